This design comes from an exercise in tuning for small area and a short achievable clock period on the open sky130 flow, not from production work. RTL that was checked went through simulation tests only; none was proved equivalent to the original. Order is by start time. A run may have started before the one above it ended, and the first run may already hold edits. The series may have gaps, and a smaller design here may also do less where the tests do not look. The RTL of runs 3, 5, 9 to 11, 14 to 17, 20 to 23, 28 to 30, 32, 43 to 45 and 48 to 51 was laid out without a check of its function.

<file path="flow/run.sh">
#!/bin/bash
# synth_recipe.tcl (not shown) runs the flow's synth.tcl, then flattens the netlist and writes it again
# the make line also repeats each setting of config.mk as NAME=value (left out here)
make -C /OpenROAD-flow-scripts/flow DESIGN_CONFIG=/design/flow/config.mk WORK_HOME=/design/flow/orfs CLKGATE_MAP_FILE= SYNTH_SCRIPT=/design/flow/synth_recipe.tcl finish
</file>
<file path="flow/config.mk">
export PLATFORM = sky130hd
export DESIGN_NAME = awstm
export DESIGN_NICKNAME = awstm
export VERILOG_FILES = /design/flow/design.v
export SDC_FILE = /design/flow/constraint.sdc
export NUM_CORES = 4
export LEC_CHECK = 0
export CAP_MARGIN = 20
export CORE_MARGIN = 2
export CORE_UTILIZATION = 40
export PLACE_DENSITY = 0.6
export SLEW_MARGIN = 20
</file>
<file path="flow/constraint.sdc">
create_clock -name core_clock -period 6.0 [get_ports {clk}]
set_input_delay 1.2000 -clock core_clock [delete_from_list [all_inputs] [get_ports {clk}]]
set_output_delay 1.2000 -clock core_clock [all_outputs]
set_load 0.01 [all_outputs]
</file>
<file path="flow/design.v">
`timescale 1ns / 1ps
module awstm(
        pps,
        tevt,
        evt,
        rst_n,
        clk
    );
    input pps;
    input [31:0] tevt;
    output [31:0] evt;
    input rst_n;
    input clk;
    reg r_pps, r_awspps;
    reg [26:0] r_tcyc;       
    reg [26:0] r_td;         
    reg [30:0] r_awstm;      
    reg [30:0] r_tmev_next;  
    reg [31:0] r_set_tmev;  
    reg [10:0] r_tcor;       
    reg [10:0] r_tcor_max;   
    reg r_pps_lock;          
    wire evt_pps;            
    parameter [26:0] p_cyc_per_sec  = 27'd9_999;   
    parameter [26:0] p_pps_to       = 27'd14_999;  
    parameter [30:0] p_awstm_max    = 31'd99_999;   
    assign evt = r_set_tmev;
    assign evt_pps = pps & ~r_pps;
    wire [26:0] td_abs;
    wire [25:0] tmp1_td_abs;
    wire [25:0] tmp2_td_abs;
    wire [10:0] tmp_tcor_max;
    assign td_abs = (r_td[26] ? (~r_td + 17'd1): r_td);
    genvar i;
    assign tmp1_td_abs[25] = td_abs[25];  
    generate 
        for(i = 24; i >= 0; i=i-1) begin :g_tmp1_td_abs
            assign tmp1_td_abs[i] = td_abs[i+1] | td_abs[i];  
        end 
    endgenerate
    assign tmp2_td_abs[25] = tmp1_td_abs[25];
    generate
        for(i = 24; i >= 0; i=i-1) begin: g_tmp2_td_abs
            assign tmp2_td_abs[i] = tmp1_td_abs[i+1] ^ tmp1_td_abs[i];
        end
    endgenerate
    assign tmp_tcor_max[2:0] = 3'b000;
    generate 
        for(i = 0; i < 7; i=i+1) begin: g_tmp_tcor_max
            assign tmp_tcor_max[i+3] = tmp2_td_abs[25-i]; 
        end
    endgenerate
    assign tmp_tcor_max[10] = (tmp1_td_abs[20] & !tmp2_td_abs[20] ? 1'b0 : 1'b1); 
    always @(posedge clk or negedge rst_n) begin
        if(rst_n == 1'b0) begin
            r_pps <= 1'b0;
            r_awspps <= 1'b0;
            r_pps_lock <= 1'b0;
            r_tcyc <= 27'd0;
            r_td <= 27'd0;
            r_tcor <= 11'd0;
            r_tcor_max <= 11'd1024;
            r_awstm <= 31'd0;
            r_tmev_next <= 31'd0;
            r_set_tmev <= 32'd0;
        end else begin
            r_pps <= pps;
            r_tcyc <= r_tcyc + 1;
            r_tcor_max <= tmp_tcor_max;
            if(r_tcor >= r_tcor_max) begin
                r_tcor <= 10'd0;
            end else begin
                r_tcor <= r_tcor + 1;
            end
            if(r_tcyc == p_cyc_per_sec) begin
                r_awspps <= 1'b1;
            end else begin
                r_awspps <= 1'b0;
            end
            if(evt_pps) begin
                r_pps_lock <= 1'b1;
                r_tcyc <= 27'd0;
                r_td <= r_td + p_cyc_per_sec + ~r_tcyc + 27'd1;
            end else begin
                if(r_tcyc == p_pps_to) begin  
                    r_pps_lock <= 1'b0;
                    r_tcyc <= (p_pps_to - p_cyc_per_sec);     
                end                
            end
            if(r_awstm >= p_awstm_max) begin
                r_awstm <= 31'd0;
            end else begin
                if(r_tcor == r_tcor_max) begin
                    if(r_td[26]) begin  
                        r_awstm <= r_awstm;
                        r_td <= r_td + 27'd1;
                    end else begin  
                        r_awstm <= r_awstm + 31'd2;
                        r_td <= r_td - 27'd1;
                    end
                end else begin
                    r_awstm <= r_awstm + 31'd1;
                end
            end
            if(r_tmev_next == r_awstm || (r_tmev_next + 31'd1) == r_awstm) begin
                r_set_tmev <= {r_pps_lock, r_awstm};
                r_tmev_next <= r_tmev_next + tevt;
            end
            if(r_tmev_next > p_awstm_max) begin
                r_tmev_next <= r_tmev_next + ~p_awstm_max + 31'd1;
            end             
        end
    end
endmodule
</file>
==> summary.md, run 1 <==
| Metric | Value |
|---|---|
| Crit share post-route | 69.3% |
| Top cells by area, synth | dfrtp_1, ha_1, xnor2_1, xor2_1, a21oi_1 |
| Critical path class | in -> reg |
| CP bufs+invs | 1 |
| Post-CTS sizing | 0 |
| IO Pins | 67 |
| Final nets | 1,781 |
| Delay-heaviest family, CP | compound AO/OA/AOI/OAI gates |
| Antenna diodes | 0 |
| Area share of fa/ha/maj cells after synthesis | 11.5% |
| Synth unique cells | 80 |
| Worst path cell trace | clkdlybuf4s50_1 -> ha_1 -> a2111oi_0 -> a211oi_1 -> nor3_1 -> o31a_1 -> o211ai_1 -> nor2_1 -> nor3_1 -> a311oi_1 -> o21ai_1 |
| Setup WS post-layout | 1.84 ns |
| CTS tree | built |
| DIE WIDTH | 189 µm |
| Post-Synth Simple-Gate Area | 19.3% |
| Die area | 35,800 µm² |
| HP Class | reg -> reg |
| Port bufs | 65 |
| Worst skew pair latency | 0.44 ns |
| Site Rows | 67 |
| Total of max-cap violations | 0 |
| Die Y | 189 µm |
| Final hold violations | 0 |
| Commonest register cell after synthesis | dfrtp_1 |
| Starting Density | 40.7% |
| Area Growth Syn to Fin | 11.5% |
| WP data required | 6.30 ns |
| Total number of vias | 11,674 |
| Global-route wire length before repair | 57,100 µm |
| Post-Synth XOR/XNOR Area | 11.7% |
| Htree depth | 4 |
| Largest net degree at the start of global routing | 64 |
| Ys Warns | 1 |
| Leading area contributor after synthesis | dfrtp_1 |
| Vias in the first global route | 11,257 |
| WHS | 0.468 ns |
| TritonRoute pass-1 iters | 7 |
| Post-synthesis mux area share | 3.43% |
| DR DRC count | 0 |
| Fin. max-slew vios | 0 |
| Async set-or-reset flop fraction in the synthesized netlist | 100% |
| First-iteration detailed-routing DRC count | 756 |
| Mapped Cells | 1,587 |
| Post-synth top area share | 30.6% |
| Max Fanout on Critical Path | 8 |
| Main combinational cell family by area after synthesis | simple AND/OR/NAND/NOR gates |
| Vias/cell | 5.60 |
| Core Area | 33,700 µm² |
| Clk sink count | 169 |
| Post-Place Setup Slack | 1.39 ns |
| Most used cell, CP | nor3_1 |
| Post-CTS Setup Bufs | 0 |
| Num CTS Buffers | 17 |
| CTS root buffer | clkbuf_16 |
| Grt ovf | 0 |
| Avg Cell Area, Syn | 8.65 µm² |
| Antenna Violating Nets Remaining | 0 |
| Gr usage total | 19.5% |
| Number of enable flip-flop cells after synthesis | 0 |
| Worst stage delay on the critical path | 0.67 ns |
| Clock buffer depth | 2 |
| Final setup viols | 0 |
| Clock Skew | 0.0115 ns |
| Critical-path top delay cell | a2111oi_0 |
| Register bit count reported by yosys | 169 |
| Setup crit end kind | register |
| Initial antenna violation count | 0 |
| Complex-gate fraction of the synthesized area | 18.5% |
| Measured slew at the worst slew-check pin | 0.795 ns |
| Drt wl/cell | 16.4 µm |
| Mapped Area | 13,700 µm² |
| Unrepaired setup endpoints after global routing | no |
| Worst Setup Start Kind | input pin |
| Outcome | complete, no violations |
| Drt total wl | 34,100 µm |
| TNS Setup | 0 ns |
| Critical path arrival | 4.46 ns |
| Share of the yosys chip area belonging to registers | 30.8% |
| Slew HR | 47.0% |
| Layout cells sized above 1 | 5.57% |
| Cts hold-fix bufs | 0 |
| DP HPWL | 25,900 µm |
| Max Freq | 240 MHz |
| Clock-pin slew on the worst setup and hold paths | 0.07 ns |
| GPL Wtd Cong | 0.880 |
| Post-layout minimum cycle time | 4.16 ns |
## cells by family after synthesis
logic type               Yosys count
adder cells (fa/ha/maj)          124
buffers and inverters            150
multiplexers                      34
flip-flops                       169
other                              1
AND/OR/NAND/NOR                  533
AO/OA/AOI/OAI                    392
XOR/XNOR                         184
## worst paths after layout
kind                                   startpoint                           to  slack (ns)  cells after the start
max                                       tevt[5]  r_tmev_next[30]$_DFFE_PN0P_        1.84                     11
min                        r_pps_lock$_DFFE_PN0P_       r_pps_lock$_DFFE_PN0P_        0.47                      2
max reg2reg                    r_td[26]$_DFF_PN0_           r_td[25]$_DFF_PN0_        2.02                     13
min reg2reg                r_pps_lock$_DFFE_PN0P_       r_pps_lock$_DFFE_PN0P_        0.47                      2
max in group asynchronous                   rst_n  r_tmev_next[15]$_DFFE_PN0P_        4.13                      2
min in group asynchronous                   rst_n         r_tcyc[23]$_DFF_PN0_        0.68                      1
## worst register-to-register path: stages, from the launching register on
cell,delay [ns]
dfrtp_1,0.36
buf_4,0.20
inv_1,0.14
buf_4,0.30
ha_1,0.34
a2111oi_0,0.59
o21a_1,0.27
o311ai_1,0.16
a211oi_1,0.45
o21ai_1,0.16
a21o_1,0.24
a2111oi_0,0.41
a41o_1,0.15
a221oi_1,0.07
## cell usage in the layout (no fill, tap or decap), types with 6 or more instances in the layout
cell type        Yosys  final
and2_1               8      8
inv_1               78     78
and3_1              20     20
dfrtp_1            168    168
and4_1               6      6
buf_4                2     10
o21bai_1            13     13
xor2_1              81     81
clkbuf_16            0     17
conb_1               1     14
o211ai_1             8      8
nor2b_1             15     15
o21ai_1             13     13
nor2_1             142    142
clkdlybuf4s50_1      0     64
a221o_1              7      7
nand3_1             62     62
o22ai_1             13     13
nand2b_1            16     16
a211oi_1            29     29
or3_1               10     10
nand4_1             40     40
o21a_1              13     13
ha_1               121    121
nor3_1              39     38
nor4_1              24     24
a31oi_1             15     15
o21ai_0             69     69
nor3b_1              7      7
o31ai_1              6      6
a21o_1              34     34
nand2_1            120    120
xnor2_1            103    103
a21oi_1            117    117
mux2_4              25     25
## layout make-up
cell class,count,area (µm²)
clock buffers,20,457
clock inverters,12,103
fillers,3324,18400
inverters,78,293
multi-input cells,1281,8930
flip-flops and latches,169,4230
well taps,448,561
repair buffers,75,727
## cells in the mapped netlist (24+ instances only)
| library cell | n |
|---|---|
| a211oi_1 | 29 |
| a21o_1 | 34 |
| a21oi_1 | 117 |
| clkbuf_1 | 46 |
| dfrtp_1 | 168 |
| ha_1 | 121 |
| inv_1 | 78 |
| mux2_4 | 25 |
| nand2_1 | 120 |
| nand3_1 | 62 |
| nand4_1 | 40 |
| nor2_1 | 142 |
| nor3_1 | 39 |
| nor4_1 | 24 |
| o21ai_0 | 69 |
| xnor2_1 | 103 |
| xor2_1 | 81 |
## state kept, by name, summed over array words and instances (netlist names)
name	count
r_tcor	11
r_tmev_next	31
r_pps_lock	1
r_awstm	31
r_set_tmev	32
r_td	27
r_pps	1
r_tcyc	27
r_tcor_max	8
## through the flow
step | util (%) | std cells | cell area [µm²]
after floorplan | - | 1600 | 13800
after global placement | 43.7 | 2051 | 14700
after detailed placement | 43.7 | 2051 | 14700
after CTS | 45.4 | 2083 | 15300
after global routing | 45.4 | 2083 | 15300
final | 45.4 | 2083 | 15300
## per-layer routing
layer / vias to the layer above / global-route usage [%] / wire, µm
met3: 41 / 3.04 / 1360
met2: 249 / 32.1 / 15900
met1: 5581 / 26.8 / 16400
li1: 5803 / - / -
met5: - / 0 / 0
met4: 0 / 4.59 / 498
Power of run 1 is not shown: the default activity estimate is doubtful for this run.
==> inputs of run 2 (changes only) <==
==> flow/design.v (replaced) <==
`timescale 1ns / 1ps
module awstm(
        pps,
        tevt,
        evt,
        rst_n,
        clk
    );
    input pps;
    input [31:0] tevt;
    output [31:0] evt;
    input rst_n;
    input clk;
    reg r_pps;
    reg r_pps_lock;
    reg [13:0] r_tcyc;
    reg [26:0] r_td;
    reg [16:0] r_awstm;
    reg [30:0] r_tmev_next;
    reg [17:0] r_set_tmev;    
    reg [10:0] r_tcor;
    reg [7:0]  r_tcor_max;    
    wire evt_pps = pps & ~r_pps;
    assign evt = {r_set_tmev[17], 14'd0, r_set_tmev[16:0]};
    wire        low_zero = ~|r_td[18:0];
    wire [6:0]  a = r_td[26] ? (~r_td[25:19] + {6'd0, low_zero}) : r_td[25:19];
    wire [6:0]  t1;
    wire [6:0]  t2;
    assign t1[6] = a[6];
    assign t1[5:0] = a[6:1] | a[5:0];
    assign t2[6] = t1[6];
    assign t2[5:0] = t1[6:1] ^ t1[5:0];
    wire [7:0]  tcm_next = {~(t1[1] & ~t2[1]), t2[0], t2[1], t2[2], t2[3], t2[4], t2[5], t2[6]};
    wire tcor_ge = r_tcor[10:3] >= r_tcor_max;
    wire tcor_eq = (r_tcor[10:3] == r_tcor_max) && (r_tcor[2:0] == 3'd0);
    wire tcyc_to = (r_tcyc == 14'd14999);
    wire aws_wrap = (r_awstm >= 17'd99999);
    wire cor = ~aws_wrap & tcor_eq;
    wire        tm_gt = (r_tmev_next > 31'd99999);
    wire [31:0] tm_d  = {15'd0, r_awstm} - {1'b0, r_tmev_next};
    wire        match = (tm_d[30:0] == 31'd0) || (tm_d[30:0] == 31'd1);
    always @(posedge clk or negedge rst_n) begin
        if (rst_n == 1'b0) begin
            r_pps <= 1'b0;
            r_pps_lock <= 1'b0;
            r_tcyc <= 14'd0;
            r_td <= 27'd0;
            r_tcor <= 11'd0;
            r_tcor_max <= 8'd128;
            r_awstm <= 17'd0;
            r_tmev_next <= 31'd0;
            r_set_tmev <= 18'd0;
        end else begin
            r_pps <= pps;
            r_tcor_max <= tcm_next;
            r_tcor <= tcor_ge ? 11'd0 : r_tcor + 11'd1;
            if (evt_pps) begin
                r_pps_lock <= 1'b1;
                r_tcyc <= 14'd0;
            end else if (tcyc_to) begin
                r_pps_lock <= 1'b0;
                r_tcyc <= 14'd5000;
            end else begin
                r_tcyc <= r_tcyc + 14'd1;
            end
            if (cor)
                r_td <= r_td[26] ? r_td + 27'd1 : r_td - 27'd1;
            else if (evt_pps)
                r_td <= r_td + 27'd9999 - {13'd0, r_tcyc};
            if (aws_wrap)
                r_awstm <= 17'd0;
            else if (tcor_eq)
                r_awstm <= r_td[26] ? r_awstm : r_awstm + 17'd2;
            else
                r_awstm <= r_awstm + 17'd1;
            if (match)
                r_set_tmev <= {r_pps_lock, r_awstm};
            if (tm_gt)
                r_tmev_next <= r_tmev_next - 31'd99999;
            else if (match)
                r_tmev_next <= r_tmev_next + tevt[30:0];
        end
    end
endmodule
==> run 2 against run 1 <==
  * Wire length fell by 9.4%
  * Highest routed layer unchanged
  * Critical endpoint is now r_tmev_next[29]$_DFFE_PN0P_
  * Register-to-register slack got worse by 0.24 ns
  * Flip-flop and latch count fell by 41
  * Clock-buffer cell count rose by 6
  * Critical path type unchanged
  * Final area fell by 12%
  * Sequential share of layout area fell by 3.8 points
  * Die area fell by 12%
  * Hold slack improved by 0.0057 ns
  * Via count fell by 9.9%
  * Still clean
==> summary.md, run 2 <==
| Metric | Value |
|---|---|
| Starting Density | 40.6% (was 40.7%) |
| Complex-gate fraction of the synthesized area | 22.8% (was 18.5%) |
| Post-synth top area share | 26.3% (was 30.6%) |
| Grt ovf | 0 (unchanged) |
| First-iteration detailed-routing DRC count | 810 (was 756) |
| Post-Synth Simple-Gate Area | 18.9% (was 19.3%) |
| Antenna diodes | 0 (unchanged) |
| Drt total wl | 30,900 µm (was 34,100 µm) |
| TritonRoute pass-1 iters | 5 (was 7) |
| Initial antenna violation count | 0 (unchanged) |
| Area occupied by registers | 3200 µm² (was 4230 µm²) |
| Area of the multi-input gates | 8310 µm² (was 8930 µm²) |
| Clk sink count | 128 (was 169) |
| Post-synthesis mux area share | 2.39% (was 3.43%) |
| WP data required | 6.32 ns (was 6.30 ns) |
| Synth unique cells | 87 (was 80) |
| Fin. max-slew vios | 0 (unchanged) |
| Max reg flops | 31 (was 32) |
| Measured slew at the worst slew-check pin | 0.963 ns (was 0.795 ns) |
| Setup crit end kind | register (unchanged) |
| Vias in the first global route | 10,298 (was 11,257) |
| Mapped Cells | 1,444 (was 1,587) |
| Max Freq | 224 MHz (was 240 MHz) |
| Final nets | 1,657 (was 1,781) |
| CTS tree | built (unchanged) |
| Cts hold-fix bufs | 0 (unchanged) |
| Port bufs | 51 (was 65) |
| R2r startpoint | r_tmev_next[8]$_DFFE_PN0P_ (was r_td[26]$_DFF_PN0_) |
| Gr usage total | 20.0% (was 19.5%) |
| Clock buffer depth | 2 (unchanged) |
| Reg with most FFs | r_tmev_next (was r_set_tmev) |
| IO Pins | 67 (unchanged) |
| TNS Setup | 0 ns (unchanged) |
| DIE WIDTH | 178 µm (was 189 µm) |
| Fillers | 2,980 (was 3,324) |
| Top cells by area, synth | dfrtp_1, ha_1, xnor2_1, a21oi_1, nor2_1 (was dfrtp_1, ha_1, xnor2_1, xor2_1, a21oi_1) |
| DP HPWL | 23,600 µm (was 25,900 µm) |
| Launch point of the critical path | tevt[1] (was tevt[5]) |
| Most common cell after layout, fill and taps aside | ha_1 (was dfrtp_1) |
| Core Area | 29,700 µm² (was 33,700 µm²) |
| Critical path arrival | 4.77 ns (was 4.46 ns) |
| Site Rows | 63 (was 67) |
| Max Fanout on Critical Path | 3 (was 8) |
| Async set-or-reset flop fraction in the synthesized netlist | 100% (unchanged) |
| Final hold violations | 0 (unchanged) |
| Crit share post-route | 74.3% (was 69.3%) |
| Die area | 31,600 µm² (was 35,800 µm²) |
| Slew HR | 35.8% (was 47.0%) |
| Clock Skew | 0.0147 ns (was 0.0115 ns) |
| Outcome | complete, no violations (unchanged) |
| Drt wl/cell | 16.4 µm (about the same) |
| Final setup viols | 0 (unchanged) |
| Number of enable flip-flop cells after synthesis | 0 (unchanged) |
| Post-layout minimum cycle time | 4.46 ns (was 4.16 ns) |
| Leading area contributor after synthesis | dfrtp_1 (unchanged) |
| WHS | 0.474 ns (was 0.468 ns) |
| Total of max-cap violations | 0 (unchanged) |
| Avg Cell Area, Syn | 8.36 µm² (was 8.65 µm²) |
| Ys Warns | 1 (unchanged) |
| GPL Wtd Cong | 0.902 (was 0.880) |
| Most common cell in the synthesized netlist | ha_1 (was dfrtp_1) |
| Post-Synth XOR/XNOR Area | 9.58% (was 11.7%) |
| Layout cells sized above 1 | 5.34% (was 5.57%) |
| Num CTS Buffers | 17 (unchanged) |
| Clock-pin slew on the worst setup and hold paths | 0.06 ns (was 0.07 ns) |
| Antenna Violating Nets Remaining | 0 (unchanged) |
| Post-CTS Setup Bufs | 0 (unchanged) |
| Global-route wire length before repair | 51,100 µm (was 57,100 µm) |
| Hold path startpoint | r_pps_lock$_DFFE_PN0P_ (unchanged) |
| Most frequent cells in the layout | ha_1, nor2_1, dfrtp_1 (was dfrtp_1, nor2_1, ha_1) |
| Unrepaired setup endpoints after global routing | no (unchanged) |
==> run 2: cell types whose count changed in the layout (fill, tap and decap cells not counted), sizes merged, moves of 16 or more <==
cell and change:
nand4 -22, xnor2 -27, nand3 -17, o211ai +26, dfrtp -41, a21oi -16
xor2 -25
==> run 2: cell families (layout without fill, tap and decap cells) <==
logic type               Yosys count  count (layout)
AND/OR/NAND/NOR                  461             461
AO/OA/AOI/OAI                    410             410
buffers and inverters            147             187
adder cells (fa/ha/maj)          138             138
XOR/XNOR                         132             132
flip-flops                       128             128
multiplexers                      27              27
other                              1              14
==> run 2: metrics by stage <==
step	utilization, %	cell area [µm²]	setup slack, ns	std cells
floorplan	-	12100	2.21	1457
global placement	43.5	12900	1.15	1855
detailed placement	43.5	12900	1.11	1855
CTS	45.3	13500	1.57	1887
global route	45.3	13500	1.33	1887
finish	45.3	13500	1.54	1887
==> run 2: path summary, 6_finish.rpt <==
path                                               end  slack, ns  cells after the start
max                        r_tmev_next[29]$_DFFE_PN0P_       1.54                     12
min                             r_pps_lock$_DFFE_PN0P_       0.47                      2
max reg2reg                 r_tmev_next[6]$_DFFE_PN0P_       1.78                     13
min reg2reg                     r_pps_lock$_DFFE_PN0P_       0.47                      2
max in group asynchronous      r_awstm[16]$_DFFE_PN0N_       4.04                      2
min in group asynchronous         r_td[19]$_DFFE_PN0P_       0.82                      1
==> run 2: metal layers <==
| metal | GRT usage (%) | share of wire (%) |
|---|---|---|
| met1 | 26.6 | 47 |
| met2 | 34.4 | 48 |
| met3 | 2.68 | 3.5 |
| met4 | 4.58 | 1.3 |
| met5 | 0 | 0 |
==> run 2: layout make-up <==
cell class | instances | area share [%]
Clock buffer | 26 | 3.63
Tap cell | 390 | 3.62
Sequential cell | 128 | 23.8
Inverter | 94 | 2.62
Clock inverter | 6 | 0.260
Timing Repair Buffer | 61 | 4.36
Multi-Input combinational cell | 1182 | 61.7
==> run 2: critical path: stages <==
cell and delay [ns]:
clkdlybuf4s50_1 0.49, ha_1 0.32, a21oi_1 0.29, o2111ai_1 0.27, o211ai_1 0.36, a31oi_1 0.17
o41a_1 0.39, a22o_1 0.27, a221oi_1 0.49, o21ai_0 0.19, xnor2_1 0.16, o31ai_1 0.18
Power of run 2 is not shown: the default activity estimate is doubtful for this run.
==> inputs of run 3 (changes only) <==
==> flow/design.v (replaced) <==
`timescale 1ns / 1ps
module awstm(
        pps,
        tevt,
        evt,
        rst_n,
        clk
    );
    input pps;
    input [31:0] tevt;
    output [31:0] evt;
    input rst_n;
    input clk;
    reg r_pps;
    reg r_pps_lock;
    reg [14:0] r_k;           
    reg [26:0] r_td;
    reg [16:0] r_awstm;
    reg [30:0] r_tmev_next;
    reg [17:0] r_set_tmev;    
    reg [10:0] r_tcor;
    reg [7:0]  r_tcor_max;    
    wire evt_pps = pps & ~r_pps;
    assign evt = {r_set_tmev[17], 14'd0, r_set_tmev[16:0]};
    wire        low_zero = ~|r_td[18:0];
    wire [6:0]  a = (r_td[25:19] ^ {7{r_td[26]}}) + {6'd0, r_td[26] & low_zero};
    wire [6:0]  t1;
    wire [6:0]  t2;
    assign t1[6] = a[6];
    assign t1[5:0] = a[6:1] | a[5:0];
    assign t2[6] = t1[6];
    assign t2[5:0] = t1[6:1] ^ t1[5:0];
    wire [7:0]  tcm_next = {~(t1[1] & t1[2]), t2[0], t2[1], t2[2], t2[3], t2[4], t2[5], t2[6]};
    wire tcor_ge = r_tcor[10:3] >= r_tcor_max;
    wire tcor_eq = (r_tcor[10:3] == r_tcor_max) && (r_tcor[2:0] == 3'd0);
    wire k_to = r_k[14] & ~r_k[12] & ~r_k[9] & ~r_k[8] & ~r_k[7] & ~r_k[2] & ~r_k[1] & ~r_k[0];
    wire aws_wrap = r_awstm[16] & r_awstm[15] & r_awstm[10] & r_awstm[9] & r_awstm[7] &
                    (r_awstm[5] | (&r_awstm[4:0]));
    wire cor = ~aws_wrap & tcor_eq;
    wire [26:0] td_op = cor ? {{26{~r_td[26]}}, 1'b1} : (evt_pps ? {{12{r_k[14]}}, r_k} : 27'd0);
    wire [1:0]  aws_inc = tcor_eq ? (r_td[26] ? 2'd0 : 2'd2) : 2'd1;
    wire        tm_gt = (r_tmev_next > 31'd99999);
    wire        tm_hz = ~|r_tmev_next[30:17];
    wire        tm_ho = &r_tmev_next[30:17];
    wire [16:0] tm_l = r_tmev_next[16:0];
    wire        match = (tm_hz & ((tm_l == r_awstm) | ({1'b0, tm_l} + 18'd1 == {1'b0, r_awstm}))) |
                        (tm_ho & (&tm_l) & (r_awstm == 17'd0));
    wire [30:0] tm_op = tm_gt ? 31'h7ffe7961 : (match ? tevt[30:0] : 31'd0);
    always @(posedge clk or negedge rst_n) begin
        if (rst_n == 1'b0) begin
            r_pps <= 1'b0;
            r_pps_lock <= 1'b0;
            r_k <= 15'd9999;
            r_td <= 27'd0;
            r_tcor <= 11'd0;
            r_tcor_max <= 8'd128;
            r_awstm <= 17'd0;
            r_tmev_next <= 31'd0;
            r_set_tmev <= 18'd0;
        end else begin
            r_pps <= pps;
            r_tcor_max <= tcm_next;
            r_tcor <= tcor_ge ? 11'd0 : r_tcor + 11'd1;
            if (evt_pps) begin
                r_pps_lock <= 1'b1;
                r_k <= 15'd9999;
            end else if (k_to) begin
                r_pps_lock <= 1'b0;
                r_k <= 15'd4999;
            end else begin
                r_k <= r_k - 15'd1;
            end
            r_td <= r_td + td_op;
            r_awstm <= aws_wrap ? 17'd0 : r_awstm + {15'd0, aws_inc};
            if (match)
                r_set_tmev <= {r_pps_lock, r_awstm};
            r_tmev_next <= r_tmev_next + tm_op;
        end
    end
endmodule
==> run 3 against run 2 <==
  * Hold slack worse by 0.012 ns
  * Clock-buffer cell count down 9
  * First-iteration DRC count decreased by 57%
  * Via count down 37%
  * Utilization is 1.8 points higher
  * Flip-flop and latch count grew 1
  * Sequential share of layout area is 8.0 points higher
  * Clock skew shrank 0.0027 ns
  * Fmax decreased by 21%
  * Critical endpoint is now r_tmev_next[30]$_DFF_PN0_
==> summary.md, run 3 <==
| Metric | Value |
|---|---|
| DP HPWL | 14,500 µm (was 23,600 µm) |
| CTS tree | built (unchanged) |
| Crit share post-route | 93.6% (was 74.3%) |
| Post-CTS Setup Bufs | 0 (unchanged) |
| Setup WS post-layout | 0.384 ns (was 1.54 ns) |
| Critical path arrival | 5.95 ns (was 4.77 ns) |
| Num CTS Buffers | 17 (unchanged) |
| Hold path startpoint | r_k[0]$_DFF_PN1_ (was r_pps_lock$_DFFE_PN0P_) |
| Antenna diodes | 0 (unchanged) |
| Top cells by count, synth | dfrtp_1, nor2_1, ha_1 (was ha_1, nor2_1, dfrtp_1) |
| Most common cell after layout, fill and taps aside | dfrtp_1 (was ha_1) |
| Die Y | 152 µm (was 178 µm) |
| Cts hold-fix bufs | 0 (unchanged) |
| Biggest regs | r_tmev_next: 31 flops, r_td: 27 flops, r_set_tmev: 18 flops (unchanged) |
| Ys Warns | 1 (unchanged) |
| Largest net degree at the start of global routing | 77 (was 81) |
| Total of max-cap violations | 0 (unchanged) |
| TNS Setup | 0 ns (unchanged) |
| Drt total wl | 19,500 µm (was 30,900 µm) |
| DR DRC count | 0 (unchanged) |
| Worst path cell trace | ha_1 -> and4_1 -> and3_1 -> and3_1 -> ha_1 -> xor2_1 -> nor4_1 -> nand3_1 -> nand4b_1 -> o41ai_4 -> o21a_2 -> a21o_1 -> ha_1 -> fa_1 -> a211oi_1 -> o21a_1 -> o31ai_1 -> o41a_1 -> a21oi_1 -> o221ai_1 -> o211ai_1 -> a31o_2 -> xnor2_1 (was clkdlybuf4s50_1 -> ha_1 -> a21oi_1 -> o2111ai_1 -> o211ai_1 -> a31oi_1 -> o41a_1 -> a22o_1 -> a221oi_1 -> o21ai_0 -> xnor2_1 -> o31ai_1) |
| Final hold violations | 0 (unchanged) |
| IO Pins | 67 (unchanged) |
| Launch point of the critical path | r_tmev_next[0]$_DFF_PN0_ (was tevt[1]) |
| TritonRoute pass-1 iters | 5 (unchanged) |
| Max reg flops | 31 (unchanged) |
| Reg with most FFs | r_tmev_next (unchanged) |
| Core Util, Final | 47.1% (was 45.3%) |
| Clock buffer depth | 2 (unchanged) |
| Core Area | 21,600 µm² (was 29,700 µm²) |
| Initial antenna violation count | 0 (unchanged) |
| Post-layout minimum cycle time | 5.62 ns (was 4.46 ns) |
| WHS | 0.462 ns (was 0.474 ns) |
| Final setup viols | 0 (unchanged) |
| Grt ovf | 0 (unchanged) |
| Unrepaired setup endpoints after global routing | no (unchanged) |
| WP data required | 6.33 ns (was 6.32 ns) |
| DIE WIDTH | 152 µm (was 178 µm) |
| Avg Cell Area, Syn | 9.52 µm² (was 8.36 µm²) |
| Async set-or-reset flop fraction in the synthesized netlist | 100% (unchanged) |
| Leading area contributor after synthesis | dfrtp_1 (unchanged) |
| Worst skew pair latency | 0.42 ns (about the same) |
| First-iteration detailed-routing DRC count | 351 (was 810) |
| Register bit count reported by yosys | 129 (was 128) |
| Share of the yosys chip area belonging to registers | 37.0% (was 26.5%) |
| Critical-path top delay cell | dfrtp_1 (was clkdlybuf4s50_1) |
| Vias in the first global route | 6,859 (was 10,298) |
| Port bufs | 51 (unchanged) |
| Starting Density | 40.5% (was 40.6%) |
| Outcome | complete, no violations (unchanged) |
| Global-route wire length before repair | 33,400 µm (was 51,100 µm) |
| R2r startpoint | r_tmev_next[0]$_DFF_PN0_ (was r_tmev_next[8]$_DFFE_PN0P_) |
| Most used cell, CP | ha_1 |
| Mapped Cells | 920 (was 1,444) |
| HP Class | reg -> reg (unchanged) |
| Setup crit end kind | register (unchanged) |
| Most common cell in the synthesized netlist | dfrtp_1 (was ha_1) |
| Worst Setup Start Kind | register (was input pin) |
| Synth unique cells | 63 (was 87) |
| Post-synth top area share | 34.3% (was 26.3%) |
| Max Fanout on Critical Path | 4 (was 3) |
| Clock Skew | 0.0120 ns (was 0.0147 ns) |
| Antenna Violating Nets Remaining | 0 (unchanged) |
| Critical path class | reg -> reg (was in -> reg) |
| Total number of vias | 6,679 (was 10,523) |
| Fin. max-slew vios | 0 (unchanged) |
| Worst stage delay on the critical path | 0.41 ns (was 0.49 ns) |
| Area Growth Syn to Fin | 16.4% (was 11.5%) |
| Clock-pin slew on the worst setup and hold paths | 0.06 ns (about the same) |
| CTS root buffer | clkbuf_16 (unchanged) |
| Measured slew at the worst slew-check pin | 0.730 ns (was 0.963 ns) |
## run 3: logic make-up (layout without fill, tap and decap cells)
group	after synthesis	count (layout)	share of synthesized area, %
AO/OA/AOI/OAI	207	207	15.8
XOR/XNOR	126	126	12.6
adder cells (fa/ha/maj)	77	77	11.3
buffers and inverters	73	137	4.02
flip-flops	129	129	37.0
multiplexers	20	20	2.70
other	1	14	0.0428
AND/OR/NAND/NOR	287	287	16.5
## run 3: area by class of cell
type                    instances  area (µm²)
inverters                      36         135
fillers                      2076       11400
well taps                     280         350
clock buffers                  17         425
flip-flops and latches        129        3240
repair buffers                 69         651
multi-input cells             731        5230
clock inverters                15         160
## run 3: path summary, 6_finish.rpt
kind	to	slack (ns)	depth (start not counted)
hold / removal	r_k[0]$_DFF_PN1_	0.46	1
setup / recovery	r_tmev_next[30]$_DFF_PN0_	0.38	23
setup reg to reg	r_tmev_next[30]$_DFF_PN0_	0.38	23
max in group asynchronous	r_tcor_max[0]$_DFF_PN0_	3.98	2
min in group asynchronous	r_tmev_next[24]$_DFF_PN0_	0.81	1
hold reg to reg	r_k[0]$_DFF_PN1_	0.46	1
## run 3: repair_timing
action	4_1_cts	5_1_grt
setup endpoints to repair	0	2
hold endpoints to repair	0	0
gates resized for setup	0	3
## run 3: through the flow
step	area (µm²)	instances
2_1_floorplan	8800	933
3_5_place_dp	9590	1245
4_1_cts	10200	1277
6_report	10200	1277
3_3_place_gp	9590	1245
5_1_grt	10200	1277
## run 3: critical path: cells and delay by family, from the launching register on
| family | cells | cell delay, ns |
|---|---|---|
| flops | 1 | 0.41 |
| simple gates | 6 | 1.22 |
| fa+ha+maj | 4 | 1.06 |
| compound gates | 11 | 2.50 |
| xor+xnor | 2 | 0.32 |
## run 3: metal layers
metal / routed length [µm] / global-route usage [%]
met4: 260 / 4.76
met1: 9200 / 23.3
met5: 0 / 0
met3: 649 / 3.28
met2: 9340 / 29.7
Power of run 3 is not shown: the default activity estimate is doubtful for this run.
==> inputs of run 4 (changes only) <==
--- a/flow/design.v
+++ b/flow/design.v
@@ -22,2 +22,4 @@
     reg [7:0]  r_tcor_max;    
+    reg r_eq;                 
+    reg r_wrap;               
     wire evt_pps = pps & ~r_pps;
@@ -34,16 +36,27 @@
     wire tcor_ge = r_tcor[10:3] >= r_tcor_max;
-    wire tcor_eq = (r_tcor[10:3] == r_tcor_max) && (r_tcor[2:0] == 3'd0);
+    wire eq_next = ~tcor_ge & (&r_tcor[2:0]) & (r_tcor[10:3] + 8'd1 == tcm_next);
     wire k_to = r_k[14] & ~r_k[12] & ~r_k[9] & ~r_k[8] & ~r_k[7] & ~r_k[2] & ~r_k[1] & ~r_k[0];
-    wire aws_wrap = r_awstm[16] & r_awstm[15] & r_awstm[10] & r_awstm[9] & r_awstm[7] &
-                    (r_awstm[5] | (&r_awstm[4:0]));
-    wire cor = ~aws_wrap & tcor_eq;
-    wire [26:0] td_op = cor ? {{26{~r_td[26]}}, 1'b1} : (evt_pps ? {{12{r_k[14]}}, r_k} : 27'd0);
-    wire [1:0]  aws_inc = tcor_eq ? (r_td[26] ? 2'd0 : 2'd2) : 2'd1;
-    wire        tm_gt = (r_tmev_next > 31'd99999);
+    wire cor = ~r_wrap & r_eq;
+    wire inc0 = r_eq & r_td[26];
+    wire inc2 = r_eq & ~r_td[26];
+    wire at_99998 = (&r_awstm[16:15]) & (&r_awstm[10:9]) & r_awstm[7] & (&r_awstm[4:1]);
+    wire at_99997 = (&r_awstm[16:15]) & (&r_awstm[10:9]) & r_awstm[7] & (&r_awstm[4:2]) & r_awstm[0];
+    wire wrap_next = ~r_wrap & ((at_99998 & ~inc0) | (at_99997 & inc2));
+    wire [16:0] aws_next = r_wrap ? 17'd0 : (inc2 ? r_awstm + 17'd2 : (inc0 ? r_awstm : r_awstm + 17'd1));
+    wire [26:0] td_pk = r_td + {{12{r_k[14]}}, r_k};
+    wire [26:0] td_pm = r_td + {{26{~r_td[26]}}, 1'b1};
+    wire [16:0] tm_l = r_tmev_next[16:0];
     wire        tm_hz = ~|r_tmev_next[30:17];
     wire        tm_ho = &r_tmev_next[30:17];
-    wire [16:0] tm_l = r_tmev_next[16:0];
-    wire        match = (tm_hz & ((tm_l == r_awstm) | ({1'b0, tm_l} + 18'd1 == {1'b0, r_awstm}))) |
-                        (tm_ho & (&tm_l) & (r_awstm == 17'd0));
-    wire [30:0] tm_op = tm_gt ? 31'h7ffe7961 : (match ? tevt[30:0] : 31'd0);
+    wire        l_ones = &tm_l;
+    wire [16:0] e = ~(tm_l ^ r_awstm);
+    wire [16:0] q;
+    assign q[16:0] = {e[16:1] ^ ~(r_awstm[15:0] | ~tm_l[15:0]), ~e[0]};
+    wire        m_eq = tm_hz & (&e);
+    wire        m_p1 = (&q) & (l_ones ? tm_ho : tm_hz);
+    wire        match = m_eq | m_p1;
+    wire        tm_gt = ~tm_hz | (tm_l > 17'd99999);
+    wire [30:0] tm_sum = {tevt[30:17], 17'd0} + {14'd0, tm_l} + {14'd0, tevt[16:0]};
+    wire [30:0] tm_sub = r_tmev_next - 31'd99999;
+    wire [30:0] tm_keep = tm_gt ? tm_sub : r_tmev_next;
     always @(posedge clk or negedge rst_n) begin
@@ -56,2 +69,4 @@
             r_tcor_max <= 8'd128;
+            r_eq <= 1'b0;
+            r_wrap <= 1'b0;
             r_awstm <= 17'd0;
@@ -63,2 +78,4 @@
             r_tcor <= tcor_ge ? 11'd0 : r_tcor + 11'd1;
+            r_eq <= eq_next;
+            r_wrap <= wrap_next;
             if (evt_pps) begin
@@ -72,7 +89,10 @@
             end
-            r_td <= r_td + td_op;
-            r_awstm <= aws_wrap ? 17'd0 : r_awstm + {15'd0, aws_inc};
+            if (cor)
+                r_td <= td_pm;
+            else if (evt_pps)
+                r_td <= td_pk;
+            r_awstm <= aws_next;
             if (match)
                 r_set_tmev <= {r_pps_lock, r_awstm};
-            r_tmev_next <= r_tmev_next + tm_op;
+            r_tmev_next <= (match & ~tm_gt) ? tm_sum : tm_keep;
         end
==> run 4 against run 3 <==
  * Flip-flop and latch count up 2
  * Register-to-register slack better by 0.92 ns
  * Largest cell class unchanged
  * Global-route usage rose by 2.1 points
  * Clock skew up 0.0059 ns
  * Non-clock buffer count fell by 14
  * Die area grew 14%
  * Critical path depth is 11 lower
  * Via count up 29%
  * Sequential share of layout area decreased by 2.7 points
  * Worst setup slack improved by 0.92 ns
==> summary.md, run 4 <==
| Metric | Value |
|---|---|
| Critical-path top delay cell | dfrtp_1 (unchanged) |
| Synth unique cells | 73 (was 63) |
| Max Freq | 213 MHz (was 178 MHz) |
| Total of max-cap violations | 0 (unchanged) |
| Measured slew at the worst slew-check pin | 0.896 ns (was 0.730 ns) |
| Max reg flops | 31 (unchanged) |
| Gr usage total | 19.8% (was 17.6%) |
| DP HPWL | 18,600 µm (was 14,500 µm) |
| Critical path class | reg -> reg (unchanged) |
| Delay-heaviest family, CP | simple AND/OR/NAND/NOR gates (was compound AO/OA/AOI/OAI gates) |
| Number of enable flip-flop cells after synthesis | 0 (unchanged) |
| R2r startpoint | r_wrap$_DFF_PN0_ (was r_tmev_next[0]$_DFF_PN0_) |
| Worst skew pair latency | 0.43 ns (was 0.42 ns) |
| CTS tree | built (unchanged) |
| Post-layout minimum cycle time | 4.69 ns (was 5.62 ns) |
| DIE WIDTH | 162 µm (was 152 µm) |
| DR DRC count | 0 (unchanged) |
| Reg-to-reg endpoint | r_td[26]$_DFFE_PN0P_ (was r_tmev_next[30]$_DFF_PN0_) |
| Htree depth | 4 (unchanged) |
| FF-to-FF setup slack | 1.31 ns (was 0.38 ns) |
| Cts hold-fix bufs | 0 (unchanged) |
| Top cells by count, synth | dfrtp_1, nand2_1, nor2_1 (was dfrtp_1, nor2_1, ha_1) |
| Layout cells sized above 1 | 5.46% (was 7.62%) |
| Vias/cell | 5.57 (was 5.23) |
| Fillers | 2,394 (was 2,076) |
| R2R cell count | 12 (was 23) |
| Grt ovf | 0 (unchanged) |
| Launch point of the critical path | r_wrap$_DFF_PN0_ (was r_tmev_next[0]$_DFF_PN0_) |
| Setup crit end kind | register (unchanged) |
| Avg Cell Area, Syn | 8.44 µm² (was 9.52 µm²) |
| TNS Setup | 0 ns (unchanged) |
| Worst Setup Start Kind | register (unchanged) |
| GPL Wtd Cong | 0.858 (was 0.868) |
| Register bit count reported by yosys | 131 (was 129) |
| Commonest register cell after synthesis | dfrtp_1 (unchanged) |
| Biggest regs | r_tmev_next: 31 flops, r_td: 27 flops, r_set_tmev: 18 flops (unchanged) |
| Antenna Violating Nets Remaining | 0 (unchanged) |
| Vias in the first global route | 8,246 (was 6,859) |
| Area Growth Syn to Fin | 12.9% (was 16.4%) |
| CP Depth | 12 (was 23) |
| Largest net degree at the start of global routing | 95 (was 77) |
| Die area | 26,300 µm² (was 23,100 µm²) |
| Critical path arrival | 4.97 ns (was 5.95 ns) |
| Final setup viols | 0 (unchanged) |
| Drt wl/cell | 16.2 µm (was 15.2 µm) |
| Most frequent cells in the layout | dfrtp_1, nand2_1, nor2_1 (was dfrtp_1, nor2_1, ha_1) |
| First-iteration detailed-routing DRC count | 555 (was 351) |
| Outcome | complete, no violations (unchanged) |
| Mapped Area | 10,000 µm² (was 8750 µm²) |
run 4: cell types whose count changed after synthesis, moves of 18 or more:
cell / previous run / this run
mux2_1: 18 / 0
nand2_1: 46 / 114
o21ai_0: 26 / 87
clkbuf_1: 17 / 37
a21oi_1: 62 / 85
a21o_1: 58 / 38
run 4: logic make-up (layout without fill, tap and decap cells):
family / Yosys count / in the layout / share of synthesized area (%)
buffers and inverters: 108 / 136 / 4.67
xor gates and xnor gates: 129 / 129 / 11.3
adders and majority gates: 80 / 80 / 10.1
DFF: 131 / 131 / 32.8
other: 1 / 14 / 0.0374
and+or+nand+nor: 422 / 422 / 20.9
AOI/OAI and AO/OA: 311 / 311 / 19.7
muxes: 4 / 4 / 0.425
run 4: worst min path at each step:
stage                           from               end  slack, ns  cells past startpoint
finish              r_k[0]$_DFF_PN1_  r_k[0]$_DFF_PN1_       0.47                      1
global route        r_k[0]$_DFF_PN1_  r_k[0]$_DFF_PN1_       0.48                      1
global placement    r_k[0]$_DFF_PN1_  r_k[0]$_DFF_PN1_       0.45                      1
floorplan           r_k[0]$_DFF_PN1_  r_k[0]$_DFF_PN1_       0.43                      1
CTS                 r_k[0]$_DFF_PN1_  r_k[0]$_DFF_PN1_       0.47                      1
detailed placement  r_k[0]$_DFF_PN1_  r_k[0]$_DFF_PN1_       0.46                      1
run 4: final cells by class:
class                           count  area (µm²)  area share, %
Multi-Input combinational cell    960        6310           55.8
Tap cell                          324         405           3.59
Clock buffer                       17         425           3.76
Inverter                           49         184           1.63
Clock inverter                     15         146           1.30
Sequential cell                   131        3290           29.1
Timing Repair Buffer               55         542           4.79
run 4: per-stage QoR:
step / util (%) / hold WS (ns) / setup WS (ns) / instances / instance area [µm²]
6_report: 46.2 / 0.466 / 1.31 / 1551 / 11300
5_1_grt: 46.2 / 0.480 / 0.852 / 1551 / 11300
4_1_cts: 46.2 / 0.472 / 1.37 / 1551 / 11300
3_5_place_dp: 43.9 / 0.456 / 1.38 / 1519 / 10700
3_3_place_gp: 43.9 / 0.448 / 1.45 / 1519 / 10700
2_1_floorplan: - / 0.433 / 2.07 / 1199 / 10100
run 4: metal layers:
layer  wire length, µm  up-vias  share of wire, %  track usage, %
li1                  -     4308                 -               -
met1             12900     4153                51            29.6
met2             11000      169                44            30.2
met3              1080       14               4.3            2.94
met4               211        0              0.84            4.26
met5                 0        -                 0               0
Power of run 4 is not shown: the default activity estimate is doubtful for this run.
==> inputs of run 5 (changes only) <==
==> flow/design.v: back to that of run 3 <==
--- a/flow/config.mk
+++ b/flow/config.mk
@@ -11,2 +11,3 @@
 export PLACE_DENSITY = 0.6
+export SETUP_SLACK_MARGIN = 3.5
 export SLEW_MARGIN = 20
==> run 5 against run 4 <==
  * Clock-buffer cell count increased by 1
  * Sequential share of layout area is 2.6 points lower
  * Non-clock buffer count up 100
  * Clock skew shrank 0.0064 ns
  * Final cell count fell by 12%
  * Die area decreased by 12%
  * Area after synthesis fell by 13%
==> summary.md, run 5 <==
| Metric | Value |
|---|---|
| Outcome | complete, no violations (unchanged) |
| Critical path class | reg -> reg (unchanged) |
| Clk sink count | 129 (was 131) |
| Starting Density | 40.5% (was 40.9%) |
| Share of the yosys chip area belonging to registers | 37.0% (was 32.8%) |
| CTS tree | built (unchanged) |
| Max Fanout on Critical Path | 6 (was 20) |
| Ys Warns | 1 (unchanged) |
| Setup crit end kind | register (unchanged) |
| Synth unique cells | 63 (was 73) |
| Antenna diodes | 0 (unchanged) |
| Crit share post-route | 84.2% (was 78.2%) |
| Leading area contributor after synthesis | dfrtp_1 (unchanged) |
| Setup WS post-layout | 0.946 ns (was 1.31 ns) |
| TritonRoute pass-1 iters | 4 (was 6) |
| Worst skew pair latency | 0.43 ns (about the same) |
| Worst stage delay on the critical path | 0.57 ns (was 0.78 ns) |
| Register bit count reported by yosys | 129 (was 131) |
| Most common cell in the synthesized netlist | dfrtp_1 (unchanged) |
| Max reg flops | 31 (unchanged) |
| Placed instance area | 10,000 µm² (was 10,700 µm²) |
| Drt total wl | 22,100 µm (was 25,200 µm) |
| Area Growth Syn to Fin | 40.0% (was 12.9%) |
| Critical-path top delay cell | or4_1 (was dfrtp_1) |
| Top cells by count, synth | dfrtp_1, nor2_1, ha_1 (was dfrtp_1, nand2_1, nor2_1) |
| Commonest register cell after synthesis | dfrtp_1 (unchanged) |
| Area occupied by registers | 3250 µm² (was 3290 µm²) |
| Antenna Violating Nets Remaining | 0 (unchanged) |
| Vias in the first global route | 7,325 (was 8,246) |
| Global-route wire length before repair | 36,200 µm (was 42,400 µm) |
| Final hold violations | 0 (unchanged) |
| Post-Place Setup Slack | 0.443 ns (was 1.38 ns) |
| GPL Wtd Cong | 0.877 (was 0.858) |
| Fillers | 1,878 (was 2,394) |
| Worst Setup Start Kind | register (unchanged) |
| Mapped Cells | 920 (was 1,186) |
| WP data required | 6.31 ns (was 6.27 ns) |
| Gr usage total | 19.1% (was 19.8%) |
| Initial antenna violation count | 0 (unchanged) |
| Total number of vias | 7,160 (was 8,644) |
| Delay-heaviest family, CP | simple AND/OR/NAND/NOR gates (unchanged) |
| Max Freq | 198 MHz (was 213 MHz) |
| Most frequent cells in the layout | dfrtp_1, nor2_1, buf_4 (was dfrtp_1, nand2_1, nor2_1) |
| Vias/cell | 5.25 (was 5.57) |
| CP bufs+invs | 2 (was 0) |
| Number of enable flip-flop cells after synthesis | 0 (unchanged) |
| Clock Skew | 0.0115 ns (was 0.0179 ns) |
| Most used cell, CP | ha_4 (was a21oi_1) |
| Die area | 23,100 µm² (was 26,300 µm²) |
| Mapped Area | 8750 µm² (was 10,000 µm²) |
| Num CTS Buffers | 17 (unchanged) |
| Slew HR | 43.7% (was 40.2%) |
| DP HPWL | 14,900 µm (was 18,600 µm) |
| TNS Setup | 0 ns (unchanged) |
| Total of max-cap violations | 0 (unchanged) |
| CTS root buffer | clkbuf_16 (unchanged) |
| HP Class | reg -> reg (unchanged) |
| Drt wl/cell | 16.2 µm (about the same) |
| Fin. max-slew vios | 0 (unchanged) |
| DIE WIDTH | 152 µm (was 162 µm) |
| IO Pins | 67 (unchanged) |
| Worst path cell trace | ha_4 -> and4_4 -> and3_4 -> and3_4 -> ha_4 -> nand4_1 -> or4_1 -> nor2_1 -> a21oi_2 -> o41ai_4 -> buf_4 -> nand3_4 -> nor2_1 -> ha_4 -> o21ai_2 -> o21a_1 -> o31ai_4 -> o41a_1 -> buf_6 -> a21oi_4 -> o221ai_4 -> o211ai_1 -> nand3b_1 -> xor2_1 (was nand2b_1 -> nor2_1 -> a21o_1 -> fa_1 -> a21oi_1 -> o211ai_1 -> a221oi_1 -> a21oi_1 -> and3_1 -> or3_1 -> a21oi_1 -> xor2_1) |
| Clock buffer depth | 2 (unchanged) |
| Core Util, Final | 56.7% (was 46.2%) |
| Measured slew at the worst slew-check pin | 0.844 ns (was 0.896 ns) |
| Critical path arrival | 5.36 ns (was 4.97 ns) |
| Most common cell after layout, fill and taps aside | dfrtp_1 (unchanged) |
| Top cells by area, synth | dfrtp_1, ha_1, xnor2_1, xor2_1, a21o_1 (was dfrtp_1, ha_1, xnor2_1, xor2_1, o21ai_0) |
| Biggest regs | r_tmev_next: 31 flops, r_td: 27 flops, r_set_tmev: 18 flops (unchanged) |
| Cts hold-fix bufs | 0 (unchanged) |
| Reg with most FFs | r_tmev_next (unchanged) |
[run 5: changes by cell type after synthesis, moves of 17 or more]
cell / before / now
mux2_1: 0 / 18
o21ai_0: 87 / 26
nand2_1: 114 / 46
clkbuf_1: 37 / 17
a21oi_1: 85 / 62
a21o_1: 38 / 58
nor2_1: 104 / 87
[run 5: final timing paths]
| path | from | end | slack, ns | cells past startpoint |
|---|---|---|---|---|
| min | r_k[0]$_DFF_PN1_ | r_k[0]$_DFF_PN1_ | 0.46 | 1 |
| max in group asynchronous | rst_n | r_td[26]$_DFF_PN0_ | 4.03 | 2 |
| min in group asynchronous | rst_n | r_tmev_next[25]$_DFF_PN0_ | 0.85 | 1 |
| max | r_tmev_next[1]$_DFF_PN0_ | r_tmev_next[28]$_DFF_PN0_ | 0.95 | 24 |
| max reg2reg | r_tmev_next[1]$_DFF_PN0_ | r_tmev_next[28]$_DFF_PN0_ | 0.95 | 24 |
| min reg2reg | r_k[0]$_DFF_PN1_ | r_k[0]$_DFF_PN1_ | 0.46 | 1 |
[run 5: area by class of cell]
cell class / count / area share [%]
inverters: 36 / 1.10
flip-flops and latches: 129 / 26.5
repair buffers: 155 / 11.6
multi-input cells: 731 / 53.0
clock inverters: 14 / 1.37
clock buffers: 18 / 3.58
well taps: 280 / 2.86
[run 5: cells by family after synthesis]
family	count (synthesis)	synth area share, %
adders and majority gates	77	11.3
xor gates and xnor gates	126	12.6
muxes	20	2.70
buffers and inverters	73	4.02
other	1	0.0428
and+or+nand+nor	287	16.5
AOI/OAI and AO/OA	207	15.8
DFF	129	37.0
[run 5: timing repair]
action	4_1_cts	5_1_grt
pin swaps	55	76
setup endpoints to repair	113	98
buffers inserted	53	36
gates cloned	1	0
gates resized for setup	106	95
[run 5: worst reg2reg max path: cells and delay by family, from the launching register on]
family | cells | cell delay (ns)
flip-flops | 1 | 0.43
adder cells (fa/ha/maj) | 3 | 0.54
AND/OR/NAND/NOR | 9 | 1.92
AO/OA/AOI/OAI | 9 | 1.58
buffers and inverters | 2 | 0.33
XOR/XNOR | 1 | 0.15
[run 5: layer usage]
metal / global-route usage [%] / share of wire [%] / vias to the layer above
met5: 0 / 0 / -
met3: 3.71 / 3.0 / 16
met2: 32.8 / 51 / 84
met4: 5.79 / 1.1 / 0
li1: - / - / 3568
met1: 24.3 / 45 / 3492
Power of run 5 is not shown: the default activity estimate is doubtful for this run.
==> inputs of run 6 (changes only) <==
==> flow/design.v: back to that of run 4 <==
==> run 6 against run 5 <==
  * Still clean
  * Clock-buffer cell count down 1
  * Area after synthesis grew 14%
  * Utilization is 3.8 points higher
  * Final cell count rose by 27%
  * Flip-flop and latch count is 2 higher
  * Critical endpoint is now r_td[26]$_DFFE_PN0P_
==> summary.md, run 6 <==
| Metric | Value |
|---|---|
| Cell count of the worst hold path | 1 (unchanged) |
| Most common cell after layout, fill and taps aside | buf_4 (was dfrtp_1) |
| Port bufs | 51 (unchanged) |
| Antenna diodes | 0 (unchanged) |
| Worst Setup Start Kind | register (unchanged) |
| Crit share post-route | 52.4% (was 84.2%) |
| Unrepaired setup endpoints after global routing | yes (unchanged) |
| Complex-gate fraction of the synthesized area | 19.7% (was 15.8%) |
| GPL Wtd Cong | 0.892 (was 0.877) |
| Cts hold-fix bufs | 0 (unchanged) |
| Clock Skew | 0.0171 ns (was 0.0115 ns) |
| Post-synth top area share | 30.5% (was 34.3%) |
| Post-CTS sizing | 236 (was 106) |
| Total of max-cap violations | 0 (unchanged) |
| Antenna Violating Nets Remaining | 0 (unchanged) |
| Largest net degree at the start of global routing | 70 (was 89) |
| FF-to-FF setup slack | 2.86 ns (was 0.95 ns) |
| TNS Setup | 0 ns (unchanged) |
| Max Fanout on Critical Path | 7 (was 6) |
| Top cells by count, synth | dfrtp_1, nand2_1, nor2_1 (was dfrtp_1, nor2_1, ha_1) |
| Drt total wl | 31,500 µm (was 22,100 µm) |
| Register bit count reported by yosys | 131 (was 129) |
| Vias in the first global route | 9,312 (was 7,325) |
| Gr usage total | 22.8% (was 19.1%) |
| Reg-to-reg endpoint | r_td[26]$_DFFE_PN0P_ (was r_tmev_next[28]$_DFF_PN0_) |
| Reg with most FFs | r_tmev_next (unchanged) |
| Core Area | 24,500 µm² (was 21,600 µm²) |
| Max reg flops | 31 (unchanged) |
| First-iteration detailed-routing DRC count | 725 (was 264) |
| Clock buffer depth | 2 (unchanged) |
| Synth unique cells | 73 (was 63) |
| Site Rows | 57 (was 54) |
| Final hold violations | 0 (unchanged) |
| Setup crit end kind | register (unchanged) |
| Mapped Cells | 1,186 (was 920) |
| Critical path class | reg -> reg (unchanged) |
| Ys Warns | 1 (unchanged) |
| Most common cell in the synthesized netlist | dfrtp_1 (unchanged) |
| Avg Cell Area, Syn | 8.44 µm² (was 9.52 µm²) |
| Grt ovf | 0 (unchanged) |
| Area Growth Syn to Fin | 47.7% (was 40.0%) |
| Post-CTS Setup Bufs | 106 (was 53) |
| IO Pins | 67 (unchanged) |
| HP Class | reg -> reg (unchanged) |
| Layout cells sized above 1 | 37.0% (was 31.6%) |
| Most frequent cells in the layout | buf_4, dfrtp_1, nor2_1, nand2_1, xnor2_1 (was dfrtp_1, nor2_1, buf_4) |
| Num CTS Buffers | 17 (unchanged) |
| DP HPWL | 19,000 µm (was 14,900 µm) |
| Measured slew at the worst slew-check pin | 0.848 ns (was 0.844 ns) |
| Outcome | complete, no violations (unchanged) |
| Clk sink count | 131 (was 129) |
| WP data required | 6.35 ns (was 6.31 ns) |
| Initial antenna violation count | 0 (unchanged) |
| Critical path arrival | 3.49 ns (was 5.36 ns) |
| R2R cell count | 13 (was 24) |
| Leading area contributor after synthesis | dfrtp_1 (unchanged) |
| Fin. max-slew vios | 0 (unchanged) |
| Mapped Area | 10,000 µm² (was 8750 µm²) |
| Async set-or-reset flop fraction in the synthesized netlist | 100% (unchanged) |
| Max Freq | 318 MHz (was 198 MHz) |
| Post-layout minimum cycle time | 3.14 ns (was 5.05 ns) |
| Main combinational cell family by area after synthesis | simple AND/OR/NAND/NOR gates (unchanged) |
| Final setup viols | 0 (unchanged) |
| Hold Crit Endpoint | r_k[0]$_DFF_PN1_ (unchanged) |
| Global-route wire length before repair | 48,300 µm (was 36,200 µm) |
| CTS root buffer | clkbuf_16 (unchanged) |
| Slew HR | 42.9% (was 43.7%) |
| Die area | 26,300 µm² (was 23,100 µm²) |
| Worst skew pair latency | 0.44 ns (was 0.43 ns) |
| Post-Synth XOR/XNOR Area | 11.3% (was 12.6%) |
| Total number of vias | 9,797 (was 7,160) |
run 6: cell count changes after synthesis, moves of 11 or more:
cell / delta
mux2_1: -18
clkbuf_1: +20
a21o_1: -20
nor3_1: +11
inv_1: +13
nor2_1: +17
a21oi_1: +23
nand4_1: +11
o21ai_0: +61
nand2_1: +68
run 6: how the worst max path moves through the flow:
stage / from / end / slack (ns)
global route: r_wrap$_DFF_PN0_ / r_td[26]$_DFFE_PN0P_ / 2.69
detailed placement: tevt[0] / r_tmev_next[22]$_DFFE_PN0P_ / 1.94
global placement: r_td[26]$_DFFE_PN0P_ / r_eq$_DFF_PN0_ / 1.92
finish: r_wrap$_DFF_PN0_ / r_td[26]$_DFFE_PN0P_ / 2.86
CTS: r_td[9]$_DFFE_PN0P_ / r_eq$_DFF_PN0_ / 2.81
floorplan: r_td[26]$_DFFE_PN0P_ / r_eq$_DFF_PN0_ / 2.83
run 6: final cells by class:
type / count / area [µm²]
Timing Repair inverter: 1 / 6.26
Clock buffer: 17 / 425
Multi-Input combinational cell: 963 / 8150
Timing Repair Buffer: 234 / 2110
Tap cell: 324 / 405
Sequential cell: 131 / 3320
Inverter: 49 / 191
Clock inverter: 15 / 181
Fill cell: 1959 / 9670
run 6: per-stage QoR:
| stage | instances | setup WS (ns) | utilization, % | hold slack (ns) | area [µm²] |
|---|---|---|---|---|---|
| after global routing | 1734 | 2.69 | 60.5 | 0.489 | 14800 |
| after CTS | 1667 | 2.81 | 55.0 | 0.468 | 13500 |
| after detailed placement | 1520 | 1.94 | 46.0 | 0.450 | 11300 |
| final | 1734 | 2.86 | 60.5 | 0.462 | 14800 |
| after global placement | 1520 | 1.92 | 46.0 | 0.447 | 11300 |
| after floorplan | 1199 | 2.83 | - | 0.433 | 10700 |
run 6: worst max-delay path, stage by stage (launching register included):
cell	delay [ns]
dfrtp_4	0.51
nand2b_4	0.21
nor2_4	0.23
buf_12	0.15
a21o_1	0.11
ha_4	0.22
a21oi_2	0.21
o211ai_1	0.19
a221oi_4	0.33
a21oi_2	0.11
and3_4	0.18
or3_1	0.33
a21oi_2	0.15
xor2_1	0.14
run 6: per-layer routing:
metal / GRT usage, % / vias up / share of wire, %
met3: 4.14 / 56 / 4.6
met5: 0 / - / 0
met2: 38.1 / 301 / 49
met1: 30.4 / 4767 / 44
li1: - / 4673 / -
met4: 6.07 / 0 / 2.0
Power of run 6 is not shown: the default activity estimate is doubtful for this run.
==> inputs of run 7 (changes only) <==
--- a/flow/config.mk
+++ b/flow/config.mk
@@ -11,3 +11,3 @@
 export PLACE_DENSITY = 0.6
-export SETUP_SLACK_MARGIN = 3.5
+export SETUP_SLACK_MARGIN = 1.5
 export SLEW_MARGIN = 20
==> run 7 against run 6 <==
  * Worst setup slack got worse by 1.1 ns
  * Utilization decreased by 14 points
  * Via count decreased by 12%
  * Fmax decreased by 26%
  * Hold slack improved by 0.0037 ns
  * Synthesized cell count unchanged
  * Clock skew decreased by 0.00066 ns
  * Wire length decreased by 20%
  * Critical endpoint unchanged
==> summary.md, run 7 <==
| Metric | Value |
|---|---|
| Fin. max-slew vios | 0 (unchanged) |
| Most common cell in the synthesized netlist | dfrtp_1 (unchanged) |
| Cts hold-fix bufs | 0 (unchanged) |
| CTS root buffer | clkbuf_16 (unchanged) |
| Total of max-cap violations | 0 (unchanged) |
| Synth unique cells | 73 (unchanged) |
| Top cells by count, synth | dfrtp_1, nand2_1, nor2_1 (unchanged) |
| Outcome | complete, no violations (unchanged) |
| Avg Cell Area, Syn | 8.44 µm² (unchanged) |
| Unrepaired setup endpoints after global routing | yes (unchanged) |
| Slew HR | 40.5% (was 42.9%) |
| Final setup viols | 0 (unchanged) |
| Hold path startpoint | r_k[0]$_DFF_PN1_ (unchanged) |
| Clock-pin slew on the worst setup and hold paths | 0.06 ns (was 0.07 ns) |
| Drt total wl | 25,200 µm (was 31,500 µm) |
| Max reg flops | 31 (unchanged) |
| Worst path cell trace | nand2b_2 -> nor2_4 -> a21o_1 -> fa_1 -> a21oi_1 -> o211ai_1 -> a221oi_1 -> a21oi_1 -> and3_1 -> or3_1 -> a21oi_1 -> xor2_1 (was nand2b_4 -> nor2_4 -> buf_12 -> a21o_1 -> ha_4 -> a21oi_2 -> o211ai_1 -> a221oi_4 -> a21oi_2 -> and3_4 -> or3_1 -> a21oi_2 -> xor2_1) |
| Biggest regs | r_tmev_next: 31 flops, r_td: 27 flops, r_set_tmev: 18 flops (unchanged) |
| Fillers | 2,390 (was 1,959) |
| Antenna diodes | 0 (unchanged) |
| Worst stage delay on the critical path | 0.77 ns (was 0.51 ns) |
| Ys Warns | 1 (unchanged) |
| Port bufs | 51 (unchanged) |
| Drt wl/cell | 16.2 µm (was 18.1 µm) |
| Leading area contributor after synthesis | dfrtp_1 (unchanged) |
| Launch point of the critical path | r_wrap$_DFF_PN0_ (unchanged) |
| Reg with most FFs | r_tmev_next (unchanged) |
| Cell count of the worst hold path | 1 (unchanged) |
| GPL Wtd Cong | 0.858 (was 0.892) |
| Site Rows | 57 (unchanged) |
| Core Area | 24,500 µm² (unchanged) |
| Total number of vias | 8,651 (was 9,797) |
| Gr usage total | 19.8% (was 22.8%) |
| Max Freq | 234 MHz (was 318 MHz) |
| Max Fanout on Critical Path | 20 (was 7) |
| Worst skew pair latency | 0.43 ns (was 0.44 ns) |
| CP bufs+invs | 0 (was 1) |
| Die Y | 162 µm (unchanged) |
| Post-synth top area share | 30.5% (unchanged) |
| Post-CTS sizing | 1 (was 236) |
| TritonRoute pass-1 iters | 5 (unchanged) |
| Mapped Cells | 1,186 (unchanged) |
| Layout cells sized above 1 | 5.70% (was 37.0%) |
| Post-layout minimum cycle time | 4.27 ns (was 3.14 ns) |
| Clock Skew | 0.0164 ns (was 0.0171 ns) |
| Async set-or-reset flop fraction in the synthesized netlist | 100% (unchanged) |
| Clock buffer depth | 2 (unchanged) |
| Register bit count reported by yosys | 131 (unchanged) |
| Antenna Violating Nets Remaining | 0 (unchanged) |
| DR DRC count | 0 (unchanged) |
| Worst Setup Start Kind | register (unchanged) |
| Setup crit end kind | register (unchanged) |
| Critical path class | reg -> reg (unchanged) |
| HP Class | reg -> reg (unchanged) |
| Vias in the first global route | 8,247 (was 9,312) |
| Largest net degree at the start of global routing | 95 (was 70) |
| DP HPWL | 18,600 µm (was 19,000 µm) |
| Post-CTS Setup Bufs | 0 (was 106) |
| Mapped Area | 10,000 µm² (unchanged) |
| Most frequent cells in the layout | dfrtp_1, nand2_1, nor2_1 (was buf_4, dfrtp_1, nor2_1, nand2_1, xnor2_1) |
| Clk sink count | 131 (unchanged) |
| Grt ovf | 0 (unchanged) |
| WP data required | 6.34 ns (was 6.35 ns) |
| Global-route wire length before repair | 42,400 µm (was 48,300 µm) |
| Measured slew at the worst slew-check pin | 0.893 ns (was 0.848 ns) |
| Share of the yosys chip area belonging to registers | 32.8% (unchanged) |
| Initial antenna violation count | 0 (unchanged) |
| Commonest register cell after synthesis | dfrtp_1 (unchanged) |
| First-iteration detailed-routing DRC count | 540 (was 725) |
| DIE WIDTH | 162 µm (unchanged) |
| IO Pins | 67 (unchanged) |
-- run 7: cell counts after synthesis --
No cell type changed its count.
-- run 7: cell type report --
| class | count | area, µm² | share of cell area, % |
|---|---|---|---|
| Sequential cell | 131 | 3290 | 29.1 |
| Tap cell | 324 | 405 | 3.58 |
| Timing Repair Buffer | 55 | 542 | 4.79 |
| Clock buffer | 17 | 425 | 3.76 |
| Multi-Input combinational cell | 960 | 6320 | 55.9 |
| Inverter | 49 | 184 | 1.63 |
| Clock inverter | 15 | 146 | 1.29 |
-- run 7: kinds of logic after synthesis --
group	after synthesis	synth area share, %
buffers and inverters	108	4.67
XOR/XNOR	129	11.3
adder cells (fa/ha/maj)	80	10.1
other	1	0.0374
AO/OA/AOI/OAI	311	19.7
AND/OR/NAND/NOR	422	20.9
multiplexers	4	0.425
flip-flops	131	32.8
-- run 7: worst reg2reg max path: stages, from the launching register on --
cell,delay (ns)
dfrtp_1,0.77
nand2b_2,0.48
nor2_4,0.14
a21o_1,0.22
fa_1,0.42
a21oi_1,0.26
o211ai_1,0.13
a221oi_1,0.54
a21oi_1,0.21
and3_1,0.31
or3_1,0.37
a21oi_1,0.18
xor2_1,0.16
-- run 7: stage by stage --
stage	worst slack (ns)	utilization (%)	hold slack [ns]	area, µm²	std cells
2_1_floorplan	2.07	-	0.433	10100	1199
4_1_cts	1.53	46.2	0.472	11300	1551
5_1_grt	1.38	46.2	0.480	11300	1551
6_report	1.73	46.2	0.466	11300	1551
3_3_place_gp	1.45	43.9	0.448	10700	1519
3_5_place_dp	1.38	43.9	0.456	10700	1519
-- run 7: layer usage --
metal	part of all wire (%)	GRT usage [%]	up-vias	wire, µm
met2	44	30.2	180	11000
met1	51	29.6	4144	12900
met3	4.1	2.94	16	1030
li1	-	-	4311	-
met5	0	0	-	0
met4	0.87	4.26	0	219
-- run 7: final timing paths --
kind | to | slack, ns
min in group asynchronous | r_td[10]$_DFFE_PN0P_ | 0.88
max in group asynchronous | r_td[26]$_DFFE_PN0P_ | 4.03
worst min register to register | r_k[0]$_DFF_PN1_ | 0.47
worst max-delay path | r_td[26]$_DFFE_PN0P_ | 1.73
worst min-delay path | r_k[0]$_DFF_PN1_ | 0.47
worst max register to register | r_td[26]$_DFFE_PN0P_ | 1.73
Power of run 7 is not shown: the default activity estimate is doubtful for this run.
==> inputs of run 8 (changes only) <==
--- a/flow/config.mk
+++ b/flow/config.mk
@@ -11,3 +11,3 @@
 export PLACE_DENSITY = 0.6
-export SETUP_SLACK_MARGIN = 1.5
+export SETUP_SLACK_MARGIN = 2.5
 export SLEW_MARGIN = 20
==> run 8 against run 7 <==
  * Largest cell class unchanged
  * Hold slack worse by 0.00089 ns
  * Still clean on timing, DRC and antenna
  * Worst setup slack better by 0.83 ns
  * Global-route usage up 0.24 points
==> summary.md, run 8 <==
| Metric | Value |
|---|---|
| Main combinational cell family by area after synthesis | simple AND/OR/NAND/NOR gates (unchanged) |
| Most common cell after layout, fill and taps aside | dfrtp_1 (unchanged) |
| Final setup viols | 0 (unchanged) |
| Unrepaired setup endpoints after global routing | yes (unchanged) |
| Placed instance area | 10,700 µm² (about the same) |
| Post-synth top area share | 30.5% (unchanged) |
| Cts hold-fix bufs | 0 (unchanged) |
| Final nets | 1,365 (was 1,328) |
| Fillers | 2,329 (was 2,390) |
| Worst stage delay on the critical path | 0.43 ns (was 0.77 ns) |
| Outcome | complete, no violations (unchanged) |
| Reg with most FFs | r_tmev_next (unchanged) |
| Async set-or-reset flop fraction in the synthesized netlist | 100% (unchanged) |
| Avg Cell Area, Syn | 8.44 µm² (unchanged) |
| Grt ovf | 0 (unchanged) |
| Max reg flops | 31 (unchanged) |
| Crit share post-route | 57.3% (was 71.2%) |
| TNS Setup | 0 ns (unchanged) |
| Fin. max-slew vios | 0 (unchanged) |
| WP data required | 6.31 ns (was 6.34 ns) |
| Worst Setup Start Kind | input pin (was register) |
| Mapped Cells | 1,186 (unchanged) |
| Critical path class | in -> reg (was reg -> reg) |
| Antenna Violating Nets Remaining | 0 (unchanged) |
| Register bit count reported by yosys | 131 (unchanged) |
| Clock Skew | 0.0115 ns (was 0.0164 ns) |
| DP HPWL | 18,600 µm (about the same) |
| Mapped Area | 10,000 µm² (unchanged) |
| Total number of vias | 8,814 (was 8,651) |
| Post-layout minimum cycle time | 3.44 ns (was 4.27 ns) |
| Vias in the first global route | 8,355 (was 8,247) |
| Die Y | 162 µm (unchanged) |
| GPL Wtd Cong | 0.855 (was 0.858) |
| CTS tree | built (unchanged) |
| Worst skew pair latency | 0.43 ns (about the same) |
| Critical-path top delay cell | clkdlybuf4s50_1 (was dfrtp_1) |
| Gr usage total | 20.0% (was 19.8%) |
| Clock-pin slew on the worst setup and hold paths | 0.07 ns (was 0.06 ns) |
| Initial antenna violation count | 0 (unchanged) |
| Starting Density | 40.9% (unchanged) |
| Area of the multi-input gates | 6650 µm² (was 6320 µm²) |
| Critical path arrival | 3.74 ns (was 4.61 ns) |
| Clock buffer depth | 2 (unchanged) |
| Ys Warns | 1 (unchanged) |
| Leading area contributor after synthesis | dfrtp_1 (unchanged) |
| Clk sink count | 131 (unchanged) |
| Post-synthesis mux area share | 0.425% (unchanged) |
| First-iteration detailed-routing DRC count | 559 (was 540) |
| Antenna diodes | 0 (unchanged) |
| Worst path cell trace | clkdlybuf4s50_1 -> ha_1 -> a21o_1 -> a21o_1 -> a211oi_1 -> o31a_1 -> o21ai_0 -> a2111oi_1 -> a211oi_1 (was nand2b_2 -> nor2_4 -> a21o_1 -> fa_1 -> a21oi_1 -> o211ai_1 -> a221oi_1 -> a21oi_1 -> and3_1 -> or3_1 -> a21oi_1 -> xor2_1) |
| Slew HR | 40.1% (was 40.5%) |
| Max Freq | 291 MHz (was 234 MHz) |
| Top cells by area, synth | dfrtp_1, ha_1, xnor2_1, xor2_1, o21ai_0 (unchanged) |
| Biggest regs | r_tmev_next: 31 flops, r_td: 27 flops, r_set_tmev: 18 flops (unchanged) |
| Num CTS Buffers | 17 (unchanged) |
| HP Class | reg -> reg (unchanged) |
| Vias/cell | 5.55 (was 5.58) |
| Site Rows | 57 (unchanged) |
| Htree depth | 4 (unchanged) |
| Synth unique cells | 73 (unchanged) |
| Area Growth Syn to Fin | 19.3% (was 13.0%) |
| Global-route wire length before repair | 42,500 µm (was 42,400 µm) |
| TritonRoute pass-1 iters | 5 (unchanged) |
| Setup crit end kind | register (unchanged) |
| Core Util, Final | 48.8% (was 46.2%) |
| IO Pins | 67 (unchanged) |
| Die area | 26,300 µm² (unchanged) |
| Complex-gate fraction of the synthesized area | 19.7% (unchanged) |
| Largest net degree at the start of global routing | 90 (was 95) |
| Port bufs | 51 (unchanged) |
| Most frequent cells in the layout | dfrtp_1, nand2_1, nor2_1 (unchanged) |
run 8: cell count changes in the layout (fill, tap and decap cells not counted), sizes merged:
cell,before,now
clkdlybuf4s50,50,49
clkinvlp,4,1
inv,56,59
a21boi,5,6
nor2,104,105
buf,5,40
dlymetal6s2s,0,1
run 8: timing repair:
| action | 4_1_cts | 5_1_grt |
|---|---|---|
| gates cloned | 1 | 1 |
| buffers inserted | 14 | 20 |
| endpoints found under the setup margin | 50 | 38 |
| pin swaps | 10 | 25 |
| gates resized for setup | 35 | 33 |
run 8: logic make-up after synthesis:
kind of cell | after synthesis
AOI/OAI and AO/OA | 311
xor gates and xnor gates | 129
adders and majority gates | 80
buffers and inverters | 108
DFF | 131
muxes | 4
other | 1
and+or+nand+nor | 422
run 8: through the flow:
step / instances / hold slack (ns) / setup WS [ns]
after floorplan: 1199 / 0.433 / 2.45
after global placement: 1520 / 0.446 / 1.50
after detailed placement: 1520 / 0.450 / 1.45
after CTS: 1567 / 0.467 / 2.48
after global routing: 1588 / 0.482 / 2.37
final: 1588 / 0.465 / 2.56
run 8: worst max-delay path: cells and delay by family:
kind | cells | cell delay [ns]
AO/OA/AOI/OAI | 7 | 1.81
adder cells (fa/ha/maj) | 1 | 0.31
buffers and inverters | 1 | 0.43
run 8: path summary, 6_finish.rpt:
kind / startpoint / endpoint / slack (ns) / cells past startpoint
max: tevt[1] / r_tmev_next[21]$_DFFE_PN0P_ / 2.56 / 9
min: r_k[0]$_DFF_PN1_ / r_k[0]$_DFF_PN1_ / 0.47 / 1
max reg2reg: r_wrap$_DFF_PN0_ / r_td[26]$_DFFE_PN0P_ / 2.59 / 12
min reg2reg: r_k[0]$_DFF_PN1_ / r_k[0]$_DFF_PN1_ / 0.47 / 1
max in group asynchronous: rst_n / r_tmev_next[6]$_DFFE_PN0P_ / 4.06 / 2
min in group asynchronous: rst_n / r_tcor[10]$_DFF_PN0_ / 0.85 / 1
run 8: cell type report:
class / instances / area share, %
clock buffers: 17 / 3.56
clock inverters: 15 / 1.34
inverters: 49 / 1.56
multi-input cells: 962 / 55.6
flip-flops and latches: 131 / 27.6
well taps: 324 / 3.39
repair buffers: 90 / 6.89
run 8: per-layer routing:
layer	track usage [%]	share of wire, %	vias up
li1	-	-	4382
met1	28.7	48	4190
met2	31.2	46	214
met3	3.58	5.1	28
met4	5.11	1.4	0
met5	0	0	-
Power of run 8 is not shown: the default activity estimate is doubtful for this run.
==> inputs of run 9 (changes only) <==
--- a/flow/design.v
+++ b/flow/design.v
@@ -44,5 +44,5 @@
     wire wrap_next = ~r_wrap & ((at_99998 & ~inc0) | (at_99997 & inc2));
-    wire [16:0] aws_next = r_wrap ? 17'd0 : (inc2 ? r_awstm + 17'd2 : (inc0 ? r_awstm : r_awstm + 17'd1));
-    wire [26:0] td_pk = r_td + {{12{r_k[14]}}, r_k};
-    wire [26:0] td_pm = r_td + {{26{~r_td[26]}}, 1'b1};
+    wire [16:0] aws_next = {17{~r_wrap}} & (r_awstm + {15'd0, inc2, ~inc0 & ~inc2});
+    wire [26:0] td_op = cor ? {{26{~r_td[26]}}, 1'b1} : ({27{evt_pps}} & {{12{r_k[14]}}, r_k});
+    wire [26:0] td_nx = r_td + td_op;
     wire [16:0] tm_l = r_tmev_next[16:0];
@@ -58,5 +58,6 @@
     wire        tm_gt = ~tm_hz | (tm_l > 17'd99999);
-    wire [30:0] tm_sum = {tevt[30:17], 17'd0} + {14'd0, tm_l} + {14'd0, tevt[16:0]};
-    wire [30:0] tm_sub = r_tmev_next - 31'd99999;
-    wire [30:0] tm_keep = tm_gt ? tm_sub : r_tmev_next;
+    wire        tm_add = match & ~tm_gt;
+    wire [30:0] tm_a = {r_tmev_next[30:17] | ({14{tm_add}} & tevt[30:17]), tm_l};
+    wire [30:0] tm_b = tm_gt ? 31'h7ffe7961 : {14'd0, {17{tm_add}} & tevt[16:0]};
+    wire [30:0] tm_nx = tm_a + tm_b;
     always @(posedge clk or negedge rst_n) begin
@@ -89,6 +90,3 @@
             end
-            if (cor)
-                r_td <= td_pm;
-            else if (evt_pps)
-                r_td <= td_pk;
+            r_td <= td_nx;
             r_awstm <= aws_next;
@@ -96,3 +94,3 @@
                 r_set_tmev <= {r_pps_lock, r_awstm};
-            r_tmev_next <= (match & ~tm_gt) ? tm_sum : tm_keep;
+            r_tmev_next <= tm_nx;
         end
--- a/flow/config.mk
+++ b/flow/config.mk
@@ -11,3 +11,3 @@
 export PLACE_DENSITY = 0.6
-export SETUP_SLACK_MARGIN = 2.5
+export SETUP_SLACK_MARGIN = 3.0
 export SLEW_MARGIN = 20
==> run 9 against run 8 <==
  * Flip-flop and latch count did not move
  * Hold slack got worse by 0.0058 ns
  * Utilization is 4.9 points higher
  * Critical endpoint is now r_tmev_next[30]$_DFF_PN0_
  * Fmax is 21% lower
  * Register-to-register slack lost 0.94 ns
==> summary.md, run 9 <==
| Metric | Value |
|---|---|
| Post-synth top area share | 33.4% (was 30.5%) |
| Clk sink count | 131 (unchanged) |
| Final design instance area without fill | 12,100 µm² (was 11,900 µm²) |
| Most frequent cells in the layout | dfrtp_1, nand2_1, nor2_1 (unchanged) |
| Cts hold-fix bufs | 0 (unchanged) |
| Core Util, Final | 53.8% (was 48.8%) |
| Leading cell kind | multi-input combinational cells (unchanged) |
| Register bit count reported by yosys | 131 (unchanged) |
| Reg with most FFs | r_tmev_next (unchanged) |
| Seq area share | 27.3% (was 27.6%) |
| Unrepaired setup endpoints after global routing | yes (unchanged) |
| Num CTS Buffers | 17 (unchanged) |
| Area of the multi-input gates | 6420 µm² (was 6650 µm²) |
| TritonRoute pass-1 iters | 5 (unchanged) |
| Layout clock buffers | 19 (was 17) |
| WP data required | 6.31 ns (about the same) |
| Fin. max-slew vios | 0 (unchanged) |
| Top cells by area, synth | dfrtp_1, ha_1, xnor2_1, a21o_1, xor2_1 (was dfrtp_1, ha_1, xnor2_1, xor2_1, o21ai_0) |
| Worst Setup Start Kind | register (was input pin) |
| Mapped Cells | 976 (was 1,186) |
| Antenna Violating Nets Remaining | 0 (unchanged) |
| Most common cell in the synthesized netlist | dfrtp_1 (unchanged) |
| Crit share post-route | 72.6% (was 57.3%) |
| CTS root buffer | clkbuf_16 (unchanged) |
| Final nets | 1,243 (was 1,365) |
| IO Pins | 67 (unchanged) |
| DP HPWL | 15,200 µm (was 18,600 µm) |
| Total number of vias | 7,558 (was 8,814) |
| Critical path class | reg -> reg (was in -> reg) |
| DR DRC count | 0 (unchanged) |
| Max reg flops | 31 (unchanged) |
| Antenna diodes | 0 (unchanged) |
| Placed instance area | 10,200 µm² (was 10,700 µm²) |
| Outcome | complete, no violations (unchanged) |
| Final setup viols | 0 (unchanged) |
| Area Growth Syn to Fin | 32.4% (was 19.3%) |
| GPL Wtd Cong | 0.855 (about the same) |
| Non-clock buffer count | 137 (was 90) |
| Commonest register cell after synthesis | dfrtp_1 (unchanged) |
| Post-CTS Setup Bufs | 63 (was 14) |
| Drt total wl | 22,200 µm (was 26,000 µm) |
| Core Area | 22,500 µm² (was 24,500 µm²) |
| Synth unique cells | 64 (was 73) |
| Share of the yosys chip area belonging to registers | 36.0% (was 32.8%) |
| Cell Count, Final, Fillers Out | 1,414 (was 1,588) |
| Most common cell after layout, fill and taps aside | dfrtp_1 (unchanged) |
| Vias in the first global route | 7,545 (was 8,355) |
| Max Freq | 230 MHz (was 291 MHz) |
| Dpl cells | 1,298 (was 1,520) |
| Measured slew at the worst slew-check pin | 0.918 ns (was 0.898 ns) |
| Total of max-cap violations | 0 (unchanged) |
| Drt wl/cell | 15.7 µm (was 16.3 µm) |
| Site Rows | 55 (was 57) |
| Critical path arrival | 4.66 ns (was 3.74 ns) |
| Avg Cell Area, Syn | 9.36 µm² (was 8.44 µm²) |
| Fillers | 1,979 (was 2,329) |
| Leading area contributor after synthesis | dfrtp_1 (unchanged) |
| Async set-or-reset flop fraction in the synthesized netlist | 100% (unchanged) |
| CTS tree | built (unchanged) |
| Ys Warns | 1 (unchanged) |
| Global-route wire length before repair | 37,200 µm (was 42,500 µm) |
| #MultiIn Comb | 778 (was 962) |
| Post-layout minimum cycle time | 4.35 ns (was 3.44 ns) |
| Post-CTS sizing | 88 (was 35) |
| Layout cells sized above 1 | 25.7% (was 11.7%) |
| Final hold violations | 0 (unchanged) |
| Worst skew pair latency | 0.42 ns (was 0.43 ns) |
| Mapped Area | 9140 µm² (was 10,000 µm²) |
| Final non-clock buffer share | 10.3% (was 6.89%) |
| Top cells by count, synth | dfrtp_1, ha_1, nor2_1 (was dfrtp_1, nand2_1, nor2_1) |
| Flip-flop and latch count | 131 (unchanged) |
-- run 9: cell types whose count changed in the layout (fill, tap and decap cells not counted), sizes merged, moves of 16 or more --
cell / change
o21ai: -49
buf: +48
nand2: -42
nor2: -32
a21o: +22
a21oi: -18
nand3: -17
mux2: +16
nor3: -16
-- run 9: final timing paths --
| kind | slack, ns | cells past startpoint | from | endpoint |
|---|---|---|---|---|
| worst max-delay path | 1.65 | 18 | r_awstm[1]$_DFF_PN0_ | r_tmev_next[30]$_DFF_PN0_ |
| worst min-delay path | 0.46 | 1 | r_k[0]$_DFF_PN1_ | r_k[0]$_DFF_PN1_ |
| worst max register to register | 1.65 | 18 | r_awstm[1]$_DFF_PN0_ | r_tmev_next[30]$_DFF_PN0_ |
| worst min register to register | 0.46 | 1 | r_k[0]$_DFF_PN1_ | r_k[0]$_DFF_PN1_ |
| max in group asynchronous | 4.06 | 2 | rst_n | r_tmev_next[1]$_DFF_PN0_ |
| min in group asynchronous | 0.80 | 1 | rst_n | r_td[2]$_DFF_PN0_ |
-- run 9: kinds of logic (layout without fill, tap and decap cells) --
| kind of cell | count (synthesis) | in the layout | synth area share (%) |
|---|---|---|---|
| AOI/OAI and AO/OA | 239 | 239 | 17.3 |
| DFF | 131 | 131 | 36.0 |
| xor gates and xnor gates | 120 | 120 | 11.5 |
| buffers and inverters | 81 | 220 | 4.05 |
| and+or+nand+nor | 292 | 293 | 15.9 |
| muxes | 19 | 19 | 2.33 |
| other | 1 | 14 | 0.0410 |
| adders and majority gates | 93 | 93 | 13.0 |
-- run 9: critical path: stages (launching register included) --
cell and delay [ns]:
dfrtp_2 0.43, inv_2 0.08, ha_4 0.21, xnor2_2 0.13
nor4_2 0.32, nand2_1 0.12, or4_4 0.44, o21a_1 0.22
o22ai_4 0.24, and3_4 0.23, ha_4 0.19, nor2b_4 0.12
o31a_1 0.26, o31a_1 0.30, o31ai_4 0.22, nand3_1 0.15
a211oi_2 0.31, o21ai_1 0.12, xor2_1 0.15
-- run 9: layer usage --
layer / GRT usage (%) / part of all wire [%] / vias to the layer above / wire, µm
met5: 0 / 0 / - / 0
met3: 2.67 / 2.3 / 26 / 512
met4: 6.35 / 1.8 / 0 / 393
li1: - / - / 3758 / -
met1: 26.1 / 49 / 3675 / 10800
met2: 31.0 / 47 / 99 / 10500
Power of run 9 is not shown: the default activity estimate is doubtful for this run.
==> inputs of run 10 (changes only) <==
--- a/flow/config.mk
+++ b/flow/config.mk
@@ -11,3 +11,3 @@
 export PLACE_DENSITY = 0.6
-export SETUP_SLACK_MARGIN = 3.0
+export SETUP_SLACK_MARGIN = 2.5
 export SLEW_MARGIN = 20
==> run 10 against run 9 <==
  * Still clean on timing, DRC and antenna
  * Clock-buffer cell count fell by 2
  * Final area fell by 3.4%
  * Sequential share of layout area up 0.99 points
  * Non-clock buffer count is 30 lower
  * Wire length decreased by 2.8%
  * Via count shrank 1.2%
  * Register-to-register slack lost 0.02 ns
  * Final cell count fell by 2.1%
  * Fmax shrank 0.36%
  * Die area unchanged
  * First-iteration DRC count up 3.2%
  * Utilization is 1.8 points lower
  * Critical path type unchanged
==> summary.md, run 10 <==
| Metric | Value |
|---|---|
| Synth unique cells | 64 (unchanged) |
| Commonest register cell after synthesis | dfrtp_1 (unchanged) |
| FF-to-FF setup slack | 1.63 ns (was 1.65 ns) |
| Clock buffer depth | 2 (unchanged) |
| Most frequent cells in the layout | dfrtp_1, nand2_1, nor2_1 (unchanged) |
| Max Freq | 229 MHz (was 230 MHz) |
| DR DRC count | 0 (unchanged) |
| Placed instance area | 10,000 µm² (was 10,200 µm²) |
| Final hold violations | 0 (unchanged) |
| M1 GR Usage | 24.9% (was 26.1%) |
| CTS tree | built (unchanged) |
| Most common cell after layout, fill and taps aside | dfrtp_1 (unchanged) |
| Gr usage total | 18.1% (was 19.0%) |
| Global-route wire length before repair | 35,600 µm (was 37,200 µm) |
| GPL Wtd Cong | 0.824 (was 0.855) |
| Grt ovf | 0 (unchanged) |
| Final setup viols | 0 (unchanged) |
| CTS root buffer | clkbuf_16 (unchanged) |
| Worst skew pair latency | 0.43 ns (was 0.42 ns) |
| Post-layout minimum cycle time | 4.37 ns (was 4.35 ns) |
| Port bufs | 51 (unchanged) |
| Worst Setup Start Kind | register (unchanged) |
| Most Used Layer, Global Route | met2 (unchanged) |
| Post-synth top area share | 33.4% (unchanged) |
| Highest routed layer | met4 (unchanged) |
| Vias/cell | 5.40 (was 5.35) |
| Drt total wl | 21,500 µm (was 22,200 µm) |
| Vias in the first global route | 7,263 (was 7,545) |
| Routed wl met3 | 539 µm (was 512 µm) |
| Die Y | 155 µm (unchanged) |
| Total number of vias | 7,469 (was 7,558) |
| Drt wl/cell | 15.6 µm (was 15.7 µm) |
| Final design instance area without fill | 11,700 µm² (was 12,100 µm²) |
| DP HPWL | 14,700 µm (was 15,200 µm) |
| Top cells by count, synth | dfrtp_1, ha_1, nor2_1 (unchanged) |
| Clock-pin slew on the worst setup and hold paths | 0.06 ns (about the same) |
| Initial antenna violation count | 0 (unchanged) |
| Number of enable flip-flop cells after synthesis | 0 (unchanged) |
| WP data required | 6.31 ns (about the same) |
| Setup WS post-layout | 1.63 ns (was 1.65 ns) |
| Clock Skew | 0.0118 ns (was 0.00971 ns) |
| Leading area contributor after synthesis | dfrtp_1 (unchanged) |
| Biggest regs | r_tmev_next: 31 flops, r_td: 27 flops, r_set_tmev: 18 flops (unchanged) |
| Layout cells sized above 1 | 21.7% (was 25.7%) |
| Crit share post-route | 72.8% (was 72.6%) |
| Async set-or-reset flop fraction in the synthesized netlist | 100% (unchanged) |
| Slew HR | 38.6% (was 38.8%) |
| Clk sink count | 131 (unchanged) |
| Die area | 24,100 µm² (unchanged) |
| Reg with most FFs | r_tmev_next (unchanged) |
| Post-Place Setup Slack | 1.19 ns (was 1.29 ns) |
| Metal2 WL | 10,100 µm (was 10,500 µm) |
| Area Growth Syn to Fin | 27.9% (was 32.4%) |
| Met2 Track Usage GR | 29.1% (was 31.0%) |
| Register bit count reported by yosys | 131 (unchanged) |
| Met1 WL | 10,400 µm (was 10,800 µm) |
| Outcome | complete, no violations (unchanged) |
| Unrepaired setup endpoints after global routing | yes (unchanged) |
| Max Fanout on Critical Path | 4 (was 5) |
| Mapped Area | 9140 µm² (unchanged) |
| Max reg flops | 31 (unchanged) |
| TNS Setup | 0 ns (unchanged) |
| Critical path class | reg -> reg (unchanged) |
| Antenna Violating Nets Remaining | 0 (unchanged) |
| IO Pins | 67 (unchanged) |
| Top cells by area, synth | dfrtp_1, ha_1, xnor2_1, a21o_1, xor2_1 (unchanged) |
| WHS | 0.461 ns (was 0.459 ns) |
| Most common cell in the synthesized netlist | dfrtp_1 (unchanged) |
| Largest net degree at the start of global routing | 91 (was 87) |
| Core Area | 22,500 µm² (unchanged) |
| Fin. max-slew vios | 0 (unchanged) |
-- run 10: cell counts after synthesis --
No cell type changed its count.
-- run 10: what timing repair did --
action,in CTS,in global routing
setup buffers,34,18
endpoints found under the hold margin,0,0
setup endpoints to repair,42,38
gates cloned,1,1
pin swaps,40,38
gates resized for setup,72,59
-- run 10: critical path, stage by stage (launching register included) --
cell      delay [ns]
dfrtp_1         0.50
ha_4            0.35
xor2_2          0.20
nand4_1         0.14
or4_4           0.55
o21a_1          0.23
o22ai_4         0.21
buf_6           0.14
and3_4          0.17
ha_4            0.21
o21a_1          0.17
o31a_1          0.12
o31a_1          0.30
o31ai_4         0.24
nand3_2         0.14
a211oi_4        0.31
o21bai_1        0.13
xor2_1          0.15
-- run 10: cells by family (layout without fill, tap and decap cells) --
group / Yosys count / count (layout) / synth area share (%)
and+or+nand+nor: 292 / 293 / 15.9
AOI/OAI and AO/OA: 239 / 239 / 17.3
DFF: 131 / 131 / 36.0
xor gates and xnor gates: 120 / 120 / 11.5
adders and majority gates: 93 / 93 / 13.0
buffers and inverters: 81 / 190 / 4.05
muxes: 19 / 19 / 2.33
other: 1 / 14 / 0.0410
-- run 10: final timing paths --
kind	from	endpoint	cells after the start
worst min-delay path	r_k[0]$_DFF_PN1_	r_k[0]$_DFF_PN1_	1
worst min register to register	r_k[0]$_DFF_PN1_	r_k[0]$_DFF_PN1_	1
max in group asynchronous	rst_n	r_td[26]$_DFF_PN0_	2
worst max register to register	r_tmev_next[10]$_DFF_PN0_	r_tmev_next[28]$_DFF_PN0_	17
worst max-delay path	r_tmev_next[10]$_DFF_PN0_	r_tmev_next[28]$_DFF_PN0_	17
min in group asynchronous	rst_n	r_td[4]$_DFF_PN0_	1
-- run 10: stage by stage --
step	instances	utilization, %
6_report	1384	52.0
3_3_place_gp	1298	44.6
2_1_floorplan	989	-
3_5_place_dp	1298	44.6
5_1_grt	1384	52.0
4_1_cts	1365	49.9
-- run 10: layout make-up --
class / instances / area, µm²
fillers: 2024 / 10800
well taps: 285 / 357
multi-input cells: 778 / 6230
clock buffers: 17 / 425
repair buffers: 107 / 978
flip-flops and latches: 131 / 3310
inverters: 51 / 191
clock inverters: 15 / 206
Power of run 10 is not shown: the default activity estimate is doubtful for this run.
==> inputs of run 11 (changes only) <==
--- a/flow/design.v
+++ b/flow/design.v
@@ -58,6 +58,5 @@
     wire        tm_gt = ~tm_hz | (tm_l > 17'd99999);
-    wire        tm_add = match & ~tm_gt;
-    wire [30:0] tm_a = {r_tmev_next[30:17] | ({14{tm_add}} & tevt[30:17]), tm_l};
-    wire [30:0] tm_b = tm_gt ? 31'h7ffe7961 : {14'd0, {17{tm_add}} & tevt[16:0]};
-    wire [30:0] tm_nx = tm_a + tm_b;
+    wire [30:0] tm_a = {r_tmev_next[30:17] | ({14{~tm_gt}} & tevt[30:17]), tm_l};
+    wire [30:0] tm_b = tm_gt ? 31'h7ffe7961 : {14'd0, tevt[16:0]};
+    wire [30:0] tm_s = tm_a + tm_b;
     always @(posedge clk or negedge rst_n) begin
@@ -94,3 +93,4 @@
                 r_set_tmev <= {r_pps_lock, r_awstm};
-            r_tmev_next <= tm_nx;
+            if (tm_gt | match)
+                r_tmev_next <= tm_s;
         end
==> run 11 against run 10 <==
  * Sequential share of layout area shrank 1.0 points
  * Critical path depth down 6
  * Clock skew fell by 0.00078 ns
==> summary.md, run 11 <==
| Metric | Value |
|---|---|
| Post-synthesis mux area share | 1.35% (was 2.33%) |
| Clk sink count | 131 (unchanged) |
| M3 GR Usage | 2.76% (was 2.53%) |
| M1 GR Usage | 27.4% (was 24.9%) |
| Main combinational cell family by area after synthesis | compound AO/OA/AOI/OAI gates (unchanged) |
| Met1 WL | 11,400 µm (was 10,400 µm) |
| Antenna diodes | 0 (unchanged) |
| Critical path class | in -> reg (was reg -> reg) |
| Final setup viols | 0 (unchanged) |
| Outcome | complete, no violations (unchanged) |
| Most Used Layer, Global Route | met2 (unchanged) |
| Synth unique cells | 67 (was 64) |
| Core Area | 23,300 µm² (was 22,500 µm²) |
| Layout cells sized above 1 | 19.9% (was 21.7%) |
| Grt ovf | 0 (unchanged) |
| GPL Wtd Cong | 0.837 (was 0.824) |
| Antenna Violating Nets Remaining | 0 (unchanged) |
| Post-Synth Simple-Gate Area | 17.3% (was 15.9%) |
| Crit share post-route | 61.8% (was 72.8%) |
| Clock-pin slew on the worst setup and hold paths | 0.06 ns (about the same) |
| CTS root buffer | clkbuf_16 (unchanged) |
| Fillers | 2,095 (was 2,024) |
| IO Pins | 67 (unchanged) |
| Htree depth | 4 (unchanged) |
| Global-route wire length before repair | 38,500 µm (was 35,600 µm) |
| Post-Synth XOR/XNOR Area | 10.8% (was 11.5%) |
| Critical path arrival | 4.07 ns (was 4.68 ns) |
| Cts hold-fix bufs | 0 (unchanged) |
| Die area | 24,900 µm² (was 24,100 µm²) |
| Met2 Track Usage GR | 30.8% (was 29.1%) |
| Measured slew at the worst slew-check pin | 0.896 ns (was 0.921 ns) |
| Clock buffer depth | 2 (unchanged) |
| Vias in the first global route | 7,612 (was 7,263) |
| Vias/cell | 5.33 (was 5.40) |
| Area Growth Syn to Fin | 27.8% (was 27.9%) |
| Complex-gate fraction of the synthesized area | 18.9% (was 17.3%) |
| Num CTS Buffers | 17 (unchanged) |
| Post-layout minimum cycle time | 3.71 ns (was 4.37 ns) |
| Ys Warns | 1 (unchanged) |
| Most frequent cells in the layout | dfrtp_1, nor2_1, xnor2_1 (was dfrtp_1, nand2_1, nor2_1) |
| Drt total wl | 23,300 µm (was 21,500 µm) |
| Number of enable flip-flop cells after synthesis | 0 (unchanged) |
| Final hold violations | 0 (unchanged) |
| Commonest register cell after synthesis | dfrtp_1 (unchanged) |
| Die Y | 158 µm (was 155 µm) |
| Top cells by count, synth | dfrtp_1, nor2_1, ha_1 (was dfrtp_1, ha_1, nor2_1) |
| Max reg flops | 31 (unchanged) |
| Routed wl met3 | 549 µm (was 539 µm) |
| Max Freq | 270 MHz (was 229 MHz) |
| Top cells by area, synth | dfrtp_1, ha_1, xnor2_1, a21o_1, a21oi_1 (was dfrtp_1, ha_1, xnor2_1, a21o_1, xor2_1) |
| Most common cell in the synthesized netlist | dfrtp_1 (unchanged) |
| Post-CTS Setup Bufs | 28 (was 34) |
| Max Fanout on Critical Path | 4 (unchanged) |
| Area occupied by registers | 3300 µm² (was 3310 µm²) |
| Post-synth top area share | 32.2% (was 33.4%) |
| Leading area contributor after synthesis | dfrtp_1 (unchanged) |
| Async set-or-reset flop fraction in the synthesized netlist | 100% (unchanged) |
| Register bit count reported by yosys | 131 (unchanged) |
| Area of the multi-input gates | 6640 µm² (was 6230 µm²) |
| Clock Skew | 0.0110 ns (was 0.0118 ns) |
| Fin. max-slew vios | 0 (unchanged) |
| Share of the yosys chip area belonging to registers | 34.7% (was 36.0%) |
| Gr usage total | 19.3% (was 18.1%) |
| DP HPWL | 16,100 µm (was 14,700 µm) |
| Worst Setup Start Kind | input pin (was register) |
| Mapped Area | 9470 µm² (was 9140 µm²) |
| Avg Cell Area, Syn | 9.04 µm² (was 9.36 µm²) |
| Unrepaired setup endpoints after global routing | yes (unchanged) |
| Setup crit end kind | register (unchanged) |
| Metal2 WL | 11,000 µm (was 10,100 µm) |
| Drt wl/cell | 15.7 µm (was 15.6 µm) |
## run 11: changes by cell type in the layout (fill, tap and decap cells not counted), sizes merged, moves of 7 or more
cell    before  now
a211oi       8   16
and2         8   18
and3        21    9
nor2        73   93
a21oi       68   78
xnor2       71   79
xor2        49   35
mux2        18    6
a21o        60   70
nand3       20   27
or3          6   23
o21ai       39   47
## run 11: path summary, 6_finish.rpt
| check | startpoint | endpoint | cells past startpoint |
|---|---|---|---|
| worst max-delay path | tevt[8] | r_tmev_next[28]$_DFFE_PN0P_ | 11 |
| worst max register to register | r_tmev_next[17]$_DFFE_PN0P_ | r_tmev_next[30]$_DFFE_PN0P_ | 15 |
| min in group asynchronous | rst_n | r_td[6]$_DFF_PN0_ | 1 |
| worst min-delay path | r_k[0]$_DFF_PN1_ | r_k[0]$_DFF_PN1_ | 1 |
| max in group asynchronous | rst_n | r_wrap$_DFF_PN0_ | 2 |
| worst min register to register | r_k[0]$_DFF_PN1_ | r_k[0]$_DFF_PN1_ | 1 |
## run 11: layout make-up
cell class,count,area share (%)
clock inverter,12,1.06
tap,319,3.30
clock buffer,20,3.86
timing repair buffer,108,8.18
inverter,48,1.52
sequential,131,27.2
multi-input combinational,844,54.9
## run 11: metrics by stage
stage / instance area (µm²) / util [%] / std cells / setup slack [ns] / hold WS [ns]
floorplan: 9640 / - / 1061 / 2.37 / 0.433
global placement: 10400 / 44.4 / 1395 / 1.51 / 0.447
detailed placement: 10400 / 44.4 / 1395 / 1.51 / 0.447
CTS: 11700 / 50.0 / 1457 / 2.28 / 0.462
global route: 12100 / 51.9 / 1482 / 2.15 / 0.490
finish: 12100 / 51.9 / 1482 / 2.29 / 0.461
## run 11: critical path, stage by stage
cell	delay [ns]
clkdlybuf4s50_1	0.40
or3_4	0.38
ha_4	0.30
nand3_2	0.07
or3_4	0.38
o22ai_4	0.23
a2111oi_4	0.12
a211oi_2	0.37
a31oi_1	0.16
or3_1	0.33
a21oi_1	0.13
## run 11: logic make-up (layout without fill, tap and decap cells)
kind of cell,Yosys count,in the layout
mux,12,12
flops,131,131
buf+inv,88,188
simple gates,334,335
fa+ha+maj,94,94
compound gates,274,275
xor+xnor,114,114
other cells,1,14
Power of run 11 is not shown: the default activity estimate is doubtful for this run.
==> inputs of run 12 (changes only) <==
--- a/flow/design.v
+++ b/flow/design.v
@@ -44,5 +44,5 @@
     wire wrap_next = ~r_wrap & ((at_99998 & ~inc0) | (at_99997 & inc2));
-    wire [16:0] aws_next = {17{~r_wrap}} & (r_awstm + {15'd0, inc2, ~inc0 & ~inc2});
-    wire [26:0] td_op = cor ? {{26{~r_td[26]}}, 1'b1} : ({27{evt_pps}} & {{12{r_k[14]}}, r_k});
-    wire [26:0] td_nx = r_td + td_op;
+    wire [16:0] aws_next = r_wrap ? 17'd0 : (inc2 ? r_awstm + 17'd2 : (inc0 ? r_awstm : r_awstm + 17'd1));
+    wire [26:0] td_pk = r_td + {{12{r_k[14]}}, r_k};
+    wire [26:0] td_pm = r_td + {{26{~r_td[26]}}, 1'b1};
     wire [16:0] tm_l = r_tmev_next[16:0];
@@ -58,5 +58,5 @@
     wire        tm_gt = ~tm_hz | (tm_l > 17'd99999);
-    wire [30:0] tm_a = {r_tmev_next[30:17] | ({14{~tm_gt}} & tevt[30:17]), tm_l};
-    wire [30:0] tm_b = tm_gt ? 31'h7ffe7961 : {14'd0, tevt[16:0]};
-    wire [30:0] tm_s = tm_a + tm_b;
+    wire [30:0] tm_sum = {tevt[30:17], 17'd0} + {14'd0, tm_l} + {14'd0, tevt[16:0]};
+    wire [30:0] tm_sub = r_tmev_next - 31'd99999;
+    wire [30:0] tm_keep = tm_gt ? tm_sub : r_tmev_next;
     always @(posedge clk or negedge rst_n) begin
@@ -89,3 +89,6 @@
             end
-            r_td <= td_nx;
+            if (cor)
+                r_td <= td_pm;
+            else if (evt_pps)
+                r_td <= td_pk;
             r_awstm <= aws_next;
@@ -93,4 +96,3 @@
                 r_set_tmev <= {r_pps_lock, r_awstm};
-            if (tm_gt | match)
-                r_tmev_next <= tm_s;
+            r_tmev_next <= (match & ~tm_gt) ? tm_sum : tm_keep;
         end
--- a/flow/config.mk
+++ b/flow/config.mk
@@ -11,3 +11,3 @@
 export PLACE_DENSITY = 0.6
-export SETUP_SLACK_MARGIN = 2.5
+export SETUP_SLACK_MARGIN = 3.0
 export SLEW_MARGIN = 20
==> run 12 against run 11 <==
  * Highest routed layer unchanged
  * Critical endpoint is now r_eq$_DFF_PN0_
  * Largest cell class unchanged
  * Synthesized cell count increased by 13%
  * Global-route usage increased by 1.7 points
  * Clock skew is 0.00083 ns lower
  * First-iteration DRC count grew 39%
==> summary.md, run 12 <==
| Metric | Value |
|---|---|
| Outcome | complete, no violations (unchanged) |
| HP Class | reg -> reg (unchanged) |
| Async set-or-reset flop fraction in the synthesized netlist | 100% (unchanged) |
| Measured slew at the worst slew-check pin | 0.760 ns (was 0.896 ns) |
| Die Y | 162 µm (was 158 µm) |
| TritonRoute pass-1 iters | 7 (was 4) |
| Post-layout minimum cycle time | 3.16 ns (was 3.71 ns) |
| Grt ovf | 0 (unchanged) |
| Clock Skew | 0.0102 ns (was 0.0110 ns) |
| Top cells by count, synth | dfrtp_1, nand2_1, nor2_1 (was dfrtp_1, nor2_1, ha_1) |
| Num CTS Buffers | 17 (unchanged) |
| Max reg flops | 31 (unchanged) |
| Antenna Violating Nets Remaining | 0 (unchanged) |
| Post-synth top area share | 30.5% (was 32.2%) |
| Avg Cell Area, Syn | 8.44 µm² (was 9.04 µm²) |
| Final nets | 1,417 (was 1,278) |
| Antenna diodes | 0 (unchanged) |
| Mapped Cells | 1,186 (was 1,048) |
| M1 GR Usage | 28.0% (was 27.4%) |
| TNS Setup | 0 ns (unchanged) |
| Most frequent cells in the layout | dfrtp_1, nand2_1, nor2_1 (was dfrtp_1, nor2_1, xnor2_1) |
| Site Rows | 57 (was 56) |
| Met1 WL | 12,700 µm (was 11,400 µm) |
| Biggest regs | r_tmev_next: 31 flops, r_td: 27 flops, r_set_tmev: 18 flops (unchanged) |
| Mapped Area | 10,000 µm² (was 9470 µm²) |
| WP data required | 6.29 ns (was 6.36 ns) |
| Vias/cell | 5.60 (was 5.33) |
| Largest net degree at the start of global routing | 79 (was 94) |
| First-iteration detailed-routing DRC count | 608 (was 437) |
| Synth unique cells | 73 (was 67) |
| Leading area contributor after synthesis | dfrtp_1 (unchanged) |
| Final hold violations | 0 (unchanged) |
| CTS root buffer | clkbuf_16 (unchanged) |
| Max Freq | 317 MHz (was 270 MHz) |
| Final setup viols | 0 (unchanged) |
| DR DRC count | 0 (unchanged) |
| Total number of vias | 9,177 (was 7,903) |
| Clock-pin slew on the worst setup and hold paths | 0.07 ns (was 0.06 ns) |
| Critical path arrival | 3.45 ns (was 4.07 ns) |
| Ys Warns | 1 (unchanged) |
| Starting Density | 40.9% (was 40.6%) |
| Number of enable flip-flop cells after synthesis | 0 (unchanged) |
| GPL Wtd Cong | 0.906 (was 0.837) |
| Drt wl/cell | 17.0 µm (was 15.7 µm) |
| Slew HR | 49.4% (was 40.3%) |
| Most common cell in the synthesized netlist | dfrtp_1 (unchanged) |
| Critical path class | reg -> reg (was in -> reg) |
| Commonest register cell after synthesis | dfrtp_1 (unchanged) |
| Area Growth Syn to Fin | 31.5% (was 27.8%) |
| Global-route wire length before repair | 44,900 µm (was 38,500 µm) |
| Htree depth | 4 (unchanged) |
| Initial antenna violation count | 0 (unchanged) |
| Met2 Track Usage GR | 35.2% (was 30.8%) |
| M3 GR Usage | 3.70% (was 2.76%) |
| Metal2 WL | 13,400 µm (was 11,000 µm) |
| IO Pins | 67 (unchanged) |
| Vias in the first global route | 8,934 (was 7,612) |
| Register bit count reported by yosys | 131 (unchanged) |
| Gr usage total | 21.0% (was 19.3%) |
| Worst Setup Start Kind | register (was input pin) |
| CTS tree | built (unchanged) |
| Most common cell after layout, fill and taps aside | dfrtp_1 (unchanged) |
| Setup crit end kind | register (unchanged) |
| Total of max-cap violations | 0 (unchanged) |
| Layout cells sized above 1 | 22.3% (was 19.9%) |
| Core Area | 24,500 µm² (was 23,300 µm²) |
| Clock buffer depth | 2 (unchanged) |
| Routed wl met3 | 1210 µm (was 549 µm) |
| Max Fanout on Critical Path | 3 (was 4) |
| Port bufs | 51 (unchanged) |
| Die area | 26,300 µm² (was 24,900 µm²) |
==> run 12: logic make-up (layout without fill, tap and decap cells) <==
kind of cell | Yosys count | in the layout | share of synthesized area [%]
fa+ha+maj | 80 | 80 | 10.1
buf+inv | 108 | 224 | 4.67
flops | 131 | 131 | 32.8
simple gates | 422 | 422 | 20.9
compound gates | 311 | 312 | 19.7
mux | 4 | 4 | 0.425
other cells | 1 | 14 | 0.0374
xor+xnor | 129 | 129 | 11.3
==> run 12: final cells by class <==
cell class / count / area, µm²
clock buffer: 17 / 425
clock inverter: 15 / 193
fill: 2147 / 11300
inverter: 49 / 189
multi-input combinational: 961 / 7340
sequential: 131 / 3300
tap: 324 / 405
timing repair buffer: 143 / 1310
==> run 12: path summary, 6_finish.rpt <==
kind                                           from                         end  slack (ns)  cells after the start
worst max-delay path            r_td[4]$_DFFE_PN0P_              r_eq$_DFF_PN0_        2.84                     13
worst min-delay path               r_k[0]$_DFF_PN1_            r_k[0]$_DFF_PN1_        0.47                      1
worst max register to register  r_td[4]$_DFFE_PN0P_              r_eq$_DFF_PN0_        2.84                     13
worst min register to register     r_k[0]$_DFF_PN1_            r_k[0]$_DFF_PN1_        0.47                      1
max in group asynchronous                     rst_n  r_tmev_next[6]$_DFFE_PN0P_        3.91                      2
min in group asynchronous                     rst_n         r_tcor[1]$_DFF_PN0_        0.81                      1
==> run 12: metrics by stage <==
stage	std cells	area, µm²	setup slack [ns]	utilization, %	hold WS (ns)
after detailed placement	1522	11000	1.99	44.8	0.453
final	1640	13200	2.84	53.8	0.468
after floorplan	1199	10300	2.83	-	0.433
after global placement	1522	11000	2.03	44.8	0.447
after global routing	1640	13200	2.69	53.8	0.482
after CTS	1617	12600	2.88	51.4	0.471
==> run 12: worst max-delay path, cell delays in order, from the launching register on <==
cell and delay (ns):
dfrtp_1 0.43, nor4_2 0.34, nand3_1 0.17, nor2_2 0.17, ha_4 0.17, ha_4 0.15, or4b_4 0.46, a22oi_2 0.21
xor2_2 0.16, nand2_1 0.10, a2bb2o_4 0.21, mux2_4 0.26, a2bb2oi_2 0.14, nor4_2 0.06
==> run 12: what timing repair did <==
item	in CTS	in global routing
gates cloned	1	3
gates resized for setup	112	84
hold buffers	0	0
setup endpoints to repair	53	44
endpoints found under the hold margin	0	0
pin swaps	54	48
buffers inserted	62	20
Power of run 12 is not shown: the default activity estimate is doubtful for this run.
==> inputs of run 13 (changes only) <==
--- a/flow/config.mk
+++ b/flow/config.mk
@@ -10,4 +10,5 @@
 export CORE_UTILIZATION = 40
+export CTS_BUF_LIST = sky130_fd_sc_hd__clkbuf_8
 export PLACE_DENSITY = 0.6
-export SETUP_SLACK_MARGIN = 3.0
+export SETUP_SLACK_MARGIN = 2.5
 export SLEW_MARGIN = 20
==> run 13 against run 12 <==
  * Final cell count fell by 3.3%
  * Global-route usage decreased by 1.1 points
  * Area after synthesis unchanged
  * Non-clock buffer count is 55 lower
  * Worst setup slack worse by 0.27 ns
  * Clock skew rose by 0.0074 ns
  * Hold slack improved by 0.0038 ns
==> summary.md, run 13 <==
| Metric | Value |
|---|---|
| First-iteration detailed-routing DRC count | 588 (was 608) |
| Initial antenna violation count | 0 (unchanged) |
| Unrepaired setup endpoints after global routing | yes (unchanged) |
| WP data required | 6.31 ns (was 6.29 ns) |
| Final nets | 1,363 (was 1,417) |
| Max reg flops | 31 (unchanged) |
| Measured slew at the worst slew-check pin | 0.892 ns (was 0.760 ns) |
| Setup crit end kind | register (unchanged) |
| Site Rows | 57 (unchanged) |
| Fin. max-slew vios | 0 (unchanged) |
| Cts hold-fix bufs | 0 (unchanged) |
| Worst stage delay on the critical path | 0.60 ns (was 0.46 ns) |
| Clock buffer depth | 2 (unchanged) |
| Htree depth | 4 (unchanged) |
| Mapped Cells | 1,186 (unchanged) |
| Port bufs | 51 (unchanged) |
| Leading area contributor after synthesis | dfrtp_1 (unchanged) |
| TritonRoute pass-1 iters | 5 (was 7) |
| Share of the yosys chip area belonging to registers | 32.8% (unchanged) |
| Worst path cell trace | nor4_4 -> nand3_2 -> nor2_4 -> ha_4 -> ha_4 -> or4b_2 -> a22oi_2 -> xor2_2 -> nand2_1 -> a2bb2o_1 -> mux2_2 -> a2bb2oi_2 -> nor4_2 (was nor4_2 -> nand3_1 -> nor2_2 -> ha_4 -> ha_4 -> or4b_4 -> a22oi_2 -> xor2_2 -> nand2_1 -> a2bb2o_4 -> mux2_4 -> a2bb2oi_2 -> nor4_2) |
| Critical path arrival | 3.73 ns (was 3.45 ns) |
| Vias in the first global route | 8,351 (was 8,934) |
| Commonest register cell after synthesis | dfrtp_1 (unchanged) |
| Clock-pin slew on the worst setup and hold paths | 0.09 ns (was 0.07 ns) |
| CTS root buffer | clkbuf_8 (was clkbuf_16) |
| Worst Setup Start Kind | register (unchanged) |
| Post-layout minimum cycle time | 3.42 ns (was 3.16 ns) |
| CTS tree | built (unchanged) |
| Max Freq | 292 MHz (was 317 MHz) |
| TNS Setup | 0 ns (unchanged) |
| Grt ovf | 0 (unchanged) |
| Post-synth top area share | 30.5% (unchanged) |
| Final setup viols | 0 (unchanged) |
| Antenna diodes | 0 (unchanged) |
| Largest net degree at the start of global routing | 90 (was 79) |
| CP bufs+invs | 0 (unchanged) |
| FF-to-FF setup slack | 2.58 ns (was 2.84 ns) |
| Delay-heaviest family, CP | simple AND/OR/NAND/NOR gates (unchanged) |
| Num CTS Buffers | 17 (unchanged) |
| Starting Density | 40.9% (unchanged) |
| Register bit count reported by yosys | 131 (unchanged) |
| Total of max-cap violations | 0 (unchanged) |
| Async set-or-reset flop fraction in the synthesized netlist | 100% (unchanged) |
| Crit share post-route | 57.1% (was 52.6%) |
| Ys Warns | 1 (unchanged) |
| Outcome | complete, no violations (unchanged) |
| Area Growth Syn to Fin | 16.9% (was 31.5%) |
| Total number of vias | 8,768 (was 9,177) |
| Core Area | 24,500 µm² (unchanged) |
| Most used cell, CP | ha_4 |
| Post-CTS sizing | 32 (was 112) |
| Critical path class | reg -> reg (unchanged) |
| Most common cell in the synthesized netlist | dfrtp_1 (unchanged) |
| Clk sink count | 131 (unchanged) |
| Reg with most FFs | r_tmev_next (unchanged) |
| Die area | 26,300 µm² (unchanged) |
| Post-CTS Setup Bufs | 13 (was 62) |
| HP Class | reg -> reg (unchanged) |
| Vias/cell | 5.53 (was 5.60) |
| Biggest regs | r_tmev_next: 31 flops, r_td: 27 flops, r_set_tmev: 18 flops (unchanged) |
| Clock Skew | 0.0176 ns (was 0.0102 ns) |
| Worst skew pair latency | 0.46 ns (was 0.42 ns) |
| GPL Wtd Cong | 0.855 (was 0.906) |
| Slew HR | 40.5% (was 49.4%) |
| Top cells by area, synth | dfrtp_1, ha_1, xnor2_1, xor2_1, o21ai_0 (unchanged) |
| Most common cell after layout, fill and taps aside | dfrtp_1 (unchanged) |
| Number of enable flip-flop cells after synthesis | 0 (unchanged) |
| Most frequent cells in the layout | dfrtp_1, nand2_1, nor2_1 (unchanged) |
| DP HPWL | 18,600 µm (was 18,400 µm) |
| Die Y | 162 µm (unchanged) |
| Global-route wire length before repair | 42,500 µm (was 44,900 µm) |
run 13: worst paths after layout:
| check | start | endpoint | cells past startpoint |
|---|---|---|---|
| worst max-delay path | r_td[8]$_DFFE_PN0P_ | r_eq$_DFF_PN0_ | 13 |
| worst min-delay path | r_k[0]$_DFF_PN1_ | r_k[0]$_DFF_PN1_ | 1 |
| worst max register to register | r_td[8]$_DFFE_PN0P_ | r_eq$_DFF_PN0_ | 13 |
| worst min register to register | r_k[0]$_DFF_PN1_ | r_k[0]$_DFF_PN1_ | 1 |
| max in group asynchronous | rst_n | r_awstm[14]$_DFFE_PN0P_ | 2 |
| min in group asynchronous | rst_n | r_tcor[10]$_DFF_PN0_ | 1 |
run 13: layer usage:
metal	track usage [%]	share of wire, %	up-vias
li1	-	-	4379
met1	28.8	49	4187
met2	31.1	46	184
met3	3.40	4.0	18
met4	4.79	1.1	0
met5	0	0	-
run 13: logic make-up (layout without fill, tap and decap cells):
family          Yosys count  count (layout)  share of synthesized area [%]
buf+inv                 108             169                           4.67
simple gates            422             423                           20.9
mux                       4               4                          0.425
compound gates          311             312                           19.7
flops                   131             131                           32.8
xor+xnor                129             129                           11.3
fa+ha+maj                80              80                           10.1
other cells               1              14                         0.0374
run 13: area by class of cell:
class | instances | area, µm²
Timing Repair Buffer | 88 | 806
Tap cell | 324 | 405
Multi-Input combinational cell | 962 | 6620
Fill cell | 2368 | 12800
Clock inverter | 15 | 160
Inverter | 49 | 186
Sequential cell | 131 | 3300
Clock buffer | 17 | 234
run 13: through the flow:
stage	instance area, µm²	hold WS (ns)	util [%]	worst slack (ns)	cells
floorplan	10100	0.433	-	2.45	1199
global placement	10700	0.446	43.9	1.50	1520
detailed placement	10700	0.450	43.9	1.45	1520
CTS	11400	0.474	46.7	2.50	1566
global route	11700	0.490	47.9	2.39	1586
finish	11700	0.472	47.9	2.58	1586
run 13: worst register-to-register path, cell delays in order, from the launching register on:
cell and delay (ns):
dfrtp_1 0.42, nor4_4 0.34, nand3_2 0.15, nor2_4 0.16, ha_4 0.18, ha_4 0.17, or4b_2 0.60, a22oi_2 0.22
xor2_2 0.19, nand2_1 0.09, a2bb2o_1 0.28, mux2_2 0.27, a2bb2oi_2 0.15, nor4_2 0.07
Power of run 13 is not shown: the default activity estimate is doubtful for this run.
==> inputs of run 14 (changes only) <==
--- a/flow/design.v
+++ b/flow/design.v
@@ -45,4 +45,8 @@
     wire [16:0] aws_next = r_wrap ? 17'd0 : (inc2 ? r_awstm + 17'd2 : (inc0 ? r_awstm : r_awstm + 17'd1));
-    wire [26:0] td_pk = r_td + {{12{r_k[14]}}, r_k};
-    wire [26:0] td_pm = r_td + {{26{~r_td[26]}}, 1'b1};
+    wire [14:0] td_o = cor ? {{14{~r_td[26]}}, 1'b1} : ({15{evt_pps}} & r_k);
+    wire [15:0] td_lo = {1'b0, r_td[14:0]} + {1'b0, td_o};
+    wire [11:0] td_hi_p = r_td[26:15] + 12'd1;
+    wire [11:0] td_hi_m = r_td[26:15] - 12'd1;
+    wire [11:0] td_hi = (td_o[14] == td_lo[15]) ? r_td[26:15] : (td_lo[15] ? td_hi_p : td_hi_m);
+    wire [26:0] td_nx = {td_hi, td_lo[14:0]};
     wire [16:0] tm_l = r_tmev_next[16:0];
@@ -58,3 +62,3 @@
     wire        tm_gt = ~tm_hz | (tm_l > 17'd99999);
-    wire [30:0] tm_sum = {tevt[30:17], 17'd0} + {14'd0, tm_l} + {14'd0, tevt[16:0]};
+    wire [30:0] tm_sum = tevt[30:0] + {14'd0, tm_l};
     wire [30:0] tm_sub = r_tmev_next - 31'd99999;
@@ -89,6 +93,3 @@
             end
-            if (cor)
-                r_td <= td_pm;
-            else if (evt_pps)
-                r_td <= td_pk;
+            r_td <= td_nx;
             r_awstm <= aws_next;
==> flow/flow/run.sh (new file) <==
#!/bin/bash
# Standard ORFS layout; the only change is the cell used to buffer the ports.
set -euo pipefail
bash standard.sh finish "BUFFER_PORTS_ARGS=-buffer_cell sky130_fd_sc_hd__buf_1" > make_finish.log 2>&1
==> flow/standard.sh (new file) <==
#!/bin/bash
# synth_recipe.tcl (not shown) runs the flow's synth.tcl, then flattens the netlist and writes it again
# the make line also repeats each setting of config.mk as NAME=value (left out here)
make -C /OpenROAD-flow-scripts/flow DESIGN_CONFIG=/design/flow/config.mk WORK_HOME=/design/flow/orfs CLKGATE_MAP_FILE= SYNTH_SCRIPT=/design/flow/synth_recipe.tcl "${@:-finish}"
removed: flow/run.sh
==> run 14 against run 13 <==
  * Still clean on timing, DRC and antenna
  * First-iteration DRC count shrank 35%
  * Synthesized cell count decreased by 10%
  * Area after synthesis decreased by 5.3%
  * Wire length is 14% lower
  * Die area is 5.2% lower
  * Via count down 10%
  * Utilization fell by 0.61 points
  * Sequential share of layout area up 1.6 points
  * Critical path depth is 6 higher
  * Non-clock buffer count down 1
==> summary.md, run 14 <==
| Metric | Value |
|---|---|
| DR DRC count | 0 (unchanged) |
| Site Rows | 56 (was 57) |
| Post-layout minimum cycle time | 4.23 ns (was 3.42 ns) |
| Number of enable flip-flop cells after synthesis | 0 (unchanged) |
| Max reg flops | 31 (unchanged) |
| Most common cell after layout, fill and taps aside | dfrtp_1 (unchanged) |
| Top cells by area, synth | dfrtp_1, ha_1, xnor2_1, nor2_1, nand2_1 (was dfrtp_1, ha_1, xnor2_1, xor2_1, o21ai_0) |
| Final hold violations | 0 (unchanged) |
| M3 GR Usage | 2.90% (was 3.40%) |
| Clock buffer depth | 2 (unchanged) |
| Initial antenna violation count | 0 (unchanged) |
| Die Y | 158 µm (was 162 µm) |
| Post-synthesis mux area share | 1.00% (was 0.425%) |
| Measured slew at the worst slew-check pin | 0.967 ns (was 0.892 ns) |
| Complex-gate fraction of the synthesized area | 17.4% (was 19.7%) |
| Critical path arrival | 4.56 ns (was 3.73 ns) |
| Avg Cell Area, Syn | 8.89 µm² (was 8.44 µm²) |
| Commonest register cell after synthesis | dfrtp_1 (unchanged) |
| Post-Synth XOR/XNOR Area | 11.7% (was 11.3%) |
| DP HPWL | 16,000 µm (was 18,600 µm) |
| Post-synth top area share | 32.2% (was 30.5%) |
| Layout cells sized above 1 | 14.0% (was 11.6%) |
| Fillers | 2,266 (was 2,368) |
| Met2 Track Usage GR | 28.9% (was 31.1%) |
| CTS tree | built (unchanged) |
| Fin. max-slew vios | 0 (unchanged) |
| Vias in the first global route | 7,411 (was 8,351) |
| Total number of vias | 7,856 (was 8,768) |
| Max Fanout on Critical Path | 8 (was 7) |
| Mapped Area | 9490 µm² (was 10,000 µm²) |
| Grt ovf | 0 (unchanged) |
| Antenna diodes | 0 (unchanged) |
| Slew HR | 35.5% (was 40.5%) |
| Clock Skew | 0.0138 ns (was 0.0176 ns) |
| Mapped Cells | 1,067 (was 1,186) |
| Most used cell, CP | a21o_1 (was ha_4) |
| TritonRoute pass-1 iters | 5 (unchanged) |
| Largest net degree at the start of global routing | 60 (was 90) |
| Htree depth | 4 (unchanged) |
| Worst Setup Start Kind | input pin (was register) |
| Crit share post-route | 70.4% (was 57.1%) |
| Clock-pin slew on the worst setup and hold paths | 0.07 ns (was 0.09 ns) |
| Gr usage total | 18.3% (was 20.0%) |
| Total of max-cap violations | 0 (unchanged) |
| Share of the yosys chip area belonging to registers | 34.7% (was 32.8%) |
| Area share of fa/ha/maj cells after synthesis | 10.9% (was 10.1%) |
| CTS root buffer | clkbuf_8 (unchanged) |
| Critical-path top delay cell | or4_4 (was or4b_2) |
| TNS Setup | 0 ns (unchanged) |
| Main combinational cell family by area after synthesis | simple AND/OR/NAND/NOR gates (unchanged) |
| Async set-or-reset flop fraction in the synthesized netlist | 100% (unchanged) |
| Cts hold-fix bufs | 0 (unchanged) |
| Outcome | complete, no violations (unchanged) |
| Top cells by count, synth | dfrtp_1, nor2_1, nand2_1 (was dfrtp_1, nand2_1, nor2_1) |
| Setup crit end kind | register (unchanged) |
| Synth unique cells | 78 (was 73) |
| Drt wl/cell | 15.0 µm (was 16.2 µm) |
| Metal2 WL | 10,000 µm (was 11,800 µm) |
| First-iteration detailed-routing DRC count | 380 (was 588) |
| Highest routed layer | met4 (unchanged) |
| Post-Synth Simple-Gate Area | 19.4% (was 20.9%) |
| Area Growth Syn to Fin | 16.6% (was 16.9%) |
| Worst skew pair latency | 0.45 ns (was 0.46 ns) |
| Biggest regs | r_tmev_next: 31 flops, r_td: 27 flops, r_set_tmev: 18 flops (unchanged) |
| Register bit count reported by yosys | 131 (unchanged) |
| Max Freq | 237 MHz (was 292 MHz) |
| Port bufs | 51 (unchanged) |
| Leading area contributor after synthesis | dfrtp_1 (unchanged) |
| Ys Warns | 1 (unchanged) |
| WP data required | 6.33 ns (was 6.31 ns) |
| Routed wl met3 | 815 µm (was 1030 µm) |
[run 14: cell count changes after synthesis, moves of 8 or more]
cell | previous run | this run
o21ai_0 | 87 | 61
nand2_1 | 114 | 95
nor3_1 | 35 | 27
nand3_1 | 37 | 28
a21oi_1 | 85 | 60
xor2_1 | 53 | 29
o21ai_1 | 1 | 9
xnor2_1 | 76 | 94
clkbuf_1 | 37 | 14
[run 14: stage by stage]
stage	hold WS, ns	std cells	setup WS, ns	utilization (%)	area (µm²)
after floorplan	0.436	1080	1.34	-	9660
after global placement	0.453	1410	0.672	42.8	10000
after detailed placement	0.453	1410	0.629	42.8	10000
after CTS	0.472	1465	1.66	46.2	10800
after global routing	0.495	1473	1.62	47.2	11100
final	0.469	1473	1.77	47.2	11100
[run 14: area by class of cell]
cell class | count | area (µm²) | area share (%)
Clock buffer | 18 | 248 | 2.24
Clock inverter | 14 | 149 | 1.35
Inverter | 47 | 176 | 1.60
Multi-Input combinational cell | 857 | 6240 | 56.4
Sequential cell | 131 | 3290 | 29.8
Tap cell | 319 | 399 | 3.61
Timing Repair Buffer | 87 | 554 | 5.01
[run 14: cell families after synthesis]
logic type / Yosys count
simple gates: 374
compound gates: 253
flops: 131
xor+xnor: 125
buf+inv: 93
fa+ha+maj: 81
mux: 9
other cells: 1
[run 14: worst max-delay path, delay by kind of cell]
kind                       cells  cell delay (ns)
and+or+nand+nor                4             0.76
AOI/OAI and AO/OA              9             1.68
xor gates and xnor gates       1             0.14
adders and majority gates      2             0.38
buffers and inverters          3             0.39
[run 14: worst paths after layout]
kind	start	end	slack [ns]	depth (start not counted)
worst max-delay path	pps	r_td[23]$_DFFE_PN0P_	1.77	19
worst min-delay path	r_k[0]$_DFF_PN1_	r_k[0]$_DFF_PN1_	0.47	1
worst max register to register	r_wrap$_DFF_PN0_	r_td[23]$_DFFE_PN0P_	1.89	18
worst min register to register	r_k[0]$_DFF_PN1_	r_k[0]$_DFF_PN1_	0.47	1
max in group asynchronous	rst_n	r_eq$_DFF_PN0_	3.84	2
min in group asynchronous	rst_n	r_tcor_max[6]$_DFF_PN0_	0.87	1
[run 14: what timing repair did]
item                                    4_1_cts  5_1_grt
endpoints found under the setup margin       15       32
cloned                                        1        1
gates resized for setup                      45       36
setup buffers                                22        7
pin swaps                                    31       25
Power of run 14 is not shown: the default activity estimate is doubtful for this run.
==> inputs of run 15 (changes only) <==
--- a/flow/design.v
+++ b/flow/design.v
@@ -62,5 +62,7 @@
     wire        tm_gt = ~tm_hz | (tm_l > 17'd99999);
-    wire [30:0] tm_sum = tevt[30:0] + {14'd0, tm_l};
-    wire [30:0] tm_sub = r_tmev_next - 31'd99999;
-    wire [30:0] tm_keep = tm_gt ? tm_sub : r_tmev_next;
+    wire [17:0] tm_sl = {1'b0, tm_l} + {1'b0, tm_gt ? 17'd31073 : tevt[16:0]};
+    wire [13:0] tm_h = r_tmev_next[30:17];
+    wire [13:0] tm_hi = tm_sl[17] ? (tm_gt ? tm_h : tevt[30:17] + 14'd1)
+                                  : (tm_gt ? tm_h - 14'd1 : tevt[30:17]);
+    wire        tm_upd = tm_gt | match;
     always @(posedge clk or negedge rst_n) begin
@@ -97,3 +99,4 @@
                 r_set_tmev <= {r_pps_lock, r_awstm};
-            r_tmev_next <= (match & ~tm_gt) ? tm_sum : tm_keep;
+            if (tm_upd)
+                r_tmev_next <= {tm_hi, tm_sl[16:0]};
         end
==> run 15 against run 14 <==
  * Still clean on timing, DRC and antenna
  * Worst setup slack lost 0.12 ns
  * Final area grew 10%
  * Die area shrank 2.7%
  * Critical path depth grew 7
  * Largest cell class unchanged
  * Sequential share of layout area shrank 2.7 points
  * Register-to-register slack lost 0.11 ns
==> summary.md, run 15 <==
| Metric | Value |
|---|---|
| Outcome | complete, no violations (unchanged) |
| Core Area | 22,600 µm² (was 23,400 µm²) |
| Gr usage total | 18.7% (was 18.3%) |
| Fin. max-slew vios | 0 (unchanged) |
| TNS Setup | 0 ns (unchanged) |
| Leading area contributor after synthesis | dfrtp_1 (unchanged) |
| Htree depth | 4 (unchanged) |
| Reg-to-reg endpoint | r_td[22]$_DFFE_PN0P_ (was r_td[23]$_DFFE_PN0P_) |
| Reg with most FFs | r_tmev_next (unchanged) |
| HP Class | reg -> reg (unchanged) |
| Synth unique cells | 64 (was 78) |
| Crit share post-route | 72.5% (was 70.4%) |
| R2r startpoint | r_eq$_DFF_PN0_ (was r_wrap$_DFF_PN0_) |
| Clock buffer depth | 2 (unchanged) |
| Die Y | 156 µm (was 158 µm) |
| Final nets | 1,298 (was 1,255) |
| WHS | 0.461 ns (was 0.469 ns) |
| Critical path class | in -> reg (unchanged) |
| Total of max-cap violations | 0 (unchanged) |
| Final hold violations | 0 (unchanged) |
| Post-synth top area share | 33.1% (was 32.2%) |
| Most used cell, CP | buf_6 (was a21o_1) |
| Clk sink count | 131 (unchanged) |
| R2R cell count | 25 (was 18) |
| Die area | 24,300 µm² (was 25,000 µm²) |
| Mapped Area | 9220 µm² (was 9490 µm²) |
| DR DRC count | 0 (unchanged) |
| Avg Cell Area, Syn | 8.93 µm² (was 8.89 µm²) |
| Delay-heaviest family, CP | buffers and inverters (was compound AO/OA/AOI/OAI gates) |
| Most frequent cells in the layout | dfrtp_1, nor2_1, nand2_1 (was dfrtp_1, nor2_1, nand2_1, xnor2_1, ha_1) |
| Max Freq | 230 MHz (was 237 MHz) |
| Drt wl/cell | 15.5 µm (was 15.0 µm) |
| Site Rows | 55 (was 56) |
| Worst stage delay on the critical path | 0.29 ns (was 0.50 ns) |
| Async set-or-reset flop fraction in the synthesized netlist | 100% (unchanged) |
| Initial antenna violation count | 0 (unchanged) |
| Ys Warns | 1 (unchanged) |
| Launch point of the critical path | pps (unchanged) |
| Mapped Cells | 1,032 (was 1,067) |
| Grt ovf | 0 (unchanged) |
| Largest net degree at the start of global routing | 62 (was 60) |
| Cts hold-fix bufs | 0 (unchanged) |
| Vias/cell | 5.27 (was 5.33) |
| Clock-pin slew on the worst setup and hold paths | 0.08 ns (was 0.07 ns) |
| GPL Wtd Cong | 0.820 (was 0.866) |
| Top cells by count, synth | dfrtp_1, nor2_1, nand2_1 (unchanged) |
| Number of enable flip-flop cells after synthesis | 0 (unchanged) |
| Max reg flops | 31 (unchanged) |
| Critical-path top delay cell | ha_4 (was or4_4) |
| Critical path arrival | 4.68 ns (was 4.56 ns) |
| Worst skew pair latency | 0.45 ns (about the same) |
| Most common cell after layout, fill and taps aside | dfrtp_1 (unchanged) |
| Slew HR | 30.4% (was 35.5%) |
| DP HPWL | 14,900 µm (was 16,000 µm) |
| Unrepaired setup endpoints after global routing | yes (unchanged) |
| Starting Density | 40.7% (was 40.5%) |
| CP Depth | 26 (was 19) |
| Global-route wire length before repair | 36,700 µm (about the same) |
| Post-Place Setup Slack | 0.794 ns (was 0.629 ns) |
| Port bufs | 51 (unchanged) |
| Final setup viols | 0 (unchanged) |
| Clock Skew | 0.0175 ns (was 0.0138 ns) |
| FF-to-FF setup slack | 1.78 ns (was 1.89 ns) |
| Vias in the first global route | 7,514 (was 7,411) |
| Antenna Violating Nets Remaining | 0 (unchanged) |
| WP data required | 6.34 ns (was 6.33 ns) |
| Max Fanout on Critical Path | 7 (was 8) |
| Total number of vias | 7,792 (was 7,856) |
| Layout cells sized above 1 | 25.1% (was 14.0%) |
| Commonest register cell after synthesis | dfrtp_1 (unchanged) |
| Top cells by area, synth | dfrtp_1, ha_1, xnor2_1, xor2_1, nor2_1 (was dfrtp_1, ha_1, xnor2_1, nor2_1, nand2_1) |
==> run 15: changes by cell type after synthesis, sizes merged, moves of 7 or more <==
cell,previous run,this run
nor2,104,95
buf,29,22
nand2b,13,23
and2,8,17
xor2,31,49
xnor2,94,76
nand3,28,35
a21o,32,24
nand2,95,87
==> run 15: what timing repair did <==
action,4_1_cts,5_1_grt
gates resized for setup,99,102
cloned,4,0
setup buffers,64,29
endpoints found under the setup margin,36,40
pin swaps,64,90
hold endpoints to repair,0,0
==> run 15: worst min path at each step <==
stage	start	endpoint	slack (ns)	cells after the start
final	r_k[0]$_DFF_PN1_	r_k[0]$_DFF_PN1_	0.46	1
after global routing	r_k[0]$_DFF_PN1_	r_k[0]$_DFF_PN1_	0.48	1
after CTS	r_k[0]$_DFF_PN1_	r_k[0]$_DFF_PN1_	0.46	1
after detailed placement	r_k[0]$_DFF_PN1_	r_k[0]$_DFF_PN1_	0.45	1
after global placement	r_k[0]$_DFF_PN1_	r_k[0]$_DFF_PN1_	0.44	1
after floorplan	r_k[0]$_DFF_PN1_	r_k[0]$_DFF_PN1_	0.43	1
==> run 15: kinds of logic (layout without fill, tap and decap cells) <==
kind of cell / after synthesis / after routing / share of synthesized area, %
buffers and inverters: 93 / 239 / 4.48
adder cells (fa/ha/maj): 83 / 83 / 11.5
other: 1 / 14 / 0.0407
AND/OR/NAND/NOR: 384 / 385 / 21.5
flip-flops: 131 / 131 / 35.7
multiplexers: 14 / 14 / 1.60
AO/OA/AOI/OAI: 201 / 202 / 13.3
XOR/XNOR: 125 / 125 / 11.9
==> run 15: per-stage QoR <==
step,util [%],std cells
floorplan,-,1045
global placement,43.5,1349
detailed placement,43.5,1349
CTS,50.7,1448
global route,53.8,1478
finish,53.8,1478
==> run 15: routing by layer <==
metal | part of all wire [%] | track usage (%)
met2 | 49 | 31.4
met3 | 3.2 | 3.36
met5 | 0 | 0
met1 | 46 | 25.0
met4 | 1.7 | 4.72
==> run 15: area by class of cell <==
type | instances | area, µm²
flip-flops and latches | 131 | 3290
well taps | 285 | 357
repair buffers | 155 | 1250
multi-input cells | 823 | 6600
clock buffers | 22 | 303
clock inverters | 9 | 175
fillers | 2001 | 10500
inverters | 53 | 199
Power of run 15 is not shown: the default activity estimate is doubtful for this run.
==> inputs of run 16 (changes only) <==
--- a/flow/design.v
+++ b/flow/design.v
@@ -36,3 +36,4 @@
     wire tcor_ge = r_tcor[10:3] >= r_tcor_max;
-    wire eq_next = ~tcor_ge & (&r_tcor[2:0]) & (r_tcor[10:3] + 8'd1 == tcm_next);
+    wire [10:0] tcor_next = tcor_ge ? 11'd0 : r_tcor + 11'd1;
+    wire eq_next = (tcor_next == {tcm_next, 3'd0});
     wire k_to = r_k[14] & ~r_k[12] & ~r_k[9] & ~r_k[8] & ~r_k[7] & ~r_k[2] & ~r_k[1] & ~r_k[0];
@@ -45,3 +46,3 @@
     wire [16:0] aws_next = r_wrap ? 17'd0 : (inc2 ? r_awstm + 17'd2 : (inc0 ? r_awstm : r_awstm + 17'd1));
-    wire [14:0] td_o = cor ? {{14{~r_td[26]}}, 1'b1} : ({15{evt_pps}} & r_k);
+    wire [14:0] td_o = cor ? {{14{~r_td[26]}}, 1'b1} : r_k;
     wire [15:0] td_lo = {1'b0, r_td[14:0]} + {1'b0, td_o};
@@ -62,7 +63,5 @@
     wire        tm_gt = ~tm_hz | (tm_l > 17'd99999);
-    wire [17:0] tm_sl = {1'b0, tm_l} + {1'b0, tm_gt ? 17'd31073 : tevt[16:0]};
-    wire [13:0] tm_h = r_tmev_next[30:17];
-    wire [13:0] tm_hi = tm_sl[17] ? (tm_gt ? tm_h : tevt[30:17] + 14'd1)
-                                  : (tm_gt ? tm_h - 14'd1 : tevt[30:17]);
-    wire        tm_upd = tm_gt | match;
+    wire [30:0] tm_sum = tevt[30:0] + {14'd0, tm_l};
+    wire [30:0] tm_sub = r_tmev_next - 31'd99999;
+    wire [30:0] tm_keep = tm_gt ? tm_sub : r_tmev_next;
     always @(posedge clk or negedge rst_n) begin
@@ -83,3 +82,3 @@
             r_tcor_max <= tcm_next;
-            r_tcor <= tcor_ge ? 11'd0 : r_tcor + 11'd1;
+            r_tcor <= tcor_next;
             r_eq <= eq_next;
@@ -95,3 +94,4 @@
             end
-            r_td <= td_nx;
+            if (cor | evt_pps)
+                r_td <= td_nx;
             r_awstm <= aws_next;
@@ -99,4 +99,3 @@
                 r_set_tmev <= {r_pps_lock, r_awstm};
-            if (tm_upd)
-                r_tmev_next <= {tm_hi, tm_sl[16:0]};
+            r_tmev_next <= (match & ~tm_gt) ? tm_sum : tm_keep;
         end
==> run 16 against run 15 <==
  * Flip-flop and latch count is the same
  * Final area shrank 6.3%
  * Clock-buffer cell count shrank 4
  * Largest cell class unchanged
==> summary.md, run 16 <==
| Metric | Value |
|---|---|
| Initial antenna violation count | 0 (unchanged) |
| Vias in the first global route | 7,903 (was 7,514) |
| Top cells by count, synth | dfrtp_1, nand2_1, nor2_1 (was dfrtp_1, nor2_1, nand2_1) |
| Clk sink count | 131 (unchanged) |
| Post-synth top area share | 31.6% (was 33.1%) |
| M1 GR Usage | 26.5% (was 25.0%) |
| Post-Synth XOR/XNOR Area | 11.1% (was 11.9%) |
| Total of max-cap violations | 0 (unchanged) |
| CP bufs+invs | 3 (was 10) |
| Drt total wl | 23,400 µm (was 23,000 µm) |
| Site Rows | 56 (was 55) |
| Clock buffer depth | 2 (unchanged) |
| Cts hold-fix bufs | 0 (unchanged) |
| Fin. max-slew vios | 0 (unchanged) |
| Worst stage delay on the critical path | 0.41 ns (was 0.29 ns) |
| Critical-path top delay cell | dfrtp_1 (was ha_4) |
| Fillers | 2,234 (was 2,001) |
| GPL Wtd Cong | 0.869 (was 0.820) |
| CTS root buffer | clkbuf_8 (unchanged) |
| Die Y | 159 µm (was 156 µm) |
| Die area | 25,400 µm² (was 24,300 µm²) |
| HP Class | reg -> reg (unchanged) |
| M3 GR Usage | 3.18% (was 3.36%) |
| Met2 Track Usage GR | 29.7% (was 31.4%) |
| Worst path cell trace | nand2b_4 -> buf_4 -> buf_4 -> a21o_1 -> ha_1 -> a21o_1 -> a21o_1 -> a21oi_2 -> o21ai_2 -> a311oi_4 -> inv_1 -> fa_2 -> nor2b_4 -> o21ai_2 -> a21boi_2 -> o21ai_2 -> a211oi_2 -> o21ai_1 -> nor3b_1 -> o41ai_1 |
| Htree depth | 4 (unchanged) |
| Total number of vias | 8,104 (was 7,792) |
| Top cells by area, synth | dfrtp_1, ha_1, xor2_1, xnor2_1, nand2_1 (was dfrtp_1, ha_1, xnor2_1, xor2_1, nor2_1) |
| Gr usage total | 18.8% (was 18.7%) |
| Unrepaired setup endpoints after global routing | yes (unchanged) |
| Crit share post-route | 69.1% (was 72.5%) |
| Most Used Layer, Global Route | met2 (unchanged) |
| Synth unique cells | 79 (was 64) |
| Avg Cell Area, Syn | 8.73 µm² (was 8.93 µm²) |
| Clock-pin slew on the worst setup and hold paths | 0.08 ns (about the same) |
| Number of enable flip-flop cells after synthesis | 0 (unchanged) |
| Most common cell after layout, fill and taps aside | dfrtp_1 (unchanged) |
| DR DRC count | 0 (unchanged) |
| Layout cells sized above 1 | 16.0% (was 25.1%) |
| TNS Setup | 0 ns (unchanged) |
| Setup crit end kind | register (unchanged) |
| TritonRoute pass-1 iters | 5 (unchanged) |
| CTS tree | built (unchanged) |
| Worst skew pair latency | 0.45 ns (about the same) |
| Outcome | complete, no violations (unchanged) |
| First-iteration detailed-routing DRC count | 520 (was 423) |
| Clock Skew | 0.0141 ns (was 0.0175 ns) |
| Mapped Area | 9660 µm² (was 9220 µm²) |
| Reg with most FFs | r_tmev_next (unchanged) |
| Port bufs | 51 (unchanged) |
| Max Freq | 241 MHz (was 230 MHz) |
| Mapped Cells | 1,106 (was 1,032) |
| Most frequent cells in the layout | dfrtp_1, nand2_1, nor2_1 (was dfrtp_1, nor2_1, nand2_1) |
| Ys Warns | 1 (unchanged) |
| Biggest regs | r_tmev_next: 31 flops, r_td: 27 flops, r_set_tmev: 18 flops (unchanged) |
| Final nets | 1,305 (was 1,298) |
| Critical path class | reg -> reg (was in -> reg) |
| Drt wl/cell | 15.3 µm (was 15.5 µm) |
| Max Fanout on Critical Path | 7 (unchanged) |
| Worst Setup Start Kind | register (was input pin) |
| Post-Synth Simple-Gate Area | 19.8% (was 21.5%) |
| Slew HR | 39.6% (was 30.4%) |
| Global-route wire length before repair | 39,400 µm (was 36,700 µm) |
| Core Area | 23,600 µm² (was 22,600 µm²) |
| Complex-gate fraction of the synthesized area | 18.0% (was 13.3%) |
| Measured slew at the worst slew-check pin | 0.903 ns (was 1.04 ns) |
| Async set-or-reset flop fraction in the synthesized netlist | 100% (unchanged) |
| Vias/cell | 5.31 (was 5.27) |
| Delay-heaviest family, CP | compound AO/OA/AOI/OAI gates (was buffers and inverters) |
| Post-synthesis mux area share | 1.68% (was 1.60%) |
| Critical path arrival | 4.49 ns (was 4.68 ns) |
## run 16: what timing repair did
| item | 4_1_cts | 5_1_grt |
|---|---|---|
| pin swaps | 29 | 14 |
| resized for setup | 49 | 32 |
| buffers inserted | 37 | 9 |
| setup endpoints to repair | 19 | 23 |
## run 16: worst paths after layout
path,start,to,slack [ns],cells after the start
max,r_wrap$_DFF_PN0_,r_td[25]$_DFFE_PN0P_,1.85,20
min,r_k[0]$_DFF_PN1_,r_k[0]$_DFF_PN1_,0.46,1
max reg2reg,r_wrap$_DFF_PN0_,r_td[25]$_DFFE_PN0P_,1.85,20
min reg2reg,r_k[0]$_DFF_PN1_,r_k[0]$_DFF_PN1_,0.46,1
max in group asynchronous,rst_n,r_eq$_DFF_PN0_,4.05,2
min in group asynchronous,rst_n,r_k[4]$_DFF_PN0_,0.83,1
## run 16: layout make-up
type | count | area (µm²) | share of cell area, %
multi-input combinational | 881 | 6410 | 56.2
tap | 319 | 399 | 3.50
inverter | 56 | 210 | 1.84
sequential | 131 | 3290 | 28.8
clock buffer | 18 | 248 | 2.17
timing repair buffer | 106 | 667 | 5.84
clock inverter | 14 | 186 | 1.63
## run 16: kinds of logic after synthesis
logic type / Yosys count
compound gates: 265
xor+xnor: 122
fa+ha+maj: 78
buf+inv: 107
flops: 131
mux: 15
other cells: 1
simple gates: 387
## run 16: worst reg2reg max path: stages (launching register included)
cell and delay, ns:
dfrtp_1 0.41, nand2b_4 0.21, buf_4 0.17, buf_4 0.15, a21o_1 0.18, ha_1 0.20, a21o_1 0.17, a21o_1 0.18
a21oi_2 0.16, o21ai_2 0.11, a311oi_4 0.29, inv_1 0.10, fa_2 0.38, nor2b_4 0.13, o21ai_2 0.07, a21boi_2 0.20
o21ai_2 0.10, a211oi_2 0.22, o21ai_1 0.13, nor3b_1 0.15, o41ai_1 0.33
## run 16: per-stage QoR
stage	cell area [µm²]	setup WS [ns]	hold slack (ns)	cells	util [%]
after floorplan	9840	1.69	0.428	1119	-
after global placement	10200	1.12	0.440	1447	43.2
after detailed placement	10200	1.03	0.444	1447	43.2
after CTS	11200	1.95	0.467	1516	47.4
after global routing	11400	1.64	0.490	1525	48.3
final	11400	1.85	0.462	1525	48.3
## run 16: metal layers
layer,routed length (µm),up-vias
met5,0,-
met4,301,0
met3,767,22
met2,10600,149
met1,11700,3853
li1,-,4080
Power of run 16 is not shown: the default activity estimate is doubtful for this run.
==> inputs of run 17 (changes only) <==
--- a/flow/design.v
+++ b/flow/design.v
@@ -63,5 +63,7 @@
     wire        tm_gt = ~tm_hz | (tm_l > 17'd99999);
-    wire [30:0] tm_sum = tevt[30:0] + {14'd0, tm_l};
-    wire [30:0] tm_sub = r_tmev_next - 31'd99999;
-    wire [30:0] tm_keep = tm_gt ? tm_sub : r_tmev_next;
+    wire [17:0] tm_sl = {1'b0, tm_l} + {1'b0, tm_gt ? 17'd31073 : tevt[16:0]};
+    wire [13:0] tm_h = r_tmev_next[30:17];
+    wire [13:0] tm_hi = tm_sl[17] ? (tm_gt ? tm_h : tevt[30:17] + 14'd1)
+                                  : (tm_gt ? tm_h - 14'd1 : tevt[30:17]);
+    wire        tm_upd = tm_gt | match;
     always @(posedge clk or negedge rst_n) begin
@@ -99,3 +101,4 @@
                 r_set_tmev <= {r_pps_lock, r_awstm};
-            r_tmev_next <= (match & ~tm_gt) ? tm_sum : tm_keep;
+            if (tm_upd)
+                r_tmev_next <= {tm_hi, tm_sl[16:0]};
         end
==> run 17 against run 16 <==
  * Fmax rose by 4.8%
  * Via count increased by 0.48%
  * Global-route usage increased by 0.69 points
  * Critical endpoint is now r_tmev_next[23]$_DFFE_PN0P_
  * First-iteration DRC count down 9.4%
  * Flip-flop and latch count stayed put
  * Non-clock buffer count grew 41
  * Sequential share of layout area decreased by 1.8 points
  * Clock skew hardly changed
  * Largest cell class unchanged
  * Area after synthesis fell by 2.7%
  * Synthesized cell count shrank 6.1%
  * Register-to-register slack better by 0.19 ns
==> summary.md, run 17 <==
| Metric | Value |
|---|---|
| Outcome | complete, no violations (unchanged) |
| TNS Setup | 0 ns (unchanged) |
| Placed instance area | 10,100 µm² (was 10,200 µm²) |
| Met2 Track Usage GR | 30.2% (was 29.7%) |
| WP data required | 6.36 ns (was 6.34 ns) |
| Worst Setup Start Kind | register (unchanged) |
| M3 GR Usage | 2.95% (was 3.18%) |
| Fillers | 2,088 (was 2,234) |
| Avg Cell Area, Syn | 9.05 µm² (was 8.73 µm²) |
| Post-synth top area share | 32.5% (was 31.6%) |
| Mapped Cells | 1,038 (was 1,106) |
| Post-synthesis mux area share | 4.02% (was 1.68%) |
| Worst skew pair latency | 0.46 ns (was 0.45 ns) |
| Clock Skew | 0.0142 ns (was 0.0141 ns) |
| DR DRC count | 0 (unchanged) |
| Top cells by count, synth | dfrtp_1, nand2_1, nor2_1 (unchanged) |
| Gr usage total | 19.4% (was 18.8%) |
| Most Used Layer, Global Route | met2 (unchanged) |
| FF-to-FF setup slack | 2.04 ns (was 1.85 ns) |
| Post-Synth XOR/XNOR Area | 10.1% (was 11.1%) |
| Commonest register cell after synthesis | dfrtp_1 (unchanged) |
| GPL Wtd Cong | 0.856 (was 0.869) |
| Post-Synth Simple-Gate Area | 19.2% (was 19.8%) |
| HP Class | reg -> reg (unchanged) |
| Total of max-cap violations | 0 (unchanged) |
| Metal2 WL | 11,200 µm (was 10,600 µm) |
| TritonRoute pass-1 iters | 5 (unchanged) |
| Launch point of the critical path | r_tmev_next[25]$_DFFE_PN0P_ (was r_wrap$_DFF_PN0_) |
| Num CTS Buffers | 17 (unchanged) |
| Antenna Violating Nets Remaining | 0 (unchanged) |
| Final hold violations | 0 (unchanged) |
| Final setup viols | 0 (unchanged) |
| Htree depth | 4 (unchanged) |
| Starting Density | 40.4% (was 40.9%) |
| Share of the yosys chip area belonging to registers | 35.0% (was 34.1%) |
| CTS root buffer | clkbuf_8 (unchanged) |
| Complex-gate fraction of the synthesized area | 16.3% (was 18.0%) |
| Clock buffer depth | 2 (unchanged) |
| Drt total wl | 23,900 µm (was 23,400 µm) |
| Critical path class | reg -> reg (unchanged) |
| Crit share post-route | 65.9% (was 69.1%) |
| Global-route wire length before repair | 38,800 µm (was 39,400 µm) |
| Die Y | 157 µm (was 159 µm) |
| First-iteration detailed-routing DRC count | 471 (was 520) |
| Mapped Area | 9390 µm² (was 9660 µm²) |
| Drt wl/cell | 15.9 µm (was 15.3 µm) |
| Max reg flops | 31 (unchanged) |
| Initial antenna violation count | 0 (unchanged) |
| Hold path startpoint | r_k[0]$_DFF_PN1_ (unchanged) |
| Most common cell in the synthesized netlist | dfrtp_1 (unchanged) |
| Met1 WL | 11,300 µm (was 11,700 µm) |
| Reg-to-reg endpoint | r_tmev_next[23]$_DFFE_PN0P_ (was r_td[25]$_DFFE_PN0P_) |
| Number of enable flip-flop cells after synthesis | 0 (unchanged) |
| Fin. max-slew vios | 0 (unchanged) |
| Area Growth Syn to Fin | 29.6% (was 18.2%) |
| Measured slew at the worst slew-check pin | 1.02 ns (was 0.903 ns) |
| DP HPWL | 15,700 µm (was 16,700 µm) |
| Max Fanout on Critical Path | 9 (was 7) |
| Slew HR | 32.1% (was 39.6%) |
| IO Pins | 67 (unchanged) |
| Largest net degree at the start of global routing | 51 (was 53) |
| CTS tree | built (unchanged) |
| Max Freq | 253 MHz (was 241 MHz) |
| Die area | 24,700 µm² (was 25,400 µm²) |
| Biggest regs | r_tmev_next: 31 flops, r_td: 27 flops, r_set_tmev: 18 flops (unchanged) |
| Highest routed layer | met4 (unchanged) |
| Total number of vias | 8,143 (was 8,104) |
| Clk sink count | 131 (unchanged) |
| Ys Warns | 1 (unchanged) |
| Final design instance area without fill | 12,200 µm² (was 11,400 µm²) |
| Site Rows | 56 (unchanged) |
run 17: cell count changes after synthesis, sizes merged, moves of 14 or more:
cell / before / now
nand3: 37 / 23
a21oi: 75 / 49
nor2: 103 / 83
mux2: 10 / 30
o21ai: 73 / 47
xor2: 62 / 36
run 17: stage by stage:
step	std cells	utilization, %	hold slack (ns)	setup slack [ns]
2_1_floorplan	1051	-	0.432	2.06
3_3_place_gp	1384	43.3	0.443	1.30
3_5_place_dp	1384	43.3	0.450	1.25
4_1_cts	1478	49.4	0.471	2.07
5_1_grt	1505	52.3	0.488	1.90
6_report	1505	52.3	0.466	2.04
run 17: final cells by class:
class / count / share of cell area (%)
clock buffers: 18 / 2.04
clock inverters: 14 / 1.45
inverters: 50 / 1.60
multi-input cells: 825 / 55.5
flip-flops and latches: 131 / 27.1
well taps: 319 / 3.28
repair buffers: 147 / 9.02
repair inverters: 1 / 0.0514
run 17: repair_timing:
| action | 4_1_cts | 5_1_grt |
|---|---|---|
| hold buffers | 0 | 0 |
| gates cloned | 6 | 0 |
| setup endpoints to repair | 35 | 34 |
| gates resized for setup | 106 | 87 |
| pin swaps | 58 | 36 |
| buffers inserted | 56 | 27 |
run 17: worst min path at each step:
stage	to	cells past startpoint	slack, ns
2_1_floorplan	r_k[0]$_DFF_PN1_	1	0.43
3_3_place_gp	r_k[0]$_DFF_PN1_	1	0.44
3_5_place_dp	r_k[0]$_DFF_PN1_	1	0.45
4_1_cts	r_k[0]$_DFF_PN1_	1	0.47
5_1_grt	r_k[0]$_DFF_PN1_	1	0.49
6_report	r_k[0]$_DFF_PN1_	1	0.47
run 17: cells by family (layout without fill, tap and decap cells):
kind of cell | count (synthesis) | in the layout
simple gates | 359 | 360
compound gates | 229 | 229
flops | 131 | 131
xor+xnor | 108 | 108
buf+inv | 96 | 230
fa+ha+maj | 80 | 80
mux | 34 | 34
other cells | 1 | 14
run 17: worst max-delay path, stage by stage (launching register included):
cell      delay [ns]
dfrtp_2         0.42
or4_4           0.54
and4bb_2        0.39
o21a_4          0.22
buf_6           0.11
buf_6           0.09
buf_12          0.11
and2_4          0.14
ha_4            0.20
a21o_1          0.17
a221o_1         0.36
nand2_2         0.13
nand3_4         0.10
a21oi_2         0.15
buf_6           0.14
a21oi_4         0.04
buf_12          0.14
buf_8           0.14
o31ai_1         0.25
Power of run 17 is not shown: the default activity estimate is doubtful for this run.
==> inputs of run 18 (changes only) <==
--- a/flow/design.v
+++ b/flow/design.v
@@ -36,4 +36,3 @@
     wire tcor_ge = r_tcor[10:3] >= r_tcor_max;
-    wire [10:0] tcor_next = tcor_ge ? 11'd0 : r_tcor + 11'd1;
-    wire eq_next = (tcor_next == {tcm_next, 3'd0});
+    wire eq_next = ~tcor_ge & (&r_tcor[2:0]) & (r_tcor[10:3] + 8'd1 == tcm_next);
     wire k_to = r_k[14] & ~r_k[12] & ~r_k[9] & ~r_k[8] & ~r_k[7] & ~r_k[2] & ~r_k[1] & ~r_k[0];
@@ -46,8 +45,4 @@
     wire [16:0] aws_next = r_wrap ? 17'd0 : (inc2 ? r_awstm + 17'd2 : (inc0 ? r_awstm : r_awstm + 17'd1));
-    wire [14:0] td_o = cor ? {{14{~r_td[26]}}, 1'b1} : r_k;
-    wire [15:0] td_lo = {1'b0, r_td[14:0]} + {1'b0, td_o};
-    wire [11:0] td_hi_p = r_td[26:15] + 12'd1;
-    wire [11:0] td_hi_m = r_td[26:15] - 12'd1;
-    wire [11:0] td_hi = (td_o[14] == td_lo[15]) ? r_td[26:15] : (td_lo[15] ? td_hi_p : td_hi_m);
-    wire [26:0] td_nx = {td_hi, td_lo[14:0]};
+    wire [26:0] td_pk = r_td + {{12{r_k[14]}}, r_k};
+    wire [26:0] td_pm = r_td + {{26{~r_td[26]}}, 1'b1};
     wire [16:0] tm_l = r_tmev_next[16:0];
@@ -63,7 +58,5 @@
     wire        tm_gt = ~tm_hz | (tm_l > 17'd99999);
-    wire [17:0] tm_sl = {1'b0, tm_l} + {1'b0, tm_gt ? 17'd31073 : tevt[16:0]};
-    wire [13:0] tm_h = r_tmev_next[30:17];
-    wire [13:0] tm_hi = tm_sl[17] ? (tm_gt ? tm_h : tevt[30:17] + 14'd1)
-                                  : (tm_gt ? tm_h - 14'd1 : tevt[30:17]);
-    wire        tm_upd = tm_gt | match;
+    wire [30:0] tm_sum = {tevt[30:17], 17'd0} + {14'd0, tm_l} + {14'd0, tevt[16:0]};
+    wire [30:0] tm_sub = r_tmev_next - 31'd99999;
+    wire [30:0] tm_keep = tm_gt ? tm_sub : r_tmev_next;
     always @(posedge clk or negedge rst_n) begin
@@ -84,3 +77,3 @@
             r_tcor_max <= tcm_next;
-            r_tcor <= tcor_next;
+            r_tcor <= tcor_ge ? 11'd0 : r_tcor + 11'd1;
             r_eq <= eq_next;
@@ -96,4 +89,6 @@
             end
-            if (cor | evt_pps)
-                r_td <= td_nx;
+            if (cor)
+                r_td <= td_pm;
+            else if (evt_pps)
+                r_td <= td_pk;
             r_awstm <= aws_next;
@@ -101,4 +96,3 @@
                 r_set_tmev <= {r_pps_lock, r_awstm};
-            if (tm_upd)
-                r_tmev_next <= {tm_hi, tm_sl[16:0]};
+            r_tmev_next <= (match & ~tm_gt) ? tm_sum : tm_keep;
         end
==> run 18 against run 17 <==
  * Hold slack about the same
  * Utilization down 6.4 points
  * Via count grew 6.3%
  * Critical path depth shrank 5
  * Worst setup slack gained 0.54 ns
  * First-iteration DRC count is 20% higher
  * Global-route usage grew 0.24 points
  * Critical path type unchanged
==> summary.md, run 18 <==
| Metric | Value |
|---|---|
| CTS root buffer | clkbuf_8 (unchanged) |
| Vias/cell | 5.50 (was 5.41) |
| Antenna diodes | 0 (unchanged) |
| Num CTS Buffers | 17 (unchanged) |
| Critical path class | reg -> reg (unchanged) |
| TritonRoute pass-1 iters | 6 (was 5) |
| Mapped Cells | 1,186 (was 1,038) |
| Max reg flops | 31 (unchanged) |
| Most common cell in the synthesized netlist | dfrtp_1 (unchanged) |
| Avg Cell Area, Syn | 8.44 µm² (was 9.05 µm²) |
| GPL Wtd Cong | 0.884 (was 0.856) |
| Drt wl/cell | 16.2 µm (was 15.9 µm) |
| Crit share post-route | 56.9% (was 65.9%) |
| Clk sink count | 131 (unchanged) |
| Layout cells sized above 1 | 9.67% (was 26.1%) |
| Max Freq | 293 MHz (was 253 MHz) |
| R2r startpoint | r_wrap$_DFF_PN0_ (was r_tmev_next[25]$_DFFE_PN0P_) |
| Die area | 26,300 µm² (was 24,700 µm²) |
| Die Y | 162 µm (was 157 µm) |
| Antenna Violating Nets Remaining | 0 (unchanged) |
| Clock Skew | 0.0197 ns (was 0.0142 ns) |
| Largest net degree at the start of global routing | 51 (unchanged) |
| DP HPWL | 18,300 µm (was 15,700 µm) |
| Worst Setup Start Kind | register (unchanged) |
| Clock-pin slew on the worst setup and hold paths | 0.09 ns (was 0.08 ns) |
| CP bufs+invs | 1 (was 6) |
| Setup crit end kind | register (unchanged) |
| Slew HR | 48.3% (was 32.1%) |
| Unrepaired setup endpoints after global routing | yes (unchanged) |
| Measured slew at the worst slew-check pin | 0.772 ns (was 1.02 ns) |
| HP Class | reg -> reg (unchanged) |
| Number of enable flip-flop cells after synthesis | 0 (unchanged) |
| Final nets | 1,352 (was 1,288) |
| Core Area | 24,500 µm² (was 23,300 µm²) |
| Post-synth top area share | 30.5% (was 32.5%) |
| Synth unique cells | 73 (was 64) |
| First-iteration detailed-routing DRC count | 564 (was 471) |
| Port bufs | 51 (unchanged) |
| Biggest regs | r_tmev_next: 31 flops, r_td: 27 flops, r_set_tmev: 18 flops (unchanged) |
| Vias in the first global route | 8,282 (was 7,806) |
| Leading area contributor after synthesis | dfrtp_1 (unchanged) |
| Critical path arrival | 3.78 ns (was 4.31 ns) |
| Final setup viols | 0 (unchanged) |
| DIE WIDTH | 162 µm (was 157 µm) |
| Clock buffer depth | 2 (unchanged) |
| WHS | 0.466 ns (about the same) |
| R2R cell count | 13 (was 18) |
| Ys Warns | 1 (unchanged) |
| Most common cell after layout, fill and taps aside | dfrtp_1 (unchanged) |
| Mapped Area | 10,000 µm² (was 9390 µm²) |
| Top cells by count, synth | dfrtp_1, nand2_1, nor2_1 (unchanged) |
| Cell count of the worst hold path | 1 (unchanged) |
| Worst skew pair latency | 0.45 ns (was 0.46 ns) |
| Starting Density | 40.9% (was 40.4%) |
| Htree depth | 4 (unchanged) |
| Most frequent cells in the layout | dfrtp_1, nand2_1, nor2_1 (unchanged) |
| Fin. max-slew vios | 0 (unchanged) |
| Final hold violations | 0 (unchanged) |
| Global-route wire length before repair | 42,000 µm (was 38,800 µm) |
| WP data required | 6.37 ns (was 6.36 ns) |
| Async set-or-reset flop fraction in the synthesized netlist | 100% (unchanged) |
| Grt ovf | 0 (unchanged) |
| Post-layout minimum cycle time | 3.41 ns (was 3.96 ns) |
| DR DRC count | 0 (unchanged) |
| Commonest register cell after synthesis | dfrtp_1 (unchanged) |
| Total number of vias | 8,658 (was 8,143) |
| Outcome | complete, no violations (unchanged) |
| Hold Crit Endpoint | r_k[0]$_DFF_PN1_ (unchanged) |
| Hold path startpoint | r_k[0]$_DFF_PN1_ (unchanged) |
| Most used cell, CP | a21oi_1 (was buf_6) |
| Total of max-cap violations | 0 (unchanged) |
-- run 18: worst max path at each step --
stage / cells past startpoint / start / slack, ns / to
after floorplan: 15 / r_td[26]$_DFFE_PN0P_ / 2.45 / r_eq$_DFF_PN0_
final: 13 / r_wrap$_DFF_PN0_ / 2.59 / r_td[26]$_DFFE_PN0P_
after detailed placement: 13 / r_wrap$_DFF_PN0_ / 1.71 / r_td[26]$_DFFE_PN0P_
after CTS: 13 / r_wrap$_DFF_PN0_ / 2.38 / r_td[26]$_DFFE_PN0P_
after global placement: 13 / r_wrap$_DFF_PN0_ / 1.76 / r_td[26]$_DFFE_PN0P_
after global routing: 13 / r_eq$_DFF_PN0_ / 2.34 / r_td[26]$_DFFE_PN0P_
-- run 18: layout make-up --
cell class	count	area, µm²	share of cell area, %
clock inverter	14	175	1.56
sequential	131	3300	29.4
clock buffer	18	248	2.21
timing repair buffer	78	402	3.58
tap	324	405	3.61
multi-input combinational	961	6510	58.0
inverter	49	184	1.64
-- run 18: repair_timing --
| action | in CTS | in global routing |
|---|---|---|
| cloned | 1 | 0 |
| setup endpoints to repair | 35 | 26 |
| buffers inserted | 5 | 15 |
| resized for setup | 17 | 22 |
| hold buffers | 0 | 0 |
| pin swaps | 3 | 9 |
-- run 18: cell families after synthesis --
family,share of synthesized area (%)
simple gates,20.9
compound gates,19.7
flops,32.8
xor+xnor,11.3
buf+inv,4.67
fa+ha+maj,10.1
mux,0.425
other cells,0.0374
-- run 18: per-stage QoR --
stage | setup WS [ns] | instances | instance area (µm²)
after floorplan | 2.45 | 1199 | 10100
after global placement | 1.76 | 1522 | 10400
after detailed placement | 1.71 | 1522 | 10400
after CTS | 2.38 | 1560 | 11000
after global routing | 2.34 | 1575 | 11200
final | 2.59 | 1575 | 11200
-- run 18: per-layer routing --
layer  wire length [µm]  vias up  global-route usage [%]  part of all wire [%]
met5                  0        -                       0                     0
met4                319        0                    4.71                   1.2
met3               1120       22                    3.63                   4.4
met2              11900      171                    31.5                    46
met1              12300     4114                    27.6                    48
li1                   -     4351                       -                     -
Power of run 18 is not shown: the default activity estimate is doubtful for this run.
==> inputs of run 19 (changes only) <==
--- a/flow/design.v
+++ b/flow/design.v
@@ -36,3 +36,4 @@
     wire tcor_ge = r_tcor[10:3] >= r_tcor_max;
-    wire eq_next = ~tcor_ge & (&r_tcor[2:0]) & (r_tcor[10:3] + 8'd1 == tcm_next);
+    wire [10:0] tcor_next = tcor_ge ? 11'd0 : r_tcor + 11'd1;
+    wire eq_next = (tcor_next == {tcm_next, 3'd0});
     wire k_to = r_k[14] & ~r_k[12] & ~r_k[9] & ~r_k[8] & ~r_k[7] & ~r_k[2] & ~r_k[1] & ~r_k[0];
@@ -45,4 +46,13 @@
     wire [16:0] aws_next = r_wrap ? 17'd0 : (inc2 ? r_awstm + 17'd2 : (inc0 ? r_awstm : r_awstm + 17'd1));
-    wire [26:0] td_pk = r_td + {{12{r_k[14]}}, r_k};
-    wire [26:0] td_pm = r_td + {{26{~r_td[26]}}, 1'b1};
+    wire [14:0] td_l = r_td[14:0];
+    wire [11:0] td_h = r_td[26:15];
+    wire [15:0] pk_l = {1'b0, td_l} + {1'b0, r_k};
+    wire [11:0] td_h_p = td_h + 12'd1;
+    wire [11:0] td_h_m = td_h - 12'd1;
+    wire [11:0] pk_h = (r_k[14] == pk_l[15]) ? td_h : (pk_l[15] ? td_h_p : td_h_m);
+    wire [14:0] pm_l = r_td[26] ? td_l + 15'd1 : td_l - 15'd1;
+    wire        pm_c = r_td[26] ? (&td_l) : ~|td_l;
+    wire [11:0] pm_h = pm_c ? (r_td[26] ? td_h_p : td_h_m) : td_h;
+    wire [26:0] td_pk = {pk_h, pk_l[14:0]};
+    wire [26:0] td_pm = {pm_h, pm_l};
     wire [16:0] tm_l = r_tmev_next[16:0];
@@ -58,3 +68,3 @@
     wire        tm_gt = ~tm_hz | (tm_l > 17'd99999);
-    wire [30:0] tm_sum = {tevt[30:17], 17'd0} + {14'd0, tm_l} + {14'd0, tevt[16:0]};
+    wire [30:0] tm_sum = tevt[30:0] + {14'd0, tm_l};
     wire [30:0] tm_sub = r_tmev_next - 31'd99999;
@@ -77,3 +87,3 @@
             r_tcor_max <= tcm_next;
-            r_tcor <= tcor_ge ? 11'd0 : r_tcor + 11'd1;
+            r_tcor <= tcor_next;
             r_eq <= eq_next;
==> run 19 against run 18 <==
  * Final area down 1.5%
  * Still clean on timing, DRC and antenna
  * Global-route usage down 0.42 points
  * Synthesized cell count down 1.1%
  * Clock-buffer cell count down 1
  * Area after synthesis up 0.20%
  * Clock skew down 0.0060 ns
==> summary.md, run 19 <==
| Metric | Value |
|---|---|
| Outcome | complete, no violations (unchanged) |
| Vias/cell | 5.53 (was 5.50) |
| Complex-gate fraction of the synthesized area | 17.9% (was 19.7%) |
| Vias in the first global route | 8,221 (was 8,282) |
| Area of the multi-input gates | 6390 µm² (was 6510 µm²) |
| WHS | 0.476 ns (was 0.466 ns) |
| Final hold violations | 0 (unchanged) |
| Ys Warns | 1 (unchanged) |
| Worst stage delay on the critical path | 0.47 ns (was 0.46 ns) |
| Crit share post-route | 55.7% (was 56.9%) |
| M1 GR Usage | 27.4% (was 27.6%) |
| Number of enable flip-flop cells after synthesis | 0 (unchanged) |
| Antenna diodes | 0 (unchanged) |
| Slew HR | 50.3% (was 48.3%) |
| Met2 Track Usage GR | 31.2% (was 31.5%) |
| Worst Setup Start Kind | register (unchanged) |
| HP Class | reg -> reg (unchanged) |
| Post-Synth Simple-Gate Area | 21.3% (was 20.9%) |
| FF-to-FF setup slack | 2.66 ns (was 2.59 ns) |
| Fin. max-slew vios | 0 (unchanged) |
| CP bufs+invs | 0 (was 1) |
| Num CTS Buffers | 17 (unchanged) |
| Most frequent cells in the layout | dfrtp_1, nor2_1, xnor2_1 (was dfrtp_1, nand2_1, nor2_1) |
| Unrepaired setup endpoints after global routing | yes (unchanged) |
| CP Depth | 13 (unchanged) |
| Clock buffer depth | 2 (unchanged) |
| Top cells by count, synth | dfrtp_1, nor2_1, xnor2_1 (was dfrtp_1, nand2_1, nor2_1) |
| Clk sink count | 131 (unchanged) |
| Synth unique cells | 74 (was 73) |
| Area occupied by registers | 3290 µm² (was 3300 µm²) |
| Port bufs | 51 (unchanged) |
| Worst path cell trace | nor3_1 -> nand4_1 -> nor3_1 -> ha_1 -> ha_2 -> nand2b_1 -> o31a_1 -> a21oi_1 -> xnor2_2 -> xnor2_1 -> and3_1 -> o21ai_0 -> nor4b_2 (was nand2b_4 -> buf_6 -> nand2_1 -> ha_1 -> fa_1 -> a21oi_2 -> o211ai_1 -> a221oi_2 -> a21oi_1 -> and3_1 -> or3_1 -> a21oi_1 -> xor2_1) |
| Mapped Area | 10,000 µm² (about the same) |
| Worst setup path end | r_eq$_DFF_PN0_ (was r_td[26]$_DFFE_PN0P_) |
| Highest routed layer | met4 (unchanged) |
| Reg-to-reg endpoint | r_eq$_DFF_PN0_ (was r_td[26]$_DFFE_PN0P_) |
| Most Used Layer, Global Route | met2 (unchanged) |
| Avg Cell Area, Syn | 8.55 µm² (was 8.44 µm²) |
| Area Growth Syn to Fin | 10.2% (was 12.1%) |
| Share of the yosys chip area belonging to registers | 32.8% (about the same) |
| Drt total wl | 24,600 µm (was 25,600 µm) |
| Critical path class | reg -> reg (unchanged) |
| Global-route wire length before repair | 41,300 µm (was 42,000 µm) |
| Grt ovf | 0 (unchanged) |
| Die area | 26,400 µm² (was 26,300 µm²) |
| R2r startpoint | r_td[10]$_DFFE_PN0P_ (was r_wrap$_DFF_PN0_) |
| Clock-pin slew on the worst setup and hold paths | 0.08 ns (was 0.09 ns) |
| Register bit count reported by yosys | 131 (unchanged) |
| GPL Wtd Cong | 0.861 (was 0.884) |
| IO Pins | 67 (unchanged) |
| Site Rows | 57 (unchanged) |
| R2R cell count | 13 (unchanged) |
| DR DRC count | 0 (unchanged) |
| Commonest register cell after synthesis | dfrtp_1 (unchanged) |
| Main combinational cell family by area after synthesis | simple AND/OR/NAND/NOR gates (unchanged) |
| Max reg flops | 31 (unchanged) |
| Post-layout minimum cycle time | 3.34 ns (was 3.41 ns) |
| Max Freq | 299 MHz (was 293 MHz) |
| Delay-heaviest family, CP | simple AND/OR/NAND/NOR gates (was compound AO/OA/AOI/OAI gates) |
| Worst skew pair latency | 0.45 ns (about the same) |
| Metal2 WL | 11,300 µm (was 11,900 µm) |
| Htree depth | 4 (unchanged) |
| Mapped Cells | 1,173 (was 1,186) |
| Antenna Violating Nets Remaining | 0 (unchanged) |
| Launch point of the critical path | r_td[10]$_DFFE_PN0P_ (was r_wrap$_DFF_PN0_) |
| DIE WIDTH | 162 µm (about the same) |
| Measured slew at the worst slew-check pin | 0.741 ns (was 0.772 ns) |
| Setup crit end kind | register (unchanged) |
| Fillers | 2,420 (was 2,378) |
| Core Area | 24,500 µm² (unchanged) |
| Gr usage total | 19.3% (was 19.7%) |
[run 19: changes by cell type after synthesis, moves of 6 or more]
| cell | previous run | this run |
|---|---|---|
| a211oi_1 | 7 | 23 |
| a21o_1 | 38 | 19 |
| and3_1 | 9 | 17 |
| clkbuf_1 | 37 | 30 |
| inv_1 | 49 | 55 |
| mux2i_1 | 2 | 9 |
| nand2_1 | 114 | 88 |
| nand3_1 | 37 | 44 |
| o21ai_0 | 87 | 62 |
| or4_1 | 2 | 14 |
| xnor2_1 | 76 | 90 |
| xor2_1 | 53 | 43 |
[run 19: metrics by stage]
stage                     cell area, µm²  utilization [%]  setup slack (ns)  std cells
after floorplan                    10100                -              2.53       1186
after global placement             10500             42.8              1.97       1515
after detailed placement           10500             42.8              1.94       1515
after CTS                          11000             44.9              2.43       1550
after global routing               11100             45.2              2.32       1553
final                              11100             45.2              2.66       1553
[run 19: layout make-up]
class | instances | area share, %
Tap cell | 324 | 3.67
Sequential cell | 131 | 29.8
Clock inverter | 15 | 2.08
Clock buffer | 17 | 2.12
Timing Repair Buffer | 64 | 2.65
Inverter | 55 | 1.90
Multi-Input combinational cell | 947 | 57.8
[run 19: how the worst min path moves through the flow]
stage	from	to	slack (ns)	depth (start not counted)
CTS	r_k[0]$_DFF_PN1_	r_k[0]$_DFF_PN1_	0.48	1
global route	r_k[0]$_DFF_PN1_	r_k[0]$_DFF_PN1_	0.49	1
finish	r_k[0]$_DFF_PN1_	r_k[0]$_DFF_PN1_	0.48	1
floorplan	r_k[0]$_DFF_PN1_	r_k[0]$_DFF_PN1_	0.44	1
global placement	r_k[0]$_DFF_PN1_	r_k[0]$_DFF_PN1_	0.45	1
detailed placement	r_k[0]$_DFF_PN1_	r_k[0]$_DFF_PN1_	0.46	1
[run 19: kinds of logic after synthesis]
family / Yosys count
AO/OA/AOI/OAI: 281
XOR/XNOR: 133
adder cells (fa/ha/maj): 82
buffers and inverters: 108
flip-flops: 131
multiplexers: 12
other: 1
AND/OR/NAND/NOR: 425
[run 19: repair_timing]
| action | 4_1_cts | 5_1_grt |
|---|---|---|
| setup buffers | 3 | 3 |
| resized for setup | 3 | 14 |
| pin swaps | 0 | 1 |
| endpoints found under the setup margin | 15 | 24 |
Power of run 19 is not shown: the default activity estimate is doubtful for this run.
==> inputs of run 20 (changes only) <==
--- a/flow/design.v
+++ b/flow/design.v
@@ -49,7 +49,26 @@
     wire [15:0] pk_l = {1'b0, td_l} + {1'b0, r_k};
-    wire [11:0] td_h_p = td_h + 12'd1;
-    wire [11:0] td_h_m = td_h - 12'd1;
+    wire [11:0] td_h_p;
+    wire [11:0] td_h_m;
+    wire [14:0] pm_l;
+    genvar gi;
+    generate
+        for (gi = 0; gi < 12; gi = gi + 1) begin : g_td_h
+            if (gi == 0) begin : g0
+                assign td_h_p[gi] = ~td_h[gi];
+                assign td_h_m[gi] = ~td_h[gi];
+            end else begin : gn
+                assign td_h_p[gi] = td_h[gi] ^ (&td_h[gi-1:0]);
+                assign td_h_m[gi] = td_h[gi] ^ ~(|td_h[gi-1:0]);
+            end
+        end
+        for (gi = 0; gi < 15; gi = gi + 1) begin : g_pm_l
+            if (gi == 0) begin : g0
+                assign pm_l[gi] = ~td_l[gi];
+            end else begin : gn
+                assign pm_l[gi] = td_l[gi] ^ (&(td_l[gi-1:0] ~^ {gi{r_td[26]}}));
+            end
+        end
+    endgenerate
     wire [11:0] pk_h = (r_k[14] == pk_l[15]) ? td_h : (pk_l[15] ? td_h_p : td_h_m);
-    wire [14:0] pm_l = r_td[26] ? td_l + 15'd1 : td_l - 15'd1;
-    wire        pm_c = r_td[26] ? (&td_l) : ~|td_l;
+    wire        pm_c = &(td_l ~^ {15{r_td[26]}});
     wire [11:0] pm_h = pm_c ? (r_td[26] ? td_h_p : td_h_m) : td_h;
==> run 20 against run 19 <==
  * Sequential share of layout area about the same
  * First-iteration DRC count up 5.1%
  * Hold slack improved by 0.0049 ns
  * Area after synthesis increased by 0.31%
  * Critical path type unchanged
  * Register-to-register slack got worse by 0.40 ns
  * Fmax is 11% lower
==> summary.md, run 20 <==
| Metric | Value |
|---|---|
| Share of the yosys chip area belonging to registers | 32.7% (was 32.8%) |
| Top cells by count, synth | dfrtp_1, nor2_1, nand2_1 (was dfrtp_1, nor2_1, xnor2_1) |
| Total number of vias | 8,631 (was 8,586) |
| Worst stage delay on the critical path | 0.55 ns (was 0.47 ns) |
| Avg Cell Area, Syn | 8.44 µm² (was 8.55 µm²) |
| Cts hold-fix bufs | 0 (unchanged) |
| Global-route wire length before repair | 40,600 µm (was 41,300 µm) |
| Leading area contributor after synthesis | dfrtp_1 (unchanged) |
| Dpl cells | 1,537 (was 1,515) |
| Synth unique cells | 88 (was 74) |
| Crit share post-route | 62.3% (was 55.7%) |
| CTS tree | built (unchanged) |
| Initial antenna violation count | 0 (unchanged) |
| Num CTS Buffers | 17 (unchanged) |
| TritonRoute pass-1 iters | 5 (unchanged) |
| Vias/cell | 5.48 (was 5.53) |
| Number of enable flip-flop cells after synthesis | 0 (unchanged) |
| Post-synth top area share | 30.3% (was 30.4%) |
| Met2 Track Usage GR | 30.3% (was 31.2%) |
| Worst Setup Start Kind | register (unchanged) |
| Final setup viols | 0 (unchanged) |
| Ys Warns | 1 (unchanged) |
| R2R cell count | 14 (was 13) |
| Most common cell in the synthesized netlist | dfrtp_1 (unchanged) |
| Post-Synth Simple-Gate Area | 22.5% (was 21.3%) |
| Starting Density | 40.3% (was 41.0%) |
| Cell Count, Final, Fillers Out | 1,575 (was 1,553) |
| DR DRC count | 0 (unchanged) |
| Area share of fa/ha/maj cells after synthesis | 9.35% (was 10.4%) |
| Vias in the first global route | 8,177 (was 8,221) |
| Grt ovf | 0 (unchanged) |
| Clock buffer depth | 2 (unchanged) |
| Clock-pin slew on the worst setup and hold paths | 0.08 ns (about the same) |
| Fin. max-slew vios | 0 (unchanged) |
| Htree depth | 4 (unchanged) |
| Mapped Cells | 1,192 (was 1,173) |
| Max Freq | 267 MHz (was 299 MHz) |
| Complex-gate fraction of the synthesized area | 18.2% (was 17.9%) |
| HP Class | reg -> reg (unchanged) |
| Unrepaired setup endpoints after global routing | yes (unchanged) |
| Mapped Area | 10,100 µm² (was 10,000 µm²) |
| Slew HR | 41.8% (was 50.3%) |
| DP HPWL | 17,900 µm (was 18,400 µm) |
| Cell count of the worst hold path | 1 (unchanged) |
| Antenna diodes | 0 (unchanged) |
| First-iteration detailed-routing DRC count | 598 (was 569) |
| Outcome | complete, no violations (unchanged) |
| Post-layout minimum cycle time | 3.74 ns (was 3.34 ns) |
| Clk sink count | 131 (unchanged) |
| Critical path arrival | 4.12 ns (was 3.69 ns) |
| Final hold violations | 0 (unchanged) |
| Core Area | 25,000 µm² (was 24,500 µm²) |
| Post-synthesis mux area share | 1.70% (was 1.23%) |
| Total of max-cap violations | 0 (unchanged) |
| Register bit count reported by yosys | 131 (unchanged) |
| M1 GR Usage | 27.1% (was 27.4%) |
| Fillers | 2,571 (was 2,420) |
| Setup crit end kind | register (unchanged) |
| WP data required | 6.38 ns (was 6.35 ns) |
| Reg with most FFs | r_tmev_next (unchanged) |
| Biggest regs | r_tmev_next: 31 flops, r_td: 27 flops, r_set_tmev: 18 flops (unchanged) |
| Layout cells sized above 1 | 8.19% (was 7.24%) |
| Site Rows | 58 (was 57) |
| Most common cell after layout, fill and taps aside | dfrtp_1 (unchanged) |
| Drt wl/cell | 15.5 µm (was 15.8 µm) |
| Async set-or-reset flop fraction in the synthesized netlist | 100% (unchanged) |
| Port bufs | 51 (unchanged) |
| Commonest register cell after synthesis | dfrtp_1 (unchanged) |
| Final nets | 1,341 (was 1,333) |
| Largest net degree at the start of global routing | 53 (unchanged) |
| Max reg flops | 31 (unchanged) |
[run 20: routing by layer]
layer  vias to the layer above  share of wire (%)
li1                       4359                  -
met1                      4116                 51
met2                       135                 45
met3                        21                2.9
met4                         0                1.1
met5                         -                  0
[run 20: worst paths after layout]
path	from	slack (ns)	endpoint
min in group asynchronous	rst_n	0.73	r_set_tmev[9]$_DFFE_PN0P_
setup / recovery	r_td[12]$_DFFE_PN0P_	2.26	r_eq$_DFF_PN0_
setup reg to reg	r_td[12]$_DFFE_PN0P_	2.26	r_eq$_DFF_PN0_
hold reg to reg	r_k[0]$_DFF_PN1_	0.48	r_k[0]$_DFF_PN1_
hold / removal	r_k[0]$_DFF_PN1_	0.48	r_k[0]$_DFF_PN1_
max in group asynchronous	rst_n	4.20	r_td[16]$_DFFE_PN0P_
[run 20: metrics by stage]
stage	hold WS [ns]	cell area, µm²	worst slack (ns)
finish	0.481	11100	2.26
global route	0.499	11100	2.06
CTS	0.484	11000	2.32
detailed placement	0.464	10500	1.75
global placement	0.459	10500	1.79
floorplan	0.438	10200	2.45
[run 20: worst max-delay path: cells and delay by family (launching register included)]
family                   cells  cell delay (ns)
AO/OA/AOI/OAI                1             0.09
XOR/XNOR                     3             0.60
adder cells (fa/ha/maj)      2             0.50
flip-flops                   1             0.40
multiplexers                 1             0.29
AND/OR/NAND/NOR              7             1.80
[run 20: logic make-up after synthesis]
group           after synthesis
simple gates                446
buf+inv                     113
fa+ha+maj                    74
compound gates              291
xor+xnor                    120
other cells                   1
mux                          16
flops                       131
[run 20: area by class of cell]
type | instances | area [µm²] | share of cell area (%)
clock buffer | 17 | 234 | 2.12
tap | 330 | 413 | 3.73
inverter | 55 | 206 | 1.87
sequential | 131 | 3290 | 29.8
timing repair buffer | 66 | 308 | 2.78
clock inverter | 15 | 173 | 1.56
multi-input combinational | 961 | 6430 | 58.2
[run 20: what timing repair did]
| item | CTS | global route |
|---|---|---|
| setup buffers | 5 | 1 |
| gates resized for setup | 12 | 7 |
| setup endpoints to repair | 18 | 10 |
| pin swaps | 2 | 3 |
Power of run 20 is not shown: the default activity estimate is doubtful for this run.
==> inputs of run 21 (changes only) <==
--- a/flow/design.v
+++ b/flow/design.v
@@ -25,2 +25,18 @@
     wire evt_pps = pps & ~r_pps;
+    function [16:0] inc17;
+        input [16:0] x;
+        integer i;
+        begin
+            for (i = 0; i < 17; i = i + 1)
+                inc17[i] = x[i] ^ (&(x | ~((17'd1 << i) - 17'd1)));
+        end
+    endfunction
+    function [16:0] dec17;
+        input [16:0] x;
+        integer i;
+        begin
+            for (i = 0; i < 17; i = i + 1)
+                dec17[i] = x[i] ^ ~(|(x & ((17'd1 << i) - 17'd1)));
+        end
+    endfunction
     assign evt = {r_set_tmev[17], 14'd0, r_set_tmev[16:0]};
@@ -36,5 +52,7 @@
     wire tcor_ge = r_tcor[10:3] >= r_tcor_max;
-    wire [10:0] tcor_next = tcor_ge ? 11'd0 : r_tcor + 11'd1;
+    wire [16:0] tcor_p1 = inc17({6'd0, r_tcor});
+    wire [10:0] tcor_next = tcor_ge ? 11'd0 : tcor_p1[10:0];
     wire eq_next = (tcor_next == {tcm_next, 3'd0});
     wire k_to = r_k[14] & ~r_k[12] & ~r_k[9] & ~r_k[8] & ~r_k[7] & ~r_k[2] & ~r_k[1] & ~r_k[0];
+    wire [16:0] k_m1 = dec17({2'd0, r_k});
     wire cor = ~r_wrap & r_eq;
@@ -45,3 +63,5 @@
     wire wrap_next = ~r_wrap & ((at_99998 & ~inc0) | (at_99997 & inc2));
-    wire [16:0] aws_next = r_wrap ? 17'd0 : (inc2 ? r_awstm + 17'd2 : (inc0 ? r_awstm : r_awstm + 17'd1));
+    wire [16:0] aws_p1 = inc17(r_awstm);
+    wire [15:0] aws_p2h = inc17({1'b0, r_awstm[16:1]});
+    wire [16:0] aws_next = r_wrap ? 17'd0 : (inc2 ? {aws_p2h, r_awstm[0]} : (inc0 ? r_awstm : aws_p1));
     wire [14:0] td_l = r_td[14:0];
@@ -87,4 +107,8 @@
     wire        tm_gt = ~tm_hz | (tm_l > 17'd99999);
-    wire [30:0] tm_sum = tevt[30:0] + {14'd0, tm_l};
-    wire [30:0] tm_sub = r_tmev_next - 31'd99999;
+    wire [17:0] tm_sl = {1'b0, tm_l} + {1'b0, tevt[16:0]};
+    wire [16:0] tevt_hi_p = inc17({3'd0, tevt[30:17]});
+    wire [30:0] tm_sum = {tm_sl[17] ? tevt_hi_p[13:0] : tevt[30:17], tm_sl[16:0]};
+    wire [17:0] tm_dl = {1'b0, tm_l} + 18'd31073;
+    wire [16:0] tm_hi_m = dec17({3'd0, r_tmev_next[30:17]});
+    wire [30:0] tm_sub = {tm_dl[17] ? r_tmev_next[30:17] : tm_hi_m[13:0], tm_dl[16:0]};
     wire [30:0] tm_keep = tm_gt ? tm_sub : r_tmev_next;
@@ -116,3 +140,3 @@
             end else begin
-                r_k <= r_k - 15'd1;
+                r_k <= k_m1[14:0];
             end
==> run 21 against run 20 <==
  * Still clean on timing, DRC and antenna
  * Synthesized cell count fell by 4.5%
  * Clock skew grew 0.0076 ns
  * Wire length shrank 2.0%
  * Non-clock buffer count shrank 9
==> summary.md, run 21 <==
| Metric | Value |
|---|---|
| Critical-path top delay cell | or4_1 (was or4_4) |
| Drt total wl | 23,900 µm (was 24,400 µm) |
| Num CTS Buffers | 17 (unchanged) |
| Slew HR | 31.4% (was 41.8%) |
| Max Fanout on Critical Path | 7 (was 8) |
| Critical path arrival | 3.86 ns (was 4.12 ns) |
| Async set-or-reset flop fraction in the synthesized netlist | 100% (unchanged) |
| Area Growth Syn to Fin | 8.36% (was 9.87%) |
| DP HPWL | 17,800 µm (was 17,900 µm) |
| Most used cell, CP | ha_2 (was xor2_1) |
| WP data required | 6.39 ns (was 6.38 ns) |
| Core Area | 24,300 µm² (was 25,000 µm²) |
| Biggest regs | r_tmev_next: 31 flops, r_td: 27 flops, r_set_tmev: 18 flops (unchanged) |
| Gr usage total | 18.9% (was 19.0%) |
| Critical path class | reg -> reg (unchanged) |
| Largest net degree at the start of global routing | 60 (was 53) |
| Reg with most FFs | r_tmev_next (unchanged) |
| Ys Warns | 1 (unchanged) |
| Final setup viols | 0 (unchanged) |
| Port bufs | 51 (unchanged) |
| Top cells by count, synth | dfrtp_1, nand2_1, nor2_1 (was dfrtp_1, nor2_1, nand2_1) |
| Grt ovf | 0 (unchanged) |
| WHS | 0.474 ns (was 0.481 ns) |
| Worst Setup Start Kind | register (unchanged) |
| Site Rows | 57 (was 58) |
| Vias/cell | 5.42 (was 5.48) |
| TritonRoute pass-1 iters | 5 (unchanged) |
| Commonest register cell after synthesis | dfrtp_1 (unchanged) |
| CTS root buffer | clkbuf_8 (unchanged) |
| Number of enable flip-flop cells after synthesis | 0 (unchanged) |
| Mapped Area | 9930 µm² (was 10,100 µm²) |
| Clock buffer depth | 2 (unchanged) |
| HP Class | reg -> reg (unchanged) |
| Avg Cell Area, Syn | 8.72 µm² (was 8.44 µm²) |
| Clock-pin slew on the worst setup and hold paths | 0.09 ns (was 0.08 ns) |
| Most frequent cells in the layout | dfrtp_1, nand2_1, nor2_1 (unchanged) |
| Synth unique cells | 92 (was 88) |
| Antenna Violating Nets Remaining | 0 (unchanged) |
| Mapped Cells | 1,138 (was 1,192) |
| Final hold violations | 0 (unchanged) |
| Drt wl/cell | 15.8 µm (was 15.5 µm) |
| Outcome | complete, no violations (unchanged) |
| Die area | 26,100 µm² (was 26,500 µm²) |
| DIE WIDTH | 162 µm (was 163 µm) |
| Fin. max-slew vios | 0 (unchanged) |
| FF-to-FF setup slack | 2.52 ns (was 2.26 ns) |
| Post-layout minimum cycle time | 3.48 ns (was 3.74 ns) |
| Global-route wire length before repair | 40,200 µm (was 40,600 µm) |
| GPL Wtd Cong | 0.815 (was 0.916) |
| Crit share post-route | 57.9% (was 62.3%) |
| Total number of vias | 8,182 (was 8,631) |
| Die Y | 162 µm (was 163 µm) |
| Starting Density | 40.8% (was 40.3%) |
| Worst path cell trace | or4_1 -> nor4_2 -> ha_2 -> ha_2 -> xnor2_1 -> xnor2_2 -> xnor3_1 -> and2_1 -> xor2_1 -> nor4_1 -> and4_1 (was or4_4 -> or4_1 -> nor4_4 -> ha_2 -> ha_4 -> nand2_1 -> or2_0 -> o21ai_1 -> xor2_1 -> xor2_1 -> mux2i_2 -> xnor2_1 -> nand4_1 -> nor3_2) |
| Total of max-cap violations | 0 (unchanged) |
| Most common cell in the synthesized netlist | dfrtp_1 (unchanged) |
| Top cells by area, synth | dfrtp_1, ha_1, xnor2_1, nand2_1, xor2_1 (was dfrtp_1, ha_1, xnor2_1, a21oi_1, nor2_1) |
| Clk sink count | 131 (unchanged) |
| Vias in the first global route | 8,093 (was 8,177) |
| Post-CTS Setup Bufs | 0 (was 5) |
| Cts hold-fix bufs | 0 (unchanged) |
| Clock Skew | 0.0229 ns (was 0.0153 ns) |
| CTS tree | built (unchanged) |
| Most common cell after layout, fill and taps aside | dfrtp_1 (unchanged) |
| Htree depth | 4 (unchanged) |
| IO Pins | 67 (unchanged) |
| Fillers | 2,388 (was 2,571) |
| Max reg flops | 31 (unchanged) |
| Register bit count reported by yosys | 131 (unchanged) |
| Setup crit end kind | register (unchanged) |
| Unrepaired setup endpoints after global routing | yes (unchanged) |
-- run 21: routing by layer --
layer / track usage (%) / wire (µm) / part of all wire, % / up-vias
li1: - / - / - / 4116
met1: 24.2 / 11000 / 46 / 3918
met2: 33.4 / 11900 / 50 / 129
met3: 3.08 / 615 / 2.6 / 19
met4: 4.75 / 329 / 1.4 / 0
met5: 0 / 0 / 0 / -
-- run 21: repair_timing --
item | CTS | global route
resized for setup | 6 | 6
pin swaps | 0 | 2
setup endpoints to repair | 1 | 5
-- run 21: critical path: cells and delay by family, from the launching register on --
family | cells | cell delay (ns)
xor+xnor | 4 | 0.88
fa+ha+maj | 2 | 0.50
simple gates | 5 | 1.59
flops | 1 | 0.45
-- run 21: layout make-up --
cell class	count	area [µm²]	area share, %
Sequential cell	131	3290	30.6
Clock inverter	14	139	1.29
Multi-Input combinational cell	903	6190	57.6
Inverter	63	238	2.21
Tap cell	324	405	3.77
Timing Repair Buffer	57	240	2.23
Clock buffer	18	248	2.30
-- run 21: worst paths after layout --
path	cells past startpoint	startpoint	to
min	1	r_k[0]$_DFF_PN1_	r_k[0]$_DFF_PN1_
max	11	r_td[18]$_DFFE_PN0P_	r_eq$_DFF_PN0_
max in group asynchronous	2	rst_n	r_tmev_next[18]$_DFFE_PN0P_
max reg2reg	11	r_td[18]$_DFFE_PN0P_	r_eq$_DFF_PN0_
min reg2reg	1	r_k[0]$_DFF_PN1_	r_k[0]$_DFF_PN1_
min in group asynchronous	1	rst_n	r_set_tmev[12]$_DFFE_PN0P_
-- run 21: cells by family (layout without fill, tap and decap cells) --
family                     Yosys count  after routing  synth area share (%)
DFF                                131            131                  33.1
xor gates and xnor gates           119            119                  10.8
and+or+nand+nor                    388            388                  19.4
other                                1             14                0.0378
buffers and inverters              117            152                  5.51
muxes                               16             16                  1.66
AOI/OAI and AO/OA                  278            278                  18.2
adders and majority gates           88             88                  11.2
-- run 21: through the flow --
stage / setup slack (ns) / instances / area (µm²) / utilization [%]
after floorplan: 2.79 / 1151 / 9970 / -
after global placement: 2.26 / 1478 / 10300 / 42.4
after detailed placement: 2.27 / 1478 / 10300 / 42.4
after CTS: 2.51 / 1510 / 10700 / 44.1
after global routing: 2.36 / 1510 / 10800 / 44.2
final: 2.52 / 1510 / 10800 / 44.2
Power of run 21 is not shown: the default activity estimate is doubtful for this run.
==> inputs of run 22 (changes only) <==
--- a/flow/design.v
+++ b/flow/design.v
@@ -43,3 +43,14 @@
     wire        low_zero = ~|r_td[18:0];
-    wire [6:0]  a = (r_td[25:19] ^ {7{r_td[26]}}) + {6'd0, r_td[26] & low_zero};
+    wire [6:0]  td_x = r_td[25:19];
+    wire [6:0]  a;
+    genvar ga;
+    generate
+        for (ga = 0; ga < 7; ga = ga + 1) begin : g_abs
+            if (ga == 0) begin : g0
+                assign a[ga] = td_x[ga] ^ (r_td[26] & ~low_zero);
+            end else begin : gn
+                assign a[ga] = td_x[ga] ^ (r_td[26] & ~(low_zero & ~|td_x[ga-1:0]));
+            end
+        end
+    endgenerate
     wire [6:0]  t1;
==> run 22 against run 21 <==
  * Clock skew decreased by 0.0093 ns
  * Worst setup slack improved by 0.024 ns
  * Critical path depth is 1 higher
  * Non-clock buffer count up 16
  * Register-to-register slack improved by 0.02 ns
  * Final area increased by 2.9%
  * Final cell count rose by 1.6%
  * Via count increased by 3.1%
  * Area after synthesis hardly changed
  * Critical endpoint unchanged
  * Largest cell class unchanged
==> summary.md, run 22 <==
| Metric | Value |
|---|---|
| Site Rows | 57 (unchanged) |
| Die Y | 162 µm (about the same) |
| Number of enable flip-flop cells after synthesis | 0 (unchanged) |
| Max Freq | 290 MHz (was 288 MHz) |
| Total of max-cap violations | 0 (unchanged) |
| HP Class | reg -> reg (unchanged) |
| Most common cell in the synthesized netlist | dfrtp_1 (unchanged) |
| Critical-path top delay cell | or4_1 (unchanged) |
| Num CTS Buffers | 17 (unchanged) |
| Launch point of the critical path | r_td[5]$_DFFE_PN0P_ (was r_td[18]$_DFFE_PN0P_) |
| Final setup viols | 0 (unchanged) |
| Post-synth top area share | 30.7% (was 30.8%) |
| Clock-pin slew on the worst setup and hold paths | 0.08 ns (was 0.09 ns) |
| CTS root buffer | clkbuf_8 (unchanged) |
| M3 GR Usage | 2.70% (was 3.08%) |
| Vias/cell | 5.50 (was 5.42) |
| Commonest register cell after synthesis | dfrtp_1 (unchanged) |
| Critical path class | reg -> reg (unchanged) |
| Clock buffer depth | 2 (unchanged) |
| Worst setup path end | r_eq$_DFF_PN0_ (unchanged) |
| Largest net degree at the start of global routing | 70 (was 60) |
| Biggest regs | r_tmev_next: 31 flops, r_td: 27 flops, r_set_tmev: 18 flops (unchanged) |
| Outcome | complete, no violations (unchanged) |
| Worst stage delay on the critical path | 0.64 ns (was 0.55 ns) |
| Leading area contributor after synthesis | dfrtp_1 (unchanged) |
| Fin. max-slew vios | 0 (unchanged) |
| Top cells by count, synth | dfrtp_1, nor2_1, o21ai_0 (was dfrtp_1, nand2_1, nor2_1) |
| Vias in the first global route | 8,046 (was 8,093) |
| R2R cell count | 12 (was 11) |
| CP Depth | 12 (was 11) |
| Met2 Track Usage GR | 32.1% (was 33.4%) |
| Slew HR | 34.8% (was 31.4%) |
| Grt ovf | 0 (unchanged) |
| Final nets | 1,318 (was 1,296) |
| CTS tree | built (unchanged) |
| Clk sink count | 131 (unchanged) |
| Most Used Layer, Global Route | met2 (unchanged) |
| Cts hold-fix bufs | 0 (unchanged) |
| R2r startpoint | r_td[5]$_DFFE_PN0P_ (was r_td[18]$_DFFE_PN0P_) |
| Fillers | 2,394 (was 2,388) |
| Register bit count reported by yosys | 131 (unchanged) |
| Antenna diodes | 0 (unchanged) |
| Synth unique cells | 65 (was 92) |
| Drt total wl | 24,100 µm (was 23,900 µm) |
| Measured slew at the worst slew-check pin | 0.978 ns (was 1.02 ns) |
| Area Growth Syn to Fin | 11.3% (was 8.36%) |
| Final design instance area without fill | 11,100 µm² (was 10,800 µm²) |
| Most frequent cells in the layout | dfrtp_1, nor2_1, o21ai_0 (was dfrtp_1, nand2_1, nor2_1) |
| Delay-heaviest family, CP | simple AND/OR/NAND/NOR gates (unchanged) |
| Final hold violations | 0 (unchanged) |
| Die area | 26,100 µm² (about the same) |
| DR DRC count | 0 (unchanged) |
| Share of the yosys chip area belonging to registers | 33.1% (about the same) |
| FF-to-FF setup slack | 2.55 ns (was 2.52 ns) |
| M1 GR Usage | 25.1% (was 24.2%) |
| First-iteration detailed-routing DRC count | 412 (was 459) |
| Antenna Violating Nets Remaining | 0 (unchanged) |
| TritonRoute pass-1 iters | 5 (unchanged) |
| Drt wl/cell | 15.7 µm (was 15.8 µm) |
| Global-route wire length before repair | 40,500 µm (was 40,200 µm) |
| TNS Setup | 0 ns (unchanged) |
| IO Pins | 67 (unchanged) |
| Most used cell, CP | nand2_1 (was ha_2) |
| CP bufs+invs | 0 (unchanged) |
| Placed instance area | 10,400 µm² (was 10,300 µm²) |
| Reg with most FFs | r_tmev_next (unchanged) |
| Top cells by area, synth | dfrtp_1, ha_1, xnor2_1, o21ai_0, nor2_1 (was dfrtp_1, ha_1, xnor2_1, nand2_1, xor2_1) |
| Clock Skew | 0.0136 ns (was 0.0229 ns) |
| Mapped Area | 9930 µm² (about the same) |
| Crit share post-route | 57.5% (was 57.9%) |
| DP HPWL | 17,400 µm (was 17,800 µm) |
run 22: cells by family (layout without fill, tap and decap cells):
| family | after synthesis | in the layout | synth area share (%) |
|---|---|---|---|
| muxes | 34 | 34 | 3.68 |
| adders and majority gates | 86 | 86 | 11.0 |
| buffers and inverters | 126 | 178 | 5.35 |
| AOI/OAI and AO/OA | 303 | 304 | 19.7 |
| and+or+nand+nor | 359 | 359 | 18.0 |
| other | 1 | 14 | 0.0377 |
| DFF | 131 | 131 | 33.1 |
| xor gates and xnor gates | 104 | 104 | 9.17 |
run 22: metrics by stage:
| stage | setup slack (ns) | instances | util, % | hold WS, ns |
|---|---|---|---|---|
| after floorplan | 2.56 | 1157 | - | 0.432 |
| after global placement | 2.02 | 1488 | 42.8 | 0.453 |
| after detailed placement | 1.99 | 1488 | 42.9 | 0.460 |
| after CTS | 2.49 | 1521 | 44.8 | 0.474 |
| after global routing | 2.29 | 1534 | 45.5 | 0.477 |
| final | 2.55 | 1534 | 45.5 | 0.473 |
run 22: final cells by class:
type / count / area [µm²] / area share (%)
Clock inverter: 15 / 171 / 1.55
Timing Repair Buffer: 73 / 380 / 3.44
Clock buffer: 17 / 234 / 2.12
Sequential cell: 131 / 3290 / 29.7
Inverter: 73 / 274 / 2.48
Tap cell: 324 / 405 / 3.66
Multi-Input combinational cell: 901 / 6310 / 57.0
run 22: worst min path at each step:
stage                        startpoint             endpoint  cells after the start
floorplan           r_tcor[0]$_DFF_PN0_  r_tcor[0]$_DFF_PN0_                      1
global placement       r_k[0]$_DFF_PN1_     r_k[0]$_DFF_PN1_                      1
detailed placement     r_k[0]$_DFF_PN1_     r_k[0]$_DFF_PN1_                      1
CTS                 r_tcor[0]$_DFF_PN0_  r_tcor[0]$_DFF_PN0_                      1
global route        r_tcor[0]$_DFF_PN0_  r_tcor[0]$_DFF_PN0_                      1
finish              r_tcor[0]$_DFF_PN0_  r_tcor[0]$_DFF_PN0_                      1
run 22: what timing repair did:
item                       4_1_cts  5_1_grt
resized for setup               13       12
gates cloned                     0        1
setup endpoints to repair       50       46
setup buffers                    1       12
pin swaps                        3        3
run 22: routing by layer:
metal	up-vias	wire length, µm
li1	4222	-
met1	4051	11200
met2	129	11800
met3	30	631
met4	0	433
met5	-	0
Power of run 22 is not shown: the default activity estimate is doubtful for this run.
==> inputs of run 23 (changes only) <==
--- a/flow/design.v
+++ b/flow/design.v
@@ -43,14 +43,3 @@
     wire        low_zero = ~|r_td[18:0];
-    wire [6:0]  td_x = r_td[25:19];
-    wire [6:0]  a;
-    genvar ga;
-    generate
-        for (ga = 0; ga < 7; ga = ga + 1) begin : g_abs
-            if (ga == 0) begin : g0
-                assign a[ga] = td_x[ga] ^ (r_td[26] & ~low_zero);
-            end else begin : gn
-                assign a[ga] = td_x[ga] ^ (r_td[26] & ~(low_zero & ~|td_x[ga-1:0]));
-            end
-        end
-    endgenerate
+    wire [6:0]  a = (r_td[25:19] ^ {7{r_td[26]}}) + {6'd0, r_td[26] & low_zero};
     wire [6:0]  t1;
--- a/flow/config.mk
+++ b/flow/config.mk
@@ -12,3 +12,3 @@
 export PLACE_DENSITY = 0.6
-export SETUP_SLACK_MARGIN = 2.5
+export SETUP_SLACK_MARGIN = 2.8
 export SLEW_MARGIN = 20
==> run 23 against run 22 <==
  * Still clean
  * Clock-buffer cell count did not move
  * Flip-flop and latch count unchanged
  * Clock skew is 0.0017 ns lower
  * Area after synthesis about the same
  * Final area rose by 0.51%
  * Global-route usage decreased by 0.33 points
  * Highest routed layer unchanged
==> summary.md, run 23 <==
| Metric | Value |
|---|---|
| IO Pins | 67 (unchanged) |
| FF-to-FF setup slack | 2.78 ns (was 2.55 ns) |
| Number of enable flip-flop cells after synthesis | 0 (unchanged) |
| Vias/cell | 5.42 (was 5.50) |
| Register bit count reported by yosys | 131 (unchanged) |
| Synth unique cells | 92 (was 65) |
| Max reg flops | 31 (unchanged) |
| GPL Wtd Cong | 0.854 (was 0.840) |
| Setup WS post-layout | 2.78 ns (was 2.55 ns) |
| Final hold violations | 0 (unchanged) |
| Core Area | 24,300 µm² (unchanged) |
| Total of max-cap violations | 0 (unchanged) |
| Fillers | 2,399 (was 2,394) |
| Die Y | 162 µm (about the same) |
| Area Growth Syn to Fin | 12.0% (was 11.3%) |
| Post-layout minimum cycle time | 3.22 ns (was 3.45 ns) |
| Drt wl/cell | 15.9 µm (was 15.7 µm) |
| Post-CTS sizing | 13 (unchanged) |
| Clock-pin slew on the worst setup and hold paths | 0.08 ns (about the same) |
| TritonRoute pass-1 iters | 5 (unchanged) |
| Total number of vias | 8,297 (was 8,432) |
| WP data required | 6.38 ns (was 6.39 ns) |
| DIE WIDTH | 162 µm (about the same) |
| Outcome | complete, no violations (unchanged) |
| Antenna Violating Nets Remaining | 0 (unchanged) |
| Antenna diodes | 0 (unchanged) |
| Most frequent cells in the layout | dfrtp_1, nand2_1, nor2_1 (was dfrtp_1, nor2_1, o21ai_0) |
| Share of the yosys chip area belonging to registers | 33.1% (about the same) |
| Num CTS Buffers | 17 (unchanged) |
| Top cells by count, synth | dfrtp_1, nand2_1, nor2_1 (was dfrtp_1, nor2_1, o21ai_0) |
| Cell Count, Final, Fillers Out | 1,531 (was 1,534) |
| First-iteration detailed-routing DRC count | 391 (was 412) |
| Mapped Area | 9930 µm² (about the same) |
| Mapped Cells | 1,138 (was 1,144) |
| Post-Place Setup Slack | 2.24 ns (was 1.99 ns) |
| Final setup viols | 0 (unchanged) |
| Largest net degree at the start of global routing | 60 (was 70) |
| Gr usage total | 18.7% (was 19.0%) |
| Initial antenna violation count | 0 (unchanged) |
| Final nets | 1,317 (was 1,318) |
| Critical path class | reg -> reg (unchanged) |
| Slew HR | 31.1% (was 34.8%) |
| Clock Skew | 0.0119 ns (was 0.0136 ns) |
| Fin. max-slew vios | 0 (unchanged) |
| Async set-or-reset flop fraction in the synthesized netlist | 100% (unchanged) |
| Setup crit end kind | register (unchanged) |
| Htree depth | 4 (unchanged) |
| Cts hold-fix bufs | 0 (unchanged) |
| Layout cells sized above 1 | 10.7% (was 8.84%) |
| Worst Setup Start Kind | register (unchanged) |
| Dpl cells | 1,479 (was 1,488) |
| DR DRC count | 0 (unchanged) |
| TNS Setup | 0 ns (unchanged) |
| Reg with most FFs | r_tmev_next (unchanged) |
| Max Fanout on Critical Path | 5 (was 8) |
| Critical path arrival | 3.60 ns (was 3.84 ns) |
| Clock buffer depth | 2 (unchanged) |
| Global-route wire length before repair | 39,500 µm (was 40,500 µm) |
| Crit share post-route | 53.7% (was 57.5%) |
| Drt total wl | 24,300 µm (was 24,100 µm) |
| Max Freq | 311 MHz (was 290 MHz) |
| Die area | 26,100 µm² (about the same) |
| Grt ovf | 0 (unchanged) |
| Port bufs | 51 (unchanged) |
| Measured slew at the worst slew-check pin | 1.03 ns (was 0.978 ns) |
| CTS tree | built (unchanged) |
| Unrepaired setup endpoints after global routing | yes (unchanged) |
| Starting Density | 40.8% (about the same) |
| CTS root buffer | clkbuf_8 (unchanged) |
| Ys Warns | 1 (unchanged) |
| Avg Cell Area, Syn | 8.72 µm² (was 8.68 µm²) |
run 23: cell types whose count changed in the layout (fill, tap and decap cells not counted), moves of 10 or more:
cell     delta
o21ai_1    +11
nand2_1    +44
o21ai_0    -11
or3_1      -12
inv_1      -10
mux2_2     -19
run 23: cells by family (layout without fill, tap and decap cells):
group / after synthesis / after routing / synth area share, %
XOR/XNOR: 119 / 119 / 10.8
multiplexers: 16 / 16 / 1.66
other: 1 / 14 / 0.0378
flip-flops: 131 / 131 / 33.1
AO/OA/AOI/OAI: 278 / 281 / 18.2
AND/OR/NAND/NOR: 388 / 388 / 19.4
buffers and inverters: 117 / 170 / 5.51
adder cells (fa/ha/maj): 88 / 88 / 11.2
run 23: layer usage:
layer | GRT usage [%] | routed length [µm] | share of wire [%] | vias to the layer above
li1 | - | - | - | 4154
met1 | 26.2 | 11900 | 49 | 3977
met2 | 30.2 | 11300 | 47 | 144
met3 | 2.65 | 758 | 3.1 | 22
met4 | 4.99 | 317 | 1.3 | 0
met5 | 0 | 0 | 0 | -
run 23: area by class of cell:
class	count	area [µm²]	share of cell area [%]
multi-input combinational	906	6350	57.1
sequential	131	3300	29.7
tap	324	405	3.65
timing repair buffer	75	375	3.38
inverter	63	239	2.15
clock buffer	17	234	2.10
clock inverter	15	213	1.91
run 23: critical path: stages, from the launching register on:
cell and delay [ns]:
dfrtp_2 0.44, nor4_4 0.34, nand4_1 0.19, nor4_4 0.27
ha_2 0.25, ha_4 0.19, xnor2_4 0.08, xnor2_2 0.26
buf_4 0.17, nand2_2 0.07, ha_4 0.23, xor2_1 0.16
nor4_2 0.27, and4_1 0.24
run 23: final timing paths:
path,depth (start not counted),start,end
setup / recovery,13,r_td[3]$_DFFE_PN0P_,r_eq$_DFF_PN0_
hold / removal,1,r_tcor[0]$_DFF_PN0_,r_tcor[0]$_DFF_PN0_
setup reg to reg,13,r_td[3]$_DFFE_PN0P_,r_eq$_DFF_PN0_
hold reg to reg,1,r_tcor[0]$_DFF_PN0_,r_tcor[0]$_DFF_PN0_
max in group asynchronous,2,rst_n,r_td[1]$_DFFE_PN0P_
min in group asynchronous,1,rst_n,r_k[11]$_DFF_PN0_
run 23: stage by stage:
stage	hold slack [ns]	cell area, µm²
floorplan	0.432	9980
detailed placement	0.451	10300
global route	0.487	11100
finish	0.469	11100
CTS	0.471	10900
global placement	0.452	10300
Power of run 23 is not shown: the default activity estimate is doubtful for this run.
==> inputs of run 24 (changes only) <==
==> flow/design.v: back to that of run 19 <==
--- a/flow/config.mk
+++ b/flow/config.mk
@@ -12,3 +12,3 @@
 export PLACE_DENSITY = 0.6
-export SETUP_SLACK_MARGIN = 2.8
+export SETUP_SLACK_MARGIN = 3.1
 export SLEW_MARGIN = 20
==> run 24 against run 23 <==
  * Still clean
  * Final cell count grew 6.0%
  * First-iteration DRC count grew 20%
  * Die area grew 1.1%
  * Final area grew 11%
  * Via count grew 8.4%
  * Wire length grew 9.9%
  * Critical path type unchanged
  * Highest routed layer unchanged
==> summary.md, run 24 <==
| Metric | Value |
|---|---|
| Avg Cell Area, Syn | 8.55 µm² (was 8.72 µm²) |
| TritonRoute pass-1 iters | 7 (was 5) |
| Max Freq | 336 MHz (was 311 MHz) |
| WP data required | 6.36 ns (was 6.38 ns) |
| Post-layout minimum cycle time | 2.97 ns (was 3.22 ns) |
| Mapped Area | 10,000 µm² (was 9930 µm²) |
| Fillers | 2,319 (was 2,399) |
| Clock-pin slew on the worst setup and hold paths | 0.08 ns (about the same) |
| Total number of vias | 8,996 (was 8,297) |
| R2r startpoint | r_td[3]$_DFFE_PN0P_ (unchanged) |
| Worst stage delay on the critical path | 0.43 ns (was 0.44 ns) |
| Most common cell after layout, fill and taps aside | nor2_1 (was dfrtp_1) |
| Port bufs | 51 (unchanged) |
| Crit share post-route | 49.6% (was 53.7%) |
| R2R cell count | 13 (unchanged) |
| Clock Skew | 0.0164 ns (was 0.0119 ns) |
| Drt total wl | 26,700 µm (was 24,300 µm) |
| IO Pins | 67 (unchanged) |
| Critical path class | reg -> reg (unchanged) |
| Unrepaired setup endpoints after global routing | yes (unchanged) |
| Top cells by area, synth | dfrtp_1, ha_1, xnor2_1, nor2_1, a21oi_1 (was dfrtp_1, ha_1, xnor2_1, nand2_1, xor2_1) |
| Register bit count reported by yosys | 131 (unchanged) |
| Die Y | 162 µm (about the same) |
| Worst path cell trace | nor4_2 -> nand4_1 -> nor3_2 -> ha_2 -> ha_4 -> nand2b_4 -> o31a_1 -> a21oi_2 -> xnor2_2 -> xnor2_1 -> and3_1 -> o21ai_0 -> nor4b_2 (was nor4_4 -> nand4_1 -> nor4_4 -> ha_2 -> ha_4 -> xnor2_4 -> xnor2_2 -> buf_4 -> nand2_2 -> ha_4 -> xor2_1 -> nor4_2 -> and4_1) |
| Initial antenna violation count | 0 (unchanged) |
| Critical-path top delay cell | dfrtp_2 (unchanged) |
| Clock buffer depth | 2 (unchanged) |
| Global-route wire length before repair | 44,000 µm (was 39,500 µm) |
| Hold path startpoint | r_set_tmev[4]$_DFFE_PN0P_ (was r_tcor[0]$_DFF_PN0_) |
| GPL Wtd Cong | 0.886 (was 0.854) |
| Antenna Violating Nets Remaining | 0 (unchanged) |
| Clk sink count | 131 (unchanged) |
| Final hold violations | 0 (unchanged) |
| Gr usage total | 20.7% (was 18.7%) |
| Num CTS Buffers | 17 (unchanged) |
| Area Growth Syn to Fin | 23.0% (was 12.0%) |
| Antenna diodes | 0 (unchanged) |
| Cell count of the worst hold path | 2 (was 1) |
| TNS Setup | 0 ns (unchanged) |
| Measured slew at the worst slew-check pin | 0.705 ns (was 1.03 ns) |
| DP HPWL | 18,400 µm (was 17,400 µm) |
| Launch point of the critical path | r_td[3]$_DFFE_PN0P_ (unchanged) |
| DR DRC count | 0 (unchanged) |
| Biggest regs | r_tmev_next: 31 flops, r_td: 27 flops, r_set_tmev: 18 flops (unchanged) |
| Final setup viols | 0 (unchanged) |
| Most common cell in the synthesized netlist | dfrtp_1 (unchanged) |
| Number of enable flip-flop cells after synthesis | 0 (unchanged) |
| Total of max-cap violations | 0 (unchanged) |
| Post-synth top area share | 30.4% (was 30.8%) |
| Outcome | complete, no violations (unchanged) |
| Synth unique cells | 74 (was 92) |
| Reg with most FFs | r_tmev_next (unchanged) |
| Max Fanout on Critical Path | 4 (was 5) |
| FF-to-FF setup slack | 3.03 ns (was 2.78 ns) |
| Area of the multi-input gates | 7000 µm² (was 6350 µm²) |
| Commonest register cell after synthesis | dfrtp_1 (unchanged) |
| Site Rows | 57 (unchanged) |
| Top cells by count, synth | dfrtp_1, nor2_1, xnor2_1 (was dfrtp_1, nand2_1, nor2_1) |
| Worst Setup Start Kind | register (unchanged) |
| Reg-to-reg endpoint | r_eq$_DFF_PN0_ (unchanged) |
| Worst skew pair latency | 0.46 ns (was 0.44 ns) |
| Grt ovf | 0 (unchanged) |
| First-iteration detailed-routing DRC count | 470 (was 391) |
| Starting Density | 41.0% (was 40.8%) |
| Fin. max-slew vios | 0 (unchanged) |
| Max reg flops | 31 (unchanged) |
| Area occupied by registers | 3320 µm² (was 3300 µm²) |
| Async set-or-reset flop fraction in the synthesized netlist | 100% (unchanged) |
| CTS tree | built (unchanged) |
| Mapped Cells | 1,173 (was 1,138) |
| Worst setup path end | r_eq$_DFF_PN0_ (unchanged) |
-- run 24: cell types whose count changed after synthesis, moves of 11 or more --
cell	before	now
nor2_1	90	109
a211oi_1	7	23
clkbuf_1	17	30
nand3_1	31	44
a21oi_1	69	80
nand2_1	114	88
o21ai_0	75	62
xnor2_1	70	90
-- run 24: repair_timing --
action / CTS / global route
hold buffers: 0 / 0
gates resized for setup: 81 / 60
setup buffers: 44 / 29
cloned: 2 / 1
endpoints found under the setup margin: 53 / 47
pin swaps: 35 / 27
endpoints found under the hold margin: 0 / 0
-- run 24: worst max-delay path, delay by kind of cell (launching register included) --
| family | cells | cell delay [ns] |
|---|---|---|
| and+or+nand+nor | 6 | 1.14 |
| AOI/OAI and AO/OA | 3 | 0.47 |
| DFF | 1 | 0.43 |
| xor gates and xnor gates | 2 | 0.40 |
| adders and majority gates | 2 | 0.43 |
-- run 24: metal layers --
layer	wire length, µm	up-vias	GRT usage (%)
met1	12600	4346	28.2
met5	0	-	0
li1	-	4441	-
met4	301	0	5.31
met2	12700	187	34.3
met3	1010	22	3.36
-- run 24: logic make-up (layout without fill, tap and decap cells) --
| kind of cell | count (synthesis) | count (layout) | synth area share, % |
|---|---|---|---|
| multiplexers | 12 | 12 | 1.23 |
| buffers and inverters | 108 | 221 | 4.71 |
| AND/OR/NAND/NOR | 425 | 425 | 21.3 |
| AO/OA/AOI/OAI | 281 | 281 | 17.9 |
| flip-flops | 131 | 131 | 32.8 |
| XOR/XNOR | 133 | 133 | 11.6 |
| other | 1 | 14 | 0.0374 |
| adder cells (fa/ha/maj) | 82 | 82 | 10.4 |
-- run 24: through the flow --
step | util (%) | instance area (µm²) | instances | setup slack [ns] | hold WS, ns
2_1_floorplan | - | 10300 | 1186 | 2.82 | 0.438
3_3_place_gp | 43.6 | 10700 | 1515 | 2.24 | 0.458
3_5_place_dp | 43.6 | 10700 | 1515 | 2.20 | 0.463
4_1_cts | 48.4 | 11900 | 1593 | 3.02 | 0.487
5_1_grt | 50.5 | 12300 | 1623 | 2.72 | 0.515
6_report | 50.5 | 12300 | 1623 | 3.03 | 0.482
-- run 24: layout make-up --
type / instances / area share (%)
clock buffer: 17 / 1.90
clock inverter: 15 / 1.67
tap: 324 / 3.28
multi-input combinational: 947 / 56.7
timing repair buffer: 134 / 7.88
inverter: 55 / 1.69
sequential: 131 / 26.9
Power of run 24 is not shown: the default activity estimate is doubtful for this run.
==> inputs of run 25 (changes only) <==
--- a/flow/config.mk
+++ b/flow/config.mk
@@ -12,3 +12,3 @@
 export PLACE_DENSITY = 0.6
-export SETUP_SLACK_MARGIN = 3.1
+export SETUP_SLACK_MARGIN = 2.8
 export SLEW_MARGIN = 20
==> run 25 against run 24 <==
  * Fmax decreased by 4.6%
  * Still clean
  * Non-clock buffer count decreased by 53
  * Utilization decreased by 4.0 points
  * Synthesized cell count unchanged
  * Final cell count decreased by 3.3%
  * First-iteration DRC count increased by 16%
  * Critical path depth decreased by 4
==> summary.md, run 25 <==
| Metric | Value |
|---|---|
| Outcome | complete, no violations (unchanged) |
| WP data required | 6.35 ns (was 6.36 ns) |
| Final hold violations | 0 (unchanged) |
| Critical path class | in -> reg (was reg -> reg) |
| Vias in the first global route | 8,299 (was 8,651) |
| Clock buffer depth | 2 (unchanged) |
| Final design instance area without fill | 11,400 µm² (was 12,300 µm²) |
| Hold Crit Endpoint | r_set_tmev[13]$_DFFE_PN0P_ (was r_set_tmev[4]$_DFFE_PN0P_) |
| Max Freq | 321 MHz (was 336 MHz) |
| Clk sink count | 131 (unchanged) |
| TNS Setup | 0 ns (unchanged) |
| DR DRC count | 0 (unchanged) |
| DP HPWL | 18,400 µm (about the same) |
| Die area | 26,400 µm² (unchanged) |
| Final setup viols | 0 (unchanged) |
| Most common cell after layout, fill and taps aside | dfrtp_1 (was nor2_1) |
| Core Area | 24,500 µm² (unchanged) |
| GPL Wtd Cong | 0.883 (was 0.886) |
| Biggest regs | r_tmev_next: 31 flops, r_td: 27 flops, r_set_tmev: 18 flops (unchanged) |
| Die Y | 162 µm (unchanged) |
| Antenna Violating Nets Remaining | 0 (unchanged) |
| Drt total wl | 25,300 µm (was 26,700 µm) |
| Avg Cell Area, Syn | 8.55 µm² (unchanged) |
| Critical path arrival | 3.46 ns (was 3.33 ns) |
| Max reg flops | 31 (unchanged) |
| Drt wl/cell | 16.1 µm (was 16.4 µm) |
| Most frequent cells in the layout | dfrtp_1, nor2_1, xnor2_1 (was nor2_1, dfrtp_1, xnor2_1) |
| DIE WIDTH | 162 µm (unchanged) |
| Hold path startpoint | r_set_tmev[13]$_DFFE_PN0P_ (was r_set_tmev[4]$_DFFE_PN0P_) |
| WHS | 0.486 ns (was 0.482 ns) |
| Area Growth Syn to Fin | 13.2% (was 23.0%) |
| Met2 Track Usage GR | 31.9% (was 34.3%) |
| Global-route wire length before repair | 42,000 µm (was 44,000 µm) |
| Vias/cell | 5.51 (was 5.54) |
| Leading area contributor after synthesis | dfrtp_1 (unchanged) |
| Slew HR | 41.6% (was 52.6%) |
| Top cells by count, synth | dfrtp_1, nor2_1, xnor2_1 (unchanged) |
| Antenna diodes | 0 (unchanged) |
| M3 GR Usage | 3.00% (was 3.36%) |
| Synth unique cells | 74 (unchanged) |
| Top cells by area, synth | dfrtp_1, ha_1, xnor2_1, nor2_1, a21oi_1 (unchanged) |
| Final nets | 1,350 (was 1,403) |
| IO Pins | 67 (unchanged) |
| Cell count of the worst hold path | 2 (unchanged) |
| Ys Warns | 1 (unchanged) |
| CTS root buffer | clkbuf_8 (unchanged) |
| Launch point of the critical path | tevt[13] (was r_td[3]$_DFFE_PN0P_) |
| Most Used Layer, Global Route | met2 (unchanged) |
| M1 GR Usage | 27.6% (was 28.2%) |
| Gr usage total | 19.7% (was 20.7%) |
| FF-to-FF setup slack | 2.90 ns (was 3.03 ns) |
| Number of enable flip-flop cells after synthesis | 0 (unchanged) |
| Largest net degree at the start of global routing | 57 (was 50) |
| TritonRoute pass-1 iters | 5 (was 7) |
| Worst Setup Start Kind | input pin (was register) |
| Grt ovf | 0 (unchanged) |
| Worst skew pair latency | 0.45 ns (was 0.46 ns) |
| Post-synth top area share | 30.4% (unchanged) |
| Mapped Area | 10,000 µm² (unchanged) |
| R2r startpoint | r_td[5]$_DFFE_PN0P_ (was r_td[3]$_DFFE_PN0P_) |
| Register bit count reported by yosys | 131 (unchanged) |
| Setup crit end kind | register (unchanged) |
| HP Class | reg -> reg (unchanged) |
| Total number of vias | 8,644 (was 8,996) |
| Post-layout minimum cycle time | 3.11 ns (was 2.97 ns) |
| Port bufs | 51 (unchanged) |
| Htree depth | 4 (unchanged) |
| Mapped Cells | 1,173 (unchanged) |
| Most common cell in the synthesized netlist | dfrtp_1 (unchanged) |
| Num CTS Buffers | 17 (unchanged) |
| Commonest register cell after synthesis | dfrtp_1 (unchanged) |
==> run 25: cell counts after synthesis <==
Identical to the previous run, type by type.
==> run 25: worst max-delay path, cell delays in order <==
cell,delay [ns]
buf_1,0.07
ha_1,0.36
a21o_1,0.21
a21o_1,0.18
a21o_1,0.19
a21oi_1,0.67
nand2_1,0.13
and3b_1,0.21
o31a_1,0.23
==> run 25: what timing repair did <==
item | CTS | global route
resized for setup | 21 | 37
gates cloned | 0 | 0
pin swaps | 6 | 14
setup endpoints to repair | 33 | 31
buffers inserted | 11 | 11
==> run 25: metrics by stage <==
| stage | worst slack, ns | cells |
|---|---|---|
| 4_1_cts | 2.78 | 1559 |
| 6_report | 2.89 | 1570 |
| 5_1_grt | 2.64 | 1570 |
| 3_5_place_dp | 2.28 | 1516 |
| 2_1_floorplan | 2.75 | 1186 |
| 3_3_place_gp | 2.33 | 1516 |
==> run 25: kinds of logic after synthesis <==
kind of cell    synth area share, %
fa+ha+maj                      10.4
mux                            1.23
compound gates                 17.9
xor+xnor                       11.6
buf+inv                        4.71
flops                          32.8
simple gates                   21.3
other cells                  0.0374
==> run 25: worst max path at each step <==
stage / cells past startpoint / to / slack, ns
final: 9 / r_tmev_next[20]$_DFFE_PN0P_ / 2.89
after global routing: 13 / r_eq$_DFF_PN0_ / 2.64
after CTS: 8 / r_tmev_next[2]$_DFFE_PN0P_ / 2.78
after detailed placement: 12 / r_tmev_next[30]$_DFFE_PN0P_ / 2.28
after global placement: 12 / r_tmev_next[30]$_DFFE_PN0P_ / 2.33
after floorplan: 11 / r_tmev_next[30]$_DFFE_PN0P_ / 2.75
==> run 25: metal layers <==
| layer | vias to the layer above | wire [µm] |
|---|---|---|
| met5 | - | 0 |
| met2 | 175 | 11600 |
| met3 | 25 | 1030 |
| met4 | 0 | 267 |
| li1 | 4340 | - |
| met1 | 4104 | 12400 |
==> run 25: cell type report <==
type | instances | area, µm²
well taps | 324 | 405
repair buffers | 81 | 424
clock inverters | 12 | 154
multi-input cells | 947 | 6600
inverters | 55 | 206
clock buffers | 20 | 275
fillers | 2398 | 13100
flip-flops and latches | 131 | 3300
Power of run 25 is not shown: the default activity estimate is doubtful for this run.
==> inputs of run 26 (changes only) <==
--- a/flow/config.mk
+++ b/flow/config.mk
@@ -9,5 +9,5 @@
 export CORE_MARGIN = 2
-export CORE_UTILIZATION = 40
+export CORE_UTILIZATION = 60
 export CTS_BUF_LIST = sky130_fd_sc_hd__clkbuf_8
-export PLACE_DENSITY = 0.6
+export PLACE_DENSITY = 0.75
 export SETUP_SLACK_MARGIN = 2.8
==> run 26 against run 25 <==
  * Register-to-register slack worse by 0.04 ns
  * Sequential share of layout area increased by 0.87 points
  * Flip-flop and latch count did not move
  * Final area down 3.1%
  * Clock-buffer cell count decreased by 2
  * Final cell count down 7.3%
  * Synthesized cell count stayed put
  * Hold slack worse by 0.0084 ns
  * Critical endpoint is now r_eq$_DFF_PN0_
  * Wire length shrank 5.0%
==> summary.md, run 26 <==
| Metric | Value |
|---|---|
| Fin. max-slew vios | 0 (unchanged) |
| Starting Density | 60.9% (was 41.0%) |
| Worst skew pair latency | 0.46 ns (was 0.45 ns) |
| Post-synth top area share | 30.4% (unchanged) |
| Num CTS Buffers | 17 (unchanged) |
| Worst path cell trace | nor4_1 -> nand4_1 -> nor3_2 -> ha_2 -> nand2b_1 -> o31a_1 -> a21oi_1 -> xor2_1 -> nor2_1 -> mux2i_1 -> o21a_1 -> nor4b_2 (was buf_1 -> ha_1 -> a21o_1 -> a21o_1 -> a21o_1 -> a21oi_1 -> nand2_1 -> and3b_1 -> o31a_1) |
| Leading area contributor after synthesis | dfrtp_1 (unchanged) |
| Htree depth | 4 (unchanged) |
| Clock buffer depth | 2 (unchanged) |
| Max Fanout on Critical Path | 5 (was 7) |
| Most common cell after layout, fill and taps aside | dfrtp_1 (unchanged) |
| Outcome | complete, no violations (unchanged) |
| Core Area | 16,500 µm² (was 24,500 µm²) |
| GPL Wtd Cong | 0.874 (was 0.883) |
| Initial antenna violation count | 1 (was 0) |
| Worst Setup Start Kind | register (was input pin) |
| Max reg flops | 31 (unchanged) |
| Mapped Cells | 1,173 (unchanged) |
| Most frequent cells in the layout | dfrtp_1, nor2_1, xnor2_1 (unchanged) |
| Drt total wl | 24,100 µm (was 25,300 µm) |
| Mapped Area | 10,000 µm² (unchanged) |
| TNS Setup | 0 ns (unchanged) |
| HP Class | reg -> reg (unchanged) |
| Post-layout minimum cycle time | 3.14 ns (was 3.11 ns) |
| Die area | 17,800 µm² (was 26,400 µm²) |
| Clock-pin slew on the worst setup and hold paths | 0.08 ns (was 0.09 ns) |
| Biggest regs | r_tmev_next: 31 flops, r_td: 27 flops, r_set_tmev: 18 flops (unchanged) |
| Avg Cell Area, Syn | 8.55 µm² (unchanged) |
| Cts hold-fix bufs | 0 (unchanged) |
| Vias/cell | 6.03 (was 5.51) |
| Worst stage delay on the critical path | 0.46 ns (was 0.67 ns) |
| Vias in the first global route | 8,164 (was 8,299) |
| WP data required | 6.37 ns (was 6.35 ns) |
| Clock Skew | 0.0101 ns (was 0.0160 ns) |
| Delay-heaviest family, CP | simple AND/OR/NAND/NOR gates (was compound AO/OA/AOI/OAI gates) |
| CP bufs+invs | 0 (was 1) |
| Global-route wire length before repair | 40,200 µm (was 42,000 µm) |
| Final setup viols | 0 (unchanged) |
| Port bufs | 51 (unchanged) |
| Critical-path top delay cell | dfrtp_1 (was a21oi_1) |
| Crit share post-route | 52.3% (was 51.9%) |
| Drt wl/cell | 16.5 µm (was 16.1 µm) |
| Top cells by area, synth | dfrtp_1, ha_1, xnor2_1, nor2_1, a21oi_1 (unchanged) |
| Critical path arrival | 3.51 ns (was 3.46 ns) |
| Register bit count reported by yosys | 131 (unchanged) |
| Measured slew at the worst slew-check pin | 0.823 ns (was 0.877 ns) |
| DP HPWL | 17,400 µm (was 18,400 µm) |
| CTS root buffer | clkbuf_8 (unchanged) |
| Grt ovf | 0 (unchanged) |
| Commonest register cell after synthesis | dfrtp_1 (unchanged) |
| Async set-or-reset flop fraction in the synthesized netlist | 100% (unchanged) |
| Critical path class | reg -> reg (was in -> reg) |
| Clk sink count | 131 (unchanged) |
| Reg with most FFs | r_tmev_next (unchanged) |
| Gr usage total | 27.7% (was 19.7%) |
| Unrepaired setup endpoints after global routing | yes (unchanged) |
| DIE WIDTH | 133 µm (was 162 µm) |
| Largest net degree at the start of global routing | 79 (was 57) |
| DR DRC count | 0 (unchanged) |
| Slew HR | 45.2% (was 41.6%) |
| TritonRoute pass-1 iters | 5 (unchanged) |
| Max Freq | 319 MHz (was 321 MHz) |
| Final hold violations | 0 (unchanged) |
| Setup crit end kind | register (unchanged) |
| Final nets | 1,338 (was 1,350) |
| IO Pins | 67 (unchanged) |
| Most common cell in the synthesized netlist | dfrtp_1 (unchanged) |
| Ys Warns | 1 (unchanged) |
| Share of the yosys chip area belonging to registers | 32.8% (unchanged) |
| Site Rows | 47 (was 57) |
| CTS tree | built (unchanged) |
run 26: final cells by class:
class / count / area (µm²) / share of cell area (%)
Multi-Input combinational cell: 949 / 6530 / 59.3
Sequential cell: 131 / 3300 / 29.9
Timing Repair Buffer: 67 / 319 / 2.90
Tap cell: 220 / 275 / 2.50
Clock buffer: 18 / 248 / 2.25
Inverter: 55 / 210 / 1.91
Clock inverter: 14 / 129 / 1.17
Antenna cell: 1 / 2.50 / 0.0227
run 26: cells by family after synthesis:
kind of cell             share of synthesized area [%]
AO/OA/AOI/OAI                                     17.9
XOR/XNOR                                          11.6
adder cells (fa/ha/maj)                           10.4
buffers and inverters                             4.71
flip-flops                                        32.8
multiplexers                                      1.23
other                                           0.0374
AND/OR/NAND/NOR                                   21.3
run 26: through the flow:
step	cells	hold WS (ns)	setup slack [ns]	area (µm²)	util [%]
floorplan	1186	0.438	2.75	10100	-
global placement	1410	0.455	2.09	10400	63.0
detailed placement	1410	0.461	2.06	10400	63.0
CTS	1450	0.482	2.76	10900	66.2
global route	1455	0.495	2.57	11000	66.8
finish	1455	0.478	2.86	11000	66.8
run 26: repair_timing:
action | in CTS | in global routing
gates cloned | 2 | 0
setup endpoints to repair | 36 | 47
buffers inserted | 6 | 4
resized for setup | 22 | 15
pin swaps | 5 | 6
run 26: worst paths after layout:
kind	startpoint	endpoint	slack, ns	cells past startpoint
max reg2reg	r_td[2]$_DFFE_PN0P_	r_eq$_DFF_PN0_	2.86	12
min	r_set_tmev[7]$_DFFE_PN0P_	r_set_tmev[7]$_DFFE_PN0P_	0.48	2
min reg2reg	r_set_tmev[7]$_DFFE_PN0P_	r_set_tmev[7]$_DFFE_PN0P_	0.48	2
min in group asynchronous	rst_n	r_tcor[10]$_DFF_PN0_	0.66	1
max in group asynchronous	rst_n	r_tmev_next[11]$_DFFE_PN0P_	4.27	2
max	r_td[2]$_DFFE_PN0P_	r_eq$_DFF_PN0_	2.86	12
run 26: metal layers:
layer | wire length (µm) | track usage (%) | vias up
li1 | - | - | 4328
met1 | 11400 | 40.0 | 4135
met2 | 10700 | 42.2 | 277
met3 | 1650 | 6.58 | 27
met4 | 320 | 6.97 | 0
met5 | 0 | 0 | -
Power of run 26 is not shown: the default activity estimate is doubtful for this run.
==> inputs of run 27 (changes only) <==
--- a/flow/config.mk
+++ b/flow/config.mk
@@ -9,5 +9,7 @@
 export CORE_MARGIN = 2
-export CORE_UTILIZATION = 60
+export CORE_UTILIZATION = 40
 export CTS_BUF_LIST = sky130_fd_sc_hd__clkbuf_8
-export PLACE_DENSITY = 0.75
+export CTS_CLUSTER_DIAMETER = 100
+export CTS_CLUSTER_SIZE = 30
+export PLACE_DENSITY = 0.6
 export SETUP_SLACK_MARGIN = 2.8
==> run 27 against run 26 <==
  * Die area is 48% higher
  * Critical endpoint is now r_tmev_next[20]$_DFFE_PN0P_
  * Hold slack better by 0.0084 ns
  * Clock skew up 0.0059 ns
  * Still clean
  * Largest cell class unchanged
  * Clock-buffer cell count rose by 2
  * Register-to-register slack improved by 0.04 ns
  * Wire length increased by 5.3%
  * Synthesized cell count unchanged
  * Utilization decreased by 20 points
  * Final cell count increased by 7.9%
==> summary.md, run 27 <==
| Metric | Value |
|---|---|
| Launch point of the critical path | tevt[13] (was r_td[2]$_DFFE_PN0P_) |
| Site Rows | 57 (was 47) |
| Mapped Area | 10,000 µm² (unchanged) |
| Max reg flops | 31 (unchanged) |
| Ys Warns | 1 (unchanged) |
| Drt total wl | 25,300 µm (was 24,100 µm) |
| IO Pins | 67 (unchanged) |
| Port bufs | 51 (unchanged) |
| Num CTS Buffers | 17 (unchanged) |
| Metal2 WL | 11,600 µm (was 10,700 µm) |
| Max Freq | 321 MHz (was 319 MHz) |
| Setup crit end kind | register (unchanged) |
| Total number of vias | 8,644 (was 8,767) |
| Worst skew pair latency | 0.45 ns (was 0.46 ns) |
| Largest net degree at the start of global routing | 57 (was 79) |
| DIE WIDTH | 162 µm (was 133 µm) |
| Share of the yosys chip area belonging to registers | 32.8% (unchanged) |
| Mapped Cells | 1,173 (unchanged) |
| Worst path cell trace | buf_1 -> ha_1 -> a21o_1 -> a21o_1 -> a21o_1 -> a21oi_1 -> nand2_1 -> and3b_1 -> o31a_1 (was nor4_1 -> nand4_1 -> nor3_2 -> ha_2 -> nand2b_1 -> o31a_1 -> a21oi_1 -> xor2_1 -> nor2_1 -> mux2i_1 -> o21a_1 -> nor4b_2) |
| Drt wl/cell | 16.1 µm (was 16.5 µm) |
| R2r startpoint | r_td[5]$_DFFE_PN0P_ (was r_td[2]$_DFFE_PN0P_) |
| Final hold violations | 0 (unchanged) |
| Gr usage total | 19.7% (was 27.7%) |
| Highest routed layer | met4 (unchanged) |
| Measured slew at the worst slew-check pin | 0.877 ns (was 0.823 ns) |
| Area Growth Syn to Fin | 13.2% (was 9.69%) |
| Post-synth top area share | 30.4% (unchanged) |
| Initial antenna violation count | 0 (was 1) |
| Reg with most FFs | r_tmev_next (unchanged) |
| Async set-or-reset flop fraction in the synthesized netlist | 100% (unchanged) |
| Hold path startpoint | r_set_tmev[13]$_DFFE_PN0P_ (was r_set_tmev[7]$_DFFE_PN0P_) |
| Starting Density | 41.0% (was 60.9%) |
| CTS tree | built (unchanged) |
| Number of enable flip-flop cells after synthesis | 0 (unchanged) |
| Vias/cell | 5.51 (was 6.03) |
| Final nets | 1,350 (was 1,338) |
| Synth unique cells | 74 (unchanged) |
| TNS Setup | 0 ns (unchanged) |
| Top cells by area, synth | dfrtp_1, ha_1, xnor2_1, nor2_1, a21oi_1 (unchanged) |
| Final setup viols | 0 (unchanged) |
| Die Y | 162 µm (was 133 µm) |
| Most common cell in the synthesized netlist | dfrtp_1 (unchanged) |
| Crit share post-route | 51.9% (was 52.3%) |
| Unrepaired setup endpoints after global routing | yes (unchanged) |
| Register bit count reported by yosys | 131 (unchanged) |
| Fin. max-slew vios | 0 (unchanged) |
| Max Fanout on Critical Path | 7 (was 5) |
| Htree depth | 4 (unchanged) |
| Slew HR | 41.6% (was 45.2%) |
| WP data required | 6.35 ns (was 6.37 ns) |
| Post-layout minimum cycle time | 3.11 ns (was 3.14 ns) |
| Core Area | 24,500 µm² (was 16,500 µm²) |
| Biggest regs | r_tmev_next: 31 flops, r_td: 27 flops, r_set_tmev: 18 flops (unchanged) |
| Total of max-cap violations | 0 (unchanged) |
| TritonRoute pass-1 iters | 5 (unchanged) |
| DR DRC count | 0 (unchanged) |
| Cts hold-fix bufs | 0 (unchanged) |
| Clock buffer depth | 2 (unchanged) |
| Met1 WL | 12,400 µm (was 11,400 µm) |
| Most used cell, CP | a21o_1 |
| Avg Cell Area, Syn | 8.55 µm² (unchanged) |
| Commonest register cell after synthesis | dfrtp_1 (unchanged) |
| HP Class | reg -> reg (unchanged) |
| Antenna diodes | 0 (was 1) |
| Routed wl met3 | 1030 µm (was 1650 µm) |
| Clock-pin slew on the worst setup and hold paths | 0.09 ns (was 0.08 ns) |
| Clk sink count | 131 (unchanged) |
| Leading area contributor after synthesis | dfrtp_1 (unchanged) |
| First-iteration detailed-routing DRC count | 546 (was 675) |
| GPL Wtd Cong | 0.883 (was 0.874) |
| Outcome | complete, no violations (unchanged) |
[run 27: cell types whose count changed in the layout (fill, tap and decap cells not counted), moves of 3 or more]
cell and delta:
nor4_2 +3, dfrtp_2 +6, dfrtp_1 -6, buf_4 +14
nor4_1 -3
[run 27: metal layers]
metal / GRT usage, % / vias to the layer above
li1: - / 4340
met4: 4.87 / 0
met3: 3.00 / 25
met1: 27.6 / 4104
met5: 0 / -
met2: 31.9 / 175
[run 27: final timing paths]
check                                               to  depth (start not counted)
max in group asynchronous         r_td[26]$_DFFE_PN0P_                          2
max reg2reg                             r_eq$_DFF_PN0_                         13
min reg2reg                 r_set_tmev[13]$_DFFE_PN0P_                          2
max                        r_tmev_next[20]$_DFFE_PN0P_                          9
min                         r_set_tmev[13]$_DFFE_PN0P_                          2
min in group asynchronous         r_td[20]$_DFFE_PN0P_                          1
[run 27: cell type report]
cell class                 instances  area [µm²]
multi-input combinational        947        6600
sequential                       131        3300
clock buffer                      20         275
tap                              324         405
inverter                          55         206
timing repair buffer              81         424
clock inverter                    12         154
fill                            2398       13100
[run 27: what timing repair did]
action | CTS | global route
pin swaps | 6 | 14
buffers inserted | 11 | 11
gates resized for setup | 21 | 37
setup endpoints to repair | 33 | 31
[run 27: metrics by stage]
step / utilization (%) / instance area [µm²] / instances / setup slack [ns]
floorplan: - / 10100 / 1186 / 2.75
global placement: 43.0 / 10500 / 1516 / 2.33
detailed placement: 43.0 / 10500 / 1516 / 2.28
CTS: 45.4 / 11100 / 1559 / 2.78
global route: 46.5 / 11400 / 1570 / 2.64
finish: 46.5 / 11400 / 1570 / 2.89
[run 27: critical path, delay by kind of cell]
kind	cells	cell delay, ns
adders and majority gates	1	0.36
and+or+nand+nor	2	0.34
buffers and inverters	1	0.07
AOI/OAI and AO/OA	5	1.48
[run 27: cell families after synthesis]
logic type / after synthesis / share of synthesized area, %
other cells: 1 / 0.0374
flops: 131 / 32.8
simple gates: 425 / 21.3
mux: 12 / 1.23
compound gates: 281 / 17.9
buf+inv: 108 / 4.71
xor+xnor: 133 / 11.6
fa+ha+maj: 82 / 10.4
Power of run 27 is not shown: the default activity estimate is doubtful for this run.
==> inputs of run 28 (changes only) <==
--- a/flow/design.v
+++ b/flow/design.v
@@ -69,4 +69,5 @@
     wire [30:0] tm_sum = tevt[30:0] + {14'd0, tm_l};
-    wire [30:0] tm_sub = r_tmev_next - 31'd99999;
-    wire [30:0] tm_keep = tm_gt ? tm_sub : r_tmev_next;
+    wire [17:0] tm_dl = {1'b0, tm_l} + {1'b0, {17{tm_gt}} & 17'd31073};
+    wire [13:0] tm_dh = r_tmev_next[30:17] - {13'd0, tm_gt & ~tm_dl[17]};
+    wire [30:0] tm_keep = {tm_dh, tm_dl[16:0]};
     always @(posedge clk or negedge rst_n) begin
--- a/flow/config.mk
+++ b/flow/config.mk
@@ -11,4 +11,2 @@
 export CTS_BUF_LIST = sky130_fd_sc_hd__clkbuf_8
-export CTS_CLUSTER_DIAMETER = 100
-export CTS_CLUSTER_SIZE = 30
 export PLACE_DENSITY = 0.6
==> run 28 against run 27 <==
  * Clock-buffer cell count is the same
  * Clock skew is essentially flat
  * Wire length shrank 7.9%
  * Final area grew 2.5%
  * Worst setup slack lost 0.76 ns
  * Die area grew 1.3%
  * Utilization shrank 0.051 points
  * Still clean
  * Final cell count grew 0.89%
==> summary.md, run 28 <==
| Metric | Value |
|---|---|
| Core Util, Final | 46.4% (was 46.5%) |
| Largest net degree at the start of global routing | 62 (was 57) |
| Post-Synth XOR/XNOR Area | 13.4% (was 11.6%) |
| Mapped Area | 10,200 µm² (was 10,000 µm²) |
| Unrepaired setup endpoints after global routing | yes (unchanged) |
| Post-layout minimum cycle time | 3.87 ns (was 3.11 ns) |
| Post-Place Setup Slack | 1.80 ns (was 2.28 ns) |
| Leading area contributor after synthesis | dfrtp_1 (unchanged) |
| Reg with most FFs | r_tmev_next (unchanged) |
| Final design instance area without fill | 11,700 µm² (was 11,400 µm²) |
| Total number of vias | 8,509 (was 8,644) |
| Outcome | complete, no violations (unchanged) |
| Mapped Cells | 1,161 (was 1,173) |
| Initial antenna violation count | 0 (unchanged) |
| Antenna Violating Nets Remaining | 0 (unchanged) |
| Complex-gate fraction of the synthesized area | 16.0% (was 17.9%) |
| Vias in the first global route | 8,023 (was 8,299) |
| Antenna diodes | 0 (unchanged) |
| Die Y | 163 µm (was 162 µm) |
| Top cells by area, synth | dfrtp_1, ha_1, xnor2_1, xor2_1, nor2_1 (was dfrtp_1, ha_1, xnor2_1, nor2_1, a21oi_1) |
| HP Class | reg -> reg (unchanged) |
| GPL Wtd Cong | 0.834 (was 0.883) |
| R2R cell count | 20 (was 13) |
| Core Area | 25,100 µm² (was 24,500 µm²) |
| Top cells by count, synth | nor2_1, dfrtp_1, nand2_1 (was dfrtp_1, nor2_1, xnor2_1) |
| Gr usage total | 18.0% (was 19.7%) |
| IO Pins | 67 (unchanged) |
| Measured slew at the worst slew-check pin | 1.00 ns (was 0.877 ns) |
| DP HPWL | 17,200 µm (was 18,400 µm) |
| DR DRC count | 0 (unchanged) |
| Register bit count reported by yosys | 131 (unchanged) |
| Async set-or-reset flop fraction in the synthesized netlist | 100% (unchanged) |
| Clk sink count | 131 (unchanged) |
| Htree depth | 4 (unchanged) |
| Port bufs | 51 (unchanged) |
| Die area | 26,700 µm² (was 26,400 µm²) |
| Dpl cells | 1,519 (was 1,516) |
| Critical path arrival | 4.17 ns (was 3.46 ns) |
| Main combinational cell family by area after synthesis | simple AND/OR/NAND/NOR gates (unchanged) |
| Post-synthesis mux area share | 1.83% (was 1.23%) |
| Clock-pin slew on the worst setup and hold paths | 0.08 ns (was 0.09 ns) |
| Fin. max-slew vios | 0 (unchanged) |
| DIE WIDTH | 163 µm (was 162 µm) |
| Vias/cell | 5.37 (was 5.51) |
| Area share of fa/ha/maj cells after synthesis | 11.6% (was 10.4%) |
| Number of enable flip-flop cells after synthesis | 0 (unchanged) |
| Clock buffer depth | 2 (unchanged) |
| Drt total wl | 23,300 µm (was 25,300 µm) |
| Slew HR | 32.4% (was 41.6%) |
| Post-Synth Simple-Gate Area | 20.2% (was 21.3%) |
| WP data required | 6.30 ns (was 6.35 ns) |
| Crit share post-route | 64.5% (was 51.9%) |
| Final hold violations | 0 (unchanged) |
| Ys Warns | 1 (unchanged) |
| Starting Density | 40.5% (was 41.0%) |
| Cell Count, Final, Fillers Out | 1,584 (was 1,570) |
| Critical path class | reg -> reg (was in -> reg) |
| TritonRoute pass-1 iters | 5 (unchanged) |
| Site Rows | 58 (was 57) |
| Global-route wire length before repair | 39,200 µm (was 42,000 µm) |
| Share of the yosys chip area belonging to registers | 32.3% (was 32.8%) |
| Most common cell in the synthesized netlist | nor2_1 (was dfrtp_1) |
| Worst Setup Start Kind | register (was input pin) |
| First-iteration detailed-routing DRC count | 526 (was 546) |
| Clock Skew | 0.0157 ns (was 0.0160 ns) |
| Layout cells sized above 1 | 14.1% (was 11.4%) |
| Setup crit end kind | register (unchanged) |
| Final setup viols | 0 (unchanged) |
| Worst skew pair latency | 0.45 ns (about the same) |
| Post-synth top area share | 30.0% (was 30.4%) |
| Cell count of the worst hold path | 1 (was 2) |
[run 28: logic make-up (layout without fill, tap and decap cells)]
| family | count (synthesis) | after routing |
|---|---|---|
| flops | 131 | 131 |
| compound gates | 253 | 253 |
| mux | 18 | 18 |
| buf+inv | 95 | 175 |
| other cells | 1 | 14 |
| xor+xnor | 155 | 155 |
| simple gates | 415 | 415 |
| fa+ha+maj | 93 | 93 |
[run 28: routing by layer]
layer  vias to the layer above  track usage, %  part of all wire, %
met1                      4069            25.7                   50
met3                        22            2.87                  3.3
met2                       122            28.5                   46
met4                         0            3.99                 0.96
met5                         -               0                    0
li1                       4296               -                    -
[run 28: path summary, 6_finish.rpt]
check	end	startpoint	slack, ns
worst max-delay path	r_tmev_next[29]$_DFF_PN0_	r_tmev_next[21]$_DFF_PN0_	2.13
worst min-delay path	r_k[0]$_DFF_PN1_	r_k[0]$_DFF_PN1_	0.48
worst max register to register	r_tmev_next[29]$_DFF_PN0_	r_tmev_next[21]$_DFF_PN0_	2.13
worst min register to register	r_k[0]$_DFF_PN1_	r_k[0]$_DFF_PN1_	0.48
max in group asynchronous	r_td[26]$_DFFE_PN0P_	rst_n	4.13
min in group asynchronous	r_tmev_next[22]$_DFF_PN0_	rst_n	0.70
[run 28: layout make-up]
class	instances	area [µm²]
fillers	2479	13500
inverters	51	195
well taps	330	413
clock inverters	12	106
flip-flops and latches	131	3300
multi-input cells	948	6840
repair buffers	92	519
clock buffers	20	275
[run 28: timing repair]
action,in CTS,in global routing
hold buffers,0,0
setup endpoints to repair,39,34
gates resized for setup,41,22
setup buffers,25,8
pin swaps,21,15
[run 28: worst max-delay path, stage by stage (launching register included)]
cell,delay (ns)
dfrtp_2,0.43
nor4_4,0.32
nand3_1,0.11
or3_4,0.36
a31o_4,0.27
ha_4,0.27
nand4_1,0.11
o21ai_2,0.23
a31oi_4,0.12
o21ai_2,0.15
nor2_2,0.06
o21bai_1,0.17
a21oi_2,0.08
o21a_1,0.20
ha_4,0.18
ha_4,0.16
and3_4,0.16
nand2_4,0.07
nor3_4,0.04
xnor2_1,0.13
mux2i_1,0.08
Power of run 28 is not shown: the default activity estimate is doubtful for this run.
==> inputs of run 29 (changes only) <==
--- a/flow/config.mk
+++ b/flow/config.mk
@@ -9,5 +9,5 @@
 export CORE_MARGIN = 2
-export CORE_UTILIZATION = 40
+export CORE_UTILIZATION = 60
 export CTS_BUF_LIST = sky130_fd_sc_hd__clkbuf_8
-export PLACE_DENSITY = 0.6
+export PLACE_DENSITY = 0.75
 export SETUP_SLACK_MARGIN = 2.8
==> run 29 against run 28 <==
  * Still clean on timing, DRC and antenna
  * Clock skew shrank 0.0039 ns
  * Flip-flop and latch count did not move
  * Die area decreased by 33%
  * Final area grew 0.48%
  * Utilization up 24 points
  * Wire length grew 1.7%
  * Hold slack got worse by 0.0032 ns
  * Clock-buffer cell count is 1 lower
  * Register-to-register slack got worse by 0.13 ns
  * Critical path type unchanged
  * Critical endpoint unchanged
==> summary.md, run 29 <==
| Metric | Value |
|---|---|
| Post-synth top area share | 30.0% (unchanged) |
| Clock-pin slew on the worst setup and hold paths | 0.08 ns (about the same) |
| Antenna Violating Nets Remaining | 0 (unchanged) |
| CTS root buffer | clkbuf_8 (unchanged) |
| TritonRoute pass-1 iters | 5 (unchanged) |
| Post-Synth XOR/XNOR Area | 13.4% (unchanged) |
| Complex-gate fraction of the synthesized area | 16.0% (unchanged) |
| Most used cell, CP | ha_4 (unchanged) |
| Htree depth | 4 (unchanged) |
| Gr usage total | 26.3% (was 18.0%) |
| Starting Density | 61.3% (was 40.5%) |
| Fillers | 1,333 (was 2,479) |
| HP Class | reg -> reg (unchanged) |
| Final design instance area without fill | 11,700 µm² (about the same) |
| IO Pins | 67 (unchanged) |
| Outcome | complete, no violations (unchanged) |
| Synth unique cells | 79 (unchanged) |
| DIE WIDTH | 134 µm (was 163 µm) |
| Max reg flops | 31 (unchanged) |
| TNS Setup | 0 ns (unchanged) |
| Crit share post-route | 66.7% (was 64.5%) |
| Area Growth Syn to Fin | 15.1% (was 14.5%) |
| Clock buffer depth | 2 (unchanged) |
| Total number of vias | 8,693 (was 8,509) |
| Unrepaired setup endpoints after global routing | yes (unchanged) |
| Site Rows | 47 (was 58) |
| Grt ovf | 0 (unchanged) |
| Async set-or-reset flop fraction in the synthesized netlist | 100% (unchanged) |
| DP HPWL | 16,400 µm (was 17,200 µm) |
| Slew HR | 28.6% (was 32.4%) |
| CP bufs+invs | 0 (unchanged) |
| Critical path arrival | 4.30 ns (was 4.17 ns) |
| Critical-path top delay cell | dfrtp_2 (unchanged) |
| WP data required | 6.30 ns (about the same) |
| GPL Wtd Cong | 0.869 (was 0.834) |
| Hold path startpoint | r_k[0]$_DFF_PN1_ (unchanged) |
| Mapped Area | 10,200 µm² (unchanged) |
| Delay-heaviest family, CP | compound AO/OA/AOI/OAI gates (was simple AND/OR/NAND/NOR gates) |
| Biggest regs | r_tmev_next: 31 flops, r_td: 27 flops, r_set_tmev: 18 flops (unchanged) |
| Final setup viols | 0 (unchanged) |
| Max Freq | 250 MHz (was 258 MHz) |
| Ys Warns | 1 (unchanged) |
| Vias/cell | 5.83 (was 5.37) |
| Mapped Cells | 1,161 (unchanged) |
| Most frequent cells in the layout | nor2_1, dfrtp_1, nand2_1 (unchanged) |
| Port bufs | 51 (unchanged) |
| Post-layout minimum cycle time | 4.00 ns (was 3.87 ns) |
| CP Depth | 20 (unchanged) |
| Largest net degree at the start of global routing | 65 (was 62) |
| R2r startpoint | r_tmev_next[21]$_DFF_PN0_ (unchanged) |
| Placed instance area | 10,600 µm² (was 10,700 µm²) |
| Leading area contributor after synthesis | dfrtp_1 (unchanged) |
| Top cells by count, synth | nor2_1, dfrtp_1, nand2_1 (unchanged) |
| Measured slew at the worst slew-check pin | 1.06 ns (was 1.00 ns) |
| Core Area | 16,600 µm² (was 25,100 µm²) |
| Worst skew pair latency | 0.44 ns (was 0.45 ns) |
| Die Y | 134 µm (was 163 µm) |
| Post-synthesis mux area share | 1.83% (unchanged) |
| Reg-to-reg endpoint | r_tmev_next[29]$_DFF_PN0_ (unchanged) |
| Layout cells sized above 1 | 15.9% (was 14.1%) |
| R2R cell count | 20 (unchanged) |
| Clock Skew | 0.0118 ns (was 0.0157 ns) |
| Core Util, Final | 70.6% (was 46.4%) |
| Total of max-cap violations | 0 (unchanged) |
| Drt wl/cell | 15.9 µm (was 14.7 µm) |
| FF-to-FF setup slack | 2.00 ns (was 2.13 ns) |
| Worst stage delay on the critical path | 0.44 ns (was 0.43 ns) |
| Most common cell in the synthesized netlist | nor2_1 (unchanged) |
| Max Fanout on Critical Path | 6 (unchanged) |
| Cell count of the worst hold path | 1 (unchanged) |
| Main combinational cell family by area after synthesis | simple AND/OR/NAND/NOR gates (unchanged) |
-- run 29: cells by family after synthesis --
| family | count (synthesis) |
|---|---|
| compound gates | 253 |
| xor+xnor | 155 |
| fa+ha+maj | 93 |
| buf+inv | 95 |
| flops | 131 |
| mux | 18 |
| other cells | 1 |
| simple gates | 415 |
-- run 29: routing by layer --
layer  up-vias  share of wire (%)  global-route usage, %
met2       159                 49                   44.0
li1       4318                  -                      -
met1      4192                 47                   36.0
met3        24                3.3                   4.20
met5         -                  0                      0
met4         0                1.2                   6.14
-- run 29: repair_timing --
action / CTS / global route
gates cloned: 0 / 0
resized for setup: 25 / 54
hold buffers: 0 / 0
pin swaps: 20 / 41
endpoints found under the hold margin: 0 / 0
buffers inserted: 20 / 28
setup endpoints to repair: 30 / 31
-- run 29: cell type report --
| type | count | area, µm² | share of cell area [%] |
|---|---|---|---|
| multi-input combinational | 948 | 6910 | 59.0 |
| timing repair buffer | 108 | 659 | 5.63 |
| clock buffer | 19 | 262 | 2.23 |
| sequential | 131 | 3310 | 28.2 |
| inverter | 51 | 195 | 1.67 |
| tap | 220 | 275 | 2.35 |
| clock inverter | 13 | 97.6 | 0.834 |
-- run 29: worst max path at each step --
stage | start | endpoint | slack [ns]
floorplan | r_tmev_next[21]$_DFF_PN0_ | r_tmev_next[29]$_DFF_PN0_ | 2.19
global placement | r_tmev_next[21]$_DFF_PN0_ | r_tmev_next[29]$_DFF_PN0_ | 1.88
detailed placement | r_tmev_next[21]$_DFF_PN0_ | r_tmev_next[28]$_DFF_PN0_ | 1.80
CTS | r_tmev_next[23]$_DFF_PN0_ | r_tmev_next[29]$_DFF_PN0_ | 2.13
global route | r_tmev_next[21]$_DFF_PN0_ | r_tmev_next[29]$_DFF_PN0_ | 1.83
finish | r_tmev_next[21]$_DFF_PN0_ | r_tmev_next[29]$_DFF_PN0_ | 2.00
-- run 29: per-stage QoR --
stage / instances / hold WS, ns / setup slack [ns]
after CTS: 1462 / 0.480 / 2.13
after detailed placement: 1410 / 0.463 / 1.80
final: 1490 / 0.478 / 2.00
after global routing: 1490 / 0.488 / 1.83
after floorplan: 1174 / 0.438 / 2.19
after global placement: 1410 / 0.460 / 1.88
Power of run 29 is not shown: the default activity estimate is doubtful for this run.
==> inputs of run 30 (changes only) <==
--- a/flow/design.v
+++ b/flow/design.v
@@ -52,3 +52,3 @@
     wire [11:0] pk_h = (r_k[14] == pk_l[15]) ? td_h : (pk_l[15] ? td_h_p : td_h_m);
-    wire [14:0] pm_l = r_td[26] ? td_l + 15'd1 : td_l - 15'd1;
+    wire [14:0] pm_l = td_l + {{14{~r_td[26]}}, 1'b1};
     wire        pm_c = r_td[26] ? (&td_l) : ~|td_l;
@@ -69,5 +69,4 @@
     wire [30:0] tm_sum = tevt[30:0] + {14'd0, tm_l};
-    wire [17:0] tm_dl = {1'b0, tm_l} + {1'b0, {17{tm_gt}} & 17'd31073};
-    wire [13:0] tm_dh = r_tmev_next[30:17] - {13'd0, tm_gt & ~tm_dl[17]};
-    wire [30:0] tm_keep = {tm_dh, tm_dl[16:0]};
+    wire [30:0] tm_sub = r_tmev_next - 31'd99999;
+    wire [30:0] tm_keep = tm_gt ? tm_sub : r_tmev_next;
     always @(posedge clk or negedge rst_n) begin
--- a/flow/config.mk
+++ b/flow/config.mk
@@ -9,5 +9,5 @@
 export CORE_MARGIN = 2
-export CORE_UTILIZATION = 60
+export CORE_UTILIZATION = 40
 export CTS_BUF_LIST = sky130_fd_sc_hd__clkbuf_8
-export PLACE_DENSITY = 0.75
+export PLACE_DENSITY = 0.6
 export SETUP_SLACK_MARGIN = 2.8
==> run 30 against run 29 <==
  * First-iteration DRC count up 15%
  * Clock skew up 0.0094 ns
  * Critical path depth down 8
  * Via count up 0.93%
  * Final cell count up 5.8%
  * Sequential share of layout area up 0.47 points
  * Fmax up 20%
  * Register-to-register slack better by 0.68 ns
  * Area after synthesis unchanged
  * Critical endpoint is now r_eq$_DFF_PN0_
  * Worst setup slack better by 0.68 ns
  * Global-route usage down 6.9 points
  * Die area up 48%
==> summary.md, run 30 <==
| Metric | Value |
|---|---|
| Worst skew pair latency | 0.48 ns (was 0.44 ns) |
| Starting Density | 40.5% (was 61.3%) |
| Mapped Area | 10,200 µm² (unchanged) |
| Die Y | 163 µm (was 134 µm) |
| Core Area | 25,100 µm² (was 16,600 µm²) |
| Mapped Cells | 1,168 (was 1,161) |
| Cts hold-fix bufs | 0 (unchanged) |
| Register bit count reported by yosys | 131 (unchanged) |
| Max Freq | 301 MHz (was 250 MHz) |
| Critical-path top delay cell | or4b_4 (was dfrtp_2) |
| Clock-pin slew on the worst setup and hold paths | 0.09 ns (was 0.08 ns) |
| Port bufs | 51 (unchanged) |
| Slew HR | 50.1% (was 28.6%) |
| Grt ovf | 0 (unchanged) |
| HP Class | reg -> reg (unchanged) |
| FF-to-FF setup slack | 2.68 ns (was 2.00 ns) |
| Measured slew at the worst slew-check pin | 0.748 ns (was 1.06 ns) |
| Drt total wl | 25,300 µm (was 23,700 µm) |
| Reg-to-reg endpoint | r_eq$_DFF_PN0_ (was r_tmev_next[29]$_DFF_PN0_) |
| Async set-or-reset flop fraction in the synthesized netlist | 100% (unchanged) |
| R2R cell count | 12 (was 20) |
| CTS root buffer | clkbuf_8 (unchanged) |
| Placed instance area | 10,700 µm² (was 10,600 µm²) |
| Clk sink count | 131 (unchanged) |
| Cell count of the worst hold path | 1 (unchanged) |
| DP HPWL | 18,400 µm (was 16,400 µm) |
| Commonest register cell after synthesis | dfrtp_1 (unchanged) |
| Dpl cells | 1,520 (was 1,410) |
| IO Pins | 67 (unchanged) |
| WHS | 0.484 ns (was 0.478 ns) |
| Antenna diodes | 0 (unchanged) |
| Vias/cell | 5.56 (was 5.83) |
| Share of the yosys chip area belonging to registers | 32.3% (unchanged) |
| Area occupied by registers | 3300 µm² (was 3310 µm²) |
| Hold path startpoint | r_k[0]$_DFF_PN1_ (unchanged) |
| DIE WIDTH | 163 µm (was 134 µm) |
| Leading area contributor after synthesis | dfrtp_1 (unchanged) |
| Top cells by area, synth | dfrtp_1, ha_1, xnor2_1, xor2_1, nor2_1 (unchanged) |
| Initial antenna violation count | 0 (unchanged) |
| Critical path class | reg -> reg (unchanged) |
| Total number of vias | 8,774 (was 8,693) |
| Worst stage delay on the critical path | 0.51 ns (was 0.44 ns) |
| Ys Warns | 1 (unchanged) |
| Core Util, Final | 45.8% (was 70.6%) |
| Cell Count, Final, Fillers Out | 1,577 (was 1,490) |
| Drt wl/cell | 16.1 µm (was 15.9 µm) |
| Worst Setup Start Kind | register (unchanged) |
| Hold Crit Endpoint | r_k[0]$_DFF_PN1_ (unchanged) |
| Global-route wire length before repair | 41,600 µm (was 39,100 µm) |
| Clock Skew | 0.0212 ns (was 0.0118 ns) |
| TritonRoute pass-1 iters | 5 (unchanged) |
| Setup WS post-layout | 2.68 ns (was 2.00 ns) |
| Outcome | complete, no violations (unchanged) |
| Largest net degree at the start of global routing | 56 (was 65) |
| Post-Place Setup Slack | 2.10 ns (was 1.80 ns) |
| Area of the multi-input gates | 6720 µm² (was 6910 µm²) |
| Site Rows | 58 (was 47) |
| Delay-heaviest family, CP | simple AND/OR/NAND/NOR gates (was compound AO/OA/AOI/OAI gates) |
| Final nets | 1,351 (was 1,384) |
| DR DRC count | 0 (unchanged) |
| Most frequent cells in the layout | dfrtp_1, nor2_1, nand2_1 (was nor2_1, dfrtp_1, nand2_1) |
| Final design instance area without fill | 11,500 µm² (was 11,700 µm²) |
| Clock buffer depth | 2 (unchanged) |
| Final setup viols | 0 (unchanged) |
| Num CTS Buffers | 17 (unchanged) |
| TNS Setup | 0 ns (unchanged) |
| R2r startpoint | r_td[14]$_DFFE_PN0P_ (was r_tmev_next[21]$_DFF_PN0_) |
| GPL Wtd Cong | 0.828 (was 0.869) |
| Post-synth top area share | 30.0% (unchanged) |
| Biggest regs | r_tmev_next: 31 flops, r_td: 27 flops, r_set_tmev: 18 flops (unchanged) |
| Max reg flops | 31 (unchanged) |
## run 30: cell count changes in the layout (fill, tap and decap cells not counted), moves of 7 or more
cell      before  now
mux2_2         5   19
o22ai_1        0    9
a21oi_1       68   79
and3_1         9   20
nor2_1       123  111
xor2_1        66   52
o211ai_1       5   14
o21ai_1       23    9
a211oi_1       9   17
nand2b_1       8   15
mux2i_1       13    5
inv_8          0    7
buf_4         52   33
## run 30: what timing repair did
action,CTS,global route
gates resized for setup,26,20
buffers inserted,13,12
endpoints found under the setup margin,41,41
pin swaps,10,11
## run 30: worst register-to-register path, stage by stage, from the launching register on
cell and delay [ns]:
dfrtp_2 0.45, nor4_4 0.25, nand4_1 0.23, nor2_1 0.18
ha_2 0.25, ha_4 0.17, a41oi_1 0.15, o22ai_2 0.25
xor2_2 0.33, or4b_4 0.51, a21oi_2 0.13, a211oi_1 0.08
nor4b_4 0.27
## run 30: layout make-up
type / instances / area share, %
Clock buffer: 17 / 2.03
Clock inverter: 15 / 1.59
Inverter: 54 / 1.80
Multi-Input combinational cell: 946 / 58.4
Sequential cell: 131 / 28.7
Tap cell: 330 / 3.59
Timing Repair Buffer: 84 / 3.85
## run 30: worst max-delay path by stage
stage	to	cells past startpoint	slack, ns	start
after CTS	r_eq$_DFF_PN0_	12	2.69	r_td[3]$_DFFE_PN0P_
after floorplan	r_eq$_DFF_PN0_	13	2.78	r_td[8]$_DFFE_PN0P_
after global routing	r_eq$_DFF_PN0_	12	2.45	r_td[4]$_DFFE_PN0P_
after global placement	r_eq$_DFF_PN0_	12	2.12	r_td[12]$_DFFE_PN0P_
after detailed placement	r_eq$_DFF_PN0_	12	2.10	r_td[12]$_DFFE_PN0P_
final	r_eq$_DFF_PN0_	12	2.68	r_td[14]$_DFFE_PN0P_
## run 30: metal layers
metal / wire [µm] / global-route usage (%)
met2: 11700 / 31.1
met1: 12400 / 27.4
met5: 0 / 0
met4: 377 / 5.54
met3: 901 / 2.59
## run 30: logic make-up (layout without fill, tap and decap cells)
logic type	Yosys count	count (layout)	share of synthesized area (%)
AND/OR/NAND/NOR	418	418	20.8
AO/OA/AOI/OAI	267	267	17.0
XOR/XNOR	139	139	12.1
flip-flops	131	131	32.3
buffers and inverters	104	170	4.56
adder cells (fa/ha/maj)	83	83	10.4
multiplexers	25	25	2.73
other	1	14	0.0369
Power of run 30 is not shown: the default activity estimate is doubtful for this run.
==> inputs of run 31 (changes only) <==
--- a/flow/design.v
+++ b/flow/design.v
@@ -52,3 +52,3 @@
     wire [11:0] pk_h = (r_k[14] == pk_l[15]) ? td_h : (pk_l[15] ? td_h_p : td_h_m);
-    wire [14:0] pm_l = td_l + {{14{~r_td[26]}}, 1'b1};
+    wire [14:0] pm_l = r_td[26] ? td_l + 15'd1 : td_l - 15'd1;
     wire        pm_c = r_td[26] ? (&td_l) : ~|td_l;
--- a/flow/config.mk
+++ b/flow/config.mk
@@ -10,3 +10,3 @@
 export CORE_UTILIZATION = 40
-export CTS_BUF_LIST = sky130_fd_sc_hd__clkbuf_8
+export CTS_BUF_LIST = sky130_fd_sc_hd__clkbuf_4 sky130_fd_sc_hd__clkbuf_8
 export PLACE_DENSITY = 0.6
==> run 31 against run 30 <==
  * Sequential share of layout area rose by 0.35 points
  * Die area shrank 1.3%
  * Clock-buffer cell count increased by 3
  * Flip-flop and latch count is the same
  * Hold slack improved by 0.0018 ns
  * Still clean
  * Synthesized cell count increased by 0.43%
  * Non-clock buffer count is 3 lower
  * Critical path type is now in -> reg
  * First-iteration DRC count fell by 13%
  * Global-route usage rose by 0.25 points
==> summary.md, run 31 <==
| Metric | Value |
|---|---|
| Outcome | complete, no violations (unchanged) |
| Critical path class | in -> reg (was reg -> reg) |
| Post-synth top area share | 30.4% (was 30.0%) |
| IO Pins | 67 (unchanged) |
| Top cells by area, synth | dfrtp_1, ha_1, xnor2_1, nor2_1, a21oi_1 (was dfrtp_1, ha_1, xnor2_1, xor2_1, nor2_1) |
| Biggest regs | r_tmev_next: 31 flops, r_td: 27 flops, r_set_tmev: 18 flops (unchanged) |
| Initial antenna violation count | 0 (unchanged) |
| Num CTS Buffers | 17 (unchanged) |
| Largest net degree at the start of global routing | 57 (was 56) |
| Clock buffer depth | 2 (unchanged) |
| CTS root buffer | clkbuf_8 (unchanged) |
| Reg with most FFs | r_tmev_next (unchanged) |
| Die area | 26,400 µm² (was 26,700 µm²) |
| Register bit count reported by yosys | 131 (unchanged) |
| Global-route wire length before repair | 42,000 µm (was 41,600 µm) |
| Area Growth Syn to Fin | 13.2% (was 13.0%) |
| Drt wl/cell | 16.1 µm (about the same) |
| HP Class | reg -> reg (unchanged) |
| Main combinational cell family by area after synthesis | simple AND/OR/NAND/NOR gates (unchanged) |
| Final setup viols | 0 (unchanged) |
| DR DRC count | 0 (unchanged) |
| Layout cells sized above 1 | 11.4% (was 12.3%) |
| Core Area | 24,500 µm² (was 25,100 µm²) |
| M3 GR Usage | 3.00% (was 2.59%) |
| Vias/cell | 5.51 (was 5.56) |
| Vias in the first global route | 8,299 (was 8,272) |
| Fillers | 2,398 (was 2,469) |
| Unrepaired setup endpoints after global routing | yes (unchanged) |
| Most frequent cells in the layout | dfrtp_1, nor2_1, xnor2_1 (was dfrtp_1, nor2_1, nand2_1) |
| Post-layout minimum cycle time | 3.11 ns (was 3.32 ns) |
| Die Y | 162 µm (was 163 µm) |
| CTS tree | built (unchanged) |
| Max Freq | 321 MHz (was 301 MHz) |
| Highest routed layer | met4 (unchanged) |
| GPL Wtd Cong | 0.883 (was 0.828) |
| Grt ovf | 0 (unchanged) |
| Most Used Layer, Global Route | met2 (unchanged) |
| Site Rows | 57 (was 58) |
| Met2 Track Usage GR | 31.9% (was 31.1%) |
| Most common cell in the synthesized netlist | dfrtp_1 (unchanged) |
| Crit share post-route | 51.9% (was 55.4%) |
| First-iteration detailed-routing DRC count | 546 (was 625) |
| TritonRoute pass-1 iters | 5 (unchanged) |
| Most common cell after layout, fill and taps aside | dfrtp_1 (unchanged) |
| Total number of vias | 8,644 (was 8,774) |
| Final nets | 1,350 (was 1,351) |
| Worst skew pair latency | 0.45 ns (was 0.48 ns) |
| Gr usage total | 19.7% (was 19.4%) |
| Cell Count, Final, Fillers Out | 1,570 (was 1,577) |
| Drt total wl | 25,300 µm (about the same) |
| Avg Cell Area, Syn | 8.55 µm² (was 8.71 µm²) |
| TNS Setup | 0 ns (unchanged) |
| Setup crit end kind | register (unchanged) |
| Mapped Cells | 1,173 (was 1,168) |
| Area share of fa/ha/maj cells after synthesis | 10.4% (about the same) |
| M1 GR Usage | 27.6% (was 27.4%) |
| WP data required | 6.35 ns (was 6.37 ns) |
| Final design instance area without fill | 11,400 µm² (was 11,500 µm²) |
| Htree depth | 4 (unchanged) |
| Mapped Area | 10,000 µm² (was 10,200 µm²) |
| Starting Density | 41.0% (was 40.5%) |
| Critical path arrival | 3.46 ns (was 3.69 ns) |
| Complex-gate fraction of the synthesized area | 17.9% (was 17.0%) |
| Max Fanout on Critical Path | 7 (was 5) |
| Worst Setup Start Kind | input pin (was register) |
| Port bufs | 51 (unchanged) |
| Total of max-cap violations | 0 (unchanged) |
| Met1 WL | 12,400 µm (about the same) |
| Post-Synth Simple-Gate Area | 21.3% (was 20.8%) |
| Post-Synth XOR/XNOR Area | 11.6% (was 12.1%) |
| Placed instance area | 10,500 µm² (was 10,700 µm²) |
[run 31: cell count changes in the layout (fill, tap and decap cells not counted), sizes merged, moves of 5 or more]
cell,previous run,this run
mux2,19,3
o21ai,51,65
nor3,27,38
or4,4,15
xor2,53,43
o211ai,14,5
inv,63,56
o21a,5,11
a21oi,85,80
nor2,114,109
xnor2,85,90
[run 31: logic make-up after synthesis]
| kind of cell | Yosys count |
|---|---|
| and+or+nand+nor | 425 |
| DFF | 131 |
| muxes | 12 |
| AOI/OAI and AO/OA | 281 |
| buffers and inverters | 108 |
| other | 1 |
| xor gates and xnor gates | 133 |
| adders and majority gates | 82 |
[run 31: through the flow]
step                      setup slack (ns)  utilization, %  hold slack, ns
final                                 2.89            46.5           0.486
after global routing                  2.64            46.5           0.498
after CTS                             2.78            45.4           0.486
after detailed placement              2.28            43.0           0.464
after global placement                2.33            43.0           0.461
after floorplan                       2.75               -           0.438
[run 31: final timing paths]
check | start | end | slack (ns) | depth (start not counted)
setup / recovery | tevt[13] | r_tmev_next[20]$_DFFE_PN0P_ | 2.89 | 9
hold reg to reg | r_set_tmev[13]$_DFFE_PN0P_ | r_set_tmev[13]$_DFFE_PN0P_ | 0.49 | 2
min in group asynchronous | rst_n | r_td[20]$_DFFE_PN0P_ | 0.88 | 1
hold / removal | r_set_tmev[13]$_DFFE_PN0P_ | r_set_tmev[13]$_DFFE_PN0P_ | 0.49 | 2
max in group asynchronous | rst_n | r_td[26]$_DFFE_PN0P_ | 4.04 | 2
setup reg to reg | r_td[5]$_DFFE_PN0P_ | r_eq$_DFF_PN0_ | 2.90 | 13
[run 31: final cells by class]
cell class / count / area, µm² / share of cell area (%)
multi-input combinational: 947 / 6600 / 58.0
clock inverter: 12 / 154 / 1.35
clock buffer: 20 / 275 / 2.42
tap: 324 / 405 / 3.57
inverter: 55 / 206 / 1.82
timing repair buffer: 81 / 424 / 3.73
sequential: 131 / 3300 / 29.1
[run 31: critical path, stage by stage]
cell and delay, ns:
buf_1 0.07, ha_1 0.36, a21o_1 0.21, a21o_1 0.18, a21o_1 0.19, a21oi_1 0.67
nand2_1 0.13, and3b_1 0.21, o31a_1 0.23
[run 31: timing repair]
action	CTS	global route
pin swaps	6	14
hold buffers	0	0
gates cloned	0	0
endpoints found under the setup margin	33	31
gates resized for setup	21	37
setup buffers	11	11
Power of run 31 is not shown: the default activity estimate is doubtful for this run.
==> inputs of run 32 (changes only) <==
--- a/flow/design.v
+++ b/flow/design.v
@@ -22,3 +22,2 @@
     reg [7:0]  r_tcor_max;    
-    reg r_eq;                 
     reg r_wrap;               
@@ -37,7 +36,7 @@
     wire [10:0] tcor_next = tcor_ge ? 11'd0 : r_tcor + 11'd1;
-    wire eq_next = (tcor_next == {tcm_next, 3'd0});
+    wire cor_eq = (r_tcor == {r_tcor_max, 3'd0});
     wire k_to = r_k[14] & ~r_k[12] & ~r_k[9] & ~r_k[8] & ~r_k[7] & ~r_k[2] & ~r_k[1] & ~r_k[0];
-    wire cor = ~r_wrap & r_eq;
-    wire inc0 = r_eq & r_td[26];
-    wire inc2 = r_eq & ~r_td[26];
+    wire cor = ~r_wrap & cor_eq;
+    wire inc0 = cor_eq & r_td[26];
+    wire inc2 = cor_eq & ~r_td[26];
     wire at_99998 = (&r_awstm[16:15]) & (&r_awstm[10:9]) & r_awstm[7] & (&r_awstm[4:1]);
@@ -52,3 +51,3 @@
     wire [11:0] pk_h = (r_k[14] == pk_l[15]) ? td_h : (pk_l[15] ? td_h_p : td_h_m);
-    wire [14:0] pm_l = r_td[26] ? td_l + 15'd1 : td_l - 15'd1;
+    wire [14:0] pm_l = td_l + {{14{~r_td[26]}}, 1'b1};
     wire        pm_c = r_td[26] ? (&td_l) : ~|td_l;
@@ -79,3 +78,2 @@
             r_tcor_max <= 8'd128;
-            r_eq <= 1'b0;
             r_wrap <= 1'b0;
@@ -88,3 +86,2 @@
             r_tcor <= tcor_next;
-            r_eq <= eq_next;
             r_wrap <= wrap_next;
--- a/flow/config.mk
+++ b/flow/config.mk
@@ -10,3 +10,3 @@
 export CORE_UTILIZATION = 40
-export CTS_BUF_LIST = sky130_fd_sc_hd__clkbuf_4 sky130_fd_sc_hd__clkbuf_8
+export CTS_BUF_LIST = sky130_fd_sc_hd__clkbuf_8
 export PLACE_DENSITY = 0.6
==> run 32 against run 31 <==
  * Still clean on timing, DRC and antenna
  * Global-route usage is 0.36 points lower
  * Clock-buffer cell count is 2 lower
  * Utilization is 0.58 points lower
==> summary.md, run 32 <==
| Metric | Value |
|---|---|
| Outcome | complete, no violations (unchanged) |
| Reg-to-reg endpoint | r_tmev_next[12]$_DFFE_PN0P_ (was r_eq$_DFF_PN0_) |
| Grt ovf | 0 (unchanged) |
| Top cells by count, synth | dfrtp_1, nand2_1, nor2_1 (was dfrtp_1, nor2_1, xnor2_1) |
| First-iteration detailed-routing DRC count | 507 (was 546) |
| Initial antenna violation count | 0 (unchanged) |
| Final hold violations | 0 (unchanged) |
| Clock Skew | 0.0155 ns (was 0.0160 ns) |
| R2R cell count | 10 (was 13) |
| DIE WIDTH | 160 µm (was 162 µm) |
| Most frequent cells in the layout | dfrtp_1, nand2_1, nor2_1 (was dfrtp_1, nor2_1, xnor2_1) |
| Setup crit end kind | register (unchanged) |
| Area Growth Syn to Fin | 13.3% (was 13.2%) |
| Most common cell after layout, fill and taps aside | dfrtp_1 (unchanged) |
| Global-route wire length before repair | 40,700 µm (was 42,000 µm) |
| Slew HR | 46.7% (was 41.6%) |
| WP data required | 6.38 ns (was 6.35 ns) |
| Clk sink count | 130 (was 131) |
| Max Freq | 317 MHz (was 321 MHz) |
| Share of the yosys chip area belonging to registers | 33.5% (was 32.8%) |
| Port bufs | 51 (unchanged) |
| Final nets | 1,322 (was 1,350) |
| Post-synth top area share | 31.0% (was 30.4%) |
| Worst Setup Start Kind | input pin (unchanged) |
| WHS | 0.474 ns (was 0.486 ns) |
| Clock buffer depth | 2 (unchanged) |
| Mapped Cells | 1,142 (was 1,173) |
| Worst skew pair latency | 0.47 ns (was 0.45 ns) |
| Critical-path top delay cell | a2111oi_4 (was a21oi_1) |
| CTS root buffer | clkbuf_8 (unchanged) |
| Mapped Area | 9760 µm² (was 10,000 µm²) |
| Most common cell in the synthesized netlist | dfrtp_1 (unchanged) |
| Num CTS Buffers | 17 (unchanged) |
| Crit share post-route | 52.6% (was 51.9%) |
| Post-Place Setup Slack | 2.21 ns (was 2.28 ns) |
| Total of max-cap violations | 0 (unchanged) |
| CTS tree | built (unchanged) |
| Vias in the first global route | 8,088 (was 8,299) |
| Max reg flops | 31 (unchanged) |
| Gr usage total | 19.3% (was 19.7%) |
| Critical path arrival | 3.54 ns (was 3.46 ns) |
| Largest net degree at the start of global routing | 49 (was 57) |
| Hold Crit Endpoint | r_k[0]$_DFF_PN1_ (was r_set_tmev[13]$_DFFE_PN0P_) |
| Die area | 25,700 µm² (was 26,400 µm²) |
| TritonRoute pass-1 iters | 6 (was 5) |
| Max Fanout on Critical Path | 4 (was 7) |
| Cell count of the worst hold path | 1 (was 2) |
| Measured slew at the worst slew-check pin | 0.794 ns (was 0.877 ns) |
| CP bufs+invs | 1 (unchanged) |
| Critical path class | in -> reg (unchanged) |
| TNS Setup | 0 ns (unchanged) |
| Ys Warns | 1 (unchanged) |
| IO Pins | 67 (unchanged) |
| Post-layout minimum cycle time | 3.16 ns (was 3.11 ns) |
| Htree depth | 4 (unchanged) |
| Starting Density | 40.5% (was 41.0%) |
| Worst path cell trace | buf_1 -> ha_4 -> nand3_2 -> a2bb2oi_4 -> a2111oi_4 -> o21ai_2 -> a32oi_2 -> nor2b_4 -> nand4_1 -> xor2_1 -> o31ai_1 (was buf_1 -> ha_1 -> a21o_1 -> a21o_1 -> a21o_1 -> a21oi_1 -> nand2_1 -> and3b_1 -> o31a_1) |
| Fin. max-slew vios | 0 (unchanged) |
| Delay-heaviest family, CP | compound AO/OA/AOI/OAI gates (unchanged) |
| Commonest register cell after synthesis | dfrtp_1 (unchanged) |
| Layout cells sized above 1 | 10.2% (was 11.4%) |
| Clock-pin slew on the worst setup and hold paths | 0.08 ns (was 0.09 ns) |
| Hold path startpoint | r_k[0]$_DFF_PN1_ (was r_set_tmev[13]$_DFFE_PN0P_) |
| Setup WS post-layout | 2.84 ns (was 2.89 ns) |
| Leading area contributor after synthesis | dfrtp_1 (unchanged) |
| Drt wl/cell | 15.7 µm (was 16.1 µm) |
| R2r startpoint | r_tmev_next[0]$_DFFE_PN0P_ (was r_td[5]$_DFFE_PN0P_) |
| Vias/cell | 5.38 (was 5.51) |
| Async set-or-reset flop fraction in the synthesized netlist | 100% (unchanged) |
| Core Area | 24,100 µm² (was 24,500 µm²) |
| Drt total wl | 24,100 µm (was 25,300 µm) |
==> run 32: cell type report <==
type,count,area (µm²)
Timing Repair inverter,1,5.00
Multi-Input combinational cell,929,6430
Fill cell,2402,13000
Sequential cell,130,3280
Clock inverter,13,113
Inverter,51,195
Tap cell,324,405
Clock buffer,18,248
Timing Repair Buffer,74,385
==> run 32: cells by family (layout without fill, tap and decap cells) <==
family	count (synthesis)	after routing	share of synthesized area, %
AO/OA/AOI/OAI	269	270	17.0
XOR/XNOR	132	132	11.8
adder cells (fa/ha/maj)	83	83	10.9
buffers and inverters	98	157	4.49
flip-flops	130	130	33.5
multiplexers	11	11	1.17
other	1	14	0.0384
AND/OR/NAND/NOR	418	419	21.1
==> run 32: what timing repair did <==
action                     CTS  global route
hold endpoints to repair     0             0
setup buffers                9             3
resized for setup           10            25
hold buffers                 0             0
pin swaps                    9             7
gates cloned                 3             0
setup endpoints to repair   57            42
==> run 32: stage by stage <==
stage | utilization [%] | instances | area (µm²)
after detailed placement | 43.1 | 1494 | 10400
after CTS | 45.1 | 1537 | 10900
after floorplan | - | 1155 | 9930
after global placement | 43.1 | 1494 | 10400
final | 45.9 | 1540 | 11100
after global routing | 45.9 | 1540 | 11100
==> run 32: worst max path at each step <==
stage	start	slack [ns]	depth (start not counted)	to
final	tevt[4]	2.84	11	r_tmev_next[25]$_DFFE_PN0P_
after global routing	tevt[4]	2.75	11	r_tmev_next[25]$_DFFE_PN0P_
after CTS	r_tmev_next[1]$_DFFE_PN0P_	2.80	10	r_tmev_next[14]$_DFFE_PN0P_
after detailed placement	tevt[0]	2.21	13	r_tmev_next[26]$_DFFE_PN0P_
after global placement	tevt[0]	2.30	13	r_tmev_next[26]$_DFFE_PN0P_
after floorplan	tevt[0]	2.75	12	r_tmev_next[16]$_DFFE_PN0P_
==> run 32: routing by layer <==
metal,vias to the layer above,share of wire [%],global-route usage [%]
met5,-,0,0
met4,0,1.0,4.22
met3,21,3.9,3.51
met2,133,45,30.8
met1,3938,50,27.3
li1,4200,-,-
Power of run 32 is not shown: the default activity estimate is doubtful for this run.
==> inputs of run 33 (changes only) <==
--- a/flow/design.v
+++ b/flow/design.v
@@ -22,3 +22,2 @@
     reg [7:0]  r_tcor_max;    
-    reg r_wrap;               
     wire evt_pps = pps & ~r_pps;
@@ -38,9 +37,7 @@
     wire k_to = r_k[14] & ~r_k[12] & ~r_k[9] & ~r_k[8] & ~r_k[7] & ~r_k[2] & ~r_k[1] & ~r_k[0];
-    wire cor = ~r_wrap & cor_eq;
+    wire cor = ~aws_wrap & cor_eq;
     wire inc0 = cor_eq & r_td[26];
     wire inc2 = cor_eq & ~r_td[26];
-    wire at_99998 = (&r_awstm[16:15]) & (&r_awstm[10:9]) & r_awstm[7] & (&r_awstm[4:1]);
-    wire at_99997 = (&r_awstm[16:15]) & (&r_awstm[10:9]) & r_awstm[7] & (&r_awstm[4:2]) & r_awstm[0];
-    wire wrap_next = ~r_wrap & ((at_99998 & ~inc0) | (at_99997 & inc2));
-    wire [16:0] aws_next = r_wrap ? 17'd0 : (inc2 ? r_awstm + 17'd2 : (inc0 ? r_awstm : r_awstm + 17'd1));
+    wire aws_wrap = (&r_awstm[16:15]) & (&r_awstm[10:9]) & r_awstm[7] & (r_awstm[5] | (&r_awstm[4:0]));
+    wire [16:0] aws_next = aws_wrap ? 17'd0 : (inc2 ? r_awstm + 17'd2 : (inc0 ? r_awstm : r_awstm + 17'd1));
     wire [14:0] td_l = r_td[14:0];
@@ -78,3 +75,2 @@
             r_tcor_max <= 8'd128;
-            r_wrap <= 1'b0;
             r_awstm <= 17'd0;
@@ -86,3 +82,2 @@
             r_tcor <= tcor_next;
-            r_wrap <= wrap_next;
             if (evt_pps) begin
==> run 33 against run 32 <==
  * Highest routed layer unchanged
  * Utilization down 0.33 points
  * Still clean on timing, DRC and antenna
  * Flip-flop and latch count down 1
  * First-iteration DRC count up 31%
  * Critical endpoint is now r_tmev_next[24]$_DFFE_PN0P_
  * Worst setup slack better by 0.10 ns
==> summary.md, run 33 <==
| Metric | Value |
|---|---|
| Core Area | 24,900 µm² (was 24,100 µm²) |
| Mapped Cells | 1,171 (was 1,142) |
| Clk sink count | 129 (was 130) |
| Site Rows | 58 (was 57) |
| Cell Count, Final, Fillers Out | 1,585 (was 1,540) |
| DP HPWL | 17,800 µm (was 17,100 µm) |
| Reg with most FFs | r_tmev_next (unchanged) |
| Largest net degree at the start of global routing | 66 (was 49) |
| Most frequent cells in the layout | dfrtp_1, nor2_1, nand2_1 (was dfrtp_1, nand2_1, nor2_1) |
| Register bit count reported by yosys | 129 (was 130) |
| Unrepaired setup endpoints after global routing | no (was yes) |
| Clock Skew | 0.0148 ns (was 0.0155 ns) |
| Final setup viols | 0 (unchanged) |
| Clock-pin slew on the worst setup and hold paths | 0.08 ns (about the same) |
| Async set-or-reset flop fraction in the synthesized netlist | 100% (unchanged) |
| ClkCell Share | 3.43% (was 3.26%) |
| Post-synthesis mux area share | 1.43% (was 1.17%) |
| Area Growth Syn to Fin | 12.8% (was 13.3%) |
| Avg Cell Area, Syn | 8.58 µm² (was 8.54 µm²) |
| DIE WIDTH | 162 µm (was 160 µm) |
| Grt ovf | 0 (unchanged) |
| CTS root buffer | clkbuf_8 (unchanged) |
| Multi-input combinational area share | 58.3% (was 58.2%) |
| Placed instance area | 10,500 µm² (was 10,400 µm²) |
| Final non-clock buffer share | 4.36% (was 3.49%) |
| Area of the multi-input gates | 6610 µm² (was 6430 µm²) |
| Worst skew pair latency | 0.46 ns (was 0.47 ns) |
| Synth unique cells | 71 (was 68) |
| TAP cells | 330 (was 324) |
| Share of the yosys chip area belonging to registers | 32.2% (was 33.5%) |
| Commonest register cell after synthesis | dfrtp_1 (unchanged) |
| WHS | 0.468 ns (was 0.474 ns) |
| Flip-flop and latch count | 129 (was 130) |
| Setup crit end kind | register (unchanged) |
| Die area | 26,400 µm² (was 25,700 µm²) |
| Layout cells sized above 1 | 11.0% (was 10.2%) |
| IO Pins | 67 (unchanged) |
| Fillers | 2,496 (was 2,402) |
| Post-Synth Simple-Gate Area | 20.7% (was 21.1%) |
| Most common cell in the synthesized netlist | dfrtp_1 (unchanged) |
| Vias in the first global route | 8,316 (was 8,088) |
| Vias/cell | 5.50 (was 5.38) |
| Max reg flops | 31 (unchanged) |
| Ys Warns | 1 (unchanged) |
| Final design instance area without fill | 11,300 µm² (was 11,100 µm²) |
| Layout clock buffers | 18 (unchanged) |
| #MultiIn Comb | 961 (was 929) |
| HP Class | reg -> reg (unchanged) |
| Drt total wl | 25,100 µm (was 24,100 µm) |
| Non-clock inverters | 49 (was 52) |
| Post-layout minimum cycle time | 3.06 ns (was 3.16 ns) |
| WP data required | 6.36 ns (was 6.38 ns) |
| Critical path class | in -> reg (unchanged) |
| Post-Place Setup Slack | 2.08 ns (was 2.21 ns) |
| Outcome | complete, no violations (unchanged) |
| TNS Setup | 0 ns (unchanged) |
| Post-Synth XOR/XNOR Area | 12.0% (was 11.8%) |
| Total of max-cap violations | 0 (unchanged) |
| Antenna diodes | 0 (unchanged) |
| Top cells by area, synth | dfrtp_1, ha_1, xnor2_1, xor2_1, nor2_1 (was dfrtp_1, ha_1, xnor2_1, xor2_1, a21oi_1) |
| Fin. max-slew vios | 0 (unchanged) |
| Final nets | 1,361 (was 1,322) |
| Crit share post-route | 50.9% (was 52.6%) |
| Setup WS post-layout | 2.94 ns (was 2.84 ns) |
| Initial antenna violation count | 0 (unchanged) |
| Total number of vias | 8,721 (was 8,292) |
| Leading area contributor after synthesis | dfrtp_1 (unchanged) |
| Clock buffer depth | 2 (unchanged) |
| Htree depth | 4 (unchanged) |
| TritonRoute pass-1 iters | 5 (was 6) |
| Mapped Area | 10,000 µm² (was 9760 µm²) |
-- run 33: changes by cell type in the layout (fill, tap and decap cells not counted), moves of 6 or more --
cell      before  now
nand2_1      105   92
xor2_1        61   52
nand4_1       20   26
o21ai_1        1   18
nor2_1        98  106
xnor2_1       70   86
o21ai_0       71   59
nand3_1       46   38
a21oi_1       85   79
nand2b_1      18   10
-- run 33: routing by layer --
| layer | up-vias | GRT usage (%) | wire length, µm |
|---|---|---|---|
| li1 | 4338 | - | - |
| met1 | 4182 | 27.4 | 12500 |
| met2 | 184 | 30.5 | 11300 |
| met3 | 17 | 3.41 | 1140 |
| met4 | 0 | 4.02 | 185 |
| met5 | - | 0 | 0 |
-- run 33: what timing repair did --
action,in CTS,in global routing
buffers inserted,11,12
cloned,2,6
hold buffers,0,0
pin swaps,4,12
gates resized for setup,11,26
endpoints found under the setup margin,41,45
-- run 33: critical path: stages --
cell and delay [ns]:
clkbuf_2 0.10, ha_4 0.15, inv_2 0.04, fa_2 0.35, nor2b_2 0.15, o2111ai_2 0.14
a31oi_2 0.22, a41o_1 0.22, nand4_1 0.11, buf_6 0.17, a211oi_1 0.27, xnor2_1 0.10
o31ai_1 0.19
-- run 33: worst paths after layout --
path	startpoint	to	slack [ns]	cells past startpoint
setup / recovery	tevt[0]	r_tmev_next[24]$_DFFE_PN0P_	2.94	13
hold / removal	r_k[0]$_DFF_PN1_	r_k[0]$_DFF_PN1_	0.47	1
setup reg to reg	r_tmev_next[19]$_DFFE_PN0P_	r_tmev_next[0]$_DFFE_PN0P_	2.95	9
hold reg to reg	r_k[0]$_DFF_PN1_	r_k[0]$_DFF_PN1_	0.47	1
max in group asynchronous	rst_n	r_tmev_next[19]$_DFFE_PN0P_	4.14	2
min in group asynchronous	rst_n	r_td[5]$_DFFE_PN0P_	0.67	1
-- run 33: cell families (layout without fill, tap and decap cells) --
family,count (synthesis),in the layout
buffers and inverters,102,165
xor gates and xnor gates,138,138
other,1,14
DFF,129,129
adders and majority gates,84,84
and+or+nand+nor,416,420
muxes,13,13
AOI/OAI and AO/OA,288,292
Power of run 33 is not shown: the default activity estimate is doubtful for this run.
==> inputs of run 34 (changes only) <==
--- a/flow/config.mk
+++ b/flow/config.mk
@@ -12,3 +12,3 @@
 export PLACE_DENSITY = 0.6
-export SETUP_SLACK_MARGIN = 2.8
+export SETUP_SLACK_MARGIN = 3.0
 export SLEW_MARGIN = 20
==> run 34 against run 33 <==
  * Area after synthesis unchanged
  * Critical path type unchanged
  * Still clean on timing, DRC and antenna
  * Hold slack improved by 0.0056 ns
  * Worst setup slack improved by 0.0084 ns
  * Via count increased by 2.2%
  * Largest cell class unchanged
  * Final cell count increased by 0.57%
  * Utilization increased by 2.0 points
  * Final area increased by 4.4%
  * Non-clock buffer count increased by 11
  * Global-route usage increased by 0.89 points
==> summary.md, run 34 <==
| Metric | Value |
|---|---|
| Outcome | complete, no violations (unchanged) |
| Max Fanout on Critical Path | 6 (was 7) |
| Max reg flops | 31 (unchanged) |
| Worst skew pair latency | 0.45 ns (was 0.46 ns) |
| Area Growth Syn to Fin | 17.8% (was 12.8%) |
| Initial antenna violation count | 0 (unchanged) |
| Gr usage total | 20.1% (was 19.2%) |
| Post-layout minimum cycle time | 3.05 ns (was 3.06 ns) |
| Vias/cell | 5.59 (was 5.50) |
| DR DRC count | 0 (unchanged) |
| First-iteration detailed-routing DRC count | 624 (was 664) |
| Worst Setup Start Kind | input pin (unchanged) |
| HP Class | reg -> reg (unchanged) |
| Placed instance area | 10,600 µm² (was 10,500 µm²) |
| Most common cell in the synthesized netlist | dfrtp_1 (unchanged) |
| DIE WIDTH | 162 µm (unchanged) |
| Ys Warns | 1 (unchanged) |
| GPL Wtd Cong | 0.852 (was 0.868) |
| CTS tree | built (unchanged) |
| Met1 WL | 13,100 µm (was 12,500 µm) |
| Measured slew at the worst slew-check pin | 0.996 ns (was 0.987 ns) |
| Site Rows | 58 (unchanged) |
| Htree depth | 4 (unchanged) |
| Metal2 WL | 11,600 µm (was 11,300 µm) |
| Top cells by count, synth | dfrtp_1, nor2_1, nand2_1 (unchanged) |
| Unrepaired setup endpoints after global routing | yes (was no) |
| Final setup viols | 0 (unchanged) |
| Global-route wire length before repair | 42,900 µm (was 41,500 µm) |
| Clock buffer depth | 2 (unchanged) |
| Total of max-cap violations | 0 (unchanged) |
| Final hold violations | 0 (unchanged) |
| Grt ovf | 0 (unchanged) |
| Leading area contributor after synthesis | dfrtp_1 (unchanged) |
| Top cells by area, synth | dfrtp_1, ha_1, xnor2_1, xor2_1, nor2_1 (unchanged) |
| TNS Setup | 0 ns (unchanged) |
| CTS root buffer | clkbuf_8 (unchanged) |
| Crit share post-route | 50.8% (was 50.9%) |
| Clock-pin slew on the worst setup and hold paths | 0.08 ns (about the same) |
| Area share of fa/ha/maj cells after synthesis | 10.7% (unchanged) |
| Die area | 26,400 µm² (unchanged) |
| Reg with most FFs | r_tmev_next (unchanged) |
| Main combinational cell family by area after synthesis | simple AND/OR/NAND/NOR gates (unchanged) |
| Clk sink count | 129 (unchanged) |
| DP HPWL | 17,800 µm (about the same) |
| Most common cell after layout, fill and taps aside | dfrtp_1 (unchanged) |
| Clock Skew | 0.0168 ns (was 0.0148 ns) |
| Number of enable flip-flop cells after synthesis | 0 (unchanged) |
| Die Y | 162 µm (unchanged) |
| Commonest register cell after synthesis | dfrtp_1 (unchanged) |
| Post-synth top area share | 29.9% (unchanged) |
| Port bufs | 51 (unchanged) |
| TritonRoute pass-1 iters | 5 (unchanged) |
| Layout cells sized above 1 | 14.2% (was 11.0%) |
| Antenna Violating Nets Remaining | 0 (unchanged) |
| Fin. max-slew vios | 0 (unchanged) |
| Final nets | 1,371 (was 1,361) |
| Setup crit end kind | register (unchanged) |
| Starting Density | 40.4% (unchanged) |
| Synth unique cells | 71 (unchanged) |
| Drt wl/cell | 16.5 µm (was 15.8 µm) |
| FF-to-FF setup slack | 3.06 ns (was 2.95 ns) |
| Max Freq | 328 MHz (was 327 MHz) |
| Most frequent cells in the layout | dfrtp_1, nor2_1, nand2_1 (unchanged) |
| Critical path class | in -> reg (unchanged) |
| Highest routed layer | met4 (unchanged) |
| Slew HR | 33.1% (was 34.1%) |
| Post-synthesis mux area share | 1.43% (unchanged) |
| WP data required | 6.33 ns (was 6.36 ns) |
| Post-Synth Simple-Gate Area | 20.7% (unchanged) |
| Drt total wl | 26,200 µm (was 25,100 µm) |
| Total number of vias | 8,911 (was 8,721) |
## run 34: cells by family after synthesis
| group | count (synthesis) |
|---|---|
| mux | 13 |
| xor+xnor | 138 |
| compound gates | 288 |
| fa+ha+maj | 84 |
| flops | 129 |
| buf+inv | 102 |
| other cells | 1 |
| simple gates | 416 |
## run 34: layout make-up
| cell class | instances | area [µm²] |
|---|---|---|
| fillers | 2413 | 13100 |
| multi-input cells | 960 | 6870 |
| flip-flops and latches | 129 | 3240 |
| repair buffers | 95 | 718 |
| well taps | 330 | 413 |
| clock buffers | 18 | 248 |
| inverters | 49 | 184 |
| clock inverters | 13 | 163 |
## run 34: metrics by stage
| step | util, % | hold slack [ns] | instances | setup slack (ns) |
|---|---|---|---|---|
| finish | 47.5 | 0.474 | 1594 | 2.95 |
| global route | 47.5 | 0.501 | 1594 | 2.85 |
| CTS | 46.2 | 0.477 | 1583 | 2.83 |
| detailed placement | 42.6 | 0.457 | 1522 | 2.02 |
| global placement | 42.6 | 0.451 | 1522 | 2.07 |
| floorplan | - | 0.438 | 1184 | 2.70 |
## run 34: worst paths after layout
check,depth (start not counted),start,end
hold / removal,1,r_k[0]$_DFF_PN1_,r_k[0]$_DFF_PN1_
max in group asynchronous,2,rst_n,r_tcor_max[7]$_DFF_PN1_
min in group asynchronous,1,rst_n,r_td[2]$_DFFE_PN0P_
hold reg to reg,1,r_k[0]$_DFF_PN1_,r_k[0]$_DFF_PN1_
setup reg to reg,9,r_tmev_next[0]$_DFFE_PN0P_,r_tmev_next[30]$_DFFE_PN0P_
setup / recovery,13,tevt[0],r_tmev_next[24]$_DFFE_PN0P_
## run 34: repair_timing
action / in CTS / in global routing
endpoints found under the setup margin: 62 / 74
hold buffers: 0 / 0
gates resized for setup: 30 / 50
gates cloned: 9 / 1
pin swaps: 26 / 24
setup buffers: 21 / 10
## run 34: critical path: stages
cell,delay [ns]
buf_6,0.08
ha_4,0.13
inv_2,0.03
fa_2,0.34
nor2b_2,0.15
o2111ai_2,0.15
a31oi_2,0.24
a41o_1,0.24
nand4_1,0.12
buf_6,0.17
a211oi_4,0.20
xnor2_1,0.10
o31ai_1,0.23
## run 34: per-layer routing
metal  global-route usage, %  vias up
met1                    29.7     4280
li1                        -     4369
met4                    3.78        0
met3                    3.36       20
met2                    31.1      242
met5                       0        -
Power of run 34 is not shown: the default activity estimate is doubtful for this run.
==> inputs of run 35 (changes only) <==
--- a/flow/design.v
+++ b/flow/design.v
@@ -41,3 +41,16 @@
     wire aws_wrap = (&r_awstm[16:15]) & (&r_awstm[10:9]) & r_awstm[7] & (r_awstm[5] | (&r_awstm[4:0]));
-    wire [16:0] aws_next = aws_wrap ? 17'd0 : (inc2 ? r_awstm + 17'd2 : (inc0 ? r_awstm : r_awstm + 17'd1));
+    wire        aws_c1 = inc2 | (~cor_eq & r_awstm[0]);
+    wire [16:0] aws_sum;
+    assign aws_sum[0] = r_awstm[0] ^ ~cor_eq;
+    genvar gw;
+    generate
+        for (gw = 1; gw < 17; gw = gw + 1) begin : g_aws
+            if (gw == 1) begin : g1
+                assign aws_sum[gw] = r_awstm[gw] ^ aws_c1;
+            end else begin : gn
+                assign aws_sum[gw] = r_awstm[gw] ^ (aws_c1 & (&r_awstm[gw-1:1]));
+            end
+        end
+    endgenerate
+    wire [16:0] aws_next = aws_wrap ? 17'd0 : aws_sum;
     wire [14:0] td_l = r_td[14:0];
@@ -64,4 +77,21 @@
     wire        tm_gt = ~tm_hz | (tm_l > 17'd99999);
-    wire [30:0] tm_sum = tevt[30:0] + {14'd0, tm_l};
-    wire [30:0] tm_sub = r_tmev_next - 31'd99999;
+    wire [17:0] tm_sl = {1'b0, tm_l} + {1'b0, tevt[16:0]};
+    wire [17:0] tm_dl = {1'b0, tm_l} + 18'd31073;
+    wire [13:0] tm_h = r_tmev_next[30:17];
+    wire [13:0] sum_h;
+    wire [13:0] sub_h;
+    genvar gt;
+    generate
+        for (gt = 0; gt < 14; gt = gt + 1) begin : g_tmh
+            if (gt == 0) begin : g0
+                assign sum_h[gt] = tevt[17] ^ tm_sl[17];
+                assign sub_h[gt] = tm_h[gt] ^ ~tm_dl[17];
+            end else begin : gn
+                assign sum_h[gt] = tevt[17+gt] ^ (tm_sl[17] & (&tevt[16+gt:17]));
+                assign sub_h[gt] = tm_h[gt] ^ (~tm_dl[17] & ~|tm_h[gt-1:0]);
+            end
+        end
+    endgenerate
+    wire [30:0] tm_sum = {sum_h, tm_sl[16:0]};
+    wire [30:0] tm_sub = {sub_h, tm_dl[16:0]};
     wire [30:0] tm_keep = tm_gt ? tm_sub : r_tmev_next;
--- a/flow/config.mk
+++ b/flow/config.mk
@@ -12,3 +12,3 @@
 export PLACE_DENSITY = 0.6
-export SETUP_SLACK_MARGIN = 3.0
+export SETUP_SLACK_MARGIN = 2.8
 export SLEW_MARGIN = 20
==> run 35 against run 34 <==
  * Still clean on timing, DRC and antenna
  * Area after synthesis fell by 4.6%
  * Flip-flop and latch count did not move
  * Utilization fell by 1.1 points
  * Clock-buffer cell count fell by 1
  * Wire length fell by 15%
  * Critical path depth fell by 4
  * Fmax fell by 2.6%
  * Critical endpoint is now r_td[26]$_DFFE_PN0P_
==> summary.md, run 35 <==
| Metric | Value |
|---|---|
| R2r startpoint | r_k[4]$_DFF_PN0_ (was r_tmev_next[0]$_DFFE_PN0P_) |
| Drt wl/cell | 14.8 µm (was 16.5 µm) |
| Antenna diodes | 0 (unchanged) |
| Worst skew pair latency | 0.46 ns (was 0.45 ns) |
| Max Freq | 319 MHz (was 328 MHz) |
| Top cells by area, synth | dfrtp_1, ha_1, xnor2_1, nand2_1, o21ai_0 (was dfrtp_1, ha_1, xnor2_1, xor2_1, nor2_1) |
| Critical path class | reg -> reg (was in -> reg) |
| Num CTS Buffers | 17 (unchanged) |
| Core Util, Final | 46.5% (was 47.5%) |
| Antenna Violating Nets Remaining | 0 (unchanged) |
| Measured slew at the worst slew-check pin | 0.908 ns (was 0.996 ns) |
| Delay-heaviest family, CP | compound AO/OA/AOI/OAI gates (unchanged) |
| Port bufs | 51 (unchanged) |
| Final nets | 1,284 (was 1,371) |
| Post-layout minimum cycle time | 3.13 ns (was 3.05 ns) |
| HP Class | reg -> reg (unchanged) |
| Mapped Area | 9580 µm² (was 10,000 µm²) |
| Clock-pin slew on the worst setup and hold paths | 0.08 ns (about the same) |
| Final design instance area without fill | 10,900 µm² (was 11,800 µm²) |
| Clock Skew | 0.0194 ns (was 0.0168 ns) |
| Commonest register cell after synthesis | dfrtp_1 (unchanged) |
| Critical-path top delay cell | a221o_4 (was fa_2) |
| Top cells by count, synth | dfrtp_1, nand2_1, nor2_1 (was dfrtp_1, nor2_1, nand2_1) |
| Setup crit end kind | register (unchanged) |
| Critical path arrival | 3.50 ns (was 3.38 ns) |
| Vias in the first global route | 7,625 (was 8,363) |
| Leading area contributor after synthesis | dfrtp_1 (unchanged) |
| Clk sink count | 129 (unchanged) |
| Worst stage delay on the critical path | 0.49 ns (was 0.34 ns) |
| DP HPWL | 16,000 µm (was 17,800 µm) |
| Fin. max-slew vios | 0 (unchanged) |
| Global-route wire length before repair | 37,400 µm (was 42,900 µm) |
| Total number of vias | 8,009 (was 8,911) |
| Final hold violations | 0 (unchanged) |
| Placed instance area | 10,100 µm² (was 10,600 µm²) |
| CP bufs+invs | 0 (was 3) |
| Fillers | 2,255 (was 2,413) |
| Clock buffer depth | 2 (unchanged) |
| Share of the yosys chip area belonging to registers | 33.8% (was 32.2%) |
| Ys Warns | 1 (unchanged) |
| Layout cells sized above 1 | 10.4% (was 14.2%) |
| Die area | 25,200 µm² (was 26,400 µm²) |
| Hold path startpoint | r_k[0]$_DFF_PN1_ (unchanged) |
| Launch point of the critical path | r_k[4]$_DFF_PN0_ (was tevt[0]) |
| Worst path cell trace | ha_1 -> or3_1 -> and4_4 -> and3b_1 -> o31a_1 -> or2_4 -> a221o_4 -> a31oi_1 -> a2bb2oi_1 (was buf_6 -> ha_4 -> inv_2 -> fa_2 -> nor2b_2 -> o2111ai_2 -> a31oi_2 -> a41o_1 -> nand4_1 -> buf_6 -> a211oi_4 -> xnor2_1 -> o31ai_1) |
| GPL Wtd Cong | 0.822 (was 0.852) |
| Core Area | 23,500 µm² (was 24,900 µm²) |
| DIE WIDTH | 159 µm (was 162 µm) |
| Area Growth Syn to Fin | 13.8% (was 17.8%) |
| CTS root buffer | clkbuf_8 (unchanged) |
| Max Fanout on Critical Path | 11 (was 6) |
| Gr usage total | 17.8% (was 20.1%) |
| Starting Density | 40.8% (was 40.4%) |
| WP data required | 6.36 ns (was 6.33 ns) |
| Vias/cell | 5.35 (was 5.59) |
| Setup WS post-layout | 2.87 ns (was 2.95 ns) |
| Most common cell in the synthesized netlist | dfrtp_1 (unchanged) |
| Crit share post-route | 52.2% (was 50.8%) |
| Outcome | complete, no violations (unchanged) |
| Worst Setup Start Kind | register (was input pin) |
| Biggest regs | r_tmev_next: 31 flops, r_td: 27 flops, r_set_tmev: 18 flops (unchanged) |
| TritonRoute pass-1 iters | 5 (unchanged) |
| Grt ovf | 0 (unchanged) |
| Async set-or-reset flop fraction in the synthesized netlist | 100% (unchanged) |
| Total of max-cap violations | 0 (unchanged) |
| Post-Place Setup Slack | 2.18 ns (was 2.02 ns) |
| Max reg flops | 31 (unchanged) |
| Drt total wl | 22,200 µm (was 26,200 µm) |
| Unrepaired setup endpoints after global routing | yes (unchanged) |
| Htree depth | 4 (unchanged) |
| Initial antenna violation count | 0 (unchanged) |
## run 35: cell count changes after synthesis, moves of 6 or more
cell and delta:
a211oi_1 -8, a21oi_1 -16, o21ai_1 -14, clkbuf_1 -6, xnor2_1 -6, o21ai_0 +18
nand2_1 +17, nor2_1 -13, xor2_1 -11, o22ai_1 -11
## run 35: area by class of cell
type,instances,area (µm²),area share [%]
timing repair inverter,1,5.00,0.0459
sequential,129,3240,29.7
tap,319,399,3.66
clock inverter,15,254,2.33
inverter,51,195,1.79
clock buffer,17,234,2.14
timing repair buffer,74,409,3.75
multi-input combinational,891,6170,56.5
## run 35: metal layers
| metal | share of wire [%] | track usage [%] |
|---|---|---|
| met2 | 45 | 27.9 |
| met5 | 0 | 0 |
| met1 | 51 | 25.2 |
| met3 | 3.0 | 3.32 |
| met4 | 1.1 | 4.59 |
## run 35: repair_timing
item | 4_1_cts | 5_1_grt
hold endpoints to repair | 0 | 0
gates cloned | 1 | 0
pin swaps | 2 | 9
buffers inserted | 5 | 12
setup endpoints to repair | 44 | 37
gates resized for setup | 15 | 31
## run 35: cell families (layout without fill, tap and decap cells)
family,count (synthesis),count (layout),synth area share (%)
AND/OR/NAND/NOR,404,404,21.0
AO/OA/AOI/OAI,260,260,17.4
flip-flops,129,129,33.8
XOR/XNOR,121,121,11.1
buffers and inverters,98,158,4.65
adder cells (fa/ha/maj),84,84,11.2
multiplexers,8,8,0.875
other,1,14,0.0391
## run 35: metrics by stage
step	hold WS (ns)	cells
2_1_floorplan	0.438	1118
3_3_place_gp	0.452	1447
3_5_place_dp	0.453	1447
4_1_cts	0.474	1485
5_1_grt	0.488	1497
6_report	0.469	1497
## run 35: path summary, 6_finish.rpt
path / slack, ns / endpoint / depth (start not counted)
hold / removal: 0.47 / r_k[0]$_DFF_PN1_ / 1
setup reg to reg: 2.87 / r_td[26]$_DFFE_PN0P_ / 9
max in group asynchronous: 4.20 / r_k[9]$_DFF_PN1_ / 2
setup / recovery: 2.87 / r_td[26]$_DFFE_PN0P_ / 9
hold reg to reg: 0.47 / r_k[0]$_DFF_PN1_ / 1
min in group asynchronous: 0.87 / r_tcor[1]$_DFF_PN0_ / 1
Power of run 35 is not shown: the default activity estimate is doubtful for this run.
==> inputs of run 36 (changes only) <==
--- a/flow/config.mk
+++ b/flow/config.mk
@@ -9,5 +9,5 @@
 export CORE_MARGIN = 2
-export CORE_UTILIZATION = 40
+export CORE_UTILIZATION = 60
 export CTS_BUF_LIST = sky130_fd_sc_hd__clkbuf_8
-export PLACE_DENSITY = 0.6
+export PLACE_DENSITY = 0.75
 export SETUP_SLACK_MARGIN = 2.8
==> run 36 against run 35 <==
  * Final cell count shrank 6.8%
  * Worst setup slack lost 0.022 ns
  * Register-to-register slack worse by 0.02 ns
  * Clock skew shrank 0.0055 ns
  * Critical path type unchanged
  * Area after synthesis stayed put
  * Hold slack improved by 0.0028 ns
  * Die area decreased by 33%
  * Clock-buffer cell count is 4 higher
  * First-iteration DRC count is 23% lower
==> summary.md, run 36 <==
| Metric | Value |
|---|---|
| Outcome | complete, no violations (unchanged) |
| Total of max-cap violations | 0 (unchanged) |
| Final setup viols | 0 (unchanged) |
| Most common cell after layout, fill and taps aside | dfrtp_1 (unchanged) |
| Max Fanout on Critical Path | 13 (was 11) |
| Register bit count reported by yosys | 129 (unchanged) |
| Critical path arrival | 3.48 ns (was 3.50 ns) |
| Slew HR | 47.5% (was 39.5%) |
| Total number of vias | 8,082 (was 8,009) |
| Antenna Violating Nets Remaining | 0 (unchanged) |
| Post-synth top area share | 31.3% (unchanged) |
| Avg Cell Area, Syn | 8.67 µm² (unchanged) |
| Commonest register cell after synthesis | dfrtp_1 (unchanged) |
| WP data required | 6.33 ns (was 6.36 ns) |
| Die area | 17,000 µm² (was 25,200 µm²) |
| Number of enable flip-flop cells after synthesis | 0 (unchanged) |
| Mapped Area | 9580 µm² (unchanged) |
| Top cells by count, synth | dfrtp_1, nand2_1, nor2_1 (unchanged) |
| Drt wl/cell | 15.2 µm (was 14.8 µm) |
| Antenna diodes | 0 (unchanged) |
| Area of the multi-input gates | 6090 µm² (was 6170 µm²) |
| Clk sink count | 129 (unchanged) |
| Fin. max-slew vios | 0 (unchanged) |
| Die Y | 130 µm (was 159 µm) |
| Final nets | 1,285 (was 1,284) |
| Mapped Cells | 1,105 (unchanged) |
| CP bufs+invs | 2 (was 0) |
| CTS root buffer | clkbuf_8 (unchanged) |
| Worst stage delay on the critical path | 0.54 ns (was 0.49 ns) |
| Area Growth Syn to Fin | 10.8% (was 13.8%) |
| Core Area | 15,800 µm² (was 23,500 µm²) |
| Clock Skew | 0.0139 ns (was 0.0194 ns) |
| Synth unique cells | 79 (unchanged) |
| HP Class | reg -> reg (unchanged) |
| TNS Setup | 0 ns (unchanged) |
| DIE WIDTH | 130 µm (was 159 µm) |
| Vias in the first global route | 7,279 (was 7,625) |
| Layout cells sized above 1 | 9.41% (was 10.4%) |
| Async set-or-reset flop fraction in the synthesized netlist | 100% (unchanged) |
| Worst skew pair latency | 0.46 ns (about the same) |
| Clock-pin slew on the worst setup and hold paths | 0.07 ns (was 0.08 ns) |
| Grt ovf | 0 (unchanged) |
| First-iteration detailed-routing DRC count | 381 (was 493) |
| Worst Setup Start Kind | register (unchanged) |
| Reg with most FFs | r_tmev_next (unchanged) |
| Most common cell in the synthesized netlist | dfrtp_1 (unchanged) |
| Leading area contributor after synthesis | dfrtp_1 (unchanged) |
| Share of the yosys chip area belonging to registers | 33.8% (unchanged) |
| Num CTS Buffers | 17 (unchanged) |
| Gr usage total | 25.4% (was 17.8%) |
| Unrepaired setup endpoints after global routing | yes (unchanged) |
| Global-route wire length before repair | 34,700 µm (was 37,400 µm) |
| Critical path class | reg -> reg (unchanged) |
| Area occupied by registers | 3240 µm² (unchanged) |
| Crit share post-route | 52.5% (was 52.2%) |
| Site Rows | 46 (was 56) |
| GPL Wtd Cong | 0.862 (was 0.822) |
| Most frequent cells in the layout | dfrtp_1, nand2_1, nor2_1 (unchanged) |
| Top cells by area, synth | dfrtp_1, ha_1, xnor2_1, nand2_1, o21ai_0 (unchanged) |
| DP HPWL | 15,100 µm (was 16,000 µm) |
| Post-Synth Simple-Gate Area | 21.0% (unchanged) |
| Critical-path top delay cell | dfrtp_2 (was a221o_4) |
| Cts hold-fix bufs | 0 (unchanged) |
| Max reg flops | 31 (unchanged) |
| Vias/cell | 5.79 (was 5.35) |
| Worst path cell trace | clkinvlp_4 -> buf_4 -> fa_1 -> a211o_1 -> a21oi_1 -> o21ai_0 -> a21oi_2 -> a311oi_1 -> xnor2_1 -> and3_1 -> or3_1 (was ha_1 -> or3_1 -> and4_4 -> and3b_1 -> o31a_1 -> or2_4 -> a221o_4 -> a31oi_1 -> a2bb2oi_1) |
| Main combinational cell family by area after synthesis | simple AND/OR/NAND/NOR gates (unchanged) |
| Ys Warns | 1 (unchanged) |
| Biggest regs | r_tmev_next: 31 flops, r_td: 27 flops, r_set_tmev: 18 flops (unchanged) |
| TritonRoute pass-1 iters | 5 (unchanged) |
| Final hold violations | 0 (unchanged) |
==> run 36: cell counts after synthesis <==
No cell type changed its count.
==> run 36: logic make-up after synthesis <==
family                   after synthesis
AO/OA/AOI/OAI                        260
XOR/XNOR                             121
buffers and inverters                 98
multiplexers                           8
other                                  1
AND/OR/NAND/NOR                      404
flip-flops                           129
adder cells (fa/ha/maj)               84
==> run 36: through the flow <==
| stage | instance area, µm² | std cells | hold slack (ns) | utilization, % | worst slack [ns] |
|---|---|---|---|---|---|
| after floorplan | 9650 | 1118 | 0.438 | - | 2.65 |
| final | 10600 | 1395 | 0.472 | 67.3 | 2.85 |
| after global routing | 10600 | 1395 | 0.498 | 67.3 | 2.70 |
| after CTS | 10500 | 1389 | 0.475 | 66.5 | 2.80 |
| after global placement | 9940 | 1347 | 0.452 | 63.0 | 2.32 |
| after detailed placement | 9940 | 1347 | 0.459 | 63.0 | 2.22 |
==> run 36: timing repair <==
action                     CTS  global route
cloned                       1             0
pin swaps                    2             3
setup buffers                9             6
setup endpoints to repair   42            39
gates resized for setup     13            21
==> run 36: per-layer routing <==
layer	part of all wire (%)	vias to the layer above	GRT usage, %	wire length [µm]
met2	46	163	40.2	9710
met1	49	3852	36.3	10400
met5	0	-	0	0
met4	0.99	0	6.01	209
li1	-	4048	-	-
met3	4.0	19	5.25	836
==> run 36: final timing paths <==
path                                 startpoint                     to  slack (ns)  cells after the start
min in group asynchronous                 rst_n   r_td[17]$_DFFE_PN0P_        0.83                      1
max in group asynchronous                 rst_n  r_awstm[10]$_DFF_PN0_        4.10                      2
hold reg to reg                r_k[0]$_DFF_PN1_       r_k[0]$_DFF_PN1_        0.47                      1
hold / removal                 r_k[0]$_DFF_PN1_       r_k[0]$_DFF_PN1_        0.47                      1
setup / recovery           r_td[26]$_DFFE_PN0P_   r_td[14]$_DFFE_PN0P_        2.85                     11
setup reg to reg           r_td[26]$_DFFE_PN0P_   r_td[14]$_DFFE_PN0P_        2.85                     11
==> run 36: area by class of cell <==
cell class                 count  area share [%]
multi-input combinational    891            57.4
tap                          216            2.55
timing repair buffer          75            3.72
timing repair inverter         1          0.0471
clock buffer                  21            2.72
inverter                      51            1.84
clock inverter                11            1.18
sequential                   129            30.6
Power of run 36 is not shown: the default activity estimate is doubtful for this run.
==> inputs of run 37 (changes only) <==
--- a/flow/config.mk
+++ b/flow/config.mk
@@ -9,6 +9,7 @@
 export CORE_MARGIN = 2
-export CORE_UTILIZATION = 60
+export CORE_UTILIZATION = 40
 export CTS_BUF_LIST = sky130_fd_sc_hd__clkbuf_8
-export PLACE_DENSITY = 0.75
+export PLACE_DENSITY = 0.6
 export SETUP_SLACK_MARGIN = 2.8
 export SLEW_MARGIN = 20
+export TNS_END_PERCENT = 5
==> run 37 against run 36 <==
  * Clock-buffer cell count fell by 4
  * Clock skew rose by 0.0029 ns
  * Final cell count rose by 7.0%
  * Die area rose by 48%
  * Register-to-register slack barely moved
  * Worst setup slack got worse by 0.0037 ns
  * Utilization fell by 21 points
  * First-iteration DRC count rose by 33%
  * Final area rose by 1.7%
==> summary.md, run 37 <==
| Metric | Value |
|---|---|
| Outcome | complete, no violations (unchanged) |
| Final design instance area without fill | 10,800 µm² (was 10,600 µm²) |
| Leading area contributor after synthesis | dfrtp_1 (unchanged) |
| Max Freq | 317 MHz (about the same) |
| TNS Setup | 0 ns (unchanged) |
| Vias/cell | 5.34 (was 5.79) |
| Core Area | 23,500 µm² (was 15,800 µm²) |
| Max Fanout on Critical Path | 9 (was 13) |
| Synth unique cells | 79 (unchanged) |
| Placed instance area | 10,100 µm² (was 9940 µm²) |
| Fin. max-slew vios | 0 (unchanged) |
| R2r startpoint | r_k[4]$_DFF_PN0_ (was r_td[26]$_DFFE_PN0P_) |
| Most frequent cells in the layout | dfrtp_1, nand2_1, nor2_1 (unchanged) |
| Final hold violations | 0 (unchanged) |
| Final setup viols | 0 (unchanged) |
| Antenna Violating Nets Remaining | 0 (unchanged) |
| Post-CTS Setup Bufs | 0 (was 9) |
| Measured slew at the worst slew-check pin | 0.783 ns (was 0.785 ns) |
| Top cells by area, synth | dfrtp_1, ha_1, xnor2_1, nand2_1, o21ai_0 (unchanged) |
| Hold path startpoint | r_k[0]$_DFF_PN1_ (unchanged) |
| Most common cell after layout, fill and taps aside | dfrtp_1 (unchanged) |
| Post-layout minimum cycle time | 3.16 ns (was 3.15 ns) |
| Drt wl/cell | 14.7 µm (was 15.2 µm) |
| Post-synth top area share | 31.3% (unchanged) |
| Biggest regs | r_tmev_next: 31 flops, r_td: 27 flops, r_set_tmev: 18 flops (unchanged) |
| Site Rows | 56 (was 46) |
| Clock-pin slew on the worst setup and hold paths | 0.08 ns (was 0.07 ns) |
| Register bit count reported by yosys | 129 (unchanged) |
| Post-CTS sizing | 13 (unchanged) |
| Setup crit end kind | register (unchanged) |
| Critical path arrival | 3.53 ns (was 3.48 ns) |
| Clock buffer depth | 2 (unchanged) |
| Vias in the first global route | 7,604 (was 7,279) |
| Worst Setup Start Kind | register (unchanged) |
| Htree depth | 4 (unchanged) |
| Ys Warns | 1 (unchanged) |
| Initial antenna violation count | 0 (unchanged) |
| Starting Density | 40.8% (was 60.8%) |
| Final nets | 1,280 (was 1,285) |
| Die area | 25,200 µm² (was 17,000 µm²) |
| CTS tree | built (unchanged) |
| DP HPWL | 16,300 µm (was 15,100 µm) |
| Clock Skew | 0.0167 ns (was 0.0139 ns) |
| Commonest register cell after synthesis | dfrtp_1 (unchanged) |
| Number of enable flip-flop cells after synthesis | 0 (unchanged) |
| Total of max-cap violations | 0 (unchanged) |
| Max reg flops | 31 (unchanged) |
| Crit share post-route | 52.6% (was 52.5%) |
| Launch point of the critical path | r_k[4]$_DFF_PN0_ (was r_td[26]$_DFFE_PN0P_) |
| Total number of vias | 7,974 (was 8,082) |
| Gr usage total | 17.5% (was 25.4%) |
| DIE WIDTH | 159 µm (was 130 µm) |
| Fillers | 2,280 (was 1,358) |
| Most common cell in the synthesized netlist | dfrtp_1 (unchanged) |
| Clk sink count | 129 (unchanged) |
| Mapped Area | 9580 µm² (unchanged) |
| Cts hold-fix bufs | 0 (unchanged) |
| WP data required | 6.37 ns (was 6.33 ns) |
| DR DRC count | 0 (unchanged) |
| Num CTS Buffers | 17 (unchanged) |
| First-iteration detailed-routing DRC count | 506 (was 381) |
| Critical path class | reg -> reg (unchanged) |
| Dpl cells | 1,449 (was 1,347) |
| Async set-or-reset flop fraction in the synthesized netlist | 100% (unchanged) |
| Grt ovf | 0 (unchanged) |
| Largest net degree at the start of global routing | 53 (was 52) |
| Worst skew pair latency | 0.45 ns (was 0.46 ns) |
| CTS root buffer | clkbuf_8 (unchanged) |
| Unrepaired setup endpoints after global routing | yes (unchanged) |
| GPL Wtd Cong | 0.836 (was 0.862) |
| Area Growth Syn to Fin | 12.7% (was 10.8%) |
==> run 37: cell counts after synthesis <==
No cell type changed its count.
==> run 37: final cells by class <==
cell class,instances,area [µm²],share of cell area [%]
tap,319,399,3.70
timing repair buffer,71,345,3.20
clock buffer,17,234,2.17
multi-input combinational,891,6130,56.8
sequential,129,3240,30.0
clock inverter,15,254,2.35
inverter,51,191,1.77
==> run 37: path summary, 6_finish.rpt <==
check                                       endpoint  slack (ns)  cells after the start
worst max-delay path            r_td[19]$_DFFE_PN0P_        2.84                     10
max in group asynchronous          r_k[14]$_DFF_PN0_        4.06                      2
worst max register to register  r_td[19]$_DFFE_PN0P_        2.84                     10
worst min register to register      r_k[0]$_DFF_PN1_        0.47                      1
min in group asynchronous        r_tcor[2]$_DFF_PN0_        0.79                      1
worst min-delay path                r_k[0]$_DFF_PN1_        0.47                      1
==> run 37: routing by layer <==
layer | track usage [%] | vias up | routed length, µm
met1 | 24.8 | 3808 | 11000
met5 | 0 | - | 0
met3 | 3.13 | 18 | 669
li1 | - | 4038 | -
met4 | 3.79 | 0 | 210
met2 | 28.0 | 110 | 10100
==> run 37: critical path, cell delays in order (launching register included) <==
cell and delay, ns:
dfrtp_1 0.44, ha_1 0.37, or3_1 0.40, and4_4 0.20
and3b_1 0.20, o31a_1 0.32, or2_4 0.27, a221o_4 0.49
buf_4 0.17, o21ai_0 0.09, xnor2_1 0.14
==> run 37: kinds of logic after synthesis <==
group                      count (synthesis)  synth area share, %
adders and majority gates                 84                 11.2
buffers and inverters                     98                 4.65
AOI/OAI and AO/OA                        260                 17.4
DFF                                      129                 33.8
muxes                                      8                0.875
other                                      1               0.0391
and+or+nand+nor                          404                 21.0
xor gates and xnor gates                 121                 11.1
==> run 37: stage by stage <==
| step | setup WS, ns | hold WS, ns | utilization, % |
|---|---|---|---|
| 2_1_floorplan | 2.65 | 0.438 | - |
| 3_3_place_gp | 2.20 | 0.450 | 42.8 |
| 5_1_grt | 2.69 | 0.499 | 46.0 |
| 4_1_cts | 2.73 | 0.473 | 45.1 |
| 3_5_place_dp | 2.20 | 0.453 | 42.8 |
| 6_report | 2.84 | 0.468 | 46.0 |
Power of run 37 is not shown: the default activity estimate is doubtful for this run.
==> inputs of run 38 (changes only) <==
--- a/flow/design.v
+++ b/flow/design.v
@@ -96,3 +96,3 @@
     wire [30:0] tm_sub = {sub_h, tm_dl[16:0]};
-    wire [30:0] tm_keep = tm_gt ? tm_sub : r_tmev_next;
+    wire [30:0] tm_keep = tm_gt ? tm_sub : {14'd0, tm_l};
     always @(posedge clk or negedge rst_n) begin
--- a/flow/config.mk
+++ b/flow/config.mk
@@ -14,2 +14 @@
 export SLEW_MARGIN = 20
-export TNS_END_PERCENT = 5
==> run 38 against run 37 <==
  * Still clean on timing, DRC and antenna
  * Global-route usage grew 0.68 points
  * Area after synthesis shrank 0.34%
  * Clock skew shrank 0.0024 ns
  * Clock-buffer cell count grew 2
  * Non-clock buffer count grew 1
  * Highest routed layer unchanged
==> summary.md, run 38 <==
| Metric | Value |
|---|---|
| Outcome | complete, no violations (unchanged) |
| Area Growth Syn to Fin | 11.1% (was 12.7%) |
| DR DRC count | 0 (unchanged) |
| Die Y | 159 µm (about the same) |
| Avg Cell Area, Syn | 8.66 µm² (was 8.67 µm²) |
| Core Area | 23,500 µm² (unchanged) |
| IO Pins | 67 (unchanged) |
| Synth unique cells | 70 (was 79) |
| WP data required | 6.33 ns (was 6.37 ns) |
| Number of enable flip-flop cells after synthesis | 0 (unchanged) |
| Mapped Cells | 1,103 (was 1,105) |
| Vias in the first global route | 7,425 (was 7,604) |
| Worst skew pair latency | 0.45 ns (about the same) |
| Async set-or-reset flop fraction in the synthesized netlist | 100% (unchanged) |
| Share of the yosys chip area belonging to registers | 33.9% (was 33.8%) |
| CTS root buffer | clkbuf_8 (unchanged) |
| Critical path arrival | 3.43 ns (was 3.53 ns) |
| Worst path cell trace | buf_1 -> ha_1 -> a21o_1 -> a21oi_2 -> nor2b_1 -> o41a_1 -> a21oi_4 -> o21ai_0 -> a21o_1 -> ha_1 -> xnor2_1 -> o22ai_1 (was ha_1 -> or3_1 -> and4_4 -> and3b_1 -> o31a_1 -> or2_4 -> a221o_4 -> buf_4 -> o21ai_0 -> xnor2_1) |
| Delay-heaviest family, CP | compound AO/OA/AOI/OAI gates (was simple AND/OR/NAND/NOR gates) |
| Reg with most FFs | r_tmev_next (unchanged) |
| Antenna diodes | 0 (unchanged) |
| Slew HR | 40.5% (was 47.6%) |
| Clk sink count | 129 (unchanged) |
| Crit share post-route | 51.7% (was 52.6%) |
| Most common cell in the synthesized netlist | dfrtp_1 (unchanged) |
| Measured slew at the worst slew-check pin | 0.893 ns (was 0.783 ns) |
| FF-to-FF setup slack | 2.96 ns (was 2.84 ns) |
| Worst Setup Start Kind | input pin (was register) |
| Clock buffer depth | 2 (unchanged) |
| Num CTS Buffers | 17 (unchanged) |
| Global-route wire length before repair | 36,700 µm (was 37,100 µm) |
| CP bufs+invs | 1 (unchanged) |
| Initial antenna violation count | 0 (unchanged) |
| Setup crit end kind | register (unchanged) |
| Total number of vias | 8,051 (was 7,974) |
| Max Fanout on Critical Path | 3 (was 9) |
| Most frequent cells in the layout | dfrtp_1, nand2_1, nor2_1 (unchanged) |
| Layout cells sized above 1 | 8.37% (was 9.54%) |
| Starting Density | 40.7% (was 40.8%) |
| DP HPWL | 16,100 µm (was 16,300 µm) |
| Critical path class | in -> reg (was reg -> reg) |
| TritonRoute pass-1 iters | 5 (unchanged) |
| Fillers | 2,389 (was 2,280) |
| CTS tree | built (unchanged) |
| Vias/cell | 5.40 (was 5.34) |
| Critical-path top delay cell | o41a_1 (was a221o_4) |
| Total of max-cap violations | 0 (unchanged) |
| Largest net degree at the start of global routing | 62 (was 53) |
| Biggest regs | r_tmev_next: 31 flops, r_td: 27 flops, r_set_tmev: 18 flops (unchanged) |
| Max Freq | 322 MHz (was 317 MHz) |
| Drt total wl | 22,200 µm (was 22,000 µm) |
| Commonest register cell after synthesis | dfrtp_1 (unchanged) |
| Top cells by count, synth | dfrtp_1, nand2_1, nor2_1 (unchanged) |
| Max reg flops | 31 (unchanged) |
| Cts hold-fix bufs | 0 (unchanged) |
| Final hold violations | 0 (unchanged) |
| Mapped Area | 9550 µm² (was 9580 µm²) |
| Clock Skew | 0.0143 ns (was 0.0167 ns) |
| Area of the multi-input gates | 6090 µm² (was 6130 µm²) |
| Post-synth top area share | 31.4% (was 31.3%) |
| Leading area contributor after synthesis | dfrtp_1 (unchanged) |
| Fin. max-slew vios | 0 (unchanged) |
| First-iteration detailed-routing DRC count | 517 (was 506) |
| Dpl cells | 1,446 (was 1,449) |
| Drt wl/cell | 14.9 µm (was 14.7 µm) |
| Core Util, Final | 45.2% (was 46.0%) |
| Worst stage delay on the critical path | 0.45 ns (was 0.49 ns) |
| Post-layout minimum cycle time | 3.10 ns (was 3.16 ns) |
| Clock-pin slew on the worst setup and hold paths | 0.08 ns (about the same) |
| Die area | 25,100 µm² (was 25,200 µm²) |
| Register bit count reported by yosys | 129 (unchanged) |
==> run 38: cell count changes after synthesis, moves of 7 or more <==
cell     previous run  this run
xor2_1             41        64
xnor2_1            80        60
nand3_1            35        46
o22ai_1             1        12
nand2_1           109       100
nor4_1             17        25
inv_1              51        44
nand4_1            23        30
==> run 38: layout make-up <==
cell class | instances | share of cell area [%]
Clock buffer | 19 | 2.46
Multi-Input combinational cell | 893 | 57.4
Timing Repair Buffer | 72 | 3.36
Inverter | 45 | 1.64
Clock inverter | 13 | 0.813
Sequential cell | 129 | 30.6
Tap cell | 319 | 3.76
==> run 38: path summary, 6_finish.rpt <==
path,startpoint,endpoint,depth (start not counted)
setup / recovery,tevt[1],r_tmev_next[18]$_DFF_PN0_,12
hold / removal,r_k[0]$_DFF_PN1_,r_k[0]$_DFF_PN1_,1
setup reg to reg,r_k[8]$_DFF_PN1_,r_td[25]$_DFFE_PN0P_,10
hold reg to reg,r_k[0]$_DFF_PN1_,r_k[0]$_DFF_PN1_,1
max in group asynchronous,rst_n,r_td[26]$_DFFE_PN0P_,2
min in group asynchronous,rst_n,r_td[7]$_DFFE_PN0P_,1
==> run 38: cell families after synthesis <==
kind of cell    count (synthesis)  synth area share, %
compound gates                262                 17.4
xor+xnor                      124                 11.4
fa+ha+maj                      84                 11.2
buf+inv                        94                 4.47
flops                         129                 33.9
mux                             7                0.734
other cells                     1               0.0393
simple gates                  402                 20.9
==> run 38: metrics by stage <==
step / setup WS (ns) / hold WS (ns) / area, µm²
after CTS: 2.75 / 0.469 / 10400
final: 2.90 / 0.466 / 10600
after floorplan: 2.80 / 0.438 / 9610
after detailed placement: 2.29 / 0.451 / 10000
after global placement: 2.33 / 0.450 / 10000
after global routing: 2.75 / 0.482 / 10600
==> run 38: metal layers <==
layer  track usage [%]  up-vias  share of wire (%)
li1                  -     4041                  -
met1              26.1     3844                 50
met3              2.56       23                3.3
met2              28.0      143                 45
met5                 0        -                  0
met4              6.61        0                1.5
==> run 38: timing repair <==
action                                  in CTS  in global routing
resized for setup                            8                 33
pin swaps                                    1                  4
endpoints found under the setup margin      21                 40
cloned                                       0                  1
buffers inserted                             1                 10
Power of run 38 is not shown: the default activity estimate is doubtful for this run.
==> inputs of run 39 (changes only) <==
--- a/flow/config.mk
+++ b/flow/config.mk
@@ -9,5 +9,5 @@
 export CORE_MARGIN = 2
-export CORE_UTILIZATION = 40
+export CORE_UTILIZATION = 60
 export CTS_BUF_LIST = sky130_fd_sc_hd__clkbuf_8
-export PLACE_DENSITY = 0.6
+export PLACE_DENSITY = 0.75
 export SETUP_SLACK_MARGIN = 2.8
==> run 39 against run 38 <==
  * Worst setup slack gained 0.014 ns
  * Critical endpoint unchanged
  * Clock-buffer cell count shrank 2
  * Critical path depth is the same
  * Synthesized cell count is the same
  * Highest routed layer unchanged
  * Clock skew shrank 0.0018 ns
  * Largest cell class unchanged
==> summary.md, run 39 <==
| Metric | Value |
|---|---|
| Outcome | complete, no violations (unchanged) |
| Number of enable flip-flop cells after synthesis | 0 (unchanged) |
| CTS tree | built (unchanged) |
| Unrepaired setup endpoints after global routing | yes (unchanged) |
| Antenna Violating Nets Remaining | 0 (unchanged) |
| Htree depth | 4 (unchanged) |
| Num CTS Buffers | 17 (unchanged) |
| DIE WIDTH | 130 µm (was 159 µm) |
| Critical path arrival | 3.42 ns (was 3.43 ns) |
| Biggest regs | r_tmev_next: 31 flops, r_td: 27 flops, r_set_tmev: 18 flops (unchanged) |
| Die Y | 130 µm (was 159 µm) |
| Crit share post-route | 51.5% (was 51.7%) |
| Total of max-cap violations | 0 (unchanged) |
| Site Rows | 46 (was 56) |
| Antenna diodes | 0 (unchanged) |
| Leading area contributor after synthesis | dfrtp_1 (unchanged) |
| IO Pins | 67 (unchanged) |
| Max Fanout on Critical Path | 3 (unchanged) |
| Grt ovf | 0 (unchanged) |
| Placed instance area | 9890 µm² (was 10,000 µm²) |
| Post-layout minimum cycle time | 3.09 ns (was 3.10 ns) |
| Most common cell in the synthesized netlist | dfrtp_1 (unchanged) |
| DP HPWL | 15,500 µm (was 16,100 µm) |
| Drt total wl | 21,300 µm (was 22,200 µm) |
| WP data required | 6.33 ns (about the same) |
| Gr usage total | 26.0% (was 18.2%) |
| Final setup viols | 0 (unchanged) |
| Vias/cell | 5.85 (was 5.40) |
| Clock Skew | 0.0125 ns (was 0.0143 ns) |
| Starting Density | 60.8% (was 40.7%) |
| Initial antenna violation count | 0 (unchanged) |
| HP Class | reg -> reg (unchanged) |
| Max Freq | 324 MHz (was 322 MHz) |
| Most common cell after layout, fill and taps aside | dfrtp_1 (unchanged) |
| Final hold violations | 0 (unchanged) |
| Most frequent cells in the layout | dfrtp_1, nand2_1, nor2_1 (unchanged) |
| Global-route wire length before repair | 35,200 µm (was 36,700 µm) |
| Post-Place Setup Slack | 2.36 ns (was 2.29 ns) |
| Core Area | 15,700 µm² (was 23,500 µm²) |
| Measured slew at the worst slew-check pin | 0.989 ns (was 0.893 ns) |
| Fin. max-slew vios | 0 (unchanged) |
| FF-to-FF setup slack | 2.94 ns (was 2.96 ns) |
| Area Growth Syn to Fin | 9.76% (was 11.1%) |
| Worst Setup Start Kind | input pin (unchanged) |
| TritonRoute pass-1 iters | 5 (unchanged) |
| Clock-pin slew on the worst setup and hold paths | 0.08 ns (about the same) |
| Async set-or-reset flop fraction in the synthesized netlist | 100% (unchanged) |
| Port bufs | 51 (unchanged) |
| Total number of vias | 8,072 (was 8,051) |
| Drt wl/cell | 15.5 µm (was 14.9 µm) |
| Worst skew pair latency | 0.46 ns (was 0.45 ns) |
| Synth unique cells | 70 (unchanged) |
| CTS root buffer | clkbuf_8 (unchanged) |
| Layout cells sized above 1 | 7.73% (was 8.37%) |
| Setup crit end kind | register (unchanged) |
| Mapped Area | 9550 µm² (unchanged) |
| Max reg flops | 31 (unchanged) |
| Avg Cell Area, Syn | 8.66 µm² (unchanged) |
| Critical-path top delay cell | o41a_1 (unchanged) |
| TNS Setup | 0 ns (unchanged) |
| GPL Wtd Cong | 0.883 (was 0.873) |
| Clock buffer depth | 2 (unchanged) |
| Final nets | 1,271 (was 1,277) |
| First-iteration detailed-routing DRC count | 509 (was 517) |
| Setup WS post-layout | 2.91 ns (was 2.90 ns) |
| Clk sink count | 129 (unchanged) |
| Share of the yosys chip area belonging to registers | 33.9% (unchanged) |
| Final design instance area without fill | 10,500 µm² (was 10,600 µm²) |
| Ys Warns | 1 (unchanged) |
| Worst path cell trace | buf_1 -> ha_1 -> a21o_1 -> a21oi_2 -> nor2b_1 -> o41a_1 -> a21oi_2 -> o21ai_0 -> a21o_1 -> ha_1 -> xnor2_1 -> o22ai_1 (was buf_1 -> ha_1 -> a21o_1 -> a21oi_2 -> nor2b_1 -> o41a_1 -> a21oi_4 -> o21ai_0 -> a21o_1 -> ha_1 -> xnor2_1 -> o22ai_1) |
| Largest net degree at the start of global routing | 64 (was 62) |
==> run 39: logic make-up (layout without fill, tap and decap cells) <==
| group | after synthesis | count (layout) | share of synthesized area (%) |
|---|---|---|---|
| fa+ha+maj | 84 | 84 | 11.2 |
| xor+xnor | 124 | 124 | 11.4 |
| compound gates | 262 | 262 | 17.4 |
| mux | 7 | 7 | 0.734 |
| buf+inv | 94 | 143 | 4.47 |
| simple gates | 402 | 402 | 20.9 |
| other cells | 1 | 14 | 0.0393 |
| flops | 129 | 129 | 33.9 |
==> run 39: repair_timing <==
item | CTS | global route
endpoints found under the setup margin | 20 | 35
pin swaps | 0 | 4
buffers inserted | 1 | 6
gates resized for setup | 7 | 17
==> run 39: layout make-up <==
type	count	area [µm²]
multi-input combinational	893	6050
sequential	129	3240
clock inverter	15	208
fill	1325	5230
clock buffer	17	234
inverter	45	174
tap	216	270
timing repair buffer	66	312
==> run 39: metal layers <==
metal / global-route usage [%] / routed length, µm / part of all wire (%) / vias up
met5: 0 / 0 / 0 / -
met4: 8.48 / 366 / 1.7 / 0
met3: 5.21 / 950 / 4.5 / 35
met2: 41.5 / 9920 / 46 / 177
met1: 35.6 / 10100 / 47 / 3832
li1: - / - / - / 4028
==> run 39: worst paths after layout <==
kind / from / endpoint / cells after the start
setup / recovery: tevt[1] / r_tmev_next[18]$_DFF_PN0_ / 12
max in group asynchronous: rst_n / r_tcor[2]$_DFF_PN0_ / 2
hold reg to reg: r_k[0]$_DFF_PN1_ / r_k[0]$_DFF_PN1_ / 1
setup reg to reg: r_td[1]$_DFFE_PN0P_ / r_td[25]$_DFFE_PN0P_ / 10
hold / removal: r_k[0]$_DFF_PN1_ / r_k[0]$_DFF_PN1_ / 1
min in group asynchronous: rst_n / r_tcor[10]$_DFF_PN0_ / 1
==> run 39: metrics by stage <==
stage / std cells / utilization [%] / hold slack, ns
2_1_floorplan: 1116 / - / 0.438
3_3_place_gp: 1342 / 62.9 / 0.449
3_5_place_dp: 1342 / 62.9 / 0.456
4_1_cts: 1375 / 65.9 / 0.473
5_1_grt: 1381 / 66.7 / 0.488
6_report: 1381 / 66.7 / 0.469
==> run 39: worst max-delay path, delay by kind of cell <==
family / cells / cell delay [ns]
fa+ha+maj: 2 / 0.47
buf+inv: 1 / 0.09
xor+xnor: 1 / 0.13
simple gates: 1 / 0.10
compound gates: 7 / 1.42
Power of run 39 is not shown: the default activity estimate is doubtful for this run.
==> inputs of run 40 (changes only) <==
--- a/flow/config.mk
+++ b/flow/config.mk
@@ -12,3 +12,3 @@
 export PLACE_DENSITY = 0.75
-export SETUP_SLACK_MARGIN = 2.8
+export SETUP_SLACK_MARGIN = 3.1
 export SLEW_MARGIN = 20
==> run 40 against run 39 <==
  * Final area rose by 5.2%
  * Clock-buffer cell count rose by 3
  * Critical endpoint is now r_tmev_next[15]$_DFFE_PN0P_
  * Clock skew barely moved
  * Sequential share of layout area fell by 1.4 points
  * Non-clock buffer count rose by 29
  * Via count rose by 2.8%
  * Still clean
  * Flip-flop and latch count did not move
  * Hold slack barely moved
  * Die area did not move
==> summary.md, run 40 <==
| Metric | Value |
|---|---|
| Post-layout minimum cycle time | 2.94 ns (was 3.09 ns) |
| Mapped Area | 9550 µm² (unchanged) |
| Antenna Violating Nets Remaining | 0 (unchanged) |
| Cts hold-fix bufs | 0 (unchanged) |
| Worst path cell trace | inv_1 -> ha_1 -> xnor2_1 -> nor4_1 -> nand2_1 -> or3_1 -> o21ai_1 -> o2bb2ai_2 -> nand2_1 -> buf_4 -> a221o_1 -> o21ai_1 (was buf_1 -> ha_1 -> a21o_1 -> a21oi_2 -> nor2b_1 -> o41a_1 -> a21oi_2 -> o21ai_0 -> a21o_1 -> ha_1 -> xnor2_1 -> o22ai_1) |
| Routed wl met3 | 999 µm (was 950 µm) |
| Delay-heaviest family, CP | simple AND/OR/NAND/NOR gates (was compound AO/OA/AOI/OAI gates) |
| Max Fanout on Critical Path | 18 (was 3) |
| CP bufs+invs | 2 (was 1) |
| Clock Skew | 0.0122 ns (was 0.0125 ns) |
| Async set-or-reset flop fraction in the synthesized netlist | 100% (unchanged) |
| DP HPWL | 15,400 µm (was 15,500 µm) |
| Top cells by count, synth | dfrtp_1, nand2_1, nor2_1 (unchanged) |
| Post-synth top area share | 31.4% (unchanged) |
| Critical path class | reg -> reg (was in -> reg) |
| Register bit count reported by yosys | 129 (unchanged) |
| Met1 WL | 10,100 µm (about the same) |
| Core Util, Final | 70.2% (was 66.7%) |
| Dpl cells | 1,343 (was 1,342) |
| Critical path arrival | 3.32 ns (was 3.42 ns) |
| Fin. max-slew vios | 0 (unchanged) |
| WP data required | 6.39 ns (was 6.33 ns) |
| TNS Setup | 0 ns (unchanged) |
| Die area | 16,900 µm² (unchanged) |
| Site Rows | 46 (unchanged) |
| Starting Density | 60.8% (unchanged) |
| Initial antenna violation count | 0 (unchanged) |
| Max Freq | 340 MHz (was 324 MHz) |
| Area Growth Syn to Fin | 15.4% (was 9.76%) |
| Grt ovf | 0 (unchanged) |
| Most common cell in the synthesized netlist | dfrtp_1 (unchanged) |
| GPL Wtd Cong | 0.911 (was 0.883) |
| Metal2 WL | 10,800 µm (was 9920 µm) |
| IO Pins | 67 (unchanged) |
| Number of enable flip-flop cells after synthesis | 0 (unchanged) |
| Gr usage total | 26.4% (was 26.0%) |
| Num CTS Buffers | 17 (unchanged) |
| Unrepaired setup endpoints after global routing | yes (unchanged) |
| Vias in the first global route | 7,485 (unchanged) |
| CTS root buffer | clkbuf_8 (unchanged) |
| Max reg flops | 31 (unchanged) |
| Clock buffer depth | 2 (unchanged) |
| Final nets | 1,301 (was 1,271) |
| Most frequent cells in the layout | dfrtp_1, nand2_1, nor2_1 (unchanged) |
| FF-to-FF setup slack | 3.06 ns (was 2.94 ns) |
| Critical-path top delay cell | dfrtp_1 (was o41a_1) |
| Global-route wire length before repair | 35,700 µm (was 35,200 µm) |
| Largest net degree at the start of global routing | 79 (was 64) |
| Commonest register cell after synthesis | dfrtp_1 (unchanged) |
| DIE WIDTH | 130 µm (unchanged) |
| Leading area contributor after synthesis | dfrtp_1 (unchanged) |
| Worst stage delay on the critical path | 0.50 ns (was 0.43 ns) |
| HP Class | reg -> reg (unchanged) |
| CTS tree | built (unchanged) |
| Die Y | 130 µm (unchanged) |
| Total of max-cap violations | 0 (unchanged) |
| Setup crit end kind | register (unchanged) |
| Outcome | complete, no violations (unchanged) |
| Final hold violations | 0 (unchanged) |
| Avg Cell Area, Syn | 8.66 µm² (unchanged) |
| Clk sink count | 129 (unchanged) |
| Mapped Cells | 1,103 (unchanged) |
| Total number of vias | 8,302 (was 8,072) |
| Setup WS post-layout | 3.06 ns (was 2.91 ns) |
| Biggest regs | r_tmev_next: 31 flops, r_td: 27 flops, r_set_tmev: 18 flops (unchanged) |
| Layout cells sized above 1 | 14.3% (was 7.73%) |
| Clock-pin slew on the worst setup and hold paths | 0.08 ns (about the same) |
| Highest routed layer | met4 (unchanged) |
| DR DRC count | 0 (unchanged) |
| Worst Setup Start Kind | register (was input pin) |
| First-iteration detailed-routing DRC count | 599 (was 509) |
-- run 40: per-stage QoR --
stage | hold slack, ns | cell area (µm²)
4_1_cts | 0.475 | 10600
3_5_place_dp | 0.456 | 9970
5_1_grt | 0.490 | 11000
3_3_place_gp | 0.450 | 9970
6_report | 0.470 | 11000
2_1_floorplan | 0.438 | 9690
-- run 40: path summary, 6_finish.rpt --
check,start,endpoint,cells after the start
setup / recovery,r_awstm[7]$_DFF_PN0_,r_tmev_next[15]$_DFFE_PN0P_,12
hold reg to reg,r_k[0]$_DFF_PN1_,r_k[0]$_DFF_PN1_,1
max in group asynchronous,rst_n,r_k[0]$_DFF_PN1_,3
min in group asynchronous,rst_n,r_tcor_max[0]$_DFF_PN0_,1
hold / removal,r_k[0]$_DFF_PN1_,r_k[0]$_DFF_PN1_,1
setup reg to reg,r_awstm[7]$_DFF_PN0_,r_tmev_next[15]$_DFFE_PN0P_,12
-- run 40: cell families after synthesis --
logic type               Yosys count  share of synthesized area, %
AO/OA/AOI/OAI                    262                          17.4
buffers and inverters             94                          4.47
other                              1                        0.0393
multiplexers                       7                         0.734
flip-flops                       129                          33.9
XOR/XNOR                         124                          11.4
adder cells (fa/ha/maj)           84                          11.2
AND/OR/NAND/NOR                  402                          20.9
-- run 40: area by class of cell --
class                      count  area [µm²]
sequential                   129        3250
tap                          216         270
multi-input combinational    894        6350
inverter                      45         176
timing repair buffer          95         582
clock buffer                  20         275
clock inverter                12         119
fill                        1277        4690
-- run 40: layer usage --
metal  up-vias  global-route usage (%)
met4         0                    7.84
met3        31                    4.47
met2       216                    42.8
li1       4106                       -
met1      3949                    36.4
met5         -                       0
-- run 40: timing repair --
item,in CTS,in global routing
pin swaps,13,26
gates resized for setup,33,50
cloned,1,0
setup buffers,13,21
endpoints found under the setup margin,54,50
Power of run 40 is not shown: the default activity estimate is doubtful for this run.
==> inputs of run 41 (changes only) <==
--- a/flow/config.mk
+++ b/flow/config.mk
@@ -12,3 +12,3 @@
 export PLACE_DENSITY = 0.75
-export SETUP_SLACK_MARGIN = 3.1
+export SETUP_SLACK_MARGIN = 2.9
 export SLEW_MARGIN = 20
==> run 41 against run 40 <==
  * Still clean on timing, DRC and antenna
  * First-iteration DRC count decreased by 11%
  * Die area unchanged
  * Synthesized cell count unchanged
  * Wire length fell by 4.4%
  * Worst setup slack got worse by 0.063 ns
  * Critical endpoint is now r_tmev_next[28]$_DFF_PN0_
==> summary.md, run 41 <==
| Metric | Value |
|---|---|
| Worst skew pair latency | 0.45 ns (was 0.46 ns) |
| Max Fanout on Critical Path | 12 (was 18) |
| DP HPWL | 15,200 µm (was 15,400 µm) |
| Fin. max-slew vios | 0 (unchanged) |
| Max Freq | 333 MHz (was 340 MHz) |
| Most common cell in the synthesized netlist | dfrtp_1 (unchanged) |
| Starting Density | 60.8% (unchanged) |
| Total number of vias | 8,086 (was 8,302) |
| Antenna Violating Nets Remaining | 0 (unchanged) |
| Avg Cell Area, Syn | 8.66 µm² (unchanged) |
| Leading area contributor after synthesis | dfrtp_1 (unchanged) |
| First-iteration detailed-routing DRC count | 533 (was 599) |
| Ys Warns | 1 (unchanged) |
| Crit share post-route | 50.0% (was 49.0%) |
| Async set-or-reset flop fraction in the synthesized netlist | 100% (unchanged) |
| Clock Skew | 0.0105 ns (was 0.0122 ns) |
| DIE WIDTH | 130 µm (unchanged) |
| Commonest register cell after synthesis | dfrtp_1 (unchanged) |
| Clk sink count | 129 (unchanged) |
| Worst path cell trace | clkbuf_2 -> ha_4 -> a21o_1 -> a21oi_2 -> nor2b_2 -> o41a_1 -> a21oi_4 -> buf_4 -> o31ai_4 -> buf_12 -> nand3_1 -> xor2_1 -> o21bai_1 (was inv_1 -> ha_1 -> xnor2_1 -> nor4_1 -> nand2_1 -> or3_1 -> o21ai_1 -> o2bb2ai_2 -> nand2_1 -> buf_4 -> a221o_1 -> o21ai_1) |
| Critical path arrival | 3.32 ns (about the same) |
| Final nets | 1,276 (was 1,301) |
| HP Class | reg -> reg (unchanged) |
| Final design instance area without fill | 10,500 µm² (was 11,000 µm²) |
| Grt ovf | 0 (unchanged) |
| DR DRC count | 0 (unchanged) |
| Die Y | 130 µm (unchanged) |
| Antenna diodes | 0 (unchanged) |
| Drt total wl | 21,300 µm (was 22,300 µm) |
| CP bufs+invs | 3 (was 2) |
| Core Area | 15,700 µm² (unchanged) |
| Vias in the first global route | 7,643 (was 7,485) |
| GPL Wtd Cong | 0.906 (was 0.911) |
| Mapped Area | 9550 µm² (unchanged) |
| Max reg flops | 31 (unchanged) |
| Reg with most FFs | r_tmev_next (unchanged) |
| TritonRoute pass-1 iters | 5 (unchanged) |
| Critical path class | in -> reg (was reg -> reg) |
| Total of max-cap violations | 0 (unchanged) |
| Post-layout minimum cycle time | 3.00 ns (was 2.94 ns) |
| WHS | 0.466 ns (was 0.470 ns) |
| Worst Setup Start Kind | input pin (was register) |
| Critical-path top delay cell | o41a_1 (was dfrtp_1) |
| Most common cell after layout, fill and taps aside | dfrtp_1 (unchanged) |
| Register bit count reported by yosys | 129 (unchanged) |
| Gr usage total | 26.1% (was 26.4%) |
| Htree depth | 4 (unchanged) |
| Delay-heaviest family, CP | compound AO/OA/AOI/OAI gates (was simple AND/OR/NAND/NOR gates) |
| Setup crit end kind | register (unchanged) |
| Global-route wire length before repair | 35,800 µm (was 35,700 µm) |
| Largest net degree at the start of global routing | 75 (was 79) |
| Setup WS post-layout | 3.00 ns (was 3.06 ns) |
| Clock buffer depth | 2 (unchanged) |
| Outcome | complete, no violations (unchanged) |
| Post-synth top area share | 31.4% (unchanged) |
| Layout cells sized above 1 | 8.63% (was 14.3%) |
| WP data required | 6.32 ns (was 6.39 ns) |
| CTS tree | built (unchanged) |
| Mapped Cells | 1,103 (unchanged) |
| Post-Place Setup Slack | 2.18 ns (was 2.08 ns) |
| Site Rows | 46 (unchanged) |
| Top cells by count, synth | dfrtp_1, nand2_1, nor2_1 (unchanged) |
| Synth unique cells | 70 (unchanged) |
| Unrepaired setup endpoints after global routing | yes (unchanged) |
| Top cells by area, synth | dfrtp_1, ha_1, xor2_1, xnor2_1, o21ai_0 (unchanged) |
| Number of enable flip-flop cells after synthesis | 0 (unchanged) |
| Slew HR | 36.8% (was 53.0%) |
| Worst stage delay on the critical path | 0.45 ns (was 0.50 ns) |
| Die area | 16,900 µm² (unchanged) |
| Vias/cell | 5.83 (was 5.88) |
| Final hold violations | 0 (unchanged) |
==> run 41: cell counts after synthesis <==
No cell type changed its count.
==> run 41: final timing paths <==
| path | start | endpoint | slack (ns) | cells after the start |
|---|---|---|---|---|
| worst max-delay path | tevt[1] | r_tmev_next[28]$_DFF_PN0_ | 3.00 | 13 |
| worst max register to register | r_k[8]$_DFF_PN1_ | r_td[25]$_DFFE_PN0P_ | 3.03 | 10 |
| max in group asynchronous | rst_n | r_tmev_next[22]$_DFF_PN0_ | 4.17 | 2 |
| min in group asynchronous | rst_n | r_set_tmev[12]$_DFFE_PN0P_ | 0.62 | 1 |
| worst min register to register | r_k[0]$_DFF_PN1_ | r_k[0]$_DFF_PN1_ | 0.47 | 1 |
| worst min-delay path | r_k[0]$_DFF_PN1_ | r_k[0]$_DFF_PN1_ | 0.47 | 1 |
==> run 41: cell families (layout without fill, tap and decap cells) <==
kind of cell / after synthesis / count (layout) / synth area share (%)
and+or+nand+nor: 402 / 402 / 20.9
AOI/OAI and AO/OA: 262 / 262 / 17.4
DFF: 129 / 129 / 33.9
xor gates and xnor gates: 124 / 124 / 11.4
buffers and inverters: 94 / 148 / 4.47
adders and majority gates: 84 / 84 / 11.2
muxes: 7 / 7 / 0.734
other: 1 / 14 / 0.0393
==> run 41: what timing repair did <==
action,CTS,global route
buffers inserted,1,11
gates resized for setup,13,19
endpoints found under the setup margin,34,49
pin swaps,1,13
==> run 41: final cells by class <==
| cell class | count | area (µm²) |
|---|---|---|
| well taps | 216 | 270 |
| multi-input cells | 893 | 6100 |
| repair buffers | 71 | 363 |
| flip-flops and latches | 129 | 3240 |
| fillers | 1353 | 5180 |
| inverters | 45 | 174 |
| clock buffers | 21 | 289 |
| clock inverters | 11 | 88.8 |
==> run 41: stage by stage <==
stage          std cells  util [%]
2_1_floorplan       1116         -
5_1_grt             1386      67.0
6_report            1386      67.0
3_5_place_dp        1342      63.0
4_1_cts             1375      65.9
3_3_place_gp        1342      63.0
==> run 41: per-layer routing <==
| layer | GRT usage, % | part of all wire (%) | wire length (µm) | vias up |
|---|---|---|---|---|
| met5 | 0 | 0 | 0 | - |
| met4 | 7.78 | 1.3 | 285 | 0 |
| met3 | 4.84 | 4.3 | 923 | 21 |
| met2 | 42.0 | 46 | 9840 | 173 |
| met1 | 36.2 | 48 | 10200 | 3833 |
| li1 | - | - | - | 4059 |
Power of run 41 is not shown: the default activity estimate is doubtful for this run.
==> inputs of run 42 (changes only) <==
--- a/flow/config.mk
+++ b/flow/config.mk
@@ -12,3 +12,3 @@
 export PLACE_DENSITY = 0.75
-export SETUP_SLACK_MARGIN = 2.9
+export SETUP_SLACK_MARGIN = 3.0
 export SLEW_MARGIN = 20
==> run 42 against run 41 <==
  * Clock skew up 0.00081 ns
  * Worst setup slack gained 0.045 ns
  * Non-clock buffer count grew 13
  * Register-to-register slack better by 0.02 ns
  * Final cell count is 1.1% higher
  * Area after synthesis is the same
  * Critical path depth is 1 lower
  * Wire length is 3.0% higher
  * Flip-flop and latch count stayed put
  * First-iteration DRC count fell by 8.1%
  * Synthesized cell count is the same
  * Critical path type unchanged
  * Critical endpoint is now r_tmev_next[18]$_DFF_PN0_
==> summary.md, run 42 <==
| Metric | Value |
|---|---|
| Outcome | complete, no violations (unchanged) |
| Die Y | 130 µm (unchanged) |
| Cts hold-fix bufs | 0 (unchanged) |
| Port bufs | 51 (unchanged) |
| Share of the yosys chip area belonging to registers | 33.9% (unchanged) |
| Avg Cell Area, Syn | 8.66 µm² (unchanged) |
| CTS root buffer | clkbuf_8 (unchanged) |
| Critical path arrival | 3.29 ns (was 3.32 ns) |
| Slew HR | 31.9% (was 36.8%) |
| Most common cell after layout, fill and taps aside | dfrtp_1 (unchanged) |
| Post-synth top area share | 31.4% (unchanged) |
| Post-Place Setup Slack | 2.05 ns (was 2.18 ns) |
| Clock-pin slew on the worst setup and hold paths | 0.08 ns (was 0.07 ns) |
| Final hold violations | 0 (unchanged) |
| Antenna diodes | 0 (unchanged) |
| HP Class | reg -> reg (unchanged) |
| Top cells by area, synth | dfrtp_1, ha_1, xor2_1, xnor2_1, o21ai_0 (unchanged) |
| TritonRoute pass-1 iters | 7 (was 5) |
| Worst Setup Start Kind | input pin (unchanged) |
| Max reg flops | 31 (unchanged) |
| Synth unique cells | 70 (unchanged) |
| Leading area contributor after synthesis | dfrtp_1 (unchanged) |
| Reg with most FFs | r_tmev_next (unchanged) |
| FF-to-FF setup slack | 3.05 ns (was 3.03 ns) |
| WP data required | 6.34 ns (was 6.32 ns) |
| M1 GR Usage | 36.9% (was 36.2%) |
| Commonest register cell after synthesis | dfrtp_1 (unchanged) |
| Most used cell, CP | a21o_1 |
| Fillers | 1,269 (was 1,353) |
| Htree depth | 4 (unchanged) |
| Starting Density | 60.8% (unchanged) |
| Ys Warns | 1 (unchanged) |
| Met2 Track Usage GR | 39.8% (was 42.0%) |
| TNS Setup | 0 ns (unchanged) |
| IO Pins | 67 (unchanged) |
| Total of max-cap violations | 0 (unchanged) |
| Core Area | 15,700 µm² (unchanged) |
| Drt wl/cell | 15.6 µm (was 15.4 µm) |
| Worst stage delay on the critical path | 0.44 ns (was 0.45 ns) |
| CP bufs+invs | 1 (was 3) |
| Worst path cell trace | clkbuf_2 -> ha_4 -> a21o_1 -> a21oi_2 -> nor2b_2 -> o41a_1 -> a21oi_4 -> o21ai_2 -> a21o_1 -> ha_2 -> xnor2_1 -> o22ai_1 (was clkbuf_2 -> ha_4 -> a21o_1 -> a21oi_2 -> nor2b_2 -> o41a_1 -> a21oi_4 -> buf_4 -> o31ai_4 -> buf_12 -> nand3_1 -> xor2_1 -> o21bai_1) |
| Final setup viols | 0 (unchanged) |
| Layout cells sized above 1 | 12.3% (was 8.63%) |
| Most common cell in the synthesized netlist | dfrtp_1 (unchanged) |
| Most frequent cells in the layout | dfrtp_1, nand2_1, nor2_1 (unchanged) |
| Max Fanout on Critical Path | 3 (was 12) |
| Fin. max-slew vios | 0 (unchanged) |
| Site Rows | 46 (unchanged) |
| Antenna Violating Nets Remaining | 0 (unchanged) |
| Clock Skew | 0.0113 ns (was 0.0105 ns) |
| Most Used Layer, Global Route | met2 (unchanged) |
| M3 GR Usage | 4.72% (was 4.84%) |
| Grt ovf | 0 (unchanged) |
| Delay-heaviest family, CP | compound AO/OA/AOI/OAI gates (unchanged) |
| Setup WS post-layout | 3.05 ns (was 3.00 ns) |
| Final nets | 1,291 (was 1,276) |
| Largest net degree at the start of global routing | 57 (was 75) |
| Top cells by count, synth | dfrtp_1, nand2_1, nor2_1 (unchanged) |
| Unrepaired setup endpoints after global routing | yes (unchanged) |
| Gr usage total | 25.9% (was 26.1%) |
| Die area | 16,900 µm² (unchanged) |
| Vias/cell | 5.92 (was 5.83) |
| Measured slew at the worst slew-check pin | 1.01 ns (was 0.948 ns) |
| Max Freq | 338 MHz (was 333 MHz) |
| CTS tree | built (unchanged) |
| GPL Wtd Cong | 0.911 (was 0.906) |
| Setup crit end kind | register (unchanged) |
| DP HPWL | 15,200 µm (about the same) |
| Initial antenna violation count | 0 (unchanged) |
| WHS | 0.469 ns (was 0.466 ns) |
| Total number of vias | 8,298 (was 8,086) |
run 42: cell counts after synthesis:
No cell type changed its count.
run 42: kinds of logic (layout without fill, tap and decap cells):
group,count (synthesis),in the layout,share of synthesized area [%]
other cells,1,14,0.0393
xor+xnor,124,124,11.4
mux,7,7,0.734
simple gates,402,402,20.9
flops,129,129,33.9
buf+inv,94,162,4.47
fa+ha+maj,84,84,11.2
compound gates,262,263,17.4
run 42: layout make-up:
cell class / instances / area, µm² / area share, %
multi-input cells: 894 / 6270 / 57.8
well taps: 216 / 270 / 2.49
clock buffers: 19 / 262 / 2.41
repair inverters: 1 / 8.76 / 0.0808
inverters: 45 / 181 / 1.67
flip-flops and latches: 129 / 3240 / 29.9
clock inverters: 13 / 144 / 1.33
repair buffers: 84 / 464 / 4.28
run 42: what timing repair did:
action                                  4_1_cts  5_1_grt
resized for setup                            15       44
pin swaps                                     3       19
gates cloned                                  0        2
buffers inserted                              4       21
hold endpoints to repair                      0        0
endpoints found under the setup margin       50       47
run 42: metrics by stage:
| stage | cells | instance area, µm² | utilization [%] |
|---|---|---|---|
| floorplan | 1116 | 9680 | - |
| global placement | 1342 | 9950 | 63.3 |
| detailed placement | 1342 | 9950 | 63.3 |
| CTS | 1378 | 10500 | 66.6 |
| global route | 1401 | 10800 | 69.0 |
| finish | 1401 | 10800 | 69.0 |
run 42: worst paths after layout:
check	from	end	cells after the start
hold / removal	r_k[0]$_DFF_PN1_	r_k[0]$_DFF_PN1_	1
setup / recovery	tevt[1]	r_tmev_next[18]$_DFF_PN0_	12
max in group asynchronous	rst_n	r_td[0]$_DFFE_PN0P_	2
min in group asynchronous	rst_n	r_td[22]$_DFFE_PN0P_	1
hold reg to reg	r_k[0]$_DFF_PN1_	r_k[0]$_DFF_PN1_	1
setup reg to reg	r_awstm[11]$_DFF_PN0_	r_tmev_next[15]$_DFFE_PN0P_	11
run 42: layer usage:
metal,routed length [µm],vias to the layer above
met5,0,-
met4,462,0
met3,1040,42
met2,10300,234
met1,10100,3939
li1,-,4083
Power of run 42 is not shown: the default activity estimate is doubtful for this run.
==> inputs of run 43 (changes only) <==
--- a/flow/design.v
+++ b/flow/design.v
@@ -60,8 +60,8 @@
     wire [11:0] td_h_m = td_h - 12'd1;
-    wire [11:0] pk_h = (r_k[14] == pk_l[15]) ? td_h : (pk_l[15] ? td_h_p : td_h_m);
     wire [14:0] pm_l = td_l + {{14{~r_td[26]}}, 1'b1};
     wire        pm_c = r_td[26] ? (&td_l) : ~|td_l;
-    wire [11:0] pm_h = pm_c ? (r_td[26] ? td_h_p : td_h_m) : td_h;
-    wire [26:0] td_pk = {pk_h, pk_l[14:0]};
-    wire [26:0] td_pm = {pm_h, pm_l};
+    wire        td_up = cor ? (r_td[26] & pm_c) : (evt_pps & pk_l[15] & ~r_k[14]);
+    wire        td_dn = cor ? (~r_td[26] & pm_c) : (evt_pps & ~pk_l[15] & r_k[14]);
+    wire [11:0] td_h_nx = td_up ? td_h_p : (td_dn ? td_h_m : td_h);
+    wire [14:0] td_l_nx = cor ? pm_l : pk_l[14:0];
     wire [16:0] tm_l = r_tmev_next[16:0];
@@ -121,6 +121,5 @@
             end
-            if (cor)
-                r_td <= td_pm;
-            else if (evt_pps)
-                r_td <= td_pk;
+            r_td[26:15] <= td_h_nx;
+            if (cor | evt_pps)
+                r_td[14:0] <= td_l_nx;
             r_awstm <= aws_next;
--- a/flow/config.mk
+++ b/flow/config.mk
@@ -12,3 +12,3 @@
 export PLACE_DENSITY = 0.75
-export SETUP_SLACK_MARGIN = 3.0
+export SETUP_SLACK_MARGIN = 2.9
 export SLEW_MARGIN = 20
==> run 43 against run 42 <==
  * Via count increased by 1.2%
  * Sequential share of layout area decreased by 0.85 points
  * Fmax decreased by 21%
  * Wire length increased by 2.3%
  * Critical path type is now reg -> reg
  * Still clean
  * Final cell count increased by 2.4%
==> summary.md, run 43 <==
| Metric | Value |
|---|---|
| IO Pins | 67 (unchanged) |
| Worst skew pair latency | 0.45 ns (was 0.46 ns) |
| Most common cell after layout, fill and taps aside | nand2_1 (was dfrtp_1) |
| Cell Count, Final, Fillers Out | 1,434 (was 1,401) |
| Clock-pin slew on the worst setup and hold paths | 0.08 ns (about the same) |
| First-iteration detailed-routing DRC count | 610 (was 490) |
| Antenna diodes | 0 (unchanged) |
| GPL Wtd Cong | 0.929 (was 0.911) |
| Die area | 17,000 µm² (was 16,900 µm²) |
| Placed instance area | 10,100 µm² (was 9950 µm²) |
| Dpl cells | 1,362 (was 1,342) |
| Largest net degree at the start of global routing | 65 (was 57) |
| Clock Skew | 0.0159 ns (was 0.0113 ns) |
| Final hold violations | 0 (unchanged) |
| Max Fanout on Critical Path | 4 (was 3) |
| WP data required | 6.33 ns (was 6.34 ns) |
| Antenna Violating Nets Remaining | 0 (unchanged) |
| Drt wl/cell | 15.6 µm (about the same) |
| Clk sink count | 129 (unchanged) |
| Most common cell in the synthesized netlist | dfrtp_1 (unchanged) |
| Vias in the first global route | 7,955 (was 7,386) |
| Worst path cell trace | ha_4 -> a21oi_4 -> a2bb2oi_4 -> a211oi_4 -> a2111oi_4 -> o21ai_2 -> a31oi_4 -> ha_1 -> a21o_1 -> a21oi_2 -> o21a_1 -> o21ai_2 -> a41oi_2 -> a21oi_2 -> and2_4 -> o21ai_4 -> o31ai_4 (was clkbuf_2 -> ha_4 -> a21o_1 -> a21oi_2 -> nor2b_2 -> o41a_1 -> a21oi_4 -> o21ai_2 -> a21o_1 -> ha_2 -> xnor2_1 -> o22ai_1) |
| Initial antenna violation count | 0 (unchanged) |
| Critical path arrival | 4.07 ns (was 3.29 ns) |
| Max Freq | 267 MHz (was 338 MHz) |
| Grt ovf | 0 (unchanged) |
| Max reg flops | 31 (unchanged) |
| Gr usage total | 26.9% (was 25.9%) |
| Setup crit end kind | register (unchanged) |
| Synth unique cells | 69 (was 70) |
| Top cells by area, synth | dfrtp_1, ha_1, xnor2_1, nand2_1, xor2_1 (was dfrtp_1, ha_1, xor2_1, xnor2_1, o21ai_0) |
| Hold path startpoint | r_k[0]$_DFF_PN1_ (unchanged) |
| Site Rows | 46 (unchanged) |
| Total of max-cap violations | 0 (unchanged) |
| Setup WS post-layout | 2.26 ns (was 3.05 ns) |
| Crit share post-route | 62.3% (was 49.2%) |
| Post-synth top area share | 31.3% (was 31.4%) |
| Core Util, Final | 70.8% (was 69.0%) |
| TNS Setup | 0 ns (unchanged) |
| Launch point of the critical path | r_k[1]$_DFF_PN1_ (was tevt[1]) |
| Drt total wl | 22,400 µm (was 21,900 µm) |
| Htree depth | 4 (unchanged) |
| Final setup viols | 0 (unchanged) |
| DIE WIDTH | 131 µm (was 130 µm) |
| Final nets | 1,333 (was 1,291) |
| Starting Density | 60.9% (was 60.8%) |
| Cts hold-fix bufs | 0 (unchanged) |
| Global-route wire length before repair | 36,800 µm (was 35,200 µm) |
| Num CTS Buffers | 17 (unchanged) |
| Most frequent cells in the layout | nand2_1, dfrtp_1, nor2_1 (was dfrtp_1, nand2_1, nor2_1) |
| Fin. max-slew vios | 0 (unchanged) |
| WHS | 0.477 ns (was 0.469 ns) |
| DP HPWL | 15,800 µm (was 15,200 µm) |
| Slew HR | 43.9% (was 31.9%) |
| Critical path class | reg -> reg (was in -> reg) |
| Worst Setup Start Kind | register (was input pin) |
| Biggest regs | r_tmev_next: 31 flops, r_td: 27 flops, r_set_tmev: 18 flops (unchanged) |
| Commonest register cell after synthesis | dfrtp_1 (unchanged) |
| Core Area | 15,800 µm² (was 15,700 µm²) |
| CTS tree | built (unchanged) |
| Post-Place Setup Slack | 1.53 ns (was 2.05 ns) |
| Measured slew at the worst slew-check pin | 0.842 ns (was 1.01 ns) |
| Number of enable flip-flop cells after synthesis | 0 (unchanged) |
| Worst stage delay on the critical path | 0.56 ns (was 0.44 ns) |
| Share of the yosys chip area belonging to registers | 33.7% (was 33.9%) |
| Leading area contributor after synthesis | dfrtp_1 (unchanged) |
| Die Y | 131 µm (was 130 µm) |
| TritonRoute pass-1 iters | 5 (was 7) |
| Ys Warns | 1 (unchanged) |
| Outcome | complete, no violations (unchanged) |
| Reg with most FFs | r_tmev_next (unchanged) |
==> run 43: cell types whose count changed after synthesis, sizes merged, moves of 6 or more <==
cell and change:
nand3 -13, a31oi +9, o21ai -6, or3 -7, xnor2 +20, a21oi +12
xor2 -15, inv +7, ha +8, nand4 -10, clkbuf -9, nand2 +18
==> run 43: kinds of logic (layout without fill, tap and decap cells) <==
family	after synthesis	in the layout	share of synthesized area, %
flops	129	129	33.7
mux	5	5	0.560
compound gates	271	271	17.2
fa+ha+maj	93	93	12.4
simple gates	393	393	20.0
other cells	1	14	0.0390
buf+inv	92	184	4.25
xor+xnor	129	129	11.8
==> run 43: routing by layer <==
layer	vias up	global-route usage, %	part of all wire [%]
met2	213	46.7	50
li1	4129	-	-
met4	0	8.45	2.6
met5	-	0	0
met1	4002	34.1	43
met3	53	5.13	3.8
==> run 43: worst max-delay path: cells and delay by family, from the launching register on <==
kind	cells	cell delay, ns
AOI/OAI and AO/OA	14	2.40
DFF	1	0.56
adders and majority gates	2	0.47
and+or+nand+nor	1	0.17
==> run 43: path summary, 6_finish.rpt <==
path	slack [ns]	endpoint	cells after the start
worst min register to register	0.48	r_k[0]$_DFF_PN1_	1
max in group asynchronous	4.02	r_td[26]$_DFFE_PN0P_	2
worst max register to register	2.26	r_td[26]$_DFFE_PN0P_	17
worst min-delay path	0.48	r_k[0]$_DFF_PN1_	1
min in group asynchronous	0.72	r_set_tmev[9]$_DFFE_PN0P_	1
worst max-delay path	2.26	r_td[26]$_DFFE_PN0P_	17
==> run 43: what timing repair did <==
item	4_1_cts	5_1_grt
pin swaps	26	39
resized for setup	31	49
setup endpoints to repair	49	41
buffers inserted	27	13
==> run 43: final cells by class <==
cell class | instances | area, µm²
clock buffer | 18 | 248
clock inverter | 14 | 156
fill | 1285 | 4610
inverter | 52 | 199
multi-input combinational | 905 | 6460
sequential | 129 | 3250
tap | 216 | 270
timing repair buffer | 100 | 589
Power of run 43 is not shown: the default activity estimate is doubtful for this run.
==> inputs of run 44 (changes only) <==
--- a/flow/design.v
+++ b/flow/design.v
@@ -34,5 +34,24 @@
     wire tcor_ge = r_tcor[10:3] >= r_tcor_max;
-    wire [10:0] tcor_next = tcor_ge ? 11'd0 : r_tcor + 11'd1;
+    wire [10:0] tcor_next = tcor_ge ? 11'd0 : tcor_p1;
     wire cor_eq = (r_tcor == {r_tcor_max, 3'd0});
     wire k_to = r_k[14] & ~r_k[12] & ~r_k[9] & ~r_k[8] & ~r_k[7] & ~r_k[2] & ~r_k[1] & ~r_k[0];
+    wire [14:0] k_m1;
+    wire [10:0] tcor_p1;
+    genvar gk;
+    generate
+        for (gk = 0; gk < 15; gk = gk + 1) begin : g_k
+            if (gk == 0) begin : g0
+                assign k_m1[gk] = ~r_k[gk];
+            end else begin : gn
+                assign k_m1[gk] = r_k[gk] ^ ~(|r_k[gk-1:0]);
+            end
+        end
+        for (gk = 0; gk < 11; gk = gk + 1) begin : g_tc
+            if (gk == 0) begin : g0
+                assign tcor_p1[gk] = ~r_tcor[gk];
+            end else begin : gn
+                assign tcor_p1[gk] = r_tcor[gk] ^ (&r_tcor[gk-1:0]);
+            end
+        end
+    endgenerate
     wire cor = ~aws_wrap & cor_eq;
@@ -60,8 +79,8 @@
     wire [11:0] td_h_m = td_h - 12'd1;
+    wire [11:0] pk_h = (r_k[14] == pk_l[15]) ? td_h : (pk_l[15] ? td_h_p : td_h_m);
     wire [14:0] pm_l = td_l + {{14{~r_td[26]}}, 1'b1};
     wire        pm_c = r_td[26] ? (&td_l) : ~|td_l;
-    wire        td_up = cor ? (r_td[26] & pm_c) : (evt_pps & pk_l[15] & ~r_k[14]);
-    wire        td_dn = cor ? (~r_td[26] & pm_c) : (evt_pps & ~pk_l[15] & r_k[14]);
-    wire [11:0] td_h_nx = td_up ? td_h_p : (td_dn ? td_h_m : td_h);
-    wire [14:0] td_l_nx = cor ? pm_l : pk_l[14:0];
+    wire [11:0] pm_h = pm_c ? (r_td[26] ? td_h_p : td_h_m) : td_h;
+    wire [26:0] td_pk = {pk_h, pk_l[14:0]};
+    wire [26:0] td_pm = {pm_h, pm_l};
     wire [16:0] tm_l = r_tmev_next[16:0];
@@ -119,7 +138,8 @@
             end else begin
-                r_k <= r_k - 15'd1;
+                r_k <= k_m1;
             end
-            r_td[26:15] <= td_h_nx;
-            if (cor | evt_pps)
-                r_td[14:0] <= td_l_nx;
+            if (cor)
+                r_td <= td_pm;
+            else if (evt_pps)
+                r_td <= td_pk;
             r_awstm <= aws_next;
==> run 44 against run 43 <==
  * Via count fell by 0.79%
  * Sequential share of layout area rose by 1.1 points
  * First-iteration DRC count fell by 3.4%
  * Area after synthesis rose by 1.1%
  * Critical path type unchanged
  * Critical endpoint is now r_td[18]$_DFFE_PN0P_
  * Highest routed layer unchanged
==> summary.md, run 44 <==
| Metric | Value |
|---|---|
| Grt ovf | 0 (unchanged) |
| Core Area | 15,800 µm² (about the same) |
| GPL Wtd Cong | 0.870 (was 0.929) |
| Vias in the first global route | 8,024 (was 7,955) |
| Cell Count, Final, Fillers Out | 1,394 (was 1,434) |
| Hold Crit Endpoint | r_set_tmev[3]$_DFFE_PN0P_ (was r_k[0]$_DFF_PN1_) |
| DIE WIDTH | 131 µm (about the same) |
| R2R cell count | 9 (was 17) |
| Starting Density | 61.4% (was 60.9%) |
| Critical path arrival | 3.45 ns (was 4.07 ns) |
| Clock Skew | 0.0137 ns (was 0.0159 ns) |
| Clock-pin slew on the worst setup and hold paths | 0.08 ns (about the same) |
| Biggest regs | r_tmev_next: 31 flops, r_td: 27 flops, r_set_tmev: 18 flops (unchanged) |
| Commonest register cell after synthesis | dfrtp_1 (unchanged) |
| Critical path class | reg -> reg (unchanged) |
| Antenna diodes | 0 (unchanged) |
| Setup crit end kind | register (unchanged) |
| Clk sink count | 129 (unchanged) |
| Slew HR | 36.4% (was 43.9%) |
| Hold path startpoint | r_set_tmev[3]$_DFFE_PN0P_ (was r_k[0]$_DFF_PN1_) |
| Initial antenna violation count | 0 (unchanged) |
| Crit share post-route | 51.8% (was 62.3%) |
| CTS root buffer | clkbuf_8 (unchanged) |
| DP HPWL | 15,900 µm (was 15,800 µm) |
| Unrepaired setup endpoints after global routing | yes (unchanged) |
| Cts hold-fix bufs | 0 (unchanged) |
| Number of enable flip-flop cells after synthesis | 0 (unchanged) |
| HP Class | reg -> reg (unchanged) |
| Port bufs | 51 (unchanged) |
| Max Fanout on Critical Path | 20 (was 4) |
| Highest routed layer | met4 (unchanged) |
| Top cells by count, synth | dfrtp_1, nand2_1, nor2_1 (was dfrtp_1, nand2_1, ha_1) |
| CTS tree | built (unchanged) |
| Die Y | 131 µm (about the same) |
| Measured slew at the worst slew-check pin | 0.954 ns (was 0.842 ns) |
| Dpl cells | 1,358 (was 1,362) |
| Async set-or-reset flop fraction in the synthesized netlist | 100% (unchanged) |
| Outcome | complete, no violations (unchanged) |
| Num CTS Buffers | 17 (unchanged) |
| Routed wl met3 | 1020 µm (was 862 µm) |
| Reg with most FFs | r_tmev_next (unchanged) |
| Share of the yosys chip area belonging to registers | 33.4% (was 33.7%) |
| Most common cell in the synthesized netlist | dfrtp_1 (unchanged) |
| Metal2 WL | 10,700 µm (was 11,300 µm) |
| Avg Cell Area, Syn | 8.66 µm² (was 8.63 µm²) |
| Top cells by area, synth | dfrtp_1, ha_1, xnor2_1, a21oi_1, nand2_1 (was dfrtp_1, ha_1, xnor2_1, nand2_1, xor2_1) |
| Reg-to-reg endpoint | r_td[18]$_DFFE_PN0P_ (was r_td[26]$_DFFE_PN0P_) |
| Met1 WL | 10,300 µm (was 9720 µm) |
| Final hold violations | 0 (unchanged) |
| Mapped Cells | 1,122 (was 1,113) |
| Clock buffer depth | 2 (unchanged) |
| Die area | 17,200 µm² (was 17,000 µm²) |
| Max Freq | 322 MHz (was 267 MHz) |
| Final nets | 1,291 (was 1,333) |
| Final setup viols | 0 (unchanged) |
| Mapped Area | 9710 µm² (was 9610 µm²) |
| Worst skew pair latency | 0.46 ns (was 0.45 ns) |
| Post-layout minimum cycle time | 3.11 ns (was 3.74 ns) |
| Post-synth top area share | 30.9% (was 31.3%) |
| Htree depth | 4 (unchanged) |
| Synth unique cells | 71 (was 69) |
| FF-to-FF setup slack | 2.89 ns (was 2.26 ns) |
| Cell count of the worst hold path | 2 (was 1) |
| Largest net degree at the start of global routing | 71 (was 65) |
| Site Rows | 46 (unchanged) |
| Total of max-cap violations | 0 (unchanged) |
| R2r startpoint | r_tcor_max[7]$_DFF_PN1_ (was r_k[1]$_DFF_PN1_) |
| Drt total wl | 22,500 µm (was 22,400 µm) |
| Ys Warns | 1 (unchanged) |
| TNS Setup | 0 ns (unchanged) |
| DR DRC count | 0 (unchanged) |
==> run 44: what timing repair did <==
action,4_1_cts,5_1_grt
setup buffers,3,2
gates resized for setup,21,19
pin swaps,0,3
hold endpoints to repair,0,0
endpoints found under the setup margin,40,36
==> run 44: final cells by class <==
class / instances / area (µm²)
tap: 216 / 270
multi-input combinational: 894 / 6250
timing repair buffer: 63 / 302
inverter: 61 / 231
clock buffer: 17 / 234
fill: 1331 / 5080
sequential: 129 / 3240
clock inverter: 14 / 215
==> run 44: stage by stage <==
step	util, %	area, µm²	setup slack [ns]
after floorplan	-	9790	2.90
after global placement	63.5	10000	2.19
after detailed placement	63.5	10000	2.18
after CTS	67.1	10600	2.93
after global routing	67.9	10700	2.82
final	67.9	10700	2.89
==> run 44: metal layers <==
layer  GRT usage, %  up-vias
li1               -     4103
met1           35.4     3956
met2           44.6      227
met3           4.48       45
met4           8.70        0
met5              0        -
==> run 44: logic make-up (layout without fill, tap and decap cells) <==
kind of cell | after synthesis | after routing | share of synthesized area (%)
flops | 129 | 129 | 33.4
buf+inv | 112 | 155 | 5.06
fa+ha+maj | 90 | 90 | 11.8
compound gates | 273 | 273 | 18.2
mux | 10 | 10 | 1.07
simple gates | 387 | 387 | 19.7
xor+xnor | 120 | 120 | 10.8
other cells | 1 | 14 | 0.0386
==> run 44: how the worst max path moves through the flow <==
stage	from	slack, ns	to
6_report	r_tcor_max[7]$_DFF_PN1_	2.89	r_td[18]$_DFFE_PN0P_
5_1_grt	r_tcor_max[7]$_DFF_PN1_	2.82	r_td[18]$_DFFE_PN0P_
4_1_cts	r_tcor_max[7]$_DFF_PN1_	2.93	r_td[18]$_DFFE_PN0P_
3_5_place_dp	tevt[6]	2.18	r_tmev_next[29]$_DFF_PN0_
3_3_place_gp	tevt[6]	2.19	r_tmev_next[29]$_DFF_PN0_
2_1_floorplan	tevt[10]	2.90	r_tmev_next[25]$_DFF_PN0_
==> run 44: critical path, stage by stage, from the launching register on <==
cell and delay (ns):
dfstp_2 0.52, inv_1 0.04, ha_1 0.28, nand4_1 0.25
nor3_2 0.41, and2_4 0.39, nand2_1 0.31, a2111oi_0 0.48
o22ai_1 0.17, xnor2_1 0.16
Power of run 44 is not shown: the default activity estimate is doubtful for this run.
==> inputs of run 45 (changes only) <==
--- a/flow/config.mk
+++ b/flow/config.mk
@@ -12,3 +12,3 @@
 export PLACE_DENSITY = 0.75
-export SETUP_SLACK_MARGIN = 2.9
+export SETUP_SLACK_MARGIN = 2.8
 export SLEW_MARGIN = 20
==> run 45 against run 44 <==
  * First-iteration DRC count is 12% lower
  * Clock skew is 0.0029 ns higher
  * Still clean on timing, DRC and antenna
  * Fmax is 0.41% lower
==> summary.md, run 45 <==
| Metric | Value |
|---|---|
| Most frequent cells in the layout | dfrtp_1, nand2_1, nor2_1 (unchanged) |
| Total of max-cap violations | 0 (unchanged) |
| Mapped Area | 9710 µm² (unchanged) |
| DR DRC count | 0 (unchanged) |
| Post-layout minimum cycle time | 3.12 ns (was 3.11 ns) |
| Async set-or-reset flop fraction in the synthesized netlist | 100% (unchanged) |
| DIE WIDTH | 131 µm (unchanged) |
| Die area | 17,200 µm² (unchanged) |
| Worst Setup Start Kind | register (unchanged) |
| Drt wl/cell | 15.7 µm (was 16.2 µm) |
| Outcome | complete, no violations (unchanged) |
| Crit share post-route | 52.0% (was 51.8%) |
| TritonRoute pass-1 iters | 5 (unchanged) |
| Largest net degree at the start of global routing | 75 (was 71) |
| Clock buffer depth | 2 (unchanged) |
| GPL Wtd Cong | 0.884 (was 0.870) |
| Met1 WL | 10,200 µm (was 10,300 µm) |
| Launch point of the critical path | r_awstm[9]$_DFF_PN0_ (was r_tcor_max[7]$_DFF_PN1_) |
| Critical path class | reg -> reg (unchanged) |
| Critical path arrival | 3.47 ns (was 3.45 ns) |
| Num CTS Buffers | 17 (unchanged) |
| Total number of vias | 8,263 (was 8,331) |
| Antenna diodes | 0 (unchanged) |
| TNS Setup | 0 ns (unchanged) |
| Grt ovf | 0 (unchanged) |
| CTS tree | built (unchanged) |
| Avg Cell Area, Syn | 8.66 µm² (unchanged) |
| Fin. max-slew vios | 0 (unchanged) |
| IO Pins | 67 (unchanged) |
| Post-Synth Simple-Gate Area | 19.7% (unchanged) |
| Clock-pin slew on the worst setup and hold paths | 0.09 ns (was 0.08 ns) |
| Biggest regs | r_tmev_next: 31 flops, r_td: 27 flops, r_set_tmev: 18 flops (unchanged) |
| Most common cell in the synthesized netlist | dfrtp_1 (unchanged) |
| Metal2 WL | 10,500 µm (was 10,700 µm) |
| Ys Warns | 1 (unchanged) |
| Starting Density | 61.4% (unchanged) |
| Post-Synth XOR/XNOR Area | 10.8% (unchanged) |
| Final hold violations | 0 (unchanged) |
| Worst skew pair latency | 0.45 ns (was 0.46 ns) |
| Post-synth top area share | 30.9% (unchanged) |
| First-iteration detailed-routing DRC count | 519 (was 589) |
| Leading area contributor after synthesis | dfrtp_1 (unchanged) |
| WP data required | 6.34 ns (about the same) |
| R2R cell count | 9 (unchanged) |
| Top cells by count, synth | dfrtp_1, nand2_1, nor2_1 (unchanged) |
| Initial antenna violation count | 0 (unchanged) |
| Setup crit end kind | register (unchanged) |
| Site Rows | 46 (unchanged) |
| Commonest register cell after synthesis | dfrtp_1 (unchanged) |
| Main combinational cell family by area after synthesis | simple AND/OR/NAND/NOR gates (unchanged) |
| Area Growth Syn to Fin | 10.7% (about the same) |
| Area share of fa/ha/maj cells after synthesis | 11.8% (unchanged) |
| Unrepaired setup endpoints after global routing | yes (unchanged) |
| Vias/cell | 5.91 (was 5.98) |
| Gr usage total | 25.3% (was 26.7%) |
| Clock Skew | 0.0166 ns (was 0.0137 ns) |
| Post-synthesis mux area share | 1.07% (unchanged) |
| Worst setup path end | r_tmev_next[4]$_DFFE_PN0P_ (was r_td[18]$_DFFE_PN0P_) |
| Most Used Layer, Global Route | met2 (unchanged) |
| M1 GR Usage | 34.7% (was 35.4%) |
| CTS root buffer | clkbuf_8 (unchanged) |
| Reg-to-reg endpoint | r_tmev_next[4]$_DFFE_PN0P_ (was r_td[18]$_DFFE_PN0P_) |
| R2r startpoint | r_awstm[9]$_DFF_PN0_ (was r_tcor_max[7]$_DFF_PN1_) |
| Share of the yosys chip area belonging to registers | 33.4% (unchanged) |
| Cts hold-fix bufs | 0 (unchanged) |
| Clk sink count | 129 (unchanged) |
| Core Area | 15,800 µm² (unchanged) |
| Measured slew at the worst slew-check pin | 0.912 ns (was 0.954 ns) |
| Synth unique cells | 71 (unchanged) |
| M3 GR Usage | 4.36% (was 4.48%) |
| Routed wl met3 | 1050 µm (was 1020 µm) |
==> run 45: layout make-up <==
class                   instances  area [µm²]
fillers                      1333        5070
inverters                      61         231
repair buffers                 65         300
flip-flops and latches        129        3250
well taps                     216         270
multi-input cells             896        6240
clock buffers                  19         262
clock inverters                13         209
==> run 45: worst min path at each step <==
stage | start | to | slack, ns | depth (start not counted)
2_1_floorplan | r_tcor[0]$_DFF_PN0_ | r_tcor[0]$_DFF_PN0_ | 0.43 | 1
3_3_place_gp | r_tcor[0]$_DFF_PN0_ | r_tcor[0]$_DFF_PN0_ | 0.45 | 1
3_5_place_dp | r_tcor[0]$_DFF_PN0_ | r_tcor[0]$_DFF_PN0_ | 0.47 | 1
4_1_cts | r_tcor[0]$_DFF_PN0_ | r_tcor[0]$_DFF_PN0_ | 0.48 | 1
5_1_grt | r_tcor[0]$_DFF_PN0_ | r_tcor[0]$_DFF_PN0_ | 0.49 | 1
6_report | r_tcor[0]$_DFF_PN0_ | r_tcor[0]$_DFF_PN0_ | 0.47 | 1
==> run 45: what timing repair did <==
item | 4_1_cts | 5_1_grt
gates cloned | 0 | 2
pin swaps | 0 | 3
buffers inserted | 2 | 5
resized for setup | 15 | 20
setup endpoints to repair | 35 | 41
==> run 45: cell families after synthesis <==
logic type,after synthesis
AND/OR/NAND/NOR,387
multiplexers,10
XOR/XNOR,120
buffers and inverters,112
adder cells (fa/ha/maj),90
other,1
flip-flops,129
AO/OA/AOI/OAI,273
==> run 45: worst max-delay path, stage by stage (launching register included) <==
cell and delay [ns]:
dfrtp_1 0.44, inv_1 0.13, ha_1 0.35, xnor2_1 0.15, nor4_1 0.31, nand2_1 0.21, o41ai_4 0.55, a21oi_4 0.24
nand2b_4 0.30, o221a_2 0.33
==> run 45: metrics by stage <==
stage	utilization (%)	cells	instance area (µm²)	hold WS, ns	setup slack (ns)
final	67.9	1399	10800	0.472	2.88
after global placement	63.4	1358	10000	0.452	2.18
after detailed placement	63.4	1358	10000	0.466	2.16
after floorplan	-	1135	9770	0.432	2.86
after global routing	67.9	1399	10800	0.492	2.75
after CTS	66.9	1392	10600	0.477	2.82
Power of run 45 is not shown: the default activity estimate is doubtful for this run.
==> inputs of run 46 (changes only) <==
--- a/flow/design.v
+++ b/flow/design.v
@@ -34,24 +34,5 @@
     wire tcor_ge = r_tcor[10:3] >= r_tcor_max;
-    wire [10:0] tcor_next = tcor_ge ? 11'd0 : tcor_p1;
+    wire [10:0] tcor_next = tcor_ge ? 11'd0 : r_tcor + 11'd1;
     wire cor_eq = (r_tcor == {r_tcor_max, 3'd0});
     wire k_to = r_k[14] & ~r_k[12] & ~r_k[9] & ~r_k[8] & ~r_k[7] & ~r_k[2] & ~r_k[1] & ~r_k[0];
-    wire [14:0] k_m1;
-    wire [10:0] tcor_p1;
-    genvar gk;
-    generate
-        for (gk = 0; gk < 15; gk = gk + 1) begin : g_k
-            if (gk == 0) begin : g0
-                assign k_m1[gk] = ~r_k[gk];
-            end else begin : gn
-                assign k_m1[gk] = r_k[gk] ^ ~(|r_k[gk-1:0]);
-            end
-        end
-        for (gk = 0; gk < 11; gk = gk + 1) begin : g_tc
-            if (gk == 0) begin : g0
-                assign tcor_p1[gk] = ~r_tcor[gk];
-            end else begin : gn
-                assign tcor_p1[gk] = r_tcor[gk] ^ (&r_tcor[gk-1:0]);
-            end
-        end
-    endgenerate
     wire cor = ~aws_wrap & cor_eq;
@@ -138,3 +119,3 @@
             end else begin
-                r_k <= k_m1;
+                r_k <= r_k - 15'd1;
             end
--- a/flow/config.mk
+++ b/flow/config.mk
@@ -9,6 +9,6 @@
 export CORE_MARGIN = 2
-export CORE_UTILIZATION = 60
+export CORE_UTILIZATION = 50
 export CTS_BUF_LIST = sky130_fd_sc_hd__clkbuf_8
-export PLACE_DENSITY = 0.75
-export SETUP_SLACK_MARGIN = 2.8
+export PLACE_DENSITY = 0.7
+export SETUP_SLACK_MARGIN = 2.9
 export SLEW_MARGIN = 20
==> run 46 against run 45 <==
  * Flip-flop and latch count stayed put
  * Clock-buffer cell count down 1
  * Critical path depth up 3
  * Final cell count up 0.93%
  * Non-clock buffer count grew 10
  * Area after synthesis down 1.7%
  * Synthesized cell count is 1.7% lower
  * Final area rose by 0.16%
  * Via count shrank 0.75%
==> summary.md, run 46 <==
| Metric | Value |
|---|---|
| Cts hold-fix bufs | 0 (unchanged) |
| Reg with most FFs | r_tmev_next (unchanged) |
| Antenna diodes | 0 (unchanged) |
| Core Area | 18,700 µm² (was 15,800 µm²) |
| Crit share post-route | 50.9% (was 52.0%) |
| Post-layout minimum cycle time | 3.06 ns (was 3.12 ns) |
| Commonest register cell after synthesis | dfrtp_1 (unchanged) |
| Max reg flops | 31 (unchanged) |
| Outcome | complete, no violations (unchanged) |
| Total number of vias | 8,201 (was 8,263) |
| Layout cells sized above 1 | 10.3% (was 8.54%) |
| Clock buffer depth | 2 (unchanged) |
| Worst Setup Start Kind | input pin (was register) |
| Top cells by area, synth | dfrtp_1, ha_1, xor2_1, xnor2_1, o21ai_0 (was dfrtp_1, ha_1, xnor2_1, a21oi_1, nand2_1) |
| Most frequent cells in the layout | dfrtp_1, nand2_1, nor2_1 (unchanged) |
| Max Freq | 327 MHz (was 320 MHz) |
| Measured slew at the worst slew-check pin | 1.16 ns (was 0.912 ns) |
| Top cells by count, synth | dfrtp_1, nand2_1, nor2_1 (unchanged) |
| Dpl cells | 1,357 (was 1,358) |
| Drt total wl | 22,100 µm (was 22,000 µm) |
| Share of the yosys chip area belonging to registers | 33.9% (was 33.4%) |
| Final hold violations | 0 (unchanged) |
| Launch point of the critical path | tevt[1] (was r_awstm[9]$_DFF_PN0_) |
| Async set-or-reset flop fraction in the synthesized netlist | 100% (unchanged) |
| Global-route wire length before repair | 36,000 µm (was 36,300 µm) |
| Starting Density | 51.1% (was 61.4%) |
| Final nets | 1,284 (was 1,295) |
| Synth unique cells | 70 (was 71) |
| Slew HR | 22.5% (was 39.2%) |
| Fin. max-slew vios | 0 (unchanged) |
| Unrepaired setup endpoints after global routing | yes (unchanged) |
| Fillers | 1,646 (was 1,333) |
| Gr usage total | 21.9% (was 25.3%) |
| Vias/cell | 5.81 (was 5.91) |
| TritonRoute pass-1 iters | 7 (was 5) |
| DIE WIDTH | 142 µm (was 131 µm) |
| Final setup viols | 0 (unchanged) |
| Core Util, Final | 57.6% (was 67.9%) |
| Worst skew pair latency | 0.46 ns (was 0.45 ns) |
| Avg Cell Area, Syn | 8.66 µm² (about the same) |
| Drt wl/cell | 15.7 µm (about the same) |
| HP Class | reg -> reg (unchanged) |
| Die area | 20,200 µm² (was 17,200 µm²) |
| Grt ovf | 0 (unchanged) |
| Number of enable flip-flop cells after synthesis | 0 (unchanged) |
| Cell count of the worst hold path | 1 (unchanged) |
| First-iteration detailed-routing DRC count | 598 (was 519) |
| R2R cell count | 10 (was 9) |
| Num CTS Buffers | 17 (unchanged) |
| Area Growth Syn to Fin | 12.8% (was 10.7%) |
| TNS Setup | 0 ns (unchanged) |
| Mapped Area | 9550 µm² (was 9710 µm²) |
| CTS root buffer | clkbuf_8 (unchanged) |
| Most common cell in the synthesized netlist | dfrtp_1 (unchanged) |
| Critical path class | in -> reg (was reg -> reg) |
| Biggest regs | r_tmev_next: 31 flops, r_td: 27 flops, r_set_tmev: 18 flops (unchanged) |
| Initial antenna violation count | 0 (unchanged) |
| Ys Warns | 1 (unchanged) |
| Mapped Cells | 1,103 (was 1,122) |
| Vias in the first global route | 7,546 (was 7,728) |
| Critical path arrival | 3.38 ns (was 3.47 ns) |
| R2r startpoint | r_tmev_next[1]$_DFFE_PN0P_ (was r_awstm[9]$_DFF_PN0_) |
| WP data required | 6.33 ns (was 6.34 ns) |
| CTS tree | built (unchanged) |
| Antenna Violating Nets Remaining | 0 (unchanged) |
| Register bit count reported by yosys | 129 (unchanged) |
| Die Y | 142 µm (was 131 µm) |
| Cell Count, Final, Fillers Out | 1,412 (was 1,399) |
| Site Rows | 50 (was 46) |
| Total of max-cap violations | 0 (unchanged) |
| Clk sink count | 129 (unchanged) |
## run 46: layout make-up
type | instances | area (µm²) | area share, %
clock buffer | 18 | 248 | 2.30
tap | 234 | 293 | 2.72
inverter | 45 | 171 | 1.59
multi-input combinational | 897 | 6240 | 57.9
clock inverter | 14 | 189 | 1.75
sequential | 129 | 3240 | 30.1
timing repair buffer | 75 | 389 | 3.61
## run 46: worst max-delay path: stages
cell	delay [ns]
clkbuf_2	0.11
ha_4	0.23
a21o_1	0.18
a21oi_2	0.16
nor2b_1	0.09
o41a_1	0.45
a21oi_4	0.24
o21ai_2	0.09
a21o_1	0.16
ha_1	0.20
xnor2_1	0.14
o22ai_1	0.11
## run 46: path summary, 6_finish.rpt
check | slack (ns) | end
worst max-delay path | 2.94 | r_tmev_next[18]$_DFF_PN0_
min in group asynchronous | 0.78 | r_tcor[0]$_DFF_PN0_
worst max register to register | 3.00 | r_tmev_next[16]$_DFFE_PN0P_
max in group asynchronous | 4.12 | r_tmev_next[26]$_DFF_PN0_
worst min-delay path | 0.47 | r_k[0]$_DFF_PN1_
worst min register to register | 0.47 | r_k[0]$_DFF_PN1_
## run 46: metal layers
layer	wire (µm)	global-route usage, %
met5	0	0
met4	388	7.37
met3	1020	3.50
met2	10300	34.8
met1	10500	30.6
## run 46: cells by family after synthesis
| logic type | synth area share (%) |
|---|---|
| AOI/OAI and AO/OA | 17.4 |
| xor gates and xnor gates | 11.4 |
| adders and majority gates | 11.2 |
| buffers and inverters | 4.47 |
| DFF | 33.9 |
| muxes | 0.734 |
| other | 0.0393 |
| and+or+nand+nor | 20.9 |
## run 46: what timing repair did
| action | CTS | global route |
|---|---|---|
| buffers inserted | 1 | 18 |
| pin swaps | 1 | 12 |
| gates cloned | 1 | 3 |
| resized for setup | 16 | 30 |
| setup endpoints to repair | 48 | 48 |
| hold endpoints to repair | 0 | 0 |
## run 46: metrics by stage
stage,setup WS [ns],hold slack [ns]
floorplan,2.87,0.438
global placement,2.27,0.451
detailed placement,2.23,0.455
CTS,2.87,0.473
global route,2.79,0.479
finish,2.94,0.473
Power of run 46 is not shown: the default activity estimate is doubtful for this run.
==> inputs of run 47 (changes only) <==
--- a/flow/config.mk
+++ b/flow/config.mk
@@ -9,5 +9,5 @@
 export CORE_MARGIN = 2
-export CORE_UTILIZATION = 50
+export CORE_UTILIZATION = 60
 export CTS_BUF_LIST = sky130_fd_sc_hd__clkbuf_8
-export PLACE_DENSITY = 0.7
+export PLACE_DENSITY = 0.85
 export SETUP_SLACK_MARGIN = 2.9
==> run 47 against run 46 <==
  * Worst setup slack better by 0.024 ns
  * Critical path type unchanged
  * Highest routed layer unchanged
  * Largest cell class unchanged
  * Still clean on timing, DRC and antenna
  * Fmax up 0.81%
  * Die area fell by 16%
  * Non-clock buffer count down 2
  * Final area is 1.6% lower
  * Wire length decreased by 2.6%
  * Hold slack improved by 0.00069 ns
  * Utilization increased by 9.9 points
  * Global-route usage up 4.6 points
==> summary.md, run 47 <==
| Metric | Value |
|---|---|
| Fillers | 1,266 (was 1,646) |
| Core Area | 15,700 µm² (was 18,700 µm²) |
| Most frequent cells in the layout | dfrtp_1, nand2_1, nor2_1 (unchanged) |
| Drt total wl | 21,600 µm (was 22,100 µm) |
| Max reg flops | 31 (unchanged) |
| Fin. max-slew vios | 0 (unchanged) |
| Number of enable flip-flop cells after synthesis | 0 (unchanged) |
| Gr usage total | 26.5% (was 21.9%) |
| Most common cell in the synthesized netlist | dfrtp_1 (unchanged) |
| Critical-path top delay cell | fa_1 (was o41a_1) |
| Final nets | 1,278 (was 1,284) |
| Max Fanout on Critical Path | 4 (was 3) |
| Starting Density | 60.8% (was 51.1%) |
| CTS root buffer | clkbuf_8 (unchanged) |
| TNS Setup | 0 ns (unchanged) |
| TritonRoute pass-1 iters | 7 (unchanged) |
| Outcome | complete, no violations (unchanged) |
| GPL Wtd Cong | 0.953 (was 0.918) |
| First-iteration detailed-routing DRC count | 773 (was 598) |
| Leading area contributor after synthesis | dfrtp_1 (unchanged) |
| Final setup viols | 0 (unchanged) |
| Most common cell after layout, fill and taps aside | dfrtp_1 (unchanged) |
| Antenna Violating Nets Remaining | 0 (unchanged) |
| Crit share post-route | 50.5% (was 50.9%) |
| Clock buffer depth | 2 (unchanged) |
| Clk sink count | 129 (unchanged) |
| Die Y | 130 µm (was 142 µm) |
| Critical path arrival | 3.37 ns (was 3.38 ns) |
| HP Class | reg -> reg (unchanged) |
| DR DRC count | 0 (unchanged) |
| Setup crit end kind | register (unchanged) |
| CTS tree | built (unchanged) |
| Register bit count reported by yosys | 129 (unchanged) |
| Biggest regs | r_tmev_next: 31 flops, r_td: 27 flops, r_set_tmev: 18 flops (unchanged) |
| Area Growth Syn to Fin | 11.0% (was 12.8%) |
| Reg with most FFs | r_tmev_next (unchanged) |
| Worst stage delay on the critical path | 0.40 ns (was 0.45 ns) |
| IO Pins | 67 (unchanged) |
| Final hold violations | 0 (unchanged) |
| Site Rows | 46 (was 50) |
| Clock Skew | 0.0110 ns (was 0.0164 ns) |
| Num CTS Buffers | 17 (unchanged) |
| DIE WIDTH | 130 µm (was 142 µm) |
| Slew HR | 29.3% (was 22.5%) |
| Global-route wire length before repair | 36,100 µm (was 36,000 µm) |
| Vias in the first global route | 7,758 (was 7,546) |
| Antenna diodes | 0 (unchanged) |
| Initial antenna violation count | 0 (unchanged) |
| Die area | 16,900 µm² (was 20,200 µm²) |
| Worst Setup Start Kind | input pin (unchanged) |
| WP data required | 6.34 ns (was 6.33 ns) |
| Async set-or-reset flop fraction in the synthesized netlist | 100% (unchanged) |
| Port bufs | 51 (unchanged) |
| Avg Cell Area, Syn | 8.66 µm² (unchanged) |
| CP bufs+invs | 2 (was 1) |
| R2r startpoint | r_k[8]$_DFF_PN1_ (was r_tmev_next[1]$_DFFE_PN0P_) |
| Synth unique cells | 70 (unchanged) |
| Drt wl/cell | 15.5 µm (was 15.7 µm) |
| Layout cells sized above 1 | 9.64% (was 10.3%) |
| Top cells by count, synth | dfrtp_1, nand2_1, nor2_1 (unchanged) |
| DP HPWL | 15,300 µm (was 15,400 µm) |
| Total number of vias | 8,267 (was 8,201) |
| Mapped Cells | 1,103 (unchanged) |
| Measured slew at the worst slew-check pin | 1.06 ns (was 1.16 ns) |
| Ys Warns | 1 (unchanged) |
| Worst skew pair latency | 0.45 ns (was 0.46 ns) |
| Total of max-cap violations | 0 (unchanged) |
| Largest net degree at the start of global routing | 61 (was 55) |
| Grt ovf | 0 (unchanged) |
| Delay-heaviest family, CP | compound AO/OA/AOI/OAI gates (unchanged) |
| Htree depth | 4 (unchanged) |
run 47: repair_timing:
item / CTS / global route
resized for setup: 11 / 28
cloned: 0 / 0
pin swaps: 2 / 13
buffers inserted: 4 / 12
setup endpoints to repair: 40 / 46
run 47: layer usage:
layer / wire length [µm] / GRT usage [%] / vias up
met5: 0 / 0 / -
met4: 353 / 8.10 / 0
met3: 1160 / 4.31 / 32
met2: 10400 / 43.6 / 238
met1: 9670 / 36.1 / 3938
li1: - / - / 4059
run 47: cell type report:
| type | count | area [µm²] | share of cell area [%] |
|---|---|---|---|
| Clock inverter | 13 | 151 | 1.43 |
| Tap cell | 216 | 270 | 2.55 |
| Clock buffer | 19 | 262 | 2.47 |
| Multi-Input combinational cell | 893 | 6130 | 57.8 |
| Sequential cell | 129 | 3240 | 30.6 |
| Timing Repair Buffer | 73 | 382 | 3.60 |
| Inverter | 45 | 171 | 1.62 |
run 47: metrics by stage:
| step | hold slack [ns] | util, % | cell area [µm²] | std cells | setup slack (ns) |
|---|---|---|---|---|---|
| 6_report | 0.474 | 67.5 | 10600 | 1388 | 2.97 |
| 5_1_grt | 0.506 | 67.5 | 10600 | 1388 | 2.80 |
| 4_1_cts | 0.479 | 66.0 | 10400 | 1376 | 2.83 |
| 3_5_place_dp | 0.459 | 62.9 | 9890 | 1340 | 2.23 |
| 3_3_place_gp | 0.449 | 62.9 | 9890 | 1340 | 2.32 |
| 2_1_floorplan | 0.438 | - | 9630 | 1116 | 2.87 |
run 47: kinds of logic after synthesis:
family | after synthesis | share of synthesized area (%)
other cells | 1 | 0.0393
mux | 7 | 0.734
fa+ha+maj | 84 | 11.2
simple gates | 402 | 20.9
xor+xnor | 124 | 11.4
buf+inv | 94 | 4.47
flops | 129 | 33.9
compound gates | 262 | 17.4
run 47: final timing paths:
check | to | cells past startpoint | slack, ns
min | r_k[0]$_DFF_PN1_ | 1 | 0.47
max in group asynchronous | r_td[1]$_DFFE_PN0P_ | 2 | 4.40
min reg2reg | r_k[0]$_DFF_PN1_ | 1 | 0.47
min in group asynchronous | r_tcor_max[0]$_DFF_PN0_ | 1 | 0.59
max reg2reg | r_td[25]$_DFFE_PN0P_ | 10 | 3.04
max | r_tmev_next[16]$_DFFE_PN0P_ | 13 | 2.97
Power of run 47 is not shown: the default activity estimate is doubtful for this run.
==> inputs of run 48 (changes only) <==
--- a/flow/design.v
+++ b/flow/design.v
@@ -18,3 +18,4 @@
     reg [16:0] r_awstm;
-    reg [30:0] r_tmev_next;
+    reg [30:0] r_tmev_next;   
+    reg        r_tmev_hc;
     reg [17:0] r_set_tmev;    
@@ -67,4 +68,4 @@
     wire [16:0] tm_l = r_tmev_next[16:0];
-    wire        tm_hz = ~|r_tmev_next[30:17];
-    wire        tm_ho = &r_tmev_next[30:17];
+    wire        tm_hz = r_tmev_hc ? (&r_tmev_next[30:17]) : ~|r_tmev_next[30:17];
+    wire        tm_ho = r_tmev_hc ? (r_tmev_next[30:17] == 14'h3ffe) : (&r_tmev_next[30:17]);
     wire        l_ones = &tm_l;
@@ -80,3 +81,2 @@
     wire [13:0] tm_h = r_tmev_next[30:17];
-    wire [13:0] sum_h;
     wire [13:0] sub_h;
@@ -86,6 +86,4 @@
             if (gt == 0) begin : g0
-                assign sum_h[gt] = tevt[17] ^ tm_sl[17];
                 assign sub_h[gt] = tm_h[gt] ^ ~tm_dl[17];
             end else begin : gn
-                assign sum_h[gt] = tevt[17+gt] ^ (tm_sl[17] & (&tevt[16+gt:17]));
                 assign sub_h[gt] = tm_h[gt] ^ (~tm_dl[17] & ~|tm_h[gt-1:0]);
@@ -94,3 +92,4 @@
     endgenerate
-    wire [30:0] tm_sum = {sum_h, tm_sl[16:0]};
+    wire        tm_add = match & ~tm_gt;
+    wire [30:0] tm_sum = {tevt[30:17], tm_sl[16:0]};
     wire [30:0] tm_sub = {sub_h, tm_dl[16:0]};
@@ -107,2 +106,3 @@
             r_tmev_next <= 31'd0;
+            r_tmev_hc <= 1'b0;
             r_set_tmev <= 18'd0;
@@ -128,3 +128,4 @@
                 r_set_tmev <= {r_pps_lock, r_awstm};
-            r_tmev_next <= (match & ~tm_gt) ? tm_sum : tm_keep;
+            r_tmev_next <= tm_add ? tm_sum : tm_keep;
+            r_tmev_hc <= tm_add ? tm_sl[17] : (tm_gt & r_tmev_hc);
         end
--- a/flow/config.mk
+++ b/flow/config.mk
@@ -11,3 +11,3 @@
 export CTS_BUF_LIST = sky130_fd_sc_hd__clkbuf_8
-export PLACE_DENSITY = 0.85
+export PLACE_DENSITY = 0.75
 export SETUP_SLACK_MARGIN = 2.9
==> run 48 against run 47 <==
  * Sequential share of layout area up 0.090 points
  * Final cell count down 4.0%
  * Area after synthesis up 0.51%
  * Highest routed layer unchanged
  * Synthesized cell count down 4.7%
  * Critical path type is now reg -> reg
  * Worst setup slack worse by 0.033 ns
  * First-iteration DRC count down 28%
==> summary.md, run 48 <==
| Metric | Value |
|---|---|
| CTS tree | built (unchanged) |
| Worst path cell trace | ha_1 -> nand4_1 -> nor4_4 -> o41ai_4 -> a22o_2 -> buf_4 -> nor2_1 -> nor2_1 -> o221a_2 (was buf_1 -> ha_1 -> inv_1 -> fa_1 -> nor2b_1 -> o21ai_0 -> a21boi_1 -> o21ai_2 -> a21oi_2 -> a221oi_2 -> o21ai_1 -> xor2_1 -> o21a_1) |
| Max Freq | 326 MHz (was 330 MHz) |
| Grt ovf | 0 (unchanged) |
| TNS Setup | 0 ns (unchanged) |
| Most common cell in the synthesized netlist | dfrtp_1 (unchanged) |
| Area of the multi-input gates | 6110 µm² (was 6130 µm²) |
| Total of max-cap violations | 0 (unchanged) |
| Drt total wl | 22,700 µm (was 21,600 µm) |
| Fin. max-slew vios | 0 (unchanged) |
| Number of enable flip-flop cells after synthesis | 0 (unchanged) |
| Ys Warns | 1 (unchanged) |
| Core Area | 15,800 µm² (was 15,700 µm²) |
| DIE WIDTH | 130 µm (about the same) |
| Starting Density | 60.9% (was 60.8%) |
| Most used cell, CP | nor2_1 |
| Final hold violations | 0 (unchanged) |
| Biggest regs | r_tmev_next: 31 flops, r_td: 27 flops, r_set_tmev: 18 flops (unchanged) |
| Die area | 17,000 µm² (was 16,900 µm²) |
| Critical-path top delay cell | dfrtp_1 (was fa_1) |
| Post-synth top area share | 31.5% (was 31.4%) |
| Area Growth Syn to Fin | 11.1% (was 11.0%) |
| Antenna Violating Nets Remaining | 0 (unchanged) |
| Gr usage total | 26.6% (was 26.5%) |
| Antenna diodes | 0 (unchanged) |
| Largest net degree at the start of global routing | 49 (was 61) |
| Worst skew pair latency | 0.47 ns (was 0.45 ns) |
| First-iteration detailed-routing DRC count | 560 (was 773) |
| Fillers | 1,333 (was 1,266) |
| Most frequent cells in the layout | dfrtp_1, nor2_1, nand2_1 (was dfrtp_1, nand2_1, nor2_1) |
| Final design instance area without fill | 10,700 µm² (was 10,600 µm²) |
| Num CTS Buffers | 17 (unchanged) |
| Slew HR | 26.9% (was 29.3%) |
| Mapped Area | 9600 µm² (was 9550 µm²) |
| Max Fanout on Critical Path | 7 (was 4) |
| Placed instance area | 9890 µm² (about the same) |
| DR DRC count | 0 (unchanged) |
| Commonest register cell after synthesis | dfrtp_1 (unchanged) |
| Cell Count, Final, Fillers Out | 1,332 (was 1,388) |
| Site Rows | 46 (unchanged) |
| Critical path arrival | 3.42 ns (was 3.37 ns) |
| Clk sink count | 130 (was 129) |
| Share of the yosys chip area belonging to registers | 34.0% (was 33.9%) |
| Die Y | 130 µm (about the same) |
| WP data required | 6.36 ns (was 6.34 ns) |
| Layout cells sized above 1 | 11.8% (was 9.64%) |
| DP HPWL | 15,400 µm (was 15,300 µm) |
| Avg Cell Area, Syn | 9.13 µm² (was 8.66 µm²) |
| TritonRoute pass-1 iters | 5 (was 7) |
| Post-layout minimum cycle time | 3.06 ns (was 3.03 ns) |
| Top cells by count, synth | dfrtp_1, nor2_1, ha_1, nand2_1, a21oi_1 (was dfrtp_1, nand2_1, nor2_1) |
| Final nets | 1,222 (was 1,278) |
| Total number of vias | 8,084 (was 8,267) |
| Leading area contributor after synthesis | dfrtp_1 (unchanged) |
| IO Pins | 67 (unchanged) |
| Most common cell after layout, fill and taps aside | dfrtp_1 (unchanged) |
| Area occupied by registers | 3270 µm² (was 3240 µm²) |
| Unrepaired setup endpoints after global routing | yes (unchanged) |
| CP bufs+invs | 1 (was 2) |
| GPL Wtd Cong | 0.918 (was 0.953) |
| Mapped Cells | 1,051 (was 1,103) |
| Clock Skew | 0.0182 ns (was 0.0110 ns) |
| Global-route wire length before repair | 36,000 µm (was 36,100 µm) |
| HP Class | reg -> reg (unchanged) |
| Worst stage delay on the critical path | 0.53 ns (was 0.40 ns) |
| Crit share post-route | 51.1% (was 50.5%) |
| Max reg flops | 31 (unchanged) |
| Outcome | complete, no violations (unchanged) |
| Top cells by area, synth | dfrtp_1, ha_1, xnor2_1, xor2_1, a21oi_1 (was dfrtp_1, ha_1, xor2_1, xnor2_1, o21ai_0) |
| Final setup viols | 0 (unchanged) |
| Clock buffer depth | 2 (unchanged) |
run 48: cell types whose count changed after synthesis, sizes merged, moves of 9 or more:
cell	previous run	this run
a211oi	13	24
buf	24	33
mux2	0	19
nand2	101	81
o21ai	83	33
o22ai	12	3
xnor2	60	69
xor2	64	50
run 48: worst paths after layout:
check	from	to	slack, ns	cells after the start
hold / removal	r_k[0]$_DFF_PN1_	r_k[0]$_DFF_PN1_	0.47	1
hold reg to reg	r_k[0]$_DFF_PN1_	r_k[0]$_DFF_PN1_	0.47	1
setup / recovery	r_tmev_next[1]$_DFFE_PN0P_	r_tmev_next[2]$_DFFE_PN0P_	2.94	9
max in group asynchronous	rst_n	r_k[14]$_DFF_PN0_	4.16	2
setup reg to reg	r_tmev_next[1]$_DFFE_PN0P_	r_tmev_next[2]$_DFFE_PN0P_	2.94	9
min in group asynchronous	rst_n	r_tcor[8]$_DFF_PN0_	0.76	1
run 48: final cells by class:
cell class / count / share of cell area [%]
Clock buffer: 19 / 2.45
Clock inverter: 12 / 1.91
Inverter: 47 / 1.70
Multi-Input combinational cell: 838 / 57.3
Sequential cell: 130 / 30.7
Tap cell: 216 / 2.53
Timing Repair Buffer: 70 / 3.43
run 48: logic make-up (layout without fill, tap and decap cells):
kind of cell    count (synthesis)  after routing  synth area share, %
fa+ha+maj                      83             83                 11.1
buf+inv                        97            148                 4.82
compound gates                236            237                 17.1
simple gates                  362            362                 19.5
mux                            23             23                 2.65
other cells                     1             14               0.0391
flops                         130            130                 34.0
xor+xnor                      119            119                 10.9
run 48: per-stage QoR:
step,hold WS (ns),setup slack [ns]
finish,0.475,2.94
floorplan,0.438,2.86
CTS,0.476,2.73
global placement,0.454,1.99
detailed placement,0.457,1.93
global route,0.495,2.84
run 48: layer usage:
metal  vias to the layer above  wire (µm)  GRT usage [%]
li1                       3912          -              -
met1                      3872      10100           35.6
met2                       253      10600           42.2
met3                        47       1440           5.90
met4                         0        514           10.5
met5                         -          0              0
run 48: what timing repair did:
item / 4_1_cts / 5_1_grt
hold endpoints to repair: 0 / 0
hold buffers: 0 / 0
endpoints found under the setup margin: 63 / 39
buffers inserted: 2 / 11
gates resized for setup: 14 / 22
gates cloned: 0 / 2
pin swaps: 1 / 8
Power of run 48 is not shown: the default activity estimate is doubtful for this run.
==> inputs of run 49 (changes only) <==
--- a/flow/config.mk
+++ b/flow/config.mk
@@ -12,3 +12,3 @@
 export PLACE_DENSITY = 0.75
-export SETUP_SLACK_MARGIN = 2.9
+export SETUP_SLACK_MARGIN = 3.1
 export SLEW_MARGIN = 20
==> run 49 against run 48 <==
  * Still clean
  * Wire length is 1.3% higher
  * Utilization is 1.8 points higher
  * Via count is 0.35% higher
  * Flip-flop and latch count stayed put
  * Clock skew is 0.0060 ns lower
  * Synthesized cell count stayed put
  * Area after synthesis stayed put
==> summary.md, run 49 <==
| Metric | Value |
|---|---|
| Outcome | complete, no violations (unchanged) |
| IO Pins | 67 (unchanged) |
| Setup crit end kind | register (unchanged) |
| Fillers | 1,306 (was 1,333) |
| Max Freq | 342 MHz (was 326 MHz) |
| CTS tree | built (unchanged) |
| Area of the multi-input gates | 6310 µm² (was 6110 µm²) |
| TNS Setup | 0 ns (unchanged) |
| Post-synth top area share | 31.5% (unchanged) |
| Fin. max-slew vios | 0 (unchanged) |
| Measured slew at the worst slew-check pin | 1.02 ns (was 1.09 ns) |
| Most frequent cells in the layout | dfrtp_1, nor2_1, nand2_1 (unchanged) |
| First-iteration detailed-routing DRC count | 503 (was 560) |
| Slew HR | 31.7% (was 26.9%) |
| Final setup viols | 0 (unchanged) |
| Grt ovf | 0 (unchanged) |
| Global-route wire length before repair | 37,400 µm (was 36,000 µm) |
| DIE WIDTH | 130 µm (unchanged) |
| Clock-pin slew on the worst setup and hold paths | 0.08 ns (about the same) |
| DP HPWL | 15,400 µm (about the same) |
| Vias/cell | 6.02 (was 6.07) |
| Total of max-cap violations | 0 (unchanged) |
| R2R cell count | 9 (unchanged) |
| Unrepaired setup endpoints after global routing | yes (unchanged) |
| Clk sink count | 130 (unchanged) |
| GPL Wtd Cong | 0.888 (was 0.918) |
| Largest net degree at the start of global routing | 83 (was 49) |
| Mapped Cells | 1,051 (unchanged) |
| Crit share post-route | 48.8% (was 51.1%) |
| Biggest regs | r_tmev_next: 31 flops, r_td: 27 flops, r_set_tmev: 18 flops (unchanged) |
| Synth unique cells | 86 (unchanged) |
| Complex-gate fraction of the synthesized area | 17.1% (unchanged) |
| Worst skew pair latency | 0.46 ns (was 0.47 ns) |
| Clock buffer depth | 2 (unchanged) |
| WP data required | 6.34 ns (was 6.36 ns) |
| Die Y | 130 µm (unchanged) |
| Async set-or-reset flop fraction in the synthesized netlist | 100% (unchanged) |
| Antenna Violating Nets Remaining | 0 (unchanged) |
| Max reg flops | 31 (unchanged) |
| Clock Skew | 0.0121 ns (was 0.0182 ns) |
| R2r startpoint | r_tmev_next[4]$_DFFE_PN0P_ (was r_tmev_next[1]$_DFFE_PN0P_) |
| Top cells by area, synth | dfrtp_1, ha_1, xnor2_1, xor2_1, a21oi_1 (unchanged) |
| Register bit count reported by yosys | 130 (unchanged) |
| Post-synthesis mux area share | 2.65% (unchanged) |
| HP Class | reg -> reg (unchanged) |
| CTS root buffer | clkbuf_8 (unchanged) |
| Avg Cell Area, Syn | 9.13 µm² (unchanged) |
| Post-Synth Simple-Gate Area | 19.5% (unchanged) |
| Post-layout minimum cycle time | 2.93 ns (was 3.06 ns) |
| Antenna diodes | 0 (unchanged) |
| Num CTS Buffers | 17 (unchanged) |
| Area share of fa/ha/maj cells after synthesis | 11.1% (unchanged) |
| DR DRC count | 0 (unchanged) |
| Most common cell after layout, fill and taps aside | dfrtp_1 (unchanged) |
| Layout cells sized above 1 | 16.0% (was 11.8%) |
| Port bufs | 51 (unchanged) |
| Hold Crit Endpoint | r_k[0]$_DFF_PN1_ (unchanged) |
| Starting Density | 60.9% (unchanged) |
| Final nets | 1,238 (was 1,222) |
| Critical path class | in -> reg (was reg -> reg) |
| Commonest register cell after synthesis | dfrtp_1 (unchanged) |
| WHS | 0.476 ns (was 0.475 ns) |
| Share of the yosys chip area belonging to registers | 34.0% (unchanged) |
| FF-to-FF setup slack | 3.19 ns (was 2.94 ns) |
| Total number of vias | 8,112 (was 8,084) |
| Leading area contributor after synthesis | dfrtp_1 (unchanged) |
| Ys Warns | 1 (unchanged) |
| Htree depth | 4 (unchanged) |
| Hold path startpoint | r_k[0]$_DFF_PN1_ (unchanged) |
| Site Rows | 46 (unchanged) |
| Vias in the first global route | 7,515 (was 7,620) |
[run 49: how the worst max path moves through the flow]
stage	slack, ns	end	start
global placement	2.43	r_tmev_next[16]$_DFFE_PN0P_	tevt[0]
global route	3.02	r_tmev_next[16]$_DFFE_PN0P_	tevt[0]
finish	3.07	r_tmev_next[8]$_DFFE_PN0P_	tevt[0]
floorplan	2.92	r_tmev_next[16]$_DFFE_PN0P_	tevt[0]
CTS	3.02	r_td[24]$_DFFE_PN0P_	r_td[1]$_DFFE_PN0P_
detailed placement	2.41	r_td[24]$_DFFE_PN0P_	r_tcor_max[7]$_DFF_PN1_
[run 49: logic make-up after synthesis]
family / count (synthesis)
AOI/OAI and AO/OA: 236
xor gates and xnor gates: 119
other: 1
buffers and inverters: 97
adders and majority gates: 83
and+or+nand+nor: 362
muxes: 23
DFF: 130
[run 49: per-stage QoR]
stage	cells	util, %	area (µm²)
5_1_grt	1348	69.4	10900
2_1_floorplan	1064	-	9700
6_report	1348	69.4	10900
3_3_place_gp	1286	62.9	9920
4_1_cts	1329	66.9	10500
3_5_place_dp	1286	62.9	9920
[run 49: critical path, stage by stage]
cell and delay (ns):
buf_8 0.10, ha_4 0.15, fa_2 0.34, a21o_1 0.21, a221oi_4 0.38, inv_1 0.11, a21o_1 0.20, a21oi_2 0.13
xnor2_1 0.10, a221o_1 0.34
[run 49: per-layer routing]
metal | track usage [%] | part of all wire, %
met3 | 5.70 | 5.8
met5 | 0 | 0
met4 | 7.45 | 1.7
met1 | 40.2 | 47
met2 | 42.3 | 46
[run 49: repair_timing]
action	4_1_cts	5_1_grt
endpoints found under the setup margin	61	63
cloned	2	1
buffers inserted	10	18
pin swaps	16	23
gates resized for setup	20	48
hold buffers	0	0
[run 49: area by class of cell]
| class | instances | share of cell area [%] |
|---|---|---|
| repair buffers | 84 | 4.49 |
| multi-input cells | 840 | 57.7 |
| inverters | 47 | 1.61 |
| flip-flops and latches | 130 | 29.9 |
| clock inverters | 12 | 1.44 |
| well taps | 216 | 2.47 |
| clock buffers | 19 | 2.39 |
Power of run 49 is not shown: the default activity estimate is doubtful for this run.
==> inputs of run 50 (changes only) <==
--- a/flow/config.mk
+++ b/flow/config.mk
@@ -12,3 +12,3 @@
 export PLACE_DENSITY = 0.75
-export SETUP_SLACK_MARGIN = 3.1
+export SETUP_SLACK_MARGIN = 3.0
 export SLEW_MARGIN = 20
==> run 50 against run 49 <==
  * Flip-flop and latch count stayed put
  * Final cell count shrank 0.89%
  * Clock-buffer cell count increased by 2
  * Hold slack lost 0.00097 ns
  * Synthesized cell count stayed put
  * Final area down 1.6%
  * Via count is 1.8% lower
  * Sequential share of layout area increased by 0.45 points
  * Clock skew rose by 0.0043 ns
  * Non-clock buffer count shrank 11
==> summary.md, run 50 <==
| Metric | Value |
|---|---|
| Clk sink count | 130 (unchanged) |
| Final nets | 1,225 (was 1,238) |
| HP Class | reg -> reg (unchanged) |
| Initial antenna violation count | 0 (unchanged) |
| Synth unique cells | 86 (unchanged) |
| Critical path arrival | 3.33 ns (was 3.26 ns) |
| Worst stage delay on the critical path | 0.36 ns (was 0.38 ns) |
| Worst Setup Start Kind | input pin (unchanged) |
| DP HPWL | 15,300 µm (was 15,400 µm) |
| Cell count of the worst hold path | 1 (unchanged) |
| Grt ovf | 0 (unchanged) |
| Drt total wl | 22,200 µm (was 23,000 µm) |
| Async set-or-reset flop fraction in the synthesized netlist | 100% (unchanged) |
| GPL Wtd Cong | 0.871 (was 0.888) |
| Drt wl/cell | 16.6 µm (was 17.1 µm) |
| Global-route wire length before repair | 35,000 µm (was 37,400 µm) |
| Hold Crit Endpoint | r_k[0]$_DFF_PN1_ (unchanged) |
| Most common cell after layout, fill and taps aside | dfrtp_1 (unchanged) |
| Avg Cell Area, Syn | 9.13 µm² (unchanged) |
| Core Util, Final | 68.3% (was 69.4%) |
| WP data required | 6.34 ns (about the same) |
| Max Freq | 334 MHz (was 342 MHz) |
| CP bufs+invs | 1 (was 2) |
| Measured slew at the worst slew-check pin | 1.09 ns (was 1.02 ns) |
| Num CTS Buffers | 17 (unchanged) |
| Most common cell in the synthesized netlist | dfrtp_1 (unchanged) |
| FF-to-FF setup slack | 3.07 ns (was 3.19 ns) |
| Setup WS post-layout | 3.01 ns (was 3.07 ns) |
| TritonRoute pass-1 iters | 5 (unchanged) |
| Share of the yosys chip area belonging to registers | 34.0% (unchanged) |
| Most frequent cells in the layout | dfrtp_1, nor2_1, nand2_1 (unchanged) |
| Mapped Area | 9600 µm² (unchanged) |
| IO Pins | 67 (unchanged) |
| Final setup viols | 0 (unchanged) |
| Slew HR | 27.0% (was 31.7%) |
| Ys Warns | 1 (unchanged) |
| Clock-pin slew on the worst setup and hold paths | 0.08 ns (about the same) |
| Port bufs | 51 (unchanged) |
| Layout cells sized above 1 | 13.5% (was 16.0%) |
| Top cells by count, synth | dfrtp_1, nor2_1, ha_1, nand2_1, a21oi_1 (unchanged) |
| Clock Skew | 0.0164 ns (was 0.0121 ns) |
| CTS root buffer | clkbuf_8 (unchanged) |
| Clock buffer depth | 2 (unchanged) |
| Unrepaired setup endpoints after global routing | yes (unchanged) |
| Total number of vias | 7,965 (was 8,112) |
| Die area | 17,000 µm² (unchanged) |
| Post-Place Setup Slack | 1.99 ns (was 2.41 ns) |
| TNS Setup | 0 ns (unchanged) |
| Leading area contributor after synthesis | dfrtp_1 (unchanged) |
| Largest net degree at the start of global routing | 74 (was 83) |
| Critical path class | in -> reg (unchanged) |
| Gr usage total | 26.1% (was 27.7%) |
| Vias/cell | 5.96 (was 6.02) |
| R2R cell count | 10 (was 9) |
| Commonest register cell after synthesis | dfrtp_1 (unchanged) |
| Max reg flops | 31 (unchanged) |
| Biggest regs | r_tmev_next: 31 flops, r_td: 27 flops, r_set_tmev: 18 flops (unchanged) |
| Area Growth Syn to Fin | 12.2% (was 14.0%) |
| Number of enable flip-flop cells after synthesis | 0 (unchanged) |
| Setup crit end kind | register (unchanged) |
| Post-synth top area share | 31.5% (unchanged) |
| Die Y | 130 µm (unchanged) |
| Worst path cell trace | buf_6 -> ha_4 -> fa_2 -> a21o_1 -> a221oi_4 -> o221a_4 -> nand3_2 -> a31oi_1 -> o21bai_1 -> xnor2_1 -> o21ai_1 (was buf_8 -> ha_4 -> fa_2 -> a21o_1 -> a221oi_4 -> inv_1 -> a21o_1 -> a21oi_2 -> xnor2_1 -> a221o_1) |
| Outcome | complete, no violations (unchanged) |
| Worst skew pair latency | 0.46 ns (about the same) |
| Register bit count reported by yosys | 130 (unchanged) |
| Fillers | 1,337 (was 1,306) |
| Final hold violations | 0 (unchanged) |
| Fin. max-slew vios | 0 (unchanged) |
| Critical-path top delay cell | a221oi_4 (unchanged) |
| Core Area | 15,800 µm² (unchanged) |
## run 50: cell families after synthesis
| kind of cell | Yosys count | share of synthesized area, % |
|---|---|---|
| other cells | 1 | 0.0391 |
| simple gates | 362 | 19.5 |
| buf+inv | 97 | 4.82 |
| fa+ha+maj | 83 | 11.1 |
| xor+xnor | 119 | 10.9 |
| flops | 130 | 34.0 |
| mux | 23 | 2.65 |
| compound gates | 236 | 17.1 |
## run 50: layer usage
metal  share of wire [%]  up-vias  global-route usage, %  wire length [µm]
met5                   0        -                      0                 0
met4                 1.2        0                   8.57               269
met3                 4.9       23                   5.21              1100
met2                  48      226                   42.8             10600
met1                  46     3810                   35.0             10300
li1                    -     3906                      -                 -
## run 50: repair_timing
| action | 4_1_cts | 5_1_grt |
|---|---|---|
| cloned | 1 | 1 |
| gates resized for setup | 22 | 27 |
| pin swaps | 3 | 18 |
| endpoints found under the setup margin | 65 | 51 |
| buffers inserted | 3 | 13 |
| endpoints found under the hold margin | 0 | 0 |
## run 50: stage by stage
step | hold WS, ns | std cells | instance area, µm²
after global routing | 0.488 | 1336 | 10800
after CTS | 0.477 | 1322 | 10500
after detailed placement | 0.457 | 1286 | 9900
after floorplan | 0.438 | 1064 | 9690
after global placement | 0.453 | 1286 | 9900
final | 0.475 | 1336 | 10800
## run 50: final cells by class
class,count,area [µm²],area share (%)
multi-input combinational,838,6180,57.4
clock inverter,11,150,1.39
inverter,47,181,1.68
tap,216,270,2.51
clock buffer,21,289,2.68
timing repair buffer,73,423,3.93
sequential,130,3270,30.4
## run 50: worst max path at each step
stage | start | to | slack, ns | cells after the start
5_1_grt | tevt[0] | r_tmev_next[16]$_DFFE_PN0P_ | 2.93 | 11
2_1_floorplan | tevt[0] | r_tmev_next[16]$_DFFE_PN0P_ | 2.92 | 10
6_report | tevt[0] | r_tmev_next[16]$_DFFE_PN0P_ | 3.01 | 11
4_1_cts | r_td[0]$_DFFE_PN0P_ | r_td[14]$_DFFE_PN0P_ | 2.97 | 10
3_5_place_dp | r_td[26]$_DFFE_PN0P_ | r_td[14]$_DFFE_PN0P_ | 1.99 | 10
3_3_place_gp | r_td[26]$_DFFE_PN0P_ | r_td[14]$_DFFE_PN0P_ | 2.14 | 10
Power of run 50 is not shown: the default activity estimate is doubtful for this run.
==> inputs of run 51 (changes only) <==
--- a/flow/config.mk
+++ b/flow/config.mk
@@ -12,3 +12,3 @@
 export PLACE_DENSITY = 0.75
-export SETUP_SLACK_MARGIN = 3.0
+export SETUP_SLACK_MARGIN = 3.3
 export SLEW_MARGIN = 20
==> run 51 against run 50 <==
  * Global-route usage up 1.6 points
  * Clock skew grew 0.0017 ns
  * Sequential share of layout area down 2.6 points
  * Wire length increased by 14%
  * Clock-buffer cell count decreased by 3
  * Fmax up 4.3%
  * Critical path depth unchanged
  * Non-clock buffer count is 66 higher
==> summary.md, run 51 <==
| Metric | Value |
|---|---|
| Critical path arrival | 3.21 ns (was 3.33 ns) |
| Core Area | 15,800 µm² (unchanged) |
| Worst Setup Start Kind | input pin (unchanged) |
| DIE WIDTH | 130 µm (unchanged) |
| Layout cells sized above 1 | 27.1% (was 13.5%) |
| Area occupied by registers | 3300 µm² (was 3270 µm²) |
| Measured slew at the worst slew-check pin | 1.11 ns (was 1.09 ns) |
| Largest net degree at the start of global routing | 54 (was 74) |
| Final setup viols | 0 (unchanged) |
| Fin. max-slew vios | 0 (unchanged) |
| Register bit count reported by yosys | 130 (unchanged) |
| WP data required | 6.35 ns (was 6.34 ns) |
| Reg-to-reg endpoint | r_tmev_next[4]$_DFFE_PN0P_ (was r_tmev_next[8]$_DFFE_PN0P_) |
| TritonRoute pass-1 iters | 5 (unchanged) |
| Crit share post-route | 47.8% (was 49.8%) |
| Post-synth top area share | 31.5% (unchanged) |
| Async set-or-reset flop fraction in the synthesized netlist | 100% (unchanged) |
| Leading area contributor after synthesis | dfrtp_1 (unchanged) |
| FF-to-FF setup slack | 3.18 ns (was 3.07 ns) |
| Most common cell in the synthesized netlist | dfrtp_1 (unchanged) |
| Number of enable flip-flop cells after synthesis | 0 (unchanged) |
| GPL Wtd Cong | 0.906 (was 0.871) |
| TNS Setup | 0 ns (unchanged) |
| Synth unique cells | 86 (unchanged) |
| Critical-path top delay cell | fa_2 (was a221oi_4) |
| Commonest register cell after synthesis | dfrtp_1 (unchanged) |
| Launch point of the critical path | tevt[0] (unchanged) |
| Initial antenna violation count | 0 (unchanged) |
| Critical path class | in -> reg (unchanged) |
| Area Growth Syn to Fin | 23.6% (was 12.2%) |
| Worst skew pair latency | 0.48 ns (was 0.46 ns) |
| Top cells by area, synth | dfrtp_1, ha_1, xnor2_1, xor2_1, a21oi_1 (unchanged) |
| Clock-pin slew on the worst setup and hold paths | 0.08 ns (about the same) |
| Port bufs | 51 (unchanged) |
| Hold path startpoint | r_pps_lock$_DFFE_PN0P_ (was r_k[0]$_DFF_PN1_) |
| CTS tree | built (unchanged) |
| Max Freq | 349 MHz (was 334 MHz) |
| Fillers | 1,097 (was 1,337) |
| Max reg flops | 31 (unchanged) |
| Num CTS Buffers | 17 (unchanged) |
| Clk sink count | 130 (unchanged) |
| Post-layout minimum cycle time | 2.87 ns (was 2.99 ns) |
| Mapped Area | 9600 µm² (unchanged) |
| Mapped Cells | 1,051 (unchanged) |
| Cell count of the worst hold path | 2 (was 1) |
| Reg with most FFs | r_tmev_next (unchanged) |
| HP Class | reg -> reg (unchanged) |
| Slew HR | 25.8% (was 27.0%) |
| Top cells by count, synth | dfrtp_1, nor2_1, ha_1, nand2_1, a21oi_1 (unchanged) |
| Grt ovf | 0 (unchanged) |
| DP HPWL | 15,400 µm (was 15,300 µm) |
| Avg Cell Area, Syn | 9.13 µm² (unchanged) |
| Antenna diodes | 0 (unchanged) |
| Drt wl/cell | 18.1 µm (was 16.6 µm) |
| Drt total wl | 25,400 µm (was 22,200 µm) |
| Vias in the first global route | 7,724 (was 7,244) |
| R2r startpoint | r_awstm[1]$_DFF_PN0_ (was r_tmev_next[4]$_DFFE_PN0P_) |
| Cts hold-fix bufs | 0 (unchanged) |
| Site Rows | 46 (unchanged) |
| Worst setup path end | r_tmev_next[8]$_DFFE_PN0P_ (was r_tmev_next[16]$_DFFE_PN0P_) |
| Gr usage total | 27.7% (was 26.1%) |
| Most used cell, CP | a21o_1 |
| Total number of vias | 8,627 (was 7,965) |
| Die Y | 130 µm (unchanged) |
| Delay-heaviest family, CP | compound AO/OA/AOI/OAI gates (unchanged) |
| CP bufs+invs | 3 (was 1) |
| Outcome | complete, no violations (unchanged) |
| Most frequent cells in the layout | dfrtp_1, nor2_1, nand2_1 (unchanged) |
| Share of the yosys chip area belonging to registers | 34.0% (unchanged) |
| Starting Density | 60.9% (unchanged) |
| Antenna Violating Nets Remaining | 0 (unchanged) |
[run 51: cell counts after synthesis]
Identical to the previous run, type by type.
[run 51: metrics by stage]
| stage | util [%] | instance area, µm² | hold WS (ns) | setup WS (ns) | instances |
|---|---|---|---|---|---|
| global route | 75.2 | 11900 | 0.510 | 3.07 | 1404 |
| CTS | 68.9 | 10900 | 0.475 | 3.12 | 1350 |
| global placement | 63.2 | 9970 | 0.450 | 2.31 | 1286 |
| detailed placement | 63.2 | 9970 | 0.454 | 2.25 | 1286 |
| floorplan | - | 9750 | 0.438 | 2.92 | 1064 |
| finish | 75.2 | 11900 | 0.484 | 3.13 | 1404 |
[run 51: cell families (layout without fill, tap and decap cells)]
logic type | count (synthesis) | count (layout) | share of synthesized area [%]
other | 1 | 14 | 0.0391
AND/OR/NAND/NOR | 362 | 363 | 19.5
flip-flops | 130 | 130 | 34.0
AO/OA/AOI/OAI | 236 | 238 | 17.1
XOR/XNOR | 119 | 119 | 10.9
buffers and inverters | 97 | 218 | 4.82
multiplexers | 23 | 23 | 2.65
adder cells (fa/ha/maj) | 83 | 83 | 11.1
[run 51: routing by layer]
| metal | track usage (%) | vias to the layer above | wire length (µm) |
|---|---|---|---|
| met3 | 4.97 | 58 | 1390 |
| li1 | - | 4058 | - |
| met1 | 40.0 | 4192 | 11400 |
| met4 | 8.51 | 0 | 558 |
| met2 | 42.6 | 319 | 12000 |
| met5 | 0 | - | 0 |
[run 51: tightest hold or removal path: cells and delay by family (launching register included)]
kind             cells  cell delay, ns
flip-flops           1            0.35
AND/OR/NAND/NOR      2            0.10
[run 51: timing repair]
action                                  4_1_cts  5_1_grt
endpoints found under the setup margin       81       70
gates resized for setup                      60      112
gates cloned                                  2        3
pin swaps                                    24       51
buffers inserted                             30       51
[run 51: cell type report]
cell class,instances,area share (%)
clock buffers,18,2.09
clock inverters,14,1.10
inverters,47,1.55
multi-input cells,840,56.9
flip-flops and latches,130,27.8
well taps,216,2.28
repair buffers,139,8.29
Power of run 51 is not shown: the default activity estimate is doubtful for this run.
==> inputs of run 52 (changes only) <==
--- a/flow/design.v
+++ b/flow/design.v
@@ -18,4 +18,3 @@
     reg [16:0] r_awstm;
-    reg [30:0] r_tmev_next;   
-    reg        r_tmev_hc;
+    reg [30:0] r_tmev_next;
     reg [17:0] r_set_tmev;    
@@ -68,4 +67,4 @@
     wire [16:0] tm_l = r_tmev_next[16:0];
-    wire        tm_hz = r_tmev_hc ? (&r_tmev_next[30:17]) : ~|r_tmev_next[30:17];
-    wire        tm_ho = r_tmev_hc ? (r_tmev_next[30:17] == 14'h3ffe) : (&r_tmev_next[30:17]);
+    wire        tm_hz = ~|r_tmev_next[30:17];
+    wire        tm_ho = &r_tmev_next[30:17];
     wire        l_ones = &tm_l;
@@ -81,2 +80,3 @@
     wire [13:0] tm_h = r_tmev_next[30:17];
+    wire [13:0] sum_h;
     wire [13:0] sub_h;
@@ -86,4 +86,6 @@
             if (gt == 0) begin : g0
+                assign sum_h[gt] = tevt[17] ^ tm_sl[17];
                 assign sub_h[gt] = tm_h[gt] ^ ~tm_dl[17];
             end else begin : gn
+                assign sum_h[gt] = tevt[17+gt] ^ (tm_sl[17] & (&tevt[16+gt:17]));
                 assign sub_h[gt] = tm_h[gt] ^ (~tm_dl[17] & ~|tm_h[gt-1:0]);
@@ -92,4 +94,3 @@
     endgenerate
-    wire        tm_add = match & ~tm_gt;
-    wire [30:0] tm_sum = {tevt[30:17], tm_sl[16:0]};
+    wire [30:0] tm_sum = {sum_h, tm_sl[16:0]};
     wire [30:0] tm_sub = {sub_h, tm_dl[16:0]};
@@ -106,3 +107,2 @@
             r_tmev_next <= 31'd0;
-            r_tmev_hc <= 1'b0;
             r_set_tmev <= 18'd0;
@@ -128,4 +128,3 @@
                 r_set_tmev <= {r_pps_lock, r_awstm};
-            r_tmev_next <= tm_add ? tm_sum : tm_keep;
-            r_tmev_hc <= tm_add ? tm_sl[17] : (tm_gt & r_tmev_hc);
+            r_tmev_next <= (match & ~tm_gt) ? tm_sum : tm_keep;
         end
--- a/flow/config.mk
+++ b/flow/config.mk
@@ -12,3 +12,3 @@
 export PLACE_DENSITY = 0.75
-export SETUP_SLACK_MARGIN = 3.3
+export SETUP_SLACK_MARGIN = 2.85
 export SLEW_MARGIN = 20
==> run 52 against run 51 <==
  * Utilization down 8.4 points
  * Clock skew down 0.0076 ns
  * Final cell count down 1.4%
  * Sequential share of layout area up 3.1 points
  * First-iteration DRC count down 10%
==> summary.md, run 52 <==
| Metric | Value |
|---|---|
| Worst stage delay on the critical path | 0.42 ns (was 0.35 ns) |
| Post-Synth XOR/XNOR Area | 11.4% (was 10.9%) |
| Fin. max-slew vios | 0 (unchanged) |
| Critical path arrival | 3.37 ns (was 3.21 ns) |
| DP HPWL | 15,400 µm (about the same) |
| Biggest regs | r_tmev_next: 31 flops, r_td: 27 flops, r_set_tmev: 18 flops (unchanged) |
| Fillers | 1,302 (was 1,097) |
| DIE WIDTH | 130 µm (about the same) |
| Post-Place Setup Slack | 2.23 ns (was 2.25 ns) |
| IO Pins | 67 (unchanged) |
| Core Area | 15,700 µm² (was 15,800 µm²) |
| Main combinational cell family by area after synthesis | simple AND/OR/NAND/NOR gates (unchanged) |
| Synth unique cells | 70 (was 86) |
| Clock buffer depth | 2 (unchanged) |
| Port bufs | 51 (unchanged) |
| Worst skew pair latency | 0.45 ns (was 0.48 ns) |
| Most frequent cells in the layout | dfrtp_1, nand2_1, nor2_1 (was dfrtp_1, nor2_1, nand2_1) |
| Grt ovf | 0 (unchanged) |
| Top cells by area, synth | dfrtp_1, ha_1, xor2_1, xnor2_1, o21ai_0 (was dfrtp_1, ha_1, xnor2_1, xor2_1, a21oi_1) |
| Area occupied by registers | 3240 µm² (was 3300 µm²) |
| Unrepaired setup endpoints after global routing | yes (unchanged) |
| Layout cells sized above 1 | 8.47% (was 27.1%) |
| CTS root buffer | clkbuf_8 (unchanged) |
| Setup crit end kind | register (unchanged) |
| Vias/cell | 5.88 (was 6.14) |
| Most common cell in the synthesized netlist | dfrtp_1 (unchanged) |
| Met2 Track Usage GR | 42.4% (was 42.6%) |
| Die Y | 130 µm (about the same) |
| Final nets | 1,275 (was 1,293) |
| Setup WS post-layout | 2.98 ns (was 3.13 ns) |
| Critical path class | in -> reg (unchanged) |
| HP Class | reg -> reg (unchanged) |
| Global-route wire length before repair | 35,400 µm (was 37,600 µm) |
| WP data required | 6.35 ns (about the same) |
| Starting Density | 60.8% (was 60.9%) |
| Largest net degree at the start of global routing | 79 (was 54) |
| Outcome | complete, no violations (unchanged) |
| Async set-or-reset flop fraction in the synthesized netlist | 100% (unchanged) |
| Clk sink count | 129 (was 130) |
| CTS tree | built (unchanged) |
| Antenna diodes | 0 (unchanged) |
| Worst Setup Start Kind | input pin (unchanged) |
| Htree depth | 4 (unchanged) |
| Final design instance area without fill | 10,500 µm² (was 11,900 µm²) |
| Max Fanout on Critical Path | 4 (was 3) |
| Reg with most FFs | r_tmev_next (unchanged) |
| Most used cell, CP | o21ai_0 (was a21o_1) |
| Post-synthesis mux area share | 0.734% (was 2.65%) |
| Commonest register cell after synthesis | dfrtp_1 (unchanged) |
| Metal2 WL | 10,200 µm (was 12,000 µm) |
| GPL Wtd Cong | 0.937 (was 0.906) |
| Max Freq | 331 MHz (was 349 MHz) |
| Post-synth top area share | 31.4% (was 31.5%) |
| Area Growth Syn to Fin | 9.89% (was 23.6%) |
| Placed instance area | 9870 µm² (was 9970 µm²) |
| Complex-gate fraction of the synthesized area | 17.4% (was 17.1%) |
| Met1 WL | 10,000 µm (was 11,400 µm) |
| Register bit count reported by yosys | 129 (was 130) |
| Mapped Area | 9550 µm² (was 9600 µm²) |
| Worst path cell trace | buf_1 -> ha_1 -> inv_1 -> fa_1 -> nor2b_1 -> o21ai_0 -> a21boi_1 -> o21ai_2 -> a21oi_4 -> a221oi_2 -> o21ai_0 -> xor2_1 -> o21a_1 (was buf_6 -> ha_4 -> fa_2 -> a21o_1 -> a221oi_4 -> buf_4 -> inv_2 -> a21o_1 -> a21oi_2 -> xnor2_1 -> a221o_1) |
| Vias in the first global route | 7,550 (was 7,724) |
| TritonRoute pass-1 iters | 5 (unchanged) |
| Clock-pin slew on the worst setup and hold paths | 0.08 ns (about the same) |
| First-iteration detailed-routing DRC count | 627 (was 698) |
| Post-Synth Simple-Gate Area | 20.9% (was 19.5%) |
| Max reg flops | 31 (unchanged) |
| M1 GR Usage | 35.0% (was 40.0%) |
| Drt total wl | 21,700 µm (was 25,400 µm) |
| Routed wl met3 | 1030 µm (was 1390 µm) |
| Antenna Violating Nets Remaining | 0 (unchanged) |
| Drt wl/cell | 15.6 µm (was 18.1 µm) |
run 52: changes by cell type in the layout (fill, tap and decap cells not counted), moves of 18 or more:
| cell | previous run | this run |
|---|---|---|
| dfrtp_1 | 92 | 119 |
| nand2_1 | 79 | 97 |
| ha_1 | 53 | 80 |
| dfrtp_2 | 29 | 0 |
| buf_4 | 73 | 16 |
| ha_4 | 21 | 0 |
| o21ai_0 | 21 | 76 |
| mux2_2 | 19 | 0 |
run 52: what timing repair did:
| item | CTS | global route |
|---|---|---|
| gates resized for setup | 10 | 22 |
| pin swaps | 0 | 7 |
| setup endpoints to repair | 34 | 36 |
| hold endpoints to repair | 0 | 0 |
| buffers inserted | 0 | 12 |
| cloned | 0 | 1 |
run 52: critical path: cells and delay by family:
family / cells / cell delay [ns]
buffers and inverters: 2 / 0.13
AOI/OAI and AO/OA: 7 / 1.23
adders and majority gates: 2 / 0.58
xor gates and xnor gates: 1 / 0.10
and+or+nand+nor: 1 / 0.13
run 52: cell families after synthesis:
family | after synthesis
buf+inv | 94
mux | 7
compound gates | 262
flops | 129
fa+ha+maj | 84
xor+xnor | 124
other cells | 1
simple gates | 402
run 52: final cells by class:
cell class,count,share of cell area (%)
multi-input combinational,894,58.2
sequential,129,30.9
timing repair buffer,69,3.22
tap,216,2.57
clock buffer,18,2.36
inverter,45,1.66
clock inverter,14,1.12
run 52: worst paths after layout:
path                                            from                           to  slack [ns]  depth (start not counted)
worst max-delay path                         tevt[0]  r_tmev_next[16]$_DFFE_PN0P_        2.98                         13
worst min-delay path                r_k[0]$_DFF_PN1_             r_k[0]$_DFF_PN1_        0.47                          1
worst max register to register  r_td[26]$_DFFE_PN0P_         r_td[14]$_DFFE_PN0P_        2.98                         11
worst min register to register      r_k[0]$_DFF_PN1_             r_k[0]$_DFF_PN1_        0.47                          1
max in group asynchronous                      rst_n         r_td[26]$_DFFE_PN0P_        4.01                          2
min in group asynchronous                      rst_n          r_tcor[8]$_DFF_PN0_        0.82                          1
run 52: per-stage QoR:
step	hold WS, ns	std cells	util [%]
global placement	0.451	1340	62.8
floorplan	0.438	1116	-
finish	0.473	1385	66.8
detailed placement	0.456	1340	62.8
global route	0.501	1385	66.8
CTS	0.477	1372	65.4
Power of run 52 is not shown: the default activity estimate is doubtful for this run.
==> inputs of run 53 (changes only) <==
--- a/flow/config.mk
+++ b/flow/config.mk
@@ -12,3 +12,3 @@
 export PLACE_DENSITY = 0.75
-export SETUP_SLACK_MARGIN = 2.85
+export SETUP_SLACK_MARGIN = 2.95
 export SLEW_MARGIN = 20
==> run 53 against run 52 <==
  * Fmax up 1.4%
  * Wire length shrank 1.3%
  * Flip-flop and latch count stayed put
  * Critical path depth shrank 1
  * Global-route usage is 0.34 points lower
  * Hold slack got worse by 0.0045 ns
  * Non-clock buffer count rose by 8
  * Via count grew 0.60%
  * Critical path type unchanged
  * Critical endpoint is now r_tmev_next[18]$_DFF_PN0_
  * Largest cell class unchanged
  * Highest routed layer unchanged
==> summary.md, run 53 <==
| Metric | Value |
|---|---|
| DIE WIDTH | 130 µm (unchanged) |
| DP HPWL | 15,300 µm (was 15,400 µm) |
| Total number of vias | 8,196 (was 8,147) |
| Critical path class | in -> reg (unchanged) |
| Number of enable flip-flop cells after synthesis | 0 (unchanged) |
| Final nets | 1,282 (was 1,275) |
| Share of the yosys chip area belonging to registers | 33.9% (unchanged) |
| IO Pins | 67 (unchanged) |
| Starting Density | 60.8% (unchanged) |
| Async set-or-reset flop fraction in the synthesized netlist | 100% (unchanged) |
| Most common cell in the synthesized netlist | dfrtp_1 (unchanged) |
| Fin. max-slew vios | 0 (unchanged) |
| Post-synth top area share | 31.4% (unchanged) |
| Top cells by area, synth | dfrtp_1, ha_1, xor2_1, xnor2_1, o21ai_0 (unchanged) |
| Outcome | complete, no violations (unchanged) |
| Top cells by count, synth | dfrtp_1, nand2_1, nor2_1 (unchanged) |
| Area Growth Syn to Fin | 12.2% (was 9.89%) |
| Max reg flops | 31 (unchanged) |
| Total of max-cap violations | 0 (unchanged) |
| Mapped Area | 9550 µm² (unchanged) |
| Avg Cell Area, Syn | 8.66 µm² (unchanged) |
| Grt ovf | 0 (unchanged) |
| Leading area contributor after synthesis | dfrtp_1 (unchanged) |
| Max Freq | 335 MHz (was 331 MHz) |
| Max Fanout on Critical Path | 3 (was 4) |
| Most common cell after layout, fill and taps aside | dfrtp_1 (unchanged) |
| Worst Setup Start Kind | input pin (unchanged) |
| Clk sink count | 129 (unchanged) |
| Antenna Violating Nets Remaining | 0 (unchanged) |
| Drt total wl | 21,400 µm (was 21,700 µm) |
| Layout cells sized above 1 | 10.5% (was 8.47%) |
| Measured slew at the worst slew-check pin | 0.695 ns (was 0.887 ns) |
| Die area | 16,900 µm² (unchanged) |
| Num CTS Buffers | 17 (unchanged) |
| Initial antenna violation count | 0 (unchanged) |
| Synth unique cells | 70 (unchanged) |
| Global-route wire length before repair | 35,100 µm (was 35,400 µm) |
| Unrepaired setup endpoints after global routing | yes (unchanged) |
| First-iteration detailed-routing DRC count | 507 (was 627) |
| Gr usage total | 25.8% (was 26.1%) |
| CTS root buffer | clkbuf_8 (unchanged) |
| Clock buffer depth | 2 (unchanged) |
| Crit share post-route | 49.7% (was 50.4%) |
| WP data required | 6.34 ns (was 6.35 ns) |
| Core Area | 15,700 µm² (unchanged) |
| Worst skew pair latency | 0.46 ns (was 0.45 ns) |
| Biggest regs | r_tmev_next: 31 flops, r_td: 27 flops, r_set_tmev: 18 flops (unchanged) |
| Post-layout minimum cycle time | 2.98 ns (was 3.02 ns) |
| Register bit count reported by yosys | 129 (unchanged) |
| Largest net degree at the start of global routing | 59 (was 79) |
| Reg with most FFs | r_tmev_next (unchanged) |
| Clock Skew | 0.0152 ns (was 0.0105 ns) |
| GPL Wtd Cong | 0.946 (was 0.937) |
| Ys Warns | 1 (unchanged) |
| Vias/cell | 5.89 (was 5.88) |
| Most frequent cells in the layout | dfrtp_1, nand2_1, nor2_1 (unchanged) |
| TritonRoute pass-1 iters | 5 (unchanged) |
| Antenna diodes | 0 (unchanged) |
| TNS Setup | 0 ns (unchanged) |
| Setup crit end kind | register (unchanged) |
| Vias in the first global route | 7,535 (was 7,550) |
| Clock-pin slew on the worst setup and hold paths | 0.08 ns (about the same) |
| Die Y | 130 µm (unchanged) |
| Mapped Cells | 1,103 (unchanged) |
| Critical path arrival | 3.32 ns (was 3.37 ns) |
| Site Rows | 46 (unchanged) |
| DR DRC count | 0 (unchanged) |
| Slew HR | 53.7% (was 40.7%) |
| WHS | 0.468 ns (was 0.473 ns) |
| Htree depth | 4 (unchanged) |
| Cts hold-fix bufs | 0 (unchanged) |
| Commonest register cell after synthesis | dfrtp_1 (unchanged) |
| Final hold violations | 0 (unchanged) |
| Final setup viols | 0 (unchanged) |
| HP Class | reg -> reg (unchanged) |
| Port bufs | 51 (unchanged) |
| CTS tree | built (unchanged) |
| Drt wl/cell | 15.4 µm (was 15.6 µm) |
## run 53: kinds of logic after synthesis
group	after synthesis	synth area share, %
simple gates	402	20.9
mux	7	0.734
flops	129	33.9
other cells	1	0.0393
xor+xnor	124	11.4
fa+ha+maj	84	11.2
buf+inv	94	4.47
compound gates	262	17.4
## run 53: metal layers
metal	global-route usage, %	vias to the layer above	share of wire, %
li1	-	4056	-
met1	34.7	3883	46
met2	41.7	216	48
met3	5.41	41	4.9
met4	8.35	0	1.6
met5	0	-	0
## run 53: timing repair
action,in CTS,in global routing
gates resized for setup,14,34
endpoints found under the setup margin,45,50
setup buffers,3,15
pin swaps,1,11
cloned,0,0
## run 53: area by class of cell
type,count,area [µm²]
Sequential cell,129,3240
Clock inverter,14,186
Timing Repair Buffer,77,415
Tap cell,216,270
Fill cell,1293,4990
Multi-Input combinational cell,893,6180
Inverter,45,174
Clock buffer,18,248
## run 53: final timing paths
check | startpoint | to | slack (ns) | depth (start not counted)
setup / recovery | tevt[1] | r_tmev_next[18]$_DFF_PN0_ | 3.02 | 12
hold / removal | r_k[0]$_DFF_PN1_ | r_k[0]$_DFF_PN1_ | 0.47 | 1
setup reg to reg | r_k[2]$_DFF_PN1_ | r_td[25]$_DFFE_PN0P_ | 3.07 | 10
hold reg to reg | r_k[0]$_DFF_PN1_ | r_k[0]$_DFF_PN1_ | 0.47 | 1
max in group asynchronous | rst_n | r_td[26]$_DFFE_PN0P_ | 4.15 | 2
min in group asynchronous | rst_n | r_tcor[1]$_DFF_PN0_ | 0.72 | 1
## run 53: per-stage QoR
stage          area (µm²)  util (%)  instances  setup WS [ns]
6_report            10700      68.2       1392           3.02
5_1_grt             10700      68.2       1392           2.93
4_1_cts             10500      66.5       1377           2.86
3_5_place_dp         9920      63.2       1342           2.23
3_3_place_gp         9920      63.2       1342           2.32
2_1_floorplan        9650         -       1116           2.92
## run 53: critical path: stages
cell,delay [ns]
clkbuf_2,0.11
ha_4,0.21
a21o_1,0.18
a21oi_2,0.20
nor2b_2,0.08
o41a_1,0.45
a21oi_4,0.25
o21ai_2,0.07
a21o_1,0.16
ha_2,0.19
xnor2_2,0.14
o22ai_1,0.07
Power of run 53 is not shown: the default activity estimate is doubtful for this run.
==> inputs of run 54 (changes only) <==
--- a/flow/design.v
+++ b/flow/design.v
@@ -37,6 +37,5 @@
     wire k_to = r_k[14] & ~r_k[12] & ~r_k[9] & ~r_k[8] & ~r_k[7] & ~r_k[2] & ~r_k[1] & ~r_k[0];
+    wire aws_wrap = (&r_awstm[16:15]) & (&r_awstm[10:9]) & r_awstm[7] & (r_awstm[5] | (&r_awstm[4:0]));
     wire cor = ~aws_wrap & cor_eq;
-    wire inc0 = cor_eq & r_td[26];
     wire inc2 = cor_eq & ~r_td[26];
-    wire aws_wrap = (&r_awstm[16:15]) & (&r_awstm[10:9]) & r_awstm[7] & (r_awstm[5] | (&r_awstm[4:0]));
     wire        aws_c1 = inc2 | (~cor_eq & r_awstm[0]);
--- a/flow/config.mk
+++ b/flow/config.mk
@@ -12,3 +12,3 @@
 export PLACE_DENSITY = 0.75
-export SETUP_SLACK_MARGIN = 2.95
+export SETUP_SLACK_MARGIN = 2.9
 export SLEW_MARGIN = 20
==> run 54 against run 53 <==
  * Die area shrank 0.29%
  * Final cell count is the same
  * Still clean on timing, DRC and antenna
  * Clock-buffer cell count grew 1
  * Critical path type unchanged
==> summary.md, run 54 <==
| Metric | Value |
|---|---|
| Max reg flops | 31 (unchanged) |
| Mapped Cells | 1,098 (was 1,103) |
| Site Rows | 46 (unchanged) |
| Clock buffer depth | 2 (unchanged) |
| Most common cell after layout, fill and taps aside | dfrtp_1 (unchanged) |
| Ys Warns | 1 (unchanged) |
| Area occupied by registers | 3250 µm² (was 3240 µm²) |
| Core Area | 15,700 µm² (unchanged) |
| Reg with most FFs | r_tmev_next (unchanged) |
| Post-Synth Simple-Gate Area | 21.0% (was 20.9%) |
| Antenna Violating Nets Remaining | 0 (unchanged) |
| Top cells by count, synth | dfrtp_1, nor2_1, nand2_1 (was dfrtp_1, nand2_1, nor2_1) |
| Total number of vias | 8,078 (was 8,196) |
| Setup crit end kind | register (unchanged) |
| CTS root buffer | clkbuf_8 (unchanged) |
| Setup WS post-layout | 3.01 ns (was 3.02 ns) |
| Total of max-cap violations | 0 (unchanged) |
| First-iteration detailed-routing DRC count | 605 (was 507) |
| Num CTS Buffers | 17 (unchanged) |
| Placed instance area | 9920 µm² (about the same) |
| Post-Synth XOR/XNOR Area | 12.0% (was 11.4%) |
| WP data required | 6.39 ns (was 6.34 ns) |
| Htree depth | 4 (unchanged) |
| Gr usage total | 26.1% (was 25.8%) |
| Outcome | complete, no violations (unchanged) |
| Vias in the first global route | 7,284 (was 7,535) |
| Mapped Area | 9520 µm² (was 9550 µm²) |
| Commonest register cell after synthesis | dfrtp_1 (unchanged) |
| Initial antenna violation count | 0 (unchanged) |
| Critical path class | in -> reg (unchanged) |
| Number of enable flip-flop cells after synthesis | 0 (unchanged) |
| Area of the multi-input gates | 6110 µm² (was 6180 µm²) |
| Worst path cell trace | buf_6 -> ha_4 -> inv_2 -> fa_2 -> nor2b_1 -> o21a_1 -> o21a_1 -> a41oi_2 -> a311o_1 -> o21bai_1 -> a21oi_1 -> xor2_1 -> a21oi_1 (was clkbuf_2 -> ha_4 -> a21o_1 -> a21oi_2 -> nor2b_2 -> o41a_1 -> a21oi_4 -> o21ai_2 -> a21o_1 -> ha_2 -> xnor2_2 -> o22ai_1) |
| Port bufs | 51 (unchanged) |
| Starting Density | 60.6% (was 60.8%) |
| Global-route wire length before repair | 35,100 µm (about the same) |
| Biggest regs | r_tmev_next: 31 flops, r_td: 27 flops, r_set_tmev: 18 flops (unchanged) |
| Drt total wl | 21,600 µm (was 21,400 µm) |
| DR DRC count | 0 (unchanged) |
| TNS Setup | 0 ns (unchanged) |
| Async set-or-reset flop fraction in the synthesized netlist | 100% (unchanged) |
| Clock Skew | 0.0146 ns (was 0.0152 ns) |
| Final nets | 1,282 (unchanged) |
| Synth unique cells | 68 (was 70) |
| Area share of fa/ha/maj cells after synthesis | 11.3% (was 11.2%) |
| Top cells by area, synth | dfrtp_1, ha_1, xnor2_1, xor2_1, nor2_1 (was dfrtp_1, ha_1, xor2_1, xnor2_1, o21ai_0) |
| Max Freq | 335 MHz (about the same) |
| Worst stage delay on the critical path | 0.40 ns (was 0.45 ns) |
| Die Y | 130 µm (about the same) |
| Complex-gate fraction of the synthesized area | 16.6% (was 17.4%) |
| Largest net degree at the start of global routing | 57 (was 59) |
| IO Pins | 67 (unchanged) |
| Area Growth Syn to Fin | 12.0% (was 12.2%) |
| HP Class | reg -> reg (unchanged) |
| Most common cell in the synthesized netlist | dfrtp_1 (unchanged) |
| Max Fanout on Critical Path | 3 (unchanged) |
| Crit share post-route | 49.8% (was 49.7%) |
| Clk sink count | 129 (unchanged) |
| Share of the yosys chip area belonging to registers | 34.0% (was 33.9%) |
| Post-synth top area share | 31.5% (was 31.4%) |
| Core Util, Final | 67.9% (was 68.2%) |
| Grt ovf | 0 (unchanged) |
| Final design instance area without fill | 10,700 µm² (about the same) |
| DP HPWL | 15,100 µm (was 15,300 µm) |
| Antenna diodes | 0 (unchanged) |
| GPL Wtd Cong | 0.890 (was 0.946) |
| Die area | 16,900 µm² (about the same) |
| Fin. max-slew vios | 0 (unchanged) |
| Clock-pin slew on the worst setup and hold paths | 0.08 ns (about the same) |
| Register bit count reported by yosys | 129 (unchanged) |
| Post-Place Setup Slack | 2.00 ns (was 2.23 ns) |
==> run 54: cell count changes after synthesis, moves of 6 or more <==
cell,delta
inv_1,+8
and3_1,+6
xnor2_1,+6
nor2_1,+12
nand2_1,-7
nand3_1,-10
a21o_1,-8
mux2i_1,-6
o21ai_0,-9
==> run 54: metal layers <==
| metal | share of wire, % | routed length [µm] | track usage [%] | up-vias |
|---|---|---|---|---|
| met2 | 46 | 9890 | 40.0 | 174 |
| met5 | 0 | 0 | 0 | - |
| met3 | 4.6 | 994 | 5.21 | 26 |
| li1 | - | - | - | 4037 |
| met4 | 1.2 | 258 | 7.15 | 0 |
| met1 | 48 | 10500 | 37.7 | 3841 |
==> run 54: through the flow <==
stage	hold slack [ns]	std cells
final	0.470	1392
after global routing	0.489	1392
after CTS	0.469	1377
after detailed placement	0.453	1339
after global placement	0.451	1338
after floorplan	0.438	1111
==> run 54: critical path, delay by kind of cell <==
family / cells / cell delay [ns]
AOI/OAI and AO/OA: 7 / 1.37
xor gates and xnor gates: 1 / 0.15
adders and majority gates: 2 / 0.45
buffers and inverters: 2 / 0.11
and+or+nand+nor: 1 / 0.11
==> run 54: path summary, 6_finish.rpt <==
path                                           startpoint                           to  slack, ns  cells past startpoint
worst max-delay path                              tevt[0]  r_tmev_next[14]$_DFFE_PN0P_       3.01                     13
min in group asynchronous                           rst_n      r_tcor_max[5]$_DFF_PN0_       0.86                      1
worst min register to register           r_k[0]$_DFF_PN1_             r_k[0]$_DFF_PN1_       0.47                      1
worst max register to register  r_tmev_next[17]$_DFF_PN0_  r_tmev_next[14]$_DFFE_PN0P_       3.04                     11
max in group asynchronous                           rst_n          r_td[0]$_DFFE_PN0P_       4.07                      2
worst min-delay path                     r_k[0]$_DFF_PN1_             r_k[0]$_DFF_PN1_       0.47                      1
==> run 54: layout make-up <==
type                            instances  area share (%)
Timing Repair Buffer                   78            3.94
Clock inverter                         13            1.36
Inverter                               52            1.87
Clock buffer                           19            2.45
Tap cell                              216            2.53
Timing Repair inverter                  1          0.0469
Multi-Input combinational cell        884            57.3
Sequential cell                       129            30.5
==> run 54: what timing repair did <==
item	CTS	global route
setup buffers	5	14
cloned	1	1
resized for setup	12	34
hold buffers	0	0
pin swaps	4	13
endpoints found under the hold margin	0	0
setup endpoints to repair	50	35
Power of run 54 is not shown: the default activity estimate is doubtful for this run.
==> inputs of run 55 (changes only) <==
--- a/flow/config.mk
+++ b/flow/config.mk
@@ -9,5 +9,5 @@
 export CORE_MARGIN = 2
-export CORE_UTILIZATION = 60
+export CORE_UTILIZATION = 70
 export CTS_BUF_LIST = sky130_fd_sc_hd__clkbuf_8
-export PLACE_DENSITY = 0.75
+export PLACE_DENSITY = 0.8
 export SETUP_SLACK_MARGIN = 2.9
==> run 55 against run 54 <==
  * Hold slack about the same
  * Die area decreased by 14%
  * Sequential share of layout area grew 0.094 points
  * Final cell count down 3.4%
  * First-iteration DRC count is 1.8% lower
  * Still clean
  * Final area is 0.54% lower
  * Area after synthesis unchanged
  * Highest routed layer unchanged
  * Clock skew shrank 0.0053 ns
  * Clock-buffer cell count rose by 1
  * Via count rose by 1.1%
==> summary.md, run 55 <==
| Metric | Value |
|---|---|
| WP data required | 6.38 ns (was 6.39 ns) |
| Critical path arrival | 3.41 ns (was 3.38 ns) |
| Top cells by area, synth | dfrtp_1, ha_1, xnor2_1, xor2_1, nor2_1 (unchanged) |
| DR DRC count | 0 (unchanged) |
| Most common cell in the synthesized netlist | dfrtp_1 (unchanged) |
| IO Pins | 67 (unchanged) |
| Clock Skew | 0.00928 ns (was 0.0146 ns) |
| Launch point of the critical path | r_k[8]$_DFF_PN1_ (was tevt[0]) |
| Gr usage total | 30.3% (was 26.1%) |
| Max Fanout on Critical Path | 9 (was 3) |
| Reg-to-reg endpoint | r_td[18]$_DFFE_PN0P_ (was r_tmev_next[14]$_DFFE_PN0P_) |
| GPL Wtd Cong | 0.914 (was 0.890) |
| Commonest register cell after synthesis | dfrtp_1 (unchanged) |
| Register bit count reported by yosys | 129 (unchanged) |
| Max Freq | 330 MHz (was 335 MHz) |
| Worst stage delay on the critical path | 0.56 ns (was 0.40 ns) |
| Starting Density | 71.9% (was 60.6%) |
| Mapped Area | 9520 µm² (unchanged) |
| Total number of vias | 8,164 (was 8,078) |
| Antenna diodes | 0 (unchanged) |
| Synth unique cells | 68 (unchanged) |
| Antenna Violating Nets Remaining | 0 (unchanged) |
| Share of the yosys chip area belonging to registers | 34.0% (unchanged) |
| Layout cells sized above 1 | 10.4% (was 11.3%) |
| Critical-path top delay cell | dfstp_2 (was a311o_1) |
| Avg Cell Area, Syn | 8.67 µm² (unchanged) |
| CTS tree | built (unchanged) |
| TritonRoute pass-1 iters | 5 (unchanged) |
| Largest net degree at the start of global routing | 82 (was 57) |
| Drt wl/cell | 16.0 µm (was 15.5 µm) |
| Async set-or-reset flop fraction in the synthesized netlist | 100% (unchanged) |
| Fin. max-slew vios | 0 (unchanged) |
| Metal2 WL | 10,200 µm (was 9890 µm) |
| Cell count of the worst hold path | 1 (unchanged) |
| Worst path cell trace | ha_1 -> a21o_1 -> a31oi_1 -> a2bb2oi_2 -> a31oi_4 -> mux2_2 -> or4_1 -> a21oi_1 -> xor2_1 (was buf_6 -> ha_4 -> inv_2 -> fa_2 -> nor2b_1 -> o21a_1 -> o21a_1 -> a41oi_2 -> a311o_1 -> o21bai_1 -> a21oi_1 -> xor2_1 -> a21oi_1) |
| Area Growth Syn to Fin | 11.4% (was 12.0%) |
| Total of max-cap violations | 0 (unchanged) |
| Post-layout minimum cycle time | 3.03 ns (was 2.99 ns) |
| Most frequent cells in the layout | dfrtp_1, nor2_1, nand2_1 (unchanged) |
| Grt ovf | 0 (unchanged) |
| Unrepaired setup endpoints after global routing | yes (unchanged) |
| Clock-pin slew on the worst setup and hold paths | 0.08 ns (about the same) |
| HP Class | reg -> reg (unchanged) |
| Highest routed layer | met4 (unchanged) |
| Leading area contributor after synthesis | dfrtp_1 (unchanged) |
| Most Used Layer, Global Route | met2 (unchanged) |
| Final nets | 1,275 (was 1,282) |
| Measured slew at the worst slew-check pin | 0.939 ns (was 0.786 ns) |
| Post-synth top area share | 31.5% (unchanged) |
| DIE WIDTH | 121 µm (was 130 µm) |
| Critical path class | reg -> reg (was in -> reg) |
| Mapped Cells | 1,098 (unchanged) |
| Reg with most FFs | r_tmev_next (unchanged) |
| Core Area | 13,200 µm² (was 15,700 µm²) |
| Routed wl met3 | 1240 µm (was 994 µm) |
| Port bufs | 51 (unchanged) |
| Setup crit end kind | register (unchanged) |
| M1 GR Usage | 41.8% (was 37.7%) |
| Global-route wire length before repair | 35,600 µm (was 35,100 µm) |
| Slew HR | 36.8% (was 47.6%) |
| Die Y | 121 µm (was 130 µm) |
| Cts hold-fix bufs | 0 (unchanged) |
| Number of enable flip-flop cells after synthesis | 0 (unchanged) |
| Initial antenna violation count | 0 (unchanged) |
| R2r startpoint | r_k[8]$_DFF_PN1_ (was r_tmev_next[17]$_DFF_PN0_) |
| M3 GR Usage | 5.42% (was 5.21%) |
| DP HPWL | 15,100 µm (about the same) |
| CTS root buffer | clkbuf_8 (unchanged) |
| Met2 Track Usage GR | 49.5% (was 40.0%) |
| Worst Setup Start Kind | register (was input pin) |
| Outcome | complete, no violations (unchanged) |
[run 55: logic make-up after synthesis]
| family | count (synthesis) | synth area share [%] |
|---|---|---|
| other | 1 | 0.0394 |
| DFF | 129 | 34.0 |
| and+or+nand+nor | 402 | 21.0 |
| buffers and inverters | 99 | 4.72 |
| xor gates and xnor gates | 130 | 12.0 |
| AOI/OAI and AO/OA | 249 | 16.6 |
| muxes | 4 | 0.460 |
| adders and majority gates | 84 | 11.3 |
[run 55: critical path: cells and delay by family (launching register included)]
kind,cells,cell delay (ns)
adder cells (fa/ha/maj),1,0.29
AO/OA/AOI/OAI,5,1.12
AND/OR/NAND/NOR,1,0.41
XOR/XNOR,1,0.18
flip-flops,1,0.56
multiplexers,1,0.39
[run 55: stage by stage]
step           hold slack, ns  area [µm²]  worst slack [ns]  std cells  util [%]
2_1_floorplan           0.438        9670              2.82       1111         -
6_report                0.471       10600              2.97       1345      80.1
3_3_place_gp            0.450        9860              2.10       1297      74.4
4_1_cts                 0.473       10400              2.90       1336      78.9
3_5_place_dp            0.454        9860              2.02       1297      74.5
5_1_grt                 0.504       10600              2.81       1345      80.1
[run 55: timing repair]
action,in CTS,in global routing
endpoints found under the setup margin,62,53
pin swaps,2,14
buffers inserted,6,8
gates cloned,1,1
gates resized for setup,16,21
[run 55: worst min path at each step]
| stage | startpoint | endpoint | slack, ns |
|---|---|---|---|
| final | r_k[0]$_DFF_PN1_ | r_k[0]$_DFF_PN1_ | 0.47 |
| after detailed placement | r_k[0]$_DFF_PN1_ | r_k[0]$_DFF_PN1_ | 0.45 |
| after global routing | r_k[0]$_DFF_PN1_ | r_k[0]$_DFF_PN1_ | 0.50 |
| after CTS | r_k[0]$_DFF_PN1_ | r_k[0]$_DFF_PN1_ | 0.47 |
| after floorplan | r_k[0]$_DFF_PN1_ | r_k[0]$_DFF_PN1_ | 0.44 |
| after global placement | r_k[0]$_DFF_PN1_ | r_k[0]$_DFF_PN1_ | 0.45 |
[run 55: final cells by class]
class                           count  area [µm²]
Multi-Input combinational cell    884        6130
Inverter                           52         199
Timing Repair inverter              1        5.00
Timing Repair Buffer               71         357
Sequential cell                   129        3240
Fill cell                         956        2640
Clock inverter                     12         180
Tap cell                          176         220
Clock buffer                       20         275
Power of run 55 is not shown: the default activity estimate is doubtful for this run.

afterwards: timing with drivers on the ports:
The flow's constraints put no driver on any port. The routed layouts listed below were extracted and timed again, unchanged, in two steps.
Step 1 (the two cells are an assumption about what drives the block):
set clk [get_ports {clk}]
set_driving_cell -lib_cell sky130_fd_sc_hd__clkbuf_16 $clk
set_driving_cell -lib_cell sky130_fd_sc_hd__buf_2 [delete_from_list [all_inputs] $clk]
Step 2 times the ports against the registers' clock, not the clock port: input delays grow and output delays shrink by t, the midpoint of the rising clock arrivals with the driver on.
Three values: ideal, step 1, step 2; two values: the first two.
| run | t (ns) | setup WS [ns] | slew at the worst register clock pin (ns) | worst data-port slew with drivers (ns) |
|---|---|---|---|---|
| run 1 | 0.482 | 1.841 / 1.864 / 1.382 | 0.07 / 0.07 | 0.04 |
| run 2 | 0.461 | 1.543 / 1.562 / 1.101 | 0.06 / 0.06 | 0.04 |
| run 3 | 0.460 | 0.384 / 0.384 / 0.384 | 0.07 / 0.07 | 0.04 |
| run 4 | 0.467 | 1.306 / 1.306 / 1.306 | 0.07 / 0.07 | 0.04 |
| run 5 | 0.466 | 0.946 / 0.946 / 0.946 | 0.07 / 0.07 | 0.04 |
| run 6 | 0.473 | 2.859 / 2.859 / 2.530 | 0.07 / 0.07 | 0.05 |
| run 7 | 0.467 | 1.727 / 1.727 / 1.684 | 0.07 / 0.07 | 0.04 |
| run 8 | 0.472 | 2.562 / 2.583 / 2.111 | 0.07 / 0.07 | 0.04 |
| run 9 | 0.465 | 1.646 / 1.646 / 1.646 | 0.06 / 0.06 | 0.05 |
| run 10 | 0.467 | 1.630 / 1.630 / 1.630 | 0.06 / 0.06 | 0.05 |
| run 11 | 0.473 | 2.290 / 2.315 / 1.842 | 0.06 / 0.06 | 0.05 |
| run 12 | 0.469 | 2.843 / 2.843 / 2.544 | 0.07 / 0.07 | 0.05 |
| run 13 | 0.489 | 2.576 / 2.576 / 2.111 | 0.10 / 0.10 | 0.04 |
| run 14 | 0.486 | 1.774 / 1.762 / 1.276 | 0.08 / 0.08 | 0.05 |
| run 15 | 0.481 | 1.652 / 1.652 / 1.171 | 0.08 / 0.08 | 0.06 |
| run 16 | 0.483 | 1.853 / 1.853 / 1.853 | 0.08 / 0.08 | 0.06 |
| run 17 | 0.493 | 2.045 / 2.045 / 2.045 | 0.09 / 0.09 | 0.04 |
| run 18 | 0.487 | 2.587 / 2.587 / 2.250 | 0.09 / 0.09 | 0.04 |
| run 19 | 0.484 | 2.657 / 2.657 / 2.224 | 0.09 / 0.09 | 0.04 |
| run 20 | 0.495 | 2.261 / 2.261 / 2.196 | 0.10 / 0.10 | 0.05 |
| run 21 | 0.487 | 2.525 / 2.525 / 2.277 | 0.10 / 0.10 | 0.03 |
| run 22 | 0.500 | 2.548 / 2.548 / 2.158 | 0.10 / 0.10 | 0.06 |
| run 23 | 0.473 | 2.781 / 2.781 / 2.494 | 0.08 / 0.08 | 0.04 |
| run 24 | 0.498 | 3.027 / 3.027 / 2.593 | 0.09 / 0.09 | 0.05 |
| run 25 | 0.484 | 2.885 / 2.895 / 2.420 | 0.09 / 0.09 | 0.03 |
| run 26 | 0.493 | 2.863 / 2.863 / 2.435 | 0.08 / 0.08 | 0.08 |
| run 27 | 0.484 | 2.885 / 2.895 / 2.420 | 0.09 / 0.09 | 0.03 |
| run 28 | 0.483 | 2.129 / 2.129 / 2.026 | 0.09 / 0.09 | 0.03 |
| run 29 | 0.475 | 1.998 / 1.998 / 1.998 | 0.08 / 0.08 | 0.03 |
| run 30 | 0.512 | 2.678 / 2.678 / 2.420 | 0.10 / 0.10 | 0.04 |
| run 31 | 0.484 | 2.885 / 2.895 / 2.420 | 0.09 / 0.09 | 0.03 |
| run 32 | 0.501 | 2.842 / 2.857 / 2.356 | 0.09 / 0.09 | 0.04 |
| run 33 | 0.495 | 2.943 / 2.949 / 2.460 | 0.08 / 0.08 | 0.04 |
| run 34 | 0.481 | 2.952 / 2.950 / 2.469 | 0.09 / 0.09 | 0.04 |
| run 35 | 0.495 | 2.869 / 2.869 / 2.465 | 0.09 / 0.09 | 0.04 |
| run 36 | 0.491 | 2.847 / 2.847 / 2.410 | 0.08 / 0.08 | 0.03 |
| run 37 | 0.484 | 2.844 / 2.844 / 2.393 | 0.09 / 0.09 | 0.03 |
| run 38 | 0.486 | 2.898 / 2.915 / 2.428 | 0.08 / 0.08 | 0.03 |
| run 39 | 0.496 | 2.912 / 2.931 / 2.435 | 0.09 / 0.09 | 0.03 |
| run 40 | 0.494 | 3.063 / 3.063 / 2.609 | 0.08 / 0.08 | 0.04 |
| run 41 | 0.485 | 3.000 / 3.018 / 2.533 | 0.08 / 0.08 | 0.03 |
| run 42 | 0.497 | 3.045 / 3.054 / 2.566 | 0.08 / 0.08 | 0.03 |
| run 43 | 0.479 | 2.261 / 2.261 / 2.061 | 0.09 / 0.09 | 0.09 |
| run 44 | 0.493 | 2.890 / 2.890 / 2.545 | 0.08 / 0.08 | 0.03 |
| run 45 | 0.480 | 2.877 / 2.877 / 2.451 | 0.09 / 0.09 | 0.03 |
| run 46 | 0.496 | 2.944 / 2.962 / 2.465 | 0.09 / 0.09 | 0.03 |
| run 47 | 0.488 | 2.969 / 2.984 / 2.496 | 0.08 / 0.08 | 0.04 |
| run 48 | 0.498 | 2.935 / 2.935 / 2.462 | 0.08 / 0.08 | 0.05 |
| run 49 | 0.488 | 3.075 / 3.073 / 2.584 | 0.08 / 0.08 | 0.05 |
| run 50 | 0.495 | 3.009 / 3.013 / 2.518 | 0.09 / 0.09 | 0.05 |
| run 51 | 0.505 | 3.134 / 3.132 / 2.627 | 0.09 / 0.09 | 0.05 |
| run 52 | 0.489 | 2.976 / 2.979 / 2.502 | 0.08 / 0.08 | 0.05 |
| run 53 | 0.491 | 3.018 / 3.034 / 2.542 | 0.08 / 0.08 | 0.03 |
| run 54 | 0.494 | 3.015 / 3.014 / 2.520 | 0.08 / 0.08 | 0.04 |
| run 55 | 0.492 | 2.968 / 2.968 / 2.517 | 0.08 / 0.08 | 0.04 |
After both steps every run listed still meets setup and hold. The setup slack of run 51, which loses most, moves by -0.002 ns with the drivers and by -0.507 ns with both steps.
